Source: an optimization exercise on an open RTL-to-GDS flow (aim: small area and a short achievable clock period). Production flows keep margins and buffers that such runs may drop.
At most, simulation tests tie the RTL to the original design; equivalence was not proved.
The runs stand in the order in which they began. Some may have run side by side, so a run need not build on the results above it, and the first need not be the original design.
Not every run is shown, and edits may drop behaviour that the tests do not exercise.
Function not checked in runs 3 to 7, 13, 14, 25, 26, 34, 35, 40 and 41: the RTL went through the layout flow alone.
Power is estimated from default activity; no workload was simulated.

==> flow/design.v <==
`timescale 1ns / 1ps
module tanh9slices (
    input wire clk,
    input wire rst_n,
    input wire signed [15:0] x0_in,  
    input wire signed [15:0] x1_in,  
    input wire valid_in,
    output reg signed [15:0] y0_out,  
    output reg signed [15:0] y1_out,  
    output reg valid_out
);
    localparam signed [15:0] BP_0 = -16'sd6144;  
    localparam signed [15:0] BP_1 = -16'sd4779;  
    localparam signed [15:0] BP_2 = -16'sd3413;  
    localparam signed [15:0] BP_3 = -16'sd2048;  
    localparam signed [15:0] BP_4 = -16'sd683;  
    localparam signed [15:0] BP_5 = 16'sd683;  
    localparam signed [15:0] BP_6 = 16'sd2048;  
    localparam signed [15:0] BP_7 = 16'sd3413;  
    localparam signed [15:0] BP_8 = 16'sd4779;  
    localparam signed [15:0] BP_9 = 16'sd6144;  
    localparam signed [15:0] M_0 = 16'sd42;  
    localparam signed [15:0] M_1 = 16'sd154;  
    localparam signed [15:0] M_2 = 16'sd521;  
    localparam signed [15:0] M_3 = 16'sd1352;  
    localparam signed [15:0] M_4 = 16'sd1975;  
    localparam signed [15:0] M_5 = 16'sd1352;  
    localparam signed [15:0] M_6 = 16'sd521;  
    localparam signed [15:0] M_7 = 16'sd154;  
    localparam signed [15:0] M_8 = 16'sd42;  
    localparam signed [15:0] C_0 = -16'sd1912;  
    localparam signed [15:0] C_1 = -16'sd1650;  
    localparam signed [15:0] C_2 = -16'sd1039;  
    localparam signed [15:0] C_3 = -16'sd208;  
    localparam signed [15:0] C_4 = 16'sd0;  
    localparam signed [15:0] C_5 = 16'sd208;  
    localparam signed [15:0] C_6 = 16'sd1039;  
    localparam signed [15:0] C_7 = 16'sd1650;  
    localparam signed [15:0] C_8 = 16'sd1912;  
    localparam signed [15:0] SAT_LOW  = -16'sd2038;  
    localparam signed [15:0] SAT_HIGH = 16'sd2038;  
    reg s1_valid;
    reg signed [15:0] s1_x0, s1_x1;
    reg signed [15:0] s1_m0, s1_c0;
    reg signed [15:0] s1_m1, s1_c1;
    reg s1_sat_low0, s1_sat_high0;
    reg s1_sat_low1, s1_sat_high1;
    always @(posedge clk or negedge rst_n) begin
        if (!rst_n) begin
            s1_valid <= 0;
            s1_x0 <= 0; s1_x1 <= 0;
            s1_m0 <= 0; s1_c0 <= 0; s1_sat_low0 <= 0; s1_sat_high0 <= 0;
            s1_m1 <= 0; s1_c1 <= 0; s1_sat_low1 <= 0; s1_sat_high1 <= 0;
        end else begin
            s1_valid <= valid_in;
            s1_x0 <= x0_in;
            s1_x1 <= x1_in;
            if (x0_in < BP_0) begin
                s1_sat_low0 <= 1; s1_sat_high0 <= 0;  
                s1_m0 <= 0; s1_c0 <= 0;               
            end else if (x0_in >= BP_9) begin
                s1_sat_low0 <= 0; s1_sat_high0 <= 1;  
                s1_m0 <= 0; s1_c0 <= 0;               
            end else begin
                s1_sat_low0 <= 0; s1_sat_high0 <= 0;
                if (x0_in < BP_1) begin              
                    s1_m0 <= M_0; s1_c0 <= C_0;
                end else if (x0_in < BP_2) begin     
                    s1_m0 <= M_1; s1_c0 <= C_1;
                end else if (x0_in < BP_3) begin                        
                    s1_m0 <= M_2; s1_c0 <= C_2;
                end else if (x0_in < BP_4) begin
                    s1_m0 <= M_3; s1_c0 <= C_3;
                end else if (x0_in < BP_5) begin
                    s1_m0 <= M_4; s1_c0 <= C_4;
                end else if (x0_in < BP_6) begin
                    s1_m0 <= M_5; s1_c0 <= C_5;
                end else if (x0_in < BP_7) begin
                    s1_m0 <= M_6; s1_c0 <= C_6;
                end else if (x0_in < BP_8) begin
                    s1_m0 <= M_7; s1_c0 <= C_7;
                end else begin
                    s1_m0 <= M_8 ; s1_c0 <= C_8;
                end
            end
            if (x1_in < BP_0) begin
                s1_sat_low1 <= 1; s1_sat_high1 <= 0;
                s1_m1 <= 0; s1_c1 <= 0;
            end else if (x1_in >= BP_9) begin
                s1_sat_low1 <= 0; s1_sat_high1 <= 1;
                s1_m1 <= 0; s1_c1 <= 0;
            end else begin
                s1_sat_low1 <= 0; s1_sat_high1 <= 0;
                if (x1_in < BP_1) begin
                    s1_m1 <= M_0; s1_c1 <= C_0;
                end else if (x1_in < BP_2) begin
                    s1_m1 <= M_1; s1_c1 <= C_1;
                end else if (x1_in < BP_3) begin
                    s1_m1 <= M_2; s1_c1 <= C_2;
                end else if (x1_in < BP_4) begin
                    s1_m1 <= M_3; s1_c1 <= C_3;
                end else if (x1_in < BP_5) begin
                    s1_m1 <= M_4; s1_c1 <= C_4;
                end else if (x1_in < BP_6) begin
                    s1_m1 <= M_5; s1_c1 <= C_5;
                end else if (x1_in < BP_7) begin
                    s1_m1 <= M_6; s1_c1 <= C_6;
                end else if (x1_in < BP_8) begin
                    s1_m1 <= M_7; s1_c1 <= C_7;
                end else begin
                    s1_m1 <= M_8; s1_c1 <= C_8;
                end
            end
        end
    end
    reg s2_valid;
    reg signed [15:0] s2_y0, s2_y1;
    reg s2_sat_low0, s2_sat_high0;
    reg s2_sat_low1, s2_sat_high1;
    reg signed [31:0] mult_res0, mult_res1;
    always @(posedge clk or negedge rst_n) begin
        if (!rst_n) begin
            s2_valid <= 0;
            s2_y0 <= 0; s2_y1 <= 0;
            s2_sat_low0 <= 0; s2_sat_high0 <= 0;
            s2_sat_low1 <= 0; s2_sat_high1 <= 0;
        end else begin
            s2_valid <= s1_valid;
            s2_sat_low0 <= s1_sat_low0; s2_sat_high0 <= s1_sat_high0;
            s2_sat_low1 <= s1_sat_low1; s2_sat_high1 <= s1_sat_high1;
            mult_res0 = s1_m0 * s1_x0;
            s2_y0 <= (mult_res0 >>> 11) + s1_c0;
            mult_res1 = s1_m1 * s1_x1;
            s2_y1 <= (mult_res1 >>> 11) + s1_c1;
        end
    end
    always @(posedge clk or negedge rst_n) begin
        if (!rst_n) begin
            valid_out <= 0;
            y0_out <= 0; y1_out <= 0;
        end else begin
            valid_out <= s2_valid;
            if (s2_sat_low0)       y0_out <= SAT_LOW;
            else if (s2_sat_high0) y0_out <= SAT_HIGH;
            else                   y0_out <= s2_y0;
            if (s2_sat_low1)       y1_out <= SAT_LOW;
            else if (s2_sat_high1) y1_out <= SAT_HIGH;
            else                   y1_out <= s2_y1;
        end
    end
endmodule
==> flow/run.sh <==
#!/bin/bash
# synth_recipe.tcl (not shown) runs the flow's synth.tcl, then flattens the netlist and writes it again
# the make line also repeats each setting of config.mk as NAME=value (left out here)
make -C /OpenROAD-flow-scripts/flow DESIGN_CONFIG=/design/flow/config.mk WORK_HOME=/design/flow/orfs CLKGATE_MAP_FILE= SYNTH_SCRIPT=/design/flow/synth_recipe.tcl finish
==> flow/config.mk <==
export PLATFORM = sky130hd
export DESIGN_NAME = tanh9slices
export DESIGN_NICKNAME = tanh9slices
export VERILOG_FILES = /design/flow/design.v
export SDC_FILE = /design/flow/constraint.sdc
export NUM_CORES = 4
export LEC_CHECK = 0
export CAP_MARGIN = 20
export CORE_MARGIN = 2
export CORE_UTILIZATION = 40
export SLEW_MARGIN = 20
==> flow/constraint.sdc <==
create_clock -name core_clock -period 8.0 [get_ports {clk}]
set_input_delay 1.6000 -clock core_clock [delete_from_list [all_inputs] [get_ports {clk}]]
set_output_delay 1.6000 -clock core_clock [all_outputs]
set_load 0.01 [all_outputs]
==> results.yml, run 1 <==
placed_design:
  port_buffers: 67
  dp_slack_ns: 0.140
  place_congestion: 0.883
  dpl.hpwl_um: 35800
setup_path:
  start_kind: "flop"
  crit_buf_inv: 3
  path_class: "reg -> reg"
  critPathSlowestCell: "dfrtp_4"
  critPathRequiredTime_ns: 8.32
  cp-startpoint: "s1_m0[7]$_DFF_PN0_"
  worst_path_most_repeated_cell: "fa_1"
  cp_max_fo: 20
  crit_family: "adder cells"
  arrival_ns: 7.89
  cpPeakStageDelay_ns: 0.57
  reg2reg_depth: 27
  r2r-start: "s1_m0[7]$_DFF_PN0_"
  end_kind: "flop"
  crit_cells: 27
layout:
  multi_input_area_mm2: 0.0125
  diodes: 0
  drive_gt1_share_pct: 3.62
  final-seq-area_mm2: 0.00364
  fillCellCount: 4279
  syn2layout_area_growth_pct: 10.6
  final_nets: 2416
pwr:
  p_clk_share_pct: 17.8
  pwr-share-comb_pct: 59.2
  intPower_mw: 2.40
  sequentialPowerShare_pct: 23.0
  power_leakage_nw: 10.6
  ir_worst_vdd_v: 0.000218
  swShare_pct: 44.5
  p_sw_mw: 1.92
  power_density_mw_per_mm2: 217
cts:
  clk_path_buf_depth: 2
  clk_pin_slew_ns: 0.07
  ctsHtreeMaxLevel: 4
  cts_buffers: 17
  cts_tree: "done"
  clock_latency_ns: 0.45
  cts_root_buffer: "clkbuf_16"
  cts.sinks: 145
worst_hold_path:
  hold_path.startpoint: "s1_sat_low1$_DFF_PN0_"
  hold_depth: 0
  hold_class: "reg -> reg"
timing:
  setup_tns_ns: 0
  fin_worst_skew_ns: 0.0107
  finalCritPeriodShare_pct: 94.6
  period_minus_slack_ns: 7.57
  rsz0062_at_grt: "false"
  max_freq_ghz: 0.132
  setup_violations: 0
  hold_viol: 0
  fin_ws_ns: 0.430
  maxSlewHeadroom_pct: 38.3
  final_max_slew_viol_count: 0
  worst_pin_slew_ns: 0.925
routing:
  first_pass_iters: 5
  avgViaCountPerCell: 4.97
  finalWirelength_um: 42600
  ant_nets: 0
  drtIter0Drc: 710
  drcViolationCount: 0
  wire_per_inst_um: 16.8
  num_vias: 12574
synthesis:
  syn_nets: 2363
  synth_ff_type: "dfrtp_1"
  synth.most_common_cell: "inv_1"
  synth_xor_area_share_pct: 4.25
  synthAdderAreaFrac_pct: 44.3
  synthTopCellsByArea: "fa_1, dfrtp_1, ha_1"
  synth-edff-count: 0
  netlist_top_cells_count: "inv_1, fa_1, nand2_1, ha_1, dfrtp_1"
  synth_seq_area_share_pct: 20.2
  synthCells: 1870
  synthSimpleGateAreaFrac_pct: 12.4
  syn_area_per_cell_um2: 9.63
  synthMuxAreaShare_pct: 0
  ys_warn_count: 1
  syn_area_mm2: 0.0180
  async_reset_ff_share_pct: 100
  synth_top_family_by_area: "adder cells"
  yosys.area.top_type_share_pct: 33.4
  ys_ff_latch: 145
  synth_area_leader_cell: "fa_1"
  synth_cell_types: 71
  synth-compound-area-share_pct: 8.67
die:
  rows: 77
  design.core.area_mm2: 0.0443
  die_w_um: 216
  io_pins: 68
  initial_core_util_pct: 40.6
  dieArea_mm2: 0.0467
  die_y_um: 216
run_status:
  status: "no timing/DRC/antenna violations"
global_routing:
  track_usage_pct: 19.5
  grt_max_degree: 74
  grt_pass1_vias: 13689
  antenna_found_initial: 2
  grt_pass1_wl_um: 71900
  overflow: 0
job:
  drv_cap: 0
## flip-flops by register name, summed over array words and instances (netlist names)
register      count
s2_y1            16
s2_y0            16
s1_c0            11
s1_sat_low1       1
s1_m1             8
s2_valid          1
s1_sat_low0       1
s1_sat_high1      1
s2_sat_high1      1
s2_sat_low0       1
s1_sat_high0      1
s1_valid          1
s1_x0            16
valid_out         1
s1_x1            16
s2_sat_high0      1
y0_out           16
y1_out           16
s2_sat_low1       1
s1_m0             8
s1_c1            11
## power groups by stage
stage               combinational (mW)  sequential (mW)  clock [mW]
finish                            2.56            0.993       0.771
global route                      2.90             1.01       0.815
CTS                               2.59            0.994       0.787
detailed placement                2.56             1.00           0
global placement                  2.52             1.01           0
floorplan                         1.84            0.972           0
## cell type report
type                       count  share of cell area [%]
multi-input combinational   1236                    63.0
tap                          592                    3.72
clock buffer                  19                    2.22
inverter                     442                    8.33
clock inverter                13                   0.591
sequential                   145                    18.3
timing repair buffer          81                    3.90
## what timing repair did
item,in CTS,in global routing
setup buffers,0,0
resized for setup,0,7
endpoints found under the setup margin,0,1
hold endpoints to repair,0,0
hold buffers,0,0
## metrics by stage
step	hold WS [ns]	std cells	cell area, um^2	power (mW)	utilization (%)
floorplan	0.331	1870	18000	2.82	-
global placement	0.334	2496	19300	3.52	43.6
detailed placement	0.336	2496	19300	3.57	43.6
CTS	0.356	2528	19900	4.38	44.9
global route	0.358	2528	19900	4.72	44.9
finish	0.351	2528	19900	4.32	44.9
## path summary, 6_finish.rpt
check	end	slack, ns
setup reg to reg	s2_y0[15]$_DFF_PN0_	0.43
max in group asynchronous	s1_m0[7]$_DFF_PN0_	5.34
hold / removal	s2_sat_low1$_DFF_PN0_	0.35
min in group asynchronous	s1_sat_low1$_DFF_PN0_	1.16
hold reg to reg	s2_sat_low1$_DFF_PN0_	0.35
setup / recovery	s2_y0[15]$_DFF_PN0_	0.43
## logic make-up (layout without fill, tap and decap cells)
| group | Yosys count | count (layout) |
|---|---|---|
| buffers and inverters | 489 | 555 |
| AND/OR/NAND/NOR | 474 | 474 |
| adder cells (fa/ha/maj) | 458 | 458 |
| AO/OA/AOI/OAI | 220 | 220 |
| flip-flops | 145 | 145 |
| XOR/XNOR | 84 | 84 |
## cells in the final DEF (no fill, tap or decap), types with 4 or more instances in the layout
master | Yosys | routed
a2111oi_0 | 4 | 4
o21ai_0 | 8 | 8
xor2_1 | 27 | 27
a21o_1 | 44 | 44
or3_1 | 9 | 9
clkbuf_16 | 0 | 17
inv_6 | 0 | 6
nor2_1 | 87 | 87
o21bai_1 | 15 | 15
dfrtp_2 | 0 | 4
dfrtp_1 | 145 | 140
fa_1 | 300 | 300
o21ai_1 | 9 | 9
a31oi_1 | 10 | 10
nand2b_1 | 7 | 7
and3_1 | 14 | 14
a211oi_1 | 11 | 11
and2_1 | 88 | 88
inv_1 | 442 | 442
o21a_1 | 15 | 15
a31o_2 | 6 | 6
xnor2_1 | 54 | 54
o211ai_1 | 6 | 6
nor3b_1 | 4 | 4
a21oi_1 | 56 | 55
clkdlybuf4s50_1 | 0 | 66
nor3_1 | 19 | 19
nand3_1 | 12 | 12
ha_1 | 158 | 158
nand2_1 | 207 | 207
buf_4 | 0 | 14
## routing by layer
layer	global-route usage [%]	up-vias	share of wire, %
li1	-	5836	-
met1	26.4	6396	44
met2	32.4	284	49
met3	3.33	56	4.3
met4	5.55	2	2.3
met5	0	-	0.019
==> inputs of run 2 (changes only) <==
==> flow/design.v (replaced) <==
`timescale 1ns / 1ps
module tanh9_lane (
    input  wire        clk,
    input  wire [15:0] x,
    output wire [15:0] y
);
    wire        s_in = x[15];
    wire [14:0] ua   = x[14:0] ^ {15{s_in}};
    wire        sat_in = (ua >= 15'd6144);
    wire lt683  = (ua[12:0] < 13'd683);
    wire lt2048 = (ua[12:0] < 13'd2048);
    wire lt3413 = (ua[12:0] < 13'd3413);
    wire lt4096 = (ua[12:0] < 13'd4096);
    wire lt4779 = (ua[12:0] < 13'd4779);
    wire [6:0] g_in;
    assign g_in[0] = ~sat_in & lt683;
    assign g_in[1] = ~sat_in & lt2048 & ~lt683;
    assign g_in[2] = ~sat_in & lt3413 & ~lt2048;
    assign g_in[3] = ~sat_in & lt4096 & ~lt3413;
    assign g_in[4] = ~sat_in & lt4779 & ~lt4096;
    assign g_in[5] = ~sat_in & ~lt4779;
    assign g_in[6] = sat_in;
    reg        s1_s;
    reg [10:0] s1_u;
    reg [6:0]  s1_g;
    always @(posedge clk) begin
        s1_s <= s_in; s1_u <= ua[10:0]; s1_g <= g_in;
    end
    wire        s = s1_s;
    wire [10:0] u = s1_u;
    wire [6:0]  g = s1_g;
    wire p1 = (g[0] & ~u[0]) | (g[2] & u[0]);
    wire gs2 = g[1] | g[3] | g[4] | g[5];
    wire k3 = g[0] | (gs2 & s);
    wire gs4 = g[3] | g[4] | g[5];
    wire p5 = (gs4 & u[0]) | (g[0] & ~u[1]) | (g[2] & u[1]);
    wire gs6 = g[0] | g[1];
    wire k7 = (gs6 & s);
    wire p8 = (gs4 & u[1]) | (g[0] & ~u[2]) | (g[2] & u[2]);
    wire k9 = (gs6 & s);
    wire gs10 = g[1] | g[2] | g[3] | g[4] | g[5];
    wire p11 = (gs10 & u[0]) | (g[0] & ~u[0]);
    wire p12 = (gs4 & u[2]) | (g[0] & ~u[3]) | (g[2] & u[3]);
    wire gs13 = g[2] | g[3] | g[4] | g[5];
    wire k14 = g[0] | (gs13 & s);
    wire p15 = (gs10 & u[1]) | (g[0] & ~u[1]);
    wire p16 = (gs4 & u[3]) | (g[0] & ~u[4]) | (g[2] & u[4]);
    wire gs17 = g[3] | g[4];
    wire p18 = (gs17 & u[0]);
    wire gs19 = g[0] | g[3] | g[4];
    wire k20 = (gs19 & s);
    wire p21 = (gs10 & u[2]) | (g[0] & ~u[5]);
    wire p22 = (gs4 & u[4]) | (g[0] & ~u[2]) | (g[2] & u[5]);
    wire p23 = (gs17 & u[1]) | (g[5] & u[0]);
    wire gs24 = g[0] | g[5];
    wire k25 = (gs24 & s);
    wire p26 = (gs10 & u[3]) | (g[0] & ~u[0]);
    wire p27 = (gs4 & u[5]) | (g[0] & ~u[3]) | (g[1] & u[0]) | (g[2] & u[6]);
    wire p28 = (gs17 & u[2]) | (g[0] & ~u[6]) | (g[5] & u[1]);
    wire k29 = g[0] | (g[1] & s);
    wire p30 = (gs10 & u[4]) | (g[0] & ~u[1]);
    wire p31 = (gs4 & u[6]) | (g[0] & ~u[4]) | (g[1] & u[1]) | (g[2] & u[7]);
    wire p32 = (gs17 & u[3]) | (g[0] & ~u[7]) | (g[5] & u[2]);
    wire p33 = (gs17 & u[0]);
    wire k34 = (gs19 & s);
    wire p35 = (gs10 & u[5]) | (g[0] & ~u[5]);
    wire p36 = (gs4 & u[7]) | (g[0] & ~u[2]) | (g[1] & u[2]) | (g[2] & u[8]);
    wire p37 = (gs17 & u[1]) | (g[0] & ~u[8]) | (g[1] & u[0]) | (g[5] & u[3]);
    wire p38 = (gs17 & u[4]);
    wire k39 = (gs6 & s);
    wire p40 = (gs10 & u[6]) | (g[0] & ~u[3]);
    wire p41 = (gs4 & u[8]) | (g[0] & ~u[6]) | (g[1] & u[1]) | (g[2] & u[9]);
    wire p42 = (gs17 & u[5]) | (g[0] & ~u[9]) | (g[1] & u[3]) | (g[2] & u[0]) | (g[5] & u[4]);
    wire p43 = (gs17 & u[2]);
    wire gs44 = g[0] | g[2];
    wire k45 = (gs44 & s);
    wire p46 = (gs10 & u[7]) | (g[0] & ~u[4]);
    wire p47 = (gs4 & u[9]) | (g[0] & ~u[7]) | (g[1] & u[4]) | (g[2] & u[1]);
    wire p48 = (gs17 & u[6]) | (g[1] & u[2]) | (g[2] & u[10]) | (g[5] & u[5]);
    wire p49 = (gs17 & u[3]) | (g[1] & u[0]);
    wire k50 = (g[0] & ~s) | (g[1] & s);
    wire p51 = (gs10 & u[8]) | (g[0] & ~u[8]);
    wire p52 = (gs17 & u[4]) | (g[5] & u[10]) | (g[0] & ~u[5]) | (g[1] & u[1]) | (g[2] & u[2]);
    wire p53 = (gs17 & u[7]) | (g[0] & u[0]) | (g[1] & u[5]) | (g[5] & u[6]);
    wire p54 = (g[1] & u[3]) | (g[3] & u[10]);
    wire k55 = (g[0] & ~s) | (g[6] & s);
    wire p56 = (gs10 & u[9]) | (g[0] & u[1]);
    wire p57 = (gs17 & u[5]) | (g[0] & ~u[6]) | (g[1] & u[4]) | (g[2] & u[3]) | (g[5] & u[7]);
    wire p58 = (gs17 & u[8]) | (g[0] & ~u[9]) | (g[1] & u[2]);
    wire p59 = (g[1] & u[6]);
    wire gs60 = g[0] | g[6];
    wire k61 = (gs60 & ~s) | g[4];
    wire gs62 = g[1] | g[2] | g[3] | g[5];
    wire p63 = (gs62 & u[10]) | (g[4] & u[9]) | (g[0] & u[2]);
    wire p64 = (gs17 & u[6]) | (g[0] & ~u[7]) | (g[1] & u[7]) | (g[2] & u[4]) | (g[5] & u[8]);
    wire p65 = (g[1] & u[5]) | (g[3] & u[9]);
    wire p66 = (g[1] & u[3]);
    wire gs67 = g[3] | g[4] | g[5] | g[6];
    wire k68 = (g[0] & s) | gs67;
    wire p69 = (gs17 & u[7]) | (g[0] & ~u[8]) | (g[1] & u[4]) | (g[2] & u[5]) | (g[5] & u[9]);
    wire p70 = (g[0] & u[3]) | (g[1] & u[8]) | (g[3] & u[10]);
    wire p71 = (g[1] & u[6]);
    wire gs72 = g[0] | g[2] | g[3] | g[5];
    wire k73 = gs72;
    wire p74 = (gs17 & u[8]) | (g[0] & ~u[9]) | (g[1] & u[9]) | (g[2] & u[6]) | (g[5] & u[10]);
    wire p75 = (g[0] & u[4]) | (g[1] & u[7]);
    wire p76 = (g[1] & u[5]);
    wire gs77 = g[0] | g[1] | g[2] | g[6];
    wire k78 = gs77;
    wire p79 = (gs17 & u[9]) | (g[0] & u[5]) | (g[1] & u[10]) | (g[2] & u[7]);
    wire p80 = (g[1] & u[8]);
    wire p81 = (g[1] & u[6]);
    wire gs82 = g[4] | g[6];
    wire k83 = gs82;
    wire p84 = (g[0] & u[6]) | (g[1] & u[9]) | (g[2] & u[8]) | (g[3] & u[10]);
    wire p85 = (g[1] & u[7]);
    wire gs86 = g[0] | g[1] | g[5] | g[6];
    wire k87 = gs86;
    wire p88 = (g[0] & u[7]) | (g[1] & u[10]) | (g[2] & u[9]);
    wire p89 = (g[1] & u[8]);
    wire gs90 = g[0] | g[1] | g[4] | g[5] | g[6];
    wire k91 = gs90;
    wire p92 = (g[0] & u[8]) | (g[1] & u[9]) | (g[2] & u[10]);
    wire gs93 = g[0] | g[3] | g[4] | g[5] | g[6];
    wire k94 = gs93;
    wire p95 = (g[0] & u[9]) | (g[1] & u[10]);
    wire gs96 = g[0] | g[2] | g[3] | g[4] | g[5] | g[6];
    wire k97 = gs96;
    wire k98 = gs96;
    wire s99 = p30 ^ p31;
    wire c100 = p30 & p31;
    wire s101 = p35 ^ p36 ^ p37;
    wire c102 = (p35 & p36) | (p35 & p37) | (p36 & p37);
    wire s103 = p40 ^ p41 ^ p42;
    wire c104 = (p40 & p41) | (p40 & p42) | (p41 & p42);
    wire s105 = p46 ^ p47 ^ p48;
    wire c106 = (p46 & p47) | (p46 & p48) | (p47 & p48);
    wire s107 = p51 ^ p52 ^ p53;
    wire c108 = (p51 & p52) | (p51 & p53) | (p52 & p53);
    wire s109 = p56 ^ p57 ^ p58;
    wire c110 = (p56 & p57) | (p56 & p58) | (p57 & p58);
    wire s111 = p63 ^ p64 ^ p65;
    wire c112 = (p63 & p64) | (p63 & p65) | (p64 & p65);
    wire s113 = p69 ^ p70;
    wire c114 = p69 & p70;
    wire s115 = p74 ^ p75;
    wire c116 = p74 & p75;
    wire s117 = p79 ^ p80;
    wire c118 = p79 & p80;
    wire s119 = p15 ^ p16;
    wire c120 = p15 & p16;
    wire s121 = p21 ^ p22 ^ p23;
    wire c122 = (p21 & p22) | (p21 & p23) | (p22 & p23);
    wire s123 = p26 ^ p27 ^ p28;
    wire c124 = (p26 & p27) | (p26 & p28) | (p27 & p28);
    wire s125 = p32 ^ p33 ^ k34;
    wire c126 = (p32 & p33) | (p32 & k34) | (p33 & k34);
    wire s127 = p38 ^ k39 ^ s101;
    wire c128 = (p38 & k39) | (p38 & s101) | (k39 & s101);
    wire s129 = p43 ^ k45 ^ s103;
    wire c130 = (p43 & k45) | (p43 & s103) | (k45 & s103);
    wire s131 = p49 ^ k50 ^ s105;
    wire c132 = (p49 & k50) | (p49 & s105) | (k50 & s105);
    wire s133 = p54 ^ k55 ^ s107;
    wire c134 = (p54 & k55) | (p54 & s107) | (k55 & s107);
    wire s135 = p59 ^ k61 ^ s109;
    wire c136 = (p59 & k61) | (p59 & s109) | (k61 & s109);
    wire s137 = p66 ^ k68 ^ s111;
    wire c138 = (p66 & k68) | (p66 & s111) | (k68 & s111);
    wire s139 = p71 ^ k73 ^ s113;
    wire c140 = (p71 & k73) | (p71 & s113) | (k73 & s113);
    wire s141 = p76 ^ k78 ^ s115;
    wire c142 = (p76 & k78) | (p76 & s115) | (k78 & s115);
    wire s143 = p81 ^ k83 ^ s117;
    wire c144 = (p81 & k83) | (p81 & s117) | (k83 & s117);
    wire s145 = p84 ^ p85 ^ k87;
    wire c146 = (p84 & p85) | (p84 & k87) | (p85 & k87);
    wire s147 = p88 ^ p89;
    wire c148 = p88 & p89;
    wire s149 = p11 ^ p12;
    wire c150 = p11 & p12;
    wire s151 = p18 ^ k20 ^ s119;
    wire c152 = (p18 & k20) | (p18 & s119) | (k20 & s119);
    wire s153 = k25 ^ s121 ^ c120;
    wire c154 = (k25 & s121) | (k25 & c120) | (s121 & c120);
    wire s155 = k29 ^ s123 ^ c122;
    wire c156 = (k29 & s123) | (k29 & c122) | (s123 & c122);
    wire s157 = s99 ^ s125 ^ c124;
    wire c158 = (s99 & s125) | (s99 & c124) | (s125 & c124);
    wire s159 = c100 ^ s127 ^ c126;
    wire c160 = (c100 & s127) | (c100 & c126) | (s127 & c126);
    wire s161 = c102 ^ s129 ^ c128;
    wire c162 = (c102 & s129) | (c102 & c128) | (s129 & c128);
    wire s163 = c104 ^ s131 ^ c130;
    wire c164 = (c104 & s131) | (c104 & c130) | (s131 & c130);
    wire s165 = c106 ^ s133 ^ c132;
    wire c166 = (c106 & s133) | (c106 & c132) | (s133 & c132);
    wire s167 = c108 ^ s135 ^ c134;
    wire c168 = (c108 & s135) | (c108 & c134) | (s135 & c134);
    wire s169 = c110 ^ s137 ^ c136;
    wire c170 = (c110 & s137) | (c110 & c136) | (s137 & c136);
    wire s171 = c112 ^ s139 ^ c138;
    wire c172 = (c112 & s139) | (c112 & c138) | (s139 & c138);
    wire s173 = c114 ^ s141 ^ c140;
    wire c174 = (c114 & s141) | (c114 & c140) | (s141 & c140);
    wire s175 = c116 ^ s143 ^ c142;
    wire c176 = (c116 & s143) | (c116 & c142) | (s143 & c142);
    wire s177 = c118 ^ s145 ^ c144;
    wire c178 = (c118 & s145) | (c118 & c144) | (s145 & c144);
    wire s179 = k91 ^ s147 ^ c146;
    wire c180 = (k91 & s147) | (k91 & c146) | (s147 & c146);
    wire s181 = p92 ^ k94 ^ c148;
    wire c182 = (p92 & k94) | (p92 & c148) | (k94 & c148);
    wire s183 = p95 ^ k97;
    wire c184 = p95 & k97;
    wire [21:0] ra = {k98, s183, s181, s179, s177, s175, s173, s171, s169, s167, s165, s163, s161, s159, s157, s155, s153, s151, k14, p8, p5, p1};
    wire [21:0] rb = {c184, c182, c180, c178, c176, c174, c172, c170, c168, c166, c164, c162, c160, c158, c156, c154, c152, c150, s149, k9, k7, k3};
    wire [21:0] sum = ra + rb;
    reg        s2_s;
    reg [10:0] s2_r;
    always @(posedge clk) begin
        s2_s <= s; s2_r <= sum[21:11];
    end
    reg        s3_s;
    reg [10:0] s3_y;
    always @(posedge clk) begin
        s3_s <= s2_s; s3_y <= s2_r ^ {11{s2_s}};
    end
    assign y = {{5{s3_s}}, s3_y};
endmodule
module tanh9slices (
    input wire clk,
    input wire rst_n,
    input wire signed [15:0] x0_in,
    input wire signed [15:0] x1_in,
    input wire valid_in,
    output wire signed [15:0] y0_out,
    output wire signed [15:0] y1_out,
    output reg valid_out
);
    reg v1, v2;
    always @(posedge clk or negedge rst_n) begin
        if (!rst_n) begin
            v1 <= 1'b0; v2 <= 1'b0; valid_out <= 1'b0;
        end else begin
            v1 <= valid_in; v2 <= v1; valid_out <= v2;
        end
    end
    tanh9_lane lane0 (.clk(clk), .x(x0_in), .y(y0_out));
    tanh9_lane lane1 (.clk(clk), .x(x1_in), .y(y1_out));
endmodule
==> results.yml, run 2 <==
layout:
  final_nets: 1076
  fin_util_pct: 45.8
  fillCellCount: 1904
  multi_input_area_mm2: 0.00541
  mostFrequentLayoutCell: "inv_1"
  syn2layout_area_growth_pct: 12.4
  diodes: 0
  drive_gt1_share_pct: 3.80
  layout.cells.non_filler: 1185
  final-seq-area_mm2: 0.00180
  fin_area_mm2: 0.00892
  mostFrequentLayoutCells: "inv_1, dfxtp_1, fa_1"
timing:
  period_minus_slack_ns: 5.31
  fin_ws_ns: 2.69
  setup_tns_ns: 0
  holdWs_ns: 0.352
  finalCritPeriodShare_pct: 66.4
  setup_violations: 0
  final_max_slew_viol_count: 0
  maxSlewHeadroom_pct: 37.9
  hold_viol: 0
  rsz0062_at_grt: "false"
  worst_pin_slew_ns: 0.907
  fin_worst_skew_ns: 0.00705
  max_freq_ghz: 0.188
synthesis:
  yosys.area.top_type_share_pct: 21.7
  ys_ff_latch: 89
  ys_warn_count: 2
  synth_cell_types: 66
  synthAdderAreaFrac_pct: 26.5
  synth_area_leader_cell: "dfxtp_1"
  synthSimpleGateAreaFrac_pct: 12.8
  syn_area_per_cell_um2: 8.77
  synthCells: 905
  synth_ff_type: "dfxtp_1"
  synth-edff-count: 0
  synthMuxAreaShare_pct: 0.756
  synthTopCellsByArea: "dfxtp_1, fa_1, ha_1"
  synth.most_common_cell: "inv_1"
  synth_xor_area_share_pct: 6.40
  synth-compound-area-share_pct: 21.7
  synth_seq_area_share_pct: 22.6
  async_reset_ff_share_pct: 3.37
  netlist_top_cells_count: "inv_1, dfxtp_1, fa_1, a21oi_1, nand2_1"
  syn_area_mm2: 0.00794
  synth_top_family_by_area: "adder cells"
  syn_nets: 1066
placed_design:
  port_buffers: 67
  placedCellCount: 1169
  dp_slack_ns: 2.70
  place_congestion: 0.914
  dpl-instance-area_mm2: 0.00864
  dpl.hpwl_um: 13600
setup_path:
  crit_family: "adder cells"
  r2r-start: "lane0.s1_g[5]$_DFF_P_"
  cpPeakStageDelay_ns: 0.68
  crit_chain: "or3_1 > or3_1 > a21oi_1 > fa_1 > inv_1 > fa_1 > inv_1 > fa_1 > inv_1 > ha_1 > nand3_1 > a2111oi_0 > o21ai_1 > a21oi_4 > o221ai_2 > a211o_1 > o311ai_1"
  critPathRequiredTime_ns: 8.25
  reg2reg_depth: 17
  crit_buf_inv: 3
  crit_cells: 17
  cp_max_fo: 17
  end_kind: "flop"
  reg2reg_to: "lane0.s2_r[8]$_DFF_P_"
  reg2reg_slack_ns: 2.69
  critPathSlowestCell: "dfxtp_1"
  path_class: "reg -> reg"
  start_kind: "flop"
  arrival_ns: 5.56
die:
  initial_core_util_pct: 40.8
  die_w_um: 145
  die_y_um: 145
  rows: 51
  dieArea_mm2: 0.0210
  io_pins: 68
  design.core.area_mm2: 0.0195
cts:
  clk_path_buf_depth: 2
  cts.sinks: 89
  post-cts-setup-buffers: 0
  cts_root_buffer: "clkbuf_16"
  clock_latency_ns: 0.34
  cts_buffers: 9
  ctsHoldBuffers: 0
  ctsHtreeMaxLevel: 3
  clk_pin_slew_ns: 0.07
  cts_tree: "done"
  cts.repair.resized: 0
global_routing:
  grt_pass1_vias: 5589
  grt_pass1_wl_um: 28600
  track_usage_pct: 16.9
  grt_max_degree: 28
  antenna_found_initial: 0
  overflow: 0
routing:
  drtIter0Drc: 1040
  first_pass_iters: 7
  finalWirelength_um: 17400
  ant_nets: 0
  num_vias: 6290
  avgViaCountPerCell: 5.31
  wire_per_inst_um: 14.7
  drcViolationCount: 0
pwr:
  power_leakage_nw: 4.14
  p_total_mw: 1.72
  power_density_mw_per_mm2: 193
  ir_worst_vdd_v: 0.0000935
worst_hold_path:
  min_to: "valid_out$_DFF_PN0_"
  hold_depth: 0
  hold_class: "reg -> reg"
  hold_path.startpoint: "v2$_DFF_PN0_"
job:
  drv_cap: 0
run_status:
  status: "no timing/DRC/antenna violations"
run 2: cell types whose count changed after synthesis, sizes merged, moves of 18 or more:
cell,change
xnor2,-40
and2,-77
inv,-334
nor2,-34
a21o,-21
nand2,-150
ha,-102
fa,-230
buf,+18
dfxtp,+86
dfrtp,-142
run 2: power breakdown:
part	internal, mW	switching [mW]
Combinational	0.338	0.334
Sequential	0.569	0.0837
Clock	0.216	0.179
Total	1.12	0.597
run 2: worst reg2reg max path, delay by kind of cell (launching register included):
kind | cells | cell delay, ns
adders and majority gates | 4 | 1.85
AOI/OAI and AO/OA | 7 | 1.59
and+or+nand+nor | 3 | 0.98
DFF | 1 | 0.68
buffers and inverters | 3 | 0.14
run 2: logic make-up after synthesis:
| family | Yosys count |
|---|---|
| compound gates | 240 |
| flops | 89 |
| xor+xnor | 58 |
| fa+ha+maj | 126 |
| buf+inv | 179 |
| mux | 6 |
| simple gates | 207 |
run 2: worst max-delay path by stage:
stage                                 end             startpoint  slack, ns
detailed placement  lane0.s2_r[8]$_DFF_P_  lane0.s1_g[5]$_DFF_P_       2.70
finish              lane0.s2_r[8]$_DFF_P_  lane0.s1_g[5]$_DFF_P_       2.69
floorplan           lane0.s2_r[8]$_DFF_P_  lane0.s1_g[3]$_DFF_P_       3.27
global route        lane0.s2_r[8]$_DFF_P_  lane0.s1_g[5]$_DFF_P_       2.37
CTS                 lane0.s2_r[8]$_DFF_P_  lane0.s1_g[5]$_DFF_P_       2.69
global placement    lane0.s2_r[8]$_DFF_P_  lane0.s1_g[5]$_DFF_P_       2.87
run 2: area by class of cell:
cell class                      count  area share [%]
Clock buffer                        9            2.52
Clock inverter                      7           0.673
Inverter                          108            4.54
Multi-Input combinational cell    637            60.6
Sequential cell                    89            20.1
Tap cell                          265            3.72
Timing Repair Buffer               70            7.77
run 2: per-layer routing:
| metal | routed length (um) | global-route usage, % | up-vias |
|---|---|---|---|
| met2 | 6730 | 22.4 | 302 |
| met1 | 9170 | 28.1 | 2847 |
| met5 | 0 | 0 | - |
| met4 | 158 | 3.12 | 0 |
| li1 | - | - | 3123 |
| met3 | 1350 | 2.80 | 18 |
==> inputs of run 3 (changes only) <==
==> flow/design.v (replaced) <==
`timescale 1ns / 1ps
module tanh9_lane (
    input  wire        clk,
    input  wire [15:0] x,
    output wire [15:0] y
);
    wire        s_in = x[15];
    wire [14:0] ua   = x[14:0] ^ {15{s_in}};
    wire sat_in = (ua >= 15'd6144);
    wire lt683  = (ua[12:0] < 13'd683);
    wire lt2048 = (ua[12:0] < 13'd2048);
    wire lt3413 = (ua[12:0] < 13'd3413);
    wire lt4096 = (ua[12:0] < 13'd4096);
    wire lt4779 = (ua[12:0] < 13'd4779);
    wire [6:0] g_in;
    assign g_in[0] = ~sat_in & lt683;                 
    assign g_in[1] = ~sat_in & lt2048 & ~lt683;       
    assign g_in[2] = ~sat_in & lt3413 & ~lt2048;      
    assign g_in[3] = ~sat_in & lt4096 & ~lt3413;      
    assign g_in[4] = ~sat_in & lt4779 & ~lt4096;      
    assign g_in[5] = ~sat_in & ~lt4779;               
    assign g_in[6] = sat_in;
    reg        s1_s;
    reg [10:0] s1_u;
    reg [6:0]  s1_g;
    always @(posedge clk) begin
        s1_s <= s_in; s1_u <= ua[10:0]; s1_g <= g_in;
    end
    wire        s = s1_s;
    wire [10:0] u = s1_u;
    wire [6:0]  g = s1_g;
    wire gs1 = g[1] | g[3] | g[4] | g[5];
    wire p2 = g[0] | (gs1 & s) | (g[2] & u[0]);
    wire p3 = (g[0] & ~u[0]);
    wire gs4 = g[0] | g[1];
    wire gs5 = g[3] | g[4] | g[5];
    wire p6 = (gs4 & s) | (gs5 & u[0]) | (g[2] & u[1]);
    wire p7 = (g[0] & ~u[1]);
    wire p8 = (gs4 & s) | (gs5 & u[1]) | (g[2] & u[2]);
    wire p9 = (g[0] & ~u[2]);
    wire gs10 = g[1] | g[2] | g[3] | g[4] | g[5];
    wire p11 = g[0] | (gs10 & u[0]);
    wire gs12 = g[2] | g[3] | g[4] | g[5];
    wire p13 = (gs12 & s) | (g[0] & ~u[0]);
    wire p14 = (gs5 & u[2]) | (g[2] & u[3]) | (g[0] & ~u[3]);
    wire p15 = (g[0] & s) | (gs10 & u[1]);
    wire p16 = (g[0] & ~u[1]) | (gs5 & u[3]) | (g[2] & u[4]);
    wire gs17 = g[3] | g[4];
    wire p18 = (gs17 & s) | (g[0] & ~u[4]);
    wire p19 = (gs17 & u[0]);
    wire p20 = (g[0] & s) | (gs10 & u[2]);
    wire p21 = (g[0] & ~u[2]) | (gs5 & u[4]) | (g[2] & u[5]);
    wire p22 = (g[5] & s) | (gs17 & u[1]) | (g[0] & ~u[5]);
    wire p23 = (g[5] & u[0]);
    wire p24 = g[0] | (gs10 & u[3]);
    wire p25 = (g[1] & s) | (g[0] & ~u[0]) | (gs5 & u[5]) | (g[2] & u[6]);
    wire p26 = (g[1] & u[0]) | (g[5] & u[1]) | (gs17 & u[2]) | (g[0] & ~u[3]);
    wire p27 = (g[0] & ~u[6]);
    wire p28 = (g[0] & s) | (gs10 & u[4]);
    wire p29 = (g[1] & u[1]) | (g[0] & ~u[1]) | (gs5 & u[6]) | (g[2] & u[7]);
    wire p30 = (gs17 & s) | (g[5] & u[2]) | (g[0] & ~u[4]);
    wire p31 = (gs17 & u[0]) | (g[0] & ~u[7]);
    wire p32 = (gs17 & u[3]);
    wire p33 = (g[0] & s) | (gs10 & u[5]);
    wire p34 = (g[1] & s) | (g[0] & ~u[2]) | (gs5 & u[7]) | (g[2] & u[8]);
    wire p35 = (g[1] & u[0]) | (gs17 & u[1]) | (g[5] & u[3]) | (g[0] & ~u[5]);
    wire p36 = (g[1] & u[2]) | (gs17 & u[4]) | (g[0] & ~u[8]);
    wire p37 = (g[0] & s) | (gs10 & u[6]);
    wire p38 = (g[2] & s) | (g[1] & u[1]) | (g[0] & ~u[3]) | (gs5 & u[8]);
    wire p39 = (g[2] & u[0]) | (gs17 & u[2]) | (g[1] & u[3]) | (g[5] & u[4]) | (g[0] & ~u[6]);
    wire p40 = (gs17 & u[5]) | (g[2] & u[9]) | (g[0] & ~u[9]);
    wire p41 = (g[0] & ~s) | (gs10 & u[7]);
    wire p42 = (g[1] & s) | (g[2] & u[1]) | (g[0] & ~u[4]) | (gs5 & u[9]);
    wire p43 = (g[1] & u[0]) | (g[2] & u[10]) | (gs17 & u[3]) | (g[5] & u[5]) | (g[0] & ~u[7]);
    wire p44 = (g[1] & u[2]) | (gs17 & u[6]);
    wire p45 = (g[1] & u[4]);
    wire p46 = (g[6] & s) | (g[0] & ~s) | (gs10 & u[8]);
    wire gs47 = g[3] | g[5];
    wire p48 = (g[0] & u[0]) | (g[1] & u[1]) | (gs47 & u[10]) | (g[2] & u[2]) | (g[4] & u[4]);
    wire p49 = (g[1] & u[3]) | (g[0] & ~u[5]) | (g[5] & u[6]) | (gs17 & u[7]);
    wire p50 = (g[3] & u[4]) | (g[1] & u[5]) | (g[0] & ~u[8]);
    wire gs51 = g[0] | g[6];
    wire p52 = (gs51 & ~s) | (gs10 & u[9]);
    wire p53 = (g[0] & u[1]) | (g[1] & u[2]) | (g[2] & u[3]) | (gs17 & u[5]) | (g[5] & u[7]);
    wire p54 = (g[1] & u[4]) | (g[0] & ~u[6]) | (gs17 & u[8]);
    wire p55 = g[4] | (g[1] & u[6]) | (g[0] & ~u[9]);
    wire gs56 = g[3] | g[4] | g[5] | g[6];
    wire gs57 = g[1] | g[2];
    wire p58 = gs56 | (g[0] & s) | (gs57 & u[10]);
    wire p59 = (gs47 & u[10]) | (g[0] & u[2]) | (g[1] & u[3]) | (g[2] & u[4]) | (g[4] & u[6]);
    wire p60 = (g[1] & u[5]) | (g[0] & ~u[7]) | (g[5] & u[8]) | (gs17 & u[9]);
    wire p61 = (g[3] & u[6]) | (g[1] & u[7]);
    wire gs62 = g[0] | g[2] | g[3] | g[5];
    wire p63 = gs62 | (g[1] & u[4]) | (g[4] & u[7]);
    wire p64 = (g[3] & u[10]) | (g[0] & u[3]) | (g[2] & u[5]) | (g[1] & u[6]) | (g[5] & u[9]);
    wire p65 = (g[3] & u[7]) | (g[1] & u[8]) | (g[0] & ~u[8]);
    wire gs66 = g[0] | g[1] | g[2] | g[6];
    wire p67 = gs66 | (g[5] & u[10]) | (gs17 & u[8]);
    wire p68 = (g[0] & u[4]) | (g[1] & u[5]) | (g[2] & u[6]);
    wire p69 = (g[1] & u[7]) | (g[0] & ~u[9]);
    wire p70 = (g[1] & u[9]);
    wire gs71 = g[4] | g[6];
    wire p72 = gs71 | (g[1] & u[10]) | (g[0] & u[5]) | (g[2] & u[7]) | (g[3] & u[9]);
    wire p73 = (g[1] & u[6]) | (g[4] & u[9]);
    wire p74 = (g[1] & u[8]);
    wire gs75 = g[0] | g[1] | g[5] | g[6];
    wire p76 = gs75 | (g[3] & u[10]) | (g[2] & u[8]);
    wire p77 = (g[0] & u[6]) | (g[1] & u[7]);
    wire p78 = (g[1] & u[9]);
    wire gs79 = g[0] | g[1] | g[4] | g[5] | g[6];
    wire p80 = gs79 | (g[2] & u[9]);
    wire p81 = (g[1] & u[10]) | (g[0] & u[7]);
    wire p82 = (g[1] & u[8]);
    wire gs83 = g[0] | g[3] | g[4] | g[5] | g[6];
    wire p84 = gs83 | (g[2] & u[10]) | (g[1] & u[9]);
    wire p85 = (g[0] & u[8]);
    wire gs86 = g[0] | g[2] | g[3] | g[4] | g[5] | g[6];
    wire p87 = gs86 | (g[1] & u[10]);
    wire p88 = (g[0] & u[9]);
    wire p89 = gs86;
    wire s90 = p28 ^ p29;
    wire c91 = p28 & p29;
    wire s92 = p33 ^ p34;
    wire c93 = p33 & p34;
    wire s94 = p37 ^ p38;
    wire c95 = p37 & p38;
    wire s96 = p41 ^ p42 ^ p43;
    wire c97 = (p41 & p42) | (p41 & p43) | (p42 & p43);
    wire s98 = p46 ^ p48;
    wire c99 = p46 & p48;
    wire s100 = p52 ^ p53;
    wire c101 = p52 & p53;
    wire s102 = p58 ^ p59;
    wire c103 = p58 & p59;
    wire s104 = p15 ^ p16;
    wire c105 = p15 & p16;
    wire s106 = p20 ^ p21 ^ p22;
    wire c107 = (p20 & p21) | (p20 & p22) | (p21 & p22);
    wire s108 = p24 ^ p25 ^ p26;
    wire c109 = (p24 & p25) | (p24 & p26) | (p25 & p26);
    wire s110 = p30 ^ p31 ^ p32;
    wire c111 = (p30 & p31) | (p30 & p32) | (p31 & p32);
    wire s112 = p35 ^ p36 ^ c91;
    wire c113 = (p35 & p36) | (p35 & c91) | (p36 & c91);
    wire s114 = p39 ^ p40 ^ c93;
    wire c115 = (p39 & p40) | (p39 & c93) | (p40 & c93);
    wire s116 = p44 ^ p45 ^ c95;
    wire c117 = (p44 & p45) | (p44 & c95) | (p45 & c95);
    wire s118 = p49 ^ p50 ^ c97;
    wire c119 = (p49 & p50) | (p49 & c97) | (p50 & c97);
    wire s120 = p54 ^ p55 ^ c99;
    wire c121 = (p54 & p55) | (p54 & c99) | (p55 & c99);
    wire s122 = p60 ^ p61 ^ c101;
    wire c123 = (p60 & p61) | (p60 & c101) | (p61 & c101);
    wire s124 = p63 ^ p64 ^ p65;
    wire c125 = (p63 & p64) | (p63 & p65) | (p64 & p65);
    wire s126 = p67 ^ p68 ^ p69;
    wire c127 = (p67 & p68) | (p67 & p69) | (p68 & p69);
    wire s128 = p72 ^ p73;
    wire c129 = p72 & p73;
    wire s130 = p76 ^ p77;
    wire c131 = p76 & p77;
    wire s132 = p80 ^ p81;
    wire c133 = p80 & p81;
    wire s134 = p11 ^ p13;
    wire c135 = p11 & p13;
    wire s136 = p18 ^ p19 ^ s104;
    wire c137 = (p18 & p19) | (p18 & s104) | (p19 & s104);
    wire s138 = p23 ^ c105 ^ s106;
    wire c139 = (p23 & c105) | (p23 & s106) | (c105 & s106);
    wire s140 = p27 ^ c107 ^ s108;
    wire c141 = (p27 & c107) | (p27 & s108) | (c107 & s108);
    wire s142 = s90 ^ c109 ^ s110;
    wire c143 = (s90 & c109) | (s90 & s110) | (c109 & s110);
    wire s144 = s92 ^ c111 ^ s112;
    wire c145 = (s92 & c111) | (s92 & s112) | (c111 & s112);
    wire s146 = s94 ^ c113 ^ s114;
    wire c147 = (s94 & c113) | (s94 & s114) | (c113 & s114);
    wire s148 = s96 ^ c115 ^ s116;
    wire c149 = (s96 & c115) | (s96 & s116) | (c115 & s116);
    wire s150 = s98 ^ c117 ^ s118;
    wire c151 = (s98 & c117) | (s98 & s118) | (c117 & s118);
    wire s152 = s100 ^ c119 ^ s120;
    wire c153 = (s100 & c119) | (s100 & s120) | (c119 & s120);
    wire s154 = s102 ^ c121 ^ s122;
    wire c155 = (s102 & c121) | (s102 & s122) | (c121 & s122);
    wire s156 = c103 ^ c123 ^ s124;
    wire c157 = (c103 & c123) | (c103 & s124) | (c123 & s124);
    wire s158 = p70 ^ c125 ^ s126;
    wire c159 = (p70 & c125) | (p70 & s126) | (c125 & s126);
    wire s160 = p74 ^ c127 ^ s128;
    wire c161 = (p74 & c127) | (p74 & s128) | (c127 & s128);
    wire s162 = p78 ^ c129 ^ s130;
    wire c163 = (p78 & c129) | (p78 & s130) | (c129 & s130);
    wire s164 = p82 ^ c131 ^ s132;
    wire c165 = (p82 & c131) | (p82 & s132) | (c131 & s132);
    wire s166 = p84 ^ p85 ^ c133;
    wire c167 = (p84 & p85) | (p84 & c133) | (p85 & c133);
    wire s168 = p87 ^ p88;
    wire c169 = p87 & p88;
    wire [21:0] ra = {p89, c167, c165, c163, c161, c159, c157, c155, c153, c151, c149, c147, c145, c143, c141, c139, c137, c135, p14, p8, p6, p2};
    wire [21:0] rb = {c169, s168, s166, s164, s162, s160, s158, s156, s154, s152, s150, s148, s146, s144, s142, s140, s138, s136, s134, p9, p7, p3};
    wire [11:0] lo = {1'b0, ra[10:0]} + {1'b0, rb[10:0]};
    reg        s2_s, s2_c;
    reg [10:0] s2_a, s2_b;
    always @(posedge clk) begin
        s2_s <= s; s2_c <= lo[11]; s2_a <= ra[21:11]; s2_b <= rb[21:11];
    end
    wire [10:0] r = s2_a + s2_b + {10'd0, s2_c};
    reg        s3_s;
    reg [10:0] s3_y;
    always @(posedge clk) begin
        s3_s <= s2_s; s3_y <= r ^ {11{s2_s}};
    end
    assign y = {{5{s3_s}}, s3_y};
endmodule
module tanh9slices (
    input wire clk,
    input wire rst_n,
    input wire signed [15:0] x0_in,
    input wire signed [15:0] x1_in,
    input wire valid_in,
    output wire signed [15:0] y0_out,
    output wire signed [15:0] y1_out,
    output reg valid_out
);
    reg v1, v2;
    always @(posedge clk or negedge rst_n) begin
        if (!rst_n) begin
            v1 <= 1'b0; v2 <= 1'b0; valid_out <= 1'b0;
        end else begin
            v1 <= valid_in; v2 <= v1; valid_out <= v2;
        end
    end
    tanh9_lane lane0 (.clk(clk), .x(x0_in), .y(y0_out));
    tanh9_lane lane1 (.clk(clk), .x(x1_in), .y(y1_out));
endmodule
--- a/flow/config.mk
+++ b/flow/config.mk
@@ -10,2 +10,3 @@
 export CORE_UTILIZATION = 40
+export SETUP_SLACK_MARGIN = 5
 export SLEW_MARGIN = 20
==> results.yml, run 3 <==
die:
  initial_core_util_pct: 40.8
  io_pins: 68
  dieArea_mm2: 0.0219
  die_w_um: 148
  design.core.area_mm2: 0.0203
  rows: 52
  die_y_um: 148
setup_path:
  reg2reg_depth: 12
  reg2reg_slack_ns: 4.97
  cp_max_fo: 7
  critPathRequiredTime_ns: 8.31
  arrival_ns: 3.34
  cp-startpoint: "lane1.s1_g[3]$_DFF_P_"
  path_class: "reg -> reg"
  crit_end: "lane1.s2_c$_DFF_P_"
  start_kind: "flop"
  r2r-start: "lane1.s1_g[3]$_DFF_P_"
  end_kind: "flop"
  reg2reg_to: "lane1.s2_c$_DFF_P_"
cts:
  cts_buffers: 17
  cts.sinks: 113
  cts_root_buffer: "clkbuf_16"
  ctsHoldBuffers: 0
  clk_path_buf_depth: 2
  cts_tree: "done"
  clk_pin_slew_ns: 0.06
  ctsHtreeMaxLevel: 4
  clock_latency_ns: 0.42
synthesis:
  syn_area_per_cell_um2: 8.79
  ys_ff_latch: 113
  synth_cell_types: 63
  ys_warn_count: 2
  synthTopCellsByArea: "dfxtp_1, fa_1, ha_1"
  synth_ff_type: "dfxtp_1"
  synth_xor_area_share_pct: 6.34
  synth.most_common_cell: "dfxtp_1"
  synth_area_leader_cell: "dfxtp_1"
  async_reset_ff_share_pct: 2.65
  yosys.area.top_type_share_pct: 26.6
  synthMuxAreaShare_pct: 0
  synth_seq_area_share_pct: 27.5
  netlist_top_cells_count: "dfxtp_1, nand2_1, inv_1, ha_1"
  synth-compound-area-share_pct: 17.5
  synthAdderAreaFrac_pct: 23.9
  synth_top_family_by_area: "adder cells"
  synthCells: 943
  syn_nets: 1100
  synth-edff-count: 0
  synthSimpleGateAreaFrac_pct: 16.9
  syn_area_mm2: 0.00829
routing:
  num_vias: 6756
  finalWirelength_um: 19000
  drtIter0Drc: 645
  avgViaCountPerCell: 5.37
  drcViolationCount: 0
  wire_per_inst_um: 15.1
  ant_nets: 0
  first_pass_iters: 6
global_routing:
  met3_usage_pct: 3.64
  top_usage_layer: "met1"
  antenna_found_initial: 0
  grt.met2_usage_pct: 25.8
  grt_pass1_vias: 6454
  overflow: 0
  grt_max_degree: 34
  grt_pass1_wl_um: 32100
  use_met1_pct: 26.5
  track_usage_pct: 17.9
timing:
  setup_tns_ns: 0
  rsz0062_at_grt: "true"
  fin_worst_skew_ns: 0.00473
  hold_viol: 0
  setup_violations: 0
  finalCritPeriodShare_pct: 37.9
  max_freq_ghz: 0.330
  period_minus_slack_ns: 3.03
  final_max_slew_viol_count: 0
  worst_pin_slew_ns: 0.699
  maxSlewHeadroom_pct: 53.3
layout:
  mostFrequentLayoutCells: "nand2_1, dfxtp_1, inv_1"
  final_nets: 1132
  diodes: 0
  multi_input_area_mm2: 0.00550
  final-seq-area_mm2: 0.00231
  drive_gt1_share_pct: 10.0
  mostFrequentLayoutCell: "nand2_1"
  syn2layout_area_growth_pct: 20.5
  layout.cells.non_filler: 1258
  fillCellCount: 1952
placed_design:
  port_buffers: 67
  placedCellCount: 1207
  dpl.hpwl_um: 13600
  place_congestion: 0.886
pwr:
  p_total_mw: 2.18
  ir_worst_vdd_v: 0.000122
  power_leakage_nw: 4.55
  power_density_mw_per_mm2: 218
job:
  drv_cap: 0
worst_hold_path:
  hold_class: "reg -> reg"
  hold_depth: 0
run_status:
  status: "no timing/DRC/antenna violations"
run 3: cell count changes in the layout (fill, tap and decap cells not counted), moves of 15 or more:
cell / previous run / this run
nor2_1: 53 / 36
inv_1: 108 / 82
nand2_1: 57 / 109
a21oi_1: 68 / 53
run 3: final cells by class:
class | count | share of cell area, %
Clock buffer | 19 | 4.44
Timing Repair Buffer | 87 | 8.60
Tap cell | 270 | 3.38
Sequential cell | 113 | 23.2
Multi-Input combinational cell | 672 | 55.1
Inverter | 84 | 3.20
Clock inverter | 13 | 2.08
run 3: cell families after synthesis:
family	Yosys count
fa+ha+maj	122
flops	113
xor+xnor	60
simple gates	282
buf+inv	160
compound gates	206
run 3: worst min-delay path by stage:
stage,slack [ns],start,to
after floorplan,0.33,v1$_DFF_PN0_,v2$_DFF_PN0_
after global placement,0.33,v2$_DFF_PN0_,valid_out$_DFF_PN0_
after detailed placement,0.34,v1$_DFF_PN0_,v2$_DFF_PN0_
after CTS,0.35,v1$_DFF_PN0_,v2$_DFF_PN0_
after global routing,0.35,v1$_DFF_PN0_,v2$_DFF_PN0_
final,0.35,v1$_DFF_PN0_,v2$_DFF_PN0_
run 3: where the power goes:
group	total, mW	switching (mW)	internal, mW
clock network	0.831	0.271	0.560
logic	0.603	0.291	0.312
registers	0.741	0.0756	0.666
run 3: layer usage:
layer	up-vias	part of all wire (%)	wire length, um
li1	3310	-	-
met1	3104	47	9010
met2	310	42	7960
met3	32	8.6	1640
met4	0	1.9	365
met5	-	0	0
run 3: what timing repair did:
action / in CTS / in global routing
setup buffers: 10 / 7
gates cloned: 1 / 1
hold endpoints to repair: 0 / 0
resized for setup: 15 / 34
pin swaps: 5 / 6
setup endpoints to repair: 11 / 11
run 3: stage by stage:
step | hold WS [ns] | instance area (um^2) | setup WS, ns | utilization (%)
2_1_floorplan | 0.331 | 8370 | 4.96 | -
3_3_place_gp | 0.334 | 9010 | 4.29 | 44.4
3_5_place_dp | 0.344 | 9010 | 4.19 | 44.4
4_1_cts | 0.355 | 9770 | 4.64 | 48.1
5_1_grt | 0.355 | 9980 | 4.85 | 49.2
6_report | 0.352 | 9980 | 4.97 | 49.2
run 3: worst max-delay path: stages, from the launching register on:
cell and delay, ns:
dfxtp_4 0.35, or3_4 0.43, nand2b_4 0.20, a21o_1 0.17, ha_2 0.17, fa_1 0.48, inv_1 0.05, fa_1 0.48
inv_1 0.05, ha_2 0.17, a21o_1 0.18, a21oi_2 0.12, o21ai_1 0.06
==> inputs of run 4 (changes only) <==
--- a/flow/config.mk
+++ b/flow/config.mk
@@ -10,3 +10,2 @@
 export CORE_UTILIZATION = 40
-export SETUP_SLACK_MARGIN = 5
 export SLEW_MARGIN = 20
==> results.yml, run 4 <==
timing:
  setup_tns_ns: 0
  period_minus_slack_ns: 3.69
  maxSlewHeadroom_pct: 36.9
  finalCritPeriodShare_pct: 46.2
  rsz0062_at_grt: "false"
  final_max_slew_viol_count: 0
  fin_ws_ns: 4.31
  worst_pin_slew_ns: 0.943
  hold_viol: 0
  setup_violations: 0
  fin_worst_skew_ns: 0.00662
  max_freq_ghz: 0.271
cts:
  cts.repair.resized: 0
  cts_tree: "done"
  ctsHoldBuffers: 0
  ctsHtreeMaxLevel: 4
  cts_buffers: 17
  cts.sinks: 113
  clock_latency_ns: 0.42
  clk_path_buf_depth: 2
  post-cts-setup-buffers: 0
  clk_pin_slew_ns: 0.06
  cts_root_buffer: "clkbuf_16"
global_routing:
  grt_pass1_vias: 6424
  overflow: 0
  track_usage_pct: 17.6
  antenna_found_initial: 0
  grt_max_degree: 34
  grt_pass1_wl_um: 31500
routing:
  ant_nets: 0
  wire_per_inst_um: 14.8
  drtIter0Drc: 520
  avgViaCountPerCell: 5.28
  num_vias: 6544
  drcViolationCount: 0
  first_pass_iters: 5
  finalWirelength_um: 18400
setup_path:
  start_kind: "flop"
  end_kind: "flop"
  cp_max_fo: 16
  critPathRequiredTime_ns: 8.31
  arrival_ns: 4.00
  path_class: "reg -> reg"
synthesis:
  synth_area_leader_cell: "dfxtp_1"
  synth.most_common_cell: "dfxtp_1"
  ys_warn_count: 2
  async_reset_ff_share_pct: 2.65
  syn_nets: 1100
  synthTopCellsByArea: "dfxtp_1, fa_1, ha_1"
  syn_area_mm2: 0.00829
  synthCells: 943
  synth_seq_area_share_pct: 27.5
  synth-edff-count: 0
  yosys.area.top_type_share_pct: 26.6
  synthSimpleGateAreaFrac_pct: 16.9
  synth_top_family_by_area: "adder cells"
  synth_ff_type: "dfxtp_1"
  synthMuxAreaShare_pct: 0
  netlist_top_cells_count: "dfxtp_1, nand2_1, inv_1, ha_1"
  synth_cell_types: 63
  synth_xor_area_share_pct: 6.34
  synthAdderAreaFrac_pct: 23.9
  synth-compound-area-share_pct: 17.5
  syn_area_per_cell_um2: 8.79
  ys_ff_latch: 113
layout:
  final-seq-area_mm2: 0.00228
  mostFrequentLayoutCells: "dfxtp_1, nand2_1, inv_1"
  multi_input_area_mm2: 0.00535
  fillCellCount: 1959
  fin_util_pct: 47.0
  final_nets: 1113
  fin_area_mm2: 0.00953
  mostFrequentLayoutCell: "dfxtp_1"
  syn2layout_area_growth_pct: 15.0
  drive_gt1_share_pct: 4.23
  diodes: 0
pwr:
  power_density_mw_per_mm2: 213
  power_leakage_nw: 4.38
  ir_worst_vdd_v: 0.000109
  p_total_mw: 2.03
worst_hold_path:
  hold_class: "reg -> reg"
die:
  rows: 52
  die_w_um: 148
  initial_core_util_pct: 40.8
  dieArea_mm2: 0.0219
  die_y_um: 148
  io_pins: 68
  design.core.area_mm2: 0.0203
placed_design:
  place_congestion: 0.876
  dpl-instance-area_mm2: 0.00897
  dpl.hpwl_um: 13700
  port_buffers: 67
  dp_slack_ns: 4.21
job:
  drv_cap: 0
run_status:
  status: "no timing/DRC/antenna violations"
## run 4: cells by family after synthesis
logic type                 count (synthesis)
AOI/OAI and AO/OA                        206
DFF                                      113
xor gates and xnor gates                  60
adders and majority gates                122
buffers and inverters                    160
and+or+nand+nor                          282
## run 4: worst max-delay path: stages (launching register included)
cell and delay, ns:
dfxtp_1 0.49, or3_1 0.63, nand2b_1 0.38, a21o_1 0.25, ha_1 0.20, fa_1 0.51, fa_1 0.43, ha_1 0.32
a21o_1 0.18, a21oi_1 0.12, o21ai_1 0.07
## run 4: final cells by class
type	instances	share of cell area, %
multi-input cells	670	56.1
flip-flops and latches	113	23.9
repair buffers	70	7.27
clock buffers	19	4.65
well taps	270	3.54
inverters	84	3.31
clock inverters	13	1.21
## run 4: path summary, 6_finish.rpt
path	startpoint	endpoint	slack, ns	cells after the start
max in group asynchronous	rst_n	v1$_DFF_PN0_	6.50	1
max	lane1.s1_g[5]$_DFF_P_	lane1.s2_c$_DFF_P_	4.31	10
min in group asynchronous	rst_n	valid_out$_DFF_PN0_	1.36	1
max reg2reg	lane1.s1_g[5]$_DFF_P_	lane1.s2_c$_DFF_P_	4.31	10
min	v1$_DFF_PN0_	v2$_DFF_PN0_	0.35	0
min reg2reg	v1$_DFF_PN0_	v2$_DFF_PN0_	0.35	0
## run 4: power by group
group	total [mW]	internal, mW	switching [mW]
Clock	0.704	0.433	0.271
Sequential	0.744	0.668	0.0763
Combinational	0.578	0.298	0.280
Total	2.03	1.40	0.628
## run 4: metal layers
layer / share of wire (%) / up-vias / routed length [um] / GRT usage [%]
li1: - / 3262 / - / -
met1: 49 / 3011 / 8990 / 25.4
met2: 43 / 250 / 7820 / 26.3
met5: 0 / - / 0 / 0
met3: 7.0 / 21 / 1290 / 3.86
met4: 1.4 / 0 / 255 / 5.57
## run 4: stage by stage
stage                     hold slack, ns  std cells
after floorplan                    0.331        943
after global placement             0.335       1207
after detailed placement           0.337       1207
after CTS                          0.354       1239
after global routing               0.356       1239
final                              0.350       1239
==> inputs of run 5 (changes only) <==
==> flow/design.v (replaced) <==
`timescale 1ns / 1ps
module tanh9_lane (
    input  wire        clk,
    input  wire [15:0] x,
    output wire [15:0] y
);
    wire        s_in = x[15];
    wire [14:0] ua   = x[14:0] ^ {15{s_in}};
    wire sat_in = ua[14] | ua[13] | (ua[12] & ua[11]);
    wire lo683  = (ua[10:0] < 11'd683);
    wire hi1365 = (~ua[10:0] < 11'd683);
    reg        s1_s, s1_sat, s1_h;
    reg [10:0] s1_u;
    reg        gA, gB, gC, gD, gE;
    always @(posedge clk) begin
        s1_s   <= s_in;
        s1_sat <= sat_in;
        s1_u   <= ua[10:0];
        s1_h   <= ua[12];
        gA <= ~ua[12] & ~ua[11] &  lo683;     
        gB <= ~ua[12] & ~ua[11] & ~lo683;     
        gC <= ~ua[12] &  ua[11] & ~hi1365;    
        gD <= (~ua[12] & ua[11] & hi1365) | (ua[12] & ~ua[11] & lo683);   
        gE <=  ua[12] & ~ua[11] & ~lo683;     
    end
    wire        s = s1_s;
    wire [10:0] u = s1_u;
    wire gD1 = gD & ~s1_h;
    wire gD2 = gD & s1_h;
    wire gs1 = gB | gD | gE;
    wire p2 = gA | (gs1 & s) | (gC & u[0]);
    wire p3 = (gA & ~u[0]);
    wire gs4 = gA | gB;
    wire gs5 = gD | gE;
    wire p6 = (gs4 & s) | (gs5 & u[0]) | (gC & u[1]);
    wire p7 = (gA & ~u[1]);
    wire p8 = (gs4 & s) | (gs5 & u[1]) | (gC & u[2]);
    wire p9 = (gA & ~u[2]);
    wire p10 = gA | (~(gA) & u[0]);
    wire gs11 = gC | gD | gE;
    wire p12 = (gs11 & s) | (gA & ~u[0]);
    wire p13 = (gs5 & u[2]) | (gC & u[3]) | (gA & ~u[3]);
    wire p14 = (gA & s) | (~(gA) & u[1]);
    wire p15 = (gA & ~u[1]) | (gs5 & u[3]) | (gC & u[4]);
    wire p16 = (gD & s) | (gA & ~u[4]);
    wire p17 = (gD & u[0]);
    wire p18 = (gA & s) | (~(gA) & u[2]);
    wire p19 = (gA & ~u[2]) | (gs5 & u[4]) | (gC & u[5]);
    wire p20 = (gE & s) | (gD & u[1]) | (gA & ~u[5]);
    wire p21 = (gE & u[0]);
    wire p22 = gA | (~(gA) & u[3]);
    wire p23 = (gB & s) | (gA & ~u[0]) | (gs5 & u[5]) | (gC & u[6]);
    wire p24 = (gB & u[0]) | (gE & u[1]) | (gD & u[2]) | (gA & ~u[3]);
    wire p25 = (gA & ~u[6]);
    wire p26 = (gA & s) | (~(gA) & u[4]);
    wire p27 = (gB & u[1]) | (gA & ~u[1]) | (gs5 & u[6]) | (gC & u[7]);
    wire p28 = (gD & s) | (gE & u[2]) | (gA & ~u[4]);
    wire p29 = (gD & u[0]) | (gA & ~u[7]);
    wire p30 = (gD & u[3]);
    wire p31 = (gA & s) | (~(gA) & u[5]);
    wire p32 = (gB & s) | (gA & ~u[2]) | (gs5 & u[7]) | (gC & u[8]);
    wire p33 = (gB & u[0]) | (gD & u[1]) | (gE & u[3]) | (gA & ~u[5]);
    wire p34 = (gB & u[2]) | (gD & u[4]) | (gA & ~u[8]);
    wire p35 = (gA & s) | (~(gA) & u[6]);
    wire p36 = (gC & s) | (gB & u[1]) | (gA & ~u[3]) | (gs5 & u[8]);
    wire p37 = (gC & u[0]) | (gD & u[2]) | (gB & u[3]) | (gE & u[4]) | (gA & ~u[6]);
    wire p38 = (gD & u[5]) | (gC & u[9]) | (gA & ~u[9]);
    wire p39 = (gA & ~s) | (~(gA) & u[7]);
    wire p40 = (gB & s) | (gC & u[1]) | (gA & ~u[4]) | (gs5 & u[9]);
    wire p41 = (gB & u[0]) | (gC & u[10]) | (gD & u[3]) | (gE & u[5]) | (gA & ~u[7]);
    wire p42 = (gB & u[2]) | (gD & u[6]);
    wire p43 = (gB & u[4]);
    wire p44 = (gA & ~s) | (~(gA) & u[8]);
    wire p45 = (gA & u[0]) | (gB & u[1]) | (gs5 & u[10]) | (gC & u[2]);
    wire p46 = (gB & u[3]) | (gD & u[4]) | (gA & ~u[5]) | (gE & u[6]);
    wire p47 = (gB & u[5]) | (gD & u[7]) | (gA & ~u[8]);
    wire p48 = (gA & ~s) | (~(gA) & u[9]);
    wire p49 = (gA & u[1]) | (gB & u[2]) | (gC & u[3]) | (gD & u[5]) | (gE & u[7]);
    wire p50 = (gB & u[4]) | (gA & ~u[6]) | (gD & u[8]);
    wire p51 = gD2 | (gB & u[6]) | (gA & ~u[9]);
    wire p52 = (gA & s) | (~(gA) & u[10]);
    wire p53 = gs5 | (gA & u[2]) | (gB & u[3]) | (gC & u[4]);
    wire p54 = (gB & u[5]) | (gD & u[6]) | (gA & ~u[7]) | (gE & u[8]);
    wire p55 = (gB & u[7]) | (gD & u[9]);
    wire gs56 = gA | gC | gE | gD1;
    wire p57 = gs56 | (gD2 & u[10]) | (gB & u[4]);
    wire p58 = (gA & u[3]) | (gC & u[5]) | (gB & u[6]) | (gD & u[7]) | (gE & u[9]);
    wire p59 = (gD1 & u[10]) | (gB & u[8]) | (gA & ~u[8]);
    wire gs60 = gA | gB | gC;
    wire p61 = gs60 | (gE & u[10]) | (gD & u[8]);
    wire p62 = (gA & u[4]) | (gB & u[5]) | (gC & u[6]);
    wire p63 = (gB & u[7]) | (gA & ~u[9]);
    wire p64 = (gB & u[9]);
    wire p65 = (gB & u[10]) | (gA & u[5]) | (gC & u[7]) | (gD & u[9]);
    wire p66 = gD2 | (gB & u[6]);
    wire p67 = (gB & u[8]);
    wire gs68 = gA | gB | gE;
    wire p69 = gs68 | (gD & u[10]) | (gC & u[8]);
    wire p70 = (gA & u[6]) | (gB & u[7]);
    wire p71 = (gB & u[9]);
    wire gs72 = gA | gB | gE | gD2;
    wire p73 = gs72 | (gC & u[9]);
    wire p74 = (gB & u[10]) | (gA & u[7]);
    wire p75 = (gB & u[8]);
    wire gs76 = gA | gD | gE;
    wire p77 = gs76 | (gC & u[10]) | (gB & u[9]);
    wire p78 = (gA & u[8]);
    wire p79 = ~(gB) | (gB & u[10]);
    wire p80 = (gA & u[9]);
    wire p81 = ~(gB);
    wire p82 = (gA & u[10]);
    wire s83 = p26 ^ p27;
    wire c84 = p26 & p27;
    wire s85 = p31 ^ p32;
    wire c86 = p31 & p32;
    wire s87 = p35 ^ p36;
    wire c88 = p35 & p36;
    wire s89 = p39 ^ p40 ^ p41;
    wire c90 = (p39 & p40) | (p39 & p41) | (p40 & p41);
    wire s91 = p44 ^ p45;
    wire c92 = p44 & p45;
    wire s93 = p48 ^ p49;
    wire c94 = p48 & p49;
    wire s95 = p52 ^ p53;
    wire c96 = p52 & p53;
    wire s97 = p14 ^ p15;
    wire c98 = p14 & p15;
    wire s99 = p18 ^ p19 ^ p20;
    wire c100 = (p18 & p19) | (p18 & p20) | (p19 & p20);
    wire s101 = p22 ^ p23 ^ p24;
    wire c102 = (p22 & p23) | (p22 & p24) | (p23 & p24);
    wire s103 = p28 ^ p29 ^ p30;
    wire c104 = (p28 & p29) | (p28 & p30) | (p29 & p30);
    wire s105 = p33 ^ p34 ^ c84;
    wire c106 = (p33 & p34) | (p33 & c84) | (p34 & c84);
    wire s107 = p37 ^ p38 ^ c86;
    wire c108 = (p37 & p38) | (p37 & c86) | (p38 & c86);
    wire s109 = p42 ^ p43 ^ c88;
    wire c110 = (p42 & p43) | (p42 & c88) | (p43 & c88);
    wire s111 = p46 ^ p47 ^ c90;
    wire c112 = (p46 & p47) | (p46 & c90) | (p47 & c90);
    wire s113 = p50 ^ p51 ^ c92;
    wire c114 = (p50 & p51) | (p50 & c92) | (p51 & c92);
    wire s115 = p54 ^ p55 ^ c94;
    wire c116 = (p54 & p55) | (p54 & c94) | (p55 & c94);
    wire s117 = p57 ^ p58 ^ p59;
    wire c118 = (p57 & p58) | (p57 & p59) | (p58 & p59);
    wire s119 = p61 ^ p62 ^ p63;
    wire c120 = (p61 & p62) | (p61 & p63) | (p62 & p63);
    wire s121 = p65 ^ p66;
    wire c122 = p65 & p66;
    wire s123 = p69 ^ p70;
    wire c124 = p69 & p70;
    wire s125 = p73 ^ p74;
    wire c126 = p73 & p74;
    wire s127 = p10 ^ p12;
    wire c128 = p10 & p12;
    wire s129 = p16 ^ p17 ^ s97;
    wire c130 = (p16 & p17) | (p16 & s97) | (p17 & s97);
    wire s131 = p21 ^ c98 ^ s99;
    wire c132 = (p21 & c98) | (p21 & s99) | (c98 & s99);
    wire s133 = p25 ^ c100 ^ s101;
    wire c134 = (p25 & c100) | (p25 & s101) | (c100 & s101);
    wire s135 = s83 ^ c102 ^ s103;
    wire c136 = (s83 & c102) | (s83 & s103) | (c102 & s103);
    wire s137 = s85 ^ c104 ^ s105;
    wire c138 = (s85 & c104) | (s85 & s105) | (c104 & s105);
    wire s139 = s87 ^ c106 ^ s107;
    wire c140 = (s87 & c106) | (s87 & s107) | (c106 & s107);
    wire s141 = s89 ^ c108 ^ s109;
    wire c142 = (s89 & c108) | (s89 & s109) | (c108 & s109);
    wire s143 = s91 ^ c110 ^ s111;
    wire c144 = (s91 & c110) | (s91 & s111) | (c110 & s111);
    wire s145 = s93 ^ c112 ^ s113;
    wire c146 = (s93 & c112) | (s93 & s113) | (c112 & s113);
    wire s147 = s95 ^ c114 ^ s115;
    wire c148 = (s95 & c114) | (s95 & s115) | (c114 & s115);
    wire s149 = c96 ^ c116 ^ s117;
    wire c150 = (c96 & c116) | (c96 & s117) | (c116 & s117);
    wire s151 = p64 ^ c118 ^ s119;
    wire c152 = (p64 & c118) | (p64 & s119) | (c118 & s119);
    wire s153 = p67 ^ c120 ^ s121;
    wire c154 = (p67 & c120) | (p67 & s121) | (c120 & s121);
    wire s155 = p71 ^ c122 ^ s123;
    wire c156 = (p71 & c122) | (p71 & s123) | (c122 & s123);
    wire s157 = p75 ^ c124 ^ s125;
    wire c158 = (p75 & c124) | (p75 & s125) | (c124 & s125);
    wire s159 = p77 ^ p78 ^ c126;
    wire c160 = (p77 & p78) | (p77 & c126) | (p78 & c126);
    wire s161 = p79 ^ p80;
    wire c162 = p79 & p80;
    wire s163 = p81 ^ p82;
    wire [21:0] ra = {c162, c160, c158, c156, c154, c152, c150, c148, c146, c144, c142, c140, c138, c136, c134, c132, c130, c128, p13, p8, p6, p2};
    wire [21:0] rb = {s163, s161, s159, s157, s155, s153, s151, s149, s147, s145, s143, s141, s139, s137, s135, s133, s131, s129, s127, p9, p7, p3};
    wire [11:0] lo = {1'b0, ra[10:0]} + {1'b0, rb[10:0]};
    reg        s2_s, s2_sat, s2_c;
    reg [10:0] s2_a, s2_b;
    always @(posedge clk) begin
        s2_s <= s; s2_sat <= s1_sat; s2_c <= lo[11]; s2_a <= ra[21:11]; s2_b <= rb[21:11];
    end
    wire [10:0] r = s2_a + s2_b + {10'd0, s2_c};
    reg        s3_s;
    reg [10:0] s3_y;
    always @(posedge clk) begin
        s3_s <= s2_s;
        s3_y <= s2_sat ? (s2_s ? 11'h00A : 11'h7F6) : (r ^ {11{s2_s}});
    end
    assign y = {{5{s3_s}}, s3_y};
endmodule
module tanh9slices (
    input wire clk,
    input wire rst_n,
    input wire signed [15:0] x0_in,
    input wire signed [15:0] x1_in,
    input wire valid_in,
    output wire signed [15:0] y0_out,
    output wire signed [15:0] y1_out,
    output reg valid_out
);
    reg v1, v2;
    always @(posedge clk or negedge rst_n) begin
        if (!rst_n) begin
            v1 <= 1'b0; v2 <= 1'b0; valid_out <= 1'b0;
        end else begin
            v1 <= valid_in; v2 <= v1; valid_out <= v2;
        end
    end
    tanh9_lane lane0 (.clk(clk), .x(x0_in), .y(y0_out));
    tanh9_lane lane1 (.clk(clk), .x(x1_in), .y(y1_out));
endmodule
==> flow/flow/run.sh (new file) <==
#!/bin/bash
set -euo pipefail
MARGIN=$(cat flow/margin.txt)
bash standard.sh SETUP_SLACK_MARGIN=$MARGIN finish > flow_make.log 2>&1
==> flow/flow/margin.txt (new file) <==
5.6
==> flow/standard.sh (new file) <==
#!/bin/bash
# synth_recipe.tcl (not shown) runs the flow's synth.tcl, then flattens the netlist and writes it again
# the make line also repeats each setting of config.mk as NAME=value (left out here)
make -C /OpenROAD-flow-scripts/flow DESIGN_CONFIG=/design/flow/config.mk WORK_HOME=/design/flow/orfs CLKGATE_MAP_FILE= SYNTH_SCRIPT=/design/flow/synth_recipe.tcl "${@:-finish}"
removed: flow/run.sh
==> results.yml, run 5 <==
run_status:
  status: "no timing/DRC/antenna violations"
routing:
  avgViaCountPerCell: 5.20
  ant_nets: 0
  drcViolationCount: 0
  wire_per_inst_um: 14.8
  num_vias: 6492
  finalWirelength_um: 18500
  first_pass_iters: 9
  drtIter0Drc: 660
die:
  io_pins: 68
  die_w_um: 145
  initial_core_util_pct: 40.9
  die_y_um: 145
  rows: 51
  design.core.area_mm2: 0.0195
  dieArea_mm2: 0.0211
cts:
  clk_pin_slew_ns: 0.05
  cts_buffers: 17
  ctsHoldBuffers: 0
  ctsHtreeMaxLevel: 4
  cts_root_buffer: "clkbuf_16"
  clk_path_buf_depth: 2
  cts_tree: "done"
  clock_latency_ns: 0.41
  cts.sinks: 115
setup_path:
  cp-startpoint: "lane0.gD$_DFF_P_"
  cp_max_fo: 6
  reg2reg_slack_ns: 5.05
  start_kind: "flop"
  path_class: "reg -> reg"
  critPathRequiredTime_ns: 8.29
  r2r-start: "lane0.gD$_DFF_P_"
  arrival_ns: 3.24
  end_kind: "flop"
timing:
  setup_tns_ns: 0
  maxSlewHeadroom_pct: 57.6
  final_max_slew_viol_count: 0
  rsz0062_at_grt: "true"
  finalCritPeriodShare_pct: 36.9
  period_minus_slack_ns: 2.95
  hold_viol: 0
  worst_pin_slew_ns: 0.635
  max_freq_ghz: 0.339
  setup_violations: 0
  fin_worst_skew_ns: 0.00990
synthesis:
  synth.most_common_cell: "nand2_1"
  syn_area_mm2: 0.00798
  syn_nets: 1081
  async_reset_ff_share_pct: 2.61
  synth_cell_types: 52
  syn_area_per_cell_um2: 8.62
  netlist_top_cells_count: "nand2_1, dfxtp_1, inv_1, ha_1, fa_1"
  ys_ff_latch: 115
  ys_warn_count: 2
  yosys.area.top_type_share_pct: 28.1
  synth-edff-count: 0
  synth_ff_type: "dfxtp_1"
  synth_area_leader_cell: "dfxtp_1"
  synthTopCellsByArea: "dfxtp_1, fa_1, ha_1"
  synth_seq_area_share_pct: 29.0
  synthCells: 926
pwr:
  p_sw_uw: 926
  power_density_mw_per_mm2: 268
  intPower_mw: 1.67
  power_leakage_nw: 4.56
  p_clk_share_pct: 27.6
  pwr-share-comb_pct: 41.9
  ir_worst_vdd_v: 0.000145
  swShare_pct: 35.7
  sequentialPowerShare_pct: 30.5
global_routing:
  overflow: 0
  grt_pass1_wl_um: 31200
  grt_max_degree: 32
  antenna_found_initial: 0
  track_usage_pct: 17.9
  grt_pass1_vias: 6409
layout:
  mostFrequentLayoutCell: "nand2_1"
  syn2layout_area_growth_pct: 21.2
  final_nets: 1126
  diodes: 0
  drive_gt1_share_pct: 18.0
  fin_util_pct: 49.6
  mostFrequentLayoutCells: "nand2_1, inv_1, dfxtp_1"
worst_hold_path:
  hold_path.startpoint: "v2$_DFF_PN0_"
  hold_class: "reg -> reg"
job:
  drv_cap: 0
placed_design:
  port_buffers: 67
  place_congestion: 0.905
  dpl.hpwl_um: 13400
## run 5: critical path, cell delays in order, from the launching register on
cell and delay [ns]:
dfxtp_4 0.34, or2_4 0.28, nand2_1 0.07, nand4_1 0.13, ha_1 0.21, inv_1 0.07, fa_1 0.44, fa_1 0.49
inv_1 0.04, ha_1 0.31, and3_1 0.15, a221o_1 0.30
## run 5: cell type report
type | count | area [um^2]
Timing Repair Buffer | 85 | 743
Clock inverter | 8 | 75.1
Tap cell | 265 | 332
Fill cell | 1874 | 9850
Inverter | 101 | 387
Sequential cell | 115 | 2380
Multi-Input combinational cell | 651 | 5260
Clock buffer | 24 | 502
## run 5: path summary, 6_finish.rpt
check	endpoint	cells past startpoint
hold / removal	valid_out$_DFF_PN0_	0
max in group asynchronous	v1$_DFF_PN0_	1
min in group asynchronous	v2$_DFF_PN0_	1
hold reg to reg	valid_out$_DFF_PN0_	0
setup / recovery	lane0.s2_c$_DFF_P_	11
setup reg to reg	lane0.s2_c$_DFF_P_	11
## run 5: timing repair
action,4_1_cts,5_1_grt
endpoints found under the setup margin,94,61
resized for setup,242,65
gates cloned,0,1
pin swaps,18,17
buffers inserted,12,4
## run 5: stage by stage
| step | setup slack, ns | cell area, um^2 | cells | power (mW) | hold slack, ns |
|---|---|---|---|---|---|
| floorplan | 5.10 | 8040 | 926 | 1.56 | 0.310 |
| global placement | 4.43 | 8740 | 1200 | 1.83 | 0.335 |
| detailed placement | 4.36 | 8740 | 1200 | 1.84 | 0.341 |
| CTS | 5.08 | 9440 | 1244 | 2.57 | 0.353 |
| global route | 4.95 | 9680 | 1249 | 2.83 | 0.368 |
| finish | 5.05 | 9680 | 1249 | 2.60 | 0.352 |
## run 5: cell families after synthesis
logic type	Yosys count	share of synthesized area (%)
flops	115	29.0
compound gates	188	15.8
fa+ha+maj	120	24.3
xor+xnor	60	6.58
simple gates	280	15.9
mux	3	0.376
buf+inv	160	8.06
## run 5: routing by layer
metal  part of all wire [%]  global-route usage (%)  up-vias
li1                       -                       -     3197
met1                     48                    26.0     2961
met2                     42                    25.9      311
met3                    8.6                    4.59       23
met4                    1.2                    5.34        0
met5                      0                       0        -
## run 5: power groups by stage
stage / clock (mW) / sequential (mW) / combinational, mW
6_report: 0.717 / 0.792 / 1.09
5_1_grt: 0.763 / 0.807 / 1.26
4_1_cts: 0.733 / 0.788 / 1.05
3_5_place_dp: 0 / 0.807 / 1.04
3_3_place_gp: 0 / 0.807 / 1.02
2_1_floorplan: 0 / 0.769 / 0.791
==> inputs of run 6 (changes only) <==
==> flow/run.sh (new file) <==
#!/bin/bash
# synth_recipe.tcl (not shown) runs the flow's synth.tcl, then flattens the netlist and writes it again
# the make line also repeats each setting of config.mk as NAME=value (left out here)
make -C /OpenROAD-flow-scripts/flow DESIGN_CONFIG=/design/flow/config.mk WORK_HOME=/design/flow/orfs CLKGATE_MAP_FILE= SYNTH_SCRIPT=/design/flow/synth_recipe.tcl finish
--- a/flow/config.mk
+++ b/flow/config.mk
@@ -10,2 +10,3 @@
 export CORE_UTILIZATION = 40
+export SETUP_SLACK_MARGIN = 5
 export SLEW_MARGIN = 20
removed: flow/flow/run.sh
removed: flow/flow/margin.txt
removed: flow/standard.sh
==> results.yml, run 6 <==
timing:
  fin_worst_skew_ns: 0.0118
  finalCritPeriodShare_pct: 37.9
  fin_ws_ns: 4.97
  worst_pin_slew_ns: 0.921
  maxSlewHeadroom_pct: 38.5
  setup_tns_ns: 0
  setup_violations: 0
  rsz0062_at_grt: "true"
  final_max_slew_viol_count: 0
  period_minus_slack_ns: 3.03
  max_freq_ghz: 0.330
  hold_viol: 0
pwr:
  power_leakage_nw: 4.51
  power_density_mw_per_mm2: 266
  ir_worst_vdd_v: 0.000140
  p_total_mw: 2.56
setup_path:
  crit_buf_inv: 4
  cp_max_fo: 6
  critPathRequiredTime_ns: 8.31
  path_class: "reg -> reg"
  end_kind: "flop"
  arrival_ns: 3.34
  crit_chain: "buf_12 > clkinvlp_4 > nor2_4 > a21oi_1 > nand4_1 > ha_1 > inv_1 > fa_1 > inv_1 > fa_1 > ha_1 > a21o_1 > a221o_1"
  crit_cells: 13
  cpPeakStageDelay_ns: 0.47
  start_kind: "flop"
  critPathSlowestCell: "fa_1"
  crit_family: "adder cells"
  reg2reg_depth: 13
layout:
  fin_area_mm2: 0.00965
  drive_gt1_share_pct: 10.5
  diodes: 0
  layout.cells.non_filler: 1258
  mostFrequentLayoutCell: "nand2_1"
  mostFrequentLayoutCells: "nand2_1, inv_1, dfxtp_1"
  final_nets: 1135
  syn2layout_area_growth_pct: 20.9
die:
  design.core.area_mm2: 0.0195
  die_w_um: 145
  die_y_um: 145
  rows: 51
  io_pins: 68
  initial_core_util_pct: 40.9
  dieArea_mm2: 0.0211
synthesis:
  synthCells: 926
  syn_nets: 1081
  syn_area_mm2: 0.00798
  ys_warn_count: 2
  synth_ff_type: "dfxtp_1"
  synthTopCellsByArea: "dfxtp_1, fa_1, ha_1"
  synth-edff-count: 0
  async_reset_ff_share_pct: 2.61
  synth_cell_types: 52
  synth.most_common_cell: "nand2_1"
  synth_area_leader_cell: "dfxtp_1"
  ys_ff_latch: 115
  netlist_top_cells_count: "nand2_1, dfxtp_1, inv_1, ha_1, fa_1"
  syn_area_per_cell_um2: 8.62
  yosys.area.top_type_share_pct: 28.1
  synth_seq_area_share_pct: 29.0
global_routing:
  grt_pass1_wl_um: 30200
  antenna_found_initial: 0
  overflow: 0
  grt_max_degree: 32
  grt_pass1_vias: 6194
  track_usage_pct: 17.3
cts:
  cts_root_buffer: "clkbuf_16"
  cts_tree: "done"
  clk_pin_slew_ns: 0.06
  clock_latency_ns: 0.42
  cts_buffers: 17
  cts.sinks: 115
  ctsHoldBuffers: 0
  ctsHtreeMaxLevel: 4
  clk_path_buf_depth: 2
placed_design:
  placedCellCount: 1201
  dpl-instance-area_mm2: 0.00874
  port_buffers: 67
  place_congestion: 0.959
  dp_slack_ns: 4.58
  dpl.hpwl_um: 13100
run_status:
  status: "no timing/DRC/antenna violations"
routing:
  avgViaCountPerCell: 5.05
  finalWirelength_um: 17500
  first_pass_iters: 5
  num_vias: 6348
  drcViolationCount: 0
  wire_per_inst_um: 13.9
  drtIter0Drc: 698
  ant_nets: 0
job:
  drv_cap: 0
worst_hold_path:
  hold_class: "reg -> reg"
  hold_depth: 0
## run 6: path summary, 6_finish.rpt
kind	startpoint	endpoint	slack, ns
min in group asynchronous	rst_n	valid_out$_DFF_PN0_	1.37
min reg2reg	v1$_DFF_PN0_	v2$_DFF_PN0_	0.35
min	v1$_DFF_PN0_	v2$_DFF_PN0_	0.35
max	lane0.gA$_DFF_P_	lane0.s2_c$_DFF_P_	4.97
max reg2reg	lane0.gA$_DFF_P_	lane0.s2_c$_DFF_P_	4.97
max in group asynchronous	rst_n	v1$_DFF_PN0_	6.49
## run 6: logic make-up (layout without fill, tap and decap cells)
| family | count (synthesis) | in the layout | share of synthesized area, % |
|---|---|---|---|
| DFF | 115 | 115 | 29.0 |
| adders and majority gates | 120 | 120 | 24.3 |
| xor gates and xnor gates | 60 | 60 | 6.58 |
| buffers and inverters | 160 | 227 | 8.06 |
| and+or+nand+nor | 280 | 280 | 15.9 |
| muxes | 3 | 3 | 0.376 |
| AOI/OAI and AO/OA | 188 | 188 | 15.8 |
## run 6: per-layer routing
layer / GRT usage, % / wire [um] / up-vias
met5: 0 / 0 / -
met4: 6.42 / 380 / 0
met1: 26.0 / 8890 / 2796
li1: - / - / 3222
met3: 3.71 / 1380 / 38
met2: 24.1 / 6880 / 292
## run 6: final cells by class
type / instances / area [um^2]
fillers: 1910 / 9870
multi-input cells: 651 / 5090
flip-flops and latches: 115 / 2350
repair buffers: 94 / 928
clock buffers: 19 / 453
inverters: 101 / 385
well taps: 265 / 332
clock inverters: 13 / 109
## run 6: worst register-to-register path, delay by kind of cell, from the launching register on
kind,cells,cell delay (ns)
AO/OA/AOI/OAI,3,0.56
adder cells (fa/ha/maj),4,1.35
buffers and inverters,4,0.37
flip-flops,1,0.36
AND/OR/NAND/NOR,2,0.30
## run 6: what timing repair did
action                                  in CTS  in global routing
setup buffers                                9                 15
pin swaps                                    4                  6
cloned                                       1                  0
endpoints found under the setup margin       2                 18
endpoints found under the hold margin        0                  0
gates resized for setup                     30                 27
## run 6: power by group
part	internal, mW	switching (mW)	total, mW	leakage (nW)
Clock	0.441	0.268	0.709	0.275
Combinational	0.510	0.554	1.06	3.26
Sequential	0.702	0.0883	0.790	0.976
## run 6: per-stage QoR
stage / hold WS, ns / utilization (%)
after floorplan: 0.310 / -
after global placement: 0.334 / 44.8
after detailed placement: 0.336 / 44.8
after CTS: 0.359 / 48.5
after global routing: 0.367 / 49.4
final: 0.355 / 49.4
==> inputs of run 7 (changes only) <==
--- a/flow/design.v
+++ b/flow/design.v
@@ -9,4 +9,6 @@
     wire sat_in = ua[14] | ua[13] | (ua[12] & ua[11]);
-    wire lo683  = (ua[10:0] < 11'd683);
-    wire hi1365 = (~ua[10:0] < 11'd683);
+    wire c1 = (~x[9] & ~x[10]) | (~x[7] & ~x[10] & x[9] & ~x[8]) | (~x[5] & ~x[10] & x[9] & ~x[8] & x[7] & ~x[6]) | (~x[3] & ~x[10] & x[9] & ~x[8] & x[7] & ~x[6] & x[5] & ~x[4]) | (~x[1] & ~x[10] & x[9] & ~x[8] & x[7] & ~x[6] & x[5] & ~x[4] & x[3] & ~x[2]) | (~x[0] & ~x[10] & x[9] & ~x[8] & x[7] & ~x[6] & x[5] & ~x[4] & x[3] & ~x[2] & x[1]);
+    wire c2 = ~((~x[10]) | (~x[8] & x[10] & ~x[9]) | (~x[6] & x[10] & ~x[9] & x[8] & ~x[7]) | (~x[4] & x[10] & ~x[9] & x[8] & ~x[7] & x[6] & ~x[5]) | (~x[2] & x[10] & ~x[9] & x[8] & ~x[7] & x[6] & ~x[5] & x[4] & ~x[3]) | (~x[0] & x[10] & ~x[9] & x[8] & ~x[7] & x[6] & ~x[5] & x[4] & ~x[3] & x[2] & ~x[1]));
+    wire lo683  = s_in ? c2 : c1;
+    wire hi1365 = s_in ? c1 : c2;
     reg        s1_s, s1_sat, s1_h;
@@ -194,9 +196,10 @@
     wire [21:0] rb = {s163, s161, s159, s157, s155, s153, s151, s149, s147, s145, s143, s141, s139, s137, s135, s133, s131, s129, s127, p9, p7, p3};
-    wire [11:0] lo = {1'b0, ra[10:0]} + {1'b0, rb[10:0]};
+    wire [4:0] lo = {1'b0, ra[3:0]} + {1'b0, rb[3:0]};
     reg        s2_s, s2_sat, s2_c;
-    reg [10:0] s2_a, s2_b;
+    reg [21:4] s2_a, s2_b;
     always @(posedge clk) begin
-        s2_s <= s; s2_sat <= s1_sat; s2_c <= lo[11]; s2_a <= ra[21:11]; s2_b <= rb[21:11];
-    end
-    wire [10:0] r = s2_a + s2_b + {10'd0, s2_c};
+        s2_s <= s; s2_sat <= s1_sat; s2_c <= lo[4]; s2_a <= ra[21:4]; s2_b <= rb[21:4];
+    end
+    wire [21:4] sum = s2_a + s2_b + {17'd0, s2_c};
+    wire [10:0] r = sum[21:11];
     reg        s3_s;
==> flow/flow/run.sh (new file) <==
#!/bin/bash
set -euo pipefail
MARGIN=$(cat flow/margin.txt)
bash standard.sh SETUP_SLACK_MARGIN=$MARGIN finish > flow_make.log 2>&1
==> flow/flow/margin.txt (new file) <==
5.6
==> flow/standard.sh (new file) <==
#!/bin/bash
# synth_recipe.tcl (not shown) runs the flow's synth.tcl, then flattens the netlist and writes it again
# the make line also repeats each setting of config.mk as NAME=value (left out here)
make -C /OpenROAD-flow-scripts/flow DESIGN_CONFIG=/design/flow/config.mk WORK_HOME=/design/flow/orfs CLKGATE_MAP_FILE= SYNTH_SCRIPT=/design/flow/synth_recipe.tcl "${@:-finish}"
--- a/flow/config.mk
+++ b/flow/config.mk
@@ -10,3 +10,2 @@
 export CORE_UTILIZATION = 40
-export SETUP_SLACK_MARGIN = 5
 export SLEW_MARGIN = 20
removed: flow/run.sh
==> results.yml, run 7 <==
run_status:
  status: "no timing/DRC/antenna violations"
setup_path:
  critPathSlowestCell: "a211oi_2"
  cp_max_fo: 3
  path_class: "in -> reg"
  end_kind: "flop"
  cpPeakStageDelay_ns: 0.24
  critPathRequiredTime_ns: 8.32
  start_kind: "input port"
  crit_chain: "buf_6 > buf_4 > buf_6 > a21o_1 > a21o_1 > a21oi_2 > o21ai_2 > a211oi_2 > a31oi_2 > and3_1"
  crit_family: "compound AO/OA/AOI/OAI gates"
  arrival_ns: 3.01
  crit_buf_inv: 3
layout:
  mostFrequentLayoutCells: "dfxtp_1, nand2_1, inv_1"
  final_nets: 1168
  diodes: 0
  fin_area_mm2: 0.0103
  syn2layout_area_growth_pct: 17.0
  fin_util_pct: 47.6
  drive_gt1_share_pct: 13.0
  mostFrequentLayoutCell: "dfxtp_1"
placed_design:
  dpl-instance-area_mm2: 0.00957
  place_congestion: 0.883
  dpl.hpwl_um: 14000
  port_buffers: 67
  dp_slack_ns: 4.30
synthesis:
  synth_area_leader_cell: "dfxtp_1"
  synth_ff_type: "dfxtp_1"
  netlist_top_cells_count: "dfxtp_1, nand2_1, inv_1, ha_1, a21oi_1"
  synth_seq_area_share_pct: 32.5
  synth.most_common_cell: "dfxtp_1"
  ys_ff_latch: 143
  synthTopCellsByArea: "dfxtp_1, fa_1, ha_1"
  syn_area_mm2: 0.00885
  synthCells: 994
  yosys.area.top_type_share_pct: 31.7
  async_reset_ff_share_pct: 2.10
  synth_cell_types: 57
  synth-edff-count: 0
  syn_area_per_cell_um2: 8.90
  ys_warn_count: 2
  syn_nets: 1147
global_routing:
  grt_pass1_vias: 6395
  grt_max_degree: 41
  overflow: 0
  grt_pass1_wl_um: 31700
  antenna_found_initial: 0
  track_usage_pct: 16.4
routing:
  drtIter0Drc: 599
  finalWirelength_um: 19100
  ant_nets: 0
  avgViaCountPerCell: 5.15
  num_vias: 6740
  first_pass_iters: 10
  drcViolationCount: 0
  wire_per_inst_um: 14.6
timing:
  setup_violations: 0
  max_freq_ghz: 0.371
  hold_viol: 0
  fin_ws_ns: 5.31
  setup_tns_ns: 0
  rsz0062_at_grt: "true"
  final_max_slew_viol_count: 0
  worst_pin_slew_ns: 0.726
  finalCritPeriodShare_pct: 33.7
  period_minus_slack_ns: 2.69
  fin_worst_skew_ns: 0.0162
  maxSlewHeadroom_pct: 51.6
die:
  die_y_um: 153
  initial_core_util_pct: 40.7
  design.core.area_mm2: 0.0218
  die_w_um: 153
  rows: 54
  dieArea_mm2: 0.0233
  io_pins: 68
cts:
  clock_latency_ns: 0.42
  cts_tree: "done"
  cts_root_buffer: "clkbuf_16"
  ctsHtreeMaxLevel: 4
  clk_pin_slew_ns: 0.06
  ctsHoldBuffers: 0
  clk_path_buf_depth: 2
  cts_buffers: 17
  cts.sinks: 143
job:
  drv_cap: 0
pwr:
  power_leakage_nw: 4.82
  power_density_mw_per_mm2: 273
  p_total_mw: 2.83
  ir_worst_vdd_v: 0.000119
worst_hold_path:
  hold_class: "reg -> reg"
[run 7: power by group]
| part | internal, mW | switching [mW] | total [mW] |
|---|---|---|---|
| Combinational | 0.478 | 0.583 | 1.06 |
| Clock | 0.458 | 0.308 | 0.765 |
| Sequential | 0.895 | 0.110 | 1.01 |
[run 7: logic make-up (layout without fill, tap and decap cells)]
family          Yosys count  in the layout  share of synthesized area [%]
xor+xnor                 57             57                           5.64
fa+ha+maj               118            118                           21.3
mux                       7              7                          0.792
compound gates          210            210                           16.0
flops                   143            143                           32.5
simple gates            301            301                           16.5
buf+inv                 158            192                           7.22
[run 7: stage by stage]
step	std cells	hold slack, ns
after floorplan	994	0.310
after global placement	1268	0.335
after detailed placement	1268	0.348
after CTS	1307	0.368
after global routing	1308	0.373
final	1308	0.362
[run 7: final cells by class]
class | count | area [um^2]
clock inverters | 14 | 143
repair buffers | 77 | 712
clock buffers | 18 | 429
inverters | 83 | 312
flip-flops and latches | 143 | 2900
multi-input cells | 693 | 5500
fillers | 2066 | 11400
well taps | 280 | 350
[run 7: what timing repair did]
action / in CTS / in global routing
endpoints found under the setup margin: 103 / 64
pin swaps: 21 / 24
setup buffers: 7 / 1
resized for setup: 207 / 51
[run 7: worst reg2reg max path, stage by stage, from the launching register on]
cell and delay [ns]:
dfxtp_1 0.75, a22oi_1 0.22, nand4b_1 0.21, fa_2 0.22, inv_2 0.04, fa_1 0.47, inv_1 0.05, fa_1 0.41
[run 7: routing by layer]
metal	GRT usage, %	wire [um]	vias to the layer above
met1	25.3	10000	3078
li1	-	-	3416
met4	4.89	281	0
met5	0	0	-
met2	22.7	7760	224
met3	3.30	1050	22
[run 7: worst paths after layout]
check | from | end | slack (ns) | cells after the start
setup / recovery | x1_in[0] | lane1.gE$_DFF_P_ | 5.31 | 10
hold / removal | v1$_DFF_PN0_ | v2$_DFF_PN0_ | 0.36 | 0
setup reg to reg | lane1.gC$_DFF_P_ | lane1.s2_b[11]$_DFF_P_ | 5.50 | 7
hold reg to reg | v1$_DFF_PN0_ | v2$_DFF_PN0_ | 0.36 | 0
max in group asynchronous | rst_n | v2$_DFF_PN0_ | 6.48 | 1
min in group asynchronous | rst_n | v1$_DFF_PN0_ | 1.37 | 1
==> inputs of run 8 (changes only) <==
--- a/flow/design.v
+++ b/flow/design.v
@@ -9,6 +9,4 @@
     wire sat_in = ua[14] | ua[13] | (ua[12] & ua[11]);
-    wire c1 = (~x[9] & ~x[10]) | (~x[7] & ~x[10] & x[9] & ~x[8]) | (~x[5] & ~x[10] & x[9] & ~x[8] & x[7] & ~x[6]) | (~x[3] & ~x[10] & x[9] & ~x[8] & x[7] & ~x[6] & x[5] & ~x[4]) | (~x[1] & ~x[10] & x[9] & ~x[8] & x[7] & ~x[6] & x[5] & ~x[4] & x[3] & ~x[2]) | (~x[0] & ~x[10] & x[9] & ~x[8] & x[7] & ~x[6] & x[5] & ~x[4] & x[3] & ~x[2] & x[1]);
-    wire c2 = ~((~x[10]) | (~x[8] & x[10] & ~x[9]) | (~x[6] & x[10] & ~x[9] & x[8] & ~x[7]) | (~x[4] & x[10] & ~x[9] & x[8] & ~x[7] & x[6] & ~x[5]) | (~x[2] & x[10] & ~x[9] & x[8] & ~x[7] & x[6] & ~x[5] & x[4] & ~x[3]) | (~x[0] & x[10] & ~x[9] & x[8] & ~x[7] & x[6] & ~x[5] & x[4] & ~x[3] & x[2] & ~x[1]));
-    wire lo683  = s_in ? c2 : c1;
-    wire hi1365 = s_in ? c1 : c2;
+    wire lo683  = (ua[10:0] < 11'd683);
+    wire hi1365 = (~ua[10:0] < 11'd683);
     reg        s1_s, s1_sat, s1_h;
==> results.yml, run 8 <==
run_status:
  status: "no timing/DRC/antenna violations"
setup_path:
  path_class: "reg -> out"
  critPathSlowestCell: "dfxtp_4"
  crit_buf_inv: 1
  r2r-start: "lane1.gD$_DFF_P_"
  crit_family: "flip-flops"
  end_kind: "output pin"
  crit_chain: "buf_6"
  cpPeakStageDelay_ns: 0.39
  start_kind: "flop"
  cp-startpoint: "lane1.s3_s$_DFF_P_"
  cp_max_fo: 5
  arrival_ns: 0.91
  critPathRequiredTime_ns: 6.40
cts:
  clock_latency_ns: 0.42
  cts_buffers: 17
  clk_pin_slew_ns: 0.07
  cts_root_buffer: "clkbuf_16"
  cts.sinks: 143
  clk_path_buf_depth: 2
  ctsHtreeMaxLevel: 4
  ctsHoldBuffers: 0
  cts_tree: "done"
synthesis:
  yosys.area.top_type_share_pct: 31.2
  async_reset_ff_share_pct: 2.10
  syn_area_per_cell_um2: 8.77
  syn_nets: 1176
  synth_cell_types: 74
  syn_area_mm2: 0.00897
  ys_ff_latch: 143
  synth_seq_area_share_pct: 32.1
  ys_warn_count: 2
  synth_ff_type: "dfxtp_1"
  synthCells: 1023
  synth_area_leader_cell: "dfxtp_1"
  synthTopCellsByArea: "dfxtp_1, fa_1, ha_1"
  netlist_top_cells_count: "dfxtp_1, nand2_1, inv_1, ha_1, a21oi_1"
  synth-edff-count: 0
layout:
  syn2layout_area_growth_pct: 15.5
  fillCellCount: 2170
  diodes: 0
  drive_gt1_share_pct: 12.7
  final_nets: 1193
  layout.cells.non_filler: 1333
  mostFrequentLayoutCell: "nand2_1"
  mostFrequentLayoutCells: "nand2_1, dfxtp_1, inv_1"
pwr:
  power_density_mw_per_mm2: 287
  ir_worst_vdd_v: 0.000138
  power_leakage_nw: 4.76
  p_total_mw: 2.97
routing:
  wire_per_inst_um: 14.6
  num_vias: 6970
  first_pass_iters: 6
  drtIter0Drc: 399
  finalWirelength_um: 19500
  drcViolationCount: 0
  ant_nets: 0
  avgViaCountPerCell: 5.23
placed_design:
  dpl.hpwl_um: 14900
  dp_slack_ns: 4.75
  port_buffers: 67
  place_congestion: 0.913
  placedCellCount: 1296
global_routing:
  track_usage_pct: 16.4
  overflow: 0
  antenna_found_initial: 0
  grt_pass1_wl_um: 32100
  grt_pass1_vias: 6628
  grt_max_degree: 33
worst_hold_path:
  hold_path.startpoint: "lane1.s1_sat$_DFF_P_"
  hold_class: "reg -> reg"
die:
  io_pins: 68
  die_y_um: 154
  initial_core_util_pct: 41.0
  die_w_um: 154
  rows: 54
  design.core.area_mm2: 0.0219
  dieArea_mm2: 0.0236
timing:
  max_freq_ghz: 0.398
  period_minus_slack_ns: 2.51
  maxSlewHeadroom_pct: 47.8
  holdWs_ns: 0.333
  fin_worst_skew_ns: 0.0116
  finalCritPeriodShare_pct: 31.4
  worst_pin_slew_ns: 0.782
  final_max_slew_viol_count: 0
  setup_tns_ns: 0
  setup_violations: 0
  hold_viol: 0
  rsz0062_at_grt: "true"
  fin_ws_ns: 5.49
job:
  drv_cap: 0
## run 8: cell types whose count changed in the layout (fill, tap and decap cells not counted), moves of 8 or more
cell | previous run | this run
nand2_1 | 119 | 140
inv_1 | 82 | 73
nor2b_1 | 17 | 4
dfxtp_1 | 128 | 118
buf_6 | 24 | 16
o21ai_1 | 4 | 15
xor2_1 | 32 | 44
nor2_1 | 35 | 55
a21o_1 | 26 | 13
## run 8: cells by family (layout without fill, tap and decap cells)
kind of cell    after synthesis  count (layout)  share of synthesized area [%]
xor+xnor                     68              68                           6.64
simple gates                324             324                           17.0
flops                       143             143                           32.1
fa+ha+maj                   118             118                           21.0
compound gates              214             214                           15.9
mux                           6               6                          0.669
buf+inv                     150             180                           6.79
## run 8: final cells by class
class | count | area, um^2 | share of cell area [%]
multi-input combinational | 730 | 5560 | 53.7
inverter | 75 | 288 | 2.78
clock inverter | 15 | 139 | 1.34
tap | 280 | 350 | 3.38
sequential | 143 | 2930 | 28.2
clock buffer | 17 | 425 | 4.11
timing repair buffer | 73 | 669 | 6.46
## run 8: metal layers
layer	vias to the layer above	global-route usage, %	part of all wire, %	routed length (um)
met5	-	0	0	0
met4	0	5.68	1.7	329
met3	26	3.18	5.2	1010
met2	195	26.1	46	8860
met1	3228	22.4	48	9250
li1	3521	-	-	-
## run 8: path summary, 6_finish.rpt
path | end | slack [ns] | depth (start not counted)
max in group asynchronous | v1$_DFF_PN0_ | 6.50 | 1
setup reg to reg | lane1.s2_b[11]$_DFF_P_ | 5.53 | 8
min in group asynchronous | valid_out$_DFF_PN0_ | 1.36 | 1
hold reg to reg | lane1.s2_sat$_DFF_P_ | 0.33 | 0
setup / recovery | y1_out[14] | 5.49 | 1
hold / removal | lane1.s2_sat$_DFF_P_ | 0.33 | 0
## run 8: per-stage QoR
| step | utilization, % | cell area, um^2 |
|---|---|---|
| floorplan | - | 9000 |
| global placement | 44.2 | 9670 |
| detailed placement | 44.2 | 9670 |
| CTS | 46.7 | 10200 |
| global route | 47.3 | 10400 |
| finish | 47.3 | 10400 |
## run 8: report_power, final
group | leakage, nW | total, mW | internal, mW | switching, mW
sequential | 1.21 | 0.998 | 0.893 | 0.104
clock | 0.274 | 0.746 | 0.413 | 0.334
combinational | 3.27 | 1.23 | 0.536 | 0.695
total | 4.76 | 2.97 | 1.84 | 1.13
## run 8: what timing repair did
| item | CTS | global route |
|---|---|---|
| cloned | 0 | 1 |
| resized for setup | 185 | 59 |
| setup buffers | 4 | 0 |
| endpoints found under the setup margin | 109 | 64 |
| pin swaps | 4 | 11 |
==> inputs of run 9 (changes only) <==
==> flow/flow/run.sh (replaced) <==
#!/bin/bash
set -euo pipefail
mapfile -t KNOBS < <(grep -v '^\s*$' flow/knobs.txt)
bash standard.sh "${KNOBS[@]}" finish > flow_make.log 2>&1
==> flow/flow/knobs.txt (new file) <==
SETUP_SLACK_MARGIN=5.6
CTS_BUF_LIST=sky130_fd_sc_hd__clkbuf_8
BUFFER_PORTS_ARGS=-buffer_cell sky130_fd_sc_hd__buf_2
removed: flow/flow/margin.txt
==> results.yml, run 9 <==
routing:
  wire_per_inst_um: 14.6
  finalWirelength_um: 19500
  first_pass_iters: 8
  ant_nets: 0
  drcViolationCount: 0
  avgViaCountPerCell: 5.21
  drtIter0Drc: 579
  num_vias: 6953
cts:
  cts_root_buffer: "clkbuf_8"
  ctsHtreeMaxLevel: 4
  cts_buffers: 17
  clk_pin_slew_ns: 0.09
  ctsHoldBuffers: 0
  cts_tree: "done"
  clock_latency_ns: 0.44
  cts.sinks: 143
  clk_path_buf_depth: 2
global_routing:
  grt_pass1_vias: 6678
  antenna_found_initial: 0
  track_usage_pct: 16.8
  overflow: 0
  grt_max_degree: 33
  grt_pass1_wl_um: 32800
die:
  io_pins: 68
  die_y_um: 154
  die_w_um: 154
  design.core.area_mm2: 0.0219
  initial_core_util_pct: 41.0
  dieArea_mm2: 0.0236
  rows: 54
timing:
  fin_worst_skew_ns: 0.0158
  worst_pin_slew_ns: 0.831
  finalCritPeriodShare_pct: 31.5
  max_freq_ghz: 0.397
  hold_viol: 0
  final_max_slew_viol_count: 0
  setup_tns_ns: 0
  maxSlewHeadroom_pct: 44.5
  rsz0062_at_grt: "true"
  period_minus_slack_ns: 2.52
  setup_violations: 0
layout:
  mostFrequentLayoutCells: "nand2_1, dfxtp_1, inv_1"
  final-seq-area_mm2: 0.00293
  syn2layout_area_growth_pct: 10.3
  final_nets: 1195
  multi_input_area_mm2: 0.00550
  drive_gt1_share_pct: 14.4
  fillCellCount: 2190
  diodes: 0
  mostFrequentLayoutCell: "nand2_1"
  fin_area_mm2: 0.00989
setup_path:
  start_kind: "flop"
  critPathRequiredTime_ns: 6.40
  reg2reg_slack_ns: 5.67
  end_kind: "output pin"
  cpPeakStageDelay_ns: 0.39
  crit_chain: "buf_6"
  cp_max_fo: 5
  arrival_ns: 0.92
  critPathSlowestCell: "dfxtp_4"
  crit_buf_inv: 1
  crit_family: "flip-flops"
  path_class: "reg -> out"
synthesis:
  synth-edff-count: 0
  async_reset_ff_share_pct: 2.10
  netlist_top_cells_count: "dfxtp_1, nand2_1, inv_1, ha_1, a21oi_1"
  synth_seq_area_share_pct: 32.1
  ys_ff_latch: 143
  synth_area_leader_cell: "dfxtp_1"
  ys_warn_count: 2
  synthCells: 1023
  synthTopCellsByArea: "dfxtp_1, fa_1, ha_1"
  synth_cell_types: 74
  syn_area_per_cell_um2: 8.77
  syn_area_mm2: 0.00897
  synth_ff_type: "dfxtp_1"
  yosys.area.top_type_share_pct: 31.2
  syn_nets: 1176
placed_design:
  place_congestion: 0.936
  dpl.hpwl_um: 14900
  dpl-instance-area_mm2: 0.00933
  port_buffers: 67
job:
  drv_cap: 0
pwr:
  pwr-share-comb_pct: 44.3
  power_density_mw_per_mm2: 276
  power_leakage_nw: 4.56
  p_sw_mw: 1.07
  intPower_mw: 1.67
  sequentialPowerShare_pct: 36.4
  p_clk_share_pct: 19.3
  swShare_pct: 39.1
  ir_worst_vdd_v: 0.000109
worst_hold_path:
  hold_class: "reg -> reg"
run_status:
  status: "no timing/DRC/antenna violations"
==> run 9: power groups by stage <==
| stage | Combinational (mW) | Clock (mW) | Sequential [mW] |
|---|---|---|---|
| CTS | 1.20 | 0.552 | 0.993 |
| floorplan | 0.955 | 0 | 0.970 |
| detailed placement | 1.19 | 0 | 1.01 |
| finish | 1.21 | 0.528 | 0.995 |
| global route | 1.38 | 0.583 | 1.01 |
| global placement | 1.18 | 0 | 1.01 |
==> run 9: stage by stage <==
| stage | hold WS (ns) | cells | util [%] | power (mW) | worst slack, ns |
|---|---|---|---|---|---|
| detailed placement | 0.313 | 1295 | 42.6 | 2.20 | 5.07 |
| finish | 0.334 | 1335 | 45.2 | 2.73 | 5.48 |
| floorplan | 0.310 | 1023 | - | 1.92 | 5.52 |
| global placement | 0.312 | 1295 | 42.6 | 2.19 | 5.07 |
| CTS | 0.335 | 1331 | 44.6 | 2.75 | 5.44 |
| global route | 0.356 | 1335 | 45.2 | 2.98 | 5.42 |
==> run 9: routing by layer <==
layer / vias up / global-route usage [%] / routed length, um
li1: 3512 / - / -
met1: 3167 / 24.3 / 9420
met2: 245 / 25.5 / 8610
met3: 29 / 3.21 / 1140
met4: 0 / 5.11 / 308
met5: - / 0 / 0
==> run 9: cell type report <==
| class | instances | area share, % |
|---|---|---|
| Multi-Input combinational cell | 730 | 55.6 |
| Sequential cell | 143 | 29.6 |
| Timing Repair Buffer | 75 | 4.67 |
| Tap cell | 280 | 3.54 |
| Inverter | 75 | 2.96 |
| Clock buffer | 18 | 2.50 |
| Clock inverter | 14 | 1.15 |
==> run 9: worst paths after layout <==
path	to	startpoint	cells after the start
max	y0_out[15]	lane0.s3_s$_DFF_P_	1
min	lane1.s2_sat$_DFF_P_	lane1.s1_sat$_DFF_P_	0
max reg2reg	lane1.s2_b[9]$_DFF_P_	lane1.gE$_DFF_P_	6
min reg2reg	lane1.s2_sat$_DFF_P_	lane1.s1_sat$_DFF_P_	0
max in group asynchronous	v1$_DFF_PN0_	rst_n	1
min in group asynchronous	valid_out$_DFF_PN0_	rst_n	1
==> run 9: cell families (layout without fill, tap and decap cells) <==
family,count (synthesis),after routing,synth area share [%]
AND/OR/NAND/NOR,324,324,17.0
XOR/XNOR,68,68,6.64
buffers and inverters,150,182,6.79
flip-flops,143,143,32.1
AO/OA/AOI/OAI,214,214,15.9
adder cells (fa/ha/maj),118,118,21.0
multiplexers,6,6,0.669
==> run 9: what timing repair did <==
| item | CTS | global route |
|---|---|---|
| setup buffers | 4 | 4 |
| endpoints found under the setup margin | 83 | 60 |
| gates resized for setup | 18 | 32 |
| pin swaps | 1 | 1 |
==> inputs of run 10 (changes only) <==
==> flow/flow/knobs.txt (replaced) <==
SETUP_SLACK_MARGIN=5.6
CTS_BUF_LIST=sky130_fd_sc_hd__clkbuf_16
CTS_CLUSTER_SIZE=30
CTS_CLUSTER_DIAMETER=100
BUFFER_PORTS_ARGS=-buffer_cell sky130_fd_sc_hd__buf_2
==> results.yml, run 10 <==
setup_path:
  path_class: "reg -> out"
  crit_cells: 1
  crit_end: "y0_out[15]"
  arrival_ns: 0.90
  start_kind: "flop"
  r2r-start: "lane0.gD$_DFF_P_"
  reg2reg_slack_ns: 5.66
  cp_max_fo: 5
  end_kind: "output pin"
  reg2reg_depth: 7
  critPathRequiredTime_ns: 6.40
  cpPeakStageDelay_ns: 0.36
  crit_family: "flip-flops"
  cp-startpoint: "lane0.s3_s$_DFF_P_"
  crit_buf_inv: 1
  reg2reg_to: "lane0.s2_b[11]$_DFF_P_"
  critPathSlowestCell: "dfxtp_4"
  crit_chain: "buf_2"
cts:
  ctsHtreeMaxLevel: 4
  cts_tree: "done"
  cts_buffers: 17
  clk_path_buf_depth: 2
  clk_pin_slew_ns: 0.06
  clock_latency_ns: 0.41
  cts_root_buffer: "clkbuf_16"
  cts.sinks: 143
layout:
  drive_gt1_share_pct: 14.0
  fin_util_pct: 45.9
  diodes: 0
  mostFrequentLayoutCells: "nand2_1, dfxtp_1, inv_1"
  syn2layout_area_growth_pct: 12.0
  final_nets: 1195
  mostFrequentLayoutCell: "nand2_1"
die:
  io_pins: 68
  die_w_um: 154
  rows: 54
  die_y_um: 154
  initial_core_util_pct: 41.0
  dieArea_mm2: 0.0236
  design.core.area_mm2: 0.0219
pwr:
  power_density_mw_per_mm2: 291
  p_total_mw: 2.93
  ir_worst_vdd_v: 0.000136
  power_leakage_nw: 4.64
global_routing:
  track_usage_pct: 17.0
  overflow: 0
  grt_pass1_vias: 6725
  antenna_found_initial: 0
  grt_pass1_wl_um: 33200
  grt_max_degree: 33
timing:
  period_minus_slack_ns: 2.50
  maxSlewHeadroom_pct: 41.8
  worst_pin_slew_ns: 0.872
  setup_tns_ns: 0
  finalCritPeriodShare_pct: 31.2
  max_freq_ghz: 0.400
  final_max_slew_viol_count: 0
  hold_viol: 0
  fin_worst_skew_ns: 0.00829
  rsz0062_at_grt: "true"
  setup_violations: 0
routing:
  wire_per_inst_um: 14.8
  avgViaCountPerCell: 5.24
  ant_nets: 0
  finalWirelength_um: 19700
  drtIter0Drc: 581
  first_pass_iters: 6
  drcViolationCount: 0
  num_vias: 6996
synthesis:
  synth_area_leader_cell: "dfxtp_1"
  synth_seq_area_share_pct: 32.1
  ys_ff_latch: 143
  synth_ff_type: "dfxtp_1"
  netlist_top_cells_count: "dfxtp_1, nand2_1, inv_1, ha_1, a21oi_1"
  async_reset_ff_share_pct: 2.10
  synth-edff-count: 0
  syn_nets: 1176
  ys_warn_count: 2
  syn_area_mm2: 0.00897
  yosys.area.top_type_share_pct: 31.2
  synth_cell_types: 74
  synthTopCellsByArea: "dfxtp_1, fa_1, ha_1"
  syn_area_per_cell_um2: 8.77
  synthCells: 1023
placed_design:
  dpl.hpwl_um: 14900
  place_congestion: 0.936
  port_buffers: 67
job:
  drv_cap: 0
worst_hold_path:
  hold_class: "reg -> reg"
run_status:
  status: "no timing/DRC/antenna violations"
run 10: cell count changes in the layout (fill, tap and decap cells not counted), moves of 3 or more:
| cell | delta |
|---|---|
| clkbuf_16 | +18 |
| clkbuf_8 | -18 |
| buf_2 | +3 |
| buf_6 | -3 |
run 10: cell families after synthesis:
kind of cell	synth area share [%]
DFF	32.1
AOI/OAI and AO/OA	15.9
muxes	0.669
and+or+nand+nor	17.0
xor gates and xnor gates	6.64
buffers and inverters	6.79
adders and majority gates	21.0
run 10: power by group:
| group | internal (mW) | switching [mW] |
|---|---|---|
| combinational | 0.522 | 0.691 |
| clock | 0.412 | 0.304 |
| sequential | 0.893 | 0.104 |
run 10: metal layers:
| layer | global-route usage, % | up-vias | routed length, um |
|---|---|---|---|
| li1 | - | 3511 | - |
| met1 | 24.4 | 3186 | 9570 |
| met2 | 26.1 | 275 | 8680 |
| met3 | 2.96 | 24 | 1230 |
| met4 | 5.16 | 0 | 251 |
| met5 | 0 | - | 0 |
run 10: metrics by stage:
step	hold slack [ns]	std cells	instance area [um^2]	setup WS [ns]
after floorplan	0.310	1023	9000	5.52
after global placement	0.312	1295	9330	5.07
after detailed placement	0.313	1295	9330	5.07
after CTS	0.329	1331	9940	5.48
after global routing	0.351	1335	10000	5.46
final	0.327	1335	10000	5.50
run 10: cell type report:
class	instances	area, um^2
Fill cell	2168	11800
Multi-Input combinational cell	730	5500
Timing Repair Buffer	75	443
Clock inverter	14	87.6
Clock buffer	18	450
Sequential cell	143	2930
Tap cell	280	350
Inverter	75	289
run 10: timing repair:
item | in CTS | in global routing
setup endpoints to repair | 81 | 62
setup buffers | 4 | 4
endpoints found under the hold margin | 0 | 0
pin swaps | 1 | 2
hold buffers | 0 | 0
resized for setup | 17 | 27
run 10: worst min-delay path by stage:
stage	from	endpoint	slack, ns	cells past startpoint
5_1_grt	lane1.s1_sat$_DFF_P_	lane1.s2_sat$_DFF_P_	0.35	0
3_3_place_gp	lane1.s1_sat$_DFF_P_	lane1.s2_sat$_DFF_P_	0.31	0
4_1_cts	lane1.s1_sat$_DFF_P_	lane1.s2_sat$_DFF_P_	0.33	0
6_report	lane1.s1_sat$_DFF_P_	lane1.s2_sat$_DFF_P_	0.33	0
2_1_floorplan	lane0.s1_sat$_DFF_P_	lane0.s2_sat$_DFF_P_	0.31	0
3_5_place_dp	lane1.s1_sat$_DFF_P_	lane1.s2_sat$_DFF_P_	0.31	0
==> inputs of run 11 (changes only) <==
==> flow/flow/knobs.txt (replaced) <==
SETUP_SLACK_MARGIN=5.6
CTS_BUF_LIST=sky130_fd_sc_hd__clkbuf_8
CTS_CLUSTER_SIZE=20
BUFFER_PORTS_ARGS=-buffer_cell sky130_fd_sc_hd__buf_2
==> results.yml, run 11 <==
setup_path:
  crit_buf_inv: 1
  crit_family: "flip-flops"
  cp_max_fo: 5
  r2r-start: "lane1.gE$_DFF_P_"
  start_kind: "flop"
  reg2reg_to: "lane1.s2_b[9]$_DFF_P_"
  critPathSlowestCell: "dfxtp_4"
  crit_chain: "buf_6"
  path_class: "reg -> out"
  arrival_ns: 0.92
  reg2reg_slack_ns: 5.67
  end_kind: "output pin"
  cpPeakStageDelay_ns: 0.39
  reg2reg_depth: 6
  critPathRequiredTime_ns: 6.40
pwr:
  ir_worst_vdd_v: 0.000109
  pwr-share-comb_pct: 44.3
  power_density_mw_per_mm2: 276
  sequentialPowerShare_pct: 36.4
  p_clk_share_pct: 19.3
  p_sw_mw: 1.07
  swShare_pct: 39.1
  power_leakage_nw: 4.56
  intPower_mw: 1.67
timing:
  setup_violations: 0
  fin_worst_skew_ns: 0.0158
  hold_viol: 0
  worst_pin_slew_ns: 0.831
  final_max_slew_viol_count: 0
  finalCritPeriodShare_pct: 31.5
  period_minus_slack_ns: 2.52
  fin_ws_ns: 5.48
  maxSlewHeadroom_pct: 44.5
  holdWs_ns: 0.334
  rsz0062_at_grt: "true"
  max_freq_ghz: 0.397
  setup_tns_ns: 0
die:
  die_y_um: 154
  initial_core_util_pct: 41.0
  dieArea_mm2: 0.0236
  die_w_um: 154
  rows: 54
  io_pins: 68
  design.core.area_mm2: 0.0219
cts:
  clk_pin_slew_ns: 0.09
  cts_root_buffer: "clkbuf_8"
  clock_latency_ns: 0.44
  cts.sinks: 143
  cts_buffers: 17
  cts_tree: "done"
  clk_path_buf_depth: 2
  ctsHtreeMaxLevel: 4
synthesis:
  synth_area_leader_cell: "dfxtp_1"
  synth-edff-count: 0
  netlist_top_cells_count: "dfxtp_1, nand2_1, inv_1, ha_1, a21oi_1"
  async_reset_ff_share_pct: 2.10
  syn_nets: 1176
  synthTopCellsByArea: "dfxtp_1, fa_1, ha_1"
  synth_seq_area_share_pct: 32.1
  syn_area_mm2: 0.00897
  yosys.area.top_type_share_pct: 31.2
  ys_warn_count: 2
  synthCells: 1023
  synth_ff_type: "dfxtp_1"
  syn_area_per_cell_um2: 8.77
  ys_ff_latch: 143
  synth_cell_types: 74
routing:
  wire_per_inst_um: 14.6
  num_vias: 6953
  drcViolationCount: 0
  ant_nets: 0
  finalWirelength_um: 19500
  drtIter0Drc: 579
  avgViaCountPerCell: 5.21
  first_pass_iters: 8
layout:
  final_nets: 1195
  fillCellCount: 2190
  fin_util_pct: 45.2
  mostFrequentLayoutCell: "nand2_1"
  drive_gt1_share_pct: 14.4
  syn2layout_area_growth_pct: 10.3
  mostFrequentLayoutCells: "nand2_1, dfxtp_1, inv_1"
  diodes: 0
placed_design:
  dpl.hpwl_um: 14900
  dp_slack_ns: 5.07
  place_congestion: 0.936
  port_buffers: 67
global_routing:
  track_usage_pct: 16.8
  grt_max_degree: 33
  antenna_found_initial: 0
  grt_pass1_wl_um: 32800
  overflow: 0
  grt_pass1_vias: 6678
job:
  drv_cap: 0
worst_hold_path:
  hold_class: "reg -> reg"
  hold_depth: 0
  hold_path.startpoint: "lane1.s1_sat$_DFF_P_"
  min_to: "lane1.s2_sat$_DFF_P_"
run_status:
  status: "no timing/DRC/antenna violations"
run 11: cell counts after synthesis:
No cell type changed its count.
run 11: power by group through the flow:
stage	clock (mW)	combinational (mW)	sequential, mW
after global placement	0	1.18	1.01
after detailed placement	0	1.19	1.01
after global routing	0.583	1.38	1.01
after CTS	0.552	1.20	0.993
after floorplan	0	0.955	0.970
final	0.528	1.21	0.995
run 11: metal layers:
layer / track usage [%] / vias up / wire, um
met5: 0 / - / 0
met4: 5.11 / 0 / 308
met3: 3.21 / 29 / 1140
met2: 25.5 / 245 / 8610
met1: 24.3 / 3167 / 9420
li1: - / 3512 / -
run 11: cell type report:
type	count	area (um^2)	share of cell area, %
Clock inverter	14	114	1.15
Sequential cell	143	2930	29.6
Timing Repair Buffer	75	462	4.67
Multi-Input combinational cell	730	5500	55.6
Clock buffer	18	248	2.50
Inverter	75	293	2.96
Tap cell	280	350	3.54
run 11: cell families after synthesis:
logic type	Yosys count	share of synthesized area, %
AND/OR/NAND/NOR	324	17.0
AO/OA/AOI/OAI	214	15.9
buffers and inverters	150	6.79
flip-flops	143	32.1
adder cells (fa/ha/maj)	118	21.0
XOR/XNOR	68	6.64
multiplexers	6	0.669
run 11: how the worst max path moves through the flow:
| stage | start | endpoint | slack [ns] | cells past startpoint |
|---|---|---|---|---|
| floorplan | x0_in[0] | lane0.gA$_DFF_P_ | 5.52 | 6 |
| global placement | lane0.gA$_DFF_P_ | lane0.s2_b[11]$_DFF_P_ | 5.07 | 7 |
| detailed placement | lane0.gA$_DFF_P_ | lane0.s2_b[12]$_DFF_P_ | 5.07 | 6 |
| CTS | lane1.s3_s$_DFF_P_ | y1_out[13] | 5.44 | 1 |
| global route | lane1.s3_s$_DFF_P_ | y1_out[13] | 5.42 | 1 |
| finish | lane0.s3_s$_DFF_P_ | y0_out[15] | 5.48 | 1 |
run 11: stage by stage:
step | std cells | area, um^2 | power (mW)
global route | 1335 | 9890 | 2.98
CTS | 1331 | 9760 | 2.75
detailed placement | 1295 | 9330 | 2.20
floorplan | 1023 | 9000 | 1.92
finish | 1335 | 9890 | 2.73
global placement | 1295 | 9330 | 2.19
run 11: what timing repair did:
item	in CTS	in global routing
hold buffers	0	0
hold endpoints to repair	0	0
buffers inserted	4	4
gates resized for setup	18	32
cloned	0	0
endpoints found under the setup margin	83	60
pin swaps	1	1
==> inputs of run 12 (changes only) <==
==> flow/flow/knobs.txt (replaced) <==
SETUP_SLACK_MARGIN=5.6
CTS_BUF_LIST=sky130_fd_sc_hd__clkbuf_8
BUFFER_PORTS_ARGS=-buffer_cell sky130_fd_sc_hd__buf_2
CORE_UTILIZATION=65
PLACE_DENSITY=0.75
==> results.yml, run 12 <==
die:
  die_w_um: 121
  die_y_um: 121
  rows: 42
  io_pins: 68
  design.core.area_mm2: 0.0133
  initial_core_util_pct: 67.2
  dieArea_mm2: 0.0148
synthesis:
  ys_ff_latch: 143
  synth_seq_area_share_pct: 32.1
  synth-edff-count: 0
  yosys.area.top_type_share_pct: 31.2
  ys_warn_count: 2
  synthMuxAreaShare_pct: 0.669
  synthAdderAreaFrac_pct: 21.0
  synth_top_family_by_area: "adder cells"
  synth-compound-area-share_pct: 15.9
  async_reset_ff_share_pct: 2.10
  syn_area_per_cell_um2: 8.77
  syn_nets: 1176
  synth_xor_area_share_pct: 6.64
  synth_area_leader_cell: "dfxtp_1"
  synthSimpleGateAreaFrac_pct: 17.0
  netlist_top_cells_count: "dfxtp_1, nand2_1, inv_1, ha_1, a21oi_1"
  synth_cell_types: 74
  syn_area_mm2: 0.00897
  synth_ff_type: "dfxtp_1"
  synthCells: 1023
  synthTopCellsByArea: "dfxtp_1, fa_1, ha_1"
layout:
  fin_area_mm2: 0.00983
  fillCellCount: 1055
  drive_gt1_share_pct: 14.4
  syn2layout_area_growth_pct: 9.61
  mostFrequentLayoutCell: "nand2_1"
  final_nets: 1198
  diodes: 0
  mostFrequentLayoutCells: "nand2_1, dfxtp_1, inv_1"
setup_path:
  cp_max_fo: 5
  path_class: "reg -> out"
  reg2reg_slack_ns: 5.68
  crit_chain: "buf_6"
  crit_family: "flip-flops"
  start_kind: "flop"
  crit_buf_inv: 1
  end_kind: "output pin"
  critPathRequiredTime_ns: 6.40
  critPathSlowestCell: "dfxtp_4"
  cpPeakStageDelay_ns: 0.39
  arrival_ns: 0.95
routing:
  finalWirelength_um: 19800
  first_pass_iters: 9
  wire_per_inst_um: 16.0
  drtIter0Drc: 1104
  num_vias: 7269
  avgViaCountPerCell: 5.89
  drcViolationCount: 0
  ant_nets: 0
worst_hold_path:
  hold_class: "reg -> reg"
pwr:
  power_density_mw_per_mm2: 281
  p_total_mw: 2.77
  power_leakage_nw: 4.59
  ir_worst_vdd_v: 0.000112
timing:
  worst_pin_slew_ns: 0.663
  fin_worst_skew_ns: 0.0230
  max_freq_ghz: 0.392
  setup_violations: 0
  setup_tns_ns: 0
  maxSlewHeadroom_pct: 55.7
  rsz0062_at_grt: "true"
  final_max_slew_viol_count: 0
  period_minus_slack_ns: 2.55
  hold_viol: 0
  finalCritPeriodShare_pct: 31.9
  fin_ws_ns: 5.45
global_routing:
  grt_pass1_wl_um: 32000
  track_usage_pct: 27.4
  antenna_found_initial: 0
  overflow: 0
  grt_pass1_vias: 6625
  grt_max_degree: 33
cts:
  cts_root_buffer: "clkbuf_8"
  cts_buffers: 17
  clock_latency_ns: 0.47
  cts.sinks: 143
  ctsHtreeMaxLevel: 4
  clk_pin_slew_ns: 0.08
  cts_tree: "done"
  clk_path_buf_depth: 2
job:
  drv_cap: 0
placed_design:
  port_buffers: 67
  place_congestion: 1.00
  dpl.hpwl_um: 14500
  dpl-instance-area_mm2: 0.00920
  dp_slack_ns: 5.00
run_status:
  status: "no timing/DRC/antenna violations"
[run 12: metal layers]
metal | wire length, um | GRT usage (%) | share of wire (%)
met3 | 1650 | 5.59 | 8.3
met1 | 9290 | 41.3 | 47
met2 | 8450 | 39.9 | 43
met5 | 0 | 0 | 0
met4 | 398 | 7.54 | 2.0
[run 12: layout make-up]
type | instances | area [um^2] | area share (%)
multi-input cells | 730 | 5500 | 55.9
inverters | 75 | 290 | 2.95
repair buffers | 77 | 527 | 5.36
repair inverters | 1 | 5.00 | 0.0509
flip-flops and latches | 143 | 2940 | 29.9
well taps | 176 | 220 | 2.24
clock inverters | 15 | 126 | 1.29
clock buffers | 17 | 234 | 2.38
[run 12: kinds of logic (layout without fill, tap and decap cells)]
group | after synthesis | count (layout)
AND/OR/NAND/NOR | 324 | 324
AO/OA/AOI/OAI | 214 | 214
buffers and inverters | 150 | 185
flip-flops | 143 | 143
adder cells (fa/ha/maj) | 118 | 118
XOR/XNOR | 68 | 68
multiplexers | 6 | 6
[run 12: report_power, final]
| part | switching [mW] | internal [mW] |
|---|---|---|
| logic | 0.708 | 0.534 |
| registers | 0.108 | 0.893 |
| clock network | 0.281 | 0.243 |
| total | 1.10 | 1.67 |
[run 12: repair_timing]
action	4_1_cts	5_1_grt
resized for setup	16	45
endpoints found under the hold margin	0	0
buffers inserted	2	8
endpoints found under the setup margin	83	50
cloned	0	1
hold buffers	0	0
pin swaps	1	0
[run 12: worst paths after layout]
path | start | endpoint | cells after the start
setup / recovery | lane0.s3_s$_DFF_P_ | y0_out[14] | 1
hold / removal | v1$_DFF_PN0_ | v2$_DFF_PN0_ | 0
min in group asynchronous | rst_n | v1$_DFF_PN0_ | 1
hold reg to reg | v1$_DFF_PN0_ | v2$_DFF_PN0_ | 0
setup reg to reg | lane1.gB$_DFF_P_ | lane1.s2_b[14]$_DFF_P_ | 6
max in group asynchronous | rst_n | valid_out$_DFF_PN0_ | 1
[run 12: per-stage QoR]
step                cells  util, %  hold WS, ns
floorplan            1023        -        0.310
global placement     1191     68.9        0.336
detailed placement   1191     68.9        0.338
CTS                  1225     72.0        0.362
global route         1234     73.7        0.377
finish               1234     73.7        0.359
==> inputs of run 13 (changes only) <==
--- a/flow/design.v
+++ b/flow/design.v
@@ -73,5 +73,5 @@
     wire p44 = (gA & ~s) | (~(gA) & u[8]);
-    wire p45 = (gA & u[0]) | (gB & u[1]) | (gs5 & u[10]) | (gC & u[2]);
-    wire p46 = (gB & u[3]) | (gD & u[4]) | (gA & ~u[5]) | (gE & u[6]);
-    wire p47 = (gB & u[5]) | (gD & u[7]) | (gA & ~u[8]);
+    wire p45 = (gA & u[0]) | (gB & u[1]) | (gE & u[10]) | (gC & u[2]) | (gD & u[4]);
+    wire p46 = (gB & u[3]) | (gA & ~u[5]) | (gE & u[6]) | (gD & u[7]);
+    wire p47 = gD1 | (gB & u[5]) | (gA & ~u[8]);
     wire p48 = (gA & ~s) | (~(gA) & u[9]);
@@ -80,33 +80,33 @@
     wire p51 = gD2 | (gB & u[6]) | (gA & ~u[9]);
-    wire p52 = (gA & s) | (~(gA) & u[10]);
-    wire p53 = gs5 | (gA & u[2]) | (gB & u[3]) | (gC & u[4]);
-    wire p54 = (gB & u[5]) | (gD & u[6]) | (gA & ~u[7]) | (gE & u[8]);
-    wire p55 = (gB & u[7]) | (gD & u[9]);
-    wire gs56 = gA | gC | gE | gD1;
-    wire p57 = gs56 | (gD2 & u[10]) | (gB & u[4]);
-    wire p58 = (gA & u[3]) | (gC & u[5]) | (gB & u[6]) | (gD & u[7]) | (gE & u[9]);
-    wire p59 = (gD1 & u[10]) | (gB & u[8]) | (gA & ~u[8]);
-    wire gs60 = gA | gB | gC;
-    wire p61 = gs60 | (gE & u[10]) | (gD & u[8]);
-    wire p62 = (gA & u[4]) | (gB & u[5]) | (gC & u[6]);
-    wire p63 = (gB & u[7]) | (gA & ~u[9]);
-    wire p64 = (gB & u[9]);
-    wire p65 = (gB & u[10]) | (gA & u[5]) | (gC & u[7]) | (gD & u[9]);
-    wire p66 = gD2 | (gB & u[6]);
-    wire p67 = (gB & u[8]);
-    wire gs68 = gA | gB | gE;
-    wire p69 = gs68 | (gD & u[10]) | (gC & u[8]);
-    wire p70 = (gA & u[6]) | (gB & u[7]);
-    wire p71 = (gB & u[9]);
-    wire gs72 = gA | gB | gE | gD2;
-    wire p73 = gs72 | (gC & u[9]);
-    wire p74 = (gB & u[10]) | (gA & u[7]);
-    wire p75 = (gB & u[8]);
-    wire gs76 = gA | gD | gE;
-    wire p77 = gs76 | (gC & u[10]) | (gB & u[9]);
-    wire p78 = (gA & u[8]);
-    wire p79 = ~(gB) | (gB & u[10]);
-    wire p80 = (gA & u[9]);
-    wire p81 = ~(gB);
-    wire p82 = (gA & u[10]);
+    wire gs52 = gB | gC | gE;
+    wire p53 = gD2 | (gA & s) | (gs52 & u[10]) | (gD1 & u[6]);
+    wire p54 = gE | (gA & u[2]) | (gB & u[3]) | (gC & u[4]) | (gD & u[9]);
+    wire p55 = (gB & u[5]) | (gD2 & u[6]) | (gA & ~u[7]) | (gE & u[8]);
+    wire p56 = (gB & u[7]);
+    wire gs57 = gA | gC | gE | gD1;
+    wire p58 = gs57 | (gB & u[4]) | (gD2 & u[7]);
+    wire p59 = (gA & u[3]) | (gC & u[5]) | (gB & u[6]) | (gD1 & u[7]) | (gE & u[9]);
+    wire p60 = (gB & u[8]) | (gA & ~u[8]);
+    wire gs61 = gA | gB | gC | gD1;
+    wire p62 = gs61 | (gE & u[10]) | (gD2 & u[8]);
+    wire p63 = (gA & u[4]) | (gB & u[5]) | (gC & u[6]) | (gD1 & u[8]);
+    wire p64 = (gB & u[7]) | (gA & ~u[9]);
+    wire p65 = (gB & u[9]);
+    wire p66 = (gB & u[10]) | (gA & u[5]) | (gC & u[7]) | (gD & u[9]);
+    wire p67 = gD2 | (gB & u[6]);
+    wire p68 = (gB & u[8]);
+    wire gs69 = gA | gB | gE | gD1;
+    wire p70 = gs69 | (gC & u[8]);
+    wire p71 = (gA & u[6]) | (gB & u[7]);
+    wire p72 = (gB & u[9]);
+    wire gs73 = gA | gB | gE | gD2;
+    wire p74 = gs73 | (gC & u[9]);
+    wire p75 = (gB & u[10]) | (gA & u[7]);
+    wire p76 = (gB & u[8]);
+    wire gs77 = gA | gD | gE;
+    wire p78 = gs77 | (gC & u[10]) | (gB & u[9]);
+    wire p79 = (gA & u[8]);
+    wire p80 = ~(gB) | (gB & u[10]);
+    wire p81 = (gA & u[9]);
+    wire p82 = ~(gB);
     wire s83 = p26 ^ p27;
@@ -123,4 +123,4 @@
     wire c94 = p48 & p49;
-    wire s95 = p52 ^ p53;
-    wire c96 = p52 & p53;
+    wire s95 = p53 ^ p54;
+    wire c96 = p53 & p54;
     wire s97 = p14 ^ p15;
@@ -143,14 +143,14 @@
     wire c114 = (p50 & p51) | (p50 & c92) | (p51 & c92);
-    wire s115 = p54 ^ p55 ^ c94;
-    wire c116 = (p54 & p55) | (p54 & c94) | (p55 & c94);
-    wire s117 = p57 ^ p58 ^ p59;
-    wire c118 = (p57 & p58) | (p57 & p59) | (p58 & p59);
-    wire s119 = p61 ^ p62 ^ p63;
-    wire c120 = (p61 & p62) | (p61 & p63) | (p62 & p63);
-    wire s121 = p65 ^ p66;
-    wire c122 = p65 & p66;
-    wire s123 = p69 ^ p70;
-    wire c124 = p69 & p70;
-    wire s125 = p73 ^ p74;
-    wire c126 = p73 & p74;
+    wire s115 = p55 ^ p56 ^ c94;
+    wire c116 = (p55 & p56) | (p55 & c94) | (p56 & c94);
+    wire s117 = p58 ^ p59 ^ p60;
+    wire c118 = (p58 & p59) | (p58 & p60) | (p59 & p60);
+    wire s119 = p62 ^ p63 ^ p64;
+    wire c120 = (p62 & p63) | (p62 & p64) | (p63 & p64);
+    wire s121 = p66 ^ p67;
+    wire c122 = p66 & p67;
+    wire s123 = p70 ^ p71;
+    wire c124 = p70 & p71;
+    wire s125 = p74 ^ p75;
+    wire c126 = p74 & p75;
     wire s127 = p10 ^ p12;
@@ -179,17 +179,16 @@
     wire c150 = (c96 & c116) | (c96 & s117) | (c116 & s117);
-    wire s151 = p64 ^ c118 ^ s119;
-    wire c152 = (p64 & c118) | (p64 & s119) | (c118 & s119);
-    wire s153 = p67 ^ c120 ^ s121;
-    wire c154 = (p67 & c120) | (p67 & s121) | (c120 & s121);
-    wire s155 = p71 ^ c122 ^ s123;
-    wire c156 = (p71 & c122) | (p71 & s123) | (c122 & s123);
-    wire s157 = p75 ^ c124 ^ s125;
-    wire c158 = (p75 & c124) | (p75 & s125) | (c124 & s125);
-    wire s159 = p77 ^ p78 ^ c126;
-    wire c160 = (p77 & p78) | (p77 & c126) | (p78 & c126);
-    wire s161 = p79 ^ p80;
-    wire c162 = p79 & p80;
-    wire s163 = p81 ^ p82;
-    wire [21:0] ra = {c162, c160, c158, c156, c154, c152, c150, c148, c146, c144, c142, c140, c138, c136, c134, c132, c130, c128, p13, p8, p6, p2};
-    wire [21:0] rb = {s163, s161, s159, s157, s155, s153, s151, s149, s147, s145, s143, s141, s139, s137, s135, s133, s131, s129, s127, p9, p7, p3};
+    wire s151 = p65 ^ c118 ^ s119;
+    wire c152 = (p65 & c118) | (p65 & s119) | (c118 & s119);
+    wire s153 = p68 ^ c120 ^ s121;
+    wire c154 = (p68 & c120) | (p68 & s121) | (c120 & s121);
+    wire s155 = p72 ^ c122 ^ s123;
+    wire c156 = (p72 & c122) | (p72 & s123) | (c122 & s123);
+    wire s157 = p76 ^ c124 ^ s125;
+    wire c158 = (p76 & c124) | (p76 & s125) | (c124 & s125);
+    wire s159 = p78 ^ p79 ^ c126;
+    wire c160 = (p78 & p79) | (p78 & c126) | (p79 & c126);
+    wire s161 = p80 ^ p81;
+    wire c162 = p80 & p81;
+    wire [21:0] ra = {p82, c160, c158, c156, c154, c152, c150, c148, c146, c144, c142, c140, c138, c136, c134, c132, c130, c128, p13, p8, p6, p2};
+    wire [21:0] rb = {c162, s161, s159, s157, s155, s153, s151, s149, s147, s145, s143, s141, s139, s137, s135, s133, s131, s129, s127, p9, p7, p3};
     wire [4:0] lo = {1'b0, ra[3:0]} + {1'b0, rb[3:0]};
==> flow/flow/knobs.txt (replaced) <==
SETUP_SLACK_MARGIN=5.6
CTS_BUF_LIST=sky130_fd_sc_hd__clkbuf_8
BUFFER_PORTS_ARGS=-buffer_cell sky130_fd_sc_hd__buf_2
==> results.yml, run 13 <==
synthesis:
  synth-edff-count: 0
  ys_warn_count: 2
  ys_ff_latch: 143
  netlist_top_cells_count: "dfxtp_1, nand2_1, inv_1, ha_1, a21oi_1"
  synth_ff_type: "dfxtp_1"
  synth_area_leader_cell: "dfxtp_1"
  async_reset_ff_share_pct: 2.10
  synth.most_common_cell: "dfxtp_1"
  syn_nets: 1175
  yosys.area.top_type_share_pct: 31.5
  synth_cell_types: 63
  synthTopCellsByArea: "dfxtp_1, fa_1, ha_1"
  syn_area_mm2: 0.00890
  synthCells: 1022
  syn_area_per_cell_um2: 8.70
  synth_seq_area_share_pct: 32.3
placed_design:
  dp_slack_ns: 4.99
  port_buffers: 67
  place_congestion: 0.904
  dpl.hpwl_um: 15200
timing:
  max_freq_ghz: 0.393
  finalCritPeriodShare_pct: 31.8
  final_max_slew_viol_count: 0
  period_minus_slack_ns: 2.55
  setup_tns_ns: 0
  hold_viol: 0
  fin_ws_ns: 5.45
  maxSlewHeadroom_pct: 57.6
  rsz0062_at_grt: "true"
  setup_violations: 0
  worst_pin_slew_ns: 0.635
  fin_worst_skew_ns: 0.00809
cts:
  clock_latency_ns: 0.45
  ctsHoldBuffers: 0
  cts_tree: "done"
  cts_root_buffer: "clkbuf_8"
  ctsHtreeMaxLevel: 4
  clk_pin_slew_ns: 0.08
  cts.sinks: 143
  cts_buffers: 17
  clk_path_buf_depth: 2
global_routing:
  antenna_found_initial: 1
  grt_pass1_vias: 6621
  overflow: 0
  grt_pass1_wl_um: 33900
  grt_max_degree: 39
  track_usage_pct: 17.6
die:
  initial_core_util_pct: 40.8
  io_pins: 68
  design.core.area_mm2: 0.0218
  rows: 54
  dieArea_mm2: 0.0234
  die_w_um: 153
  die_y_um: 153
setup_path:
  cp-startpoint: "lane1.s3_s$_DFF_P_"
  critPathSlowestCell: "dfxtp_4"
  r2r-start: "lane1.s1_u[5]$_DFF_P_"
  crit_chain: "buf_6"
  end_kind: "output pin"
  arrival_ns: 0.95
  crit_family: "flip-flops"
  cp_max_fo: 5
  cpPeakStageDelay_ns: 0.39
  start_kind: "flop"
  crit_buf_inv: 1
  path_class: "reg -> out"
  critPathRequiredTime_ns: 6.40
routing:
  drtIter0Drc: 661
  avgViaCountPerCell: 5.26
  top_layer_used: "met4"
  drcViolationCount: 0
  met3_wirelength_um: 1340
  ant_nets: 0
  drt-met1-wl_um: 10800
  met2WireLength_um: 8210
  first_pass_iters: 5
  wire_per_inst_um: 15.2
  num_vias: 7139
  finalWirelength_um: 20600
layout:
  mostFrequentLayoutCell: "nand2_1"
  diodes: 0
  fin_util_pct: 46.4
  syn2layout_area_growth_pct: 13.9
  multi_input_area_mm2: 0.00550
  final_nets: 1216
  final-seq-area_mm2: 0.00293
  mostFrequentLayoutCells: "nand2_1, dfxtp_1, inv_1"
  drive_gt1_share_pct: 16.4
  fillCellCount: 2144
run_status:
  status: "no timing/DRC/antenna violations"
pwr:
  power_density_mw_per_mm2: 272
  ir_worst_vdd_v: 0.000105
  power_leakage_nw: 4.71
job:
  drv_cap: 0
worst_hold_path:
  hold_class: "reg -> reg"
  hold_path.startpoint: "v1$_DFF_PN0_"
run 13: cell count changes in the layout (fill, tap and decap cells not counted), moves of 7 or more:
cell      previous run  this run
a221oi_1             2         9
a31oi_1              3        10
buf_4                9        24
inv_1               77        84
nand2_1            140       133
nor2_1              57        45
o21ai_0             40        48
o21ai_1             19         7
xor2_1              44        34
run 13: kinds of logic (layout without fill, tap and decap cells):
family                   after synthesis  after routing  synth area share [%]
flip-flops                           143            143                  32.3
adder cells (fa/ha/maj)              118            118                  21.2
multiplexers                           5              5                 0.563
buffers and inverters                156            210                  7.03
AO/OA/AOI/OAI                        222            222                  15.8
AND/OR/NAND/NOR                      315            315                  16.9
XOR/XNOR                              63             63                  6.20
run 13: metal layers:
metal | global-route usage (%) | vias up
li1 | - | 3563
met1 | 27.7 | 3275
met2 | 24.0 | 276
met3 | 3.32 | 25
met4 | 5.20 | 0
met5 | 0 | -
run 13: through the flow:
stage	hold slack [ns]	area, um^2	power [mW]	std cells
floorplan	0.310	8930	1.88	1022
global placement	0.338	9280	2.15	1297
detailed placement	0.342	9280	2.16	1297
CTS	0.372	9790	2.73	1336
global route	0.383	10100	3.00	1356
finish	0.363	10100	2.76	1356
run 13: area by class of cell:
class | count | area share (%)
multi-input combinational | 723 | 54.3
sequential | 143 | 28.9
timing repair buffer | 95 | 6.63
tap | 280 | 3.46
inverter | 83 | 3.11
clock buffer | 17 | 2.31
clock inverter | 15 | 1.26
run 13: worst paths after layout:
| kind | end | slack [ns] | depth (start not counted) |
|---|---|---|---|
| min | v2$_DFF_PN0_ | 0.36 | 0 |
| max | y1_out[15] | 5.45 | 1 |
| max reg2reg | lane1.s2_b[11]$_DFF_P_ | 5.58 | 7 |
| max in group asynchronous | valid_out$_DFF_PN0_ | 6.96 | 1 |
| min reg2reg | v2$_DFF_PN0_ | 0.36 | 0 |
| min in group asynchronous | v2$_DFF_PN0_ | 0.94 | 1 |
run 13: repair_timing:
item                                    CTS  global route
resized for setup                        30            46
gates cloned                              0             2
endpoints found under the setup margin   79            65
setup buffers                             7            18
pin swaps                                 0             8
run 13: power breakdown:
| group | internal, mW | leakage (nW) | switching (mW) |
|---|---|---|---|
| Combinational | 0.540 | 3.30 | 0.677 |
| Sequential | 0.893 | 1.21 | 0.114 |
| Clock | 0.244 | 0.195 | 0.287 |
==> inputs of run 14 (changes only) <==
==> flow/design.v (replaced) <==
`timescale 1ns / 1ps
module tanh9_lane (
    input  wire        clk,
    input  wire [15:0] x,
    output wire [15:0] y
);
    wire        s_in = x[15];
    wire [14:0] ua   = x[14:0] ^ {15{s_in}};
    wire sat_in = ua[14] | ua[13] | (ua[12] & ua[11]);
    wire lo683  = (ua[10:0] < 11'd683);
    wire hi1365 = (~ua[10:0] < 11'd683);
    reg        s1_s, s1_sat, s1_h;
    reg [10:0] s1_u;
    reg        gA, gB, gC, gD, gE;
    always @(posedge clk) begin
        s1_s   <= s_in;
        s1_sat <= sat_in;
        s1_u   <= x[10:0];
        s1_h   <= ua[12];
        gA <= ~ua[12] & ~ua[11] &  lo683;     
        gB <= ~ua[12] & ~ua[11] & ~lo683;     
        gC <= ~ua[12] &  ua[11] & ~hi1365;    
        gD <= (~ua[12] & ua[11] & hi1365) | (ua[12] & ~ua[11] & lo683);   
        gE <=  ua[12] & ~ua[11] & ~lo683;     
    end
    wire        s = s1_s;
    wire [10:0] u = s1_u;
    wire gD1 = gD & ~s1_h;
    wire gD2 = gD & s1_h;
    wire p1 = gA | (gC & u[0]);
    wire p2 = (gA & ~u[0]);
    wire gs3 = gD | gE;
    wire p4 = (gs3 & u[0]) | (gC & u[1]) | (gA & ~u[1]);
    wire p5 = (gs3 & u[1]) | (gC & u[2]) | (gA & ~u[2]);
    wire p6 = gA | (~(gA) & u[0]);
    wire p7 = (gA & ~u[0]) | (gs3 & u[2]) | (gC & u[3]);
    wire p8 = (gA & ~u[3]);
    wire p9 = (~(gA) & u[1]) | (gA & ~u[1]);
    wire p10 = (gs3 & u[3]) | (gC & u[4]) | (gA & ~u[4]);
    wire p11 = (gD & u[0]);
    wire p12 = (~(gA) & u[2]) | (gA & ~u[2]);
    wire p13 = (gs3 & u[4]) | (gC & u[5]) | (gA & ~u[5]);
    wire p14 = (gE & u[0]) | (gD & u[1]);
    wire p15 = gA | (~(gA) & u[3]);
    wire p16 = (gB & u[0]) | (gA & ~u[0]) | (gs3 & u[5]) | (gC & u[6]);
    wire p17 = (gE & u[1]) | (gD & u[2]) | (gA & ~u[3]);
    wire p18 = (gA & ~u[6]);
    wire p19 = (gA & ~u[1]) | (~(gA) & u[4]);
    wire p20 = (gB & u[1]) | (gA & ~u[4]) | (gs3 & u[6]) | (gC & u[7]);
    wire p21 = (gD & u[0]) | (gE & u[2]) | (gA & ~u[7]);
    wire p22 = (gD & u[3]);
    wire p23 = (gA & ~u[2]) | (~(gA) & u[5]);
    wire p24 = (gB & u[0]) | (gA & ~u[5]) | (gs3 & u[7]) | (gC & u[8]);
    wire p25 = (gD & u[1]) | (gB & u[2]) | (gE & u[3]) | (gA & ~u[8]);
    wire p26 = (gD & u[4]);
    wire p27 = (gA & ~u[3]) | (~(gA) & u[6]);
    wire p28 = (gC & u[0]) | (gB & u[1]) | (gA & ~u[6]) | (gs3 & u[8]);
    wire p29 = (gD & u[2]) | (gB & u[3]) | (gE & u[4]) | (gC & u[9]) | (gA & ~u[9]);
    wire p30 = (gD & u[5]);
    wire p31 = (gA & ~u[10]) | (~(gA) & u[7]);
    wire p32 = (gB & u[0]) | (gC & u[1]) | (gA & ~u[4]) | (gs3 & u[9]);
    wire p33 = (gC & u[10]) | (gB & u[2]) | (gD & u[3]) | (gE & u[5]) | (gA & ~u[7]);
    wire p34 = (gB & u[4]) | (gD & u[6]);
    wire p35 = (gA & ~s) | (~(gA) & u[8]);
    wire p36 = (gC & s) | (gA & u[0]) | (gB & u[1]) | (gs3 & u[10]);
    wire p37 = (gC & u[2]) | (gB & u[3]) | (gD & u[4]) | (gA & ~u[5]) | (gE & u[6]);
    wire p38 = (gB & u[5]) | (gD & u[7]) | (gA & ~u[8]);
    wire p39 = (gA & ~s) | (~(gA) & u[9]);
    wire gs40 = gC | gE | gD1;
    wire p41 = (gs40 & s) | (gA & u[1]) | (gB & u[2]) | (gD2 & u[5]);
    wire p42 = (gC & u[3]) | (gB & u[4]) | (gA & ~u[6]) | (gE & u[7]) | (gD & u[8]);
    wire p43 = (gD2 & ~s) | (gD1 & u[5]) | (gB & u[6]) | (gA & ~u[9]);
    wire p44 = (gA & ~s) | (~(gA) & u[10]);
    wire p45 = (gC & s) | (gs3 & ~s) | (gA & ~u[10]) | (gB & u[3]);
    wire p46 = (gA & u[2]) | (gC & u[4]) | (gB & u[5]) | (gD & u[6]) | (gE & u[8]);
    wire p47 = (gB & u[7]) | (gA & ~u[7]) | (gD & u[9]);
    wire p48 = gs40 | (gB & s) | (gD2 & u[10]) | (gA & u[3]);
    wire p49 = (gB & u[4]) | (gC & u[5]) | (gD & u[7]) | (gA & ~u[8]) | (gE & u[9]);
    wire p50 = (gD1 & u[10]) | (gB & u[6]);
    wire p51 = (gB & u[8]);
    wire gs52 = gA | gB;
    wire p53 = gC | (gs52 & ~s) | (gE & u[10]) | (gD & u[8]);
    wire p54 = (gD1 & s) | (gA & u[4]) | (gB & u[5]) | (gC & u[6]);
    wire p55 = (gB & u[7]) | (gA & ~u[9]);
    wire p56 = (gB & u[9]);
    wire gs57 = gA | gD2;
    wire p58 = (gB & s) | (gs57 & ~s) | (gC & u[7]) | (gD1 & u[9]);
    wire p59 = (gB & u[10]) | (gA & ~u[10]) | (gD2 & u[9]);
    wire p60 = (gA & u[5]) | (gB & u[6]);
    wire p61 = (gB & u[8]);
    wire gs62 = gC | gD;
    wire p63 = gB | (gs62 & s) | (gE & ~s) | (gA & u[6]);
    wire p64 = (gD & u[10]) | (gB & u[7]) | (gC & u[8]);
    wire p65 = (gB & u[9]);
    wire gs66 = gB | gD2;
    wire gs67 = gA | gE;
    wire p68 = gs66 | (gC & s) | (gs67 & ~s);
    wire p69 = (gB & u[10]) | (gA & u[7]) | (gC & u[9]);
    wire p70 = (gB & u[8]);
    wire gs71 = gB | gC;
    wire gs72 = gA | gE | gD1;
    wire p73 = gD2 | (gs71 & s) | (gs72 & ~s);
    wire p74 = (gC & u[10]) | (gA & u[8]) | (gB & u[9]);
    wire gs75 = gC | gD2;
    wire p76 = gs75 | (gs72 & ~s) | (gB & u[10]);
    wire p77 = (gA & u[9]);
    wire p78 = gs75 | (gs72 & ~s);
    wire p79 = (gA & u[10]);
    wire s80 = p15 ^ p16;
    wire c81 = p15 & p16;
    wire s82 = p19 ^ p20 ^ p21;
    wire c83 = (p19 & p20) | (p19 & p21) | (p20 & p21);
    wire s84 = p23 ^ p24 ^ p25;
    wire c85 = (p23 & p24) | (p23 & p25) | (p24 & p25);
    wire s86 = p27 ^ p28 ^ p29;
    wire c87 = (p27 & p28) | (p27 & p29) | (p28 & p29);
    wire s88 = p31 ^ p32 ^ p33;
    wire c89 = (p31 & p32) | (p31 & p33) | (p32 & p33);
    wire s90 = p35 ^ p36 ^ p37;
    wire c91 = (p35 & p36) | (p35 & p37) | (p36 & p37);
    wire s92 = p39 ^ p41 ^ p42;
    wire c93 = (p39 & p41) | (p39 & p42) | (p41 & p42);
    wire s94 = p44 ^ p45 ^ p46;
    wire c95 = (p44 & p45) | (p44 & p46) | (p45 & p46);
    wire s96 = p48 ^ p49 ^ p50;
    wire c97 = (p48 & p49) | (p48 & p50) | (p49 & p50);
    wire s98 = p53 ^ p54 ^ p55;
    wire c99 = (p53 & p54) | (p53 & p55) | (p54 & p55);
    wire s100 = p58 ^ p59 ^ p60;
    wire c101 = (p58 & p59) | (p58 & p60) | (p59 & p60);
    wire s102 = p63 ^ p64;
    wire c103 = p63 & p64;
    wire s104 = p68 ^ p69;
    wire c105 = p68 & p69;
    wire s106 = p6 ^ p7;
    wire c107 = p6 & p7;
    wire s108 = p9 ^ p10 ^ p11;
    wire c109 = (p9 & p10) | (p9 & p11) | (p10 & p11);
    wire s110 = p12 ^ p13 ^ p14;
    wire c111 = (p12 & p13) | (p12 & p14) | (p13 & p14);
    wire s112 = p17 ^ p18 ^ s80;
    wire c113 = (p17 & p18) | (p17 & s80) | (p18 & s80);
    wire s114 = p22 ^ c81 ^ s82;
    wire c115 = (p22 & c81) | (p22 & s82) | (c81 & s82);
    wire s116 = p26 ^ c83 ^ s84;
    wire c117 = (p26 & c83) | (p26 & s84) | (c83 & s84);
    wire s118 = p30 ^ c85 ^ s86;
    wire c119 = (p30 & c85) | (p30 & s86) | (c85 & s86);
    wire s120 = p34 ^ c87 ^ s88;
    wire c121 = (p34 & c87) | (p34 & s88) | (c87 & s88);
    wire s122 = p38 ^ c89 ^ s90;
    wire c123 = (p38 & c89) | (p38 & s90) | (c89 & s90);
    wire s124 = p43 ^ c91 ^ s92;
    wire c125 = (p43 & c91) | (p43 & s92) | (c91 & s92);
    wire s126 = p47 ^ c93 ^ s94;
    wire c127 = (p47 & c93) | (p47 & s94) | (c93 & s94);
    wire s128 = p51 ^ c95 ^ s96;
    wire c129 = (p51 & c95) | (p51 & s96) | (c95 & s96);
    wire s130 = p56 ^ c97 ^ s98;
    wire c131 = (p56 & c97) | (p56 & s98) | (c97 & s98);
    wire s132 = p61 ^ c99 ^ s100;
    wire c133 = (p61 & c99) | (p61 & s100) | (c99 & s100);
    wire s134 = p65 ^ c101 ^ s102;
    wire c135 = (p65 & c101) | (p65 & s102) | (c101 & s102);
    wire s136 = p70 ^ c103 ^ s104;
    wire c137 = (p70 & c103) | (p70 & s104) | (c103 & s104);
    wire s138 = p73 ^ p74 ^ c105;
    wire c139 = (p73 & p74) | (p73 & c105) | (p74 & c105);
    wire s140 = p76 ^ p77;
    wire c141 = p76 & p77;
    wire s142 = p78 ^ p79;
    wire [21:0] ra = {c141, c139, c137, c135, c133, c131, c129, c127, c125, c123, c121, c119, c117, c115, c113, c111, c109, c107, p8, p5, p4, p1};
    wire [21:0] rb = {s142, s140, s138, s136, s134, s132, s130, s128, s126, s124, s122, s120, s118, s116, s114, s112, s110, s108, s106, 1'b0, 1'b0, p2};
    wire [8:0] lo = {1'b0, ra[7:0]} + {1'b0, rb[7:0]};
    reg        s2_s, s2_sat, s2_c;
    reg [21:8] s2_a, s2_b;
    always @(posedge clk) begin
        s2_s <= s; s2_sat <= s1_sat; s2_c <= lo[8]; s2_a <= ra[21:8]; s2_b <= rb[21:8];
    end
    wire [21:8] sum = s2_a + s2_b + {13'd0, s2_c};
    wire [10:0] r = sum[21:11];
    reg        s3_s;
    reg [10:0] s3_y;
    always @(posedge clk) begin
        s3_s <= s2_s;
        s3_y <= s2_sat ? (s2_s ? 11'h00A : 11'h7F6) : r;
    end
    assign y = {{5{s3_s}}, s3_y};
endmodule
module tanh9slices (
    input wire clk,
    input wire rst_n,
    input wire signed [15:0] x0_in,
    input wire signed [15:0] x1_in,
    input wire valid_in,
    output wire signed [15:0] y0_out,
    output wire signed [15:0] y1_out,
    output reg valid_out
);
    reg v1, v2;
    always @(posedge clk or negedge rst_n) begin
        if (!rst_n) begin
            v1 <= 1'b0; v2 <= 1'b0; valid_out <= 1'b0;
        end else begin
            v1 <= valid_in; v2 <= v1; valid_out <= v2;
        end
    end
    tanh9_lane lane0 (.clk(clk), .x(x0_in), .y(y0_out));
    tanh9_lane lane1 (.clk(clk), .x(x1_in), .y(y1_out));
endmodule
==> results.yml, run 14 <==
cts:
  clock_latency_ns: 0.44
  cts.sinks: 127
  cts_tree: "done"
  cts_buffers: 17
  clk_pin_slew_ns: 0.07
  ctsHoldBuffers: 0
  cts_root_buffer: "clkbuf_8"
  clk_path_buf_depth: 2
  ctsHtreeMaxLevel: 4
layout:
  drive_gt1_share_pct: 25.1
  mostFrequentLayoutCells: "nand2_1, dfxtp_1, inv_1"
  syn2layout_area_growth_pct: 22.3
  diodes: 0
  fillCellCount: 1733
  fin_util_pct: 50.0
  mostFrequentLayoutCell: "nand2_1"
  layout.cells.non_filler: 1157
  fin_area_mm2: 0.00935
  final_nets: 1051
worst_hold_path:
  hold_depth: 0
  hold_class: "reg -> reg"
  min_to: "lane0.s2_sat$_DFF_P_"
  hold_path.startpoint: "lane0.s1_sat$_DFF_P_"
pwr:
  power_density_mw_per_mm2: 241
  power_leakage_nw: 4.33
  pwr-share-comb_pct: 35.5
  sequentialPowerShare_pct: 37.7
  p_clk_share_pct: 26.8
  intPower_mw: 1.50
  p_sw_uw: 759
  ir_worst_vdd_v: 0.000136
  p_total_mw: 2.25
  swShare_pct: 33.7
global_routing:
  grt_pass1_wl_um: 29500
  overflow: 0
  antenna_found_initial: 0
  grt_pass1_vias: 5841
  grt_max_degree: 27
  track_usage_pct: 18.3
timing:
  max_freq_ghz: 0.389
  setup_violations: 0
  holdWs_ns: 0.341
  fin_ws_ns: 5.43
  rsz0062_at_grt: "true"
  maxSlewHeadroom_pct: 64.8
  worst_pin_slew_ns: 0.527
  fin_worst_skew_ns: 0.0172
  setup_tns_ns: 0
  finalCritPeriodShare_pct: 32.1
  period_minus_slack_ns: 2.57
  hold_viol: 0
  final_max_slew_viol_count: 0
placed_design:
  dpl.hpwl_um: 12600
  dpl-instance-area_mm2: 0.00797
  placedCellCount: 1080
  dp_slack_ns: 4.79
  place_congestion: 0.943
  port_buffers: 67
die:
  initial_core_util_pct: 40.8
  rows: 50
  io_pins: 68
  die_y_um: 142
  design.core.area_mm2: 0.0187
  dieArea_mm2: 0.0202
  die_w_um: 142
synthesis:
  syn_area_per_cell_um2: 9.04
  synth.most_common_cell: "dfxtp_1"
  synth-edff-count: 0
  synth_area_leader_cell: "dfxtp_1"
  synth_ff_type: "dfxtp_1"
  ys_ff_latch: 127
  netlist_top_cells_count: "dfxtp_1, nand2_1, inv_1, a21oi_1, ha_1"
  synth_cell_types: 62
  syn_area_mm2: 0.00764
  synthTopCellsByArea: "dfxtp_1, fa_1, ha_1"
  syn_nets: 986
  yosys.area.top_type_share_pct: 32.5
  ys_warn_count: 2
  synthCells: 845
  synth_seq_area_share_pct: 33.5
  async_reset_ff_share_pct: 2.36
routing:
  ant_nets: 0
  wire_per_inst_um: 16.0
  finalWirelength_um: 18500
  num_vias: 6188
  first_pass_iters: 6
  drtIter0Drc: 620
  drcViolationCount: 0
  avgViaCountPerCell: 5.35
setup_path:
  cp_max_fo: 5
  r2r-start: "lane1.gE$_DFF_P_"
  crit_family: "compound AO/OA/AOI/OAI gates"
  crit_buf_inv: 1
  critPathSlowestCell: "o32a_1"
  end_kind: "flop"
  critPathRequiredTime_ns: 8.33
  crit_chain: "buf_6 > nor4bb_1 > and2_1 > o32a_1 > a21o_1 > a21oi_2 > a21oi_1 > o32ai_2"
  arrival_ns: 2.90
  start_kind: "input port"
  reg2reg_to: "lane1.s2_c$_DFF_P_"
  reg2reg_slack_ns: 5.50
  cpPeakStageDelay_ns: 0.31
  reg2reg_depth: 9
  path_class: "in -> reg"
job:
  drv_cap: 0
run_status:
  status: "no timing/DRC/antenna violations"
run 14: how the worst max path moves through the flow:
| stage | end | cells after the start | slack [ns] | start |
|---|---|---|---|---|
| after floorplan | lane1.gD$_DFF_P_ | 7 | 5.17 | x1_in[4] |
| after global placement | lane1.s2_c$_DFF_P_ | 8 | 4.82 | lane1.gA$_DFF_P_ |
| after detailed placement | lane1.s2_c$_DFF_P_ | 8 | 4.79 | lane1.gA$_DFF_P_ |
| after CTS | lane1.s2_c$_DFF_P_ | 9 | 5.42 | lane1.gD$_DFF_P_ |
| after global routing | lane1.gD$_DFF_P_ | 8 | 5.39 | x1_in[4] |
| final | lane1.gD$_DFF_P_ | 8 | 5.43 | x1_in[4] |
run 14: worst reg2reg max path, cell delays in order, from the launching register on:
cell and delay, ns:
dfxtp_4 0.38, or2_4 0.28, a221o_1 0.33, ha_1 0.29, ha_1 0.29, a41o_1 0.21, a21o_1 0.16, a21o_1 0.16
a21o_1 0.16, a21o_1 0.15
run 14: power groups by stage:
stage               Combinational [mW]  Sequential [mW]  Clock, mW
finish                           0.799            0.851      0.604
global route                     0.908            0.864      0.649
CTS                              0.720            0.842      0.622
detailed placement               0.681            0.858          0
global placement                 0.672            0.858          0
floorplan                        0.540            0.825          0
run 14: cell type report:
class	count	area [um^2]	area share, %
Sequential cell	127	2630	28.1
Clock buffer	18	248	2.65
Clock inverter	14	189	2.02
Timing Repair Buffer	113	886	9.48
Inverter	61	236	2.53
Multi-Input combinational cell	590	4870	52.1
Tap cell	234	293	3.13
run 14: what timing repair did:
action	CTS	global route
setup buffers	22	22
setup endpoints to repair	79	59
gates cloned	1	0
pin swaps	10	35
gates resized for setup	62	73
run 14: layer usage:
metal	wire length (um)	vias up	GRT usage, %
li1	-	3049	-
met5	0	-	0
met1	9020	2837	27.4
met3	1340	23	3.80
met4	250	0	6.74
met2	7850	279	25.9
run 14: kinds of logic (layout without fill, tap and decap cells):
kind of cell	Yosys count	after routing	share of synthesized area, %
buffers and inverters	128	206	7.19
AO/OA/AOI/OAI	205	205	18.2
AND/OR/NAND/NOR	253	253	15.6
flip-flops	127	127	33.5
adder cells (fa/ha/maj)	106	106	22.5
multiplexers	6	6	0.786
XOR/XNOR	20	20	2.29
==> inputs of run 15 (changes only) <==
--- a/flow/design.v
+++ b/flow/design.v
@@ -173,9 +173,9 @@
     wire [21:0] rb = {s142, s140, s138, s136, s134, s132, s130, s128, s126, s124, s122, s120, s118, s116, s114, s112, s110, s108, s106, 1'b0, 1'b0, p2};
-    wire [8:0] lo = {1'b0, ra[7:0]} + {1'b0, rb[7:0]};
+    wire [6:0] lo = {1'b0, ra[5:0]} + {1'b0, rb[5:0]};
     reg        s2_s, s2_sat, s2_c;
-    reg [21:8] s2_a, s2_b;
+    reg [21:6] s2_a, s2_b;
     always @(posedge clk) begin
-        s2_s <= s; s2_sat <= s1_sat; s2_c <= lo[8]; s2_a <= ra[21:8]; s2_b <= rb[21:8];
-    end
-    wire [21:8] sum = s2_a + s2_b + {13'd0, s2_c};
+        s2_s <= s; s2_sat <= s1_sat; s2_c <= lo[6]; s2_a <= ra[21:6]; s2_b <= rb[21:6];
+    end
+    wire [21:6] sum = s2_a + s2_b + {15'd0, s2_c};
     wire [10:0] r = sum[21:11];
==> results.yml, run 15 <==
routing:
  finalWirelength_um: 18500
  avgViaCountPerCell: 5.35
  drcViolationCount: 0
  drtIter0Drc: 559
  first_pass_iters: 5
  num_vias: 6492
  ant_nets: 0
  wire_per_inst_um: 15.3
setup_path:
  arrival_ns: 0.94
  critPathSlowestCell: "dfrtp_1"
  end_kind: "output pin"
  critPathRequiredTime_ns: 6.40
  cp_max_fo: 1
  cpPeakStageDelay_ns: 0.36
  path_class: "reg -> out"
  crit_chain: "buf_2"
  start_kind: "flop"
  crit_family: "flip-flops"
  crit_buf_inv: 1
cts:
  cts.sinks: 135
  cts_tree: "done"
  cts_root_buffer: "clkbuf_8"
  ctsHoldBuffers: 0
  clock_latency_ns: 0.46
  clk_pin_slew_ns: 0.07
  cts_buffers: 17
  clk_path_buf_depth: 2
  ctsHtreeMaxLevel: 4
layout:
  mostFrequentLayoutCell: "dfxtp_1"
  syn2layout_area_growth_pct: 12.9
  mostFrequentLayoutCells: "dfxtp_1, nand2_1, inv_1"
  final_nets: 1071
  diodes: 0
  drive_gt1_share_pct: 19.4
die:
  initial_core_util_pct: 40.8
  rows: 52
  design.core.area_mm2: 0.0202
  dieArea_mm2: 0.0218
  io_pins: 68
  die_y_um: 148
  die_w_um: 148
pwr:
  sequentialPowerShare_pct: 38.2
  swShare_pct: 37.5
  pwr-share-comb_pct: 39.5
  intPower_mw: 1.49
  power_density_mw_per_mm2: 256
  p_sw_uw: 897
  power_leakage_nw: 4.28
  ir_worst_vdd_v: 0.0000984
  p_clk_share_pct: 22.3
global_routing:
  antenna_found_initial: 0
  overflow: 0
  grt_pass1_vias: 6236
  grt_max_degree: 29
  grt_pass1_wl_um: 30400
  track_usage_pct: 17.2
synthesis:
  synth_seq_area_share_pct: 32.9
  syn_area_per_cell_um2: 9.18
  syn_nets: 1041
  synth_cell_types: 85
  ys_ff_latch: 135
  synthTopCellsByArea: "dfxtp_1, fa_1, ha_1"
  synth_area_leader_cell: "dfxtp_1"
  ys_warn_count: 2
  syn_area_mm2: 0.00826
  synthCells: 900
  yosys.area.top_type_share_pct: 32.0
  synth.most_common_cell: "dfxtp_1"
  synth-edff-count: 0
  synth_ff_type: "dfxtp_1"
  async_reset_ff_share_pct: 2.22
  netlist_top_cells_count: "dfxtp_1, nand2_1, inv_1, ha_1, fa_1"
worst_hold_path:
  hold_class: "reg -> reg"
timing:
  maxSlewHeadroom_pct: 63.9
  hold_viol: 0
  rsz0062_at_grt: "true"
  fin_worst_skew_ns: 0.0133
  holdWs_ns: 0.354
  setup_violations: 0
  max_freq_ghz: 0.394
  finalCritPeriodShare_pct: 31.7
  setup_tns_ns: 0
  worst_pin_slew_ns: 0.541
  final_max_slew_viol_count: 0
  period_minus_slack_ns: 2.54
placed_design:
  place_congestion: 0.888
  port_buffers: 67
  dpl.hpwl_um: 13300
job:
  drv_cap: 0
run_status:
  status: "no timing/DRC/antenna violations"
-- run 15: changes by cell type after synthesis, sizes merged, moves of 5 or more --
| cell | delta |
|---|---|
| nand4 | +7 |
| a21oi | -5 |
| dfxtp | +8 |
| inv | +11 |
| nand3 | -7 |
| o21ai | +6 |
| and3 | +8 |
-- run 15: metal layers --
layer | wire (um) | up-vias | share of wire [%] | GRT usage [%]
met5 | 0 | - | 0 | 0
met4 | 217 | 0 | 1.2 | 4.47
met3 | 1190 | 24 | 6.4 | 3.36
met2 | 8060 | 256 | 44 | 26.7
met1 | 9030 | 3024 | 49 | 24.6
li1 | - | 3188 | - | -
-- run 15: cells by family (layout without fill, tap and decap cells) --
kind of cell | Yosys count | after routing | synth area share, %
multiplexers | 12 | 12 | 1.48
flip-flops | 135 | 135 | 32.9
XOR/XNOR | 22 | 22 | 2.33
adder cells (fa/ha/maj) | 106 | 106 | 20.8
AO/OA/AOI/OAI | 218 | 218 | 19.1
buffers and inverters | 138 | 181 | 7.27
AND/OR/NAND/NOR | 269 | 269 | 16.2
-- run 15: layout make-up --
| cell class | instances | area [um^2] |
|---|---|---|
| inverter | 72 | 285 |
| clock inverter | 14 | 126 |
| multi-input combinational | 627 | 5080 |
| tap | 270 | 338 |
| sequential | 135 | 2750 |
| timing repair buffer | 77 | 499 |
| clock buffer | 18 | 248 |
| fill | 1953 | 10900 |
-- run 15: per-stage QoR --
| step | worst slack, ns | instances | util (%) | cell area [um^2] | total power [mW] |
|---|---|---|---|---|---|
| floorplan | 5.39 | 900 | - | 8330 | 1.64 |
| global placement | 5.01 | 1172 | 42.9 | 8670 | 1.84 |
| detailed placement | 4.97 | 1172 | 42.9 | 8670 | 1.85 |
| CTS | 5.43 | 1207 | 45.0 | 9110 | 2.39 |
| global route | 5.42 | 1213 | 46.1 | 9330 | 2.58 |
| finish | 5.46 | 1213 | 46.1 | 9330 | 2.39 |
-- run 15: final timing paths --
path	startpoint	to	slack [ns]	depth (start not counted)
worst max-delay path	valid_out$_DFF_PN0_	valid_out	5.46	1
worst min-delay path	v2$_DFF_PN0_	valid_out$_DFF_PN0_	0.35	0
worst max register to register	lane1.gD$_DFF_P_	lane1.s2_c$_DFF_P_	5.71	9
worst min register to register	v2$_DFF_PN0_	valid_out$_DFF_PN0_	0.35	0
max in group asynchronous	rst_n	v2$_DFF_PN0_	6.97	1
min in group asynchronous	rst_n	valid_out$_DFF_PN0_	0.93	1
-- run 15: power groups by stage --
| stage | logic [mW] | registers [mW] | clock network (mW) |
|---|---|---|---|
| final | 0.945 | 0.912 | 0.533 |
| after global routing | 1.08 | 0.927 | 0.576 |
| after CTS | 0.935 | 0.909 | 0.551 |
| after detailed placement | 0.924 | 0.923 | 0 |
| after global placement | 0.915 | 0.923 | 0 |
| after floorplan | 0.756 | 0.885 | 0 |
-- run 15: repair_timing --
action,CTS,global route
pin swaps,0,7
resized for setup,17,49
setup buffers,3,6
gates cloned,0,0
setup endpoints to repair,75,58
==> inputs of run 16 (changes only) <==
==> flow/flow/knobs.txt (replaced) <==
SETUP_SLACK_MARGIN=5.45
CTS_BUF_LIST=sky130_fd_sc_hd__clkbuf_8
BUFFER_PORTS_ARGS=-buffer_cell sky130_fd_sc_hd__buf_2
==> results.yml, run 16 <==
global_routing:
  grt_pass1_wl_um: 31000
  grt_pass1_vias: 6345
  track_usage_pct: 17.4
  overflow: 0
  antenna_found_initial: 1
  grt_max_degree: 29
die:
  die_y_um: 148
  die_w_um: 148
  design.core.area_mm2: 0.0202
  io_pins: 68
  dieArea_mm2: 0.0218
  rows: 52
  initial_core_util_pct: 40.8
placed_design:
  dpl.hpwl_um: 13300
  port_buffers: 67
  place_congestion: 0.915
synthesis:
  ys_ff_latch: 135
  synth_seq_area_share_pct: 32.9
  syn_nets: 1041
  synthCells: 900
  synthTopCellsByArea: "dfxtp_1, fa_1, ha_1"
  async_reset_ff_share_pct: 2.22
  yosys.area.top_type_share_pct: 32.0
  synth_cell_types: 85
  synth_ff_type: "dfxtp_1"
  synth.most_common_cell: "dfxtp_1"
  synth-edff-count: 0
  syn_area_per_cell_um2: 9.18
  netlist_top_cells_count: "dfxtp_1, nand2_1, inv_1, ha_1, fa_1"
  syn_area_mm2: 0.00826
  ys_warn_count: 2
  synth_area_leader_cell: "dfxtp_1"
setup_path:
  crit_family: "flip-flops"
  crit_cells: 1
  path_class: "reg -> out"
  reg2reg_slack_ns: 5.57
  crit_end: "y0_out[11]"
  reg2reg_depth: 8
  reg2reg_to: "lane1.s2_b[8]$_DFF_P_"
  end_kind: "output pin"
  critPathRequiredTime_ns: 6.40
  crit_chain: "buf_2"
  arrival_ns: 0.93
  r2r-start: "lane1.gA$_DFF_P_"
  critPathSlowestCell: "dfxtp_2"
  cp_max_fo: 5
  crit_buf_inv: 1
  cp-startpoint: "lane0.s3_s$_DFF_P_"
  start_kind: "flop"
  cpPeakStageDelay_ns: 0.36
cts:
  ctsHoldBuffers: 0
  cts_buffers: 17
  ctsHtreeMaxLevel: 4
  clk_path_buf_depth: 2
  cts_root_buffer: "clkbuf_8"
  clk_pin_slew_ns: 0.08
  clock_latency_ns: 0.45
  cts_tree: "done"
  cts.sinks: 135
timing:
  final_max_slew_viol_count: 0
  fin_worst_skew_ns: 0.0151
  hold_viol: 0
  maxSlewHeadroom_pct: 48.8
  setup_violations: 0
  max_freq_ghz: 0.395
  finalCritPeriodShare_pct: 31.6
  setup_tns_ns: 0
  holdWs_ns: 0.356
  period_minus_slack_ns: 2.53
  worst_pin_slew_ns: 0.767
  rsz0062_at_grt: "true"
layout:
  diodes: 0
  fillCellCount: 1947
  drive_gt1_share_pct: 16.3
  final-seq-area_mm2: 0.00274
  mostFrequentLayoutCell: "dfxtp_1"
  fin_util_pct: 45.3
  syn2layout_area_growth_pct: 11.1
  final_nets: 1071
  multi_input_area_mm2: 0.00497
  mostFrequentLayoutCells: "dfxtp_1, nand2_1, inv_1"
routing:
  first_pass_iters: 5
  avgViaCountPerCell: 5.28
  finalWirelength_um: 18100
  ant_nets: 0
  wire_per_inst_um: 14.9
  num_vias: 6407
  drcViolationCount: 0
  drtIter0Drc: 643
pwr:
  p_total_mw: 2.42
  ir_worst_vdd_v: 0.000125
  power_density_mw_per_mm2: 264
  power_leakage_nw: 4.27
run_status:
  status: "no timing/DRC/antenna violations"
job:
  drv_cap: 0
worst_hold_path:
  hold_class: "reg -> reg"
-- run 16: what timing repair did --
item | CTS | global route
setup buffers | 0 | 8
setup endpoints to repair | 29 | 27
hold endpoints to repair | 0 | 0
resized for setup | 8 | 12
cloned | 0 | 0
pin swaps | 0 | 0
-- run 16: stage by stage --
step | area (um^2) | setup slack (ns) | std cells
after floorplan | 8290 | 5.37 | 900
after global routing | 9170 | 5.41 | 1213
after global placement | 8640 | 4.99 | 1173
after detailed placement | 8640 | 4.96 | 1173
final | 9170 | 5.47 | 1213
after CTS | 9070 | 5.43 | 1205
-- run 16: cell families after synthesis --
logic type               Yosys count  synth area share [%]
AND/OR/NAND/NOR                  269                  16.2
AO/OA/AOI/OAI                    218                  19.1
buffers and inverters            138                  7.27
flip-flops                       135                  32.9
adder cells (fa/ha/maj)          106                  20.8
XOR/XNOR                          22                  2.33
multiplexers                      12                  1.48
-- run 16: final cells by class --
| cell class | instances | area share, % |
|---|---|---|
| flip-flops and latches | 135 | 29.8 |
| inverters | 72 | 3.03 |
| clock buffers | 18 | 2.70 |
| multi-input cells | 627 | 54.2 |
| clock inverters | 14 | 1.75 |
| well taps | 270 | 3.68 |
| repair buffers | 77 | 4.82 |
-- run 16: where the power goes --
part / switching [mW] / internal, mW / leakage [nW] / total (mW)
clock: 0.265 / 0.314 / 0.215 / 0.579
sequential: 0.0888 / 0.819 / 1.14 / 0.908
combinational: 0.525 / 0.408 / 2.91 / 0.932
-- run 16: routing by layer --
layer	share of wire [%]	track usage, %	up-vias
met5	0	0	-
met4	1.6	5.38	0
met3	6.5	3.58	29
met2	43	26.1	234
met1	49	25.1	2952
li1	-	-	3192
-- run 16: worst min-delay path by stage --
| stage | startpoint | to | slack [ns] | cells past startpoint |
|---|---|---|---|---|
| 3_3_place_gp | v2$_DFF_PN0_ | valid_out$_DFF_PN0_ | 0.34 | 0 |
| 6_report | v1$_DFF_PN0_ | v2$_DFF_PN0_ | 0.36 | 0 |
| 5_1_grt | v1$_DFF_PN0_ | v2$_DFF_PN0_ | 0.37 | 0 |
| 3_5_place_dp | v2$_DFF_PN0_ | valid_out$_DFF_PN0_ | 0.34 | 0 |
| 4_1_cts | v1$_DFF_PN0_ | v2$_DFF_PN0_ | 0.36 | 0 |
| 2_1_floorplan | lane0.s1_sat$_DFF_P_ | lane0.s2_sat$_DFF_P_ | 0.31 | 0 |
==> inputs of run 17 (changes only) <==
==> flow/flow/knobs.txt (replaced) <==
SETUP_SLACK_MARGIN=5.50
CTS_BUF_LIST=sky130_fd_sc_hd__clkbuf_8
BUFFER_PORTS_ARGS=-buffer_cell sky130_fd_sc_hd__buf_2
==> results.yml, run 17 <==
timing:
  rsz0062_at_grt: "true"
  finalCritPeriodShare_pct: 32.0
  setup_violations: 0
  fin_worst_skew_ns: 0.0111
  hold_viol: 0
  max_freq_ghz: 0.391
  period_minus_slack_ns: 2.56
  final_max_slew_viol_count: 0
  setup_tns_ns: 0
  worst_pin_slew_ns: 0.609
  maxSlewHeadroom_pct: 59.3
die:
  die_w_um: 148
  dieArea_mm2: 0.0218
  initial_core_util_pct: 40.8
  io_pins: 68
  die_y_um: 148
  rows: 52
  design.core.area_mm2: 0.0202
placed_design:
  port_buffers: 67
  place_congestion: 0.893
  dpl-instance-area_mm2: 0.00867
  dpl.hpwl_um: 13000
synthesis:
  synth.most_common_cell: "dfxtp_1"
  synth_cell_types: 85
  synth-edff-count: 0
  syn_area_per_cell_um2: 9.18
  synth_ff_type: "dfxtp_1"
  yosys.area.top_type_share_pct: 32.0
  synth_seq_area_share_pct: 32.9
  synthMuxAreaShare_pct: 1.48
  ys_warn_count: 2
  synth_area_leader_cell: "dfxtp_1"
  ys_ff_latch: 135
  synthAdderAreaFrac_pct: 20.8
  synth-compound-area-share_pct: 19.1
  synthSimpleGateAreaFrac_pct: 16.2
  synthTopCellsByArea: "dfxtp_1, fa_1, ha_1"
  syn_nets: 1041
  netlist_top_cells_count: "dfxtp_1, nand2_1, inv_1, ha_1, fa_1"
  syn_area_mm2: 0.00826
  synth_xor_area_share_pct: 2.33
  synthCells: 900
  synth_top_family_by_area: "adder cells"
  async_reset_ff_share_pct: 2.22
worst_hold_path:
  hold_class: "reg -> reg"
setup_path:
  path_class: "reg -> out"
  cpPeakStageDelay_ns: 0.38
  crit_buf_inv: 1
  start_kind: "flop"
  crit_chain: "buf_2"
  cp_max_fo: 5
  critPathSlowestCell: "dfxtp_4"
  critPathRequiredTime_ns: 6.40
  arrival_ns: 0.96
  end_kind: "output pin"
  crit_family: "flip-flops"
global_routing:
  overflow: 0
  grt_pass1_vias: 6138
  track_usage_pct: 17.2
  grt.met2_usage_pct: 25.3
  met3_usage_pct: 3.27
  antenna_found_initial: 0
  grt_pass1_wl_um: 30400
  use_met1_pct: 25.2
  top_usage_layer: "met2"
  grt_max_degree: 29
cts:
  clk_path_buf_depth: 2
  clock_latency_ns: 0.45
  clk_pin_slew_ns: 0.08
  cts.sinks: 135
  ctsHtreeMaxLevel: 4
  cts_root_buffer: "clkbuf_8"
  cts_tree: "done"
  cts_buffers: 17
pwr:
  swShare_pct: 36.1
  sequentialPowerShare_pct: 37.7
  ir_worst_vdd_v: 0.000111
  power_density_mw_per_mm2: 262
  power_leakage_nw: 4.26
  pwr-share-comb_pct: 38.5
  p_clk_share_pct: 23.8
  intPower_mw: 1.55
  p_sw_uw: 875
routing:
  ant_nets: 0
  avgViaCountPerCell: 5.28
  finalWirelength_um: 17900
  drtIter0Drc: 494
  first_pass_iters: 5
  num_vias: 6371
  drcViolationCount: 0
  wire_per_inst_um: 14.8
layout:
  final_nets: 1065
  diodes: 0
  mostFrequentLayoutCell: "dfxtp_1"
  mostFrequentLayoutCells: "dfxtp_1, nand2_1, inv_1"
  fin_area_mm2: 0.00924
  drive_gt1_share_pct: 17.7
  syn2layout_area_growth_pct: 11.8
  fillCellCount: 1919
run_status:
  status: "no timing/DRC/antenna violations"
job:
  drv_cap: 0
run 17: timing repair:
| action | CTS | global route |
|---|---|---|
| buffers inserted | 0 | 3 |
| hold buffers | 0 | 0 |
| endpoints found under the setup margin | 56 | 63 |
| gates resized for setup | 20 | 22 |
run 17: layout make-up:
| cell class | instances | area, um^2 | area share, % |
|---|---|---|---|
| multi-input cells | 627 | 5000 | 54.2 |
| flip-flops and latches | 135 | 2750 | 29.8 |
| repair buffers | 71 | 462 | 5.00 |
| well taps | 270 | 338 | 3.66 |
| inverters | 72 | 282 | 3.05 |
| clock buffers | 18 | 248 | 2.68 |
| clock inverters | 13 | 154 | 1.67 |
run 17: power by group through the flow:
| stage | Sequential (mW) | Clock, mW | Combinational [mW] |
|---|---|---|---|
| 2_1_floorplan | 0.885 | 0 | 0.756 |
| 3_3_place_gp | 0.923 | 0 | 0.915 |
| 3_5_place_dp | 0.924 | 0 | 0.918 |
| 4_1_cts | 0.910 | 0.592 | 0.930 |
| 5_1_grt | 0.929 | 0.624 | 1.07 |
| 6_report | 0.913 | 0.576 | 0.933 |
run 17: kinds of logic after synthesis:
kind of cell	Yosys count
mux	12
flops	135
xor+xnor	22
buf+inv	138
fa+ha+maj	106
simple gates	269
compound gates	218
run 17: through the flow:
| stage | utilization, % | setup slack (ns) | power [mW] | hold slack (ns) | std cells |
|---|---|---|---|---|---|
| after global placement | 42.8 | 4.99 | 1.84 | 0.335 | 1172 |
| after floorplan | - | 5.39 | 1.64 | 0.310 | 900 |
| after CTS | 45.1 | 5.41 | 2.43 | 0.358 | 1203 |
| after detailed placement | 42.8 | 4.97 | 1.84 | 0.339 | 1172 |
| after global routing | 45.7 | 5.38 | 2.62 | 0.382 | 1206 |
| final | 45.7 | 5.44 | 2.42 | 0.357 | 1206 |
run 17: path summary, 6_finish.rpt:
path / from / endpoint / slack (ns) / depth (start not counted)
hold / removal: v2$_DFF_PN0_ / valid_out$_DFF_PN0_ / 0.36 / 0
setup reg to reg: lane1.gA$_DFF_P_ / lane1.s2_b[9]$_DFF_P_ / 5.61 / 7
hold reg to reg: v2$_DFF_PN0_ / valid_out$_DFF_PN0_ / 0.36 / 0
max in group asynchronous: rst_n / v2$_DFF_PN0_ / 6.97 / 1
setup / recovery: lane0.s3_s$_DFF_P_ / y0_out[11] / 5.44 / 1
min in group asynchronous: rst_n / valid_out$_DFF_PN0_ / 0.92 / 1
run 17: metal layers:
metal	wire length (um)	vias up
met5	0	-
met4	325	0
met3	1100	31
met2	7730	230
met1	8700	2938
li1	-	3172
==> inputs of run 18 (changes only) <==
==> flow/flow/knobs.txt (replaced) <==
SETUP_SLACK_MARGIN=5.4
CTS_BUF_LIST=sky130_fd_sc_hd__clkbuf_8
BUFFER_PORTS_ARGS=-buffer_cell sky130_fd_sc_hd__buf_2
==> results.yml, run 18 <==
die:
  design.core.area_mm2: 0.0202
  rows: 52
  die_w_um: 148
  io_pins: 68
  initial_core_util_pct: 40.8
  die_y_um: 148
  dieArea_mm2: 0.0218
setup_path:
  start_kind: "flop"
  crit_chain: "buf_2"
  arrival_ns: 0.93
  cp-startpoint: "valid_out$_DFF_PN0_"
  cpPeakStageDelay_ns: 0.36
  end_kind: "output pin"
  path_class: "reg -> out"
  critPathRequiredTime_ns: 6.40
  r2r-start: "lane1.gA$_DFF_P_"
  critPathSlowestCell: "dfrtp_1"
  cp_max_fo: 1
  crit_family: "flip-flops"
  crit_buf_inv: 1
cts:
  ctsHtreeMaxLevel: 4
  cts.sinks: 135
  cts_buffers: 17
  clk_pin_slew_ns: 0.07
  cts_tree: "done"
  cts_root_buffer: "clkbuf_8"
  clock_latency_ns: 0.45
  clk_path_buf_depth: 2
pwr:
  p_clk_share_pct: 22.0
  p_sw_uw: 876
  sequentialPowerShare_pct: 38.7
  power_density_mw_per_mm2: 260
  ir_worst_vdd_v: 0.000106
  pwr-share-comb_pct: 39.3
  power_leakage_nw: 4.20
  swShare_pct: 37.3
  intPower_mw: 1.47
synthesis:
  synth-edff-count: 0
  synth_area_leader_cell: "dfxtp_1"
  netlist_top_cells_count: "dfxtp_1, nand2_1, inv_1, ha_1, fa_1"
  synth_ff_type: "dfxtp_1"
  synthCells: 900
  synth_cell_types: 85
  synth_seq_area_share_pct: 32.9
  syn_area_per_cell_um2: 9.18
  synth.most_common_cell: "dfxtp_1"
  syn_area_mm2: 0.00826
  ys_ff_latch: 135
  yosys.area.top_type_share_pct: 32.0
  syn_nets: 1041
  ys_warn_count: 2
  async_reset_ff_share_pct: 2.22
  synthTopCellsByArea: "dfxtp_1, fa_1, ha_1"
layout:
  syn2layout_area_growth_pct: 9.47
  diodes: 0
  mostFrequentLayoutCells: "dfxtp_1, nand2_1, inv_1"
  drive_gt1_share_pct: 16.0
  final_nets: 1065
  mostFrequentLayoutCell: "dfxtp_1"
  fin_util_pct: 44.7
placed_design:
  dpl.hpwl_um: 13300
  place_congestion: 0.915
  port_buffers: 67
routing:
  finalWirelength_um: 18000
  top_layer_used: "met4"
  drt-met1-wl_um: 8830
  drtIter0Drc: 615
  met3_wirelength_um: 1250
  avgViaCountPerCell: 5.30
  met2WireLength_um: 7750
  first_pass_iters: 6
  wire_per_inst_um: 14.9
  num_vias: 6396
  drcViolationCount: 0
  ant_nets: 0
global_routing:
  grt_pass1_wl_um: 30900
  track_usage_pct: 17.4
  overflow: 0
  grt_pass1_vias: 6244
  grt_max_degree: 29
  antenna_found_initial: 1
timing:
  setup_violations: 0
  period_minus_slack_ns: 2.53
  rsz0062_at_grt: "false"
  max_freq_ghz: 0.396
  finalCritPeriodShare_pct: 31.6
  final_max_slew_viol_count: 0
  worst_pin_slew_ns: 0.818
  fin_worst_skew_ns: 0.0113
  setup_tns_ns: 0
  maxSlewHeadroom_pct: 45.4
  hold_viol: 0
worst_hold_path:
  hold_path.startpoint: "v2$_DFF_PN0_"
  hold_class: "reg -> reg"
run_status:
  status: "no timing/DRC/antenna violations"
job:
  drv_cap: 0
run 18: changes by cell type in the layout (fill, tap and decap cells not counted), moves of 2 or more:
cell        before  now
clkinvlp_4       4    2
dfxtp_4          4    2
inv_1           71   73
clkinv_4         0    4
bufinv_16        3    1
dfxtp_2         14    7
buf_6           15    0
buf_2           51   66
dfxtp_1        114  123
run 18: routing by layer:
metal,up-vias,track usage [%]
li1,3177,-
met3,18,4.04
met4,0,4.81
met5,-,0
met1,2971,25.2
met2,230,25.9
run 18: worst paths after layout:
kind / endpoint / slack [ns] / cells after the start
max in group asynchronous: v1$_DFF_PN0_ / 6.96 / 1
worst max-delay path: valid_out / 5.47 / 1
worst min-delay path: valid_out$_DFF_PN0_ / 0.36 / 0
worst min register to register: valid_out$_DFF_PN0_ / 0.36 / 0
min in group asynchronous: valid_out$_DFF_PN0_ / 0.94 / 1
worst max register to register: lane1.s2_b[9]$_DFF_P_ / 5.54 / 7
run 18: metrics by stage:
step | setup WS [ns] | hold WS, ns | total power, mW | cells | area [um^2]
after floorplan | 5.37 | 0.310 | 1.64 | 900 | 8280
after global placement | 4.99 | 0.334 | 1.84 | 1172 | 8630
after detailed placement | 4.97 | 0.336 | 1.85 | 1172 | 8630
after CTS | 5.40 | 0.359 | 2.37 | 1203 | 8990
after global routing | 5.40 | 0.369 | 2.55 | 1206 | 9040
final | 5.47 | 0.357 | 2.35 | 1206 | 9040
run 18: repair_timing:
| action | in CTS | in global routing |
|---|---|---|
| cloned | 0 | 0 |
| hold buffers | 0 | 0 |
| hold endpoints to repair | 0 | 0 |
| buffers inserted | 0 | 3 |
| gates resized for setup | 5 | 11 |
| endpoints found under the setup margin | 24 | 21 |
run 18: final cells by class:
type	instances	area, um^2
fillers	1936	11200
multi-input cells	627	4970
flip-flops and latches	135	2730
repair buffers	71	368
well taps	270	338
inverters	72	274
clock buffers	18	248
clock inverters	13	109
run 18: cells by family after synthesis:
kind of cell    share of synthesized area, %
buf+inv                                 7.27
simple gates                            16.2
flops                                   32.9
mux                                     1.48
compound gates                          19.1
fa+ha+maj                               20.8
xor+xnor                                2.33
run 18: power groups by stage:
stage	clock [mW]	sequential, mW	combinational [mW]
4_1_cts	0.531	0.909	0.929
3_5_place_dp	0	0.923	0.922
2_1_floorplan	0	0.885	0.754
5_1_grt	0.566	0.925	1.06
3_3_place_gp	0	0.921	0.914
6_report	0.515	0.909	0.923
==> inputs of run 19 (changes only) <==
==> flow/flow/knobs.txt (replaced) <==
SETUP_SLACK_MARGIN=5.45
CTS_ARGS=-sink_clustering_enable -repair_clock_nets -buf_list sky130_fd_sc_hd__clkbuf_8 -dont_use_dummy_load
BUFFER_PORTS_ARGS=-buffer_cell sky130_fd_sc_hd__buf_1
==> results.yml, run 19 <==
global_routing:
  grt_max_degree: 29
  grt_pass1_wl_um: 30500
  grt_pass1_vias: 6171
  track_usage_pct: 17.3
  antenna_found_initial: 0
  overflow: 0
pwr:
  p_sw_uw: 830
  pwr-share-comb_pct: 41.1
  intPower_mw: 1.41
  power_density_mw_per_mm2: 251
  sequentialPowerShare_pct: 40.8
  swShare_pct: 37.1
  power_leakage_nw: 4.02
  p_clk_share_pct: 18.0
  ir_worst_vdd_v: 0.000120
setup_path:
  r2r-start: "lane0.gA$_DFF_P_"
  end_kind: "output pin"
  reg2reg_slack_ns: 5.63
  crit_family: "flip-flops"
  crit_chain: "buf_2"
  reg2reg_to: "lane0.s2_b[8]$_DFF_P_"
  critPathSlowestCell: "dfxtp_2"
  crit_cells: 1
  cpPeakStageDelay_ns: 0.36
  arrival_ns: 0.94
  path_class: "reg -> out"
  crit_buf_inv: 1
  reg2reg_depth: 8
  critPathRequiredTime_ns: 6.40
  start_kind: "flop"
  cp_max_fo: 5
cts:
  cts_tree: "done"
  clk_pin_slew_ns: 0.07
  ctsHtreeMaxLevel: 4
  clk_path_buf_depth: 2
  cts_root_buffer: "clkbuf_8"
  clock_latency_ns: 0.45
  post-cts-setup-buffers: 0
  ctsHoldBuffers: 0
  cts_buffers: 17
  cts.sinks: 135
die:
  rows: 52
  initial_core_util_pct: 40.8
  die_w_um: 148
  die_y_um: 148
  design.core.area_mm2: 0.0202
  dieArea_mm2: 0.0218
  io_pins: 68
timing:
  setup_tns_ns: 0
  hold_viol: 0
  maxSlewHeadroom_pct: 51.0
  fin_ws_ns: 5.46
  finalCritPeriodShare_pct: 31.8
  max_freq_ghz: 0.393
  fin_worst_skew_ns: 0.0293
  setup_violations: 0
  worst_pin_slew_ns: 0.735
  final_max_slew_viol_count: 0
  holdWs_ns: 0.359
  period_minus_slack_ns: 2.54
  rsz0062_at_grt: "true"
synthesis:
  synth-edff-count: 0
  synth-compound-area-share_pct: 19.1
  netlist_top_cells_count: "dfxtp_1, nand2_1, inv_1, ha_1, fa_1"
  synthCells: 900
  synthSimpleGateAreaFrac_pct: 16.2
  synthAdderAreaFrac_pct: 20.8
  synth.most_common_cell: "dfxtp_1"
  syn_nets: 1041
  synth_top_family_by_area: "adder cells"
  synth_area_leader_cell: "dfxtp_1"
  synth_cell_types: 85
  synthMuxAreaShare_pct: 1.48
  async_reset_ff_share_pct: 2.22
  synthTopCellsByArea: "dfxtp_1, fa_1, ha_1"
  syn_area_per_cell_um2: 9.18
  ys_warn_count: 2
  synth_seq_area_share_pct: 32.9
  synth_ff_type: "dfxtp_1"
  syn_area_mm2: 0.00826
  ys_ff_latch: 135
  synth_xor_area_share_pct: 2.33
  yosys.area.top_type_share_pct: 32.0
routing:
  ant_nets: 0
  num_vias: 6299
  avgViaCountPerCell: 5.30
  first_pass_iters: 5
  drtIter0Drc: 544
  top_layer_used: "met4"
  drt-met1-wl_um: 9010
  finalWirelength_um: 18100
  drcViolationCount: 0
  met2WireLength_um: 7750
  wire_per_inst_um: 15.2
  met3_wirelength_um: 1090
layout:
  diodes: 0
  syn2layout_area_growth_pct: 7.79
  fillCellCount: 2018
  drive_gt1_share_pct: 10.3
  final_nets: 1061
  multi_input_area_mm2: 0.00498
  mostFrequentLayoutCell: "dfxtp_1"
  final-seq-area_mm2: 0.00274
  mostFrequentLayoutCells: "dfxtp_1, nand2_1, inv_1"
job:
  drv_cap: 0
run_status:
  status: "no timing/DRC/antenna violations"
placed_design:
  port_buffers: 67
  place_congestion: 0.903
  dpl.hpwl_um: 13400
  dp_slack_ns: 4.58
worst_hold_path:
  hold_class: "reg -> reg"
  hold_depth: 0
  hold_path.startpoint: "v1$_DFF_PN0_"
  min_to: "v2$_DFF_PN0_"
==> run 19: cell counts after synthesis <==
No cell type changed its count.
==> run 19: worst max path at each step <==
stage / slack, ns / end / startpoint
2_1_floorplan: 5.37 / lane1.gD$_DFF_P_ / x1_in[3]
3_3_place_gp: 4.61 / lane1.gD$_DFF_P_ / x1_in[15]
3_5_place_dp: 4.58 / lane1.gD$_DFF_P_ / x1_in[15]
4_1_cts: 5.41 / y0_out[12] / lane0.s3_s$_DFF_P_
5_1_grt: 5.41 / y0_out[11] / lane0.s3_s$_DFF_P_
6_report: 5.46 / y1_out[13] / lane1.s3_s$_DFF_P_
==> run 19: routing by layer <==
metal / vias up / GRT usage, %
li1: 3147 / -
met1: 2918 / 25.3
met2: 214 / 25.7
met3: 20 / 3.36
met4: 0 / 5.34
met5: - / 0
==> run 19: power by group through the flow <==
stage / Clock (mW) / Sequential [mW] / Combinational, mW
after floorplan: 0 / 0.885 / 0.755
after global placement: 0 / 0.924 / 0.902
after detailed placement: 0 / 0.926 / 0.912
after CTS: 0.421 / 0.912 / 0.921
after global routing: 0.449 / 0.929 / 1.06
final: 0.403 / 0.913 / 0.919
==> run 19: logic make-up (layout without fill, tap and decap cells) <==
logic type,after synthesis,in the layout
AO/OA/AOI/OAI,218,218
XOR/XNOR,22,22
AND/OR/NAND/NOR,269,269
buffers and inverters,138,156
flip-flops,135,135
adder cells (fa/ha/maj),106,106
multiplexers,12,12
==> run 19: per-stage QoR <==
stage               std cells  util (%)  power [mW]  instance area (um^2)
floorplan                 900         -        1.64                  8290
global placement         1171      42.2        1.83                  8540
detailed placement       1171      42.2        1.84                  8540
CTS                      1188      43.7        2.25                  8830
global route             1188      44.0        2.43                  8900
finish                   1188      44.0        2.24                  8900
==> run 19: timing repair <==
action	CTS	global route
gates resized for setup	28	25
hold endpoints to repair	0	0
setup endpoints to repair	52	43
gates cloned	0	0
pin swaps	0	1
==> run 19: layout make-up <==
type,count,share of cell area [%]
tap,270,3.79
clock buffer,17,2.63
timing repair buffer,67,3.74
multi-input combinational,627,56.0
inverter,72,3.04
sequential,135,30.8
==> inputs of run 20 (changes only) <==
==> flow/design.v (replaced) <==
`timescale 1ns / 1ps
module tanh9_lane (
    input  wire        clk,
    input  wire [15:0] x,
    output wire [15:0] y
);
    wire        s_in = x[15];
    wire [14:0] ua   = x[14:0] ^ {15{s_in}};
    wire sat_in = ua[14] | ua[13] | (ua[12] & ua[11]);
    wire lo683  = (ua[10:0] < 11'd683);
    wire hi1365 = (~ua[10:0] < 11'd683);
    reg        s1_s, s1_sat, s1_h;
    reg [10:0] s1_u;
    reg        gA, gB, gC, gD, gE;
    always @(posedge clk) begin
        s1_s   <= s_in;
        s1_sat <= sat_in;
        s1_u   <= x[10:0];
        s1_h   <= ua[12];
        gA <= ~sat_in & ~ua[12] & ~ua[11] &  lo683;     
        gB <= ~sat_in & ~ua[12] & ~ua[11] & ~lo683;     
        gC <= ~sat_in & ~ua[12] &  ua[11] & ~hi1365;    
        gD <= ~sat_in & ((~ua[12] & ua[11] & hi1365) | (ua[12] & ~ua[11] & lo683));   
        gE <= ~sat_in & ua[12] & ~ua[11] & ~lo683;     
    end
    wire        s = s1_s;
    wire [10:0] u = s1_u;
    wire gD1 = gD & ~s1_h;
    wire gD2 = gD & s1_h;
    wire p1 = gA | (gC & u[0]);
    wire p2 = (gA & ~u[0]);
    wire gs3 = gD | gE;
    wire p4 = (gs3 & u[0]) | (gC & u[1]) | (gA & ~u[1]);
    wire p5 = (gs3 & u[1]) | (gC & u[2]) | (gA & ~u[2]);
    wire gs6 = ~(gA | s1_sat);
    wire p7 = gA | (gs6 & u[0]);
    wire p8 = (gA & ~u[0]) | (gs3 & u[2]) | (gC & u[3]);
    wire p9 = (gA & ~u[3]);
    wire p10 = (gs6 & u[1]) | (gA & ~u[1]);
    wire p11 = (gs3 & u[3]) | (gC & u[4]) | (gA & ~u[4]);
    wire p12 = (gD & u[0]);
    wire p13 = (gs6 & u[2]) | (gA & ~u[2]);
    wire p14 = (gs3 & u[4]) | (gC & u[5]) | (gA & ~u[5]);
    wire p15 = (gE & u[0]) | (gD & u[1]);
    wire p16 = gA | (gs6 & u[3]);
    wire p17 = (gB & u[0]) | (gA & ~u[0]) | (gs3 & u[5]) | (gC & u[6]);
    wire p18 = (gE & u[1]) | (gD & u[2]) | (gA & ~u[3]);
    wire p19 = (gA & ~u[6]);
    wire p20 = (gA & ~u[1]) | (gs6 & u[4]);
    wire p21 = (gB & u[1]) | (gA & ~u[4]) | (gs3 & u[6]) | (gC & u[7]);
    wire p22 = (gD & u[0]) | (gE & u[2]) | (gA & ~u[7]);
    wire p23 = (gD & u[3]);
    wire p24 = (gA & ~u[2]) | (gs6 & u[5]);
    wire p25 = (gB & u[0]) | (gA & ~u[5]) | (gs3 & u[7]) | (gC & u[8]);
    wire p26 = (gD & u[1]) | (gB & u[2]) | (gE & u[3]) | (gA & ~u[8]);
    wire p27 = (gD & u[4]);
    wire p28 = (gA & ~u[3]) | (gs6 & u[6]);
    wire p29 = (gC & u[0]) | (gB & u[1]) | (gA & ~u[6]) | (gs3 & u[8]);
    wire p30 = (gD & u[2]) | (gB & u[3]) | (gE & u[4]) | (gC & u[9]) | (gA & ~u[9]);
    wire p31 = (gD & u[5]);
    wire p32 = (gA & ~u[10]) | (gs6 & u[7]);
    wire p33 = (gB & u[0]) | (gC & u[1]) | (gA & ~u[4]) | (gs3 & u[9]);
    wire p34 = (gC & u[10]) | (gB & u[2]) | (gD & u[3]) | (gE & u[5]) | (gA & ~u[7]);
    wire p35 = (gB & u[4]) | (gD & u[6]);
    wire p36 = (gA & ~s) | (gs6 & u[8]);
    wire p37 = (gC & s) | (gA & u[0]) | (gB & u[1]) | (gs3 & u[10]);
    wire p38 = (gC & u[2]) | (gB & u[3]) | (gD & u[4]) | (gA & ~u[5]) | (gE & u[6]);
    wire p39 = (gB & u[5]) | (gD & u[7]) | (gA & ~u[8]);
    wire p40 = s1_sat | (gA & ~s) | (gs6 & u[9]);
    wire gs41 = gC | gE | gD1;
    wire p42 = (gs41 & s) | (gA & u[1]) | (gB & u[2]) | (gD2 & u[5]);
    wire p43 = (gC & u[3]) | (gB & u[4]) | (gA & ~u[6]) | (gE & u[7]) | (gD & u[8]);
    wire p44 = (gD2 & ~s) | (gD1 & u[5]) | (gB & u[6]) | (gA & ~u[9]);
    wire gs45 = ~(gB | gC);
    wire gs46 = gB | gC;
    wire p47 = (gs45 & ~s) | (gs46 & u[10]);
    wire p48 = (gC & s) | (gs3 & u[10]) | (gA & ~u[10]) | (gB & u[3]);
    wire p49 = (gA & u[2]) | (gC & u[4]) | (gB & u[5]) | (gD & u[6]) | (gE & u[8]);
    wire p50 = (gB & u[7]) | (gA & ~u[7]) | (gD & u[9]);
    wire gs51 = gB | s1_sat;
    wire p52 = gs41 | (gs51 & s) | (gD2 & u[10]) | (gA & u[3]);
    wire p53 = (gB & u[4]) | (gC & u[5]) | (gD & u[7]) | (gA & ~u[8]) | (gE & u[9]);
    wire p54 = (gD1 & u[10]) | (gB & u[6]);
    wire p55 = (gB & u[8]);
    wire gs56 = gA | gB | s1_sat;
    wire p57 = gC | (gs56 & ~s) | (gE & u[10]) | (gD & u[8]);
    wire p58 = (gD1 & s) | (gA & u[4]) | (gB & u[5]) | (gC & u[6]);
    wire p59 = (gB & u[7]) | (gA & ~u[9]);
    wire p60 = (gB & u[9]);
    wire gs61 = gA | s1_sat | gD2;
    wire p62 = (gB & s) | (gs61 & ~s) | (gC & u[7]) | (gD1 & u[9]);
    wire p63 = (gB & u[10]) | (gA & ~u[10]) | (gD2 & u[9]);
    wire p64 = (gA & u[5]) | (gB & u[6]);
    wire p65 = (gB & u[8]);
    wire gs66 = gC | gD;
    wire gs67 = gE | s1_sat;
    wire p68 = gB | (gs66 & s) | (gs67 & ~s) | (gA & u[6]);
    wire p69 = (gD & u[10]) | (gB & u[7]) | (gC & u[8]);
    wire p70 = (gB & u[9]);
    wire gs71 = gB | gD2;
    wire gs72 = gA | gE | s1_sat;
    wire p73 = gs71 | (gC & s) | (gs72 & ~s);
    wire p74 = (gB & u[10]) | (gA & u[7]) | (gC & u[9]);
    wire p75 = (gB & u[8]);
    wire gs76 = gA | gE | s1_sat | gD1;
    wire p77 = gD2 | (gs46 & s) | (gs76 & ~s);
    wire p78 = (gC & u[10]) | (gA & u[8]) | (gB & u[9]);
    wire gs79 = gC | gD2;
    wire p80 = gs79 | (gs76 & ~s) | (gB & u[10]);
    wire p81 = (gA & u[9]);
    wire p82 = gs79 | (gs76 & ~s);
    wire p83 = (gA & u[10]);
    wire s84 = p16 ^ p17;
    wire c85 = p16 & p17;
    wire s86 = p20 ^ p21 ^ p22;
    wire c87 = (p20 & p21) | (p20 & p22) | (p21 & p22);
    wire s88 = p24 ^ p25 ^ p26;
    wire c89 = (p24 & p25) | (p24 & p26) | (p25 & p26);
    wire s90 = p28 ^ p29 ^ p30;
    wire c91 = (p28 & p29) | (p28 & p30) | (p29 & p30);
    wire s92 = p32 ^ p33 ^ p34;
    wire c93 = (p32 & p33) | (p32 & p34) | (p33 & p34);
    wire s94 = p36 ^ p37 ^ p38;
    wire c95 = (p36 & p37) | (p36 & p38) | (p37 & p38);
    wire s96 = p40 ^ p42 ^ p43;
    wire c97 = (p40 & p42) | (p40 & p43) | (p42 & p43);
    wire s98 = p47 ^ p48 ^ p49;
    wire c99 = (p47 & p48) | (p47 & p49) | (p48 & p49);
    wire s100 = p52 ^ p53 ^ p54;
    wire c101 = (p52 & p53) | (p52 & p54) | (p53 & p54);
    wire s102 = p57 ^ p58 ^ p59;
    wire c103 = (p57 & p58) | (p57 & p59) | (p58 & p59);
    wire s104 = p62 ^ p63 ^ p64;
    wire c105 = (p62 & p63) | (p62 & p64) | (p63 & p64);
    wire s106 = p68 ^ p69;
    wire c107 = p68 & p69;
    wire s108 = p73 ^ p74;
    wire c109 = p73 & p74;
    wire s110 = p7 ^ p8;
    wire c111 = p7 & p8;
    wire s112 = p10 ^ p11 ^ p12;
    wire c113 = (p10 & p11) | (p10 & p12) | (p11 & p12);
    wire s114 = p13 ^ p14 ^ p15;
    wire c115 = (p13 & p14) | (p13 & p15) | (p14 & p15);
    wire s116 = p18 ^ p19 ^ s84;
    wire c117 = (p18 & p19) | (p18 & s84) | (p19 & s84);
    wire s118 = p23 ^ c85 ^ s86;
    wire c119 = (p23 & c85) | (p23 & s86) | (c85 & s86);
    wire s120 = p27 ^ c87 ^ s88;
    wire c121 = (p27 & c87) | (p27 & s88) | (c87 & s88);
    wire s122 = p31 ^ c89 ^ s90;
    wire c123 = (p31 & c89) | (p31 & s90) | (c89 & s90);
    wire s124 = p35 ^ c91 ^ s92;
    wire c125 = (p35 & c91) | (p35 & s92) | (c91 & s92);
    wire s126 = p39 ^ c93 ^ s94;
    wire c127 = (p39 & c93) | (p39 & s94) | (c93 & s94);
    wire s128 = p44 ^ c95 ^ s96;
    wire c129 = (p44 & c95) | (p44 & s96) | (c95 & s96);
    wire s130 = p50 ^ c97 ^ s98;
    wire c131 = (p50 & c97) | (p50 & s98) | (c97 & s98);
    wire s132 = p55 ^ c99 ^ s100;
    wire c133 = (p55 & c99) | (p55 & s100) | (c99 & s100);
    wire s134 = p60 ^ c101 ^ s102;
    wire c135 = (p60 & c101) | (p60 & s102) | (c101 & s102);
    wire s136 = p65 ^ c103 ^ s104;
    wire c137 = (p65 & c103) | (p65 & s104) | (c103 & s104);
    wire s138 = p70 ^ c105 ^ s106;
    wire c139 = (p70 & c105) | (p70 & s106) | (c105 & s106);
    wire s140 = p75 ^ c107 ^ s108;
    wire c141 = (p75 & c107) | (p75 & s108) | (c107 & s108);
    wire s142 = p77 ^ p78 ^ c109;
    wire c143 = (p77 & p78) | (p77 & c109) | (p78 & c109);
    wire s144 = p80 ^ p81;
    wire c145 = p80 & p81;
    wire s146 = p82 ^ p83;
    wire [21:0] ra = {c145, c143, c141, c139, c137, c135, c133, c131, c129, c127, c125, c123, c121, c119, c117, c115, c113, c111, p9, p5, p4, p1};
    wire [21:0] rb = {s146, s144, s142, s140, s138, s136, s134, s132, s130, s128, s126, s124, s122, s120, s118, s116, s114, s112, s110, 1'b0, 1'b0, p2};
    wire [6:0] lo = {1'b0, ra[5:0]} + {1'b0, rb[5:0]};
    reg        s2_s, s2_c;
    reg [21:6] s2_a, s2_b;
    always @(posedge clk) begin
        s2_s <= s; s2_c <= lo[6]; s2_a <= ra[21:6]; s2_b <= rb[21:6];
    end
    wire [21:6] sum = s2_a + s2_b + {15'd0, s2_c};
    wire [10:0] r = sum[21:11];
    reg        s3_s;
    reg [10:0] s3_y;
    always @(posedge clk) begin
        s3_s <= s2_s;
        s3_y <= r;
    end
    assign y = {{5{s3_s}}, s3_y};
endmodule
module tanh9slices (
    input wire clk,
    input wire rst_n,
    input wire signed [15:0] x0_in,
    input wire signed [15:0] x1_in,
    input wire valid_in,
    output wire signed [15:0] y0_out,
    output wire signed [15:0] y1_out,
    output reg valid_out
);
    reg v1, v2;
    always @(posedge clk or negedge rst_n) begin
        if (!rst_n) begin
            v1 <= 1'b0; v2 <= 1'b0; valid_out <= 1'b0;
        end else begin
            v1 <= valid_in; v2 <= v1; valid_out <= v2;
        end
    end
    tanh9_lane lane0 (.clk(clk), .x(x0_in), .y(y0_out));
    tanh9_lane lane1 (.clk(clk), .x(x1_in), .y(y1_out));
endmodule
==> flow/flow/knobs.txt (replaced) <==
SETUP_SLACK_MARGIN=5.3
CTS_ARGS=-sink_clustering_enable -repair_clock_nets -buf_list sky130_fd_sc_hd__clkbuf_8 -dont_use_dummy_load
BUFFER_PORTS_ARGS=-buffer_cell sky130_fd_sc_hd__buf_1
==> results.yml, run 20 <==
run_status:
  status: "no timing/DRC/antenna violations"
setup_path:
  path_class: "reg -> out"
  start_kind: "flop"
  crit_cells: 1
  reg2reg_depth: 5
  end_kind: "output pin"
  crit_chain: "buf_1"
  cpPeakStageDelay_ns: 0.39
  crit_family: "flip-flops"
  critPathSlowestCell: "dfxtp_1"
  reg2reg_slack_ns: 5.41
  crit_end: "y0_out[14]"
  cp-startpoint: "lane0.s3_s$_DFF_P_"
  crit_buf_inv: 1
  r2r-start: "lane0.gE$_DFF_P_"
  cp_max_fo: 5
  arrival_ns: 1.01
  reg2reg_to: "lane0.s2_b[11]$_DFF_P_"
  critPathRequiredTime_ns: 6.40
die:
  die_y_um: 142
  die_w_um: 142
  initial_core_util_pct: 40.9
  rows: 50
  design.core.area_mm2: 0.0188
  io_pins: 68
  dieArea_mm2: 0.0203
timing:
  setup_tns_ns: 0
  holdWs_ns: 0.331
  maxSlewHeadroom_pct: 39.6
  max_freq_ghz: 0.384
  period_minus_slack_ns: 2.61
  final_max_slew_viol_count: 0
  worst_pin_slew_ns: 0.904
  setup_violations: 0
  fin_worst_skew_ns: 0.0228
  rsz0062_at_grt: "true"
  finalCritPeriodShare_pct: 32.6
  hold_viol: 0
synthesis:
  synth_ff_type: "dfxtp_1"
  synth-edff-count: 0
  ys_warn_count: 2
  synthCells: 839
  ys_ff_latch: 133
  synth_area_leader_cell: "dfxtp_1"
  yosys.area.top_type_share_pct: 33.9
  netlist_top_cells_count: "dfxtp_1, nand2_1, a21oi_1, inv_1, clkbuf_1"
  synth_cell_types: 54
  synthTopCellsByArea: "dfxtp_1, fa_1, ha_1"
  synth_seq_area_share_pct: 34.9
  syn_nets: 972
  syn_area_mm2: 0.00767
  syn_area_per_cell_um2: 9.14
  async_reset_ff_share_pct: 2.26
  synth.most_common_cell: "dfxtp_1"
pwr:
  power_leakage_nw: 3.81
  swShare_pct: 29.4
  pwr-share-comb_pct: 20.9
  sequentialPowerShare_pct: 53.3
  intPower_mw: 1.08
  power_density_mw_per_mm2: 187
  p_clk_share_pct: 25.8
  ir_worst_vdd_v: 0.000101
  p_sw_uw: 449
cts:
  ctsHoldBuffers: 0
  cts.repair.resized: 3
  cts_tree: "done"
  ctsHtreeMaxLevel: 4
  clk_pin_slew_ns: 0.08
  cts_root_buffer: "clkbuf_8"
  post-cts-setup-buffers: 0
  cts.sinks: 133
  cts_buffers: 17
  clock_latency_ns: 0.44
  clk_path_buf_depth: 2
routing:
  finalWirelength_um: 16000
  ant_nets: 0
  avgViaCountPerCell: 5.35
  num_vias: 5842
  first_pass_iters: 5
  wire_per_inst_um: 14.7
  drtIter0Drc: 402
  drcViolationCount: 0
global_routing:
  antenna_found_initial: 0
  overflow: 0
  grt_max_degree: 32
  grt_pass1_vias: 5544
  grt_pass1_wl_um: 27300
  track_usage_pct: 16.9
layout:
  mostFrequentLayoutCell: "dfxtp_1"
  diodes: 0
  layout.cells.non_filler: 1092
  drive_gt1_share_pct: 4.20
  final_nets: 993
  fin_util_pct: 43.6
  syn2layout_area_growth_pct: 6.67
  mostFrequentLayoutCells: "dfxtp_1, nand2_1, a21oi_1"
placed_design:
  placedCellCount: 1075
  port_buffers: 67
  place_congestion: 0.911
  dpl.hpwl_um: 12000
worst_hold_path:
  hold_path.startpoint: "lane1.s2_s$_DFF_P_"
  hold_class: "reg -> reg"
job:
  drv_cap: 0
[run 20: stage by stage]
stage	instance area (um^2)	setup WS [ns]	power, mW
floorplan	7670	5.40	1.05
global placement	7930	5.19	1.15
detailed placement	7930	5.20	1.15
CTS	8170	5.30	1.55
global route	8180	5.28	1.64
finish	8180	5.39	1.53
[run 20: power groups by stage]
stage	logic (mW)	clock network, mW	registers [mW]
floorplan	0.235	0	0.816
global placement	0.320	0	0.827
detailed placement	0.322	0	0.827
CTS	0.325	0.415	0.813
global route	0.371	0.441	0.825
finish	0.320	0.394	0.814
[run 20: worst min-delay path by stage]
stage	slack, ns	end	cells after the start
floorplan	0.31	lane0.s3_s$_DFF_P_	0
global placement	0.33	lane1.s3_s$_DFF_P_	0
detailed placement	0.31	lane0.s3_s$_DFF_P_	0
CTS	0.34	lane1.s3_s$_DFF_P_	0
global route	0.35	lane1.s3_s$_DFF_P_	0
finish	0.33	lane1.s3_s$_DFF_P_	0
[run 20: cell type report]
class / instances / area [um^2]
multi-input combinational: 574 / 4470
tap: 234 / 293
timing repair buffer: 67 / 251
inverter: 67 / 251
clock buffer: 17 / 234
fill: 1907 / 10600
sequential: 133 / 2690
[run 20: routing by layer]
metal  up-vias  routed length, um  global-route usage, %
met5         -                  0                      0
met3        41                889                   4.31
met1      2691               7340                   22.1
met4         0                344                   7.09
met2       209               7430                   26.7
li1       2901                  -                      -
[run 20: logic make-up after synthesis]
family / count (synthesis) / synth area share [%]
AO/OA/AOI/OAI: 207 / 18.0
XOR/XNOR: 24 / 2.74
adder cells (fa/ha/maj): 98 / 21.1
buffers and inverters: 132 / 6.95
flip-flops: 133 / 34.9
multiplexers: 4 / 0.522
AND/OR/NAND/NOR: 241 / 15.8
==> inputs of run 21 (changes only) <==
==> flow/flow/knobs.txt (replaced) <==
SETUP_SLACK_MARGIN=5.4
CTS_ARGS=-sink_clustering_enable -repair_clock_nets -buf_list sky130_fd_sc_hd__clkbuf_8 -dont_use_dummy_load
BUFFER_PORTS_ARGS=-buffer_cell sky130_fd_sc_hd__buf_1
==> results.yml, run 21 <==
setup_path:
  end_kind: "output pin"
  cp_max_fo: 5
  start_kind: "flop"
  crit_chain: "buf_2"
  critPathRequiredTime_ns: 6.40
  reg2reg_to: "lane0.s2_c$_DFF_P_"
  critPathSlowestCell: "dfxtp_2"
  crit_family: "flip-flops"
  path_class: "reg -> out"
  crit_buf_inv: 1
  arrival_ns: 0.95
  r2r-start: "lane0.gD$_DFF_P_"
  reg2reg_depth: 7
  cpPeakStageDelay_ns: 0.36
  reg2reg_slack_ns: 5.52
synthesis:
  synthTopCellsByArea: "dfxtp_1, fa_1, ha_1"
  synth_area_leader_cell: "dfxtp_1"
  yosys.area.top_type_share_pct: 33.9
  syn_area_per_cell_um2: 9.14
  ys_warn_count: 2
  netlist_top_cells_count: "dfxtp_1, nand2_1, a21oi_1, inv_1, clkbuf_1"
  syn_area_mm2: 0.00767
  synth_ff_type: "dfxtp_1"
  synth_cell_types: 54
  synth.most_common_cell: "dfxtp_1"
  synthCells: 839
  async_reset_ff_share_pct: 2.26
  synth_seq_area_share_pct: 34.9
  ys_ff_latch: 133
  syn_nets: 972
  synth-edff-count: 0
die:
  design.core.area_mm2: 0.0188
  io_pins: 68
  initial_core_util_pct: 40.9
  die_w_um: 142
  dieArea_mm2: 0.0203
  die_y_um: 142
  rows: 50
global_routing:
  grt_max_degree: 32
  antenna_found_initial: 0
  track_usage_pct: 17.0
  overflow: 0
  grt_pass1_wl_um: 27400
  grt_pass1_vias: 5682
placed_design:
  dpl-instance-area_mm2: 0.00793
  placedCellCount: 1075
  dpl.hpwl_um: 12000
  port_buffers: 67
  place_congestion: 0.915
pwr:
  power_density_mw_per_mm2: 186
  p_sw_uw: 450
  power_leakage_nw: 3.84
  swShare_pct: 29.4
  p_total_mw: 1.53
  sequentialPowerShare_pct: 53.2
  p_clk_share_pct: 25.8
  intPower_mw: 1.08
  pwr-share-comb_pct: 21.1
  ir_worst_vdd_v: 0.0000952
cts:
  ctsHoldBuffers: 0
  cts_tree: "done"
  cts_buffers: 17
  clk_pin_slew_ns: 0.08
  clock_latency_ns: 0.45
  cts.sinks: 133
  cts_root_buffer: "clkbuf_8"
  ctsHtreeMaxLevel: 4
  clk_path_buf_depth: 2
timing:
  fin_worst_skew_ns: 0.0319
  period_minus_slack_ns: 2.55
  maxSlewHeadroom_pct: 50.2
  worst_pin_slew_ns: 0.746
  rsz0062_at_grt: "true"
  finalCritPeriodShare_pct: 31.9
  hold_viol: 0
  setup_tns_ns: 0
  max_freq_ghz: 0.392
  setup_violations: 0
  final_max_slew_viol_count: 0
routing:
  first_pass_iters: 6
  finalWirelength_um: 16200
  wire_per_inst_um: 14.8
  num_vias: 5849
  ant_nets: 0
  drcViolationCount: 0
  avgViaCountPerCell: 5.36
  drtIter0Drc: 380
run_status:
  status: "no timing/DRC/antenna violations"
layout:
  fin_area_mm2: 0.00822
  drive_gt1_share_pct: 6.29
  mostFrequentLayoutCells: "dfxtp_1, nand2_1, a21oi_1"
  mostFrequentLayoutCell: "dfxtp_1"
  layout.cells.non_filler: 1092
  syn2layout_area_growth_pct: 7.11
  diodes: 0
  final_nets: 993
  fin_util_pct: 43.8
worst_hold_path:
  hold_class: "reg -> reg"
  min_to: "lane1.s3_s$_DFF_P_"
  hold_depth: 0
  hold_path.startpoint: "lane1.s2_s$_DFF_P_"
job:
  drv_cap: 0
## run 21: cell counts after synthesis
No cell type changed its count.
## run 21: worst max path at each step
stage,slack [ns],to,start,cells past startpoint
after floorplan,5.43,lane0.gD$_DFF_P_,x0_in[1],6
after global placement,5.20,lane0.gA$_DFF_P_,x0_in[0],7
after detailed placement,5.18,lane0.gA$_DFF_P_,x0_in[0],7
after CTS,5.40,y1_out[14],lane1.s3_s$_DFF_P_,1
after global routing,5.39,y0_out[14],lane0.s3_s$_DFF_P_,1
final,5.45,y0_out[14],lane0.s3_s$_DFF_P_,1
## run 21: cell type report
class | count | area (um^2)
clock buffer | 17 | 234
fill | 1884 | 10600
inverter | 67 | 251
multi-input combinational | 574 | 4480
sequential | 133 | 2690
tap | 234 | 293
timing repair buffer | 67 | 264
## run 21: cell families after synthesis
family          count (synthesis)  synth area share, %
simple gates                  241                 15.8
xor+xnor                       24                 2.74
fa+ha+maj                      98                 21.1
mux                             4                0.522
flops                         133                 34.9
compound gates                207                 18.0
buf+inv                       132                 6.95
## run 21: timing repair
item,4_1_cts,5_1_grt
buffers inserted,0,0
resized for setup,17,12
setup endpoints to repair,26,23
pin swaps,0,0
## run 21: power by group through the flow
stage               logic (mW)  registers [mW]  clock network, mW
floorplan                0.235           0.816                  0
global placement         0.320           0.827                  0
detailed placement       0.323           0.827                  0
CTS                      0.327           0.813              0.414
global route             0.375           0.824              0.433
finish                   0.322           0.814              0.395
## run 21: metrics by stage
stage	hold slack, ns	setup WS (ns)
after CTS	0.343	5.40
after global placement	0.331	5.20
after floorplan	0.310	5.43
after global routing	0.348	5.39
final	0.335	5.45
after detailed placement	0.315	5.18
## run 21: routing by layer
metal | GRT usage (%) | vias up | share of wire (%)
met2 | 27.7 | 198 | 46
met1 | 21.8 | 2702 | 46
met3 | 3.84 | 36 | 5.9
met5 | 0 | - | 0
met4 | 6.77 | 0 | 2.3
li1 | - | 2913 | -
==> inputs of run 22 (changes only) <==
==> flow/flow/run.sh (replaced) <==
#!/bin/bash
set -euo pipefail
mapfile -t KNOBS < <(grep -v '^\s*$' flow/knobs.txt)
bash standard.sh "${KNOBS[@]}" "PRE_GLOBAL_PLACE_TCL=$PWD/flow/ports.tcl" finish > flow_make.log 2>&1
==> flow/flow/knobs.txt (replaced) <==
SETUP_SLACK_MARGIN=5.5
CTS_ARGS=-sink_clustering_enable -repair_clock_nets -root_buf sky130_fd_sc_hd__clkbuf_16 -buf_list sky130_fd_sc_hd__clkbuf_8 -dont_use_dummy_load
BUFFER_PORTS_ARGS=-inputs -buffer_cell sky130_fd_sc_hd__buf_1
==> flow/flow/ports.tcl (new file) <==
# Buffer the output ports (ORFS's buffer_ports call then buffers the inputs).
buffer_ports -outputs -buffer_cell sky130_fd_sc_hd__buf_2
==> results.yml, run 22 <==
run_status:
  status: "no timing/DRC/antenna violations"
routing:
  drcViolationCount: 0
  finalWirelength_um: 16100
  first_pass_iters: 7
  wire_per_inst_um: 15.2
  drtIter0Drc: 447
  num_vias: 5756
  ant_nets: 0
  avgViaCountPerCell: 5.44
die:
  dieArea_mm2: 0.0203
  die_w_um: 142
  rows: 50
  io_pins: 68
  die_y_um: 142
  initial_core_util_pct: 40.9
  design.core.area_mm2: 0.0188
synthesis:
  synth_area_leader_cell: "dfxtp_1"
  async_reset_ff_share_pct: 2.26
  ys_warn_count: 2
  syn_area_mm2: 0.00767
  synth_ff_type: "dfxtp_1"
  synthCells: 839
  yosys.area.top_type_share_pct: 33.9
  netlist_top_cells_count: "dfxtp_1, nand2_1, a21oi_1, inv_1, clkbuf_1"
  syn_nets: 972
  synth-edff-count: 0
  synth_cell_types: 54
  ys_ff_latch: 133
  synth_seq_area_share_pct: 34.9
  synth.most_common_cell: "dfxtp_1"
  syn_area_per_cell_um2: 9.14
  synthTopCellsByArea: "dfxtp_1, fa_1, ha_1"
setup_path:
  reg2reg_to: "lane0.s2_c$_DFF_P_"
  reg2reg_depth: 7
  start_kind: "flop"
  r2r-start: "lane0.gD$_DFF_P_"
  path_class: "reg -> reg"
  arrival_ns: 2.73
  end_kind: "flop"
  crit_end: "lane0.s2_c$_DFF_P_"
  reg2reg_slack_ns: 5.51
  cp_max_fo: 26
  critPathRequiredTime_ns: 8.24
  cp-startpoint: "lane0.gD$_DFF_P_"
timing:
  period_minus_slack_ns: 2.49
  rsz0062_at_grt: "true"
  fin_ws_ns: 5.51
  holdWs_ns: 0.339
  maxSlewHeadroom_pct: 56.3
  worst_pin_slew_ns: 0.655
  max_freq_ghz: 0.402
  setup_violations: 0
  setup_tns_ns: 0
  finalCritPeriodShare_pct: 31.1
  final_max_slew_viol_count: 0
  hold_viol: 0
  fin_worst_skew_ns: 0.0264
worst_hold_path:
  hold_path.startpoint: "lane1.s2_s$_DFF_P_"
  hold_class: "reg -> reg"
layout:
  syn2layout_area_growth_pct: 5.87
  mostFrequentLayoutCells: "dfxtp_1, nand2_1, a21oi_1"
  mostFrequentLayoutCell: "dfxtp_1"
  drive_gt1_share_pct: 6.06
  diodes: 0
  final_nets: 960
cts:
  cts_root_buffer: "clkbuf_16"
  clk_pin_slew_ns: 0.08
  clk_path_buf_depth: 2
  post-cts-setup-buffers: 0
  ctsHtreeMaxLevel: 4
  clock_latency_ns: 0.37
  cts_tree: "done"
  cts.sinks: 133
  cts_buffers: 17
placed_design:
  port_buffers: 67
  place_congestion: 0.903
  dp_slack_ns: 5.19
  dpl.hpwl_um: 12000
pwr:
  power_leakage_nw: 3.79
  power_density_mw_per_mm2: 187
  ir_worst_vdd_v: 0.0000941
global_routing:
  grt_pass1_wl_um: 27200
  track_usage_pct: 16.8
  antenna_found_initial: 0
  overflow: 0
  grt_pass1_vias: 5588
  grt_max_degree: 32
job:
  drv_cap: 0
==> run 22: cell counts after synthesis <==
Identical to the previous run, type by type.
==> run 22: through the flow <==
step           util, %  power, mW  std cells  instance area [um^2]
6_report          43.3       1.52       1059                  8120
5_1_grt           43.3       1.62       1059                  8120
4_1_cts           43.1       1.55       1059                  8090
3_5_place_dp      41.6       1.13       1042                  7810
3_3_place_gp      41.6       1.12       1042                  7810
2_1_floorplan        -       1.05        839                  7680
==> run 22: layer usage <==
metal,global-route usage [%],wire length [um]
met1,22.3,7370
met2,26.9,7490
met3,3.80,971
met4,6.25,295
met5,0,0
==> run 22: power by group <==
| group | internal [mW] | switching (mW) |
|---|---|---|
| logic | 0.122 | 0.150 |
| clock network | 0.199 | 0.208 |
| registers | 0.757 | 0.0847 |
| total | 1.08 | 0.443 |
==> run 22: worst min path at each step <==
| stage | end | slack (ns) | cells past startpoint |
|---|---|---|---|
| global route | lane1.s3_s$_DFF_P_ | 0.35 | 0 |
| floorplan | lane0.s3_s$_DFF_P_ | 0.31 | 0 |
| global placement | v2$_DFF_PN0_ | 0.33 | 0 |
| detailed placement | lane0.s3_s$_DFF_P_ | 0.32 | 0 |
| CTS | lane0.s3_s$_DFF_P_ | 0.34 | 0 |
| finish | lane1.s3_s$_DFF_P_ | 0.34 | 0 |
==> run 22: layout make-up <==
cell class | count | area [um^2]
Clock buffer | 17 | 245
Fill cell | 1846 | 10600
Inverter | 67 | 251
Multi-Input combinational cell | 574 | 4500
Sequential cell | 133 | 2700
Tap cell | 234 | 293
Timing Repair Buffer | 34 | 129
==> run 22: cells by family after synthesis <==
kind of cell,count (synthesis),synth area share (%)
and+or+nand+nor,241,15.8
adders and majority gates,98,21.1
DFF,133,34.9
xor gates and xnor gates,24,2.74
AOI/OAI and AO/OA,207,18.0
muxes,4,0.522
buffers and inverters,132,6.95
==> run 22: timing repair <==
item | CTS | global route
setup endpoints to repair | 47 | 40
hold buffers | 0 | 0
cloned | 0 | 0
gates resized for setup | 15 | 13
==> run 22: worst max-delay path, cell delays in order (launching register included) <==
cell	delay, ns
dfxtp_2	0.47
or2_2	0.46
a221o_1	0.33
ha_1	0.27
ha_1	0.29
a31o_2	0.20
a21o_1	0.17
a21o_1	0.17
==> inputs of run 23 (changes only) <==
==> flow/flow/knobs.txt (replaced) <==
SETUP_SLACK_MARGIN=5.4
CTS_ARGS=-sink_clustering_enable -repair_clock_nets -root_buf sky130_fd_sc_hd__clkbuf_16 -buf_list sky130_fd_sc_hd__clkbuf_8 -dont_use_dummy_load
BUFFER_PORTS_ARGS=-inputs -buffer_cell sky130_fd_sc_hd__buf_1
==> results.yml, run 23 <==
pwr:
  power_density_mw_per_mm2: 188
  p_total_mw: 1.52
  power_leakage_nw: 3.79
  ir_worst_vdd_v: 0.000106
run_status:
  status: "no timing/DRC/antenna violations"
placed_design:
  placedCellCount: 1042
  dpl-instance-area_mm2: 0.00781
  dpl.hpwl_um: 11900
  dp_slack_ns: 5.20
  place_congestion: 0.890
  port_buffers: 67
routing:
  finalWirelength_um: 16100
  wire_per_inst_um: 15.2
  avgViaCountPerCell: 5.44
  num_vias: 5760
  ant_nets: 0
  drtIter0Drc: 419
  first_pass_iters: 5
  drcViolationCount: 0
synthesis:
  ys_ff_latch: 133
  synth.most_common_cell: "dfxtp_1"
  synthMuxAreaShare_pct: 0.522
  syn_nets: 972
  syn_area_per_cell_um2: 9.14
  synth_cell_types: 54
  synthSimpleGateAreaFrac_pct: 15.8
  synthTopCellsByArea: "dfxtp_1, fa_1, ha_1"
  ys_warn_count: 2
  synth_top_family_by_area: "adder cells"
  synth_ff_type: "dfxtp_1"
  synth-compound-area-share_pct: 18.0
  yosys.area.top_type_share_pct: 33.9
  synth_xor_area_share_pct: 2.74
  synth-edff-count: 0
  synth_area_leader_cell: "dfxtp_1"
  syn_area_mm2: 0.00767
  synthCells: 839
  synthAdderAreaFrac_pct: 21.1
  synth_seq_area_share_pct: 34.9
  netlist_top_cells_count: "dfxtp_1, nand2_1, a21oi_1, inv_1, clkbuf_1"
  async_reset_ff_share_pct: 2.26
cts:
  clk_path_buf_depth: 2
  cts_root_buffer: "clkbuf_16"
  cts_buffers: 17
  cts_tree: "done"
  ctsHtreeMaxLevel: 4
  post-cts-setup-buffers: 0
  clk_pin_slew_ns: 0.08
  clock_latency_ns: 0.37
  cts.sinks: 133
setup_path:
  path_class: "reg -> reg"
  critPathSlowestCell: "dfxtp_1"
  reg2reg_slack_ns: 5.53
  worst_path_most_repeated_cell: "fa_1"
  arrival_ns: 2.70
  crit_family: "adder cells"
  cp_max_fo: 11
  end_kind: "flop"
  cpPeakStageDelay_ns: 0.63
  crit_buf_inv: 1
  critPathRequiredTime_ns: 8.22
  start_kind: "flop"
  crit_chain: "nor2b_1 > a2111oi_1 > fa_1 > inv_1 > fa_1"
layout:
  final-seq-area_mm2: 0.00269
  fin_area_mm2: 0.00810
  mostFrequentLayoutCells: "dfxtp_1, nand2_1, a21oi_1"
  diodes: 0
  syn2layout_area_growth_pct: 5.63
  fin_util_pct: 43.2
  final_nets: 960
  layout.cells.non_filler: 1059
  drive_gt1_share_pct: 5.58
  mostFrequentLayoutCell: "dfxtp_1"
  multi_input_area_mm2: 0.00449
  fillCellCount: 1866
die:
  io_pins: 68
  die_w_um: 142
  dieArea_mm2: 0.0203
  rows: 50
  design.core.area_mm2: 0.0188
  die_y_um: 142
  initial_core_util_pct: 40.9
global_routing:
  antenna_found_initial: 0
  overflow: 0
  grt_pass1_vias: 5643
  grt_pass1_wl_um: 27500
  track_usage_pct: 16.9
  grt_max_degree: 32
timing:
  hold_viol: 0
  setup_tns_ns: 0
  fin_worst_skew_ns: 0.0305
  worst_pin_slew_ns: 0.726
  fin_ws_ns: 5.53
  rsz0062_at_grt: "false"
  holdWs_ns: 0.315
  final_max_slew_viol_count: 0
  maxSlewHeadroom_pct: 51.5
  max_freq_ghz: 0.404
  period_minus_slack_ns: 2.47
  finalCritPeriodShare_pct: 30.9
  setup_violations: 0
worst_hold_path:
  hold_class: "reg -> reg"
job:
  drv_cap: 0
[run 23: cell counts after synthesis]
No cell type changed its count.
[run 23: cell type report]
class	count	share of cell area, %
Multi-Input combinational cell	574	55.5
Sequential cell	133	33.2
Tap cell	234	3.61
Inverter	67	3.10
Clock buffer	17	3.03
Timing Repair Buffer	34	1.58
[run 23: per-layer routing]
metal | GRT usage [%] | vias up | wire, um
met5 | 0 | - | 0
met1 | 21.9 | 2664 | 7370
li1 | - | 2829 | -
met4 | 6.51 | 0 | 371
met2 | 27.0 | 229 | 7370
met3 | 4.58 | 38 | 973
[run 23: final timing paths]
check	startpoint	to	depth (start not counted)
min	lane1.s2_s$_DFF_P_	lane1.s3_s$_DFF_P_	0
max reg2reg	lane1.s1_u[5]$_DFF_P_	lane1.s2_b[11]$_DFF_P_	5
min in group asynchronous	rst_n	valid_out$_DFF_PN0_	1
max	lane1.s1_u[5]$_DFF_P_	lane1.s2_b[11]$_DFF_P_	5
min reg2reg	lane1.s2_s$_DFF_P_	lane1.s3_s$_DFF_P_	0
max in group asynchronous	rst_n	v1$_DFF_PN0_	1
[run 23: cell families after synthesis]
logic type      count (synthesis)
mux                             4
compound gates                207
flops                         133
buf+inv                       132
xor+xnor                       24
simple gates                  241
fa+ha+maj                      98
[run 23: power by group]
group	switching [mW]	leakage, nW	total [mW]	internal (mW)
Sequential	0.0846	1.12	0.842	0.757
Clock	0.209	0.127	0.408	0.199
Combinational	0.149	2.54	0.271	0.122
[run 23: worst register-to-register path: stages (launching register included)]
cell       delay, ns
dfxtp_1         0.63
nor2b_1         0.17
a2111oi_1       0.56
fa_1            0.50
inv_1           0.08
fa_1            0.40
[run 23: timing repair]
item,4_1_cts,5_1_grt
hold buffers,0,0
endpoints found under the setup margin,29,11
gates resized for setup,10,11
hold endpoints to repair,0,0
==> inputs of run 24 (changes only) <==
==> flow/flow/knobs.txt (replaced) <==
SETUP_SLACK_MARGIN=5.4
CTS_ARGS=-sink_clustering_enable -repair_clock_nets -buf_list sky130_fd_sc_hd__clkbuf_8 -dont_use_dummy_load
BUFFER_PORTS_ARGS=-inputs -buffer_cell sky130_fd_sc_hd__buf_1
==> results.yml, run 24 <==
run_status:
  status: "no timing/DRC/antenna violations"
cts:
  cts_root_buffer: "clkbuf_8"
  cts_buffers: 17
  cts_tree: "done"
  clk_pin_slew_ns: 0.06
  clock_latency_ns: 0.44
  cts.sinks: 133
  ctsHoldBuffers: 0
  post-cts-setup-buffers: 0
  ctsHtreeMaxLevel: 4
  clk_path_buf_depth: 2
setup_path:
  cp_max_fo: 5
  critPathRequiredTime_ns: 6.40
  end_kind: "output pin"
  arrival_ns: 0.92
  start_kind: "flop"
  path_class: "reg -> out"
routing:
  avgViaCountPerCell: 5.44
  wire_per_inst_um: 15.2
  drtIter0Drc: 422
  num_vias: 5758
  drcViolationCount: 0
  ant_nets: 0
  finalWirelength_um: 16100
  first_pass_iters: 5
timing:
  setup_tns_ns: 0
  rsz0062_at_grt: "false"
  holdWs_ns: 0.316
  final_max_slew_viol_count: 0
  worst_pin_slew_ns: 0.731
  hold_viol: 0
  finalCritPeriodShare_pct: 31.5
  period_minus_slack_ns: 2.52
  setup_violations: 0
  max_freq_ghz: 0.397
  fin_worst_skew_ns: 0.0316
  maxSlewHeadroom_pct: 51.2
synthesis:
  ys_ff_latch: 133
  async_reset_ff_share_pct: 2.26
  syn_area_mm2: 0.00767
  netlist_top_cells_count: "dfxtp_1, nand2_1, a21oi_1, inv_1, clkbuf_1"
  yosys.area.top_type_share_pct: 33.9
  synth_seq_area_share_pct: 34.9
  syn_nets: 972
  ys_warn_count: 2
  synth.most_common_cell: "dfxtp_1"
  synth_area_leader_cell: "dfxtp_1"
  synth_ff_type: "dfxtp_1"
  synth-edff-count: 0
  syn_area_per_cell_um2: 9.14
  synthTopCellsByArea: "dfxtp_1, fa_1, ha_1"
  synth_cell_types: 54
  synthCells: 839
pwr:
  swShare_pct: 29.4
  p_sw_uw: 443
  p_clk_share_pct: 26.2
  intPower_mw: 1.07
  pwr-share-comb_pct: 18.0
  sequentialPowerShare_pct: 55.8
  power_leakage_nw: 3.78
  power_density_mw_per_mm2: 186
  ir_worst_vdd_v: 0.000106
placed_design:
  dpl.hpwl_um: 11900
  place_congestion: 0.890
  port_buffers: 67
layout:
  final_nets: 960
  diodes: 0
  drive_gt1_share_pct: 5.70
  mostFrequentLayoutCells: "dfxtp_1, nand2_1, a21oi_1"
  mostFrequentLayoutCell: "dfxtp_1"
  syn2layout_area_growth_pct: 5.50
die:
  initial_core_util_pct: 40.9
  design.core.area_mm2: 0.0188
  die_y_um: 142
  io_pins: 68
  dieArea_mm2: 0.0203
  rows: 50
  die_w_um: 142
global_routing:
  grt_pass1_vias: 5645
  overflow: 0
  track_usage_pct: 17.0
  grt_max_degree: 32
  grt_pass1_wl_um: 27500
  antenna_found_initial: 0
job:
  drv_cap: 0
worst_hold_path:
  hold_class: "reg -> reg"
run 24: cell types whose count changed in the layout (fill, tap and decap cells not counted):
cell and delta:
clkbuf_16 -1, clkbuf_8 +1, dfxtp_2 +1, dfxtp_1 -1
run 24: final cells by class:
type                    instances  area (um^2)
clock buffers                  17          234
fillers                      1865        10700
inverters                      67          251
multi-input cells             574         4490
flip-flops and latches        133         2690
well taps                     234          293
repair buffers                 34          128
run 24: timing repair:
item | 4_1_cts | 5_1_grt
gates resized for setup | 10 | 12
endpoints found under the setup margin | 29 | 11
endpoints found under the hold margin | 0 | 0
run 24: kinds of logic (layout without fill, tap and decap cells):
group | count (synthesis) | after routing | synth area share, %
AOI/OAI and AO/OA | 207 | 207 | 18.0
xor gates and xnor gates | 24 | 24 | 2.74
adders and majority gates | 98 | 98 | 21.1
buffers and inverters | 132 | 118 | 6.95
DFF | 133 | 133 | 34.9
muxes | 4 | 4 | 0.522
and+or+nand+nor | 241 | 241 | 15.8
run 24: final timing paths:
path / startpoint / end / slack (ns) / cells past startpoint
max: lane0.s3_s$_DFF_P_ / y0_out[12] / 5.48 / 0
min reg2reg: lane1.s2_s$_DFF_P_ / lane1.s3_s$_DFF_P_ / 0.32 / 0
max reg2reg: lane0.gD$_DFF_P_ / lane0.s2_c$_DFF_P_ / 5.53 / 7
min in group asynchronous: rst_n / valid_out$_DFF_PN0_ / 0.96 / 1
min: lane1.s2_s$_DFF_P_ / lane1.s3_s$_DFF_P_ / 0.32 / 0
max in group asynchronous: rst_n / v1$_DFF_PN0_ / 6.90 / 1
run 24: metal layers:
layer	vias up	wire length, um	GRT usage (%)	share of wire [%]
li1	2832	-	-	-
met1	2674	7400	21.8	46
met2	218	7350	27.0	46
met3	34	932	4.58	5.8
met4	0	378	7.03	2.4
met5	-	0	0	0
run 24: through the flow:
| step | util (%) | worst slack, ns | area [um^2] | power (mW) | cells |
|---|---|---|---|---|---|
| 3_3_place_gp | 41.6 | 5.20 | 7810 | 1.12 | 1042 |
| 6_report | 43.1 | 5.48 | 8090 | 1.51 | 1059 |
| 4_1_cts | 42.9 | 5.43 | 8060 | 1.53 | 1059 |
| 3_5_place_dp | 41.6 | 5.20 | 7810 | 1.13 | 1042 |
| 5_1_grt | 43.1 | 5.42 | 8090 | 1.61 | 1059 |
| 2_1_floorplan | - | 5.43 | 7670 | 1.05 | 839 |
run 24: power groups by stage:
stage | clock network (mW) | registers [mW] | logic (mW)
2_1_floorplan | 0 | 0.816 | 0.235
3_3_place_gp | 0 | 0.856 | 0.268
3_5_place_dp | 0 | 0.856 | 0.272
4_1_cts | 0.417 | 0.842 | 0.275
5_1_grt | 0.442 | 0.853 | 0.316
6_report | 0.395 | 0.842 | 0.271
==> inputs of run 25 (changes only) <==
--- a/flow/design.v
+++ b/flow/design.v
@@ -177,9 +177,9 @@
     wire [21:0] rb = {s146, s144, s142, s140, s138, s136, s134, s132, s130, s128, s126, s124, s122, s120, s118, s116, s114, s112, s110, 1'b0, 1'b0, p2};
-    wire [6:0] lo = {1'b0, ra[5:0]} + {1'b0, rb[5:0]};
+    wire [7:0] lo = {1'b0, ra[6:0]} + {1'b0, rb[6:0]};
     reg        s2_s, s2_c;
-    reg [21:6] s2_a, s2_b;
+    reg [21:7] s2_a, s2_b;
     always @(posedge clk) begin
-        s2_s <= s; s2_c <= lo[6]; s2_a <= ra[21:6]; s2_b <= rb[21:6];
-    end
-    wire [21:6] sum = s2_a + s2_b + {15'd0, s2_c};
+        s2_s <= s; s2_c <= lo[7]; s2_a <= ra[21:7]; s2_b <= rb[21:7];
+    end
+    wire [21:7] sum = s2_a + s2_b + {14'd0, s2_c};
     wire [10:0] r = sum[21:11];
==> results.yml, run 25 <==
layout:
  syn2layout_area_growth_pct: 5.10
  diodes: 0
  mostFrequentLayoutCell: "dfxtp_1"
  drive_gt1_share_pct: 5.99
  fin_util_pct: 42.8
  final_nets: 986
  mostFrequentLayoutCells: "dfxtp_1, nand2_1, a21oi_1"
synthesis:
  ys_ff_latch: 129
  syn_area_per_cell_um2: 9.13
  ys_warn_count: 2
  async_reset_ff_share_pct: 2.33
  synthCells: 868
  synth_cell_types: 71
  syn_area_mm2: 0.00793
  yosys.area.top_type_share_pct: 31.8
  netlist_top_cells_count: "dfxtp_1, nand2_1, a21oi_1, inv_1, fa_1"
  synth_seq_area_share_pct: 32.8
  synth-edff-count: 0
  synth_area_leader_cell: "dfxtp_1"
  synth_ff_type: "dfxtp_1"
  synthTopCellsByArea: "dfxtp_1, fa_1, ha_1"
  syn_nets: 1001
  synth.most_common_cell: "dfxtp_1"
worst_hold_path:
  min_to: "lane1.s3_s$_DFF_P_"
  hold_path.startpoint: "lane1.s2_s$_DFF_P_"
  hold_class: "reg -> reg"
  hold_depth: 0
timing:
  fin_ws_ns: 5.46
  final_max_slew_viol_count: 0
  holdWs_ns: 0.337
  setup_tns_ns: 0
  rsz0062_at_grt: "true"
  setup_violations: 0
  maxSlewHeadroom_pct: 44.0
  hold_viol: 0
  max_freq_ghz: 0.394
  worst_pin_slew_ns: 0.839
  period_minus_slack_ns: 2.54
  fin_worst_skew_ns: 0.0233
  finalCritPeriodShare_pct: 31.7
routing:
  drtIter0Drc: 453
  avgViaCountPerCell: 5.34
  drcViolationCount: 0
  finalWirelength_um: 17000
  num_vias: 5956
  wire_per_inst_um: 15.3
  ant_nets: 0
  first_pass_iters: 5
pwr:
  ir_worst_vdd_v: 0.0000927
  p_total_mw: 1.55
  p_clk_share_pct: 26.1
  intPower_mw: 1.07
  p_sw_uw: 483
  pwr-share-comb_pct: 20.8
  power_leakage_nw: 3.92
  sequentialPowerShare_pct: 53.1
  power_density_mw_per_mm2: 186
  swShare_pct: 31.2
setup_path:
  end_kind: "output pin"
  start_kind: "flop"
  reg2reg_slack_ns: 5.50
  cp_max_fo: 5
  crit_cells: 0
  arrival_ns: 0.94
  critPathRequiredTime_ns: 6.40
  path_class: "reg -> out"
  reg2reg_depth: 7
  reg2reg_to: "lane0.s2_c$_DFF_P_"
  r2r-start: "lane0.gD$_DFF_P_"
die:
  die_y_um: 145
  initial_core_util_pct: 40.7
  design.core.area_mm2: 0.0195
  io_pins: 68
  die_w_um: 145
  rows: 51
  dieArea_mm2: 0.0210
placed_design:
  port_buffers: 67
  dp_slack_ns: 5.09
  dpl.hpwl_um: 12400
  place_congestion: 0.896
global_routing:
  antenna_found_initial: 0
  overflow: 0
  track_usage_pct: 17.2
  grt_pass1_wl_um: 28600
  grt_pass1_vias: 5663
  grt_max_degree: 31
cts:
  clock_latency_ns: 0.44
  clk_pin_slew_ns: 0.08
  cts_root_buffer: "clkbuf_8"
  cts_tree: "done"
  ctsHoldBuffers: 0
  clk_path_buf_depth: 2
  ctsHtreeMaxLevel: 4
  cts.sinks: 129
  cts_buffers: 17
job:
  drv_cap: 0
run_status:
  status: "no timing/DRC/antenna violations"
[run 25: cell count changes in the layout (fill, tap and decap cells not counted), moves of 6 or more]
cell / previous run / this run
xnor2_1: 14 / 7
a221o_1: 8 / 14
nand2_1: 86 / 79
a21boi_0: 4 / 10
o21ai_0: 26 / 20
nand3b_1: 8 / 1
nor3_1: 19 / 27
[run 25: worst max path at each step]
stage	start	to	slack (ns)
finish	lane0.s3_s$_DFF_P_	y0_out[11]	5.46
global route	lane1.gD$_DFF_P_	lane1.s2_b[14]$_DFF_P_	5.40
CTS	lane0.gE$_DFF_P_	lane0.s2_c$_DFF_P_	5.32
detailed placement	lane0.gA$_DFF_P_	lane0.s2_c$_DFF_P_	5.09
global placement	lane0.gA$_DFF_P_	lane0.s2_c$_DFF_P_	5.17
floorplan	x0_in[1]	lane0.gA$_DFF_P_	5.41
[run 25: through the flow]
| stage | cell area (um^2) | cells |
|---|---|---|
| floorplan | 7930 | 868 |
| global placement | 8070 | 1099 |
| detailed placement | 8070 | 1099 |
| CTS | 8310 | 1116 |
| global route | 8330 | 1116 |
| finish | 8330 | 1116 |
[run 25: layer usage]
layer  wire length, um  track usage (%)
met1              8690             25.3
met3              1150             4.57
met4               208             5.06
met2              6970             24.7
met5                 0                0
[run 25: timing repair]
| item | in CTS | in global routing |
|---|---|---|
| buffers inserted | 0 | 0 |
| endpoints found under the hold margin | 0 | 0 |
| gates resized for setup | 8 | 10 |
| endpoints found under the setup margin | 29 | 17 |
[run 25: kinds of logic after synthesis]
logic type / Yosys count / synth area share (%)
buffers and inverters: 134 / 7.18
AOI/OAI and AO/OA: 244 / 22.0
adders and majority gates: 98 / 20.4
DFF: 129 / 32.8
muxes: 2 / 0.253
xor gates and xnor gates: 17 / 1.88
and+or+nand+nor: 244 / 15.5
[run 25: area by class of cell]
type	instances	area, um^2
flip-flops and latches	129	2620
well taps	265	332
multi-input cells	605	4770
clock buffers	17	234
inverters	66	248
repair buffers	34	128
fillers	1921	11100
[run 25: power by group through the flow]
| stage | clock [mW] | sequential, mW | combinational [mW] |
|---|---|---|---|
| 2_1_floorplan | 0 | 0.795 | 0.285 |
| 3_3_place_gp | 0 | 0.837 | 0.318 |
| 3_5_place_dp | 0 | 0.836 | 0.323 |
| 4_1_cts | 0.420 | 0.823 | 0.325 |
| 5_1_grt | 0.447 | 0.835 | 0.372 |
| 6_report | 0.405 | 0.822 | 0.323 |
==> inputs of run 26 (changes only) <==
--- a/flow/design.v
+++ b/flow/design.v
@@ -84,3 +84,3 @@
     wire p55 = (gB & u[8]);
-    wire gs56 = gA | gB | s1_sat;
+    wire gs56 = ~(gC | gD | gE);
     wire p57 = gC | (gs56 & ~s) | (gE & u[10]) | (gD & u[8]);
@@ -100,3 +100,3 @@
     wire gs71 = gB | gD2;
-    wire gs72 = gA | gE | s1_sat;
+    wire gs72 = ~(gB | gC | gD);
     wire p73 = gs71 | (gC & s) | (gs72 & ~s);
@@ -177,9 +177,9 @@
     wire [21:0] rb = {s146, s144, s142, s140, s138, s136, s134, s132, s130, s128, s126, s124, s122, s120, s118, s116, s114, s112, s110, 1'b0, 1'b0, p2};
-    wire [7:0] lo = {1'b0, ra[6:0]} + {1'b0, rb[6:0]};
+    wire [6:0] lo = {1'b0, ra[5:0]} + {1'b0, rb[5:0]};
     reg        s2_s, s2_c;
-    reg [21:7] s2_a, s2_b;
+    reg [21:6] s2_a, s2_b;
     always @(posedge clk) begin
-        s2_s <= s; s2_c <= lo[7]; s2_a <= ra[21:7]; s2_b <= rb[21:7];
-    end
-    wire [21:7] sum = s2_a + s2_b + {14'd0, s2_c};
+        s2_s <= s; s2_c <= lo[6]; s2_a <= ra[21:6]; s2_b <= rb[21:6];
+    end
+    wire [21:6] sum = s2_a + s2_b + {15'd0, s2_c};
     wire [10:0] r = sum[21:11];
==> results.yml, run 26 <==
die:
  initial_core_util_pct: 41.0
  dieArea_mm2: 0.0204
  rows: 50
  die_y_um: 143
  die_w_um: 143
  io_pins: 68
  design.core.area_mm2: 0.0188
pwr:
  power_leakage_nw: 3.85
  power_density_mw_per_mm2: 187
  ir_worst_vdd_v: 0.0000920
timing:
  period_minus_slack_ns: 2.52
  setup_violations: 0
  max_freq_ghz: 0.396
  hold_viol: 0
  worst_pin_slew_ns: 0.753
  fin_ws_ns: 5.48
  maxSlewHeadroom_pct: 49.8
  fin_worst_skew_ns: 0.0256
  rsz0062_at_grt: "true"
  setup_tns_ns: 0
  final_max_slew_viol_count: 0
  holdWs_ns: 0.328
  finalCritPeriodShare_pct: 31.5
cts:
  ctsHtreeMaxLevel: 4
  clk_pin_slew_ns: 0.06
  cts_tree: "done"
  cts.sinks: 133
  cts_root_buffer: "clkbuf_8"
  cts_buffers: 17
  ctsHoldBuffers: 0
  clock_latency_ns: 0.44
  clk_path_buf_depth: 2
  post-cts-setup-buffers: 0
placed_design:
  dpl.hpwl_um: 12200
  place_congestion: 0.899
  dp_slack_ns: 5.27
  port_buffers: 67
  placedCellCount: 1083
synthesis:
  syn_area_per_cell_um2: 9.12
  synth_cell_types: 66
  ys_warn_count: 2
  yosys.area.top_type_share_pct: 33.7
  synth.most_common_cell: "dfxtp_1"
  ys_ff_latch: 133
  netlist_top_cells_count: "dfxtp_1, nand2_1, inv_1, a21oi_1, fa_1"
  synth_seq_area_share_pct: 34.7
  syn_nets: 980
  synth_area_leader_cell: "dfxtp_1"
  async_reset_ff_share_pct: 2.26
  syn_area_mm2: 0.00772
  synth-edff-count: 0
  synthTopCellsByArea: "dfxtp_1, fa_1, ha_1"
  synth_ff_type: "dfxtp_1"
  synthCells: 847
setup_path:
  end_kind: "output pin"
  cp-startpoint: "lane1.s3_s$_DFF_P_"
  cp_max_fo: 5
  start_kind: "flop"
  arrival_ns: 0.92
  path_class: "reg -> out"
  r2r-start: "lane1.gD$_DFF_P_"
  critPathRequiredTime_ns: 6.40
global_routing:
  antenna_found_initial: 0
  overflow: 0
  track_usage_pct: 16.9
  grt_pass1_wl_um: 27500
  grt_max_degree: 30
  grt_pass1_vias: 5622
routing:
  ant_nets: 0
  first_pass_iters: 5
  wire_per_inst_um: 14.8
  num_vias: 5801
  drtIter0Drc: 462
  avgViaCountPerCell: 5.27
  drcViolationCount: 0
  finalWirelength_um: 16200
layout:
  mostFrequentLayoutCells: "dfxtp_1, nand2_1, inv_1"
  drive_gt1_share_pct: 5.95
  layout.cells.non_filler: 1100
  syn2layout_area_growth_pct: 5.67
  fin_util_pct: 43.3
  final_nets: 975
  mostFrequentLayoutCell: "dfxtp_1"
  diodes: 0
worst_hold_path:
  hold_path.startpoint: "lane0.s2_s$_DFF_P_"
  hold_class: "reg -> reg"
job:
  drv_cap: 0
run_status:
  status: "no timing/DRC/antenna violations"
==> run 26: power breakdown <==
group	internal, mW	switching, mW	total, mW
Clock	0.186	0.208	0.395
Sequential	0.758	0.0809	0.839
Combinational	0.124	0.166	0.290
==> run 26: cell families after synthesis <==
family                   share of synthesized area [%]
AND/OR/NAND/NOR                                   15.2
buffers and inverters                             6.82
multiplexers                                     0.259
flip-flops                                        34.7
adder cells (fa/ha/maj)                           20.9
AO/OA/AOI/OAI                                     19.1
XOR/XNOR                                          3.06
==> run 26: routing by layer <==
layer	GRT usage [%]	vias up	share of wire [%]
met1	22.1	2679	45
met4	5.58	0	1.9
li1	-	2851	-
met3	3.79	38	6.4
met5	0	-	0
met2	27.8	233	47
==> run 26: area by class of cell <==
cell class              count  area [um^2]
clock buffers              17          234
repair buffers             34          128
flip-flops and latches    133         2690
well taps                 260          325
fillers                  1888        10700
inverters                  70          263
multi-input cells         586         4520
==> run 26: through the flow <==
stage                     area, um^2  total power [mW]
after global placement          7910              1.14
after CTS                       8150              1.55
after detailed placement        7910              1.14
final                           8160              1.52
after global routing            8160              1.63
after floorplan                 7720              1.07
==> run 26: repair_timing <==
item,in CTS,in global routing
cloned,0,0
setup endpoints to repair,19,16
resized for setup,6,6
==> run 26: final timing paths <==
| kind | end | slack [ns] | depth (start not counted) |
|---|---|---|---|
| worst max-delay path | y1_out[11] | 5.48 | 0 |
| worst min-delay path | lane0.s3_s$_DFF_P_ | 0.33 | 0 |
| worst max register to register | lane1.s2_c$_DFF_P_ | 5.53 | 7 |
| worst min register to register | lane0.s3_s$_DFF_P_ | 0.33 | 0 |
| max in group asynchronous | v1$_DFF_PN0_ | 6.89 | 1 |
| min in group asynchronous | valid_out$_DFF_PN0_ | 0.96 | 1 |
==> inputs of run 27 (changes only) <==
--- a/flow/design.v
+++ b/flow/design.v
@@ -84,3 +84,3 @@
     wire p55 = (gB & u[8]);
-    wire gs56 = ~(gC | gD | gE);
+    wire gs56 = gA | gB | s1_sat;
     wire p57 = gC | (gs56 & ~s) | (gE & u[10]) | (gD & u[8]);
@@ -100,3 +100,3 @@
     wire gs71 = gB | gD2;
-    wire gs72 = ~(gB | gC | gD);
+    wire gs72 = gA | gE | s1_sat;
     wire p73 = gs71 | (gC & s) | (gs72 & ~s);
==> flow/flow/knobs.txt (replaced) <==
SETUP_SLACK_MARGIN=5.4
CTS_ARGS=-sink_clustering_enable -repair_clock_nets -root_buf sky130_fd_sc_hd__clkbuf_16 -buf_list sky130_fd_sc_hd__clkbuf_4 -dont_use_dummy_load
BUFFER_PORTS_ARGS=-inputs -buffer_cell sky130_fd_sc_hd__buf_1
==> results.yml, run 27 <==
run_status:
  status: "no timing/DRC/antenna violations"
synthesis:
  synth_cell_types: 54
  syn_area_mm2: 0.00767
  async_reset_ff_share_pct: 2.26
  yosys.area.top_type_share_pct: 33.9
  synthCells: 839
  netlist_top_cells_count: "dfxtp_1, nand2_1, a21oi_1, inv_1, clkbuf_1"
  synth_seq_area_share_pct: 34.9
  syn_area_per_cell_um2: 9.14
  synthTopCellsByArea: "dfxtp_1, fa_1, ha_1"
  ys_warn_count: 2
  syn_nets: 972
  synth-edff-count: 0
  synth.most_common_cell: "dfxtp_1"
  ys_ff_latch: 133
  synth_area_leader_cell: "dfxtp_1"
  synth_ff_type: "dfxtp_1"
setup_path:
  cpPeakStageDelay_ns: 0.59
  reg2reg_to: "lane0.s2_b[14]$_DFF_P_"
  crit_chain: "o21ai_0 > nand2_1 > a2111oi_1 > fa_1 > inv_1 > fa_1"
  r2r-start: "lane0.gB$_DFF_P_"
  reg2reg_slack_ns: 5.42
  start_kind: "flop"
  end_kind: "flop"
  crit_family: "adder cells"
  critPathSlowestCell: "a2111oi_1"
  path_class: "reg -> reg"
  reg2reg_depth: 6
  critPathRequiredTime_ns: 8.23
  cp_max_fo: 22
  crit_buf_inv: 1
  crit_cells: 6
  arrival_ns: 2.81
  worst_path_most_repeated_cell: "fa_1"
pwr:
  p_total_mw: 1.42
  ir_worst_vdd_v: 0.0000882
  power_leakage_nw: 3.74
  power_density_mw_per_mm2: 178
layout:
  mostFrequentLayoutCell: "dfxtp_1"
  mostFrequentLayoutCells: "dfxtp_1, nand2_1, a21oi_1"
  final_nets: 960
  drive_gt1_share_pct: 5.33
  fin_area_mm2: 0.00799
  syn2layout_area_growth_pct: 4.13
  final-seq-area_mm2: 0.00270
  fillCellCount: 1878
  multi_input_area_mm2: 0.00447
  diodes: 0
placed_design:
  place_congestion: 0.890
  port_buffers: 67
  dpl.hpwl_um: 11900
  dpl-instance-area_mm2: 0.00781
cts:
  cts_buffers: 17
  cts_tree: "done"
  cts.sinks: 133
  ctsHtreeMaxLevel: 4
  clock_latency_ns: 0.37
  clk_path_buf_depth: 2
  cts_root_buffer: "clkbuf_16"
  clk_pin_slew_ns: 0.09
  post-cts-setup-buffers: 0
global_routing:
  grt_pass1_wl_um: 27400
  grt_pass1_vias: 5645
  antenna_found_initial: 0
  track_usage_pct: 16.9
  grt_max_degree: 32
  overflow: 0
worst_hold_path:
  min_to: "lane1.s3_s$_DFF_P_"
  hold_class: "reg -> reg"
  hold_depth: 0
  hold_path.startpoint: "lane1.s2_s$_DFF_P_"
die:
  die_w_um: 142
  rows: 50
  die_y_um: 142
  io_pins: 68
  initial_core_util_pct: 40.9
  dieArea_mm2: 0.0203
  design.core.area_mm2: 0.0188
timing:
  rsz0062_at_grt: "true"
  max_freq_ghz: 0.388
  period_minus_slack_ns: 2.58
  maxSlewHeadroom_pct: 52.4
  fin_worst_skew_ns: 0.0433
  worst_pin_slew_ns: 0.713
  setup_violations: 0
  hold_viol: 0
  final_max_slew_viol_count: 0
  finalCritPeriodShare_pct: 32.2
  holdWs_ns: 0.309
  setup_tns_ns: 0
routing:
  drcViolationCount: 0
  first_pass_iters: 6
  num_vias: 5794
  ant_nets: 0
  drtIter0Drc: 421
  finalWirelength_um: 16000
  avgViaCountPerCell: 5.47
  wire_per_inst_um: 15.1
job:
  drv_cap: 0
[run 27: cell count changes after synthesis, sizes merged, moves of 5 or more]
cell / before / now
a21oi: 71 / 76
nand2: 95 / 86
nor2: 40 / 22
clkbuf: 43 / 53
nor3: 12 / 19
nor2b: 28 / 23
a22oi: 19 / 11
nand3b: 1 / 8
nor4: 1 / 6
[run 27: how the worst max path moves through the flow]
stage / slack, ns / endpoint / start
CTS: 5.41 / lane1.s2_b[11]$_DFF_P_ / lane1.gD$_DFF_P_
finish: 5.42 / lane0.s2_b[14]$_DFF_P_ / lane0.gB$_DFF_P_
floorplan: 5.43 / lane0.gD$_DFF_P_ / x0_in[1]
global placement: 5.20 / lane0.gA$_DFF_P_ / x0_in[0]
global route: 5.29 / lane0.s2_b[14]$_DFF_P_ / lane0.gB$_DFF_P_
detailed placement: 5.20 / lane1.gA$_DFF_P_ / x1_in[15]
[run 27: where the power goes]
part | total [mW] | internal, mW | switching, mW | leakage, nW
Clock | 0.311 | 0.116 | 0.195 | 0.0859
Sequential | 0.840 | 0.756 | 0.0841 | 1.12
Combinational | 0.271 | 0.121 | 0.149 | 2.54
Total | 1.42 | 0.993 | 0.429 | 3.74
[run 27: final cells by class]
cell class                 count  share of cell area (%)
inverter                      67                    3.15
timing repair buffer          34                    1.60
clock buffer                  17                    1.82
sequential                   133                    33.7
multi-input combinational    574                    56.0
tap                          234                    3.67
[run 27: what timing repair did]
action	in CTS	in global routing
endpoints found under the setup margin	30	13
hold buffers	0	0
resized for setup	10	9
[run 27: logic make-up after synthesis]
group                      count (synthesis)  synth area share (%)
AOI/OAI and AO/OA                        207                  18.0
muxes                                      4                 0.522
DFF                                      133                  34.9
buffers and inverters                    132                  6.95
xor gates and xnor gates                  24                  2.74
adders and majority gates                 98                  21.1
and+or+nand+nor                          241                  15.8
[run 27: per-stage QoR]
| step | utilization (%) | instances | setup WS, ns |
|---|---|---|---|
| 2_1_floorplan | - | 839 | 5.43 |
| 3_3_place_gp | 41.6 | 1042 | 5.20 |
| 3_5_place_dp | 41.6 | 1042 | 5.20 |
| 4_1_cts | 42.4 | 1059 | 5.41 |
| 5_1_grt | 42.6 | 1059 | 5.29 |
| 6_report | 42.6 | 1059 | 5.42 |
[run 27: worst register-to-register path, cell delays in order (launching register included)]
cell       delay [ns]
dfxtp_1          0.55
o21ai_0          0.26
nand2_1          0.07
a2111oi_1        0.59
fa_1             0.50
inv_1            0.08
fa_1             0.40
[run 27: metal layers]
metal | track usage (%) | part of all wire, % | up-vias | wire length (um)
met5 | 0 | 0 | - | 0
met4 | 5.84 | 2.1 | 0 | 334
met3 | 4.68 | 6.3 | 39 | 1010
met2 | 27.0 | 46 | 238 | 7290
met1 | 22.0 | 46 | 2677 | 7360
li1 | - | - | 2840 | -
==> inputs of run 28 (changes only) <==
==> flow/flow/knobs.txt (replaced) <==
SETUP_SLACK_MARGIN=5.4
CTS_ARGS=-sink_clustering_enable -repair_clock_nets -buf_list sky130_fd_sc_hd__clkbuf_8 -dont_use_dummy_load
BUFFER_PORTS_ARGS=-inputs -buffer_cell sky130_fd_sc_hd__buf_1
==> flow/flow/ports.tcl (replaced) <==
# Buffer the output ports (ORFS's buffer_ports call then buffers the inputs).
buffer_ports -outputs -buffer_cell sky130_fd_sc_hd__buf_4
==> results.yml, run 28 <==
synthesis:
  synth_seq_area_share_pct: 34.9
  synth_cell_types: 54
  synth.most_common_cell: "dfxtp_1"
  async_reset_ff_share_pct: 2.26
  synthCells: 839
  syn_nets: 972
  ys_warn_count: 2
  synthTopCellsByArea: "dfxtp_1, fa_1, ha_1"
  synth_ff_type: "dfxtp_1"
  syn_area_per_cell_um2: 9.14
  synth-edff-count: 0
  netlist_top_cells_count: "dfxtp_1, nand2_1, a21oi_1, inv_1, clkbuf_1"
  synth_area_leader_cell: "dfxtp_1"
  syn_area_mm2: 0.00767
  yosys.area.top_type_share_pct: 33.9
  ys_ff_latch: 133
setup_path:
  path_class: "reg -> out"
  reg2reg_to: "lane0.s2_c$_DFF_P_"
  reg2reg_depth: 7
  r2r-start: "lane0.gD$_DFF_P_"
  cp-startpoint: "lane0.s3_s$_DFF_P_"
  start_kind: "flop"
  arrival_ns: 0.92
  reg2reg_slack_ns: 5.53
  critPathRequiredTime_ns: 6.40
  cp_max_fo: 5
  end_kind: "output pin"
routing:
  avgViaCountPerCell: 5.44
  drtIter0Drc: 422
  finalWirelength_um: 16100
  drcViolationCount: 0
  wire_per_inst_um: 15.2
  ant_nets: 0
  first_pass_iters: 5
  num_vias: 5758
global_routing:
  grt.met2_usage_pct: 27.0
  top_usage_layer: "met2"
  met3_usage_pct: 4.58
  overflow: 0
  track_usage_pct: 17.0
  use_met1_pct: 21.8
  grt_max_degree: 32
  grt_pass1_wl_um: 27500
  grt_pass1_vias: 5645
  antenna_found_initial: 0
timing:
  fin_worst_skew_ns: 0.0316
  holdWs_ns: 0.316
  period_minus_slack_ns: 2.52
  setup_violations: 0
  worst_pin_slew_ns: 0.731
  fin_ws_ns: 5.48
  final_max_slew_viol_count: 0
  rsz0062_at_grt: "false"
  maxSlewHeadroom_pct: 51.2
  finalCritPeriodShare_pct: 31.5
  setup_tns_ns: 0
  max_freq_ghz: 0.397
  hold_viol: 0
die:
  die_y_um: 142
  io_pins: 68
  design.core.area_mm2: 0.0188
  initial_core_util_pct: 40.9
  rows: 50
  dieArea_mm2: 0.0203
  die_w_um: 142
pwr:
  swShare_pct: 29.4
  p_clk_share_pct: 26.2
  pwr-share-comb_pct: 18.0
  p_sw_uw: 443
  power_density_mw_per_mm2: 186
  power_leakage_nw: 3.78
  intPower_mw: 1.07
  ir_worst_vdd_v: 0.000106
  p_total_mw: 1.51
  sequentialPowerShare_pct: 55.8
worst_hold_path:
  hold_depth: 0
  hold_path.startpoint: "lane1.s2_s$_DFF_P_"
  hold_class: "reg -> reg"
  min_to: "lane1.s3_s$_DFF_P_"
layout:
  drive_gt1_share_pct: 5.70
  final_nets: 960
  diodes: 0
  syn2layout_area_growth_pct: 5.50
  mostFrequentLayoutCell: "dfxtp_1"
  mostFrequentLayoutCells: "dfxtp_1, nand2_1, a21oi_1"
cts:
  cts_root_buffer: "clkbuf_8"
  cts.sinks: 133
  cts_buffers: 17
  ctsHtreeMaxLevel: 4
  cts_tree: "done"
  clk_path_buf_depth: 2
  clk_pin_slew_ns: 0.06
  post-cts-setup-buffers: 0
  ctsHoldBuffers: 0
  cts.repair.resized: 10
  clock_latency_ns: 0.44
placed_design:
  place_congestion: 0.890
  dp_slack_ns: 5.20
  port_buffers: 67
  dpl.hpwl_um: 11900
job:
  drv_cap: 0
run_status:
  status: "no timing/DRC/antenna violations"
[run 28: layout make-up]
cell class                 instances  area [um^2]
clock buffer                      17          234
fill                            1865        10700
inverter                          67          251
multi-input combinational        574         4490
sequential                       133         2690
tap                              234          293
timing repair buffer              34          128
[run 28: per-layer routing]
layer / vias up / share of wire [%]
met2: 218 / 46
met1: 2674 / 46
met5: - / 0
li1: 2832 / -
met4: 0 / 2.4
met3: 34 / 5.8
[run 28: kinds of logic (layout without fill, tap and decap cells)]
kind of cell,Yosys count,in the layout,synth area share (%)
mux,4,4,0.522
fa+ha+maj,98,98,21.1
buf+inv,132,118,6.95
xor+xnor,24,24,2.74
flops,133,133,34.9
compound gates,207,207,18.0
simple gates,241,241,15.8
[run 28: worst register-to-register path, cell delays in order (launching register included)]
cell and delay, ns:
dfxtp_2 0.46, or2_2 0.47, a221o_1 0.33, ha_1 0.28
ha_1 0.29, a31o_2 0.20, a21o_1 0.17, a21o_1 0.16
[run 28: stage by stage]
stage               util (%)  instances  area (um^2)
floorplan                  -        839         7670
CTS                     42.9       1059         8060
finish                  43.1       1059         8090
detailed placement      41.6       1042         7810
global route            43.1       1059         8090
global placement        41.6       1042         7810
[run 28: power groups by stage]
stage	registers (mW)	logic (mW)	clock network, mW
CTS	0.842	0.275	0.417
finish	0.842	0.271	0.395
detailed placement	0.856	0.272	0
global placement	0.856	0.268	0
global route	0.853	0.316	0.442
floorplan	0.816	0.235	0
[run 28: worst max path at each step]
stage | endpoint | slack, ns | cells past startpoint
CTS | lane1.s2_b[11]$_DFF_P_ | 5.43 | 6
global placement | lane0.gA$_DFF_P_ | 5.20 | 7
floorplan | lane0.gD$_DFF_P_ | 5.43 | 6
global route | y0_out[12] | 5.42 | 0
finish | y0_out[12] | 5.48 | 0
detailed placement | lane1.gA$_DFF_P_ | 5.20 | 6
==> inputs of run 29 (changes only) <==
==> flow/flow/knobs.txt (replaced) <==
SETUP_SLACK_MARGIN=5.4
CTS_ARGS=-sink_clustering_enable -repair_clock_nets -buf_list sky130_fd_sc_hd__clkbuf_8 -dont_use_dummy_load
==> flow/flow/ports.tcl (replaced) <==
# Port buffers, sourced before global placement: ORFS's own buffer_ports call
# is replaced by two calls, so every port still gets a buffer, but the inputs
# get buf_1 and the outputs buf_2 (timing repair may resize them later).
rename buffer_ports orfs_buffer_ports
proc buffer_ports {args} {
  orfs_buffer_ports -outputs -buffer_cell sky130_fd_sc_hd__buf_2
  orfs_buffer_ports -inputs -buffer_cell sky130_fd_sc_hd__buf_1
}
==> results.yml, run 29 <==
pwr:
  ir_worst_vdd_v: 0.000106
  power_density_mw_per_mm2: 187
  power_leakage_nw: 3.91
  p_total_mw: 1.54
die:
  io_pins: 68
  initial_core_util_pct: 40.9
  die_y_um: 142
  design.core.area_mm2: 0.0188
  dieArea_mm2: 0.0203
  rows: 50
  die_w_um: 142
routing:
  first_pass_iters: 6
  finalWirelength_um: 16200
  num_vias: 5830
  drtIter0Drc: 356
  ant_nets: 0
  avgViaCountPerCell: 5.34
  drcViolationCount: 0
  wire_per_inst_um: 14.8
worst_hold_path:
  min_to: "lane1.s3_s$_DFF_P_"
  hold_depth: 0
  hold_class: "reg -> reg"
  hold_path.startpoint: "lane1.s2_s$_DFF_P_"
synthesis:
  synth_ff_type: "dfxtp_1"
  synth_cell_types: 54
  synthTopCellsByArea: "dfxtp_1, fa_1, ha_1"
  ys_ff_latch: 133
  async_reset_ff_share_pct: 2.26
  synth_top_family_by_area: "adder cells"
  synth-edff-count: 0
  synthAdderAreaFrac_pct: 21.1
  synthCells: 839
  synthSimpleGateAreaFrac_pct: 15.8
  synth_area_leader_cell: "dfxtp_1"
  yosys.area.top_type_share_pct: 33.9
  synthMuxAreaShare_pct: 0.522
  synth_xor_area_share_pct: 2.74
  syn_area_mm2: 0.00767
  netlist_top_cells_count: "dfxtp_1, nand2_1, a21oi_1, inv_1, clkbuf_1"
  syn_area_per_cell_um2: 9.14
  synth.most_common_cell: "dfxtp_1"
  synth_seq_area_share_pct: 34.9
  synth-compound-area-share_pct: 18.0
  ys_warn_count: 2
  syn_nets: 972
setup_path:
  crit_buf_inv: 1
  r2r-start: "lane1.s1_u[8]$_DFF_P_"
  critPathRequiredTime_ns: 6.40
  path_class: "reg -> out"
  arrival_ns: 0.93
  cp_max_fo: 5
  crit_cells: 1
  reg2reg_depth: 7
  reg2reg_to: "lane1.s2_b[14]$_DFF_P_"
  reg2reg_slack_ns: 5.50
  cpPeakStageDelay_ns: 0.35
  crit_chain: "buf_2"
  start_kind: "flop"
  crit_family: "flip-flops"
  end_kind: "output pin"
  critPathSlowestCell: "dfxtp_2"
layout:
  mostFrequentLayoutCells: "dfxtp_1, nand2_1, a21oi_1"
  syn2layout_area_growth_pct: 7.65
  final_nets: 993
  layout.cells.non_filler: 1092
  fin_util_pct: 44.0
  drive_gt1_share_pct: 8.97
  fin_area_mm2: 0.00826
  mostFrequentLayoutCell: "dfxtp_1"
  fillCellCount: 1825
  diodes: 0
  multi_input_area_mm2: 0.00449
  final-seq-area_mm2: 0.00269
global_routing:
  overflow: 0
  grt_pass1_vias: 5572
  antenna_found_initial: 0
  grt_pass1_wl_um: 27100
  track_usage_pct: 16.8
  grt_max_degree: 32
timing:
  setup_tns_ns: 0
  fin_ws_ns: 5.47
  max_freq_ghz: 0.395
  holdWs_ns: 0.326
  worst_pin_slew_ns: 0.708
  rsz0062_at_grt: "true"
  final_max_slew_viol_count: 0
  period_minus_slack_ns: 2.53
  hold_viol: 0
  maxSlewHeadroom_pct: 52.7
  fin_worst_skew_ns: 0.0267
  finalCritPeriodShare_pct: 31.7
  setup_violations: 0
cts:
  ctsHoldBuffers: 0
  clk_path_buf_depth: 2
  cts_tree: "done"
  cts.sinks: 133
  ctsHtreeMaxLevel: 4
  clock_latency_ns: 0.45
  cts_buffers: 17
  post-cts-setup-buffers: 0
  cts_root_buffer: "clkbuf_8"
  clk_pin_slew_ns: 0.08
run_status:
  status: "no timing/DRC/antenna violations"
placed_design:
  place_congestion: 0.914
  dpl-instance-area_mm2: 0.00797
  dpl.hpwl_um: 12000
  port_buffers: 67
  dp_slack_ns: 5.20
  placedCellCount: 1075
job:
  drv_cap: 0
run 29: logic make-up (layout without fill, tap and decap cells):
logic type               count (synthesis)  in the layout
XOR/XNOR                                24             24
buffers and inverters                  132            151
AO/OA/AOI/OAI                          207            207
adder cells (fa/ha/maj)                 98             98
multiplexers                             4              4
AND/OR/NAND/NOR                        241            241
flip-flops                             133            133
run 29: per-layer routing:
layer	share of wire, %	track usage (%)	up-vias
met4	1.5	5.63	0
li1	-	-	2910
met3	6.4	4.54	32
met2	47	27.1	211
met5	0	0	-
met1	45	21.8	2677
run 29: area by class of cell:
cell class                      count  area share [%]
Tap cell                          234            3.55
Sequential cell                   133            32.6
Timing Repair Buffer               67            3.55
Multi-Input combinational cell    574            54.4
Clock buffer                       17            2.83
Inverter                           67            3.05
run 29: worst max path at each step:
stage	end	from	slack [ns]
6_report	y0_out[13]	lane0.s3_s$_DFF_P_	5.47
5_1_grt	lane1.s2_b[14]$_DFF_P_	lane1.s1_h$_DFF_P_	5.39
4_1_cts	lane1.s2_b[11]$_DFF_P_	lane1.gE$_DFF_P_	5.34
3_5_place_dp	lane0.gA$_DFF_P_	x0_in[0]	5.20
3_3_place_gp	lane0.gA$_DFF_P_	x0_in[0]	5.20
2_1_floorplan	lane0.gD$_DFF_P_	x0_in[1]	5.43
run 29: what timing repair did:
action	in CTS	in global routing
pin swaps	0	0
gates resized for setup	9	11
hold endpoints to repair	0	0
setup endpoints to repair	25	16
run 29: power by group:
group	switching (mW)	leakage, nW	total [mW]	internal [mW]
logic	0.184	2.67	0.333	0.149
registers	0.0564	1.12	0.812	0.756
clock network	0.211	0.122	0.397	0.186
==> inputs of run 30 (changes only) <==
==> flow/flow/run.sh (replaced) <==
#!/bin/bash
set -euo pipefail
mapfile -t KNOBS < <(grep -v '^\s*$' flow/knobs.txt)
bash standard.sh "${KNOBS[@]}" finish > flow_make.log 2>&1
==> flow/flow/knobs.txt (replaced) <==
SETUP_SLACK_MARGIN=5.4
CTS_ARGS=-sink_clustering_enable -repair_clock_nets -buf_list sky130_fd_sc_hd__clkbuf_8 -dont_use_dummy_load
BUFFER_PORTS_ARGS=-buffer_cell sky130_fd_sc_hd__buf_2
removed: flow/flow/ports.tcl
==> results.yml, run 30 <==
run_status:
  status: "no timing/DRC/antenna violations"
cts:
  clk_pin_slew_ns: 0.08
  clk_path_buf_depth: 2
  cts_root_buffer: "clkbuf_8"
  cts_tree: "done"
  ctsHtreeMaxLevel: 4
  cts.sinks: 133
  cts_buffers: 17
  clock_latency_ns: 0.44
  ctsHoldBuffers: 0
setup_path:
  cpPeakStageDelay_ns: 0.36
  arrival_ns: 0.93
  crit_buf_inv: 1
  critPathRequiredTime_ns: 6.40
  start_kind: "flop"
  crit_family: "flip-flops"
  end_kind: "output pin"
  reg2reg_slack_ns: 5.52
  cp-startpoint: "lane0.s3_s$_DFF_P_"
  r2r-start: "lane0.gD$_DFF_P_"
  reg2reg_depth: 5
  reg2reg_to: "lane0.s2_b[11]$_DFF_P_"
  path_class: "reg -> out"
  cp_max_fo: 5
  critPathSlowestCell: "dfxtp_2"
  crit_cells: 1
  crit_chain: "buf_2"
  crit_end: "y0_out[13]"
synthesis:
  synth_area_leader_cell: "dfxtp_1"
  synth-edff-count: 0
  ys_ff_latch: 133
  synth_ff_type: "dfxtp_1"
  syn_nets: 972
  synthCells: 839
  synth_seq_area_share_pct: 34.9
  synth.most_common_cell: "dfxtp_1"
  synth_cell_types: 54
  syn_area_per_cell_um2: 9.14
  netlist_top_cells_count: "dfxtp_1, nand2_1, a21oi_1, inv_1, clkbuf_1"
  ys_warn_count: 2
  syn_area_mm2: 0.00767
  yosys.area.top_type_share_pct: 33.9
  async_reset_ff_share_pct: 2.26
  synthTopCellsByArea: "dfxtp_1, fa_1, ha_1"
die:
  io_pins: 68
  die_w_um: 142
  initial_core_util_pct: 40.9
  dieArea_mm2: 0.0203
  design.core.area_mm2: 0.0188
  die_y_um: 142
  rows: 50
timing:
  final_max_slew_viol_count: 0
  maxSlewHeadroom_pct: 51.2
  hold_viol: 0
  worst_pin_slew_ns: 0.731
  finalCritPeriodShare_pct: 31.6
  rsz0062_at_grt: "true"
  period_minus_slack_ns: 2.53
  setup_violations: 0
  max_freq_ghz: 0.395
  setup_tns_ns: 0
  fin_worst_skew_ns: 0.0248
global_routing:
  grt_max_degree: 32
  grt_pass1_vias: 5637
  overflow: 0
  antenna_found_initial: 0
  grt_pass1_wl_um: 27000
  track_usage_pct: 16.7
routing:
  first_pass_iters: 5
  wire_per_inst_um: 14.7
  avgViaCountPerCell: 5.30
  drtIter0Drc: 370
  num_vias: 5785
  drcViolationCount: 0
  ant_nets: 0
  finalWirelength_um: 16100
pwr:
  pwr-share-comb_pct: 21.6
  p_total_mw: 1.55
  ir_worst_vdd_v: 0.000108
  swShare_pct: 29.3
  sequentialPowerShare_pct: 52.6
  p_clk_share_pct: 25.9
  power_density_mw_per_mm2: 187
  p_sw_uw: 453
  power_leakage_nw: 4.00
  intPower_mw: 1.09
placed_design:
  port_buffers: 67
  dpl.hpwl_um: 11900
  place_congestion: 0.904
layout:
  fillCellCount: 1843
  final_nets: 993
  mostFrequentLayoutCell: "dfxtp_1"
  mostFrequentLayoutCells: "dfxtp_1, nand2_1, a21oi_1"
  syn2layout_area_growth_pct: 7.98
  drive_gt1_share_pct: 12.9
  diodes: 0
worst_hold_path:
  hold_depth: 0
  hold_class: "reg -> reg"
job:
  drv_cap: 0
==> run 30: cell counts after synthesis <==
No cell type changed its count.
==> run 30: cells by family after synthesis <==
kind of cell / after synthesis / synth area share, %
and+or+nand+nor: 241 / 15.8
AOI/OAI and AO/OA: 207 / 18.0
muxes: 4 / 0.522
DFF: 133 / 34.9
buffers and inverters: 132 / 6.95
xor gates and xnor gates: 24 / 2.74
adders and majority gates: 98 / 21.1
==> run 30: per-stage QoR <==
stage / hold WS, ns / util (%) / worst slack (ns) / cell area, um^2 / std cells
after floorplan: 0.310 / - / 5.43 / 7670 / 839
after global placement: 0.317 / 42.7 / 5.19 / 8020 / 1075
after detailed placement: 0.312 / 42.7 / 5.16 / 8020 / 1075
after CTS: 0.333 / 44.0 / 5.38 / 8260 / 1092
after global routing: 0.338 / 44.1 / 5.40 / 8280 / 1092
final: 0.327 / 44.1 / 5.47 / 8280 / 1092
==> run 30: worst min path at each step <==
stage	startpoint	to
final	lane1.s2_s$_DFF_P_	lane1.s3_s$_DFF_P_
after global routing	lane1.s2_s$_DFF_P_	lane1.s3_s$_DFF_P_
after CTS	lane1.s2_s$_DFF_P_	lane1.s3_s$_DFF_P_
after detailed placement	lane0.s2_s$_DFF_P_	lane0.s3_s$_DFF_P_
after global placement	lane1.s2_s$_DFF_P_	lane1.s3_s$_DFF_P_
after floorplan	lane0.s2_s$_DFF_P_	lane0.s3_s$_DFF_P_
==> run 30: what timing repair did <==
action                     4_1_cts  5_1_grt
setup endpoints to repair       25       17
resized for setup                8       11
setup buffers                    0        0
==> run 30: area by class of cell <==
class / instances / area (um^2) / share of cell area [%]
Inverter: 67 / 251 / 3.04
Timing Repair Buffer: 67 / 335 / 4.05
Tap cell: 234 / 293 / 3.54
Sequential cell: 133 / 2690 / 32.5
Multi-Input combinational cell: 574 / 4480 / 54.0
Clock buffer: 17 / 234 / 2.83
==> run 30: layer usage <==
| layer | vias to the layer above | wire length (um) | global-route usage (%) |
|---|---|---|---|
| li1 | 2903 | - | - |
| met1 | 2642 | 7380 | 21.6 |
| met2 | 198 | 7470 | 26.9 |
| met3 | 42 | 891 | 4.21 |
| met4 | 0 | 360 | 6.62 |
| met5 | - | 0 | 0 |
==> run 30: power by group through the flow <==
stage          registers [mW]  logic, mW  clock network, mW
2_1_floorplan           0.816      0.235                  0
3_3_place_gp            0.826      0.334                  0
3_5_place_dp            0.826      0.336                  0
4_1_cts                 0.812      0.338              0.421
5_1_grt                 0.824      0.382              0.446
6_report                0.813      0.333              0.400
==> inputs of run 31 (changes only) <==
--- a/flow/design.v
+++ b/flow/design.v
@@ -175,4 +175,5 @@
     wire s146 = p82 ^ p83;
-    wire [21:0] ra = {c145, c143, c141, c139, c137, c135, c133, c131, c129, c127, c125, c123, c121, c119, c117, c115, c113, c111, p9, p5, p4, p1};
-    wire [21:0] rb = {s146, s144, s142, s140, s138, s136, s134, s132, s130, s128, s126, s124, s122, s120, s118, s116, s114, s112, s110, 1'b0, 1'b0, p2};
+    wire s147 = c145 ^ s146;
+    wire [21:0] ra = {s147, c143, c141, c139, c137, c135, c133, c131, c129, c127, c125, c123, c121, c119, c117, c115, c113, c111, p9, p5, p4, p1};
+    wire [21:0] rb = {1'b0, s144, s142, s140, s138, s136, s134, s132, s130, s128, s126, s124, s122, s120, s118, s116, s114, s112, s110, 1'b0, 1'b0, p2};
     wire [6:0] lo = {1'b0, ra[5:0]} + {1'b0, rb[5:0]};
==> flow/flow/knobs.txt (replaced) <==
SETUP_SLACK_MARGIN=5.4
CTS_ARGS=-sink_clustering_enable -repair_clock_nets -buf_list sky130_fd_sc_hd__clkbuf_8 -dont_use_dummy_load
BUFFER_PORTS_ARGS=-buffer_cell sky130_fd_sc_hd__buf_1
==> results.yml, run 31 <==
run_status:
  status: "no timing/DRC/antenna violations"
setup_path:
  path_class: "reg -> out"
  critPathRequiredTime_ns: 6.40
  cp_max_fo: 1
  cpPeakStageDelay_ns: 0.36
  reg2reg_slack_ns: 5.50
  start_kind: "flop"
  crit_chain: "clkbuf_2"
  arrival_ns: 0.93
  crit_buf_inv: 1
  end_kind: "output pin"
  critPathSlowestCell: "dfxtp_1"
  crit_family: "flip-flops"
global_routing:
  grt_max_degree: 30
  track_usage_pct: 16.7
  overflow: 0
  antenna_found_initial: 0
  grt_pass1_vias: 5637
  grt_pass1_wl_um: 26900
timing:
  final_max_slew_viol_count: 0
  maxSlewHeadroom_pct: 47.9
  worst_pin_slew_ns: 0.780
  hold_viol: 0
  fin_worst_skew_ns: 0.0213
  setup_tns_ns: 0
  finalCritPeriodShare_pct: 31.7
  max_freq_ghz: 0.395
  setup_violations: 0
  rsz0062_at_grt: "true"
  period_minus_slack_ns: 2.53
synthesis:
  yosys.area.top_type_share_pct: 33.9
  synth_seq_area_share_pct: 34.8
  syn_nets: 967
  synth.most_common_cell: "dfxtp_1"
  synth-compound-area-share_pct: 17.9
  synth_xor_area_share_pct: 2.66
  syn_area_per_cell_um2: 9.08
  syn_area_mm2: 0.00757
  netlist_top_cells_count: "dfxtp_1, nand2_1, inv_1, a21oi_1, fa_1"
  async_reset_ff_share_pct: 2.29
  synth_cell_types: 63
  synthAdderAreaFrac_pct: 21.4
  synth_area_leader_cell: "dfxtp_1"
  synthTopCellsByArea: "dfxtp_1, fa_1, ha_1"
  ys_ff_latch: 131
  synthCells: 834
  synth_top_family_by_area: "adder cells"
  synthSimpleGateAreaFrac_pct: 15.8
  ys_warn_count: 2
  synth_ff_type: "dfxtp_1"
  synth-edff-count: 0
  synthMuxAreaShare_pct: 0.579
die:
  design.core.area_mm2: 0.0186
  die_y_um: 142
  dieArea_mm2: 0.0200
  initial_core_util_pct: 40.6
  io_pins: 68
  rows: 50
  die_w_um: 142
pwr:
  p_sw_uw: 446
  p_clk_share_pct: 26.0
  power_density_mw_per_mm2: 186
  p_total_mw: 1.52
  pwr-share-comb_pct: 21.3
  power_leakage_nw: 3.84
  sequentialPowerShare_pct: 52.7
  ir_worst_vdd_v: 0.000100
  swShare_pct: 29.4
  intPower_mw: 1.07
placed_design:
  place_congestion: 0.916
  port_buffers: 67
  dpl.hpwl_um: 11900
cts:
  cts_tree: "done"
  cts_buffers: 17
  clk_pin_slew_ns: 0.08
  cts.sinks: 131
  clk_path_buf_depth: 2
  ctsHtreeMaxLevel: 4
  clock_latency_ns: 0.44
  cts_root_buffer: "clkbuf_8"
layout:
  mostFrequentLayoutCells: "dfxtp_1, nand2_1, inv_1"
  reg_top3: "lane0.s2_a (16), lane1.s2_a (16)"
  drive_gt1_share_pct: 6.14
  mostFrequentLayoutCell: "dfxtp_1"
  fin_util_pct: 43.7
  final_nets: 998
  syn2layout_area_growth_pct: 7.74
  diodes: 0
routing:
  ant_nets: 0
  avgViaCountPerCell: 5.31
  first_pass_iters: 6
  wire_per_inst_um: 14.5
  finalWirelength_um: 15900
  drcViolationCount: 0
  drtIter0Drc: 494
  num_vias: 5822
job:
  drv_cap: 0
worst_hold_path:
  hold_class: "reg -> reg"
[run 31: changes by cell type in the layout (fill, tap and decap cells not counted), moves of 7 or more]
cell      previous run  this run
nand2_1             86        99
nand3b_1             8         0
buf_1                0        60
buf_2               67         2
a21oi_1             76        65
o21ai_0             26        19
nor2_1              20        38
a22oi_1             11        19
[run 31: final timing paths]
| path | from | endpoint | depth (start not counted) |
|---|---|---|---|
| min | lane1.s2_s$_DFF_P_ | lane1.s3_s$_DFF_P_ | 0 |
| max | lane1.s3_y[0]$_DFF_P_ | y1_out[0] | 1 |
| min in group asynchronous | rst_n | v1$_DFF_PN0_ | 1 |
| max reg2reg | lane0.gB$_DFF_P_ | lane0.s2_b[14]$_DFF_P_ | 6 |
| min reg2reg | lane1.s2_s$_DFF_P_ | lane1.s3_s$_DFF_P_ | 0 |
| max in group asynchronous | rst_n | v2$_DFF_PN0_ | 1 |
[run 31: per-layer routing]
metal	wire (um)	part of all wire, %	global-route usage (%)
met1	6990	44	21.1
met2	7670	48	27.8
met3	880	5.5	3.51
met4	404	2.5	7.00
met5	0	0	0
[run 31: area by class of cell]
class | instances | area [um^2]
fill | 1859 | 10500
tap | 234 | 293
sequential | 131 | 2650
timing repair buffer | 70 | 283
inverter | 70 | 267
clock buffer | 17 | 234
multi-input combinational | 575 | 4430
[run 31: logic make-up after synthesis]
group	count (synthesis)
AND/OR/NAND/NOR	253
adder cells (fa/ha/maj)	98
XOR/XNOR	23
multiplexers	4
flip-flops	131
AO/OA/AOI/OAI	197
buffers and inverters	128
[run 31: worst reg2reg max path: cells and delay by family (launching register included)]
kind,cells,cell delay (ns)
DFF,1,0.52
adders and majority gates,2,0.90
and+or+nand+nor,1,0.08
AOI/OAI and AO/OA,2,0.80
buffers and inverters,1,0.08
[run 31: repair_timing]
action,4_1_cts,5_1_grt
buffers inserted,0,3
resized for setup,7,14
hold buffers,0,0
endpoints found under the setup margin,24,22
[run 31: power by group through the flow]
stage	Combinational (mW)	Clock (mW)	Sequential, mW
after global placement	0.320	0	0.815
after floorplan	0.239	0	0.804
after detailed placement	0.327	0	0.813
after CTS	0.327	0.422	0.799
after global routing	0.375	0.444	0.809
final	0.323	0.394	0.800
[run 31: through the flow]
stage | instance area [um^2] | std cells | setup WS (ns) | hold slack (ns)
final | 8160 | 1097 | 5.47 | 0.336
after global routing | 8160 | 1097 | 5.29 | 0.351
after CTS | 8110 | 1094 | 5.40 | 0.339
after detailed placement | 7870 | 1077 | 5.19 | 0.322
after global placement | 7870 | 1077 | 5.19 | 0.310
after floorplan | 7580 | 834 | 5.39 | 0.310
==> inputs of run 32 (changes only) <==
==> flow/flow/knobs.txt (replaced) <==
SETUP_SLACK_MARGIN=5.5
CTS_ARGS=-sink_clustering_enable -repair_clock_nets -buf_list sky130_fd_sc_hd__clkbuf_8 -dont_use_dummy_load
BUFFER_PORTS_ARGS=-buffer_cell sky130_fd_sc_hd__buf_1
==> results.yml, run 32 <==
routing:
  first_pass_iters: 6
  num_vias: 5878
  finalWirelength_um: 16200
  ant_nets: 0
  wire_per_inst_um: 14.8
  drtIter0Drc: 567
  drcViolationCount: 0
  avgViaCountPerCell: 5.37
pwr:
  pwr-share-comb_pct: 22.6
  p_sw_uw: 458
  power_leakage_nw: 3.93
  swShare_pct: 29.4
  sequentialPowerShare_pct: 51.7
  ir_worst_vdd_v: 0.0000945
  intPower_mw: 1.10
  p_clk_share_pct: 25.7
  power_density_mw_per_mm2: 188
cts:
  clock_latency_ns: 0.44
  ctsHtreeMaxLevel: 4
  clk_path_buf_depth: 2
  clk_pin_slew_ns: 0.08
  cts_buffers: 17
  cts.sinks: 131
  ctsHoldBuffers: 0
  cts_root_buffer: "clkbuf_8"
  cts_tree: "done"
timing:
  setup_violations: 0
  max_freq_ghz: 0.392
  finalCritPeriodShare_pct: 31.9
  period_minus_slack_ns: 2.55
  worst_pin_slew_ns: 0.657
  maxSlewHeadroom_pct: 56.1
  fin_worst_skew_ns: 0.0229
  hold_viol: 0
  setup_tns_ns: 0
  rsz0062_at_grt: "true"
  final_max_slew_viol_count: 0
  holdWs_ns: 0.319
layout:
  reg_top3: "lane0.s2_a (16), lane1.s2_a (16)"
  fin_util_pct: 44.5
  diodes: 0
  drive_gt1_share_pct: 10.3
  fillCellCount: 1863
  mostFrequentLayoutCells: "dfxtp_1, nand2_1, inv_1"
  final_nets: 996
  mostFrequentLayoutCell: "dfxtp_1"
  layout.cells.non_filler: 1095
  syn2layout_area_growth_pct: 9.57
global_routing:
  grt_pass1_wl_um: 27400
  overflow: 0
  track_usage_pct: 17.1
  grt_pass1_vias: 5708
  antenna_found_initial: 0
  grt_max_degree: 30
setup_path:
  crit_buf_inv: 1
  crit_chain: "buf_2"
  cpPeakStageDelay_ns: 0.37
  cp_max_fo: 5
  critPathSlowestCell: "dfxtp_4"
  arrival_ns: 0.95
  critPathRequiredTime_ns: 6.40
  start_kind: "flop"
  crit_family: "flip-flops"
  end_kind: "output pin"
  path_class: "reg -> out"
run_status:
  status: "no timing/DRC/antenna violations"
die:
  die_w_um: 142
  rows: 50
  design.core.area_mm2: 0.0186
  initial_core_util_pct: 40.6
  io_pins: 68
  die_y_um: 142
  dieArea_mm2: 0.0200
synthesis:
  ys_ff_latch: 131
  synth_area_leader_cell: "dfxtp_1"
  syn_nets: 967
  ys_warn_count: 2
  synth.most_common_cell: "dfxtp_1"
  synth_cell_types: 63
  yosys.area.top_type_share_pct: 33.9
  syn_area_mm2: 0.00757
  syn_area_per_cell_um2: 9.08
  async_reset_ff_share_pct: 2.29
  synth_seq_area_share_pct: 34.8
  synth-edff-count: 0
  synth_ff_type: "dfxtp_1"
  synthCells: 834
  synthTopCellsByArea: "dfxtp_1, fa_1, ha_1"
  netlist_top_cells_count: "dfxtp_1, nand2_1, inv_1, a21oi_1, fa_1"
job:
  drv_cap: 0
placed_design:
  dpl.hpwl_um: 12000
  port_buffers: 67
  place_congestion: 0.915
  placedCellCount: 1077
worst_hold_path:
  hold_class: "reg -> reg"
run 32: cell counts after synthesis:
No cell type changed its count.
run 32: power by group through the flow:
stage          clock [mW]  combinational, mW  sequential, mW
2_1_floorplan           0              0.239           0.804
3_3_place_gp            0              0.319           0.815
3_5_place_dp            0              0.326           0.814
4_1_cts             0.421              0.341           0.801
5_1_grt             0.448              0.403           0.816
6_report            0.400              0.351           0.806
run 32: cell type report:
type / instances / area [um^2] / share of cell area, %
clock buffer: 17 / 234 / 2.82
inverter: 70 / 267 / 3.21
multi-input combinational: 575 / 4450 / 53.7
sequential: 131 / 2670 / 32.1
tap: 234 / 293 / 3.53
timing repair buffer: 68 / 382 / 4.60
run 32: worst paths after layout:
check,cells past startpoint,from,slack (ns),endpoint
setup / recovery,1,lane1.s3_s$_DFF_P_,5.45,y1_out[13]
hold / removal,0,lane0.s2_s$_DFF_P_,0.32,lane0.s3_s$_DFF_P_
setup reg to reg,7,lane0.s1_u[8]$_DFF_P_,5.61,lane0.s2_b[14]$_DFF_P_
hold reg to reg,0,lane0.s2_s$_DFF_P_,0.32,lane0.s3_s$_DFF_P_
max in group asynchronous,1,rst_n,6.87,valid_out$_DFF_PN0_
min in group asynchronous,1,rst_n,0.98,v1$_DFF_PN0_
run 32: routing by layer:
| metal | part of all wire (%) | track usage (%) | routed length, um | vias up |
|---|---|---|---|---|
| met5 | 0 | 0 | 0 | - |
| met4 | 2.6 | 7.63 | 419 | 0 |
| met3 | 5.7 | 4.52 | 923 | 44 |
| met2 | 49 | 28.2 | 7920 | 216 |
| met1 | 43 | 21.0 | 6970 | 2741 |
| li1 | - | - | - | 2877 |
run 32: cells by family after synthesis:
family / after synthesis / share of synthesized area, %
AO/OA/AOI/OAI: 197 / 17.9
XOR/XNOR: 23 / 2.66
adder cells (fa/ha/maj): 98 / 21.4
buffers and inverters: 128 / 6.84
flip-flops: 131 / 34.8
multiplexers: 4 / 0.578
AND/OR/NAND/NOR: 253 / 15.8
run 32: per-stage QoR:
stage               worst slack, ns  area [um^2]  power (mW)
floorplan                      5.39         7580        1.04
detailed placement             5.18         7870        1.14
global route                   5.39         8290        1.67
CTS                            5.41         8210        1.56
global placement               5.20         7870        1.13
finish                         5.45         8290        1.56
run 32: what timing repair did:
item / CTS / global route
setup endpoints to repair: 61 / 57
gates resized for setup: 51 / 24
setup buffers: 0 / 1
run 32: worst register-to-register path: cells and delay by family (launching register included):
kind,cells,cell delay (ns)
fa+ha+maj,2,0.87
flops,1,0.58
compound gates,2,0.45
simple gates,2,0.30
buf+inv,1,0.08
==> inputs of run 33 (changes only) <==
==> flow/flow/knobs.txt (replaced) <==
SETUP_SLACK_MARGIN=5.45
CTS_ARGS=-sink_clustering_enable -repair_clock_nets -buf_list sky130_fd_sc_hd__clkbuf_8 -dont_use_dummy_load
BUFFER_PORTS_ARGS=-buffer_cell sky130_fd_sc_hd__buf_1
==> results.yml, run 33 <==
run_status:
  status: "no timing/DRC/antenna violations"
layout:
  drive_gt1_share_pct: 7.88
  fillCellCount: 1858
  diodes: 0
  syn2layout_area_growth_pct: 8.53
  mostFrequentLayoutCell: "dfxtp_1"
  layout.cells.non_filler: 1097
  final_nets: 998
  fin_util_pct: 44.1
  reg_top3: "lane0.s2_a (16), lane1.s2_a (16)"
  mostFrequentLayoutCells: "dfxtp_1, nand2_1, inv_1"
placed_design:
  dp_slack_ns: 5.19
  place_congestion: 0.916
  port_buffers: 67
  dpl.hpwl_um: 11900
  placedCellCount: 1077
synthesis:
  syn_nets: 967
  synth-edff-count: 0
  synth_seq_area_share_pct: 34.8
  async_reset_ff_share_pct: 2.29
  syn_area_per_cell_um2: 9.08
  syn_area_mm2: 0.00757
  synth.most_common_cell: "dfxtp_1"
  ys_warn_count: 2
  ys_ff_latch: 131
  synth_area_leader_cell: "dfxtp_1"
  synth_ff_type: "dfxtp_1"
  yosys.area.top_type_share_pct: 33.9
  netlist_top_cells_count: "dfxtp_1, nand2_1, inv_1, a21oi_1, fa_1"
  synthCells: 834
  synthTopCellsByArea: "dfxtp_1, fa_1, ha_1"
  synth_cell_types: 63
routing:
  wire_per_inst_um: 14.5
  finalWirelength_um: 15900
  num_vias: 5796
  drcViolationCount: 0
  avgViaCountPerCell: 5.28
  ant_nets: 0
  drtIter0Drc: 548
  met3_wirelength_um: 886
  first_pass_iters: 5
  drt-met1-wl_um: 6970
  met2WireLength_um: 7770
  top_layer_used: "met4"
global_routing:
  grt_max_degree: 30
  track_usage_pct: 16.7
  grt_pass1_vias: 5643
  grt_pass1_wl_um: 27000
  overflow: 0
  antenna_found_initial: 0
setup_path:
  crit_buf_inv: 1
  arrival_ns: 0.93
  crit_cells: 1
  cpPeakStageDelay_ns: 0.36
  end_kind: "output pin"
  crit_chain: "buf_2"
  critPathRequiredTime_ns: 6.40
  path_class: "reg -> out"
  start_kind: "flop"
  crit_family: "flip-flops"
  cp_max_fo: 5
  critPathSlowestCell: "dfxtp_4"
  reg2reg_depth: 6
cts:
  clk_path_buf_depth: 2
  cts_tree: "done"
  clock_latency_ns: 0.44
  clk_pin_slew_ns: 0.08
  ctsHtreeMaxLevel: 4
  cts.sinks: 131
  cts_buffers: 17
  cts_root_buffer: "clkbuf_8"
timing:
  setup_violations: 0
  period_minus_slack_ns: 2.53
  fin_ws_ns: 5.47
  hold_viol: 0
  worst_pin_slew_ns: 0.712
  rsz0062_at_grt: "true"
  maxSlewHeadroom_pct: 52.5
  max_freq_ghz: 0.395
  setup_tns_ns: 0
  finalCritPeriodShare_pct: 31.7
  final_max_slew_viol_count: 0
  fin_worst_skew_ns: 0.0216
die:
  io_pins: 68
  die_y_um: 142
  dieArea_mm2: 0.0200
  die_w_um: 142
  rows: 50
  initial_core_util_pct: 40.6
  design.core.area_mm2: 0.0186
worst_hold_path:
  hold_depth: 0
  hold_class: "reg -> reg"
pwr:
  ir_worst_vdd_v: 0.000101
  power_leakage_nw: 3.88
  power_density_mw_per_mm2: 185
  p_total_mw: 1.52
job:
  drv_cap: 0
[run 33: changes by cell type in the layout (fill, tap and decap cells not counted), moves of 2 or more]
cell	change
buf_1	+17
buf_2	-10
buf_6	-8
dfxtp_1	+4
dfxtp_2	-4
buf_4	+2
[run 33: final timing paths]
kind	start	endpoint	slack [ns]
worst max-delay path	lane1.s3_s$_DFF_P_	y1_out[15]	5.47
worst min-delay path	lane1.s2_s$_DFF_P_	lane1.s3_s$_DFF_P_	0.33
worst max register to register	lane1.gD$_DFF_P_	lane1.s2_b[11]$_DFF_P_	5.56
worst min register to register	lane1.s2_s$_DFF_P_	lane1.s3_s$_DFF_P_	0.33
max in group asynchronous	rst_n	v2$_DFF_PN0_	6.87
min in group asynchronous	rst_n	v1$_DFF_PN0_	0.98
[run 33: layer usage]
metal / vias to the layer above / track usage, %
li1: 2870 / -
met3: 27 / 3.51
met4: 0 / 7.00
met5: - / 0
met1: 2681 / 21.1
met2: 218 / 27.8
[run 33: what timing repair did]
item                       CTS  global route
hold buffers                 0             0
setup buffers                0             3
resized for setup           19            27
pin swaps                    0             0
setup endpoints to repair   41            30
[run 33: through the flow]
stage,area (um^2),hold slack (ns)
3_3_place_gp,7870,0.310
5_1_grt,8220,0.349
3_5_place_dp,7870,0.322
4_1_cts,8130,0.339
6_report,8220,0.335
2_1_floorplan,7580,0.310
[run 33: worst register-to-register path, stage by stage, from the launching register on]
cell and delay, ns:
dfxtp_2 0.59, or2_1 0.38, a22oi_1 0.14, and3_1 0.23
fa_1 0.50, inv_1 0.05, fa_1 0.42
[run 33: kinds of logic (layout without fill, tap and decap cells)]
kind of cell / count (synthesis) / in the layout / share of synthesized area, %
fa+ha+maj: 98 / 98 / 21.4
simple gates: 253 / 253 / 15.8
compound gates: 197 / 197 / 17.9
xor+xnor: 23 / 23 / 2.66
flops: 131 / 131 / 34.8
mux: 4 / 4 / 0.578
buf+inv: 128 / 157 / 6.84
[run 33: area by class of cell]
type | instances | area, um^2 | share of cell area, %
clock buffers | 17 | 234 | 2.85
inverters | 70 | 267 | 3.24
multi-input cells | 575 | 4440 | 54.0
flip-flops and latches | 131 | 2660 | 32.4
well taps | 234 | 293 | 3.56
repair buffers | 70 | 325 | 3.96
[run 33: power breakdown]
part | total, mW | internal, mW | switching [mW]
clock network | 0.394 | 0.187 | 0.208
registers | 0.800 | 0.745 | 0.0552
logic | 0.326 | 0.142 | 0.184
==> inputs of run 34 (changes only) <==
--- a/flow/design.v
+++ b/flow/design.v
@@ -9,4 +9,6 @@
     wire sat_in = ua[14] | ua[13] | (ua[12] & ua[11]);
-    wire lo683  = (ua[10:0] < 11'd683);
-    wire hi1365 = (~ua[10:0] < 11'd683);
+    wire c1 = (~x[9] & ~x[10]) | (~x[7] & ~x[10] & x[9] & ~x[8]) | (~x[5] & ~x[10] & x[9] & ~x[8] & x[7] & ~x[6]) | (~x[3] & ~x[10] & x[9] & ~x[8] & x[7] & ~x[6] & x[5] & ~x[4]) | (~x[1] & ~x[10] & x[9] & ~x[8] & x[7] & ~x[6] & x[5] & ~x[4] & x[3] & ~x[2]) | (~x[0] & ~x[10] & x[9] & ~x[8] & x[7] & ~x[6] & x[5] & ~x[4] & x[3] & ~x[2] & x[1]);
+    wire c2 = ~((~x[10]) | (~x[8] & x[10] & ~x[9]) | (~x[6] & x[10] & ~x[9] & x[8] & ~x[7]) | (~x[4] & x[10] & ~x[9] & x[8] & ~x[7] & x[6] & ~x[5]) | (~x[2] & x[10] & ~x[9] & x[8] & ~x[7] & x[6] & ~x[5] & x[4] & ~x[3]) | (~x[0] & x[10] & ~x[9] & x[8] & ~x[7] & x[6] & ~x[5] & x[4] & ~x[3] & x[2] & ~x[1]));
+    wire lo683  = s_in ? c2 : c1;
+    wire hi1365 = s_in ? c1 : c2;
     reg        s1_s, s1_sat, s1_h;
==> results.yml, run 34 <==
placed_design:
  place_congestion: 0.934
  placedCellCount: 1089
  dpl.hpwl_um: 12400
  port_buffers: 67
synthesis:
  synth_ff_type: "dfxtp_1"
  synth_seq_area_share_pct: 34.3
  syn_area_mm2: 0.00769
  synth-edff-count: 0
  synth-compound-area-share_pct: 17.9
  synth_area_leader_cell: "dfxtp_1"
  synth_xor_area_share_pct: 3.19
  async_reset_ff_share_pct: 2.29
  synth_top_family_by_area: "adder cells"
  ys_ff_latch: 131
  syn_nets: 983
  synthSimpleGateAreaFrac_pct: 16.9
  syn_area_per_cell_um2: 9.05
  synth.most_common_cell: "dfxtp_1"
  synthAdderAreaFrac_pct: 21.0
  yosys.area.top_type_share_pct: 33.3
  ys_warn_count: 2
  synthMuxAreaShare_pct: 0
  synth_cell_types: 55
  netlist_top_cells_count: "dfxtp_1, nand2_1, a21oi_1, inv_1, fa_1"
  synthCells: 850
  synthTopCellsByArea: "dfxtp_1, fa_1, ha_1"
routing:
  finalWirelength_um: 16700
  ant_nets: 0
  drtIter0Drc: 581
  num_vias: 5966
  first_pass_iters: 6
  avgViaCountPerCell: 5.39
  wire_per_inst_um: 15.1
  drcViolationCount: 0
global_routing:
  track_usage_pct: 17.7
  grt_pass1_wl_um: 28600
  overflow: 0
  grt_max_degree: 30
  antenna_found_initial: 0
  grt_pass1_vias: 5768
pwr:
  power_density_mw_per_mm2: 187
  pwr-share-comb_pct: 22.3
  swShare_pct: 30.4
  sequentialPowerShare_pct: 51.8
  p_clk_share_pct: 25.9
  intPower_mw: 1.08
  power_leakage_nw: 3.91
  p_sw_uw: 471
  ir_worst_vdd_v: 0.0000984
cts:
  cts_buffers: 17
  post-cts-setup-buffers: 0
  cts.sinks: 131
  cts_root_buffer: "clkbuf_8"
  ctsHtreeMaxLevel: 4
  clk_path_buf_depth: 2
  clk_pin_slew_ns: 0.06
  clock_latency_ns: 0.44
  cts_tree: "done"
  ctsHoldBuffers: 0
layout:
  syn2layout_area_growth_pct: 8.13
  mostFrequentLayoutCells: "dfxtp_1, nand2_1, a21oi_1"
  mostFrequentLayoutCell: "dfxtp_1"
  fillCellCount: 1842
  layout.cells.non_filler: 1106
  drive_gt1_share_pct: 7.68
  final-seq-area_mm2: 0.00266
  final_nets: 1007
  diodes: 0
  reg_top3: "lane0.s2_a (16), lane1.s2_a (16)"
  multi_input_area_mm2: 0.00456
die:
  rows: 50
  design.core.area_mm2: 0.0188
  die_y_um: 143
  dieArea_mm2: 0.0204
  initial_core_util_pct: 41.0
  io_pins: 68
  die_w_um: 143
setup_path:
  crit_family: "flip-flops"
  reg2reg_to: "lane0.s2_b[13]$_DFF_P_"
  reg2reg_slack_ns: 5.56
  r2r-start: "lane0.gE$_DFF_P_"
  crit_end: "y1_out[13]"
  start_kind: "flop"
  cpPeakStageDelay_ns: 0.39
  crit_cells: 1
  crit_buf_inv: 1
  critPathSlowestCell: "dfxtp_4"
  critPathRequiredTime_ns: 6.40
  end_kind: "output pin"
  cp_max_fo: 5
  crit_chain: "buf_6"
  reg2reg_depth: 6
  arrival_ns: 0.94
  path_class: "reg -> out"
  cp-startpoint: "lane1.s3_s$_DFF_P_"
timing:
  maxSlewHeadroom_pct: 54.0
  hold_viol: 0
  final_max_slew_viol_count: 0
  setup_violations: 0
  fin_worst_skew_ns: 0.0231
  max_freq_ghz: 0.394
  worst_pin_slew_ns: 0.689
  finalCritPeriodShare_pct: 31.7
  setup_tns_ns: 0
  period_minus_slack_ns: 2.54
  rsz0062_at_grt: "true"
job:
  drv_cap: 0
worst_hold_path:
  hold_class: "reg -> reg"
run_status:
  status: "no timing/DRC/antenna violations"
[run 34: cell types whose count changed after synthesis, sizes merged, moves of 3 or more]
cell	previous run	this run
nor2b	18	31
a21oi	68	75
a221o	6	13
nor2	38	31
nand2	99	93
xor2	6	12
a22oi	19	14
inv	70	65
nand3	29	34
o21a	12	7
a21o	16	19
mux2	3	0
nand4	7	10
[run 34: logic make-up (layout without fill, tap and decap cells)]
group | count (synthesis) | after routing
flip-flops | 131 | 131
AO/OA/AOI/OAI | 203 | 203
XOR/XNOR | 28 | 28
buffers and inverters | 127 | 149
AND/OR/NAND/NOR | 263 | 263
adder cells (fa/ha/maj) | 98 | 98
[run 34: power by group through the flow]
| stage | clock network [mW] | logic, mW | registers, mW |
|---|---|---|---|
| 2_1_floorplan | 0 | 0.246 | 0.807 |
| 3_3_place_gp | 0 | 0.337 | 0.818 |
| 3_5_place_dp | 0 | 0.339 | 0.817 |
| 4_1_cts | 0.420 | 0.345 | 0.804 |
| 5_1_grt | 0.449 | 0.401 | 0.815 |
| 6_report | 0.401 | 0.346 | 0.805 |
[run 34: routing by layer]
layer  track usage [%]  part of all wire [%]  vias up
li1                  -                     -     2938
met1              24.6                    47     2716
met2              26.3                    43      277
met3              3.59                   7.7       35
met4              8.34                   2.5        0
met5                 0                     0        -
[run 34: area by class of cell]
cell class,count,area share (%)
Inverter,65,2.93
Tap cell,234,3.52
Timing Repair Buffer,67,3.99
Clock buffer,17,2.81
Sequential cell,131,32.0
Multi-Input combinational cell,592,54.8
[run 34: stage by stage]
step	power (mW)	hold slack, ns	worst slack [ns]	instance area (um^2)	utilization [%]
detailed placement	1.16	0.315	5.11	7960	42.4
global placement	1.15	0.310	5.14	7960	42.4
global route	1.67	0.332	5.42	8320	44.3
CTS	1.57	0.329	5.43	8270	44.1
floorplan	1.05	0.310	5.48	7690	-
finish	1.55	0.327	5.46	8320	44.3
[run 34: worst min path at each step]
| stage | start | end | slack, ns | cells past startpoint |
|---|---|---|---|---|
| after CTS | lane0.s2_s$_DFF_P_ | lane0.s3_s$_DFF_P_ | 0.33 | 0 |
| after global routing | lane0.s2_s$_DFF_P_ | lane0.s3_s$_DFF_P_ | 0.33 | 0 |
| after detailed placement | lane0.s2_s$_DFF_P_ | lane0.s3_s$_DFF_P_ | 0.31 | 0 |
| final | lane0.s2_s$_DFF_P_ | lane0.s3_s$_DFF_P_ | 0.33 | 0 |
| after floorplan | lane0.s2_s$_DFF_P_ | lane0.s3_s$_DFF_P_ | 0.31 | 0 |
| after global placement | lane0.s2_s$_DFF_P_ | lane0.s3_s$_DFF_P_ | 0.31 | 0 |
[run 34: what timing repair did]
item	CTS	global route
gates cloned	0	0
resized for setup	29	24
setup endpoints to repair	31	39
==> inputs of run 35 (changes only) <==
--- a/flow/design.v
+++ b/flow/design.v
@@ -9,4 +9,4 @@
     wire sat_in = ua[14] | ua[13] | (ua[12] & ua[11]);
-    wire c1 = (~x[9] & ~x[10]) | (~x[7] & ~x[10] & x[9] & ~x[8]) | (~x[5] & ~x[10] & x[9] & ~x[8] & x[7] & ~x[6]) | (~x[3] & ~x[10] & x[9] & ~x[8] & x[7] & ~x[6] & x[5] & ~x[4]) | (~x[1] & ~x[10] & x[9] & ~x[8] & x[7] & ~x[6] & x[5] & ~x[4] & x[3] & ~x[2]) | (~x[0] & ~x[10] & x[9] & ~x[8] & x[7] & ~x[6] & x[5] & ~x[4] & x[3] & ~x[2] & x[1]);
-    wire c2 = ~((~x[10]) | (~x[8] & x[10] & ~x[9]) | (~x[6] & x[10] & ~x[9] & x[8] & ~x[7]) | (~x[4] & x[10] & ~x[9] & x[8] & ~x[7] & x[6] & ~x[5]) | (~x[2] & x[10] & ~x[9] & x[8] & ~x[7] & x[6] & ~x[5] & x[4] & ~x[3]) | (~x[0] & x[10] & ~x[9] & x[8] & ~x[7] & x[6] & ~x[5] & x[4] & ~x[3] & x[2] & ~x[1]));
+    wire c1 = (x[10:0] < 11'd683);
+    wire c2 = (x[10:0] > 11'd1364);
     wire lo683  = s_in ? c2 : c1;
==> results.yml, run 35 <==
run_status:
  status: "no timing/DRC/antenna violations"
die:
  initial_core_util_pct: 40.4
  design.core.area_mm2: 0.0193
  io_pins: 68
  rows: 51
  die_y_um: 144
  dieArea_mm2: 0.0206
  die_w_um: 144
timing:
  worst_pin_slew_ns: 0.663
  max_freq_ghz: 0.388
  fin_worst_skew_ns: 0.0289
  final_max_slew_viol_count: 0
  rsz0062_at_grt: "true"
  setup_tns_ns: 0
  holdWs_ns: 0.325
  period_minus_slack_ns: 2.58
  hold_viol: 0
  setup_violations: 0
  maxSlewHeadroom_pct: 55.7
  finalCritPeriodShare_pct: 32.2
synthesis:
  ys_warn_count: 2
  synth_ff_type: "dfxtp_1"
  synth_seq_area_share_pct: 33.8
  synth_cell_types: 65
  syn_area_per_cell_um2: 8.90
  synth_area_leader_cell: "dfxtp_1"
  synth-edff-count: 0
  netlist_top_cells_count: "dfxtp_1, nand2_1, a21oi_1, inv_1, fa_1"
  yosys.area.top_type_share_pct: 32.8
  syn_nets: 1010
  synth.most_common_cell: "dfxtp_1"
  syn_area_mm2: 0.00780
  async_reset_ff_share_pct: 2.29
  ys_ff_latch: 131
  synthCells: 877
  synthTopCellsByArea: "dfxtp_1, fa_1, ha_1"
global_routing:
  antenna_found_initial: 0
  overflow: 0
  grt_max_degree: 30
  track_usage_pct: 17.9
  grt_pass1_vias: 5897
  grt_pass1_wl_um: 29100
routing:
  drcViolationCount: 0
  finalWirelength_um: 17600
  drtIter0Drc: 532
  avgViaCountPerCell: 5.25
  first_pass_iters: 6
  num_vias: 6138
  wire_per_inst_um: 15.0
  ant_nets: 0
setup_path:
  crit_cells: 7
  crit_family: "simple AND/OR/NAND/NOR gates"
  r2r-start: "lane1.gD$_DFF_P_"
  critPathSlowestCell: "nor4bb_4"
  critPathRequiredTime_ns: 8.29
  cp_max_fo: 4
  cp-startpoint: "x0_in[3]"
  crit_buf_inv: 1
  reg2reg_to: "lane1.s2_c$_DFF_P_"
  crit_end: "lane0.gA$_DFF_P_"
  arrival_ns: 2.87
  end_kind: "flop"
  crit_chain: "buf_4 > nor4bb_4 > nand4b_1 > a21oi_2 > nor2_2 > mux2_4 > and2_1"
  path_class: "in -> reg"
  reg2reg_slack_ns: 5.49
  reg2reg_depth: 7
  start_kind: "input port"
  cpPeakStageDelay_ns: 0.28
cts:
  cts_root_buffer: "clkbuf_8"
  clk_pin_slew_ns: 0.07
  cts_buffers: 17
  cts_tree: "done"
  ctsHoldBuffers: 0
  cts.sinks: 131
  clk_path_buf_depth: 2
  ctsHtreeMaxLevel: 4
  clock_latency_ns: 0.44
layout:
  mostFrequentLayoutCells: "dfxtp_1, nand2_1, a21oi_1"
  reg_top3: "lane0.s2_a (16), lane1.s2_a (16)"
  layout.cells.non_filler: 1169
  final_nets: 1039
  drive_gt1_share_pct: 9.51
  diodes: 0
  mostFrequentLayoutCell: "dfxtp_1"
  syn2layout_area_growth_pct: 10.3
  fillCellCount: 1924
worst_hold_path:
  hold_depth: 0
  hold_class: "reg -> reg"
placed_design:
  port_buffers: 67
  placedCellCount: 1149
  place_congestion: 0.871
  dpl.hpwl_um: 13100
pwr:
  power_leakage_nw: 3.99
  power_density_mw_per_mm2: 198
  p_total_mw: 1.70
  ir_worst_vdd_v: 0.000136
job:
  drv_cap: 0
==> run 35: changes by cell type after synthesis, sizes merged, moves of 4 or more <==
cell / change
a221o: -5
o211ai: +4
nand4: -4
nor2: +20
nor2b: -13
a21o: -4
inv: +6
==> run 35: power breakdown <==
| group | leakage (nW) | total, mW | switching [mW] | internal [mW] |
|---|---|---|---|---|
| Clock | 0.122 | 0.396 | 0.210 | 0.186 |
| Combinational | 2.76 | 0.473 | 0.273 | 0.200 |
| Sequential | 1.11 | 0.833 | 0.0661 | 0.767 |
| Total | 3.99 | 1.70 | 0.549 | 1.15 |
==> run 35: area by class of cell <==
type / instances / area [um^2] / area share (%)
clock buffer: 17 / 234 / 2.72
multi-input combinational: 615 / 4720 / 54.8
sequential: 131 / 2660 / 30.9
inverter: 71 / 270 / 3.14
timing repair buffer: 70 / 392 / 4.55
tap: 265 / 332 / 3.85
==> run 35: worst min path at each step <==
| stage | start | endpoint | slack (ns) |
|---|---|---|---|
| global placement | lane1.s2_s$_DFF_P_ | lane1.s3_s$_DFF_P_ | 0.31 |
| floorplan | lane0.s2_s$_DFF_P_ | lane0.s3_s$_DFF_P_ | 0.31 |
| CTS | lane0.s2_s$_DFF_P_ | lane0.s3_s$_DFF_P_ | 0.33 |
| global route | lane1.s2_s$_DFF_P_ | lane1.s3_s$_DFF_P_ | 0.34 |
| finish | lane0.s2_s$_DFF_P_ | lane0.s3_s$_DFF_P_ | 0.32 |
| detailed placement | lane0.s2_s$_DFF_P_ | lane0.s3_s$_DFF_P_ | 0.31 |
==> run 35: layer usage <==
metal  wire, um  vias to the layer above  track usage, %
met5          0                        -               0
met4        348                        0            6.50
met3       1300                       29            4.20
met2       7650                      252            26.9
met1       8290                     2804            25.0
li1           -                     3053               -
==> run 35: metrics by stage <==
stage	worst slack (ns)	area [um^2]	util [%]
finish	5.42	8610	44.5
global route	5.39	8610	44.5
CTS	5.41	8420	43.6
detailed placement	4.99	8150	42.2
global placement	5.02	8150	42.2
floorplan	5.26	7850	-
==> run 35: worst register-to-register path, stage by stage, from the launching register on <==
cell	delay, ns
dfxtp_2	0.45
or2_2	0.45
a221oi_1	0.39
fa_1	0.47
inv_1	0.07
ha_1	0.22
a21o_1	0.16
a21o_1	0.18
==> run 35: cell families after synthesis <==
kind of cell / after synthesis / synth area share, %
AO/OA/AOI/OAI: 218 / 19.0
XOR/XNOR: 24 / 2.69
adder cells (fa/ha/maj): 98 / 20.7
buffers and inverters: 131 / 6.80
flip-flops: 131 / 33.8
multiplexers: 3 / 0.401
AND/OR/NAND/NOR: 272 / 16.6
==> run 35: timing repair <==
item / 4_1_cts / 5_1_grt
buffers inserted: 0 / 3
pin swaps: 1 / 6
setup endpoints to repair: 47 / 38
gates resized for setup: 27 / 49
==> inputs of run 36 (changes only) <==
--- a/flow/design.v
+++ b/flow/design.v
@@ -9,6 +9,4 @@
     wire sat_in = ua[14] | ua[13] | (ua[12] & ua[11]);
-    wire c1 = (x[10:0] < 11'd683);
-    wire c2 = (x[10:0] > 11'd1364);
-    wire lo683  = s_in ? c2 : c1;
-    wire hi1365 = s_in ? c1 : c2;
+    wire lo683  = (ua[10:0] < 11'd683);
+    wire hi1365 = (~ua[10:0] < 11'd683);
     reg        s1_s, s1_sat, s1_h;
==> flow/flow/knobs.txt (replaced) <==
SETUP_SLACK_MARGIN=5.55
CTS_ARGS=-sink_clustering_enable -repair_clock_nets -buf_list sky130_fd_sc_hd__clkbuf_8 -dont_use_dummy_load
BUFFER_PORTS_ARGS=-buffer_cell sky130_fd_sc_hd__buf_1
MATCH_CELL_FOOTPRINT=0
==> results.yml, run 36 <==
timing:
  max_freq_ghz: 0.393
  holdWs_ns: 0.329
  setup_tns_ns: 0
  worst_pin_slew_ns: 0.565
  period_minus_slack_ns: 2.55
  finalCritPeriodShare_pct: 31.8
  setup_violations: 0
  hold_viol: 0
  rsz0062_at_grt: "true"
  final_max_slew_viol_count: 0
  maxSlewHeadroom_pct: 62.3
  fin_worst_skew_ns: 0.0250
layout:
  fillCellCount: 1865
  fin_util_pct: 44.9
  layout.cells.non_filler: 1100
  drive_gt1_share_pct: 11.9
  reg_top3: "lane0.s2_a (16), lane1.s2_a (16)"
  mostFrequentLayoutCells: "dfxtp_1, nand2_1, inv_1"
  syn2layout_area_growth_pct: 10.6
  mostFrequentLayoutCell: "dfxtp_1"
  multi_input_area_mm2: 0.00446
  final-seq-area_mm2: 0.00268
  final_nets: 1001
  diodes: 0
synthesis:
  synth.most_common_cell: "dfxtp_1"
  synth-edff-count: 0
  yosys.area.top_type_share_pct: 33.9
  ys_warn_count: 2
  syn_nets: 967
  async_reset_ff_share_pct: 2.29
  synth_ff_type: "dfxtp_1"
  syn_area_mm2: 0.00757
  synthCells: 834
  synth_cell_types: 63
  synthTopCellsByArea: "dfxtp_1, fa_1, ha_1"
  netlist_top_cells_count: "dfxtp_1, nand2_1, inv_1, a21oi_1, fa_1"
  synth_area_leader_cell: "dfxtp_1"
  ys_ff_latch: 131
  syn_area_per_cell_um2: 9.08
  synth_seq_area_share_pct: 34.8
setup_path:
  end_kind: "output pin"
  crit_buf_inv: 1
  arrival_ns: 0.95
  crit_chain: "buf_6"
  cp_max_fo: 5
  cpPeakStageDelay_ns: 0.39
  critPathSlowestCell: "dfxtp_4"
  path_class: "reg -> out"
  critPathRequiredTime_ns: 6.40
  crit_family: "flip-flops"
  start_kind: "flop"
cts:
  clock_latency_ns: 0.44
  clk_pin_slew_ns: 0.08
  ctsHoldBuffers: 0
  ctsHtreeMaxLevel: 4
  cts.sinks: 131
  clk_path_buf_depth: 2
  cts_buffers: 17
  cts_tree: "done"
  cts_root_buffer: "clkbuf_8"
placed_design:
  dpl.hpwl_um: 12000
  place_congestion: 0.903
  placedCellCount: 1077
  port_buffers: 67
die:
  io_pins: 68
  die_w_um: 142
  rows: 50
  dieArea_mm2: 0.0200
  design.core.area_mm2: 0.0186
  initial_core_util_pct: 40.6
  die_y_um: 142
routing:
  finalWirelength_um: 16300
  ant_nets: 0
  wire_per_inst_um: 14.8
  drtIter0Drc: 474
  drcViolationCount: 0
  first_pass_iters: 5
  avgViaCountPerCell: 5.31
  num_vias: 5839
job:
  drv_cap: 0
global_routing:
  overflow: 0
  grt_pass1_vias: 5695
  grt_max_degree: 30
  grt_pass1_wl_um: 27400
  antenna_found_initial: 0
  track_usage_pct: 17.1
pwr:
  power_leakage_nw: 3.96
  p_total_mw: 1.56
  ir_worst_vdd_v: 0.0000930
  power_density_mw_per_mm2: 186
worst_hold_path:
  hold_class: "reg -> reg"
run_status:
  status: "no timing/DRC/antenna violations"
[run 36: cell count changes after synthesis, sizes merged, moves of 4 or more]
cell	before	now
nor2	51	38
a21oi	74	68
or3	5	0
a22oi	15	19
o211ai	11	7
o21bai	7	3
xor2	10	6
[run 36: cells by family (layout without fill, tap and decap cells)]
logic type	after synthesis	after routing	synth area share, %
simple gates	253	253	15.8
compound gates	197	197	17.9
flops	131	131	34.8
buf+inv	128	160	6.84
fa+ha+maj	98	98	21.4
xor+xnor	23	23	2.66
mux	4	4	0.578
[run 36: where the power goes]
| group | internal (mW) | switching (mW) |
|---|---|---|
| combinational | 0.167 | 0.186 |
| sequential | 0.747 | 0.0590 |
| clock | 0.186 | 0.212 |
[run 36: worst paths after layout]
check                           slack (ns)          startpoint  cells past startpoint                  end
min in group asynchronous             0.98               rst_n                      1         v1$_DFF_PN0_
worst min-delay path                  0.33  lane0.s2_s$_DFF_P_                      0   lane0.s3_s$_DFF_P_
worst max register to register        5.66    lane0.gE$_DFF_P_                      7   lane0.s2_c$_DFF_P_
worst max-delay path                  5.45  lane1.s3_s$_DFF_P_                      1           y1_out[15]
worst min register to register        0.33  lane0.s2_s$_DFF_P_                      0   lane0.s3_s$_DFF_P_
max in group asynchronous             6.86               rst_n                      1  valid_out$_DFF_PN0_
[run 36: what timing repair did]
item | 4_1_cts | 5_1_grt
pin swaps | 0 | 0
buffers inserted | 0 | 6
gates resized for setup | 90 | 29
endpoints found under the setup margin | 71 | 65
[run 36: per-layer routing]
metal  up-vias  track usage [%]  share of wire (%)
met5         -                0                  0
met4         0             7.68                2.5
met3        38             4.35                5.0
met2       196             28.1                 49
met1      2720             21.3                 44
li1       2885                -                  -
[run 36: through the flow]
step / area [um^2] / setup slack (ns)
6_report: 8370 / 5.45
3_3_place_gp: 7880 / 5.19
3_5_place_dp: 7880 / 5.16
5_1_grt: 8370 / 5.38
2_1_floorplan: 7590 / 5.39
4_1_cts: 8230 / 5.42
[run 36: final cells by class]
| cell class | instances | share of cell area, % |
|---|---|---|
| flip-flops and latches | 131 | 32.0 |
| inverters | 70 | 3.18 |
| multi-input cells | 575 | 53.2 |
| well taps | 234 | 3.50 |
| clock buffers | 17 | 2.79 |
| repair buffers | 73 | 5.30 |
==> inputs of run 37 (changes only) <==
==> flow/flow/knobs.txt (replaced) <==
SETUP_SLACK_MARGIN=5.45
CTS_ARGS=-sink_clustering_enable -repair_clock_nets -buf_list sky130_fd_sc_hd__clkbuf_8 -dont_use_dummy_load
BUFFER_PORTS_ARGS=-buffer_cell sky130_fd_sc_hd__buf_1
MATCH_CELL_FOOTPRINT=0
==> results.yml, run 37 <==
routing:
  drtIter0Drc: 512
  num_vias: 5823
  drcViolationCount: 0
  finalWirelength_um: 15900
  ant_nets: 0
  first_pass_iters: 5
  wire_per_inst_um: 14.5
  avgViaCountPerCell: 5.31
cts:
  cts_tree: "done"
  clock_latency_ns: 0.44
  ctsHtreeMaxLevel: 4
  clk_pin_slew_ns: 0.08
  cts.sinks: 131
  cts_root_buffer: "clkbuf_8"
  clk_path_buf_depth: 2
  ctsHoldBuffers: 0
  cts_buffers: 17
timing:
  max_freq_ghz: 0.395
  final_max_slew_viol_count: 0
  setup_violations: 0
  fin_worst_skew_ns: 0.0215
  holdWs_ns: 0.335
  finalCritPeriodShare_pct: 31.6
  maxSlewHeadroom_pct: 54.4
  rsz0062_at_grt: "true"
  worst_pin_slew_ns: 0.684
  setup_tns_ns: 0
  hold_viol: 0
  period_minus_slack_ns: 2.53
placed_design:
  port_buffers: 67
  place_congestion: 0.916
  dpl-instance-area_mm2: 0.00787
  dpl.hpwl_um: 11900
run_status:
  status: "no timing/DRC/antenna violations"
global_routing:
  met3_usage_pct: 3.51
  antenna_found_initial: 0
  top_usage_layer: "met2"
  grt.met2_usage_pct: 27.8
  grt_pass1_vias: 5643
  grt_pass1_wl_um: 27000
  use_met1_pct: 21.1
  overflow: 0
  grt_max_degree: 30
  track_usage_pct: 16.7
layout:
  drive_gt1_share_pct: 7.88
  mostFrequentLayoutCells: "dfxtp_1, nand2_1, inv_1"
  syn2layout_area_growth_pct: 8.28
  reg_top3: "lane0.s2_a (16), lane1.s2_a (16)"
  fillCellCount: 1860
  diodes: 0
  final_nets: 998
  mostFrequentLayoutCell: "dfxtp_1"
  fin_area_mm2: 0.00820
pwr:
  intPower_mw: 1.07
  sequentialPowerShare_pct: 52.7
  power_leakage_nw: 3.87
  power_density_mw_per_mm2: 185
  pwr-share-comb_pct: 21.4
  ir_worst_vdd_v: 0.000100
  p_clk_share_pct: 25.9
  swShare_pct: 29.4
  p_sw_uw: 446
synthesis:
  async_reset_ff_share_pct: 2.29
  syn_nets: 967
  synthCells: 834
  synth-edff-count: 0
  synth.most_common_cell: "dfxtp_1"
  synthTopCellsByArea: "dfxtp_1, fa_1, ha_1"
  syn_area_per_cell_um2: 9.08
  netlist_top_cells_count: "dfxtp_1, nand2_1, inv_1, a21oi_1, fa_1"
  syn_area_mm2: 0.00757
  ys_warn_count: 2
  yosys.area.top_type_share_pct: 33.9
  synth_area_leader_cell: "dfxtp_1"
  synth_ff_type: "dfxtp_1"
  synth_cell_types: 63
  ys_ff_latch: 131
  synth_seq_area_share_pct: 34.8
die:
  die_y_um: 142
  dieArea_mm2: 0.0200
  design.core.area_mm2: 0.0186
  initial_core_util_pct: 40.6
  rows: 50
  io_pins: 68
  die_w_um: 142
setup_path:
  cpPeakStageDelay_ns: 0.36
  start_kind: "flop"
  arrival_ns: 0.93
  cp_max_fo: 5
  reg2reg_depth: 6
  critPathSlowestCell: "dfxtp_4"
  crit_chain: "buf_2"
  path_class: "reg -> out"
  end_kind: "output pin"
  crit_family: "flip-flops"
  critPathRequiredTime_ns: 6.40
  crit_cells: 1
  crit_buf_inv: 1
worst_hold_path:
  hold_depth: 0
  hold_class: "reg -> reg"
job:
  drv_cap: 0
==> run 37: what timing repair did <==
item / in CTS / in global routing
pin swaps: 0 / 0
resized for setup: 24 / 22
endpoints found under the setup margin: 41 / 31
setup buffers: 0 / 3
hold endpoints to repair: 0 / 0
==> run 37: cells by family (layout without fill, tap and decap cells) <==
family	count (synthesis)	in the layout	share of synthesized area [%]
simple gates	253	253	15.8
compound gates	197	197	17.9
flops	131	131	34.8
buf+inv	128	157	6.84
fa+ha+maj	98	98	21.4
xor+xnor	23	23	2.66
mux	4	4	0.578
==> run 37: worst paths after layout <==
check / startpoint / end / slack, ns
min in group asynchronous: rst_n / v1$_DFF_PN0_ / 0.98
worst max-delay path: lane1.s3_s$_DFF_P_ / y1_out[15] / 5.47
worst min-delay path: lane1.s2_s$_DFF_P_ / lane1.s3_s$_DFF_P_ / 0.33
max in group asynchronous: rst_n / v2$_DFF_PN0_ / 6.87
worst max register to register: lane1.gD$_DFF_P_ / lane1.s2_b[11]$_DFF_P_ / 5.55
worst min register to register: lane1.s2_s$_DFF_P_ / lane1.s3_s$_DFF_P_ / 0.33
==> run 37: metal layers <==
metal  wire length (um)  vias to the layer above
met2               7610                      234
met5                  0                        -
met4                415                        0
li1                   -                     2871
met1               6980                     2676
met3                897                       42
==> run 37: power groups by stage <==
| stage | clock (mW) | sequential, mW | combinational, mW |
|---|---|---|---|
| 2_1_floorplan | 0 | 0.804 | 0.239 |
| 3_3_place_gp | 0 | 0.815 | 0.320 |
| 3_5_place_dp | 0 | 0.813 | 0.327 |
| 4_1_cts | 0.422 | 0.800 | 0.329 |
| 5_1_grt | 0.444 | 0.810 | 0.378 |
| 6_report | 0.394 | 0.800 | 0.325 |
==> run 37: area by class of cell <==
cell class	count	area, um^2	area share, %
clock buffers	17	234	2.85
inverters	70	267	3.25
multi-input cells	575	4440	54.1
flip-flops and latches	131	2660	32.5
well taps	234	293	3.57
repair buffers	70	307	3.74
==> run 37: through the flow <==
stage / setup slack [ns] / total power [mW] / instances / utilization, %
after floorplan: 5.39 / 1.04 / 834 / -
final: 5.47 / 1.52 / 1097 / 44.0
after CTS: 5.41 / 1.55 / 1094 / 43.6
after global placement: 5.19 / 1.13 / 1077 / 42.2
after global routing: 5.40 / 1.63 / 1097 / 44.0
after detailed placement: 5.19 / 1.14 / 1077 / 42.2
==> inputs of run 38 (changes only) <==
==> flow/flow/knobs.txt (replaced) <==
SETUP_SLACK_MARGIN=5.55
CTS_ARGS=-sink_clustering_enable -repair_clock_nets -root_buf sky130_fd_sc_hd__clkbuf_16 -buf_list sky130_fd_sc_hd__clkbuf_8 -dont_use_dummy_load
BUFFER_PORTS_ARGS=-buffer_cell sky130_fd_sc_hd__buf_1
MATCH_CELL_FOOTPRINT=0
==> results.yml, run 38 <==
run_status:
  status: "no timing/DRC/antenna violations"
setup_path:
  critPathSlowestCell: "dfxtp_4"
  path_class: "reg -> out"
  reg2reg_to: "lane0.s2_c$_DFF_P_"
  crit_family: "flip-flops"
  reg2reg_slack_ns: 5.67
  critPathRequiredTime_ns: 6.40
  end_kind: "output pin"
  start_kind: "flop"
  crit_chain: "buf_2"
  reg2reg_depth: 7
  r2r-start: "lane0.gE$_DFF_P_"
  crit_cells: 1
  cpPeakStageDelay_ns: 0.37
  crit_buf_inv: 1
  cp_max_fo: 5
  arrival_ns: 0.87
global_routing:
  grt_max_degree: 30
  grt_pass1_wl_um: 27400
  overflow: 0
  antenna_found_initial: 0
  track_usage_pct: 17.1
  grt_pass1_vias: 5695
layout:
  syn2layout_area_growth_pct: 10.2
  mostFrequentLayoutCells: "dfxtp_1, nand2_1, inv_1"
  layout.cells.non_filler: 1100
  reg_top3: "lane0.s2_a (16), lane1.s2_a (16)"
  diodes: 0
  drive_gt1_share_pct: 11.9
  fin_area_mm2: 0.00835
  final_nets: 1001
  mostFrequentLayoutCell: "dfxtp_1"
job:
  drv_cap: 0
synthesis:
  async_reset_ff_share_pct: 2.29
  synth_area_leader_cell: "dfxtp_1"
  netlist_top_cells_count: "dfxtp_1, nand2_1, inv_1, a21oi_1, fa_1"
  synthCells: 834
  synth_cell_types: 63
  synth_ff_type: "dfxtp_1"
  syn_nets: 967
  synth_seq_area_share_pct: 34.8
  syn_area_mm2: 0.00757
  ys_ff_latch: 131
  synth.most_common_cell: "dfxtp_1"
  synth-edff-count: 0
  yosys.area.top_type_share_pct: 33.9
  synthTopCellsByArea: "dfxtp_1, fa_1, ha_1"
  ys_warn_count: 2
  syn_area_per_cell_um2: 9.08
placed_design:
  dpl.hpwl_um: 12000
  port_buffers: 67
  placedCellCount: 1077
  dpl-instance-area_mm2: 0.00788
  place_congestion: 0.903
worst_hold_path:
  hold_depth: 0
  hold_path.startpoint: "lane0.s2_s$_DFF_P_"
  hold_class: "reg -> reg"
  min_to: "lane0.s3_s$_DFF_P_"
timing:
  finalCritPeriodShare_pct: 30.9
  holdWs_ns: 0.329
  setup_violations: 0
  max_freq_ghz: 0.405
  final_max_slew_viol_count: 0
  rsz0062_at_grt: "true"
  hold_viol: 0
  maxSlewHeadroom_pct: 61.4
  period_minus_slack_ns: 2.47
  worst_pin_slew_ns: 0.579
  setup_tns_ns: 0
  fin_worst_skew_ns: 0.0243
routing:
  wire_per_inst_um: 14.9
  ant_nets: 0
  drcViolationCount: 0
  avgViaCountPerCell: 5.34
  first_pass_iters: 5
  finalWirelength_um: 16300
  drtIter0Drc: 541
  num_vias: 5879
pwr:
  p_total_mw: 1.55
  power_leakage_nw: 3.95
  power_density_mw_per_mm2: 186
  ir_worst_vdd_v: 0.000105
die:
  die_w_um: 142
  io_pins: 68
  rows: 50
  design.core.area_mm2: 0.0186
  dieArea_mm2: 0.0200
  die_y_um: 142
  initial_core_util_pct: 40.6
cts:
  ctsHtreeMaxLevel: 4
  clk_path_buf_depth: 2
  cts_tree: "done"
  cts.sinks: 131
  clock_latency_ns: 0.37
  cts_root_buffer: "clkbuf_16"
  cts_buffers: 17
  clk_pin_slew_ns: 0.08
-- run 38: cell counts after synthesis --
No cell type changed its count.
-- run 38: how the worst max path moves through the flow --
stage,endpoint,startpoint,slack (ns)
CTS,y1_out[14],lane1.s3_s$_DFF_P_,5.50
global placement,lane1.gA$_DFF_P_,x1_in[1],5.19
floorplan,lane0.gA$_DFF_P_,x0_in[1],5.39
global route,y1_out[14],lane1.s3_s$_DFF_P_,5.47
detailed placement,lane1.gA$_DFF_P_,x1_in[1],5.16
finish,y1_out[12],lane1.s3_s$_DFF_P_,5.53
-- run 38: through the flow --
step	util [%]	worst slack, ns
2_1_floorplan	-	5.39
3_3_place_gp	42.2	5.19
3_5_place_dp	42.2	5.16
4_1_cts	44.0	5.50
5_1_grt	44.8	5.47
6_report	44.8	5.53
-- run 38: area by class of cell --
type,count,area [um^2]
Tap cell,234,293
Timing Repair Buffer,73,393
Clock buffer,17,245
Multi-Input combinational cell,575,4480
Sequential cell,131,2670
Inverter,70,267
Fill cell,1864,10300
-- run 38: power breakdown --
part	switching (mW)	internal [mW]	leakage [nW]	total, mW
logic	0.187	0.154	2.72	0.341
registers	0.0576	0.745	1.11	0.803
clock network	0.211	0.200	0.127	0.411
total	0.456	1.10	3.95	1.55
-- run 38: logic make-up after synthesis --
family                   Yosys count  synth area share, %
XOR/XNOR                          23                 2.66
adder cells (fa/ha/maj)           98                 21.4
flip-flops                       131                 34.8
buffers and inverters            128                 6.84
multiplexers                       4                0.578
AND/OR/NAND/NOR                  253                 15.8
AO/OA/AOI/OAI                    197                 17.9
-- run 38: timing repair --
action,CTS,global route
setup buffers,0,6
gates cloned,0,0
gates resized for setup,47,47
hold buffers,0,0
setup endpoints to repair,53,64
pin swaps,0,4
-- run 38: metal layers --
metal	global-route usage (%)	vias to the layer above	share of wire (%)
li1	-	2886	-
met1	21.2	2739	43
met2	28.1	219	49
met3	4.56	35	5.6
met4	7.37	0	2.3
met5	0	-	0
==> inputs of run 39 (changes only) <==
==> flow/flow/knobs.txt (replaced) <==
SETUP_SLACK_MARGIN=5.5
CTS_ARGS=-sink_clustering_enable -repair_clock_nets -root_buf sky130_fd_sc_hd__clkbuf_16 -buf_list sky130_fd_sc_hd__clkbuf_8 -dont_use_dummy_load
BUFFER_PORTS_ARGS=-buffer_cell sky130_fd_sc_hd__buf_1
MATCH_CELL_FOOTPRINT=0
==> results.yml, run 39 <==
run_status:
  status: "no timing/DRC/antenna violations"
cts:
  clock_latency_ns: 0.37
  clk_path_buf_depth: 2
  cts_tree: "done"
  cts_root_buffer: "clkbuf_16"
  ctsHtreeMaxLevel: 4
  clk_pin_slew_ns: 0.08
  cts.sinks: 131
  cts_buffers: 17
placed_design:
  dp_slack_ns: 5.18
  place_congestion: 0.915
  dpl.hpwl_um: 12000
  placedCellCount: 1077
  port_buffers: 67
global_routing:
  grt_pass1_wl_um: 27300
  track_usage_pct: 17.0
  grt_max_degree: 30
  overflow: 0
  grt_pass1_vias: 5646
  antenna_found_initial: 0
layout:
  final_nets: 996
  mostFrequentLayoutCell: "dfxtp_1"
  reg_top3: "lane0.s2_a (16), lane1.s2_a (16)"
  diodes: 0
  layout.cells.non_filler: 1095
  mostFrequentLayoutCells: "dfxtp_1, nand2_1, inv_1"
  drive_gt1_share_pct: 7.20
  syn2layout_area_growth_pct: 8.41
die:
  initial_core_util_pct: 40.6
  design.core.area_mm2: 0.0186
  rows: 50
  io_pins: 68
  die_y_um: 142
  die_w_um: 142
  dieArea_mm2: 0.0200
setup_path:
  crit_chain: "buf_6"
  crit_family: "flip-flops"
  crit_buf_inv: 1
  path_class: "reg -> out"
  critPathSlowestCell: "dfxtp_4"
  start_kind: "flop"
  end_kind: "output pin"
  critPathRequiredTime_ns: 6.40
  cpPeakStageDelay_ns: 0.39
  arrival_ns: 0.87
  cp_max_fo: 5
  r2r-start: "lane0.s1_u[8]$_DFF_P_"
  cp-startpoint: "lane1.s3_s$_DFF_P_"
routing:
  drtIter0Drc: 533
  finalWirelength_um: 16200
  wire_per_inst_um: 14.8
  first_pass_iters: 7
  drcViolationCount: 0
  ant_nets: 0
  avgViaCountPerCell: 5.41
  num_vias: 5922
worst_hold_path:
  hold_path.startpoint: "lane0.s2_s$_DFF_P_"
  hold_class: "reg -> reg"
synthesis:
  synthCells: 834
  ys_ff_latch: 131
  synth_ff_type: "dfxtp_1"
  syn_nets: 967
  async_reset_ff_share_pct: 2.29
  synthMuxAreaShare_pct: 0.579
  synth_area_leader_cell: "dfxtp_1"
  synthAdderAreaFrac_pct: 21.4
  netlist_top_cells_count: "dfxtp_1, nand2_1, inv_1, a21oi_1, fa_1"
  synth-compound-area-share_pct: 17.9
  yosys.area.top_type_share_pct: 33.9
  synth-edff-count: 0
  synth_xor_area_share_pct: 2.66
  synth_seq_area_share_pct: 34.8
  syn_area_per_cell_um2: 9.08
  synthTopCellsByArea: "dfxtp_1, fa_1, ha_1"
  synth.most_common_cell: "dfxtp_1"
  synthSimpleGateAreaFrac_pct: 15.8
  syn_area_mm2: 0.00757
  synth_top_family_by_area: "adder cells"
  synth_cell_types: 63
  ys_warn_count: 2
timing:
  hold_viol: 0
  maxSlewHeadroom_pct: 56.0
  period_minus_slack_ns: 2.47
  max_freq_ghz: 0.404
  fin_ws_ns: 5.53
  fin_worst_skew_ns: 0.0211
  final_max_slew_viol_count: 0
  worst_pin_slew_ns: 0.659
  setup_tns_ns: 0
  rsz0062_at_grt: "true"
  finalCritPeriodShare_pct: 30.9
  setup_violations: 0
pwr:
  power_density_mw_per_mm2: 188
  ir_worst_vdd_v: 0.000110
  power_leakage_nw: 3.85
job:
  drv_cap: 0
run 39: final timing paths:
check,cells after the start,end,slack [ns]
max,1,y1_out[15],5.53
min,0,lane0.s3_s$_DFF_P_,0.32
max reg2reg,7,lane0.s2_b[14]$_DFF_P_,5.61
min reg2reg,0,lane0.s3_s$_DFF_P_,0.32
max in group asynchronous,1,valid_out$_DFF_PN0_,6.80
min in group asynchronous,1,v1$_DFF_PN0_,1.05
run 39: what timing repair did:
item                                    in CTS  in global routing
endpoints found under the setup margin      42                 35
pin swaps                                    0                  0
hold buffers                                 0                  0
resized for setup                           21                 21
setup buffers                                0                  1
run 39: layout make-up:
class	count	area (um^2)
Inverter	70	267
Timing Repair Buffer	68	304
Multi-Input combinational cell	575	4440
Tap cell	234	293
Fill cell	1868	10400
Clock buffer	17	245
Sequential cell	131	2660
run 39: cell families (layout without fill, tap and decap cells):
logic type               count (synthesis)  in the layout
multiplexers                             4              4
buffers and inverters                  128            155
AO/OA/AOI/OAI                          197            197
XOR/XNOR                                23             23
adder cells (fa/ha/maj)                 98             98
flip-flops                             131            131
AND/OR/NAND/NOR                        253            253
run 39: metrics by stage:
| step | hold WS (ns) | area (um^2) | util (%) | power [mW] |
|---|---|---|---|---|
| after floorplan | 0.310 | 7580 | - | 1.04 |
| after global placement | 0.311 | 7870 | 42.2 | 1.13 |
| after detailed placement | 0.314 | 7870 | 42.2 | 1.14 |
| after CTS | 0.322 | 8140 | 43.7 | 1.56 |
| after global routing | 0.318 | 8210 | 44.0 | 1.65 |
| final | 0.319 | 8210 | 44.0 | 1.54 |
run 39: per-layer routing:
layer	track usage, %	vias to the layer above	routed length (um)
li1	-	2874	-
met1	21.2	2756	7030
met2	28.0	239	7710
met3	4.35	53	967
met4	7.26	0	485
met5	0	-	0
run 39: report_power, final:
part	total (mW)	internal, mW	switching, mW
clock network	0.413	0.200	0.213
registers	0.801	0.745	0.0561
logic	0.326	0.141	0.185
total	1.54	1.09	0.454
==> inputs of run 40 (changes only) <==
--- a/flow/design.v
+++ b/flow/design.v
@@ -178,9 +178,9 @@
     wire [21:0] rb = {1'b0, s144, s142, s140, s138, s136, s134, s132, s130, s128, s126, s124, s122, s120, s118, s116, s114, s112, s110, 1'b0, 1'b0, p2};
-    wire [6:0] lo = {1'b0, ra[5:0]} + {1'b0, rb[5:0]};
+    wire [5:0] lo = {1'b0, ra[4:0]} + {1'b0, rb[4:0]};
     reg        s2_s, s2_c;
-    reg [21:6] s2_a, s2_b;
+    reg [21:5] s2_a, s2_b;
     always @(posedge clk) begin
-        s2_s <= s; s2_c <= lo[6]; s2_a <= ra[21:6]; s2_b <= rb[21:6];
-    end
-    wire [21:6] sum = s2_a + s2_b + {15'd0, s2_c};
+        s2_s <= s; s2_c <= lo[5]; s2_a <= ra[21:5]; s2_b <= rb[21:5];
+    end
+    wire [21:5] sum = s2_a + s2_b + {16'd0, s2_c};
     wire [10:0] r = sum[21:11];
==> results.yml, run 40 <==
run_status:
  status: "no timing/DRC/antenna violations"
routing:
  top_layer_used: "met4"
  avgViaCountPerCell: 5.38
  first_pass_iters: 5
  drt-met1-wl_um: 9110
  drcViolationCount: 0
  drtIter0Drc: 680
  met2WireLength_um: 7230
  wire_per_inst_um: 15.5
  num_vias: 6199
  ant_nets: 0
  finalWirelength_um: 17800
  met3_wirelength_um: 1210
synthesis:
  synth_cell_types: 66
  netlist_top_cells_count: "dfxtp_1, nand2_1, inv_1, a21oi_1, fa_1"
  synth.most_common_cell: "dfxtp_1"
  syn_nets: 999
  synth-edff-count: 0
  synth_seq_area_share_pct: 34.1
  async_reset_ff_share_pct: 2.22
  yosys.area.top_type_share_pct: 33.2
  ys_ff_latch: 135
  syn_area_mm2: 0.00797
  ys_warn_count: 2
  synth_ff_type: "dfxtp_1"
  synthTopCellsByArea: "dfxtp_1, fa_1, ha_1"
  syn_area_per_cell_um2: 9.20
  synthCells: 866
  synth_area_leader_cell: "dfxtp_1"
cts:
  cts_root_buffer: "clkbuf_16"
  clk_pin_slew_ns: 0.06
  cts_buffers: 17
  cts.sinks: 135
  cts_tree: "done"
  clock_latency_ns: 0.37
  ctsHtreeMaxLevel: 4
  clk_path_buf_depth: 2
setup_path:
  end_kind: "flop"
  critPathRequiredTime_ns: 8.25
  r2r-start: "lane1.gE$_DFF_P_"
  reg2reg_slack_ns: 5.57
  worst_path_most_repeated_cell: "o21a_1"
  path_class: "in -> reg"
  crit_chain: "buf_6 > o21a_1 > o21a_1 > o21a_1 > o311a_1 > o21ba_2"
  cp-startpoint: "x1_in[1]"
  reg2reg_to: "lane1.s2_b[13]$_DFF_P_"
  arrival_ns: 2.78
  cp_max_fo: 3
  start_kind: "input port"
  reg2reg_depth: 5
  critPathSlowestCell: "o311a_1"
  cpPeakStageDelay_ns: 0.36
worst_hold_path:
  hold_path.startpoint: "lane1.s2_s$_DFF_P_"
  hold_class: "reg -> reg"
  min_to: "lane1.s3_s$_DFF_P_"
  hold_depth: 0
timing:
  finalCritPeriodShare_pct: 31.7
  setup_tns_ns: 0
  period_minus_slack_ns: 2.54
  maxSlewHeadroom_pct: 52.6
  worst_pin_slew_ns: 0.710
  setup_violations: 0
  max_freq_ghz: 0.394
  fin_worst_skew_ns: 0.0166
  hold_viol: 0
  final_max_slew_viol_count: 0
  rsz0062_at_grt: "true"
die:
  dieArea_mm2: 0.0211
  io_pins: 68
  design.core.area_mm2: 0.0195
  die_w_um: 145
  die_y_um: 145
  rows: 51
  initial_core_util_pct: 40.8
global_routing:
  track_usage_pct: 17.3
  grt_pass1_wl_um: 29800
  grt_pass1_vias: 5882
  grt_max_degree: 33
  overflow: 0
  antenna_found_initial: 0
pwr:
  power_density_mw_per_mm2: 189
  ir_worst_vdd_v: 0.000100
  power_leakage_nw: 4.04
placed_design:
  dpl-instance-area_mm2: 0.00830
  placedCellCount: 1135
  dpl.hpwl_um: 13200
  port_buffers: 67
  place_congestion: 0.886
layout:
  mostFrequentLayoutCells: "dfxtp_1, nand2_1, inv_1"
  syn2layout_area_growth_pct: 8.40
  reg_top3: "lane0.s2_a (17), lane1.s2_a (17)"
  mostFrequentLayoutCell: "dfxtp_1"
  final_nets: 1023
  diodes: 0
  drive_gt1_share_pct: 7.09
  fin_area_mm2: 0.00864
  layout.cells.non_filler: 1153
job:
  drv_cap: 0
run 40: cell count changes in the layout (fill, tap and decap cells not counted), moves of 5 or more:
cell and delta:
nor3_1 +5, nor2_1 -11, nand3_1 -9, inv_1 +5, nor2b_1 +7, a221o_1 +6
or3_1 +8, o21ai_1 -5, nand2_1 -16
run 40: power by group:
part	total [mW]	switching, mW	leakage, nW	internal [mW]
combinational	0.385	0.225	2.78	0.160
sequential	0.830	0.0601	1.14	0.770
clock	0.417	0.217	0.127	0.200
run 40: how the worst max path moves through the flow:
stage | to | slack (ns) | depth (start not counted)
after global routing | lane0.gE$_DFF_P_ | 5.42 | 6
after detailed placement | lane0.gE$_DFF_P_ | 5.05 | 4
after floorplan | lane1.gA$_DFF_P_ | 5.29 | 5
after global placement | lane0.gE$_DFF_P_ | 5.08 | 4
after CTS | lane1.gA$_DFF_P_ | 5.49 | 6
final | lane1.gA$_DFF_P_ | 5.46 | 6
run 40: through the flow:
step | setup WS, ns | hold WS [ns] | power (mW) | utilization, %
floorplan | 5.29 | 0.310 | 1.11 | -
global placement | 5.08 | 0.310 | 1.22 | 42.5
detailed placement | 5.05 | 0.312 | 1.23 | 42.5
CTS | 5.49 | 0.331 | 1.65 | 43.9
global route | 5.42 | 0.344 | 1.74 | 44.2
finish | 5.46 | 0.329 | 1.63 | 44.2
run 40: cell type report:
cell class / count / area [um^2]
clock buffers: 17 / 245
well taps: 265 / 332
inverters: 74 / 278
multi-input cells: 594 / 4760
fillers: 1985 / 10900
flip-flops and latches: 135 / 2740
repair buffers: 68 / 285
run 40: worst max-delay path: cells and delay by family:
family | cells | cell delay [ns]
compound gates | 5 | 1.08
buf+inv | 1 | 0.09
run 40: per-layer routing:
metal | up-vias | track usage, %
li1 | 3068 | -
met1 | 2873 | 26.6
met2 | 238 | 23.6
met3 | 20 | 3.30
met4 | 0 | 6.52
met5 | - | 0
run 40: cells by family after synthesis:
family / Yosys count / synth area share (%)
flops: 135 / 34.1
fa+ha+maj: 98 / 20.3
compound gates: 236 / 21.3
mux: 1 / 0.126
buf+inv: 137 / 6.94
xor+xnor: 21 / 2.31
simple gates: 238 / 15.0
run 40: timing repair:
item | CTS | global route
hold buffers | 0 | 0
endpoints found under the hold margin | 0 | 0
gates resized for setup | 16 | 24
buffers inserted | 0 | 1
setup endpoints to repair | 49 | 23
pin swaps | 0 | 2
==> inputs of run 41 (changes only) <==
--- a/flow/design.v
+++ b/flow/design.v
@@ -178,10 +178,10 @@
     wire [21:0] rb = {1'b0, s144, s142, s140, s138, s136, s134, s132, s130, s128, s126, s124, s122, s120, s118, s116, s114, s112, s110, 1'b0, 1'b0, p2};
-    wire [5:0] lo = {1'b0, ra[4:0]} + {1'b0, rb[4:0]};
+    wire [6:0] lo = {1'b0, ra[5:0]} + {1'b0, rb[5:0]};
     reg        s2_s, s2_c;
-    reg [21:5] s2_a, s2_b;
+    reg [21:6] s2_a, s2_b;
     always @(posedge clk) begin
-        s2_s <= s; s2_c <= lo[5]; s2_a <= ra[21:5]; s2_b <= rb[21:5];
-    end
-    wire [21:5] sum = s2_a + s2_b + {16'd0, s2_c};
-    wire [10:0] r = sum[21:11];
+        s2_s <= s; s2_c <= lo[6]; s2_a <= ra[21:6]; s2_b <= rb[21:6];
+    end
+    wire [5:0] mid = {1'b0, s2_a[10:6]} + {1'b0, s2_b[10:6]} + {5'd0, s2_c};
+    wire [10:0] r = s2_a[21:11] + s2_b[21:11] + {10'd0, mid[5]};
     reg        s3_s;
==> results.yml, run 41 <==
placed_design:
  dp_slack_ns: 4.86
  place_congestion: 0.875
  dpl.hpwl_um: 12700
  port_buffers: 67
synthesis:
  syn_nets: 1032
  yosys.area.top_type_share_pct: 32.1
  synthCells: 897
  netlist_top_cells_count: "dfxtp_1, nand2_1, inv_1, a21oi_1, fa_1"
  ys_warn_count: 2
  synth_cell_types: 63
  syn_area_mm2: 0.00799
  synth_ff_type: "dfxtp_1"
  synth-edff-count: 0
  synthTopCellsByArea: "dfxtp_1, fa_1, ha_1"
  async_reset_ff_share_pct: 2.29
  ys_ff_latch: 131
  synth.most_common_cell: "dfxtp_1"
  syn_area_per_cell_um2: 8.91
  synth_area_leader_cell: "dfxtp_1"
  synth_seq_area_share_pct: 33.0
layout:
  final_nets: 1059
  reg_top3: "lane0.s2_a (16), lane1.s2_a (16)"
  fin_util_pct: 45.9
  mostFrequentLayoutCells: "dfxtp_1, nand2_1, inv_1"
  mostFrequentLayoutCell: "dfxtp_1"
  drive_gt1_share_pct: 12.1
  fillCellCount: 1947
  multi_input_area_mm2: 0.00504
  final-seq-area_mm2: 0.00267
  diodes: 0
  syn2layout_area_growth_pct: 12.1
setup_path:
  r2r-start: "lane0.s2_a[6]$_DFF_P_"
  path_class: "reg -> reg"
  reg2reg_depth: 14
  crit_buf_inv: 1
  crit_chain: "ha_4 > a21o_1 > a21o_1 > a21oi_2 > nor2_1 > a211oi_2 > fa_2 > inv_2 > fa_2 > a21oi_2 > o211ai_1 > or4_4 > a211o_1 > nand3_1"
  crit_family: "compound AO/OA/AOI/OAI gates"
  critPathRequiredTime_ns: 8.31
  critPathSlowestCell: "or4_4"
  cp_max_fo: 3
  cp-startpoint: "lane0.s2_a[6]$_DFF_P_"
  start_kind: "flop"
  arrival_ns: 3.41
  reg2reg_to: "lane0.s3_y[10]$_DFF_P_"
  reg2reg_slack_ns: 4.91
  cpPeakStageDelay_ns: 0.53
  end_kind: "flop"
routing:
  avgViaCountPerCell: 5.32
  finalWirelength_um: 17500
  ant_nets: 0
  wire_per_inst_um: 14.7
  drtIter0Drc: 495
  num_vias: 6320
  first_pass_iters: 5
  drcViolationCount: 0
global_routing:
  overflow: 0
  grt_max_degree: 32
  grt_pass1_wl_um: 29800
  antenna_found_initial: 0
  track_usage_pct: 17.1
  grt_pass1_vias: 6091
worst_hold_path:
  hold_depth: 0
  min_to: "lane0.s3_s$_DFF_P_"
  hold_class: "reg -> reg"
  hold_path.startpoint: "lane0.s2_s$_DFF_P_"
timing:
  max_freq_ghz: 0.323
  rsz0062_at_grt: "true"
  fin_ws_ns: 4.91
  period_minus_slack_ns: 3.09
  hold_viol: 0
  setup_tns_ns: 0
  finalCritPeriodShare_pct: 38.7
  maxSlewHeadroom_pct: 60.7
  setup_violations: 0
  final_max_slew_viol_count: 0
  holdWs_ns: 0.331
  worst_pin_slew_ns: 0.587
  fin_worst_skew_ns: 0.0272
cts:
  ctsHoldBuffers: 0
  cts_buffers: 17
  cts.sinks: 131
  clk_path_buf_depth: 2
  clock_latency_ns: 0.37
  cts_tree: "done"
  cts_root_buffer: "clkbuf_16"
  clk_pin_slew_ns: 0.07
  ctsHtreeMaxLevel: 4
run_status:
  status: "no timing/DRC/antenna violations"
pwr:
  ir_worst_vdd_v: 0.000102
  p_sw_uw: 484
  intPower_mw: 1.12
  power_density_mw_per_mm2: 179
  p_total_mw: 1.60
  sequentialPowerShare_pct: 50.7
  p_clk_share_pct: 25.6
  power_leakage_nw: 4.13
  pwr-share-comb_pct: 23.7
  swShare_pct: 30.2
job:
  drv_cap: 0
die:
  die_y_um: 145
  design.core.area_mm2: 0.0195
  die_w_um: 145
  dieArea_mm2: 0.0211
  rows: 51
  io_pins: 68
  initial_core_util_pct: 40.9
## run 41: cell types whose count changed after synthesis, moves of 6 or more
| cell | before | now |
|---|---|---|
| nand2_1 | 83 | 98 |
| nand3_1 | 20 | 34 |
| nor2_1 | 25 | 37 |
| a21oi_1 | 69 | 60 |
| o211ai_1 | 2 | 9 |
| a22oi_1 | 16 | 10 |
| nor2b_1 | 25 | 31 |
| o21ai_0 | 18 | 24 |
## run 41: power by group through the flow
stage,logic [mW],registers (mW),clock network [mW]
global route,0.437,0.822,0.458
CTS,0.365,0.811,0.432
finish,0.380,0.812,0.409
floorplan,0.259,0.814,0
global placement,0.354,0.823,0
detailed placement,0.358,0.824,0
## run 41: final cells by class
class | instances | area share [%]
tap | 265 | 3.70
multi-input combinational | 626 | 56.2
timing repair buffer | 72 | 4.34
sequential | 131 | 29.8
clock buffer | 17 | 2.74
inverter | 76 | 3.18
## run 41: worst max path at each step
| stage | slack (ns) | end | cells past startpoint |
|---|---|---|---|
| 4_1_cts | 4.88 | lane0.s3_y[10]$_DFF_P_ | 14 |
| 3_5_place_dp | 4.86 | lane0.s3_y[10]$_DFF_P_ | 14 |
| 6_report | 4.91 | lane0.s3_y[10]$_DFF_P_ | 14 |
| 5_1_grt | 4.79 | lane0.s3_y[10]$_DFF_P_ | 14 |
| 2_1_floorplan | 5.05 | lane0.s3_y[10]$_DFF_P_ | 14 |
| 3_3_place_gp | 4.85 | lane0.s3_y[10]$_DFF_P_ | 14 |
## run 41: worst register-to-register path, delay by kind of cell, from the launching register on
| kind | cells | cell delay, ns |
|---|---|---|
| buf+inv | 1 | 0.04 |
| flops | 1 | 0.32 |
| compound gates | 7 | 1.22 |
| fa+ha+maj | 3 | 0.84 |
| simple gates | 3 | 0.64 |
## run 41: layer usage
| metal | GRT usage (%) | share of wire, % |
|---|---|---|
| met1 | 24.9 | 48 |
| met2 | 24.8 | 43 |
| met3 | 4.17 | 7.2 |
| met4 | 5.88 | 1.5 |
| met5 | 0 | 0 |
## run 41: metrics by stage
step	cells	instance area (um^2)
after global routing	1187	8960
after global placement	1165	8370
final	1187	8960
after floorplan	897	8070
after CTS	1184	8720
after detailed placement	1165	8370
## run 41: cells by family after synthesis
| kind of cell | synth area share (%) |
|---|---|
| adders and majority gates | 20.9 |
| muxes | 0.407 |
| xor gates and xnor gates | 1.97 |
| AOI/OAI and AO/OA | 17.0 |
| and+or+nand+nor | 19.7 |
| DFF | 33.0 |
| buffers and inverters | 7.07 |
## run 41: timing repair
item,4_1_cts,5_1_grt
buffers inserted,2,3
setup endpoints to repair,70,52
pin swaps,10,10
cloned,0,0
gates resized for setup,42,65
endpoints found under the hold margin,0,0
==> inputs of run 42 (changes only) <==
--- a/flow/design.v
+++ b/flow/design.v
@@ -184,4 +184,4 @@
     end
-    wire [5:0] mid = {1'b0, s2_a[10:6]} + {1'b0, s2_b[10:6]} + {5'd0, s2_c};
-    wire [10:0] r = s2_a[21:11] + s2_b[21:11] + {10'd0, mid[5]};
+    wire [21:6] sum = s2_a + s2_b + {15'd0, s2_c};
+    wire [10:0] r = sum[21:11];
     reg        s3_s;
==> flow/flow/knobs.txt (replaced) <==
SETUP_SLACK_MARGIN=5.5
CTS_ARGS=-sink_clustering_enable -repair_clock_nets -root_buf sky130_fd_sc_hd__clkbuf_16 -buf_list sky130_fd_sc_hd__clkbuf_8 -sink_clustering_size 25 -sink_clustering_max_diameter 80 -dont_use_dummy_load
BUFFER_PORTS_ARGS=-buffer_cell sky130_fd_sc_hd__buf_1
MATCH_CELL_FOOTPRINT=0
==> results.yml, run 42 <==
setup_path:
  critPathRequiredTime_ns: 6.40
  end_kind: "output pin"
  cp_max_fo: 5
  critPathSlowestCell: "dfxtp_4"
  crit_chain: "buf_6"
  arrival_ns: 0.87
  crit_buf_inv: 1
  path_class: "reg -> out"
  crit_cells: 1
  start_kind: "flop"
  crit_family: "flip-flops"
  cpPeakStageDelay_ns: 0.39
  reg2reg_depth: 7
job:
  drv_cap: 0
global_routing:
  grt_pass1_wl_um: 27300
  grt_max_degree: 30
  overflow: 0
  track_usage_pct: 17.0
  grt_pass1_vias: 5646
  antenna_found_initial: 0
layout:
  multi_input_area_mm2: 0.00444
  reg_top3: "lane0.s2_a (16), lane1.s2_a (16)"
  final-seq-area_mm2: 0.00266
  drive_gt1_share_pct: 7.20
  syn2layout_area_growth_pct: 8.41
  fillCellCount: 1868
  final_nets: 996
  layout.cells.non_filler: 1095
  diodes: 0
  mostFrequentLayoutCell: "dfxtp_1"
  mostFrequentLayoutCells: "dfxtp_1, nand2_1, inv_1"
synthesis:
  synth_ff_type: "dfxtp_1"
  synth_cell_types: 63
  ys_ff_latch: 131
  syn_area_mm2: 0.00757
  async_reset_ff_share_pct: 2.29
  synth_area_leader_cell: "dfxtp_1"
  netlist_top_cells_count: "dfxtp_1, nand2_1, inv_1, a21oi_1, fa_1"
  synth_seq_area_share_pct: 34.8
  yosys.area.top_type_share_pct: 33.9
  ys_warn_count: 2
  syn_area_per_cell_um2: 9.08
  synth-edff-count: 0
  synth.most_common_cell: "dfxtp_1"
  synthTopCellsByArea: "dfxtp_1, fa_1, ha_1"
  synthCells: 834
  syn_nets: 967
routing:
  finalWirelength_um: 16200
  wire_per_inst_um: 14.8
  met3_wirelength_um: 967
  drcViolationCount: 0
  avgViaCountPerCell: 5.41
  ant_nets: 0
  top_layer_used: "met4"
  num_vias: 5922
  drt-met1-wl_um: 7030
  first_pass_iters: 7
  met2WireLength_um: 7710
  drtIter0Drc: 533
timing:
  finalCritPeriodShare_pct: 30.9
  fin_worst_skew_ns: 0.0211
  worst_pin_slew_ns: 0.659
  hold_viol: 0
  period_minus_slack_ns: 2.47
  final_max_slew_viol_count: 0
  maxSlewHeadroom_pct: 56.0
  setup_violations: 0
  setup_tns_ns: 0
  max_freq_ghz: 0.404
  rsz0062_at_grt: "true"
placed_design:
  placedCellCount: 1077
  port_buffers: 67
  place_congestion: 0.915
  dpl.hpwl_um: 12000
die:
  initial_core_util_pct: 40.6
  rows: 50
  die_y_um: 142
  io_pins: 68
  die_w_um: 142
  dieArea_mm2: 0.0200
  design.core.area_mm2: 0.0186
pwr:
  power_density_mw_per_mm2: 188
  intPower_mw: 1.09
  swShare_pct: 29.5
  p_clk_share_pct: 26.8
  sequentialPowerShare_pct: 52.0
  power_leakage_nw: 3.85
  pwr-share-comb_pct: 21.2
  ir_worst_vdd_v: 0.000110
  p_sw_uw: 454
cts:
  ctsHtreeMaxLevel: 4
  clk_path_buf_depth: 2
  cts_tree: "done"
  cts_root_buffer: "clkbuf_16"
  clk_pin_slew_ns: 0.08
  cts_buffers: 17
  cts.sinks: 131
  clock_latency_ns: 0.37
  ctsHoldBuffers: 0
worst_hold_path:
  hold_class: "reg -> reg"
  hold_depth: 0
run_status:
  status: "no timing/DRC/antenna violations"
[run 42: logic make-up (layout without fill, tap and decap cells)]
| family | after synthesis | after routing | share of synthesized area, % |
|---|---|---|---|
| simple gates | 253 | 253 | 15.8 |
| compound gates | 197 | 197 | 17.9 |
| flops | 131 | 131 | 34.8 |
| buf+inv | 128 | 155 | 6.84 |
| fa+ha+maj | 98 | 98 | 21.4 |
| xor+xnor | 23 | 23 | 2.66 |
| mux | 4 | 4 | 0.578 |
[run 42: metrics by stage]
step	worst slack (ns)	total power, mW	hold WS, ns	instance area (um^2)	utilization, %
final	5.53	1.54	0.319	8210	44.0
after global routing	5.44	1.65	0.318	8210	44.0
after CTS	5.49	1.56	0.322	8140	43.7
after detailed placement	5.18	1.14	0.314	7870	42.2
after global placement	5.20	1.13	0.311	7870	42.2
after floorplan	5.39	1.04	0.310	7580	-
[run 42: path summary, 6_finish.rpt]
kind                                       start                endpoint  slack (ns)
setup / recovery              lane1.s3_s$_DFF_P_              y1_out[15]        5.53
hold / removal                lane0.s2_s$_DFF_P_      lane0.s3_s$_DFF_P_        0.32
setup reg to reg           lane0.s1_u[8]$_DFF_P_  lane0.s2_b[14]$_DFF_P_        5.61
hold reg to reg               lane0.s2_s$_DFF_P_      lane0.s3_s$_DFF_P_        0.32
max in group asynchronous                  rst_n     valid_out$_DFF_PN0_        6.80
min in group asynchronous                  rst_n            v1$_DFF_PN0_        1.05
[run 42: power by group through the flow]
| stage | clock (mW) | combinational, mW | sequential, mW |
|---|---|---|---|
| after floorplan | 0 | 0.239 | 0.804 |
| after global placement | 0 | 0.319 | 0.815 |
| after detailed placement | 0 | 0.326 | 0.814 |
| after CTS | 0.434 | 0.329 | 0.801 |
| after global routing | 0.461 | 0.377 | 0.811 |
| final | 0.413 | 0.326 | 0.801 |
[run 42: layout make-up]
cell class / instances / share of cell area, %
clock buffer: 17 / 2.99
inverter: 70 / 3.25
multi-input combinational: 575 / 54.1
sequential: 131 / 32.4
tap: 234 / 3.57
timing repair buffer: 68 / 3.70
[run 42: repair_timing]
action                                  CTS  global route
endpoints found under the setup margin   42            35
gates cloned                              0             0
gates resized for setup                  21            21
endpoints found under the hold margin     0             0
setup buffers                             0             1
[run 42: per-layer routing]
layer	vias up	GRT usage (%)
li1	2874	-
met1	2756	21.2
met2	239	28.0
met3	53	4.35
met4	0	7.26
met5	-	0
==> inputs of run 43 (changes only) <==
==> flow/flow/knobs.txt (replaced) <==
SETUP_SLACK_MARGIN=5.4
CTS_ARGS=-sink_clustering_enable -repair_clock_nets -root_buf sky130_fd_sc_hd__clkbuf_16 -buf_list sky130_fd_sc_hd__clkbuf_8 -dont_use_dummy_load
BUFFER_PORTS_ARGS=-buffer_cell sky130_fd_sc_hd__buf_1
MATCH_CELL_FOOTPRINT=0
==> results.yml, run 43 <==
run_status:
  status: "no timing/DRC/antenna violations"
cts:
  cts_tree: "done"
  cts.sinks: 131
  clk_pin_slew_ns: 0.08
  clock_latency_ns: 0.37
  clk_path_buf_depth: 2
  cts_root_buffer: "clkbuf_16"
  cts_buffers: 17
  ctsHoldBuffers: 0
  ctsHtreeMaxLevel: 4
setup_path:
  crit_chain: "buf_1"
  reg2reg_depth: 7
  reg2reg_to: "lane0.s2_c$_DFF_P_"
  critPathRequiredTime_ns: 6.40
  start_kind: "flop"
  r2r-start: "lane0.gE$_DFF_P_"
  arrival_ns: 0.92
  crit_family: "flip-flops"
  crit_buf_inv: 1
  reg2reg_slack_ns: 5.50
  cpPeakStageDelay_ns: 0.38
  end_kind: "output pin"
  critPathSlowestCell: "dfxtp_1"
  cp_max_fo: 5
  crit_cells: 1
  path_class: "reg -> out"
synthesis:
  synth.most_common_cell: "dfxtp_1"
  syn_nets: 967
  yosys.area.top_type_share_pct: 33.9
  ys_warn_count: 2
  syn_area_per_cell_um2: 9.08
  synth_cell_types: 63
  ys_ff_latch: 131
  synthTopCellsByArea: "dfxtp_1, fa_1, ha_1"
  syn_area_mm2: 0.00757
  synth_ff_type: "dfxtp_1"
  async_reset_ff_share_pct: 2.29
  synth-edff-count: 0
  synth_area_leader_cell: "dfxtp_1"
  synth_seq_area_share_pct: 34.8
  netlist_top_cells_count: "dfxtp_1, nand2_1, inv_1, a21oi_1, fa_1"
  synthCells: 834
layout:
  mostFrequentLayoutCells: "dfxtp_1, nand2_1, inv_1"
  final_nets: 998
  fin_util_pct: 43.7
  fin_area_mm2: 0.00816
  diodes: 0
  mostFrequentLayoutCell: "dfxtp_1"
  syn2layout_area_growth_pct: 7.74
  drive_gt1_share_pct: 5.10
  reg_top3: "lane0.s2_a (16), lane1.s2_a (16)"
worst_hold_path:
  hold_depth: 0
  min_to: "lane1.s3_s$_DFF_P_"
  hold_class: "reg -> reg"
  hold_path.startpoint: "lane1.s2_s$_DFF_P_"
placed_design:
  port_buffers: 67
  place_congestion: 0.916
  dpl.hpwl_um: 11900
  dp_slack_ns: 5.19
  dpl-instance-area_mm2: 0.00787
timing:
  worst_pin_slew_ns: 0.757
  final_max_slew_viol_count: 0
  setup_violations: 0
  fin_ws_ns: 5.48
  hold_viol: 0
  finalCritPeriodShare_pct: 31.5
  fin_worst_skew_ns: 0.0210
  setup_tns_ns: 0
  rsz0062_at_grt: "true"
  max_freq_ghz: 0.397
  maxSlewHeadroom_pct: 49.4
  holdWs_ns: 0.341
  period_minus_slack_ns: 2.52
die:
  rows: 50
  dieArea_mm2: 0.0200
  design.core.area_mm2: 0.0186
  io_pins: 68
  initial_core_util_pct: 40.6
  die_w_um: 142
  die_y_um: 142
routing:
  drcViolationCount: 0
  drtIter0Drc: 548
  num_vias: 5815
  avgViaCountPerCell: 5.30
  first_pass_iters: 5
  finalWirelength_um: 15900
  wire_per_inst_um: 14.5
  ant_nets: 0
global_routing:
  grt_max_degree: 30
  antenna_found_initial: 0
  track_usage_pct: 16.7
  overflow: 0
  grt_pass1_wl_um: 26900
  grt_pass1_vias: 5637
pwr:
  power_density_mw_per_mm2: 187
  intPower_mw: 1.08
  p_clk_share_pct: 26.6
  swShare_pct: 29.2
  pwr-share-comb_pct: 21.1
  sequentialPowerShare_pct: 52.3
  p_sw_uw: 447
  ir_worst_vdd_v: 0.0000991
  power_leakage_nw: 3.82
job:
  drv_cap: 0
==> run 43: power by group through the flow <==
stage | registers (mW) | logic [mW] | clock network [mW]
4_1_cts | 0.799 | 0.327 | 0.434
3_5_place_dp | 0.813 | 0.327 | 0
6_report | 0.800 | 0.322 | 0.407
3_3_place_gp | 0.815 | 0.320 | 0
2_1_floorplan | 0.804 | 0.239 | 0
5_1_grt | 0.809 | 0.374 | 0.458
==> run 43: how the worst max path moves through the flow <==
stage / slack [ns] / from / to
2_1_floorplan: 5.39 / x0_in[1] / lane0.gA$_DFF_P_
3_3_place_gp: 5.19 / x1_in[1] / lane1.gA$_DFF_P_
3_5_place_dp: 5.19 / x1_in[1] / lane1.gA$_DFF_P_
4_1_cts: 5.40 / lane1.gE$_DFF_P_ / lane1.s2_b[11]$_DFF_P_
5_1_grt: 5.29 / lane0.s1_h$_DFF_P_ / lane0.s2_b[14]$_DFF_P_
6_report: 5.48 / lane1.s3_s$_DFF_P_ / y1_out[12]
==> run 43: cell type report <==
| type | count | area, um^2 |
|---|---|---|
| clock buffers | 17 | 245 |
| fillers | 1855 | 10500 |
| inverters | 70 | 267 |
| multi-input cells | 575 | 4430 |
| flip-flops and latches | 131 | 2650 |
| well taps | 234 | 293 |
| repair buffers | 70 | 274 |
==> run 43: timing repair <==
item	4_1_cts	5_1_grt
setup buffers	0	3
resized for setup	5	6
endpoints found under the setup margin	19	12
==> run 43: kinds of logic (layout without fill, tap and decap cells) <==
kind of cell    after synthesis  after routing  share of synthesized area [%]
flops                       131            131                           34.8
mux                           4              4                          0.578
compound gates              197            197                           17.9
simple gates                253            253                           15.8
buf+inv                     128            157                           6.84
fa+ha+maj                    98             98                           21.4
xor+xnor                     23             23                           2.66
==> run 43: layer usage <==
metal	wire length [um]	GRT usage, %
met4	348	6.84
met5	0	0
met1	6990	21.1
met2	7730	27.8
met3	876	3.41
==> run 43: stage by stage <==
stage | cells | total power [mW]
3_3_place_gp | 1077 | 1.13
5_1_grt | 1097 | 1.64
4_1_cts | 1094 | 1.56
2_1_floorplan | 834 | 1.04
3_5_place_dp | 1077 | 1.14
6_report | 1097 | 1.53
==> inputs of run 44 (changes only) <==
==> flow/flow/knobs.txt (replaced) <==
SETUP_SLACK_MARGIN=5.45
CTS_ARGS=-sink_clustering_enable -repair_clock_nets -root_buf sky130_fd_sc_hd__clkbuf_16 -buf_list sky130_fd_sc_hd__clkbuf_8 -dont_use_dummy_load
BUFFER_PORTS_ARGS=-buffer_cell sky130_fd_sc_hd__buf_1
MATCH_CELL_FOOTPRINT=0
==> results.yml, run 44 <==
global_routing:
  overflow: 0
  grt_pass1_vias: 5637
  track_usage_pct: 16.7
  grt_pass1_wl_um: 26900
  antenna_found_initial: 0
  grt_max_degree: 30
synthesis:
  syn_area_per_cell_um2: 9.08
  synth_seq_area_share_pct: 34.8
  syn_nets: 967
  synthTopCellsByArea: "dfxtp_1, fa_1, ha_1"
  synth.most_common_cell: "dfxtp_1"
  netlist_top_cells_count: "dfxtp_1, nand2_1, inv_1, a21oi_1, fa_1"
  synth_ff_type: "dfxtp_1"
  synth-edff-count: 0
  ys_ff_latch: 131
  synth_cell_types: 63
  synth_area_leader_cell: "dfxtp_1"
  ys_warn_count: 2
  async_reset_ff_share_pct: 2.29
  syn_area_mm2: 0.00757
  yosys.area.top_type_share_pct: 33.9
  synthCells: 834
layout:
  fin_area_mm2: 0.00817
  reg_top3: "lane0.s2_a (16), lane1.s2_a (16)"
  fin_util_pct: 43.8
  final_nets: 998
  fillCellCount: 1856
  syn2layout_area_growth_pct: 7.95
  diodes: 0
  drive_gt1_share_pct: 6.14
  mostFrequentLayoutCells: "dfxtp_1, nand2_1, inv_1"
  mostFrequentLayoutCell: "dfxtp_1"
timing:
  finalCritPeriodShare_pct: 31.1
  rsz0062_at_grt: "true"
  max_freq_ghz: 0.402
  maxSlewHeadroom_pct: 54.3
  setup_violations: 0
  final_max_slew_viol_count: 0
  worst_pin_slew_ns: 0.685
  setup_tns_ns: 0
  fin_worst_skew_ns: 0.0210
  hold_viol: 0
  period_minus_slack_ns: 2.49
routing:
  avgViaCountPerCell: 5.31
  first_pass_iters: 5
  drtIter0Drc: 554
  drcViolationCount: 0
  finalWirelength_um: 16000
  num_vias: 5823
  ant_nets: 0
  wire_per_inst_um: 14.6
die:
  design.core.area_mm2: 0.0186
  die_w_um: 142
  io_pins: 68
  rows: 50
  initial_core_util_pct: 40.6
  dieArea_mm2: 0.0200
  die_y_um: 142
cts:
  ctsHtreeMaxLevel: 4
  cts_buffers: 17
  cts_root_buffer: "clkbuf_16"
  clk_pin_slew_ns: 0.08
  cts_tree: "done"
  cts.sinks: 131
  ctsHoldBuffers: 0
  clock_latency_ns: 0.37
  clk_path_buf_depth: 2
setup_path:
  crit_family: "flip-flops"
  path_class: "reg -> out"
  start_kind: "flop"
  end_kind: "output pin"
  reg2reg_slack_ns: 5.55
  arrival_ns: 0.89
  critPathRequiredTime_ns: 6.40
  crit_chain: "buf_1"
  crit_buf_inv: 1
  cpPeakStageDelay_ns: 0.36
  cp_max_fo: 1
  critPathSlowestCell: "dfxtp_1"
placed_design:
  port_buffers: 67
  place_congestion: 0.916
  dpl.hpwl_um: 11900
  dpl-instance-area_mm2: 0.00787
pwr:
  ir_worst_vdd_v: 0.0000988
  power_leakage_nw: 3.83
  p_total_mw: 1.53
  sequentialPowerShare_pct: 52.3
  power_density_mw_per_mm2: 187
  p_clk_share_pct: 26.6
  swShare_pct: 29.2
  p_sw_uw: 447
  intPower_mw: 1.08
  pwr-share-comb_pct: 21.1
run_status:
  status: "no timing/DRC/antenna violations"
worst_hold_path:
  hold_class: "reg -> reg"
job:
  drv_cap: 0
[run 44: metrics by stage]
stage          hold slack (ns)  setup slack (ns)  instances
2_1_floorplan            0.310              5.39        834
3_3_place_gp             0.310              5.19       1077
3_5_place_dp             0.322              5.19       1077
4_1_cts                  0.345              5.41       1094
5_1_grt                  0.351              5.42       1097
6_report                 0.336              5.51       1097
[run 44: path summary, 6_finish.rpt]
kind | startpoint | end | cells past startpoint
min reg2reg | lane1.s2_s$_DFF_P_ | lane1.s3_s$_DFF_P_ | 0
max reg2reg | lane1.gD$_DFF_P_ | lane1.s2_b[11]$_DFF_P_ | 6
max | lane1.s3_y[0]$_DFF_P_ | y1_out[0] | 1
min in group asynchronous | rst_n | v1$_DFF_PN0_ | 1
min | lane1.s2_s$_DFF_P_ | lane1.s3_s$_DFF_P_ | 0
max in group asynchronous | rst_n | v2$_DFF_PN0_ | 1
[run 44: power groups by stage]
| stage | Combinational (mW) | Clock (mW) | Sequential (mW) |
|---|---|---|---|
| CTS | 0.328 | 0.434 | 0.799 |
| global route | 0.375 | 0.458 | 0.810 |
| finish | 0.322 | 0.407 | 0.800 |
| detailed placement | 0.327 | 0 | 0.813 |
| global placement | 0.320 | 0 | 0.815 |
| floorplan | 0.239 | 0 | 0.804 |
[run 44: cell families after synthesis]
logic type / Yosys count / share of synthesized area, %
xor+xnor: 23 / 2.66
compound gates: 197 / 17.9
buf+inv: 128 / 6.84
flops: 131 / 34.8
simple gates: 253 / 15.8
fa+ha+maj: 98 / 21.4
mux: 4 / 0.578
[run 44: metal layers]
metal | routed length [um] | vias to the layer above | part of all wire (%) | track usage, %
li1 | - | 2870 | - | -
met2 | 7670 | 231 | 48 | 27.8
met4 | 388 | 0 | 2.4 | 6.84
met1 | 6990 | 2683 | 44 | 21.1
met3 | 912 | 39 | 5.7 | 3.41
met5 | 0 | - | 0 | 0
[run 44: layout make-up]
class	instances	area [um^2]	area share (%)
tap	234	293	3.58
clock buffer	17	245	3.00
sequential	131	2650	32.5
timing repair buffer	70	278	3.40
inverter	70	267	3.26
multi-input combinational	575	4440	54.3
[run 44: repair_timing]
action                                  in CTS  in global routing
gates resized for setup                      9                 11
buffers inserted                             0                  3
cloned                                       0                  0
endpoints found under the hold margin        0                  0
endpoints found under the setup margin      31                 23
pin swaps                                    0                  0

## separate check: timing with driven ports
The flow's constraints put no driver on any port. The routed layouts listed below were extracted and timed again, unchanged, in two steps. Step 1 sets driving cells, clkbuf_16 on the clock port and buf_2 on the other inputs (assumed; they add their load-dependent delay and slew). Step 2 moves the port delays by t, midway between the first and last clock arrival at a register: inputs arrive t later, outputs are due t later. That takes back most of the time a late clock gives input paths. Three values: ideal, step 1, step 2; two values: the first two.
run	t (ns)	setup WS [ns]	pins driven straight from the clock port
run 1	0.495	0.430 / 0.430 / 0.430	1
run 2	0.378	2.691 / 2.691 / 2.691	1
run 3	0.459	4.968 / 4.968 / 4.655	1
run 4	0.457	4.306 / 4.306 / 4.192	1
run 5	0.444	5.050 / 5.050 / 5.050	1
run 6	0.452	4.971 / 4.971 / 4.763	1
run 7	0.457	5.306 / 5.306 / 4.849	1
run 8	0.458	5.488 / 5.446 / 5.211	1
run 9	0.472	5.478 / 5.438 / 5.272	1
run 10	0.452	5.501 / 5.460 / 5.285	1
run 11	0.472	5.478 / 5.438 / 5.272	1
run 12	0.493	5.451 / 5.413 / 5.216	1
run 13	0.482	5.455 / 5.417 / 5.205	1
run 14	0.463	5.428 / 5.420 / 4.957	1
run 15	0.486	5.464 / 5.426 / 5.117	1
run 16	0.476	5.468 / 5.429 / 5.056	1
run 17	0.485	5.441 / 5.401 / 5.105	1
run 18	0.477	5.472 / 5.434 / 5.067	1
run 19	0.479	5.457 / 5.417 / 5.084	1
run 20	0.474	5.394 / 5.351 / 5.181	1
run 21	0.477	5.449 / 5.409 / 5.192	1
run 22	0.404	5.514 / 5.514 / 5.240	1
run 23	0.400	5.525 / 5.510 / 5.198	1
run 24	0.471	5.480 / 5.436 / 5.201	1
run 25	0.473	5.463 / 5.424 / 5.167	1
run 26	0.465	5.478 / 5.442 / 5.296	1
run 27	0.393	5.425 / 5.425 / 5.197	1
run 28	0.471	5.480 / 5.436 / 5.201	1
run 29	0.474	5.467 / 5.429 / 5.200	1
run 30	0.471	5.469 / 5.431 / 5.174	1
run 31	0.459	5.467 / 5.429 / 5.199	1
run 32	0.468	5.450 / 5.413 / 5.202	1
run 33	0.461	5.468 / 5.430 / 5.198	1
run 34	0.469	5.463 / 5.423 / 5.183	1
run 35	0.462	5.422 / 5.429 / 4.968	1
run 36	0.470	5.452 / 5.415 / 5.175	1
run 37	0.460	5.469 / 5.431 / 5.198	1
run 38	0.402	5.530 / 5.488 / 5.178	1
run 39	0.399	5.527 / 5.485 / 5.201	1
run 40	0.398	5.463 / 5.473 / 5.075	1
run 41	0.403	4.906 / 4.906 / 4.906	1
run 42	0.399	5.527 / 5.485 / 5.201	1
run 43	0.395	5.483 / 5.442 / 5.198	1
run 44	0.394	5.514 / 5.474 / 5.199	1
After both steps every run listed still meets setup and hold. The setup slack of run 14, which loses most, moves by -0.008 ns with the drivers and by -0.471 ns with both steps.
